Background: an optimization exercise with open tools, aiming at small area. Do not read the settings as production practice. RTL that was checked went through simulation tests only; none was proved equivalent to the original. Order is by start time. A run may have started before the one above it ended, and the first run may already hold edits. The series may have gaps, and a smaller design here may also do less where the tests do not look. Function not checked in runs 1 to 3, 7 to 15, 23 and 24: the RTL went through the layout flow alone.

File: design/flow/config.mk
export PLATFORM = sky130hd
export DESIGN_NAME = Mesh
export DESIGN_NICKNAME = Mesh
export VERILOG_FILES = /design/flow/design.v
export SDC_FILE = /design/flow/constraint.sdc
export NUM_CORES = 4
export LEC_CHECK = 0
export CAP_MARGIN = 20
export CORE_MARGIN = 2
export CORE_UTILIZATION = 40
export PLACE_DENSITY = 0.6
export SLEW_MARGIN = 20
File: design/flow/constraint.sdc
create_clock -name core_clock -period 5.2 [get_ports {clock}]
set_input_delay 1.0400 -clock core_clock [delete_from_list [all_inputs] [get_ports {clock}]]
set_output_delay 1.0400 -clock core_clock [all_outputs]
set_load 0.01 [all_outputs]
File: design/flow/design.v
module PE_16( 
  input         clock, 
  input  [7:0]  io_in_a, 
  input  [7:0] io_in_b, 
  input  [15:0] io_in_d, 
  output [7:0]  io_out_a,
  output [7:0] io_out_b, 
  output [15:0] io_out_c,
  input         io_in_control_propagate, 
  output        io_out_control_propagate 
);
  wire [7:0] _T_36;    
  wire [7:0] _T_37;    
  wire [15:0] _T_38;   
  wire [15:0] _T_39;   
  wire [15:0] _GEN_20; 
  wire [15:0] _T_40; 
  wire [15:0] _T_41; 
  wire [15:0] _T_78; 
  wire [15:0] _T_79; 
  wire [15:0] _GEN_1; 
  wire [15:0] _GEN_13; 
  wire  _T_99; 
  wire [18:0] _GEN_25; 
  assign _T_36 = io_in_b;  
  assign _T_37 = $signed(_T_36);
  assign _T_38 = $signed(_T_37) * $signed(io_in_a); 
  assign _GEN_20 = _T_38; 
  assign _T_40 = $signed(_GEN_20) + $signed(_T_39); 
  assign _T_41 = $signed(_T_40); 
  assign io_out_a = io_in_a; 											
  assign io_out_b = io_in_b; 											
  assign io_out_control_propagate = io_in_control_propagate;			
double_buffer uutDB(.clock(clock),.io_in_control_propagate(io_in_control_propagate),.io_in_d(io_in_d),.io_in_c(_T_41),.c_fb(_T_39),.c_out(io_out_c)
    );
endmodule
module double_buffer(
input clock,
input io_in_control_propagate, 
input [15:0]io_in_d, 
input [15:0]io_in_c, 
output [15:0] c_fb,  
output [15:0] c_out 
    );
reg [15:0] c1_s; 
reg [15:0] c2_s;
always @(posedge clock) 
begin
 if (io_in_control_propagate)
	  begin
        c1_s <= io_in_d;
      end 
 else 
      begin
        c1_s <= io_in_c;
      end
if (!io_in_control_propagate) 
	  begin
        c2_s <= io_in_d;
      end 
 else 
	  begin
        c2_s <= io_in_c;
	  end
end
assign c_fb =io_in_control_propagate?c2_s:c1_s;
assign c_out=!io_in_control_propagate?c2_s:c1_s;
endmodule
module Tile( 
  input         clock, 
  input  [7:0]  io_in_a_0, 
  input  [7:0] io_in_b_0, 
  input  [15:0] io_in_d_0, 
  input         io_in_control_0_propagate, 
  output [7:0]  io_out_a_0, 
  output [15:0] io_out_c_0, 
  output [7:0] io_out_b_0, 
  output        io_out_control_0_propagate
);
  wire  tile_0_0_clock; 
  wire [7:0] tile_0_0_io_in_a; 
  wire [7:0] tile_0_0_io_in_b;
  wire [15:0] tile_0_0_io_in_d;
  wire [7:0] tile_0_0_io_out_a;
  wire [7:0] tile_0_0_io_out_b; 
  wire [15:0] tile_0_0_io_out_c; 
  wire  tile_0_0_io_in_control_propagate; 
  wire  tile_0_0_io_out_control_propagate;
  PE_16 tile_0_0 ( 
    .clock(tile_0_0_clock),
    .io_in_a(tile_0_0_io_in_a),
    .io_in_b(tile_0_0_io_in_b),
    .io_in_d(tile_0_0_io_in_d),
    .io_out_a(tile_0_0_io_out_a),
    .io_out_b(tile_0_0_io_out_b),
    .io_out_c(tile_0_0_io_out_c),
    .io_in_control_propagate(tile_0_0_io_in_control_propagate),
    .io_out_control_propagate(tile_0_0_io_out_control_propagate)
  );
  assign io_out_a_0 = tile_0_0_io_out_a; 
  assign io_out_c_0 = tile_0_0_io_out_c; 
  assign io_out_b_0 = tile_0_0_io_out_b; 
  assign io_out_control_0_propagate = tile_0_0_io_out_control_propagate;
  assign tile_0_0_clock = clock;
  assign tile_0_0_io_in_a = io_in_a_0; 
  assign tile_0_0_io_in_b = io_in_b_0; 
  assign tile_0_0_io_in_d = io_in_d_0; 
  assign tile_0_0_io_in_control_propagate = io_in_control_0_propagate; 
 endmodule
module Mesh( 
  input         clock, 
  input  [7:0]  io_in_a_0_0, 
  input  [7:0]  io_in_a_1_0, 
  input  [7:0]  io_in_a_2_0, 
  input  [7:0]  io_in_a_3_0, 
  input  [7:0]  io_in_d_0_0, 
  input  [7:0]  io_in_d_1_0, 
  input  [7:0]  io_in_d_2_0, 
  input  [7:0]  io_in_d_3_0, 
  input  [15:0]  io_in_b_0_0, 
  input  [15:0]  io_in_b_1_0, 
  input  [15:0]  io_in_b_2_0, 
  input  [15:0]  io_in_b_3_0, 
  input         io_in_control_0_0_propagate, 
  input         io_in_control_1_0_propagate, 
  input         io_in_control_2_0_propagate, 
  input         io_in_control_3_0_propagate, 
  output reg [15:0] io_out_c_0_0, 
  output reg [15:0] io_out_c_1_0, 
  output reg [15:0] io_out_c_2_0, 
  output reg [15:0] io_out_c_3_0
 );
  wire  mesh_0_0_clock; 		  			
  wire [7:0] mesh_0_0_io_in_a_0;  			
  wire [7:0] mesh_0_0_io_in_b_0; 			
  wire [15:0] mesh_0_0_io_in_d_0; 			
  wire  mesh_0_0_io_in_control_0_propagate; 
  wire [7:0] mesh_0_0_io_out_a_0; 			
  wire [15:0] mesh_0_0_io_out_c_0;			
  wire [7:0] mesh_0_0_io_out_b_0;			
  wire  mesh_0_0_io_out_control_0_propagate;
  wire  mesh_0_1_clock; 
  wire [7:0] mesh_0_1_io_in_a_0; 
  wire [7:0] mesh_0_1_io_in_b_0;
  wire [15:0] mesh_0_1_io_in_d_0;
  wire  mesh_0_1_io_in_control_0_propagate; 
  wire [7:0] mesh_0_1_io_out_a_0; 
  wire [15:0] mesh_0_1_io_out_c_0;
  wire [7:0] mesh_0_1_io_out_b_0;
  wire  mesh_0_1_io_out_control_0_propagate; 
  wire  mesh_0_2_clock; 			
  wire [7:0] mesh_0_2_io_in_a_0; 	
  wire [7:0] mesh_0_2_io_in_b_0; 	
  wire [15:0] mesh_0_2_io_in_d_0; 	
  wire  mesh_0_2_io_in_control_0_propagate; 
  wire [7:0] mesh_0_2_io_out_a_0; 
  wire [15:0] mesh_0_2_io_out_c_0;
  wire [7:0] mesh_0_2_io_out_b_0;
  wire  mesh_0_2_io_out_control_0_propagate; 
  wire  mesh_0_3_clock; 		 
  wire [7:0] mesh_0_3_io_in_a_0; 
  wire [7:0] mesh_0_3_io_in_b_0;
  wire [15:0] mesh_0_3_io_in_d_0;
  wire  mesh_0_3_io_in_control_0_propagate; 
  wire [7:0] mesh_0_3_io_out_a_0; 
  wire [15:0] mesh_0_3_io_out_c_0;
  wire [7:0] mesh_0_3_io_out_b_0;
  wire  mesh_0_3_io_out_control_0_propagate; 
  wire  mesh_1_0_clock;
  wire [7:0] mesh_1_0_io_in_a_0; 
  wire [7:0] mesh_1_0_io_in_b_0;
  wire [15:0] mesh_1_0_io_in_d_0;
  wire  mesh_1_0_io_in_control_0_propagate; 
  wire [7:0] mesh_1_0_io_out_a_0; 
  wire [15:0] mesh_1_0_io_out_c_0;
  wire [7:0] mesh_1_0_io_out_b_0;
  wire  mesh_1_0_io_out_control_0_propagate;
  wire  mesh_1_1_clock; 		 
  wire [7:0] mesh_1_1_io_in_a_0; 
  wire [7:0] mesh_1_1_io_in_b_0;
  wire [15:0] mesh_1_1_io_in_d_0;
  wire  mesh_1_1_io_in_control_0_propagate; 
  wire [7:0] mesh_1_1_io_out_a_0; 			
  wire [15:0] mesh_1_1_io_out_c_0;			
  wire [7:0] mesh_1_1_io_out_b_0;			
  wire  mesh_1_1_io_out_control_0_propagate;
  wire  mesh_1_2_clock; 
  wire [7:0] mesh_1_2_io_in_a_0; 
  wire [7:0] mesh_1_2_io_in_b_0;
  wire [15:0] mesh_1_2_io_in_d_0;
  wire  mesh_1_2_io_in_control_0_propagate; 
  wire [7:0] mesh_1_2_io_out_a_0; 
  wire [15:0] mesh_1_2_io_out_c_0;
  wire [7:0] mesh_1_2_io_out_b_0;
  wire  mesh_1_2_io_out_control_0_propagate;
  wire  mesh_1_3_clock; 		 
  wire [7:0] mesh_1_3_io_in_a_0; 
  wire [7:0] mesh_1_3_io_in_b_0;
  wire [15:0] mesh_1_3_io_in_d_0;
  wire  mesh_1_3_io_in_control_0_propagate; 
  wire [7:0] mesh_1_3_io_out_a_0; 
  wire [15:0] mesh_1_3_io_out_c_0;
  wire [7:0] mesh_1_3_io_out_b_0;
  wire  mesh_1_3_io_out_control_0_propagate;
  wire  mesh_2_0_clock; 
  wire [7:0] mesh_2_0_io_in_a_0; 
  wire [7:0] mesh_2_0_io_in_b_0;
  wire [15:0] mesh_2_0_io_in_d_0;
  wire  mesh_2_0_io_in_control_0_propagate; 
  wire [7:0] mesh_2_0_io_out_a_0; 			
  wire [15:0] mesh_2_0_io_out_c_0;			
  wire [7:0] mesh_2_0_io_out_b_0;			
  wire  mesh_2_0_io_out_control_0_propagate;
  wire  mesh_2_1_clock;						
  wire [7:0] mesh_2_1_io_in_a_0; 			
  wire [7:0] mesh_2_1_io_in_b_0;			
  wire [15:0] mesh_2_1_io_in_d_0;			
  wire  mesh_2_1_io_in_control_0_propagate; 
  wire [7:0] mesh_2_1_io_out_a_0; 			
  wire [15:0] mesh_2_1_io_out_c_0;			
  wire [7:0] mesh_2_1_io_out_b_0;			
  wire  mesh_2_1_io_out_control_0_propagate;
  wire  mesh_2_2_clock; 		 			
  wire [7:0] mesh_2_2_io_in_a_0; 			
  wire [7:0] mesh_2_2_io_in_b_0;			
  wire [15:0] mesh_2_2_io_in_d_0;			
  wire  mesh_2_2_io_in_control_0_propagate; 
  wire [7:0] mesh_2_2_io_out_a_0; 			
  wire [15:0] mesh_2_2_io_out_c_0;			
  wire [7:0] mesh_2_2_io_out_b_0;			
  wire  mesh_2_2_io_out_control_0_propagate;
  wire  mesh_2_3_clock; 		 			
  wire [7:0] mesh_2_3_io_in_a_0; 			
  wire [7:0] mesh_2_3_io_in_b_0;			
  wire [15:0] mesh_2_3_io_in_d_0;			
  wire  mesh_2_3_io_in_control_0_propagate; 
  wire [7:0] mesh_2_3_io_out_a_0; 			
  wire [15:0] mesh_2_3_io_out_c_0;			
  wire [7:0] mesh_2_3_io_out_b_0;			
  wire  mesh_2_3_io_out_control_0_propagate;
  wire  mesh_3_0_clock;			 
  wire [7:0] mesh_3_0_io_in_a_0; 
  wire [7:0] mesh_3_0_io_in_b_0;
  wire [15:0] mesh_3_0_io_in_d_0;
  wire  mesh_3_0_io_in_control_0_propagate; 
  wire [7:0] mesh_3_0_io_out_a_0; 
  wire [15:0] mesh_3_0_io_out_c_0;
  wire [7:0] mesh_3_0_io_out_b_0;
  wire  mesh_3_0_io_out_control_0_propagate;
  wire  mesh_3_1_clock; 		 
  wire [7:0] mesh_3_1_io_in_a_0; 
  wire [7:0] mesh_3_1_io_in_b_0;
  wire [15:0] mesh_3_1_io_in_d_0;
  wire  mesh_3_1_io_in_control_0_propagate; 
  wire [7:0] mesh_3_1_io_out_a_0; 
  wire [15:0] mesh_3_1_io_out_c_0;
  wire [7:0] mesh_3_1_io_out_b_0;
  wire  mesh_3_1_io_out_control_0_propagate;
  wire  mesh_3_2_clock; 
  wire [7:0] mesh_3_2_io_in_a_0; 
  wire [7:0] mesh_3_2_io_in_b_0;
  wire [15:0] mesh_3_2_io_in_d_0;
  wire  mesh_3_2_io_in_control_0_propagate; 
  wire [7:0] mesh_3_2_io_out_a_0; 
  wire [15:0] mesh_3_2_io_out_c_0;
  wire [7:0] mesh_3_2_io_out_b_0;
  wire  mesh_3_2_io_out_control_0_propagate;
  wire  mesh_3_3_clock;
  wire [7:0] mesh_3_3_io_in_a_0; 
  wire [7:0] mesh_3_3_io_in_b_0;
  wire [15:0] mesh_3_3_io_in_d_0;
  wire  mesh_3_3_io_in_control_0_propagate; 
  wire [7:0] mesh_3_3_io_out_a_0; 
  wire [15:0] mesh_3_3_io_out_c_0;
  wire [7:0] mesh_3_3_io_out_b_0;
  wire  mesh_3_3_io_out_control_0_propagate;
  reg [7:0] _T_1_0; 
  reg [7:0] _T_2_0; 
  reg [7:0] _T_3_0; 
  reg [7:0] _T_4_0; 
  reg [7:0] _T_10_0;
  reg [7:0] _T_11_0;
  reg [7:0] _T_12_0; 
  reg [7:0] _T_13_0; 
  reg [7:0] _T_19_0; 
  reg [7:0] _T_20_0; 
  reg [7:0] _T_21_0; 
  reg [7:0] _T_22_0; 
  reg [7:0] _T_28_0;  
  reg [7:0] _T_29_0;  
  reg [7:0] _T_30_0;  
  reg [7:0] _T_31_0;  
  reg [7:0]  _T_74_0;
  reg [7:0]  _T_75_0; 
  reg [7:0]  _T_76_0; 
  reg [7:0]  _T_77_0; 
  reg [7:0]  _T_84_0;
  reg [7:0]  _T_85_0; 
  reg [7:0]  _T_86_0; 
  reg [7:0]  _T_87_0; 
  reg [7:0]  _T_94_0; 
  reg [7:0]  _T_95_0; 
  reg [7:0]  _T_96_0; 
  reg [7:0]  _T_97_0; 
  reg [7:0]  _T_98_0; 
  reg [7:0]  _T_99_0; 
  reg [7:0]  _T_100_0;
  reg [7:0]  _T_101_0; 
  reg [7:0]  _T_104_0; 
  reg [7:0]  _T_105_0; 
  reg [7:0]  _T_106_0; 
  reg [7:0]  _T_107_0; 
  reg [15:0] _T_154_0;
  reg [15:0] _T_155_0; 
  reg [15:0] _T_156_0; 
  reg [15:0] _T_157_0; 
  reg [15:0] _T_164_0; 
  reg [15:0] _T_165_0;
  reg [15:0] _T_166_0;
  reg [15:0] _T_167_0;
  reg [15:0] _T_174_0; 
  reg [15:0] _T_175_0;
  reg [15:0] _T_176_0;
  reg [15:0] _T_177_0;
  reg [15:0] _T_184_0; 
  reg [15:0] _T_185_0;
  reg [15:0] _T_186_0;
  reg [15:0] _T_187_0;
  reg  _T_236; 
  reg  _T_239; 
  reg  _T_242; 
  reg  _T_245; 
  reg  _T_262; 
  reg  _T_265; 
  reg  _T_268; 
  reg  _T_271; 
  reg  _T_288; 
  reg  _T_291; 
  reg  _T_294; 
  reg  _T_297; 
  reg  _T_314; 
  reg  _T_317; 
  reg  _T_320; 
  reg  _T_323; 
  Tile mesh_0_0 ( 
    .clock(mesh_0_0_clock),
    .io_in_a_0(mesh_0_0_io_in_a_0),
    .io_in_b_0(mesh_0_0_io_in_b_0),
    .io_in_d_0(mesh_0_0_io_in_d_0),
    .io_in_control_0_propagate(mesh_0_0_io_in_control_0_propagate),
    .io_out_a_0(mesh_0_0_io_out_a_0),
    .io_out_c_0(mesh_0_0_io_out_c_0),
    .io_out_b_0(mesh_0_0_io_out_b_0),
    .io_out_control_0_propagate(mesh_0_0_io_out_control_0_propagate)
  );
  Tile mesh_0_1 ( 
    .clock(mesh_0_1_clock),
    .io_in_a_0(mesh_0_1_io_in_a_0),
    .io_in_b_0(mesh_0_1_io_in_b_0),
    .io_in_d_0(mesh_0_1_io_in_d_0),
    .io_in_control_0_propagate(mesh_0_1_io_in_control_0_propagate),
    .io_out_a_0(mesh_0_1_io_out_a_0),
    .io_out_c_0(mesh_0_1_io_out_c_0),
    .io_out_b_0(mesh_0_1_io_out_b_0),
    .io_out_control_0_propagate(mesh_0_1_io_out_control_0_propagate)
  );
  Tile mesh_0_2 ( 
    .clock(mesh_0_2_clock),
    .io_in_a_0(mesh_0_2_io_in_a_0),
    .io_in_b_0(mesh_0_2_io_in_b_0),
    .io_in_d_0(mesh_0_2_io_in_d_0),
    .io_in_control_0_propagate(mesh_0_2_io_in_control_0_propagate),
    .io_out_a_0(mesh_0_2_io_out_a_0),
    .io_out_c_0(mesh_0_2_io_out_c_0),
    .io_out_b_0(mesh_0_2_io_out_b_0),
    .io_out_control_0_propagate(mesh_0_2_io_out_control_0_propagate)
  );
  Tile mesh_0_3 (
    .clock(mesh_0_3_clock),
    .io_in_a_0(mesh_0_3_io_in_a_0),
    .io_in_b_0(mesh_0_3_io_in_b_0),
    .io_in_d_0(mesh_0_3_io_in_d_0),
    .io_in_control_0_propagate(mesh_0_3_io_in_control_0_propagate),
    .io_out_a_0(mesh_0_3_io_out_a_0),
    .io_out_c_0(mesh_0_3_io_out_c_0),
    .io_out_b_0(mesh_0_3_io_out_b_0),
    .io_out_control_0_propagate(mesh_0_3_io_out_control_0_propagate)
  );
   Tile mesh_1_0 ( 
    .clock(mesh_1_0_clock),
    .io_in_a_0(mesh_1_0_io_in_a_0),
    .io_in_b_0(mesh_1_0_io_in_b_0),
    .io_in_d_0(mesh_1_0_io_in_d_0),
    .io_in_control_0_propagate(mesh_1_0_io_in_control_0_propagate),
    .io_out_a_0(mesh_1_0_io_out_a_0),
    .io_out_c_0(mesh_1_0_io_out_c_0),
    .io_out_b_0(mesh_1_0_io_out_b_0),
    .io_out_control_0_propagate(mesh_1_0_io_out_control_0_propagate)
  );
  Tile mesh_1_1 ( 
    .clock(mesh_1_1_clock),
    .io_in_a_0(mesh_1_1_io_in_a_0),
    .io_in_b_0(mesh_1_1_io_in_b_0),
    .io_in_d_0(mesh_1_1_io_in_d_0),
    .io_in_control_0_propagate(mesh_1_1_io_in_control_0_propagate),
    .io_out_a_0(mesh_1_1_io_out_a_0),
    .io_out_c_0(mesh_1_1_io_out_c_0),
    .io_out_b_0(mesh_1_1_io_out_b_0),
    .io_out_control_0_propagate(mesh_1_1_io_out_control_0_propagate)
     );
  Tile mesh_1_2 ( 
    .clock(mesh_1_2_clock),
    .io_in_a_0(mesh_1_2_io_in_a_0),
    .io_in_b_0(mesh_1_2_io_in_b_0),
    .io_in_d_0(mesh_1_2_io_in_d_0),
    .io_in_control_0_propagate(mesh_1_2_io_in_control_0_propagate),
    .io_out_a_0(mesh_1_2_io_out_a_0),
    .io_out_c_0(mesh_1_2_io_out_c_0),
    .io_out_b_0(mesh_1_2_io_out_b_0),
    .io_out_control_0_propagate(mesh_1_2_io_out_control_0_propagate)
      );
  Tile mesh_1_3 ( 
    .clock(mesh_1_3_clock),
    .io_in_a_0(mesh_1_3_io_in_a_0),
    .io_in_b_0(mesh_1_3_io_in_b_0),
    .io_in_d_0(mesh_1_3_io_in_d_0),
    .io_in_control_0_propagate(mesh_1_3_io_in_control_0_propagate),
    .io_out_a_0(mesh_1_3_io_out_a_0),
    .io_out_c_0(mesh_1_3_io_out_c_0),
    .io_out_b_0(mesh_1_3_io_out_b_0),
    .io_out_control_0_propagate(mesh_1_3_io_out_control_0_propagate)
      );
   Tile mesh_2_0 ( 
    .clock(mesh_2_0_clock),
    .io_in_a_0(mesh_2_0_io_in_a_0),
    .io_in_b_0(mesh_2_0_io_in_b_0),
    .io_in_d_0(mesh_2_0_io_in_d_0),
    .io_in_control_0_propagate(mesh_2_0_io_in_control_0_propagate),
    .io_out_a_0(mesh_2_0_io_out_a_0),
    .io_out_c_0(mesh_2_0_io_out_c_0),
    .io_out_b_0(mesh_2_0_io_out_b_0),
    .io_out_control_0_propagate(mesh_2_0_io_out_control_0_propagate)
     );
  Tile mesh_2_1 ( 
    .clock(mesh_2_1_clock),
    .io_in_a_0(mesh_2_1_io_in_a_0),
    .io_in_b_0(mesh_2_1_io_in_b_0),
    .io_in_d_0(mesh_2_1_io_in_d_0),
    .io_in_control_0_propagate(mesh_2_1_io_in_control_0_propagate),
    .io_out_a_0(mesh_2_1_io_out_a_0),
    .io_out_c_0(mesh_2_1_io_out_c_0),
    .io_out_b_0(mesh_2_1_io_out_b_0),
    .io_out_control_0_propagate(mesh_2_1_io_out_control_0_propagate)
     );
  Tile mesh_2_2 (
    .clock(mesh_2_2_clock),
    .io_in_a_0(mesh_2_2_io_in_a_0),
    .io_in_b_0(mesh_2_2_io_in_b_0),
    .io_in_d_0(mesh_2_2_io_in_d_0),
    .io_in_control_0_propagate(mesh_2_2_io_in_control_0_propagate),
    .io_out_a_0(mesh_2_2_io_out_a_0),
    .io_out_c_0(mesh_2_2_io_out_c_0),
    .io_out_b_0(mesh_2_2_io_out_b_0),
    .io_out_control_0_propagate(mesh_2_2_io_out_control_0_propagate)
     );
  Tile mesh_2_3 ( 
    .clock(mesh_2_3_clock),
    .io_in_a_0(mesh_2_3_io_in_a_0),
    .io_in_b_0(mesh_2_3_io_in_b_0),
    .io_in_d_0(mesh_2_3_io_in_d_0),
    .io_in_control_0_propagate(mesh_2_3_io_in_control_0_propagate),
    .io_out_a_0(mesh_2_3_io_out_a_0),
    .io_out_c_0(mesh_2_3_io_out_c_0),
    .io_out_b_0(mesh_2_3_io_out_b_0),
    .io_out_control_0_propagate(mesh_2_3_io_out_control_0_propagate)
     );
    Tile mesh_3_0 ( 
    .clock(mesh_3_0_clock),
    .io_in_a_0(mesh_3_0_io_in_a_0),
    .io_in_b_0(mesh_3_0_io_in_b_0),
    .io_in_d_0(mesh_3_0_io_in_d_0),
    .io_in_control_0_propagate(mesh_3_0_io_in_control_0_propagate),
    .io_out_a_0(mesh_3_0_io_out_a_0),
    .io_out_c_0(mesh_3_0_io_out_c_0),
    .io_out_b_0(mesh_3_0_io_out_b_0),
    .io_out_control_0_propagate(mesh_3_0_io_out_control_0_propagate)
  );
  Tile mesh_3_1 ( 
    .clock(mesh_3_1_clock),
    .io_in_a_0(mesh_3_1_io_in_a_0),
    .io_in_b_0(mesh_3_1_io_in_b_0),
    .io_in_d_0(mesh_3_1_io_in_d_0),
    .io_in_control_0_propagate(mesh_3_1_io_in_control_0_propagate),
    .io_out_a_0(mesh_3_1_io_out_a_0),
    .io_out_c_0(mesh_3_1_io_out_c_0),
    .io_out_b_0(mesh_3_1_io_out_b_0),
    .io_out_control_0_propagate(mesh_3_1_io_out_control_0_propagate)
  );
  Tile mesh_3_2 ( 
    .clock(mesh_3_2_clock),
    .io_in_a_0(mesh_3_2_io_in_a_0),
    .io_in_b_0(mesh_3_2_io_in_b_0),
    .io_in_d_0(mesh_3_2_io_in_d_0),
    .io_in_control_0_propagate(mesh_3_2_io_in_control_0_propagate),
    .io_out_a_0(mesh_3_2_io_out_a_0),
    .io_out_c_0(mesh_3_2_io_out_c_0),
    .io_out_b_0(mesh_3_2_io_out_b_0),
    .io_out_control_0_propagate(mesh_3_2_io_out_control_0_propagate)
  );
  Tile mesh_3_3 ( 
    .clock(mesh_3_3_clock),
    .io_in_a_0(mesh_3_3_io_in_a_0),
    .io_in_b_0(mesh_3_3_io_in_b_0),
    .io_in_d_0(mesh_3_3_io_in_d_0),
    .io_in_control_0_propagate(mesh_3_3_io_in_control_0_propagate),
    .io_out_a_0(mesh_3_3_io_out_a_0),
    .io_out_c_0(mesh_3_3_io_out_c_0),
    .io_out_b_0(mesh_3_3_io_out_b_0),
    .io_out_control_0_propagate(mesh_3_3_io_out_control_0_propagate)
   );
always @(posedge clock) begin
  io_out_c_0_0 <= mesh_3_0_io_out_c_0; 
  io_out_c_1_0 <= mesh_3_1_io_out_c_0; 
  io_out_c_2_0 <= mesh_3_2_io_out_c_0; 
  io_out_c_3_0 <= mesh_3_3_io_out_c_0; 
end
  assign mesh_0_0_clock = clock; 	  
  assign mesh_0_0_io_in_a_0 = _T_1_0; 
  assign mesh_0_0_io_in_b_0 = _T_74_0;
  assign mesh_0_0_io_in_d_0 = _T_154_0; 
  assign mesh_0_0_io_in_control_0_propagate = _T_236; 
  assign mesh_0_1_clock = clock; 		
  assign mesh_0_1_io_in_a_0 = _T_2_0; 	
  assign mesh_0_1_io_in_b_0 = _T_84_0; 
  assign mesh_0_1_io_in_d_0 = _T_164_0;
  assign mesh_0_1_io_in_control_0_propagate = _T_262; 
  assign mesh_0_2_clock = clock; 		
  assign mesh_0_2_io_in_a_0 = _T_3_0; 	
  assign mesh_0_2_io_in_b_0 = _T_94_0; 
  assign mesh_0_2_io_in_d_0 = _T_174_0;
  assign mesh_0_2_io_in_control_0_propagate = _T_288; 
  assign mesh_0_3_clock = clock; 		
  assign mesh_0_3_io_in_a_0 = _T_4_0; 	
  assign mesh_0_3_io_in_b_0 = _T_104_0;
  assign mesh_0_3_io_in_d_0 = _T_184_0;
  assign mesh_0_3_io_in_control_0_propagate = _T_314; 
  assign mesh_1_0_clock = clock; 		
  assign mesh_1_0_io_in_a_0 = _T_10_0; 	
  assign mesh_1_0_io_in_b_0 = _T_75_0; 	
  assign mesh_1_0_io_in_d_0 = _T_155_0; 
  assign mesh_1_0_io_in_control_0_propagate = _T_239; 
  assign mesh_1_1_clock = clock; 		
  assign mesh_1_1_io_in_a_0 = _T_11_0; 
  assign mesh_1_1_io_in_b_0 = _T_85_0; 
  assign mesh_1_1_io_in_d_0 = _T_165_0;
  assign mesh_1_1_io_in_control_0_propagate = _T_265; 
  assign mesh_1_2_clock = clock; 		
  assign mesh_1_2_io_in_a_0 = _T_12_0; 
  assign mesh_1_2_io_in_b_0 = _T_95_0; 
  assign mesh_1_2_io_in_d_0 = _T_175_0;
  assign mesh_1_2_io_in_control_0_propagate = _T_291; 
  assign mesh_1_3_clock = clock; 		
  assign mesh_1_3_io_in_a_0 = _T_13_0; 
  assign mesh_1_3_io_in_b_0 = _T_105_0;
  assign mesh_1_3_io_in_d_0 = _T_185_0;
  assign mesh_1_3_io_in_control_0_propagate = _T_317; 
  assign mesh_2_0_clock = clock; 		
  assign mesh_2_0_io_in_a_0 = _T_19_0; 
  assign mesh_2_0_io_in_b_0 = _T_76_0; 
  assign mesh_2_0_io_in_d_0 = _T_156_0;
  assign mesh_2_0_io_in_control_0_propagate = _T_242; 
  assign mesh_2_1_clock = clock; 		
  assign mesh_2_1_io_in_a_0 = _T_20_0; 
  assign mesh_2_1_io_in_b_0 = _T_86_0; 
  assign mesh_2_1_io_in_d_0 = _T_166_0;
  assign mesh_2_1_io_in_control_0_propagate = _T_268; 
  assign mesh_2_2_clock = clock; 		
  assign mesh_2_2_io_in_a_0 = _T_21_0; 
  assign mesh_2_2_io_in_b_0 = _T_96_0; 
  assign mesh_2_2_io_in_d_0 = _T_176_0;
  assign mesh_2_2_io_in_control_0_propagate = _T_294; 
  assign mesh_2_3_clock = clock; 		
  assign mesh_2_3_io_in_a_0 = _T_22_0; 
  assign mesh_2_3_io_in_b_0 = _T_106_0;
  assign mesh_2_3_io_in_d_0 = _T_186_0;
  assign mesh_2_3_io_in_control_0_propagate = _T_320; 
  assign mesh_3_0_clock = clock; 		
  assign mesh_3_0_io_in_a_0 = _T_28_0; 
  assign mesh_3_0_io_in_b_0 = _T_77_0; 
  assign mesh_3_0_io_in_d_0 = _T_157_0;
  assign mesh_3_0_io_in_control_0_propagate = _T_245; 
  assign mesh_3_1_clock = clock; 		
  assign mesh_3_1_io_in_a_0 = _T_29_0; 
  assign mesh_3_1_io_in_b_0 = _T_87_0; 
  assign mesh_3_1_io_in_d_0 = _T_167_0;
  assign mesh_3_1_io_in_control_0_propagate = _T_271; 
  assign mesh_3_2_clock = clock; 		
  assign mesh_3_2_io_in_a_0 = _T_30_0; 
  assign mesh_3_2_io_in_b_0 = _T_97_0; 
  assign mesh_3_2_io_in_d_0 = _T_177_0;
  assign mesh_3_2_io_in_control_0_propagate = _T_297; 
  assign mesh_3_3_clock = clock; 		
  assign mesh_3_3_io_in_a_0 = _T_31_0; 
  assign mesh_3_3_io_in_b_0 = _T_107_0;
  assign mesh_3_3_io_in_d_0 = _T_187_0;
  assign mesh_3_3_io_in_control_0_propagate = _T_323; 
  always @(posedge clock) begin
    _T_1_0 <= io_in_a_0_0;
    _T_2_0 <= mesh_0_0_io_out_a_0;
    _T_3_0 <= mesh_0_1_io_out_a_0;
    _T_4_0 <= mesh_0_2_io_out_a_0;
    _T_10_0 <= io_in_a_1_0;
    _T_11_0 <= mesh_1_0_io_out_a_0;
    _T_12_0 <= mesh_1_1_io_out_a_0;
    _T_13_0 <= mesh_1_2_io_out_a_0;
    _T_19_0 <= io_in_a_2_0;
    _T_20_0 <= mesh_2_0_io_out_a_0;
    _T_21_0 <= mesh_2_1_io_out_a_0;
    _T_22_0 <= mesh_2_2_io_out_a_0;
    _T_28_0 <= io_in_a_3_0;;
    _T_29_0 <= mesh_3_0_io_out_a_0;
    _T_30_0 <= mesh_3_1_io_out_a_0;
    _T_31_0 <= mesh_3_2_io_out_a_0;
    _T_74_0 <= io_in_d_0_0;
    _T_75_0 <= mesh_0_0_io_out_b_0;
    _T_76_0 <= mesh_1_0_io_out_b_0;
    _T_77_0 <= mesh_2_0_io_out_b_0;
    _T_84_0 <= io_in_d_1_0;
    _T_85_0 <= mesh_0_1_io_out_b_0;
    _T_86_0 <= mesh_1_1_io_out_b_0;
    _T_87_0 <= mesh_2_1_io_out_b_0;
    _T_94_0 <=  io_in_d_2_0;
    _T_95_0 <= mesh_0_2_io_out_b_0;
    _T_96_0 <= mesh_1_2_io_out_b_0;
    _T_97_0 <= mesh_2_2_io_out_b_0;
    _T_104_0 <= io_in_d_3_0;
    _T_105_0 <= mesh_0_3_io_out_b_0;
    _T_106_0 <= mesh_1_3_io_out_b_0;
    _T_107_0 <= mesh_2_3_io_out_b_0;
    _T_154_0 <= io_in_b_0_0;
    _T_155_0 <= mesh_0_0_io_out_c_0;
    _T_156_0 <= mesh_1_0_io_out_c_0;
    _T_157_0 <= mesh_2_0_io_out_c_0;
    _T_164_0 <= io_in_b_1_0;
    _T_165_0 <= mesh_0_1_io_out_c_0;
    _T_166_0 <= mesh_1_1_io_out_c_0;
    _T_167_0 <= mesh_2_1_io_out_c_0;
    _T_174_0 <= io_in_b_2_0;
    _T_175_0 <= mesh_0_2_io_out_c_0;
    _T_176_0 <= mesh_1_2_io_out_c_0;
    _T_177_0 <= mesh_2_2_io_out_c_0;
    _T_184_0 <= io_in_b_3_0;
    _T_185_0 <= mesh_0_3_io_out_c_0;
    _T_186_0 <= mesh_1_3_io_out_c_0;
    _T_187_0 <= mesh_2_3_io_out_c_0;
    _T_236 <= io_in_control_0_0_propagate;
    _T_239 <= mesh_0_0_io_out_control_0_propagate;
    _T_242 <= mesh_1_0_io_out_control_0_propagate;
    _T_245 <= mesh_2_0_io_out_control_0_propagate;
	_T_262 <=io_in_control_1_0_propagate;
    _T_265 <= mesh_0_1_io_out_control_0_propagate;
    _T_268 <= mesh_1_1_io_out_control_0_propagate;
    _T_271 <= mesh_2_1_io_out_control_0_propagate;
    _T_288 <=  io_in_control_2_0_propagate;
    _T_291 <= mesh_0_2_io_out_control_0_propagate;
    _T_294 <= mesh_1_2_io_out_control_0_propagate;
    _T_297 <= mesh_2_2_io_out_control_0_propagate;
    _T_314 <= io_in_control_3_0_propagate;
    _T_317 <= mesh_0_3_io_out_control_0_propagate;
    _T_320 <= mesh_1_3_io_out_control_0_propagate;
    _T_323 <= mesh_2_3_io_out_control_0_propagate;
  end
endmodule
File: design/flow/run.sh
#!/bin/bash
# synth_recipe.tcl (not shown) runs the flow's synth.tcl, then flattens the netlist and writes it again
# the make line also repeats each setting of config.mk as NAME=value (left out here)
make -C /OpenROAD-flow-scripts/flow DESIGN_CONFIG=/design/flow/config.mk WORK_HOME=/design/flow/orfs CLKGATE_MAP_FILE= SYNTH_SCRIPT=/design/flow/synth_recipe.tcl finish
==> results.txt, run 1 <==
Largest net degree at the start of global routing = 33
CTS max path bufs = 3
Vias in the first global route = 53929
Synthesized area per cell = 11.0 um2
Final setup viols = 0
Max_cap viols = 0
Max Transition Viols Final = 0
Number of port buffers = 196
Cell count after synthesis = 7270
Place WS = 0.0885 ns
GPL Wtd Cong = 0.857
DRT iter0 DRCs = 2059
CTS tree = yes
Initial antenna violation count = 9
Ys async rst share = 0%
Vias per inst = 4.77
F_max = 0.201 GHz
Least-Margin Pin Slew = 0.593 ns
Antenna Nets Post-Route = 0
DRC = 0
Top Layer Used = met5
Predominant post-synthesis flop cell = dfxtp_1
Slew margin rel. = 60.4%
Gr usage total = 17.6%
Final nets = 9488
GR Overflow Total = 0
Post-Syn Area = 79900 um2
Critical path endpoint category = register
Clock tree root buffer cell = clkbuf_16
Post-synth EDFFs = 0
Startpoint Class = register
First-pass GRT wire length = 288000 um
Clock latency at the later pin of the worst-skew pair = 0.79 ns
CTS Buf Count = 134
Worst Path Arrival = 5.63 ns
Metal-1 WL = 81000 um
Final WL = 173000 um
Tcrit/Tclk final = 95.5%
# clock sinks = 1104
Post-synth top cells = inv_1, fa_1, dfxtp_1
Die X-Extent = 451 um
Outcome = finished clean
Fraction of layout cells with a size suffix above 1 = 14.4%
Num ports = 197
Flops & latches, synth = 1104
Critical Path RT = 5.86 ns
DR WL/cell = 16.6 um
Met3 Routed Length = 5900 um
Largest area contributor in the netlist = fa_1
Synth cell types = 38
Setup tns final = 0 ns
Synth top area share = 28.5%
Max FO, Critical Path = 9
CTS H-tree lvls = 4
DP HPWL = 144000 um
HP Class = register to register
Router iterations before antenna repair = 5
Fin. Hold Viols = 0
Area grow syn2layout = 13.4%
Routed length on met2 = 81600 um
Starting Density = 40.1%
Setup slack after layout = 0.236 ns
Core Footprint = 199000 um2
Skew final = 0.0301 ns
Kind of critical path = register to register
Num rows = 164
Die H = 451 um
Tmin final = 4.96 ns
Die Footprint = 203000 um2
Clk pin slew, worst setup/hold paths = 0.06 ns
Top cells by area, synth = fa_1, dfxtp_1, ha_1, mux2_2, inv_1
Dominant cell by count in the synthesized netlist = inv_1
Synth Warn # = 2
Routed via count = 49603
Register area share after synthesis = 27.7%
Hold buffer count at CTS = 0
final cells by class:
| cell class | instances | area, um2 |
|---|---|---|
| Clock buffer | 173 | 3710 |
| Antenna cell | 3 | 7.51 |
| Clock inverter | 67 | 862 |
| Inverter | 1168 | 4400 |
| Fill cell | 18491 | 108000 |
| Tap cell | 2656 | 3320 |
| Timing Repair Buffer | 367 | 3300 |
| Sequential cell | 1104 | 22200 |
| Multi-Input combinational cell | 4852 | 52900 |
cells in the final DEF (no fill, tap or decap), types with 17 or more instances in the layout:
master / synthesis / final
a211oi_1: 32 / 32
a21o_1: 47 / 47
a21oi_1: 183 / 182
and2_1: 512 / 512
buf_4: 0 / 167
clkbuf_1: 106 / 20
clkbuf_16: 0 / 136
clkbuf_8: 0 / 17
clkdlybuf4s50_1: 0 / 196
dfxtp_1: 1104 / 1073
dfxtp_2: 0 / 27
fa_1: 1136 / 1136
ha_1: 592 / 592
inv_1: 1151 / 1147
mux2_2: 621 / 621
mux2i_1: 224 / 221
nand2_1: 592 / 592
nand2b_1: 32 / 32
nor2_1: 197 / 197
o21ai_0: 108 / 108
o21bai_1: 48 / 42
o31ai_1: 32 / 32
xnor2_1: 205 / 205
xor2_1: 99 / 99
metrics by stage:
| stage | instances | util [%] | instance area, um2 | hold WS [ns] |
|---|---|---|---|---|
| floorplan | 7270 | - | 79900 | 0.326 |
| global placement | 10130 | 43.1 | 85800 | 0.408 |
| detailed placement | 10130 | 43.1 | 85800 | 0.406 |
| CTS | 10370 | 45.4 | 90400 | 0.407 |
| global route | 10388 | 45.5 | 90600 | 0.418 |
| finish | 10390 | 45.5 | 90600 | 0.408 |
cells by family after synthesis:
logic type,Yosys count,synth area share (%)
adders and majority gates,1728,37.7
and+or+nand+nor,1413,8.76
buffers and inverters,1314,6.20
DFF,1104,27.7
muxes,845,11.6
AOI/OAI and AO/OA,562,4.73
xor gates and xnor gates,304,3.33
path summary, 6_finish.rpt:
| check | start | depth (start not counted) | slack [ns] | endpoint |
|---|---|---|---|---|
| min reg2reg | _T_1_0[7] | 0 | 0.41 | _T_2_0[7] |
| max | _T_96_0[4] | 17 | 0.24 | mesh_2_2.tile_0_0.uutDB.c2_s[14] |
| min | _T_1_0[7] | 0 | 0.41 | _T_2_0[7] |
| max reg2reg | _T_96_0[4] | 17 | 0.24 | mesh_2_2.tile_0_0.uutDB.c2_s[14] |
worst max-delay path, stage by stage (launching register included):
cell and delay, ns:
dfxtp_1 0.63, nand2_1 0.16, fa_1 0.53, inv_1 0.05, fa_1 0.46, ha_1 0.30
inv_1 0.05, fa_1 0.49, inv_1 0.05, ha_1 0.27, ha_1 0.23, fa_1 0.47
a21o_1 0.19, a21oi_2 0.23, o21ba_4 0.17, o211ai_2 0.11, and4b_1 0.21, a211o_1 0.25
routing by layer:
layer / GRT usage [%] / vias to the layer above
li1: - / 23762
met1: 24.2 / 24903
met2: 29.0 / 701
met3: 2.48 / 233
met4: 5.01 / 4
met5: 0 / -
what timing repair did:
action	4_1_cts	5_1_grt
setup buffers	0	17
resized for setup	0	34
hold endpoints to repair	0	0
endpoints found under the setup margin	0	58
Power of run 1 is left out: the tool's default activity adds up to more than one toggle a clock period on the data nets, which glitch-free logic cannot reach.
==> inputs of run 2 (changes only) <==
==> design/flow/design.v (replaced) <==
module PE_MAC(
  input [7:0] a,
  input [7:0] b,
  input [15:0] acc,
  output [15:0] sum
);
  wire w1, w2, w3, w4, w5, w6, w7, w8, w9, w10, w11, w12, w13, w14, w15, w16, w17, w18, w19, w20, w21, w22, w23, w24, w25, w26, w27, w28, w29, w30, w31, w32, w33, w34, w35, w36, w37, w38, w39, w40, w41, w42, w43, w44, w45, w46, w47, w48, w49, w50, w51, w52, w53, w54, w55, w56, w57, w58, w59, w60, w61, w62, w63, w64, w65, w66, w67, w68, w69, w70, w71, w72, w73, w74, w75, w76, w77, w78, w79, w80, w81, w82, w83, w84, w85, w86, w87, w88, w89, w90, w91, w92, w93, w94, w95, w96, w97, w98, w99, w100, w101, w102, w103, w104, w105, w106, w107, w108, w109, w110, w111, w112, w113, w114, w115, w116, w117, w118, w119, w120, w121, w122, w123, w124, w125, w126, w127, w128, w129, w130, w131, w132, w133, w134, w135, w136, w137, w138, w139, w140, w141, w142, w143, w144, w145, w146, w147, w148, w149, w150, w151, w152, w153, w154, w155, w156, w157, w158, w159, w160, w161, w162, w163, w164, w165, w166, w167, w168, w169, w170, w171, w172, w173, w174, w175, w176, w177, w178, w179, w180, w181, w182, w183, w184, w185, w186, w187, w188, w189, w190, w191, w192, w193, w194, w195, w196, w197, w198, w199, w200, w201, w202, w203, w204, w205, w206, w207, w208, w209, w210, w211, w212, w213, w214, w215, w216, w217, w218, w219, w220, w221, w222, w223, w224, w225, w226, w227, w228, w229, w230, w231, w232, w233, w234, w235, w236, w237, w238, w239, w240, w241, w242, w243, w244, w245, w246, w247, w248, w249, w250, w251, w252, w253, w254, w255, w256, w257, w258, w259, w260, w261, w262, w263;
  assign w1 = a[0] & b[0];
  assign w2 = a[0] & b[1];
  assign w3 = a[0] & b[2];
  assign w4 = a[0] & b[3];
  assign w5 = a[0] & b[4];
  assign w6 = a[0] & b[5];
  assign w7 = a[0] & b[6];
  assign w8 = ~(a[0] & b[7]);
  assign w9 = a[1] & b[0];
  assign w10 = a[1] & b[1];
  assign w11 = a[1] & b[2];
  assign w12 = a[1] & b[3];
  assign w13 = a[1] & b[4];
  assign w14 = a[1] & b[5];
  assign w15 = a[1] & b[6];
  assign w16 = ~(a[1] & b[7]);
  assign w17 = a[2] & b[0];
  assign w18 = a[2] & b[1];
  assign w19 = a[2] & b[2];
  assign w20 = a[2] & b[3];
  assign w21 = a[2] & b[4];
  assign w22 = a[2] & b[5];
  assign w23 = a[2] & b[6];
  assign w24 = ~(a[2] & b[7]);
  assign w25 = a[3] & b[0];
  assign w26 = a[3] & b[1];
  assign w27 = a[3] & b[2];
  assign w28 = a[3] & b[3];
  assign w29 = a[3] & b[4];
  assign w30 = a[3] & b[5];
  assign w31 = a[3] & b[6];
  assign w32 = ~(a[3] & b[7]);
  assign w33 = a[4] & b[0];
  assign w34 = a[4] & b[1];
  assign w35 = a[4] & b[2];
  assign w36 = a[4] & b[3];
  assign w37 = a[4] & b[4];
  assign w38 = a[4] & b[5];
  assign w39 = a[4] & b[6];
  assign w40 = ~(a[4] & b[7]);
  assign w41 = a[5] & b[0];
  assign w42 = a[5] & b[1];
  assign w43 = a[5] & b[2];
  assign w44 = a[5] & b[3];
  assign w45 = a[5] & b[4];
  assign w46 = a[5] & b[5];
  assign w47 = a[5] & b[6];
  assign w48 = ~(a[5] & b[7]);
  assign w49 = a[6] & b[0];
  assign w50 = a[6] & b[1];
  assign w51 = a[6] & b[2];
  assign w52 = a[6] & b[3];
  assign w53 = a[6] & b[4];
  assign w54 = a[6] & b[5];
  assign w55 = a[6] & b[6];
  assign w56 = ~(a[6] & b[7]);
  assign w57 = ~(a[7] & b[0]);
  assign w58 = ~(a[7] & b[1]);
  assign w59 = ~(a[7] & b[2]);
  assign w60 = ~(a[7] & b[3]);
  assign w61 = ~(a[7] & b[4]);
  assign w62 = ~(a[7] & b[5]);
  assign w63 = ~(a[7] & b[6]);
  assign w64 = a[7] & b[7];
  assign w65 = ~w58;
  assign w66 = acc[1] ^ w2;
  assign w67 = acc[1] & w2;
  assign w68 = acc[2] ^ w3 ^ w10;
  assign w69 = (acc[2] & w3) | (acc[2] & w10) | (w3 & w10);
  assign w70 = w17 ^ w67;
  assign w71 = w17 & w67;
  assign w72 = acc[3] ^ w4 ^ w11;
  assign w73 = (acc[3] & w4) | (acc[3] & w11) | (w4 & w11);
  assign w74 = w18 ^ w25 ^ w69;
  assign w75 = (w18 & w25) | (w18 & w69) | (w25 & w69);
  assign w76 = w72 ^ w71;
  assign w77 = w72 & w71;
  assign w78 = acc[4] ^ w5 ^ w12;
  assign w79 = (acc[4] & w5) | (acc[4] & w12) | (w5 & w12);
  assign w80 = w19 ^ w26 ^ w33;
  assign w81 = (w19 & w26) | (w19 & w33) | (w26 & w33);
  assign w82 = w73 ^ w78 ^ w80;
  assign w83 = (w73 & w78) | (w73 & w80) | (w78 & w80);
  assign w84 = w77 ^ w75;
  assign w85 = w77 & w75;
  assign w86 = acc[5] ^ w6 ^ w13;
  assign w87 = (acc[5] & w6) | (acc[5] & w13) | (w6 & w13);
  assign w88 = w20 ^ w27 ^ w34;
  assign w89 = (w20 & w27) | (w20 & w34) | (w27 & w34);
  assign w90 = w41 ^ w79 ^ w81;
  assign w91 = (w41 & w79) | (w41 & w81) | (w79 & w81);
  assign w92 = w86 ^ w88 ^ w83;
  assign w93 = (w86 & w88) | (w86 & w83) | (w88 & w83);
  assign w94 = w90 ^ w85;
  assign w95 = w90 & w85;
  assign w96 = acc[6] ^ w7 ^ w14;
  assign w97 = (acc[6] & w7) | (acc[6] & w14) | (w7 & w14);
  assign w98 = w21 ^ w28 ^ w35;
  assign w99 = (w21 & w28) | (w21 & w35) | (w28 & w35);
  assign w100 = w42 ^ w49 ^ w87;
  assign w101 = (w42 & w49) | (w42 & w87) | (w49 & w87);
  assign w102 = w89 ^ w96 ^ w98;
  assign w103 = (w89 & w96) | (w89 & w98) | (w96 & w98);
  assign w104 = w91 ^ w100 ^ w102;
  assign w105 = (w91 & w100) | (w91 & w102) | (w100 & w102);
  assign w106 = w93 ^ w95;
  assign w107 = w93 & w95;
  assign w108 = acc[7] ^ w8 ^ w15;
  assign w109 = (acc[7] & w8) | (acc[7] & w15) | (w8 & w15);
  assign w110 = w22 ^ w29 ^ w36;
  assign w111 = (w22 & w29) | (w22 & w36) | (w29 & w36);
  assign w112 = w43 ^ w50 ^ w57;
  assign w113 = (w43 & w50) | (w43 & w57) | (w50 & w57);
  assign w114 = w97 ^ w99 ^ w108;
  assign w115 = (w97 & w99) | (w97 & w108) | (w99 & w108);
  assign w116 = w110 ^ w112 ^ w101;
  assign w117 = (w110 & w112) | (w110 & w101) | (w112 & w101);
  assign w118 = w103 ^ w114 ^ w116;
  assign w119 = (w103 & w114) | (w103 & w116) | (w114 & w116);
  assign w120 = w105 ^ w107;
  assign w121 = w105 & w107;
  assign w122 = acc[8] ^ w16 ^ w23;
  assign w123 = (acc[8] & w16) | (acc[8] & w23) | (w16 & w23);
  assign w124 = w30 ^ w37 ^ w44;
  assign w125 = (w30 & w37) | (w30 & w44) | (w37 & w44);
  assign w126 = w51 ^ w65 ^ w109;
  assign w127 = (w51 & w65) | (w51 & w109) | (w65 & w109);
  assign w128 = w111 ^ w113 ^ w122;
  assign w129 = (w111 & w113) | (w111 & w122) | (w113 & w122);
  assign w130 = w124 ^ w115 ^ w126;
  assign w131 = (w124 & w115) | (w124 & w126) | (w115 & w126);
  assign w132 = w128 ^ w117 ^ w130;
  assign w133 = (w128 & w117) | (w128 & w130) | (w117 & w130);
  assign w134 = w119 ^ w132;
  assign w135 = w119 & w132;
  assign w136 = acc[9] ^ w24 ^ w31;
  assign w137 = (acc[9] & w24) | (acc[9] & w31) | (w24 & w31);
  assign w138 = w38 ^ w45 ^ w52;
  assign w139 = (w38 & w45) | (w38 & w52) | (w45 & w52);
  assign w140 = w59 ^ w58 ^ w123;
  assign w141 = (w59 & w58) | (w59 & w123) | (w58 & w123);
  assign w142 = w125 ^ w136 ^ w138;
  assign w143 = (w125 & w136) | (w125 & w138) | (w136 & w138);
  assign w144 = w127 ^ w129 ^ w140;
  assign w145 = (w127 & w129) | (w127 & w140) | (w129 & w140);
  assign w146 = w142 ^ w131 ^ w144;
  assign w147 = (w142 & w131) | (w142 & w144) | (w131 & w144);
  assign w148 = w133 ^ w146;
  assign w149 = w133 & w146;
  assign w150 = acc[10] ^ w32 ^ w39;
  assign w151 = (acc[10] & w32) | (acc[10] & w39) | (w32 & w39);
  assign w152 = w46 ^ w53 ^ w60;
  assign w153 = (w46 & w53) | (w46 & w60) | (w53 & w60);
  assign w154 = w137 ^ w139 ^ w150;
  assign w155 = (w137 & w139) | (w137 & w150) | (w139 & w150);
  assign w156 = w152 ^ w141 ^ w143;
  assign w157 = (w152 & w141) | (w152 & w143) | (w141 & w143);
  assign w158 = w154 ^ w145 ^ w156;
  assign w159 = (w154 & w145) | (w154 & w156) | (w145 & w156);
  assign w160 = w147 ^ w158;
  assign w161 = w147 & w158;
  assign w162 = acc[11] ^ w40 ^ w47;
  assign w163 = (acc[11] & w40) | (acc[11] & w47) | (w40 & w47);
  assign w164 = w54 ^ w61 ^ w151;
  assign w165 = (w54 & w61) | (w54 & w151) | (w61 & w151);
  assign w166 = w153 ^ w162 ^ w155;
  assign w167 = (w153 & w162) | (w153 & w155) | (w162 & w155);
  assign w168 = w164 ^ w157 ^ w166;
  assign w169 = (w164 & w157) | (w164 & w166) | (w157 & w166);
  assign w170 = w159 ^ w168;
  assign w171 = w159 & w168;
  assign w172 = acc[12] ^ w48 ^ w55;
  assign w173 = (acc[12] & w48) | (acc[12] & w55) | (w48 & w55);
  assign w174 = w62 ^ w163 ^ w172;
  assign w175 = (w62 & w163) | (w62 & w172) | (w163 & w172);
  assign w176 = w165 ^ w174 ^ w167;
  assign w177 = (w165 & w174) | (w165 & w167) | (w174 & w167);
  assign w178 = w176 ^ w169;
  assign w179 = w176 & w169;
  assign w180 = acc[13] ^ w56 ^ w63;
  assign w181 = (acc[13] & w56) | (acc[13] & w63) | (w56 & w63);
  assign w182 = w173 ^ w180 ^ w175;
  assign w183 = (w173 & w180) | (w173 & w175) | (w180 & w175);
  assign w184 = w182 ^ w177;
  assign w185 = w182 & w177;
  assign w186 = acc[14] ^ w64 ^ w181;
  assign w187 = (acc[14] & w64) | (acc[14] & w181) | (w64 & w181);
  assign w188 = w186 ^ w183;
  assign w189 = w186 & w183;
  assign w190 = acc[15] ^ w187;
  assign w191 = acc[0] ^ w1;
  assign w192 = acc[0] & w1;
  assign w193 = w9 ^ w66 ^ w192;
  assign w194 = (w9 & w66) | (w9 & w192) | (w66 & w192);
  assign w195 = w68 ^ w70 ^ w194;
  assign w196 = (w68 & w70) | (w68 & w194) | (w70 & w194);
  assign w197 = w76 ^ w74 ^ w196;
  assign w198 = (w76 & w74) | (w76 & w196) | (w74 & w196);
  assign w199 = w82 ^ w84 ^ w198;
  assign w200 = (w82 & w84) | (w82 & w198) | (w84 & w198);
  assign w201 = w92 ^ w94 ^ w200;
  assign w202 = (w92 & w94) | (w92 & w200) | (w94 & w200);
  assign w203 = w104 & w106;
  assign w204 = w104 ^ w106;
  assign w205 = w118 & w120;
  assign w206 = w118 ^ w120;
  assign w207 = w121 & w134;
  assign w208 = w121 ^ w134;
  assign w209 = w135 & w148;
  assign w210 = w135 ^ w148;
  assign w211 = w149 & w160;
  assign w212 = w149 ^ w160;
  assign w213 = w161 & w170;
  assign w214 = w161 ^ w170;
  assign w215 = w171 & w178;
  assign w216 = w171 ^ w178;
  assign w217 = w184 & w179;
  assign w218 = w184 ^ w179;
  assign w219 = w188 & w185;
  assign w220 = w188 ^ w185;
  assign w221 = w190 & w189;
  assign w222 = w190 ^ w189;
  assign w223 = w203 | (w204 & w202);
  assign w224 = w205 | (w206 & w223);
  assign w225 = w206 & w204;
  assign w226 = w209 | (w210 & w207);
  assign w227 = w210 & w208;
  assign w228 = w213 | (w214 & w211);
  assign w229 = w214 & w212;
  assign w230 = w217 | (w218 & w215);
  assign w231 = w218 & w216;
  assign w232 = w221 | (w222 & w219);
  assign w233 = w222 & w220;
  assign w234 = w207 | (w208 & w224);
  assign w235 = w208 & w225;
  assign w236 = w226 | (w227 & w224);
  assign w237 = w227 & w225;
  assign w238 = w215 | (w216 & w228);
  assign w239 = w216 & w229;
  assign w240 = w230 | (w231 & w228);
  assign w241 = w231 & w229;
  assign w242 = w211 | (w212 & w236);
  assign w243 = w212 & w237;
  assign w244 = w228 | (w229 & w236);
  assign w245 = w229 & w237;
  assign w246 = w238 | (w239 & w236);
  assign w247 = w239 & w237;
  assign w248 = w240 | (w241 & w236);
  assign w249 = w241 & w237;
  assign w250 = w219 | (w220 & w248);
  assign w251 = w220 & w249;
  assign w252 = w232 | (w233 & w248);
  assign w253 = w233 & w249;
  assign w254 = w204 ^ w202;
  assign w255 = w206 ^ w223;
  assign w256 = w208 ^ w224;
  assign w257 = w210 ^ w234;
  assign w258 = w212 ^ w236;
  assign w259 = w214 ^ w242;
  assign w260 = w216 ^ w244;
  assign w261 = w218 ^ w246;
  assign w262 = w220 ^ w248;
  assign w263 = w222 ^ w250;
  assign sum[0] = w191;
  assign sum[1] = w193;
  assign sum[2] = w195;
  assign sum[3] = w197;
  assign sum[4] = w199;
  assign sum[5] = w201;
  assign sum[6] = w254;
  assign sum[7] = w255;
  assign sum[8] = w256;
  assign sum[9] = w257;
  assign sum[10] = w258;
  assign sum[11] = w259;
  assign sum[12] = w260;
  assign sum[13] = w261;
  assign sum[14] = w262;
  assign sum[15] = ~w263;
endmodule
module PE_16(
  input         clock,
  input  [7:0]  a,
  input  [7:0]  b,
  input  [15:0] d,
  input         p,
  input         p_next,
  output [15:0] c_out
);
  reg  [15:0] acc;
  reg  [15:0] sh;
  wire [15:0] sum;
  wire        keep = (p == p_next);
  PE_MAC mac (.a(a), .b(b), .acc(acc), .sum(sum));
  always @(posedge clock) begin
    acc <= keep ? sum : d;
    sh  <= keep ? d : sum;
  end
  assign c_out = sh;
endmodule
module Mesh(
  input         clock,
  input  [7:0]  io_in_a_0_0,
  input  [7:0]  io_in_a_1_0,
  input  [7:0]  io_in_a_2_0,
  input  [7:0]  io_in_a_3_0,
  input  [7:0]  io_in_d_0_0,
  input  [7:0]  io_in_d_1_0,
  input  [7:0]  io_in_d_2_0,
  input  [7:0]  io_in_d_3_0,
  input  [15:0] io_in_b_0_0,
  input  [15:0] io_in_b_1_0,
  input  [15:0] io_in_b_2_0,
  input  [15:0] io_in_b_3_0,
  input         io_in_control_0_0_propagate,
  input         io_in_control_1_0_propagate,
  input         io_in_control_2_0_propagate,
  input         io_in_control_3_0_propagate,
  output [15:0] io_out_c_0_0,
  output [15:0] io_out_c_1_0,
  output [15:0] io_out_c_2_0,
  output [15:0] io_out_c_3_0
);
  wire [7:0]  in_a [0:3];
  wire [7:0]  in_b [0:3];
  wire [15:0] in_d [0:3];
  wire        in_p [0:3];
  assign in_a[0] = io_in_a_0_0; assign in_a[1] = io_in_a_1_0;
  assign in_a[2] = io_in_a_2_0; assign in_a[3] = io_in_a_3_0;
  assign in_b[0] = io_in_d_0_0; assign in_b[1] = io_in_d_1_0;
  assign in_b[2] = io_in_d_2_0; assign in_b[3] = io_in_d_3_0;
  assign in_d[0] = io_in_b_0_0; assign in_d[1] = io_in_b_1_0;
  assign in_d[2] = io_in_b_2_0; assign in_d[3] = io_in_b_3_0;
  assign in_p[0] = io_in_control_0_0_propagate;
  assign in_p[1] = io_in_control_1_0_propagate;
  assign in_p[2] = io_in_control_2_0_propagate;
  assign in_p[3] = io_in_control_3_0_propagate;
  genvar i, j;
  generate
    for (i = 0; i < 4; i = i + 1) begin : row
      for (j = 0; j < 4; j = j + 1) begin : col
        reg  [7:0]  a_r;
        reg  [7:0]  b_r;
        reg  [15:0] d_r;
        reg         p_r;
        wire [15:0] c_out;
        wire        p_next;
        if (j == 0) begin : ain
          always @(posedge clock) a_r <= in_a[i];
        end else begin : ain
          always @(posedge clock) a_r <= row[i].col[j-1].a_r;
        end
        if (i == 0) begin : top
          always @(posedge clock) begin
            b_r <= in_b[j];
            d_r <= in_d[j];
            p_r <= in_p[j];
          end
          assign p_next = in_p[j];
        end else begin : top
          always @(posedge clock) begin
            b_r <= row[i-1].col[j].b_r;
            d_r <= row[i-1].col[j].c_out;
            p_r <= row[i-1].col[j].p_r;
          end
          assign p_next = row[i-1].col[j].p_r;
        end
        PE_16 pe (
          .clock(clock),
          .a(a_r),
          .b(b_r),
          .d(d_r),
          .p(p_r),
          .p_next(p_next),
          .c_out(c_out)
        );
      end
    end
  endgenerate
  reg [15:0] out_0, out_1, out_2, out_3;
  always @(posedge clock) begin
    out_0 <= row[3].col[0].c_out;
    out_1 <= row[3].col[1].c_out;
    out_2 <= row[3].col[2].c_out;
    out_3 <= row[3].col[3].c_out;
  end
  assign io_out_c_0_0 = out_0;
  assign io_out_c_1_0 = out_1;
  assign io_out_c_2_0 = out_2;
  assign io_out_c_3_0 = out_3;
endmodule
==> run 2 against run 1 <==
  * Critical path depth is the same
  * Worst hold slack lost 0.11 ns
  * Final cell count shrank 14%
  * Final area shrank 18%
  * Via count shrank 17%
  * Sequential share of layout area grew 5.3 points
  * Non-clock buffer count grew 112
  * Wire length shrank 18%
  * Core utilization grew 2.0 points
  * Still clean
==> results.txt, run 2 <==
Router iterations before antenna repair = 5
Die H = 401 um
Synth Warn # = 2
Met2 Usage GRT = 28.7%
Clock tree root buffer cell = clkbuf_16
Post-synthesis mux area share = 0%
Gr usage total = 18.2%
WP buf/inv = 0
XOR/XNOR share of the synthesized area = 1.66%
Final nets = 8222
Synth cell types = 30
Fillers = 14409
Fin. Hold Viols = 0
Final WL = 142000 um
Setup tns final = 0 ns
Kind of critical path = register to register
DP HPWL = 114000 um
CTS Buf Count = 120
Antenna Nets Post-Route = 0
Crit-path most repeated cell = fa_2
Max_cap viols = 0
Post-Synth Adder-Cell Area = 36.1%
Worst-path cell chain = and2_1 -> ha_1 -> fa_2 -> fa_2 -> fa_2 -> fa_2 -> fa_2 -> fa_2 -> fa_2 -> a211oi_2 -> o21ai_2 -> and4_1 -> nor2_2 -> fa_2 -> xnor2_2 -> xnor2_1 -> a21oi_1
Final setup viols = 0
Least-Margin Pin Slew = 1.00 ns
Post-synth top cells = nand2_1, inv_1, dfxtp_1
Setup slack after layout = 0.164 ns
Num rows = 145
GR Util met1 = 25.6%
Biggest regs = row.col.d_r x256, row.col.pe.acc x256, row.col.pe.sh x256
CTS H-tree lvls = 3
Skew final = 0.0550 ns
Vias in the first global route = 43656
First-pass GRT wire length = 234000 um
Clock latency at the later pin of the worst-skew pair = 0.74 ns
Commonest non-fill, non-tap cell in the layout = nand2_1
Synthesized area per cell = 9.97 um2
Initial antenna violation count = 3
Critical Path RT = 5.80 ns
DRT iter0 DRCs = 2118
Number of port buffers = 196
Largest net degree at the start of global routing = 43
HP Class = register to register
Slew margin rel. = 33.2%
M3 GR Usage = 2.75%
Tcrit/Tclk final = 96.8%
Max Transition Viols Final = 0
Area grow syn2layout = 17.7%
CTS max path bufs = 3
Clk pin slew, worst setup/hold paths = 0.06 ns
Dominant cell by count in the synthesized netlist = nand2_1
F_max = 0.199 GHz
Max FO, Critical Path = 3
Hold buffer count at CTS = 0
Core Footprint = 157000 um2
Largest family of logic cells by synthesized area = adder cells
Largest area contributor in the netlist = dfxtp_1
Tmin final = 5.04 ns
CP max-delay cell = fa_2
Fraction of layout cells with a size suffix above 1 = 10.6%
Die X-Extent = 401 um
GR Overflow Total = 0
Startpoint Class = register
Outcome = finished clean
Global route hottest layer = met2
# clock sinks = 1104
Register area share after synthesis = 35.0%
Place WS = -0.388 ns
Top cells by area, synth = dfxtp_1, fa_1, nand2_1, inv_1, ha_1
Critical path endpoint category = register
Compound-gate portion of the synthesized area = 4.15%
CTS tree = yes
Routed via count = 41179
Worst stage delay on the critical path = 0.42 ns
DRC = 0
Num ports = 197
Post-synth EDFFs = 0
Flops & latches, synth = 1104
Synth top area share = 35.0%
Simple-Gate Fraction of Synth Area = 15.4%
Vias per inst = 4.59
Ys async rst share = 0%
Post-Syn Area = 63200 um2
GPL Wtd Cong = 0.865
Starting Density = 40.3%
Most frequent cells in the layout = nand2_1, inv_1, dfxtp_1
Die Footprint = 161000 um2
Cell count after synthesis = 6336
Worst Path Arrival = 5.64 ns
DR WL/cell = 15.8 um
Delay-heaviest family, CP = adder cells
Predominant post-synthesis flop cell = dfxtp_1
==> run 2: cell types whose count changed in the layout (fill, tap and decap cells not counted), sizes merged, moves of 112 or more <==
| cell | previous run | this run |
|---|---|---|
| buf | 171 | 283 |
| fa | 1136 | 928 |
| ha | 592 | 336 |
| mux2 | 621 | 0 |
| mux2i | 224 | 0 |
| nand2 | 592 | 1456 |
| nor2 | 197 | 80 |
| xnor2 | 205 | 64 |
==> run 2: final timing paths <==
path | startpoint | endpoint | slack (ns) | cells after the start
hold reg to reg | row[1].col[2].pe.sh[4] | row[2].col[2].d_r[4] | 0.30 | 0
setup / recovery | row[1].col[0].a_r[0] | row[1].col[0].pe.sh[15] | 0.16 | 17
setup reg to reg | row[1].col[0].a_r[0] | row[1].col[0].pe.sh[15] | 0.16 | 17
hold / removal | row[1].col[2].pe.sh[4] | row[2].col[2].d_r[4] | 0.30 | 0
==> run 2: what timing repair did <==
item                                   CTS  global route
gates resized for setup                 64           111
pin swaps                                6            79
setup endpoints to repair               68            68
setup buffers                            3            10
endpoints found under the hold margin    0             0
==> run 2: cell families after synthesis <==
kind of cell	Yosys count
buf+inv	1264
compound gates	432
flops	1104
xor+xnor	112
simple gates	2160
fa+ha+maj	1264
==> run 2: final cells by class <==
class / count / area, um2 / area share [%]
Clock buffer: 144 / 3240 / 4.35
Clock inverter: 71 / 842 / 1.13
Timing Repair Buffer: 479 / 4090 / 5.50
Tap cell: 2058 / 2570 / 3.46
Multi-Input combinational cell: 3968 / 37200 / 50.0
Sequential cell: 1104 / 22100 / 29.8
Inverter: 1152 / 4320 / 5.82
Antenna cell: 3 / 7.51 / 0.0101
==> run 2: metal layers <==
layer	vias up	wire, um
li1	19928	-
met1	20229	67000
met2	786	64300
met3	232	6350
met4	4	4250
met5	-	33
==> run 2: metrics by stage <==
step,instances,util [%],cell area (um2),hold slack (ns)
floorplan,6336,-,63300,0.310
global placement,8748,44.4,69500,0.311
detailed placement,8748,44.4,69600,0.312
CTS,8966,47.1,73800,0.299
global route,8977,47.5,74300,0.303
finish,8979,47.5,74300,0.303
Power of run 2 is left out for the same reason.
==> inputs of run 3 (changes only) <==
--- a/design/flow/design.v
+++ b/design/flow/design.v
@@ -1,3 +1,11 @@
+module FA(input x, input y, input z, output s, output c);
+  assign s = x ^ y ^ z;
+  assign c = (x & y) | (x & z) | (y & z);
+endmodule
+module HA(input x, input y, output s, output c);
+  assign s = x ^ y;
+  assign c = x & y;
+endmodule
 module PE_MAC(
   input [7:0] a,
   input [7:0] b,
@@ -70,143 +78,75 @@
   assign w63 = ~(a[7] & b[6]);
   assign w64 = a[7] & b[7];
   assign w65 = ~w58;
-  assign w66 = acc[1] ^ w2;
-  assign w67 = acc[1] & w2;
-  assign w68 = acc[2] ^ w3 ^ w10;
-  assign w69 = (acc[2] & w3) | (acc[2] & w10) | (w3 & w10);
-  assign w70 = w17 ^ w67;
-  assign w71 = w17 & w67;
-  assign w72 = acc[3] ^ w4 ^ w11;
-  assign w73 = (acc[3] & w4) | (acc[3] & w11) | (w4 & w11);
-  assign w74 = w18 ^ w25 ^ w69;
-  assign w75 = (w18 & w25) | (w18 & w69) | (w25 & w69);
-  assign w76 = w72 ^ w71;
-  assign w77 = w72 & w71;
-  assign w78 = acc[4] ^ w5 ^ w12;
-  assign w79 = (acc[4] & w5) | (acc[4] & w12) | (w5 & w12);
-  assign w80 = w19 ^ w26 ^ w33;
-  assign w81 = (w19 & w26) | (w19 & w33) | (w26 & w33);
-  assign w82 = w73 ^ w78 ^ w80;
-  assign w83 = (w73 & w78) | (w73 & w80) | (w78 & w80);
-  assign w84 = w77 ^ w75;
-  assign w85 = w77 & w75;
-  assign w86 = acc[5] ^ w6 ^ w13;
-  assign w87 = (acc[5] & w6) | (acc[5] & w13) | (w6 & w13);
-  assign w88 = w20 ^ w27 ^ w34;
-  assign w89 = (w20 & w27) | (w20 & w34) | (w27 & w34);
-  assign w90 = w41 ^ w79 ^ w81;
-  assign w91 = (w41 & w79) | (w41 & w81) | (w79 & w81);
-  assign w92 = w86 ^ w88 ^ w83;
-  assign w93 = (w86 & w88) | (w86 & w83) | (w88 & w83);
-  assign w94 = w90 ^ w85;
-  assign w95 = w90 & w85;
-  assign w96 = acc[6] ^ w7 ^ w14;
-  assign w97 = (acc[6] & w7) | (acc[6] & w14) | (w7 & w14);
-  assign w98 = w21 ^ w28 ^ w35;
-  assign w99 = (w21 & w28) | (w21 & w35) | (w28 & w35);
-  assign w100 = w42 ^ w49 ^ w87;
-  assign w101 = (w42 & w49) | (w42 & w87) | (w49 & w87);
-  assign w102 = w89 ^ w96 ^ w98;
-  assign w103 = (w89 & w96) | (w89 & w98) | (w96 & w98);
-  assign w104 = w91 ^ w100 ^ w102;
-  assign w105 = (w91 & w100) | (w91 & w102) | (w100 & w102);
-  assign w106 = w93 ^ w95;
-  assign w107 = w93 & w95;
-  assign w108 = acc[7] ^ w8 ^ w15;
-  assign w109 = (acc[7] & w8) | (acc[7] & w15) | (w8 & w15);
-  assign w110 = w22 ^ w29 ^ w36;
-  assign w111 = (w22 & w29) | (w22 & w36) | (w29 & w36);
-  assign w112 = w43 ^ w50 ^ w57;
-  assign w113 = (w43 & w50) | (w43 & w57) | (w50 & w57);
-  assign w114 = w97 ^ w99 ^ w108;
-  assign w115 = (w97 & w99) | (w97 & w108) | (w99 & w108);
-  assign w116 = w110 ^ w112 ^ w101;
-  assign w117 = (w110 & w112) | (w110 & w101) | (w112 & w101);
-  assign w118 = w103 ^ w114 ^ w116;
-  assign w119 = (w103 & w114) | (w103 & w116) | (w114 & w116);
-  assign w120 = w105 ^ w107;
-  assign w121 = w105 & w107;
-  assign w122 = acc[8] ^ w16 ^ w23;
-  assign w123 = (acc[8] & w16) | (acc[8] & w23) | (w16 & w23);
-  assign w124 = w30 ^ w37 ^ w44;
-  assign w125 = (w30 & w37) | (w30 & w44) | (w37 & w44);
-  assign w126 = w51 ^ w65 ^ w109;
-  assign w127 = (w51 & w65) | (w51 & w109) | (w65 & w109);
-  assign w128 = w111 ^ w113 ^ w122;
-  assign w129 = (w111 & w113) | (w111 & w122) | (w113 & w122);
-  assign w130 = w124 ^ w115 ^ w126;
-  assign w131 = (w124 & w115) | (w124 & w126) | (w115 & w126);
-  assign w132 = w128 ^ w117 ^ w130;
-  assign w133 = (w128 & w117) | (w128 & w130) | (w117 & w130);
-  assign w134 = w119 ^ w132;
-  assign w135 = w119 & w132;
-  assign w136 = acc[9] ^ w24 ^ w31;
-  assign w137 = (acc[9] & w24) | (acc[9] & w31) | (w24 & w31);
-  assign w138 = w38 ^ w45 ^ w52;
-  assign w139 = (w38 & w45) | (w38 & w52) | (w45 & w52);
-  assign w140 = w59 ^ w58 ^ w123;
-  assign w141 = (w59 & w58) | (w59 & w123) | (w58 & w123);
-  assign w142 = w125 ^ w136 ^ w138;
-  assign w143 = (w125 & w136) | (w125 & w138) | (w136 & w138);
-  assign w144 = w127 ^ w129 ^ w140;
-  assign w145 = (w127 & w129) | (w127 & w140) | (w129 & w140);
-  assign w146 = w142 ^ w131 ^ w144;
-  assign w147 = (w142 & w131) | (w142 & w144) | (w131 & w144);
-  assign w148 = w133 ^ w146;
-  assign w149 = w133 & w146;
-  assign w150 = acc[10] ^ w32 ^ w39;
-  assign w151 = (acc[10] & w32) | (acc[10] & w39) | (w32 & w39);
-  assign w152 = w46 ^ w53 ^ w60;
-  assign w153 = (w46 & w53) | (w46 & w60) | (w53 & w60);
-  assign w154 = w137 ^ w139 ^ w150;
-  assign w155 = (w137 & w139) | (w137 & w150) | (w139 & w150);
-  assign w156 = w152 ^ w141 ^ w143;
-  assign w157 = (w152 & w141) | (w152 & w143) | (w141 & w143);
-  assign w158 = w154 ^ w145 ^ w156;
-  assign w159 = (w154 & w145) | (w154 & w156) | (w145 & w156);
-  assign w160 = w147 ^ w158;
-  assign w161 = w147 & w158;
-  assign w162 = acc[11] ^ w40 ^ w47;
-  assign w163 = (acc[11] & w40) | (acc[11] & w47) | (w40 & w47);
-  assign w164 = w54 ^ w61 ^ w151;
-  assign w165 = (w54 & w61) | (w54 & w151) | (w61 & w151);
-  assign w166 = w153 ^ w162 ^ w155;
-  assign w167 = (w153 & w162) | (w153 & w155) | (w162 & w155);
-  assign w168 = w164 ^ w157 ^ w166;
-  assign w169 = (w164 & w157) | (w164 & w166) | (w157 & w166);
-  assign w170 = w159 ^ w168;
-  assign w171 = w159 & w168;
-  assign w172 = acc[12] ^ w48 ^ w55;
-  assign w173 = (acc[12] & w48) | (acc[12] & w55) | (w48 & w55);
-  assign w174 = w62 ^ w163 ^ w172;
-  assign w175 = (w62 & w163) | (w62 & w172) | (w163 & w172);
-  assign w176 = w165 ^ w174 ^ w167;
-  assign w177 = (w165 & w174) | (w165 & w167) | (w174 & w167);
-  assign w178 = w176 ^ w169;
-  assign w179 = w176 & w169;
-  assign w180 = acc[13] ^ w56 ^ w63;
-  assign w181 = (acc[13] & w56) | (acc[13] & w63) | (w56 & w63);
-  assign w182 = w173 ^ w180 ^ w175;
-  assign w183 = (w173 & w180) | (w173 & w175) | (w180 & w175);
-  assign w184 = w182 ^ w177;
-  assign w185 = w182 & w177;
-  assign w186 = acc[14] ^ w64 ^ w181;
-  assign w187 = (acc[14] & w64) | (acc[14] & w181) | (w64 & w181);
-  assign w188 = w186 ^ w183;
-  assign w189 = w186 & w183;
+  HA uw66 (.x(acc[1]), .y(w2), .s(w66), .c(w67));
+  FA uw68 (.x(acc[2]), .y(w3), .z(w10), .s(w68), .c(w69));
+  HA uw70 (.x(w17), .y(w67), .s(w70), .c(w71));
+  FA uw72 (.x(acc[3]), .y(w4), .z(w11), .s(w72), .c(w73));
+  FA uw74 (.x(w18), .y(w25), .z(w69), .s(w74), .c(w75));
+  HA uw76 (.x(w72), .y(w71), .s(w76), .c(w77));
+  FA uw78 (.x(acc[4]), .y(w5), .z(w12), .s(w78), .c(w79));
+  FA uw80 (.x(w19), .y(w26), .z(w33), .s(w80), .c(w81));
+  FA uw82 (.x(w73), .y(w78), .z(w80), .s(w82), .c(w83));
+  HA uw84 (.x(w77), .y(w75), .s(w84), .c(w85));
+  FA uw86 (.x(acc[5]), .y(w6), .z(w13), .s(w86), .c(w87));
+  FA uw88 (.x(w20), .y(w27), .z(w34), .s(w88), .c(w89));
+  FA uw90 (.x(w41), .y(w79), .z(w81), .s(w90), .c(w91));
+  FA uw92 (.x(w86), .y(w88), .z(w83), .s(w92), .c(w93));
+  HA uw94 (.x(w90), .y(w85), .s(w94), .c(w95));
+  FA uw96 (.x(acc[6]), .y(w7), .z(w14), .s(w96), .c(w97));
+  FA uw98 (.x(w21), .y(w28), .z(w35), .s(w98), .c(w99));
+  FA uw100 (.x(w42), .y(w49), .z(w87), .s(w100), .c(w101));
+  FA uw102 (.x(w89), .y(w96), .z(w98), .s(w102), .c(w103));
+  FA uw104 (.x(w91), .y(w100), .z(w102), .s(w104), .c(w105));
+  HA uw106 (.x(w93), .y(w95), .s(w106), .c(w107));
+  FA uw108 (.x(acc[7]), .y(w8), .z(w15), .s(w108), .c(w109));
+  FA uw110 (.x(w22), .y(w29), .z(w36), .s(w110), .c(w111));
+  FA uw112 (.x(w43), .y(w50), .z(w57), .s(w112), .c(w113));
+  FA uw114 (.x(w97), .y(w99), .z(w108), .s(w114), .c(w115));
+  FA uw116 (.x(w110), .y(w112), .z(w101), .s(w116), .c(w117));
+  FA uw118 (.x(w103), .y(w114), .z(w116), .s(w118), .c(w119));
+  HA uw120 (.x(w105), .y(w107), .s(w120), .c(w121));
+  FA uw122 (.x(acc[8]), .y(w16), .z(w23), .s(w122), .c(w123));
+  FA uw124 (.x(w30), .y(w37), .z(w44), .s(w124), .c(w125));
+  FA uw126 (.x(w51), .y(w65), .z(w109), .s(w126), .c(w127));
+  FA uw128 (.x(w111), .y(w113), .z(w122), .s(w128), .c(w129));
+  FA uw130 (.x(w124), .y(w115), .z(w126), .s(w130), .c(w131));
+  FA uw132 (.x(w128), .y(w117), .z(w130), .s(w132), .c(w133));
+  HA uw134 (.x(w119), .y(w132), .s(w134), .c(w135));
+  FA uw136 (.x(acc[9]), .y(w24), .z(w31), .s(w136), .c(w137));
+  FA uw138 (.x(w38), .y(w45), .z(w52), .s(w138), .c(w139));
+  FA uw140 (.x(w59), .y(w58), .z(w123), .s(w140), .c(w141));
+  FA uw142 (.x(w125), .y(w136), .z(w138), .s(w142), .c(w143));
+  FA uw144 (.x(w127), .y(w129), .z(w140), .s(w144), .c(w145));
+  FA uw146 (.x(w142), .y(w131), .z(w144), .s(w146), .c(w147));
+  HA uw148 (.x(w133), .y(w146), .s(w148), .c(w149));
+  FA uw150 (.x(acc[10]), .y(w32), .z(w39), .s(w150), .c(w151));
+  FA uw152 (.x(w46), .y(w53), .z(w60), .s(w152), .c(w153));
+  FA uw154 (.x(w137), .y(w139), .z(w150), .s(w154), .c(w155));
+  FA uw156 (.x(w152), .y(w141), .z(w143), .s(w156), .c(w157));
+  FA uw158 (.x(w154), .y(w145), .z(w156), .s(w158), .c(w159));
+  HA uw160 (.x(w147), .y(w158), .s(w160), .c(w161));
+  FA uw162 (.x(acc[11]), .y(w40), .z(w47), .s(w162), .c(w163));
+  FA uw164 (.x(w54), .y(w61), .z(w151), .s(w164), .c(w165));
+  FA uw166 (.x(w153), .y(w162), .z(w155), .s(w166), .c(w167));
+  FA uw168 (.x(w164), .y(w157), .z(w166), .s(w168), .c(w169));
+  HA uw170 (.x(w159), .y(w168), .s(w170), .c(w171));
+  FA uw172 (.x(acc[12]), .y(w48), .z(w55), .s(w172), .c(w173));
+  FA uw174 (.x(w62), .y(w163), .z(w172), .s(w174), .c(w175));
+  FA uw176 (.x(w165), .y(w174), .z(w167), .s(w176), .c(w177));
+  HA uw178 (.x(w176), .y(w169), .s(w178), .c(w179));
+  FA uw180 (.x(acc[13]), .y(w56), .z(w63), .s(w180), .c(w181));
+  FA uw182 (.x(w173), .y(w180), .z(w175), .s(w182), .c(w183));
+  HA uw184 (.x(w182), .y(w177), .s(w184), .c(w185));
+  FA uw186 (.x(acc[14]), .y(w64), .z(w181), .s(w186), .c(w187));
+  HA uw188 (.x(w186), .y(w183), .s(w188), .c(w189));
   assign w190 = acc[15] ^ w187;
-  assign w191 = acc[0] ^ w1;
-  assign w192 = acc[0] & w1;
-  assign w193 = w9 ^ w66 ^ w192;
-  assign w194 = (w9 & w66) | (w9 & w192) | (w66 & w192);
-  assign w195 = w68 ^ w70 ^ w194;
-  assign w196 = (w68 & w70) | (w68 & w194) | (w70 & w194);
-  assign w197 = w76 ^ w74 ^ w196;
-  assign w198 = (w76 & w74) | (w76 & w196) | (w74 & w196);
-  assign w199 = w82 ^ w84 ^ w198;
-  assign w200 = (w82 & w84) | (w82 & w198) | (w84 & w198);
-  assign w201 = w92 ^ w94 ^ w200;
-  assign w202 = (w92 & w94) | (w92 & w200) | (w94 & w200);
+  HA uw191 (.x(acc[0]), .y(w1), .s(w191), .c(w192));
+  FA uw193 (.x(w9), .y(w66), .z(w192), .s(w193), .c(w194));
+  FA uw195 (.x(w68), .y(w70), .z(w194), .s(w195), .c(w196));
+  FA uw197 (.x(w76), .y(w74), .z(w196), .s(w197), .c(w198));
+  FA uw199 (.x(w82), .y(w84), .z(w198), .s(w199), .c(w200));
+  FA uw201 (.x(w92), .y(w94), .z(w200), .s(w201), .c(w202));
   assign w203 = w104 & w106;
   assign w204 = w104 ^ w106;
   assign w205 = w118 & w120;
--- a/design/flow/config.mk
+++ b/design/flow/config.mk
@@ -10,3 +10,4 @@
 export CORE_UTILIZATION = 40
 export PLACE_DENSITY = 0.6
 export SLEW_MARGIN = 20
+export SYNTH_HIERARCHICAL = 1
==> run 3 against run 2 <==
  * Core utilization is 1.6 points lower
  * Via count is 18% lower
  * Sequential share of layout area is 1.2 points higher
  * Register-to-register slack hardly changed
  * Still clean on timing, DRC and antenna
  * Final cell count is 20% lower
  * Critical endpoint is now row[1].col[2].pe.sh[13]
==> results.txt, run 3 <==
Vias per inst = 4.69
Worst-path cell chain = buf_4 -> and2_1 -> fa_1 -> fa_1 -> fa_1 -> fa_1 -> ha_1 -> ha_1 -> a211oi_2 -> buf_4 -> buf_4 -> buf_4 -> buf_4 -> buf_4 -> o2111a_1 -> or3_1 -> mux2_2
Ys async rst share = 0%
F_max = 0.199 GHz
Antenna Nets Post-Route = 0
Place WS = -0.267 ns
Clock tree root buffer cell = clkbuf_16
Clock latency at the later pin of the worst-skew pair = 0.78 ns
Largest family of logic cells by synthesized area = adder cells
Die H = 399 um
Critical path endpoint category = register
Tcrit/Tclk final = 96.9%
Hold endpoint = row[2].col[2].d_r[1]
Worst Path Arrival = 5.61 ns
Simple-Gate Fraction of Synth Area = 10.1%
Worst hold path stage count = 0
Reg2reg start = row[1].col[2].a_r[1]
Dominant cell by count in the synthesized netlist = dfxtp_1
Clk pin slew, worst setup/hold paths = 0.06 ns
Synthesized area per cell = 13.2 um2
XOR/XNOR share of the synthesized area = 2.18%
WP buf/inv = 6
Post-synthesis mux area share = 9.23%
Commonest non-fill, non-tap cell in the layout = dfxtp_1
Max FO, Critical Path = 5
Startpoint Class = register
Die X-Extent = 399 um
Min-delay src = row[1].col[2].pe.sh[1]
HP Class = register to register
Critical Path RT = 5.77 ns
Reg2Reg Setup Slack = 0.16 ns
Fin. Hold Viols = 0
Core Footprint = 156000 um2
Reg2Reg Depth = 17
Area grow syn2layout = 14.4%
Routed via count = 33613
GPL Wtd Cong = 0.832
Router iterations before antenna repair = 5
CTS Buf Count = 121
Initial antenna violation count = 9
Worst stage delay on the critical path = 0.57 ns
DRC = 0
Largest net degree at the start of global routing = 20
Compound-gate portion of the synthesized area = 2.02%
Outcome = finished clean
Register area share after synthesis = 35.4%
Tmin final = 5.04 ns
Num ports = 197
Biggest regs = row.col.d_r x256, row.col.pe.acc x256, row.col.pe.sh x256
Post-Synth Adder-Cell Area = 36.5%
Gr usage total = 17.6%
First-pass GRT wire length = 218000 um
Number of port buffers = 196
Starting Density = 40.1%
Reg2reg end = row[1].col[2].pe.sh[13]
GR Overflow Total = 0
Final setup viols = 0
Worst hold slack = 0.246 ns
CTS max path bufs = 3
Post-synth EDFFs = 0
Fraction of layout cells with a size suffix above 1 = 23.3%
Fin util = 45.9%
Delay-heaviest family, CP = adder cells
Vias in the first global route = 38331
# clock sinks = 1104
Skew final = 0.0833 ns
Top cells by area, synth = dfxtp_1, fa_1, mux2_2, and2_1, ha_1
Post-Syn Area = 62500 um2
DR WL/cell = 18.9 um
Synth cell types = 27
Setup tns final = 0 ns
Final WL = 136000 um
Synth top area share = 35.4%
Flops & latches, synth = 1104
Kind of critical path = register to register
Synth Warn # = 8
Cell count after synthesis = 4736
Largest area contributor in the netlist = dfxtp_1
Die Footprint = 159000 um2
Max Transition Viols Final = 0
Setup slack after layout = 0.162 ns
Hold buffer count at CTS = 0
Most frequent cells in the layout = dfxtp_1, fa_1, and2_1
Least-Margin Pin Slew = 1.12 ns
Post-synth top cells = dfxtp_1, fa_1, and2_1
CTS tree = yes
CP max-delay cell = fa_1
CTS H-tree lvls = 3
Slew margin rel. = 25.2%
Predominant post-synthesis flop cell = dfxtp_1
Final nets = 6401
Num rows = 145
DP HPWL = 107000 um
Crit-path most repeated cell = buf_4
DRT iter0 DRCs = 1330
Max_cap viols = 0
==> run 3: changes by cell type in the layout (fill, tap and decap cells not counted), moves of 46 or more <==
| cell | before | now |
|---|---|---|
| nand2_1 | 1456 | 240 |
| inv_1 | 1152 | 175 |
| mux2_2 | 0 | 512 |
| and2_1 | 512 | 800 |
| o21ai_0 | 127 | 1 |
| a21oi_1 | 112 | 32 |
| nor2_1 | 65 | 0 |
| buf_4 | 283 | 237 |
==> run 3: logic make-up (layout without fill, tap and decap cells) <==
family / after synthesis / after routing
AOI/OAI and AO/OA: 160 / 160
adders and majority gates: 1264 / 1264
other: 0 / 3
muxes: 512 / 512
and+or+nand+nor: 1104 / 1104
DFF: 1104 / 1104
xor gates and xnor gates: 128 / 128
buffers and inverters: 464 / 838
==> run 3: layer usage <==
metal  wire length [um]  global-route usage (%)
met5                 31                       0
met4               2900                    4.77
met3               5060                    2.89
met2              66100                    29.3
met1              61800                    23.9
==> run 3: final cells by class <==
type	instances	area (um2)
Clock buffer	150	3290
Tap cell	2058	2570
Multi-Input combinational cell	3168	38100
Sequential cell	1104	22100
Fill cell	14003	84200
Clock inverter	79	982
Inverter	176	661
Antenna cell	3	7.51
Timing Repair Buffer	433	3740
==> run 3: worst max-delay path by stage <==
stage,start,endpoint,depth (start not counted)
floorplan,row[3].col[0].b_r[1],row[3].col[0].pe.sh[15],18
global placement,row[3].col[1].a_r[0],row[3].col[1].pe.sh[15],19
detailed placement,row[3].col[3].a_r[0],row[3].col[3].pe.acc[15],18
CTS,row[0].col[1].a_r[0],row[0].col[1].pe.sh[15],18
global route,row[1].col[0].b_r[1],row[1].col[0].pe.sh[15],18
finish,row[1].col[2].a_r[1],row[1].col[2].pe.sh[13],17
==> run 3: worst reg2reg max path, cell delays in order, from the launching register on <==
cell      delay (ns)
dfxtp_2         0.36
buf_4           0.15
and2_1          0.16
fa_1            0.48
fa_1            0.44
fa_1            0.57
fa_1            0.45
ha_1            0.34
ha_1            0.31
a211oi_2        0.08
buf_4           0.13
buf_4           0.12
buf_4           0.12
buf_4           0.12
buf_4           0.12
o2111a_1        0.21
or3_1           0.41
mux2_2          0.32
==> run 3: what timing repair did <==
item	in CTS	in global routing
gates resized for setup	61	79
buffers inserted	16	14
endpoints found under the setup margin	57	45
pin swaps	48	90
hold endpoints to repair	0	0
==> run 3: metrics by stage <==
step | area, um2 | std cells
6_report | 71500 | 7171
5_1_grt | 71500 | 7170
4_1_cts | 71000 | 7154
3_5_place_dp | 66500 | 6909
3_3_place_gp | 66500 | 6909
2_1_floorplan | 62600 | 4736
==> run 3: Yosys stat by module (local to each module, per instance) <==
module	cells	flops+latches
HA	1	0
FA	1	0
Mesh	592	592
PE_MAC	123	0
PE_16	68	32
Power of run 3 is left out for the same reason.
--- run 4: outline of the changes from run 3 ---
design/flow/design.v: 338 -> 1288 lines; modules unchanged: 2
  CPA_R0: new, 34 lines
  PE_R0: new, 255 lines, not shown
  CPA_R1: new, 34 lines
  PE_R1: new, 255 lines, shown in part
  CPA_R2: new, 34 lines, not shown
  PE_R2: new, 255 lines, not shown
  CPA_R3: new, 34 lines, not shown
  PE_R3: new, 255 lines, not shown
  AN2: new, 3 lines
  ND2: new, 3 lines
  NR2: new, 3 lines
  OR2: new, 3 lines
  XOR2: new, 3 lines
  XNR2: new, 3 lines
  INV: new, 3 lines
  MUXI: new, 3 lines
  MUXN: new, 3 lines
  MUXM: new, 3 lines
  Mesh: edited, 91 -> 94 lines, not shown
  removed: PE_MAC, PE_16
==> module CPA_R0 as of run 4 <==
module CPA_R0(input ci, input [8:0] g, input [8:0] p, output [9:0] c);
  wire cin = ~ci;
  wire t1 = g[0] | (p[0] & cin);
  wire t2 = g[2] | (p[2] & g[1]);
  wire t3 = p[2] & p[1];
  wire t4 = g[4] | (p[4] & g[3]);
  wire t5 = p[4] & p[3];
  wire t6 = g[6] | (p[6] & g[5]);
  wire t7 = p[6] & p[5];
  wire t8 = g[8] | (p[8] & g[7]);
  wire t9 = p[8] & p[7];
  wire t10 = g[1] | (p[1] & t1);
  wire t11 = t2 | (t3 & t1);
  wire t12 = g[5] | (p[5] & t4);
  wire t13 = p[5] & t5;
  wire t14 = t6 | (t7 & t4);
  wire t15 = t7 & t5;
  wire t16 = g[3] | (p[3] & t11);
  wire t17 = t4 | (t5 & t11);
  wire t18 = t12 | (t13 & t11);
  wire t19 = t14 | (t15 & t11);
  wire t20 = g[7] | (p[7] & t19);
  wire t21 = t8 | (t9 & t19);
  assign c[0] = cin;
  assign c[1] = t1;
  assign c[2] = t10;
  assign c[3] = t11;
  assign c[4] = t16;
  assign c[5] = t17;
  assign c[6] = t18;
  assign c[7] = t19;
  assign c[8] = t20;
  assign c[9] = t21;
endmodule
==> module CPA_R1 as of run 4 <==
module CPA_R1(input ci, input [8:0] g, input [8:0] p, output [9:0] c);
  wire cin = ~ci;
  wire t1 = g[0] | (p[0] & cin);
  wire t2 = g[2] | (p[2] & g[1]);
  wire t3 = p[2] & p[1];
  wire t4 = g[4] | (p[4] & g[3]);
  wire t5 = p[4] & p[3];
  wire t6 = g[6] | (p[6] & g[5]);
  wire t7 = p[6] & p[5];
  wire t8 = g[8] | (p[8] & g[7]);
  wire t9 = p[8] & p[7];
  wire t10 = g[1] | (p[1] & t1);
  wire t11 = t2 | (t3 & t1);
  wire t12 = g[5] | (p[5] & t4);
  wire t13 = p[5] & t5;
  wire t14 = t6 | (t7 & t4);
  wire t15 = t7 & t5;
  wire t16 = g[3] | (p[3] & t11);
  wire t17 = t4 | (t5 & t11);
  wire t18 = t12 | (t13 & t11);
  wire t19 = t14 | (t15 & t11);
  wire t20 = g[7] | (p[7] & t19);
  wire t21 = t8 | (t9 & t19);
  assign c[0] = cin;
  assign c[1] = t1;
  assign c[2] = t10;
  assign c[3] = t11;
  assign c[4] = t16;
  assign c[5] = t17;
  assign c[6] = t18;
  assign c[7] = t19;
  assign c[8] = t20;
  assign c[9] = t21;
endmodule
==> module PE_R1 as of run 4, first 31 of 255 lines <==
module PE_R1(
  input         clock,
  input  [7:0]  a,
  input  [7:0]  b,
  input  [15:0] d,         
  input         keep,
  input         keep_n,
  output [15:0] c_out      
);
  reg  [15:0] acc;
  reg  [15:0] sh;
  wire [15:0] acc_d, sh_d;
  wire n1, n2, n3, n4, n5, n6, n7, n8, n9, n10, n11, n12, n13, n14, n15, n16;
  wire n17, n18, n19, n20, n21, n22, n23, n24, n25, n26, n27, n28, n29, n30, n31, n32;
  wire n33, n34, n35, n36, n37, n38, n39, n40, n41, n42, n43, n44, n45, n46, n47, n48;
  wire n49, n50, n51, n52, n53, n54, n55, n56, n57, n58, n59, n60, n61, n62, n63, n64;
  wire n65, n66, n67, n68, n69, n70, n71, n72, n73, n74, n75, n76, n77, n78, n79, n80;
  wire n81, n82, n83, n84, n85, n86, n87, n88, n89, n90, n91, n92, n93, n94, n95, n96;
  wire n97, n98, n99, n100, n101, n102, n103, n104, n105, n106, n107, n108, n109, n110, n111, n112;
  wire n113, n114, n115, n116, n117, n118, n119, n120, n121, n122, n123, n124, n125, n126, n127, n128;
  wire n129, n130, n131, n132, n133, n134, n135, n136, n137, n138, n139, n140, n141, n142, n143, n144;
  wire n145, n146, n147, n148, n149, n150, n151, n152, n153, n154, n155, n156, n157, n158, n159, n160;
  wire n161, n162, n163, n164, n165, n166, n167, n168, n169, n170, n171, n172, n173, n174, n175, n176;
  wire n177, n178, n179, n180, n181, n182, n183, n184, n185, n186, n187, n188, n189, n190, n191, n192;
  wire n193, n194, n195, n196, n197, n198, n199, n200, n201, n202, n203, n204, n205, n206, n207, n208;
  wire n209, n210, n211, n212, n213, n214, n215, n216, n217, n218, n219, n220, n221, n222, n223, n224;
  wire n225, n226, n227, n228, n229, n230;
  ND2 u1 (.a(a[0]), .b(b[0]), .y(n1));
  ND2 u2 (.a(a[0]), .b(b[1]), .y(n2));
  ND2 u3 (.a(a[0]), .b(b[2]), .y(n3));
  ND2 u4 (.a(a[0]), .b(b[3]), .y(n4));
==> module AN2 as of run 4 <==
module AN2(input a, input b, output y);
  assign y = a & b;
endmodule
==> module ND2 as of run 4 <==
module ND2(input a, input b, output y);
  assign y = ~(a & b);
endmodule
==> module NR2 as of run 4 <==
module NR2(input a, input b, output y);
  assign y = ~(a | b);
endmodule
==> module OR2 as of run 4 <==
module OR2(input a, input b, output y);
  assign y = a | b;
endmodule
==> module XOR2 as of run 4 <==
module XOR2(input a, input b, output y);
  assign y = a ^ b;
endmodule
==> module XNR2 as of run 4 <==
module XNR2(input a, input b, output y);
  assign y = ~(a ^ b);
endmodule
==> module INV as of run 4 <==
module INV(input a, output y);
  assign y = ~a;
endmodule
==> module MUXI as of run 4 <==
module MUXI(input s, input sn, input x1, input x0, output y);
  assign y = ~((sn | x1) & (s | x0));
endmodule
==> module MUXN as of run 4 <==
module MUXN(input s, input sn, input x1, input x0, output y);
  assign y = (s & x1) | (sn & x0);
endmodule
==> module MUXM as of run 4 <==
module MUXM(input s, input x1, input x0, output y);
  assign y = ~((~s & ~x0) | (s & x1));
endmodule
--- a/design/flow/config.mk
+++ b/design/flow/config.mk
@@ -8,6 +8,9 @@
 export CAP_MARGIN = 20
 export CORE_MARGIN = 2
 export CORE_UTILIZATION = 40
+export CTS_BUF_LIST = sky130_fd_sc_hd__clkbuf_8 sky130_fd_sc_hd__clkbuf_16
+export CTS_CLUSTER_DIAMETER = 50
+export CTS_CLUSTER_SIZE = 20
 export PLACE_DENSITY = 0.6
 export SLEW_MARGIN = 20
 export SYNTH_HIERARCHICAL = 1
==> run 4 against run 3 <==
  * Register-to-register slack better by 0.49 ns
  * Count of clock-buffer cells in the layout down 33
  * Global-route usage fell by 0.086 points
  * Clock skew is 0.054 ns lower
  * Highest routed layer is now met4
  * Critical endpoint is now row[1].col[3].genblk3.pe.u.sh[15]
  * Synthesized cell count increased by 10%
  * Core utilization fell by 0.30 points
==> results.txt, run 4 <==
Outcome = finished clean
Min-delay src = row[2].col[0].genblk3.genblk1.pe.u.sh[4]
Starting Density = 40.3%
Synthesized area per cell = 11.3 um2
Least-Margin Pin Slew = 1.07 ns
Tcrit/Tclk final = 87.4%
Skew final = 0.0290 ns
Max_cap viols = 0
Reg2Reg Setup Slack = 0.65 ns
DP HPWL = 99500 um
Num rows = 140
Routed via count = 36177
Core Footprint = 146000 um2
Most frequent cells in the layout = dfxtp_1, nand2_1, fa_1
Number of port buffers = 196
Die H = 388 um
Final nets = 6378
Top cells by area, synth = dfxtp_1, fa_1, nand2_1, xnor2_1, xor2_1
Worst-path cell chain = nand2_1 -> fa_1 -> fa_1 -> fa_1 -> fa_1 -> or2_1 -> xor2_1 -> a21oi_1 -> o21ai_1 -> nor3_1 -> a21oi_1 -> xor2_1 -> o22ai_1
CTS tree = yes
XOR/XNOR share of the synthesized area = 8.81%
Reg2Reg Depth = 13
Synth cell types = 25
Simple-Gate Fraction of Synth Area = 13.1%
Final WL = 129000 um
Max FO, Critical Path = 9
Final setup viols = 0
Crit-path most repeated cell = fa_1
Largest family of logic cells by synthesized area = adder cells
Vias in the first global route = 39026
Fin. Hold Viols = 0
Commonest non-fill, non-tap cell in the layout = dfxtp_1
Synth top area share = 37.5%
Compound-gate portion of the synthesized area = 7.58%
Flops & latches, synth = 1104
Router iterations before antenna repair = 6
Fin util = 45.6%
Met2 Usage GRT = 27.5%
Register area share after synthesis = 37.5%
Max reg flops = 256
Dominant cell by count in the synthesized netlist = dfxtp_1
Reg2reg end = row[1].col[3].genblk3.pe.u.sh[15]
Setup tns final = 0 ns
Vias per inst = 4.88
Cell count after synthesis = 5216
Fillers = 13402
Slew margin rel. = 28.6%
GR Util met1 = 25.1%
Post-Synth Adder-Cell Area = 28.8%
M3 GR Usage = 2.40%
Global route hottest layer = met2
Post-Syn Area = 58900 um2
Hold endpoint = row[3].col[0].d_r[4]
Delay-heaviest family, CP = adder cells
CTS max path bufs = 3
Critical path endpoint category = register
Worst hold path stage count = 0
# clock sinks = 1104
DR WL/cell = 17.4 um
Gr usage total = 17.6%
GR Overflow Total = 0
Top reg by flops = row.col.d_r
Predominant post-synthesis flop cell = dfxtp_1
First-pass GRT wire length = 213000 um
Fraction of layout cells with a size suffix above 1 = 5.55%
Worst stage delay on the critical path = 0.63 ns
Critical Path RT = 5.78 ns
Ys async rst share = 0%
Tmin final = 4.55 ns
Die X-Extent = 388 um
WP buf/inv = 0
Clk pin slew, worst setup/hold paths = 0.08 ns
Post-synthesis mux area share = 1.36%
Num ports = 197
Post-synth EDFFs = 0
Initial antenna violation count = 1
Clock tree root buffer cell = clkbuf_16
Multi-input gate area = 35300 um2
CTS Buf Count = 112
HP Class = register to register
DRT iter0 DRCs = 2068
Largest net degree at the start of global routing = 34
Antenna Nets Post-Route = 0
Post-synth top cells = dfxtp_1, fa_1, nand2_1
Hold buffer count at CTS = 0
RSZ-0062 raised after global routing = no
Clock latency at the later pin of the worst-skew pair = 0.74 ns
F_max = 0.220 GHz
Worst Path Arrival = 5.12 ns
Kind of critical path = register to register
Area grow syn2layout = 13.1%
Die Footprint = 150000 um2
CP max-delay cell = dfxtp_1
Critical path depth = 13
Max Transition Viols Final = 0
Post-CTS Resized = 0
Largest area contributor in the netlist = dfxtp_1
FF/Latch Area = 22100 um2
DRC = 0
Post-CTS Setup Bufs = 0
Startpoint Class = register
Synth Warn # = 11
Reg2reg start = row[1].col[3].b_r[6]
CTS H-tree lvls = 3
GPL Wtd Cong = 0.834
[run 4: cell types whose count changed after synthesis, moves of 128 or more]
cell / delta
ha_1: -336
o22ai_1: +304
xor2_1: +232
nor2_1: +208
a22o_1: +128
nand2_1: +608
xnor2_1: +264
or2_1: +272
and2_1: -576
mux2_2: -512
[run 4: cells by family (layout without fill, tap and decap cells)]
logic type               after synthesis  count (layout)
AND/OR/NAND/NOR                     1664            1664
flip-flops                          1104            1104
adder cells (fa/ha/maj)              848             848
AO/OA/AOI/OAI                        656             656
XOR/XNOR                             592             592
buffers and inverters                272             553
multiplexers                          80              80
other                                  0               1
[run 4: stage by stage]
| stage | cells | area (um2) | hold slack (ns) | setup slack [ns] |
|---|---|---|---|---|
| 3_3_place_gp | 7200 | 62400 | 0.310 | 0.724 |
| 2_1_floorplan | 5216 | 58900 | 0.310 | 1.19 |
| 4_1_cts | 7414 | 66600 | 0.311 | 0.649 |
| 5_1_grt | 7415 | 66600 | 0.313 | 0.352 |
| 3_5_place_dp | 7200 | 62400 | 0.312 | 0.665 |
| 6_report | 7415 | 66600 | 0.307 | 0.653 |
[run 4: layout make-up]
type / instances / share of cell area, %
Multi-Input combinational cell: 3840 / 53.0
Clock inverter: 97 / 1.98
Sequential cell: 1104 / 33.2
Antenna cell: 1 / 0.00376
Clock buffer: 117 / 4.31
Timing Repair Buffer: 227 / 3.30
Inverter: 112 / 0.631
Tap cell: 1917 / 3.60
[run 4: how the worst max path moves through the flow]
stage,slack (ns),startpoint,endpoint
after floorplan,1.19,row[1].col[0].a_r[2],row[1].col[0].genblk3.pe.u.sh[15]
after global placement,0.72,row[3].col[3].a_r[6],row[3].col[3].genblk3.genblk1.pe.u.sh[15]
after detailed placement,0.66,row[3].col[3].a_r[6],row[3].col[3].genblk3.genblk1.pe.u.sh[15]
after CTS,0.65,row[3].col[3].a_r[6],row[3].col[3].genblk3.genblk1.pe.u.sh[15]
after global routing,0.35,row[3].col[3].a_r[3],row[3].col[3].genblk3.genblk1.pe.u.sh[15]
final,0.65,row[1].col[3].b_r[6],row[1].col[3].genblk3.pe.u.sh[15]
[run 4: per-layer routing]
layer  wire length (um)  part of all wire [%]
met5                  0                     0
met4               3450                   2.7
met3               5600                   4.3
met2              58400                    45
met1              61400                    48
[run 4: modules after synthesis, one instance, submodules excluded, a selection]
module	flops+latches	cell area (um2)	cells	times used
Mesh	592	11900	592	1
PE_R0	32	641	32	4
PE_R3	32	641	32	4
PE_R2	32	641	32	4
CPA_R2	0	245	40	4
CPA_R0	0	245	40	4
CPA_R3	0	245	40	4
FA	0	20.0	1	848
XOR2	0	8.76	1	248
MUXN	0	8.76	1	128
AN2	0	6.26	1	224
MUXI	0	6.26	1	304
OR2	0	6.26	1	240
ND2	0	3.75	1	816
INV	0	3.75	1	16
NR2	0	3.75	1	144
Power of run 4 is left out for the same reason.
==> inputs of run 5 (changes only) <==
==> design/flow/config.mk (replaced) <==
export PLATFORM = sky130hd
export DESIGN_NAME = Mesh
export DESIGN_NICKNAME = Mesh
export VERILOG_FILES = /design/flow/design.v
export SDC_FILE = /design/flow/constraint.sdc
export NUM_CORES = 4
export LEC_CHECK = 0
export CAP_MARGIN = 20
export CORE_MARGIN = 2
export CORE_UTILIZATION = 40
export CTS_BUF_LIST = sky130_fd_sc_hd__clkbuf_8
export CTS_CLUSTER_DIAMETER = 40
export CTS_CLUSTER_SIZE = 16
export PLACE_DENSITY = 0.6
export SLEW_MARGIN = 20
export SYNTH_HIERARCHICAL = 1
==> run 5 against run 4 <==
  * Global-route usage up 0.21 points
  * Highest routed layer unchanged
  * Final cell count up 1.2%
  * Critical path type unchanged
  * Synthesized cell count unchanged
  * Critical endpoint is now row[2].col[2].genblk3.genblk1.pe.u.sh[14]
  * Final area down 0.39%
  * Setup slack better by 0.0065 ns
==> results.txt, run 5 <==
Worst Path Arrival = 5.27 ns
Register area share after synthesis = 37.5%
Synth Warn # = 11
Post-CTS Resized = 0
Clock tree root buffer cell = clkbuf_8
Startpoint Class = register
Setup tns final = 0 ns
Initial antenna violation count = 5
Max Transition Viols Final = 0
Cell count after synthesis = 5216
Final WL = 130000 um
Commonest non-fill, non-tap cell in the layout = dfxtp_1
Fin. Hold Viols = 0
Skew final = 0.0553 ns
Fin area = 66300 um2
Starting Density = 40.3%
Clock latency at the later pin of the worst-skew pair = 0.93 ns
Synth cell types = 25
Vias in the first global route = 39557
GR Overflow Total = 0
Die X-Extent = 388 um
Synth top area share = 37.5%
Place WS = 0.665 ns
HP Class = register to register
Router iterations before antenna repair = 5
Vias per inst = 4.88
Max_cap viols = 0
Tcrit/Tclk final = 87.3%
Metal-1 WL = 61400 um
Kind of critical path = register to register
Final setup viols = 0
Flops & latches, synth = 1104
Final nets = 6427
Post-CTS Setup Bufs = 0
Gr usage total = 17.8%
Tmin final = 4.54 ns
Fraction of layout cells with a size suffix above 1 = 6.99%
Max FO, Critical Path = 9
Outcome = finished clean
Cell Area, Placed = 62400 um2
Post-Syn Area = 58900 um2
DP HPWL = 99500 um
F_max = 0.220 GHz
Num ports = 197
Post-synth top cells = dfxtp_1, fa_1, nand2_1
Post-synth EDFFs = 0
Routed via count = 36580
Top Layer Used = met4
Routed length on met2 = 58200 um
Area grow syn2layout = 12.6%
RSZ-0062 raised after global routing = no
GPL Wtd Cong = 0.834
Die Footprint = 150000 um2
CTS H-tree lvls = 4
CTS Buf Count = 160
CTS tree = yes
Slew margin rel. = 27.7%
Die H = 388 um
Predominant post-synthesis flop cell = dfxtp_1
Fillers = 13462
DR WL/cell = 17.3 um
Critical Path RT = 5.93 ns
Top cells by area, synth = dfxtp_1, fa_1, nand2_1, xnor2_1, xor2_1
Synthesized area per cell = 11.3 um2
Critical path endpoint category = register
Least-Margin Pin Slew = 1.08 ns
Hold buffer count at CTS = 0
Max reg flops = 256
Setup slack after layout = 0.659 ns
Dominant cell by count in the synthesized netlist = dfxtp_1
CTS max path bufs = 3
Core Footprint = 146000 um2
Num rows = 140
First-pass GRT wire length = 214000 um
Top reg by flops = row.col.d_r
Number of port buffers = 196
DRC = 0
Clk pin slew, worst setup/hold paths = 0.08 ns
Met3 Routed Length = 6380 um
Largest area contributor in the netlist = dfxtp_1
# clock sinks = 1104
Ys async rst share = 0%
Antenna Nets Post-Route = 0
Most frequent cells in the layout = dfxtp_1, nand2_1, fa_1
Largest net degree at the start of global routing = 34
DRT iter0 DRCs = 2036
## run 5: changes by cell type in the layout (fill, tap and decap cells not counted), moves of 2 or more
cell / change
inv_16: -8
bufinv_16: +3
inv_8: +17
clkinvlp_4: +11
inv_1: -2
clkinv_8: +10
clkinv_16: -2
clkbuf_8: +161
clkbuf_16: -112
inv_6: +7
clkinv_4: +3
diode_2: +5
inv_12: -5
## run 5: worst paths after layout
check	slack, ns	cells after the start	startpoint	to
hold / removal	0.30	0	row[3].col[2].genblk3.genblk1.pe.u.sh[4]	out_2[4]
setup / recovery	0.66	13	row[2].col[2].a_r[2]	row[2].col[2].genblk3.genblk1.pe.u.sh[14]
hold reg to reg	0.30	0	row[3].col[2].genblk3.genblk1.pe.u.sh[4]	out_2[4]
setup reg to reg	0.66	13	row[2].col[2].a_r[2]	row[2].col[2].genblk3.genblk1.pe.u.sh[14]
## run 5: per-layer routing
metal | global-route usage [%] | up-vias
met2 | 27.2 | 867
met4 | 6.30 | 0
met5 | 0 | -
li1 | - | 17387
met3 | 3.55 | 241
met1 | 25.0 | 18085
## run 5: cell type report
cell class	instances	area, um2	share of cell area (%)
antenna	6	15.0	0.0226
clock buffer	166	2280	3.44
clock inverter	130	1620	2.44
inverter	112	420	0.634
multi-input combinational	3840	35300	53.2
sequential	1104	22100	33.3
tap	1917	2400	3.62
timing repair buffer	228	2210	3.33
## run 5: modules after synthesis, one instance, submodules excluded, excerpt
module	times used	area, um2	flops+latches
PE_R1	4	641	32
MUXM	80	13.8	0
Mesh	1	11900	592
XNR2	344	8.76	0
AN2	224	6.26	0
FA	848	20.0	0
PE_R2	4	641	32
XOR2	248	8.76	0
NR2	144	3.75	0
## run 5: logic make-up (layout without fill, tap and decap cells)
group                      count (synthesis)  count (layout)  synth area share [%]
AOI/OAI and AO/OA                        656             656                  7.58
xor gates and xnor gates                 592             592                  8.81
adders and majority gates                848             848                  28.8
buffers and inverters                    272             636                  2.75
DFF                                     1104            1104                  37.5
muxes                                     80              80                  1.36
other                                      0               6                     0
and+or+nand+nor                         1664            1664                  13.1
## run 5: metrics by stage
step	hold slack, ns	util [%]	cells
finish	0.296	45.5	7503
global route	0.292	45.5	7503
CTS	0.294	45.4	7496
detailed placement	0.312	42.8	7200
global placement	0.310	42.8	7200
floorplan	0.310	-	5216
## run 5: critical path, stage by stage (launching register included)
cell      delay [ns]
dfxtp_1         0.65
nand2_1         0.16
fa_1            0.52
fa_1            0.46
fa_1            0.58
fa_1            0.44
or2_1           0.27
xor2_1          0.33
a21oi_1         0.12
o21ai_1         0.21
nor2_1          0.06
a21boi_1        0.18
xor2_1          0.23
o22ai_1         0.13
Power of run 5 is left out for the same reason.
==> inputs of run 6 (changes only) <==
==> design/flow/flow/run.sh (new file) <==
#!/bin/bash
# Layout with the standard flow (standard synthesis unchanged), with two
# changes: the port buffers are the smallest buffer cell, and clock tree
# synthesis inserts no dummy load cells.
set -euo pipefail
CTS="-sink_clustering_enable -repair_clock_nets -sink_clustering_size 16 -sink_clustering_max_diameter 40 -buf_list sky130_fd_sc_hd__clkbuf_8 -dont_use_dummy_load"
bash standard.sh \
  "BUFFER_PORTS_ARGS=-buffer_cell sky130_fd_sc_hd__buf_1" \
  "CTS_ARGS=$CTS" \
  finish > flow.log 2>&1
==> design/flow/standard.sh (new file) <==
#!/bin/bash
# synth_recipe.tcl (not shown) runs the flow's synth.tcl, then flattens the netlist and writes it again
# the make line also repeats each setting of config.mk as NAME=value (left out here)
make -C /OpenROAD-flow-scripts/flow DESIGN_CONFIG=/design/flow/config.mk WORK_HOME=/design/flow/orfs CLKGATE_MAP_FILE= SYNTH_SCRIPT=/design/flow/synth_recipe.tcl "${@:-finish}"
removed: design/flow/run.sh
==> run 6 against run 5 <==
  * Still clean
  * Critical path type unchanged
  * Critical endpoint is now row[3].col[1].genblk3.genblk1.pe.u.sh[15]
  * Non-clock buffer count shrank 4
  * First-iteration DRC count shrank 0.34%
  * Synthesized cell count did not move
  * Sequential share of layout area increased by 1.6 points
  * Worst hold slack worse by 0.063 ns
==> results.txt, run 6 <==
Outcome = finished clean
CTS Buf Count = 157
Num ports = 197
Kind of critical path = register to register
Top reg by flops = row.col.d_r
DP HPWL = 99600 um
Number of port buffers = 196
Worst hold slack = 0.234 ns
Final nets = 6420
Final setup viols = 0
Post-Syn Area = 58900 um2
Worst Path Arrival = 5.32 ns
Die H = 388 um
GR Overflow Total = 0
Synth cell types = 25
Cell count after synthesis = 5216
Reg2Reg Setup Slack = 0.63 ns
Reg2reg start = row[3].col[1].a_r[2]
DRT iter0 DRCs = 2029
Cell Area, Placed = 61100 um2
Core Footprint = 146000 um2
Reg2Reg Depth = 13
Max_cap viols = 0
Commonest non-fill, non-tap cell in the layout = dfxtp_1
Flops & latches, synth = 1104
Final WL = 129000 um
Synth top area share = 37.5%
Largest net degree at the start of global routing = 34
Fraction of layout cells with a size suffix above 1 = 4.58%
Initial antenna violation count = 4
Top cells by area, synth = dfxtp_1, fa_1, nand2_1, xnor2_1, xor2_1
Starting Density = 40.3%
F_max = 0.219 GHz
Post-CTS Setup Bufs = 0
Router iterations before antenna repair = 5
Hold endpoint = row[0].col[1].d_r[13]
CTS tree = yes
First-pass GRT wire length = 212000 um
Reg2reg end = row[3].col[1].genblk3.genblk1.pe.u.sh[15]
Die Footprint = 150000 um2
Vias in the first global route = 38633
Antenna Nets Post-Route = 0
Fin area = 63300 um2
Vias per inst = 4.91
DR WL/cell = 17.6 um
Critical Path RT = 5.94 ns
Clock latency at the later pin of the worst-skew pair = 0.89 ns
Setup tns final = 0 ns
Gr usage total = 17.6%
Num rows = 140
Max reg flops = 256
# clock sinks = 1104
CTS H-tree lvls = 4
Max FO, Critical Path = 9
DRC = 0
Least-Margin Pin Slew = 1.03 ns
Ys async rst share = 0%
Skew final = 0.110 ns
Synth Warn # = 11
Most frequent cells in the layout = dfxtp_1, nand2_1, fa_1
Fin. Hold Viols = 0
Post-synth top cells = dfxtp_1, fa_1, nand2_1
Synthesized area per cell = 11.3 um2
Tmin final = 4.57 ns
Largest area contributor in the netlist = dfxtp_1
Die X-Extent = 388 um
RSZ-0062 raised after global routing = no
Routed via count = 36155
Startpoint Class = register
CTS max path bufs = 3
Post-synth EDFFs = 0
Max Transition Viols Final = 0
Register area share after synthesis = 37.5%
GPL Wtd Cong = 0.837
Clock tree root buffer cell = clkbuf_8
Area grow syn2layout = 7.53%
Critical path endpoint category = register
Dominant cell by count in the synthesized netlist = dfxtp_1
Post-CTS Resized = 0
Predominant post-synthesis flop cell = dfxtp_1
Clk pin slew, worst setup/hold paths = 0.10 ns
Min-delay src = io_in_b_1_0[13]
Slew margin rel. = 31.0%
Hold buffer count at CTS = 0
Worst hold path stage count = 1
Tcrit/Tclk final = 87.9%
HP Class = primary input to register
run 6: cell counts after synthesis:
No cell type changed its count.
run 6: how the worst max path moves through the flow:
stage                                    start                                        end  slack, ns
after floorplan           row[1].col[0].a_r[2]          row[1].col[0].genblk3.pe.u.sh[15]       1.19
final                     row[3].col[1].a_r[2]  row[3].col[1].genblk3.genblk1.pe.u.sh[15]       0.63
after detailed placement  row[1].col[3].b_r[6]          row[1].col[3].genblk3.pe.u.sh[15]       0.65
after global routing      row[0].col[0].a_r[5]                 row[0].col[0].pe.u.acc[14]       0.28
after CTS                 row[1].col[3].b_r[6]          row[1].col[3].genblk3.pe.u.sh[15]       0.65
after global placement    row[1].col[3].b_r[6]          row[1].col[3].genblk3.pe.u.sh[15]       0.72
run 6: layer usage:
layer | global-route usage (%) | wire length [um]
met2 | 26.9 | 57600
met1 | 25.3 | 62300
met3 | 2.95 | 5510
met4 | 6.14 | 3920
met5 | 0 | 0
run 6: area by class of cell:
| type | instances | area, um2 |
|---|---|---|
| multi-input cells | 3840 | 35300 |
| fillers | 13707 | 82600 |
| repair buffers | 224 | 946 |
| inverters | 112 | 420 |
| clock buffers | 157 | 2160 |
| well taps | 1917 | 2400 |
| diodes | 4 | 10.0 |
| flip-flops and latches | 1104 | 22100 |
run 6: critical path: stages, from the launching register on:
cell,delay (ns)
dfxtp_1,0.62
nand2_1,0.15
fa_1,0.53
fa_1,0.44
fa_1,0.59
fa_1,0.46
or2_1,0.28
xor2_1,0.36
a21oi_1,0.13
o21ai_1,0.25
nor3_1,0.07
a21oi_1,0.23
xor2_1,0.22
o22ai_1,0.12
run 6: Yosys stat by module (local to each module, per instance), a selection:
module | cell area, um2 | cells inside | times used | flops+latches
XOR2 | 8.76 | 1 | 248 | 0
CPA_R1 | 245 | 40 | 4 | 0
PE_R0 | 641 | 32 | 4 | 32
CPA_R0 | 245 | 40 | 4 | 0
MUXN | 8.76 | 1 | 128 | 0
CPA_R2 | 245 | 40 | 4 | 0
run 6: stage by stage:
step / utilization (%) / std cells / worst slack [ns]
floorplan: - / 5216 / 1.19
global placement: 41.9 / 7197 / 0.719
detailed placement: 41.9 / 7197 / 0.654
CTS: 43.4 / 7354 / 0.647
global route: 43.4 / 7358 / 0.277
finish: 43.4 / 7358 / 0.627
run 6: kinds of logic after synthesis:
group	Yosys count	synth area share, %
adders and majority gates	848	28.8
xor gates and xnor gates	592	8.81
DFF	1104	37.5
and+or+nand+nor	1664	13.1
buffers and inverters	272	2.75
muxes	80	1.36
AOI/OAI and AO/OA	656	7.58
Power of run 6 is left out for the same reason.
## Run 7: large edit since run 6, in outline
design/flow/design.v: 1288 -> 1228 lines; modules unchanged: 13
  CPA_R0: edited, 34 -> 28 lines
  PE_R0: edited, 255 -> 246 lines, not shown
  CPA_R1: edited, 34 -> 28 lines
  PE_R1: edited, 255 -> 246 lines, shown in part
  CPA_R2: edited, 34 -> 28 lines
  PE_R2: edited, 255 -> 246 lines, not shown
  CPA_R3: edited, 34 -> 28 lines
  PE_R3: edited, 255 -> 246 lines, not shown
==> module CPA_R0 as of run 7 <==
module CPA_R0(input ci, input [7:0] g, input [7:0] p, output [8:0] c);
  wire cin = ~ci;
  wire t1 = g[0] | (p[0] & cin);
  wire t2 = g[2] | (p[2] & g[1]);
  wire t3 = p[2] & p[1];
  wire t4 = g[4] | (p[4] & g[3]);
  wire t5 = p[4] & p[3];
  wire t6 = g[6] | (p[6] & g[5]);
  wire t7 = p[6] & p[5];
  wire t8 = t2 | (t3 & t1);
  wire t9 = t6 | (t7 & t4);
  wire t10 = t7 & t5;
  wire t11 = t9 | (t10 & t8);
  wire t12 = t4 | (t5 & t8);
  wire t13 = g[1] | (p[1] & t1);
  wire t14 = g[3] | (p[3] & t8);
  wire t15 = g[5] | (p[5] & t12);
  wire t16 = g[7] | (p[7] & t11);
  assign c[0] = cin;
  assign c[1] = t1;
  assign c[2] = t13;
  assign c[3] = t8;
  assign c[4] = t14;
  assign c[5] = t12;
  assign c[6] = t15;
  assign c[7] = t11;
  assign c[8] = t16;
endmodule
==> module CPA_R1 as of run 7 <==
module CPA_R1(input ci, input [7:0] g, input [7:0] p, output [8:0] c);
  wire cin = ~ci;
  wire t1 = g[0] | (p[0] & cin);
  wire t2 = g[2] | (p[2] & g[1]);
  wire t3 = p[2] & p[1];
  wire t4 = g[4] | (p[4] & g[3]);
  wire t5 = p[4] & p[3];
  wire t6 = g[6] | (p[6] & g[5]);
  wire t7 = p[6] & p[5];
  wire t8 = t2 | (t3 & t1);
  wire t9 = t6 | (t7 & t4);
  wire t10 = t7 & t5;
  wire t11 = t9 | (t10 & t8);
  wire t12 = t4 | (t5 & t8);
  wire t13 = g[1] | (p[1] & t1);
  wire t14 = g[3] | (p[3] & t8);
  wire t15 = g[5] | (p[5] & t12);
  wire t16 = g[7] | (p[7] & t11);
  assign c[0] = cin;
  assign c[1] = t1;
  assign c[2] = t13;
  assign c[3] = t8;
  assign c[4] = t14;
  assign c[5] = t12;
  assign c[6] = t15;
  assign c[7] = t11;
  assign c[8] = t16;
endmodule
==> module PE_R1 as of run 7, first 32 of 246 lines <==
module PE_R1(
  input         clock,
  input  [7:0]  a,
  input  [7:0]  b,
  input  [15:0] d,         
  input         keep,
  input         keep_n,
  output [15:0] c_out      
);
  reg  [15:0] acc;
  reg  [15:0] sh;
  wire [15:0] acc_d, sh_d;
  wire n1, n2, n3, n4, n5, n6, n7, n8, n9, n10, n11, n12, n13, n14, n15, n16;
  wire n17, n18, n19, n20, n21, n22, n23, n24, n25, n26, n27, n28, n29, n30, n31, n32;
  wire n33, n34, n35, n36, n37, n38, n39, n40, n41, n42, n43, n44, n45, n46, n47, n48;
  wire n49, n50, n51, n52, n53, n54, n55, n56, n57, n58, n59, n60, n61, n62, n63, n64;
  wire n65, n66, n67, n68, n69, n70, n71, n72, n73, n74, n75, n76, n77, n78, n79, n80;
  wire n81, n82, n83, n84, n85, n86, n87, n88, n89, n90, n91, n92, n93, n94, n95, n96;
  wire n97, n98, n99, n100, n101, n102, n103, n104, n105, n106, n107, n108, n109, n110, n111, n112;
  wire n113, n114, n115, n116, n117, n118, n119, n120, n121, n122, n123, n124, n125, n126, n127, n128;
  wire n129, n130, n131, n132, n133, n134, n135, n136, n137, n138, n139, n140, n141, n142, n143, n144;
  wire n145, n146, n147, n148, n149, n150, n151, n152, n153, n154, n155, n156, n157, n158, n159, n160;
  wire n161, n162, n163, n164, n165, n166, n167, n168, n169, n170, n171, n172, n173, n174, n175, n176;
  wire n177, n178, n179, n180, n181, n182, n183, n184, n185, n186, n187, n188, n189, n190, n191, n192;
  wire n193, n194, n195, n196, n197, n198, n199, n200, n201, n202, n203, n204, n205, n206, n207, n208;
  wire n209, n210, n211, n212, n213, n214, n215, n216, n217, n218, n219;
  ND2 u1 (.a(a[0]), .b(b[0]), .y(n1));
  ND2 u2 (.a(a[0]), .b(b[1]), .y(n2));
  ND2 u3 (.a(a[0]), .b(b[2]), .y(n3));
  ND2 u4 (.a(a[0]), .b(b[3]), .y(n4));
  ND2 u5 (.a(a[0]), .b(b[4]), .y(n5));
  ND2 u6 (.a(a[0]), .b(b[5]), .y(n6));
==> module CPA_R2 as of run 7 <==
module CPA_R2(input ci, input [7:0] g, input [7:0] p, output [8:0] c);
  wire cin = ~ci;
  wire t1 = g[0] | (p[0] & cin);
  wire t2 = g[2] | (p[2] & g[1]);
  wire t3 = p[2] & p[1];
  wire t4 = g[4] | (p[4] & g[3]);
  wire t5 = p[4] & p[3];
  wire t6 = g[6] | (p[6] & g[5]);
  wire t7 = p[6] & p[5];
  wire t8 = t2 | (t3 & t1);
  wire t9 = t6 | (t7 & t4);
  wire t10 = t7 & t5;
  wire t11 = t9 | (t10 & t8);
  wire t12 = t4 | (t5 & t8);
  wire t13 = g[1] | (p[1] & t1);
  wire t14 = g[3] | (p[3] & t8);
  wire t15 = g[5] | (p[5] & t12);
  wire t16 = g[7] | (p[7] & t11);
  assign c[0] = cin;
  assign c[1] = t1;
  assign c[2] = t13;
  assign c[3] = t8;
  assign c[4] = t14;
  assign c[5] = t12;
  assign c[6] = t15;
  assign c[7] = t11;
  assign c[8] = t16;
endmodule
==> module CPA_R3 as of run 7 <==
module CPA_R3(input ci, input [7:0] g, input [7:0] p, output [8:0] c);
  wire cin = ~ci;
  wire t1 = g[0] | (p[0] & cin);
  wire t2 = g[2] | (p[2] & g[1]);
  wire t3 = p[2] & p[1];
  wire t4 = g[4] | (p[4] & g[3]);
  wire t5 = p[4] & p[3];
  wire t6 = g[6] | (p[6] & g[5]);
  wire t7 = p[6] & p[5];
  wire t8 = t2 | (t3 & t1);
  wire t9 = t6 | (t7 & t4);
  wire t10 = t7 & t5;
  wire t11 = t9 | (t10 & t8);
  wire t12 = t4 | (t5 & t8);
  wire t13 = g[1] | (p[1] & t1);
  wire t14 = g[3] | (p[3] & t8);
  wire t15 = g[5] | (p[5] & t12);
  wire t16 = g[7] | (p[7] & t11);
  assign c[0] = cin;
  assign c[1] = t1;
  assign c[2] = t13;
  assign c[3] = t8;
  assign c[4] = t14;
  assign c[5] = t12;
  assign c[6] = t15;
  assign c[7] = t11;
  assign c[8] = t16;
endmodule
==> run 7 against run 6 <==
  * Still clean
  * Wire length decreased by 1.8%
  * Final area up 0.53%
  * Global-route usage up 0.35 points
  * Sequential share of layout area shrank 0.17 points
  * Critical path depth up 1
  * Maximum frequency decreased by 7.6%
  * Setup slack worse by 0.37 ns
  * Final cell count down 0.63%
  * Core utilization grew 0.97 points
  * Count of clock-buffer cells in the layout grew 3
  * Critical endpoint is now row[1].col[2].genblk3.pe.u.sh[12]
  * Largest cell class unchanged
==> results.txt, run 7 <==
Outcome = finished clean
CP max-delay cell = fa_1
Synth cell types = 27
Ys async rst share = 0%
Final setup viols = 0
Max Transition Viols Final = 0
Vias per inst = 4.86
Die Footprint = 147000 um2
Vias in the first global route = 38894
DRC = 0
Post-synthesis mux area share = 0.277%
Largest family of logic cells by synthesized area = adder cells
Largest net degree at the start of global routing = 34
GR Overflow Total = 0
Max reg flops = 256
Router iterations before antenna repair = 5
Delay-heaviest family, CP = adder cells
Crit-path most repeated cell = fa_1
Clock tree root buffer cell = clkbuf_8
DRT iter0 DRCs = 1976
Core Footprint = 143000 um2
Largest area contributor in the netlist = dfxtp_1
Compound-gate portion of the synthesized area = 8.42%
First-pass GRT wire length = 211000 um
Fin util = 44.4%
DR WL/cell = 17.4 um
Synth Warn # = 11
Post-CTS Resized = 0
Top reg by flops = row.col.d_r
Tcrit/Tclk final = 95.1%
Die H = 384 um
Final nets = 6486
Simple-Gate Fraction of Synth Area = 11.4%
Worst-path cell chain = nand2_1 -> fa_1 -> fa_1 -> fa_1 -> fa_1 -> fa_1 -> or2_1 -> fa_1 -> inv_2 -> a21o_1 -> a41oi_2 -> a21boi_0 -> xnor2_1 -> o22ai_1
Post-Syn Area = 57700 um2
XOR/XNOR share of the synthesized area = 6.07%
WP buf/inv = 1
Area grow syn2layout = 10.2%
CTS max path bufs = 3
Predominant post-synthesis flop cell = dfxtp_1
Clock latency at the later pin of the worst-skew pair = 0.87 ns
Routed via count = 35557
Top cells by area, synth = dfxtp_1, fa_1, nand2_1, o22ai_1, xnor2_1
Max FO, Critical Path = 6
Least-Margin Pin Slew = 1.08 ns
Clk pin slew, worst setup/hold paths = 0.09 ns
Tmin final = 4.95 ns
Final WL = 127000 um
Dominant cell by count in the synthesized netlist = dfxtp_1
Hold buffer count at CTS = 0
Post-synth EDFFs = 0
CTS tree = yes
Post-Synth Adder-Cell Area = 32.7%
Reg2Reg Setup Slack = 0.25 ns
Flops & latches, synth = 1104
Commonest non-fill, non-tap cell in the layout = dfxtp_1
CTS H-tree lvls = 4
Register area share after synthesis = 38.3%
Post-synth top cells = dfxtp_1, fa_1, nand2_1
DP HPWL = 99300 um
Antenna Nets Post-Route = 0
CTS Buf Count = 160
Worst Path Arrival = 5.63 ns
Num ports = 197
Starting Density = 40.2%
Cell count after synthesis = 4896
Startpoint Class = register
Max_cap viols = 0
Critical path endpoint category = register
Fraction of layout cells with a size suffix above 1 = 6.34%
Synthesized area per cell = 11.8 um2
Skew final = 0.0943 ns
Synth top area share = 38.3%
Number of port buffers = 196
HP Class = primary input to register
Kind of critical path = register to register
Worst stage delay on the critical path = 0.52 ns
Fillers = 13358
Num rows = 139
# clock sinks = 1104
Gr usage total = 18.0%
Slew margin rel. = 27.8%
Most frequent cells in the layout = dfxtp_1, fa_1, nand2_1
Fin. Hold Viols = 0
Post-CTS Setup Bufs = 0
Die X-Extent = 384 um
GPL Wtd Cong = 0.844
Critical Path RT = 5.88 ns
Initial antenna violation count = 3
F_max = 0.202 GHz
[run 7: changes by cell type after synthesis, moves of 32 or more]
cell | before | now
a21oi_1 | 96 | 48
fa_1 | 848 | 944
mux2i_1 | 80 | 16
nand3_1 | 0 | 32
nor2_1 | 208 | 112
o21ai_2 | 32 | 0
o22ai_1 | 304 | 384
or2_1 | 272 | 160
xnor2_1 | 344 | 216
xor2_1 | 248 | 184
[run 7: logic make-up (layout without fill, tap and decap cells)]
family | Yosys count | in the layout
AO/OA/AOI/OAI | 688 | 688
XOR/XNOR | 400 | 400
adder cells (fa/ha/maj) | 944 | 944
buffers and inverters | 272 | 591
flip-flops | 1104 | 1104
multiplexers | 16 | 16
other | 16 | 210
AND/OR/NAND/NOR | 1456 | 1456
[run 7: layout make-up]
class | instances | area [um2] | share of cell area, %
clock buffers | 160 | 2200 | 3.46
flip-flops and latches | 1104 | 22100 | 34.7
inverters | 128 | 480 | 0.755
multi-input cells | 3712 | 34900 | 54.9
diodes | 2 | 5.00 | 0.00786
repair buffers | 303 | 1540 | 2.42
well taps | 1903 | 2380 | 3.74
[run 7: path summary, 6_finish.rpt]
check        cells past startpoint                                end                              from
max reg2reg                     14  row[1].col[2].genblk3.pe.u.sh[12]              row[1].col[2].b_r[2]
min reg2reg                      0               row[2].col[1].d_r[1]  row[1].col[1].genblk3.pe.u.sh[1]
min                              1               row[3].col[0].a_r[0]                    io_in_a_3_0[0]
max                             14  row[1].col[2].genblk3.pe.u.sh[12]              row[1].col[2].b_r[2]
[run 7: stage by stage]
stage / hold WS, ns / instance area, um2 / TNS [ns] / cells / setup WS, ns
finish: 0.240 / 63600 / 0 / 7312 / 0.253
global route: 0.147 / 63600 / -0.00618 / 7311 / -0.00618
CTS: 0.112 / 63600 / 0 / 7310 / 0.117
detailed placement: 0.312 / 61400 / 0 / 7150 / 0.162
global placement: 0.310 / 61400 / 0 / 7150 / 0.176
floorplan: 0.310 / 58500 / 0 / 5088 / 0.669
[run 7: routing by layer]
metal  up-vias  part of all wire [%]  global-route usage, %
met5         -                 0.010                      0
met4         2                   2.7                   5.82
met3       211                   5.3                   3.56
met2       898                    46                   28.1
met1     17792                    46                   25.1
li1      16654                     -                      -
[run 7: per-module statistics from Yosys, one instance, submodules excluded, a selection]
| module | flops+latches | times used | cells inside | cell area (um2) |
|---|---|---|---|---|
| AN2 | 0 | 224 | 1 | 6.26 |
| CPA_R0 | 0 | 4 | 35 | 234 |
| CPA_R1 | 0 | 4 | 35 | 215 |
| CPA_R2 | 0 | 4 | 35 | 215 |
| CPA_R3 | 0 | 4 | 35 | 215 |
| FA | 0 | 944 | 1 | 20.0 |
| MUXM | 0 | 16 | 2 | 13.8 |
| MUXN | 0 | 128 | 1 | 8.76 |
| Mesh | 592 | 1 | 592 | 11900 |
| ND2 | 0 | 816 | 1 | 3.75 |
| NR2 | 0 | 48 | 1 | 3.75 |
| OR2 | 0 | 160 | 1 | 6.26 |
| PE_R1 | 32 | 4 | 33 | 644 |
| PE_R2 | 32 | 4 | 33 | 644 |
| PE_R3 | 32 | 4 | 33 | 644 |
| XNR2 | 0 | 216 | 1 | 8.76 |
[run 7: worst reg2reg max path, delay by kind of cell (launching register included)]
family	cells	cell delay, ns
adder cells (fa/ha/maj)	6	2.77
XOR/XNOR	1	0.18
buffers and inverters	1	0.08
flip-flops	1	0.51
AO/OA/AOI/OAI	4	0.86
AND/OR/NAND/NOR	2	0.38
Power of run 7 is left out for the same reason.
## Run 8: large edit since run 7, in outline
design/flow/design.v: 1228 -> 1194 lines; modules unchanged: 13
  PE_R0: edited, 246 -> 264 lines, shown in part
  PE_R1: edited, 246 -> 264 lines, not shown
  PE_R2: edited, 246 -> 264 lines, not shown
  PE_R3: edited, 246 -> 264 lines, not shown
  AOI21: new, 3 lines
  OAI21: new, 3 lines
  removed: CPA_R0, CPA_R1, CPA_R2, CPA_R3
==> module PE_R0, changes in run 8, first 30 of 230 lines <==
@@ -23,7 +23,8 @@
   wire n161, n162, n163, n164, n165, n166, n167, n168, n169, n170, n171, n172, n173, n174, n175, n176;
   wire n177, n178, n179, n180, n181, n182, n183, n184, n185, n186, n187, n188, n189, n190, n191, n192;
   wire n193, n194, n195, n196, n197, n198, n199, n200, n201, n202, n203, n204, n205, n206, n207, n208;
-  wire n209, n210, n211, n212, n213, n214, n215, n216, n217, n218, n219;
+  wire n209, n210, n211, n212, n213, n214, n215, n216, n217, n218, n219, n220, n221, n222, n223, n224;
+  wire n225;
   ND2 u1 (.a(a[0]), .b(b[0]), .y(n1));
   ND2 u2 (.a(a[0]), .b(b[1]), .y(n2));
   ND2 u3 (.a(a[0]), .b(b[2]), .y(n3));
@@ -109,133 +110,150 @@
   FA u83 (.x(n42), .y(n49), .z(n87), .s(n100), .c(n101));
   FA u84 (.x(n89), .y(n96), .z(n98), .s(n102), .c(n103));
   FA u85 (.x(n91), .y(n100), .z(n102), .s(n104), .c(n105));
-  XNR2 u86 (.a(n93), .b(n104), .y(n106));
-  OR2 u87 (.a(n93), .b(n104), .y(n107));
-  FA u88 (.x(acc[7]), .y(n8), .z(n15), .s(n108), .c(n109));
-  FA u89 (.x(n22), .y(n29), .z(n36), .s(n110), .c(n111));
-  FA u90 (.x(n43), .y(n50), .z(n57), .s(n112), .c(n113));
-  FA u91 (.x(n97), .y(n99), .z(n108), .s(n114), .c(n115));
-  FA u92 (.x(n110), .y(n112), .z(n101), .s(n116), .c(n117));
-  FA u93 (.x(n103), .y(n114), .z(n116), .s(n118), .c(n119));
-  FA u94 (.x(n105), .y(n107), .z(n118), .s(n120), .c(n121));
+  FA u86 (.x(n93), .y(n104), .z(n95), .s(n106), .c(n107));
+  FA u87 (.x(acc[7]), .y(n8), .z(n15), .s(n108), .c(n109));
+  FA u88 (.x(n22), .y(n29), .z(n36), .s(n110), .c(n111));
+  FA u89 (.x(n43), .y(n50), .z(n57), .s(n112), .c(n113));
+  FA u90 (.x(n97), .y(n99), .z(n108), .s(n114), .c(n115));
+  FA u91 (.x(n110), .y(n112), .z(n101), .s(n116), .c(n117));
+  FA u92 (.x(n103), .y(n114), .z(n116), .s(n118), .c(n119));
==> module AOI21 as of run 8 <==
module AOI21(input a1, input a2, input b1, output y);
  assign y = ~((a1 & a2) | b1);
endmodule
==> module OAI21 as of run 8 <==
module OAI21(input a1, input a2, input b1, output y);
  assign y = ~((a1 | a2) & b1);
endmodule
==> run 8 against run 7 <==
  * Wire length fell by 1.4%
  * First-iteration DRC count is 4.5% higher
  * Setup slack got worse by 0.049 ns
  * Synthesized cell count down 6.5%
  * Still clean on timing, DRC and antenna
==> results.txt, run 8 <==
Ys async rst share = 0%
Routed via count = 34288
GR Overflow Total = 0
Kind of critical path = register to register
FF/Latch Area = 22100 um2
Synth top area share = 40.0%
Startpoint Class = register
Final setup viols = 0
Dominant cell by count in the synthesized netlist = dfxtp_1
Setup tns final = 0 ns
Post-synth top cells = dfxtp_1, fa_1, nand2_1
Vias per inst = 4.95
Fraction of layout cells with a size suffix above 1 = 8.55%
# clock sinks = 1104
GPL Wtd Cong = 0.857
Die X-Extent = 376 um
RSZ-0062 raised after global routing = no
Skew final = 0.107 ns
Commonest non-fill, non-tap cell in the layout = dfxtp_1
Critical path endpoint category = register
Die H = 376 um
Worst stage delay on the critical path = 0.51 ns
Flops & latches, synth = 1104
Predominant post-synthesis flop cell = dfxtp_1
Post-CTS Setup Bufs = 0
Largest area contributor in the netlist = dfxtp_1
Max FO, Critical Path = 6
CP max-delay cell = fa_1
Fin. Hold Viols = 0
DRC = 0
Antenna Nets Post-Route = 0
Die Footprint = 141000 um2
Cell Area, Placed = 59900 um2
F_max = 0.200 GHz
Max Transition Viols Final = 0
Final WL = 125000 um
Delay-heaviest family, CP = adder cells
Fin util = 45.2%
Max reg flops = 256
Cells after DPL = 6763
First-pass GRT wire length = 203000 um
Starting Density = 40.3%
Tcrit/Tclk final = 96.1%
Tmin final = 5.00 ns
Post-CTS Resized = 0
DP HPWL = 97600 um
Router iterations before antenna repair = 5
CTS Buf Count = 155
Gr usage total = 18.3%
Critical Path RT = 5.94 ns
CTS H-tree lvls = 4
Fillers = 12545
Num rows = 136
Synthesized area per cell = 12.1 um2
Num ports = 197
Outcome = finished clean
Clk pin slew, worst setup/hold paths = 0.09 ns
Register area share after synthesis = 40.0%
DR WL/cell = 18.1 um
WP buf/inv = 2
Post-synth EDFFs = 0
Vias in the first global route = 37256
CTS max path bufs = 3
Post-Syn Area = 55300 um2
DRT iter0 DRCs = 2065
Fin area = 62000 um2
Crit-path most repeated cell = fa_1
Worst-path cell chain = nand2_1 -> fa_1 -> fa_1 -> fa_1 -> fa_1 -> fa_1 -> fa_1 -> or2_1 -> inv_1 -> a21oi_2 -> o21ai_1 -> inv_1 -> o21ai_1 -> a21oi_2 -> xor2_1 -> a22o_1
Synth Warn # = 11
Final nets = 6187
HP Class = primary input to register
Number of port buffers = 196
Initial antenna violation count = 3
Area grow syn2layout = 12.2%
Hold buffer count at CTS = 0
Synth cell types = 13
Least-Margin Pin Slew = 1.06 ns
Worst Path Arrival = 5.73 ns
Clock latency at the later pin of the worst-skew pair = 0.90 ns
Cell count after synthesis = 4576
CTS tree = yes
Largest net degree at the start of global routing = 34
Top reg by flops = row.col.d_r
Top cells by area, synth = dfxtp_1, fa_1, nand2_1, o22ai_1, xor2_1
Slew margin rel. = 29.0%
Core Footprint = 137000 um2
Multi-input gate area = 32900 um2
Max_cap viols = 0
Post-Layout Cell Count = 6921
Most frequent cells in the layout = dfxtp_1, fa_1, nand2_1
Clock tree root buffer cell = clkbuf_8
==> run 8: changes by cell type in the layout (fill, tap and decap cells not counted), moves of 28 or more <==
| cell | change |
|---|---|
| a21o_1 | -44 |
| a21oi_1 | -48 |
| a21oi_2 | +48 |
| buf_4 | +90 |
| conb_1 | -208 |
| nand2_1 | +32 |
| nand3_1 | -32 |
| nor3_1 | -32 |
| o21ai_0 | -32 |
| o21ai_1 | +28 |
| xor2_1 | +41 |
==> run 8: area by class of cell <==
| cell class | count | share of cell area [%] |
|---|---|---|
| Antenna cell | 3 | 0.0121 |
| Clock buffer | 155 | 3.44 |
| Inverter | 112 | 0.678 |
| Multi-Input combinational cell | 3360 | 53.0 |
| Sequential cell | 1104 | 35.7 |
| Tap cell | 1794 | 3.62 |
| Timing Repair Buffer | 393 | 3.57 |
==> run 8: kinds of logic (layout without fill, tap and decap cells) <==
kind of cell | Yosys count | in the layout | synth area share (%)
adder cells (fa/ha/maj) | 928 | 928 | 33.6
XOR/XNOR | 432 | 432 | 6.85
flip-flops | 1104 | 1104 | 40.0
AO/OA/AOI/OAI | 592 | 592 | 7.42
other | 0 | 3 | 0
AND/OR/NAND/NOR | 1408 | 1408 | 11.4
buffers and inverters | 112 | 660 | 0.761
==> run 8: Yosys stat by module, one instance, submodules excluded, a selection <==
module / flip-flops and latches / times used
AN2: 0 / 224
FA: 0 / 928
MUXI: 0 / 384
OAI21: 0 / 32
OR2: 0 / 176
PE_R1: 32 / 4
PE_R2: 32 / 4
XNR2: 0 / 208
==> run 8: through the flow <==
stage	hold WS, ns	setup WS (ns)
2_1_floorplan	0.310	0.499
3_3_place_gp	0.311	0.143
3_5_place_dp	0.312	0.0493
4_1_cts	0.112	0.0484
5_1_grt	0.156	0.00348
6_report	0.238	0.204
==> run 8: final timing paths <==
kind / to / slack [ns] / depth (start not counted) / from
worst max-delay path: row[1].col[0].genblk3.pe.u.acc[15] / 0.20 / 16 / row[1].col[0].a_r[1]
worst min-delay path: row[0].col[2].d_r[8] / 0.24 / 1 / io_in_b_2_0[8]
worst max register to register: row[1].col[0].genblk3.pe.u.acc[15] / 0.20 / 16 / row[1].col[0].a_r[1]
worst min register to register: row[3].col[2].d_r[2] / 0.26 / 0 / row[2].col[2].genblk3.genblk1.pe.u.sh[2]
==> run 8: per-layer routing <==
metal	track usage [%]	wire length (um)	vias to the layer above
li1	-	-	15930
met1	25.6	58100	17258
met2	28.2	57000	892
met3	3.80	6870	208
met4	6.08	3300	0
met5	0	0	-
Power of run 8 is left out for the same reason.
==> run 9: too many edits to list; what changed since run 8 <==
design/flow/design.v: 1194 -> 1174 lines; modules unchanged: 15
  PE_R0: edited, 264 -> 259 lines, shown in part
  PE_R1: edited, 264 -> 259 lines, not shown
  PE_R2: edited, 264 -> 259 lines, not shown
  PE_R3: edited, 264 -> 259 lines, not shown
==> module PE_R0, changes in run 9, first 29 of 205 lines <==
@@ -23,8 +23,7 @@
   wire n161, n162, n163, n164, n165, n166, n167, n168, n169, n170, n171, n172, n173, n174, n175, n176;
   wire n177, n178, n179, n180, n181, n182, n183, n184, n185, n186, n187, n188, n189, n190, n191, n192;
   wire n193, n194, n195, n196, n197, n198, n199, n200, n201, n202, n203, n204, n205, n206, n207, n208;
-  wire n209, n210, n211, n212, n213, n214, n215, n216, n217, n218, n219, n220, n221, n222, n223, n224;
-  wire n225;
+  wire n209, n210, n211, n212, n213, n214, n215, n216, n217, n218, n219, n220, n221, n222, n223;
   ND2 u1 (.a(a[0]), .b(b[0]), .y(n1));
   ND2 u2 (.a(a[0]), .b(b[1]), .y(n2));
   ND2 u3 (.a(a[0]), .b(b[2]), .y(n3));
@@ -117,81 +116,77 @@
   FA u90 (.x(n97), .y(n99), .z(n108), .s(n114), .c(n115));
   FA u91 (.x(n110), .y(n112), .z(n101), .s(n116), .c(n117));
   FA u92 (.x(n103), .y(n114), .z(n116), .s(n118), .c(n119));
-  XNR2 u93 (.a(n105), .b(n118), .y(n120));
-  OR2 u94 (.a(n105), .b(n118), .y(n121));
-  FA u95 (.x(acc[8]), .y(n23), .z(n30), .s(n122), .c(n123));
-  FA u96 (.x(n37), .y(n44), .z(n51), .s(n124), .c(n125));
-  FA u97 (.x(n58), .y(n65), .z(n109), .s(n126), .c(n127));
-  FA u98 (.x(n111), .y(n113), .z(n122), .s(n128), .c(n129));
-  FA u99 (.x(n124), .y(n115), .z(n126), .s(n130), .c(n131));
-  FA u100 (.x(n128), .y(n117), .z(n130), .s(n132), .c(n133));
-  FA u101 (.x(n119), .y(n132), .z(n121), .s(n134), .c(n135));
+  FA u93 (.x(n105), .y(n118), .z(n107), .s(n120), .c(n121));
+  FA u94 (.x(acc[8]), .y(n23), .z(n30), .s(n122), .c(n123));
+  FA u95 (.x(n37), .y(n44), .z(n51), .s(n124), .c(n125));
+  FA u96 (.x(n58), .y(n65), .z(n109), .s(n126), .c(n127));
+  FA u97 (.x(n111), .y(n113), .z(n122), .s(n128), .c(n129));
+  FA u98 (.x(n124), .y(n115), .z(n126), .s(n130), .c(n131));
==> run 9 against run 8 <==
  * Die area down 0.50%
  * Non-clock buffer count up 59
  * Critical path depth up 1
  * Synthesized cell count down 1.4%
  * Via count down 0.26%
  * Still clean on timing, DRC and antenna
==> results.txt, run 9 <==
Place WS = -0.00829 ns
Startpoint Class = register
CP max-delay cell = fa_1
Cell count after synthesis = 4512
WP buf/inv = 1
Initial antenna violation count = 1
Fin util = 45.6%
CTS max path bufs = 3
RSZ-0062 raised after global routing = yes
Worst hold path stage count = 1
DRT iter0 DRCs = 2133
GPL Wtd Cong = 0.873
Synth Warn # = 11
Clk pin slew, worst setup/hold paths = 0.09 ns
Die Footprint = 140000 um2
Fraction of layout cells with a size suffix above 1 = 11.5%
Post-synth top cells = dfxtp_1, fa_1, nand2_1
Worst hold slack = 0.240 ns
DR WL/cell = 18.1 um
Routed via count = 34200
Reg2Reg Depth = 17
Slew margin rel. = 30.8%
Flops & latches, synth = 1104
CTS H-tree lvls = 4
Outcome = finished clean
Synthesized area per cell = 12.2 um2
Final nets = 6210
Vias in the first global route = 37127
CTS Buf Count = 151
Largest area contributor in the netlist = dfxtp_1
Final WL = 125000 um
Vias per inst = 4.95
Register area share after synthesis = 40.2%
DP HPWL = 98400 um
GR Overflow Total = 0
Fin. Hold Viols = 0
Top cells by area, synth = dfxtp_1, fa_1, nand2_1, o22ai_1, xor2_1
# clock sinks = 1104
Reg2Reg Setup Slack = 0.17 ns
Critical path depth = 17
Setup slack after layout = 0.173 ns
Skew final = 0.0693 ns
DRC = 0
Synth top area share = 40.2%
Worst Path Arrival = 5.76 ns
Clock tree root buffer cell = clkbuf_8
Ys async rst share = 0%
Critical path endpoint category = register
Delay-heaviest family, CP = adder cells
Number of port buffers = 196
Area grow syn2layout = 13.7%
Num rows = 136
Post-Syn Area = 55000 um2
Critical Path End = row[2].col[0].genblk3.genblk1.pe.u.sh[15]
Antenna Nets Post-Route = 0
Dominant cell by count in the synthesized netlist = dfxtp_1
Predominant post-synthesis flop cell = dfxtp_1
Critical Path RT = 5.93 ns
Reg2reg start = row[2].col[0].b_r[6]
Post-synth EDFFs = 0
First-pass GRT wire length = 202000 um
Max FO, Critical Path = 4
Least-Margin Pin Slew = 1.04 ns
Max_cap viols = 0
Worst setup path startpoint = row[2].col[0].b_r[6]
Starting Density = 40.1%
Kind of critical path = register to register
Die X-Extent = 375 um
F_max = 0.199 GHz
Die H = 375 um
HP Class = primary input to register
Commonest non-fill, non-tap cell in the layout = dfxtp_1
Worst-path cell chain = nand2_1 -> fa_1 -> fa_1 -> fa_1 -> fa_1 -> or2_1 -> fa_1 -> fa_1 -> xor2_2 -> nand2_1 -> o21ai_1 -> a21oi_2 -> inv_1 -> nand2_1 -> nor2_1 -> xor2_1 -> o22ai_1
Reg2reg end = row[2].col[0].genblk3.genblk1.pe.u.sh[15]
Crit-path most repeated cell = fa_1
Synth cell types = 13
Final setup viols = 0
Max Transition Viols Final = 0
Largest net degree at the start of global routing = 34
Most frequent cells in the layout = dfxtp_1, fa_1, nand2_1
Tmin final = 5.03 ns
Clock latency at the later pin of the worst-skew pair = 0.88 ns
Core Footprint = 137000 um2
Worst stage delay on the critical path = 0.59 ns
Num ports = 197
Top reg by flops = row.col.d_r
Setup tns final = 0 ns
Max reg flops = 256
Router iterations before antenna repair = 5
Tcrit/Tclk final = 96.7%
Gr usage total = 18.3%
CTS tree = yes
run 9: area by class of cell:
cell class              instances  area (um2)
diodes                          3        7.51
flip-flops and latches       1104       22300
fillers                     12471       74500
multi-input cells            3296       32800
repair buffers                452        2660
well taps                    1794        2240
clock buffers                 151        2080
inverters                     112         420
run 9: repair_timing:
item,in CTS,in global routing
hold endpoints to repair,0,0
pin swaps,0,12
setup endpoints to repair,8,125
resized for setup,5,160
buffers inserted,0,9
hold buffers,0,0
gates cloned,0,0
run 9: kinds of logic (layout without fill, tap and decap cells):
logic type | count (synthesis) | count (layout) | synth area share, %
compound gates | 576 | 576 | 7.21
xor+xnor | 368 | 368 | 5.86
fa+ha+maj | 960 | 960 | 34.9
buf+inv | 112 | 715 | 0.764
flops | 1104 | 1104 | 40.2
other cells | 0 | 3 | 0
simple gates | 1392 | 1392 | 11.0
run 9: how the worst min path moves through the flow:
stage	startpoint	to	slack (ns)
6_report	io_in_b_3_0[0]	row[0].col[3].d_r[0]	0.24
3_5_place_dp	row[3].col[0].genblk3.genblk1.pe.u.sh[10]	out_0[10]	0.31
2_1_floorplan	row[3].col[0].genblk3.genblk1.pe.u.sh[0]	out_0[0]	0.31
4_1_cts	io_in_b_3_0[1]	row[0].col[3].d_r[1]	0.13
5_1_grt	io_in_a_2_0[4]	row[2].col[0].a_r[4]	0.17
3_3_place_gp	row[2].col[2].genblk3.genblk1.pe.u.sh[8]	row[3].col[2].d_r[8]	0.31
run 9: stage by stage:
| stage | instances | area (um2) |
|---|---|---|
| after floorplan | 4512 | 55000 |
| after global routing | 6912 | 62500 |
| after CTS | 6899 | 62000 |
| after global placement | 6748 | 59900 |
| after detailed placement | 6748 | 59900 |
| final | 6912 | 62500 |
run 9: routing by layer:
metal  vias up  GRT usage (%)  part of all wire, %
li1      15839              -                    -
met1     17198           25.9                   46
met2       943           27.8                   45
met3       220           4.14                  5.8
met4         0           5.90                  2.7
met5         -              0                    0
run 9: worst register-to-register path: cells and delay by family (launching register included):
kind            cells  cell delay, ns
buf+inv             1            0.06
compound gates      3            0.37
xor+xnor            2            0.43
simple gates        5            0.70
flops               1            0.44
fa+ha+maj           6            2.89
run 9: modules after synthesis, one instance, submodules excluded, a selection:
module / times used / cells / flops+latches / area [um2]
AN2: 224 / 1 / 0 / 6.26
FA: 960 / 1 / 0 / 20.0
INV: 112 / 1 / 0 / 3.75
MUXN: 128 / 1 / 0 / 8.76
ND2: 928 / 1 / 0 / 3.75
NR2: 128 / 1 / 0 / 3.75
OAI21: 32 / 1 / 0 / 5.00
OR2: 112 / 1 / 0 / 6.26
PE_R0: 4 / 32 / 32 / 641
PE_R2: 4 / 32 / 32 / 641
PE_R3: 4 / 32 / 32 / 641
XNR2: 176 / 1 / 0 / 8.76
XOR2: 192 / 1 / 0 / 8.76
Power of run 9 is left out for the same reason.
==> inputs of run 10 (changes only) <==
==> design/flow/design.v: back to that of run 8 <==
--- a/design/flow/config.mk
+++ b/design/flow/config.mk
@@ -8,9 +8,7 @@
 export CAP_MARGIN = 20
 export CORE_MARGIN = 2
 export CORE_UTILIZATION = 40
-export CTS_BUF_LIST = sky130_fd_sc_hd__clkbuf_8
-export CTS_CLUSTER_DIAMETER = 40
-export CTS_CLUSTER_SIZE = 16
+export GPL_TIMING_DRIVEN = 0
 export PLACE_DENSITY = 0.6
 export SLEW_MARGIN = 20
 export SYNTH_HIERARCHICAL = 1
==> run 10 against run 9 <==
  * Sequential cell count stayed put
  * Maximum frequency is 0.46% lower
  * Non-clock buffer count is 231 lower
  * Die area is 0.50% higher
  * Count of clock-buffer cells in the layout is 5 higher
  * Setup slack worse by 0.023 ns
  * Synthesized area is 0.51% higher
  * Final area is 2.2% lower
  * Register-to-register slack worse by 0.02 ns
  * Clock skew is 0.030 ns higher
  * Via count is 1.7% lower
  * Global-route usage is 0.53 points lower
  * Critical path type unchanged
  * Critical endpoint is now row[1].col[1].genblk3.pe.u.sh[15]
==> results.txt, run 10 <==
Area grow syn2layout = 10.6%
Reg2Reg Setup Slack = 0.15 ns
Final setup viols = 0
Starting Density = 40.3%
Number of port buffers = 196
Max FO, Critical Path = 9
Top Layer Used = met4
Routed via count = 33615
Post-synth top cells = dfxtp_1, fa_1, nand2_1
Fillers = 12664
Largest net degree at the start of global routing = 33
Fin. Hold Viols = 0
CTS tree = yes
Place WS = -0.193 ns
Setup slack after layout = 0.150 ns
Post-CTS Setup Bufs = 0
Flops & latches, synth = 1104
Max Transition Viols Final = 0
CTS H-tree lvls = 4
Vias per inst = 4.98
Critical path endpoint category = register
Critical Path End = row[1].col[1].genblk3.pe.u.sh[15]
Register area share after synthesis = 40.0%
Clock tree root buffer cell = clkbuf_8
Startpoint Class = register
Skew final = 0.0996 ns
Post-synth EDFFs = 0
F_max = 0.198 GHz
Synthesized area per cell = 12.1 um2
Num ports = 197
Top reg by flops = row.col.d_r
Worst setup path startpoint = row[1].col[1].b_r[2]
Die X-Extent = 376 um
Worst Path Arrival = 5.80 ns
DRT iter0 DRCs = 1937
Most frequent cells in the layout = dfxtp_1, fa_1, nand2_1
Slew margin rel. = 27.8%
Reg2reg end = row[1].col[1].genblk3.pe.u.sh[15]
Die H = 376 um
Predominant post-synthesis flop cell = dfxtp_1
GR Overflow Total = 0
DRC = 0
Kind of critical path = register to register
Reg2Reg Depth = 16
CTS Buf Count = 156
Routed length on met2 = 56100 um
DR WL/cell = 17.9 um
Final WL = 121000 um
Initial antenna violation count = 3
Post-Syn Area = 55300 um2
Top cells by area, synth = dfxtp_1, fa_1, nand2_1, o22ai_1, xor2_1
Least-Margin Pin Slew = 1.08 ns
CTS max path bufs = 3
Fraction of layout cells with a size suffix above 1 = 7.41%
GPL Wtd Cong = 0.831
Max_cap viols = 0
Final nets = 6016
# clock sinks = 1104
Ys async rst share = 0%
Outcome = finished clean
Die Footprint = 141000 um2
Dominant cell by count in the synthesized netlist = dfxtp_1
Hold buffer count at CTS = 0
Critical Path RT = 5.95 ns
Synth cell types = 13
Vias in the first global route = 36899
Clk pin slew, worst setup/hold paths = 0.09 ns
Worst hold slack = 0.232 ns
Tmin final = 5.05 ns
Commonest non-fill, non-tap cell in the layout = dfxtp_1
First-pass GRT wire length = 199000 um
Gr usage total = 17.8%
Synth top area share = 40.0%
Tcrit/Tclk final = 97.1%
Clock latency at the later pin of the worst-skew pair = 0.90 ns
Antenna Nets Post-Route = 0
Cell count after synthesis = 4576
Metal-1 WL = 55600 um
HP Class = primary input to register
DP HPWL = 92300 um
Max reg flops = 256
Reg2reg start = row[1].col[1].b_r[2]
Num rows = 136
Router iterations before antenna repair = 5
Largest area contributor in the netlist = dfxtp_1
Core Footprint = 137000 um2
Met3 Routed Length = 6450 um
Synth Warn # = 11
[run 10: cell count changes after synthesis, sizes merged]
cell   previous run  this run
xor2            192       224
or2             112       176
nand2           928       896
fa              960       928
nor2            128       112
a21oi            32        48
xnor2           176       208
[run 10: metal layers]
| layer | vias to the layer above | track usage [%] |
|---|---|---|
| met2 | 852 | 27.8 |
| met4 | 0 | 5.71 |
| met5 | - | 0 |
| met3 | 193 | 3.52 |
| li1 | 15574 | - |
| met1 | 16996 | 24.8 |
[run 10: worst min path at each step]
stage                                              startpoint  slack [ns]                   end  cells past startpoint
CTS                                            io_in_a_0_0[6]        0.11  row[0].col[0].a_r[6]                      1
global route                                   io_in_a_0_0[6]        0.14  row[0].col[0].a_r[6]                      1
detailed placement  row[3].col[3].genblk3.genblk1.pe.u.sh[11]        0.31             out_3[11]                      0
global placement     row[2].col[2].genblk3.genblk1.pe.u.sh[6]        0.31  row[3].col[2].d_r[6]                      0
floorplan            row[3].col[0].genblk3.genblk1.pe.u.sh[0]        0.31              out_0[0]                      0
finish                                         io_in_a_0_0[1]        0.23  row[0].col[0].a_r[1]                      1
[run 10: area by class of cell]
type | instances | area [um2] | share of cell area, %
Antenna cell | 1 | 2.50 | 0.00409
Clock buffer | 156 | 2150 | 3.51
Inverter | 112 | 420 | 0.688
Multi-Input combinational cell | 3360 | 33000 | 54.1
Sequential cell | 1104 | 22300 | 36.4
Tap cell | 1794 | 2240 | 3.67
Timing Repair Buffer | 221 | 1020 | 1.68
[run 10: modules after synthesis (local to each module, per instance), excerpt]
module  flops+latches  copies in the design
NR2                 0                   112
XNR2                0                   208
FA                  0                   928
XOR2                0                   224
INV                 0                   112
Mesh              592                     1
OAI21               0                    32
[run 10: cells by family after synthesis]
group           count (synthesis)  share of synthesized area, %
flops                        1104                          40.0
compound gates                592                          7.42
buf+inv                       112                         0.761
simple gates                 1408                          11.4
xor+xnor                      432                          6.85
fa+ha+maj                     928                          33.6
[run 10: repair_timing]
action	4_1_cts	5_1_grt
endpoints found under the setup margin	37	83
pin swaps	0	1
resized for setup	42	101
[run 10: critical path, cell delays in order (launching register included)]
cell and delay, ns:
dfxtp_2 0.46, nand2_1 0.12, fa_1 0.51, fa_1 0.44, fa_1 0.46, fa_1 0.43
fa_1 0.44, fa_1 0.50, or2_1 0.26, inv_1 0.08, a21oi_2 0.08, o21ai_2 0.26
inv_1 0.09, o21ai_2 0.21, a21oi_2 0.08, xor2_1 0.18, o22ai_1 0.32
[run 10: through the flow]
| step | std cells | TNS, ns | area, um2 | util, % |
|---|---|---|---|---|
| after floorplan | 4576 | 0 | 55300 | - |
| after global placement | 6566 | -2.81 | 58300 | 42.4 |
| after detailed placement | 6591 | -1.04 | 58700 | 42.7 |
| after CTS | 6747 | 0 | 60900 | 44.3 |
| after global routing | 6748 | -0.0316 | 61100 | 44.5 |
| final | 6748 | 0 | 61100 | 44.5 |
Power of run 10 is left out for the same reason.
--- run 11: outline of the changes from run 10 ---
design/flow/design.v: 1194 -> 1226 lines; modules unchanged: 15
  PE_R0: edited, 264 -> 272 lines, shown in part
  PE_R1: edited, 264 -> 272 lines, not shown
  PE_R2: edited, 264 -> 272 lines, not shown
  PE_R3: edited, 264 -> 272 lines, not shown
==> module PE_R0, changes in run 11, first 32 of 259 lines <==
@@ -24,7 +24,7 @@
   wire n177, n178, n179, n180, n181, n182, n183, n184, n185, n186, n187, n188, n189, n190, n191, n192;
   wire n193, n194, n195, n196, n197, n198, n199, n200, n201, n202, n203, n204, n205, n206, n207, n208;
   wire n209, n210, n211, n212, n213, n214, n215, n216, n217, n218, n219, n220, n221, n222, n223, n224;
-  wire n225;
+  wire n225, n226, n227, n228, n229, n230, n231;
   ND2 u1 (.a(a[0]), .b(b[0]), .y(n1));
   ND2 u2 (.a(a[0]), .b(b[1]), .y(n2));
   ND2 u3 (.a(a[0]), .b(b[2]), .y(n3));
@@ -110,150 +110,158 @@
   FA u83 (.x(n42), .y(n49), .z(n87), .s(n100), .c(n101));
   FA u84 (.x(n89), .y(n96), .z(n98), .s(n102), .c(n103));
   FA u85 (.x(n91), .y(n100), .z(n102), .s(n104), .c(n105));
-  FA u86 (.x(n93), .y(n104), .z(n95), .s(n106), .c(n107));
-  FA u87 (.x(acc[7]), .y(n8), .z(n15), .s(n108), .c(n109));
-  FA u88 (.x(n22), .y(n29), .z(n36), .s(n110), .c(n111));
-  FA u89 (.x(n43), .y(n50), .z(n57), .s(n112), .c(n113));
-  FA u90 (.x(n97), .y(n99), .z(n108), .s(n114), .c(n115));
-  FA u91 (.x(n110), .y(n112), .z(n101), .s(n116), .c(n117));
-  FA u92 (.x(n103), .y(n114), .z(n116), .s(n118), .c(n119));
-  XNR2 u93 (.a(n105), .b(n118), .y(n120));
-  OR2 u94 (.a(n105), .b(n118), .y(n121));
+  XNR2 u86 (.a(n93), .b(n104), .y(n106));
+  OR2 u87 (.a(n93), .b(n104), .y(n107));
+  FA u88 (.x(acc[7]), .y(n8), .z(n15), .s(n108), .c(n109));
+  FA u89 (.x(n22), .y(n29), .z(n36), .s(n110), .c(n111));
+  FA u90 (.x(n43), .y(n50), .z(n57), .s(n112), .c(n113));
+  FA u91 (.x(n97), .y(n99), .z(n108), .s(n114), .c(n115));
+  FA u92 (.x(n110), .y(n112), .z(n101), .s(n116), .c(n117));
+  FA u93 (.x(n103), .y(n114), .z(n116), .s(n118), .c(n119));
+  FA u94 (.x(n105), .y(n107), .z(n118), .s(n120), .c(n121));
   FA u95 (.x(acc[8]), .y(n23), .z(n30), .s(n122), .c(n123));
--- a/design/flow/config.mk
+++ b/design/flow/config.mk
@@ -8,7 +8,9 @@
 export CAP_MARGIN = 20
 export CORE_MARGIN = 2
 export CORE_UTILIZATION = 40
-export GPL_TIMING_DRIVEN = 0
+export CTS_BUF_LIST = sky130_fd_sc_hd__clkbuf_8
+export CTS_CLUSTER_DIAMETER = 40
+export CTS_CLUSTER_SIZE = 16
 export PLACE_DENSITY = 0.6
 export SLEW_MARGIN = 20
 export SYNTH_HIERARCHICAL = 1
==> run 11 against run 10 <==
  * Still clean on timing, DRC and antenna
  * Synthesized cell count is 2.8% higher
  * Sequential cell count stayed put
  * Final cell count is 4.0% higher
  * Register-to-register slack better by 0.18 ns
  * Setup slack better by 0.18 ns
  * Sequential share of layout area is 0.66 points lower
  * Critical path type unchanged
  * Largest cell class unchanged
==> results.txt, run 11 <==
CTS max path bufs = 3
Max Transition Viols Final = 0
Fraction of layout cells with a size suffix above 1 = 6.87%
Largest family of logic cells by synthesized area = adder cells
CTS Buf Count = 157
First-pass GRT wire length = 204000 um
Synthesized area per cell = 11.9 um2
Post-synth EDFFs = 0
Critical Path RT = 5.92 ns
Slew margin rel. = 29.7%
Top cells by area, synth = dfxtp_1, fa_1, nand2_1, o22ai_1, xnor2_1
Max reg flops = 256
CTS H-tree lvls = 4
Worst Path Arrival = 5.59 ns
DR WL/cell = 17.8 um
Flops & latches, synth = 1104
Final WL = 125000 um
Dominant cell by count in the synthesized netlist = dfxtp_1
Skew final = 0.0807 ns
Synth cell types = 13
Largest net degree at the start of global routing = 34
Clock latency at the later pin of the worst-skew pair = 0.90 ns
Setup tns final = 0 ns
Max_cap viols = 0
Post-CTS Setup Bufs = 0
Outcome = finished clean
Clk pin slew, worst setup/hold paths = 0.09 ns
# clock sinks = 1104
Post-synthesis mux area share = 0%
Delay-heaviest family, CP = adder cells
Post-Syn Area = 55900 um2
Worst-path cell chain = nand2_1 -> fa_1 -> fa_1 -> fa_1 -> fa_1 -> fa_1 -> or2_1 -> inv_1 -> a21oi_2 -> o21ai_1 -> inv_1 -> o21ai_1 -> a21oi_2 -> xor2_1 -> a22o_1
Initial antenna violation count = 2
Post-Synth Adder-Cell Area = 32.1%
Routed via count = 34530
DRC = 0
Kind of critical path = register to register
DRT iter0 DRCs = 2023
Router iterations before antenna repair = 8
Worst stage delay on the critical path = 0.61 ns
Vias in the first global route = 37399
Predominant post-synthesis flop cell = dfxtp_1
Critical path endpoint category = register
Vias per inst = 4.92
XOR/XNOR share of the synthesized area = 7.78%
Final setup viols = 0
Fin. Hold Viols = 0
Starting Density = 40.2%
HP Class = primary input to register
GR Overflow Total = 0
Tmin final = 4.87 ns
DP HPWL = 97000 um
Commonest non-fill, non-tap cell in the layout = dfxtp_1
F_max = 0.205 GHz
Ys async rst share = 0%
Die Footprint = 143000 um2
Number of port buffers = 196
Cell count after synthesis = 4704
Largest area contributor in the netlist = dfxtp_1
RSZ-0062 raised after global routing = no
Die H = 378 um
CTS tree = yes
Die X-Extent = 378 um
Synth top area share = 39.6%
CP max-delay cell = dfxtp_1
Simple-Gate Fraction of Synth Area = 11.6%
Max FO, Critical Path = 9
Num ports = 197
Most frequent cells in the layout = dfxtp_1, fa_1, nand2_1
Compound-gate portion of the synthesized area = 8.24%
Clock tree root buffer cell = clkbuf_8
Gr usage total = 18.2%
WP buf/inv = 2
Top reg by flops = row.col.d_r
Tcrit/Tclk final = 93.7%
Antenna Nets Post-Route = 0
GPL Wtd Cong = 0.864
Startpoint Class = register
Num rows = 137
Least-Margin Pin Slew = 1.05 ns
Register area share after synthesis = 39.6%
Crit-path most repeated cell = fa_1
Final nets = 6170
Area grow syn2layout = 10.7%
Post-synth top cells = dfxtp_1, fa_1, nand2_1
Core Footprint = 139000 um2
Synth Warn # = 11
## run 11: cell types whose count changed after synthesis, moves of 32 or more
cell     before  now
nor2_1      112  160
fa_1        928  896
xnor2_1     208  256
a21oi_2      48   96
## run 11: per-module statistics from Yosys, one instance, submodules excluded, excerpt
| module | cells | times used |
|---|---|---|
| PE_R1 | 32 | 4 |
| OR2 | 1 | 192 |
| PE_R0 | 32 | 4 |
| FA | 1 | 896 |
| XOR2 | 1 | 240 |
| AN2 | 1 | 224 |
| PE_R2 | 32 | 4 |
| NR2 | 1 | 160 |
| INV | 1 | 96 |
| MUXN | 1 | 128 |
| AOI21 | 1 | 96 |
| ND2 | 1 | 880 |
| OAI21 | 1 | 48 |
| Mesh | 592 | 1 |
| MUXI | 1 | 384 |
## run 11: cells by family (layout without fill, tap and decap cells)
group / count (synthesis) / count (layout)
flops: 1104 / 1104
other cells: 0 / 1
compound gates: 656 / 656
buf+inv: 96 / 531
xor+xnor: 496 / 496
fa+ha+maj: 896 / 896
simple gates: 1456 / 1456
## run 11: final cells by class
cell class / instances / area (um2)
Antenna cell: 1 / 2.50
Clock buffer: 157 / 2160
Fill cell: 12930 / 77200
Inverter: 96 / 360
Multi-Input combinational cell: 3504 / 33500
Sequential cell: 1104 / 22100
Tap cell: 1876 / 2350
Timing Repair Buffer: 278 / 1360
## run 11: worst register-to-register path: stages, from the launching register on
cell,delay [ns]
dfxtp_1,0.61
nand2_1,0.16
fa_1,0.52
fa_1,0.44
fa_1,0.45
fa_1,0.43
fa_1,0.50
or2_1,0.26
inv_1,0.07
a21oi_2,0.07
o21ai_1,0.39
inv_1,0.09
o21ai_1,0.25
a21oi_2,0.09
xor2_1,0.19
a22o_1,0.24
## run 11: final timing paths
kind	start	endpoint	slack [ns]	cells past startpoint
worst min-delay path	io_in_a_1_0[0]	row[1].col[0].a_r[0]	0.25	1
worst max-delay path	row[3].col[0].a_r[0]	row[3].col[0].genblk3.genblk1.pe.u.acc[12]	0.33	15
worst min register to register	row[2].col[1].genblk3.genblk1.pe.u.sh[6]	row[3].col[1].d_r[6]	0.28	0
worst max register to register	row[3].col[0].a_r[0]	row[3].col[0].genblk3.genblk1.pe.u.acc[12]	0.33	15
## run 11: repair_timing
item / 4_1_cts / 5_1_grt
gates resized for setup: 0 / 2
endpoints found under the setup margin: 0 / 2
hold buffers: 0 / 0
## run 11: metal layers
metal,wire length (um),global-route usage (%)
met5,13,0
met1,58400,25.7
met4,3440,6.13
met2,56800,28.0
met3,6560,3.51
## run 11: per-stage QoR
stage	utilization [%]	instances	hold WS (ns)	cell area (um2)	setup WS, ns
after floorplan	-	4704	0.310	55900	0.874
after global placement	42.9	6857	0.311	59700	0.218
after detailed placement	42.9	6857	0.312	59700	0.238
after CTS	44.5	7014	0.106	61800	0.209
after global routing	44.5	7016	0.165	61800	0.0497
final	44.5	7016	0.251	61800	0.329
Power of run 11 is left out for the same reason.
==> inputs of run 12 (changes only) <==
==> design/flow/design.v: back to that of run 8 <==
==> design/flow/flow/run.sh (replaced) <==
#!/bin/bash
# Layout with the standard flow (standard synthesis unchanged), with two
# changes: the port buffers are the smallest buffer cell, and clock tree
# synthesis inserts no dummy load cells.
set -euo pipefail
CTS="-sink_clustering_enable -repair_clock_nets -sink_clustering_size 30 -sink_clustering_max_diameter 60 -buf_list sky130_fd_sc_hd__clkbuf_16 -dont_use_dummy_load"
bash standard.sh \
  "BUFFER_PORTS_ARGS=-buffer_cell sky130_fd_sc_hd__buf_1" \
  "CTS_ARGS=$CTS" \
  finish > flow.log 2>&1
--- a/design/flow/config.mk
+++ b/design/flow/config.mk
@@ -8,9 +8,7 @@
 export CAP_MARGIN = 20
 export CORE_MARGIN = 2
 export CORE_UTILIZATION = 40
-export CTS_BUF_LIST = sky130_fd_sc_hd__clkbuf_8
-export CTS_CLUSTER_DIAMETER = 40
-export CTS_CLUSTER_SIZE = 16
+export GPL_TIMING_DRIVEN = 0
 export PLACE_DENSITY = 0.6
 export SLEW_MARGIN = 20
 export SYNTH_HIERARCHICAL = 1
==> run 12 against run 11 <==
  * Sequential share of layout area rose by 0.48 points
  * Still clean on timing, DRC and antenna
  * Wire length fell by 3.8%
  * Via count fell by 3.1%
  * Synthesized cell count fell by 2.7%
  * Sequential cell count did not move
  * Clock skew fell by 0.012 ns
  * Count of clock-buffer cells in the layout fell by 60
  * Highest routed layer is now met4
  * Final cell count fell by 4.7%
  * Core utilization rose by 0.21 points
  * Critical path depth rose by 1
  * Synthesized area fell by 1.0%
==> results.txt, run 12 <==
Num ports = 197
Fraction of layout cells with a size suffix above 1 = 6.13%
DR WL/cell = 18.0 um
Dominant cell by count in the synthesized netlist = dfxtp_1
Top reg by flops = row.col.d_r
Max_cap viols = 0
Worst stage delay on the critical path = 0.51 ns
Hold endpoint = row[1].col[2].d_r[11]
Die Footprint = 141000 um2
Clock latency at the later pin of the worst-skew pair = 0.71 ns
CTS tree = yes
Outcome = finished clean
Routed via count = 33455
Largest net degree at the start of global routing = 33
Max FO, Critical Path = 9
Area grow syn2layout = 11.0%
Synthesized area per cell = 12.1 um2
Post-synth EDFFs = 0
DRT iter0 DRCs = 1902
Worst-path cell chain = nand2_1 -> fa_1 -> fa_1 -> fa_1 -> fa_1 -> fa_1 -> fa_1 -> or2_1 -> inv_1 -> a21oi_2 -> o21ai_2 -> inv_1 -> o21ai_2 -> a21oi_2 -> xor2_1 -> o22ai_1
Place WS = -0.193 ns
Worst Path Arrival = 5.58 ns
Worst setup path startpoint = row[1].col[2].b_r[2]
Slew margin rel. = 27.6%
CTS Buf Count = 97
Commonest non-fill, non-tap cell in the layout = dfxtp_1
CTS H-tree lvls = 3
Antenna Nets Post-Route = 0
GR Overflow Total = 0
Reg2Reg Setup Slack = 0.20 ns
Cell Area, Placed = 58700 um2
Vias in the first global route = 36520
Tmin final = 5.00 ns
CP max-delay cell = fa_1
Crit-path most repeated cell = fa_1
Clock tree root buffer cell = clkbuf_16
Metal-1 WL = 55400 um
Most frequent cells in the layout = dfxtp_1, fa_1, nand2_1
Critical Path RT = 5.78 ns
Reg2Reg Depth = 16
Initial antenna violation count = 2
DRC = 0
Gr usage total = 17.6%
Fin. Hold Viols = 0
Synth cell types = 13
Synth top area share = 40.0%
Reg2reg start = row[1].col[2].b_r[2]
Met3 Routed Length = 6140 um
Startpoint Class = register
WP buf/inv = 2
# clock sinks = 1104
Setup slack after layout = 0.197 ns
Router iterations before antenna repair = 5
Die X-Extent = 376 um
Critical path endpoint category = register
Post-CTS Setup Bufs = 0
Max reg flops = 256
Worst hold slack = 0.295 ns
Least-Margin Pin Slew = 1.09 ns
Clk pin slew, worst setup/hold paths = 0.07 ns
Reg2reg end = row[1].col[2].genblk3.pe.u.sh[15]
Die H = 376 um
Kind of critical path = register to register
Synth Warn # = 11
Predominant post-synthesis flop cell = dfxtp_1
Antenna diode count = 0
First-pass GRT wire length = 199000 um
Post-Syn Area = 55300 um2
CTS max path bufs = 3
Starting Density = 40.3%
Critical path depth = 16
Number of port buffers = 196
Core Footprint = 137000 um2
Post-synth top cells = dfxtp_1, fa_1, nand2_1
Fin area = 61400 um2
Ys async rst share = 0%
Flops & latches, synth = 1104
Top cells by area, synth = dfxtp_1, fa_1, nand2_1, o22ai_1, xor2_1
Final WL = 120000 um
Cell count after synthesis = 4576
Routed length on met2 = 55900 um
GPL Wtd Cong = 0.831
Vias per inst = 5.00
HP Class = register to register
Max Transition Viols Final = 0
F_max = 0.200 GHz
Tcrit/Tclk final = 96.2%
Final setup viols = 0
Top Layer Used = met4
Final nets = 5958
Register area share after synthesis = 40.0%
DP HPWL = 92300 um
Skew final = 0.0684 ns
Largest area contributor in the netlist = dfxtp_1
Num rows = 136
Setup tns final = 0 ns
Worst hold path stage count = 0
Delay-heaviest family, CP = adder cells
Min-delay src = row[0].col[2].pe.u.sh[11]
[run 12: stage by stage]
stage | util [%] | std cells
2_1_floorplan | - | 4576
3_3_place_gp | 42.4 | 6566
3_5_place_dp | 42.7 | 6591
4_1_cts | 44.5 | 6688
5_1_grt | 44.7 | 6689
6_report | 44.7 | 6689
[run 12: repair_timing]
item | 4_1_cts | 5_1_grt
hold buffers | 0 | 0
pin swaps | 0 | 1
endpoints found under the setup margin | 30 | 94
resized for setup | 28 | 96
[run 12: area by class of cell]
cell class,count,area (um2)
inverters,112,420
repair buffers,222,1050
well taps,1794,2240
flip-flops and latches,1104,22200
fillers,12632,75900
multi-input cells,3360,33000
clock buffers,97,2430
[run 12: worst max path at each step]
stage / to / slack (ns)
4_1_cts: row[0].col[0].pe.u.acc[15] / 0.003
3_3_place_gp: row[1].col[1].genblk3.pe.u.sh[15] / -0.20
2_1_floorplan: row[1].col[0].genblk3.pe.u.acc[15] / 0.50
5_1_grt: row[1].col[2].genblk3.pe.u.sh[15] / -0.02
6_report: row[1].col[2].genblk3.pe.u.sh[15] / 0.20
3_5_place_dp: row[1].col[3].genblk3.pe.u.sh[15] / -0.19
[run 12: cell families after synthesis]
| kind of cell | count (synthesis) | share of synthesized area (%) |
|---|---|---|
| simple gates | 1408 | 11.4 |
| fa+ha+maj | 928 | 33.6 |
| compound gates | 592 | 7.42 |
| xor+xnor | 432 | 6.85 |
| flops | 1104 | 40.0 |
| buf+inv | 112 | 0.761 |
[run 12: Yosys stat by module (local to each module, per instance), excerpt]
module  flops+latches  area (um2)  cells inside
Mesh              592       11900           592
AOI21               0        8.76             1
PE_R3              32         641            32
PE_R1              32         641            32
PE_R0              32         641            32
MUXN                0        8.76             1
FA                  0        20.0             1
OAI21               0        5.00             1
ND2                 0        3.75             1
PE_R2              32         641            32
NR2                 0        3.75             1
OR2                 0        6.26             1
MUXI                0        6.26             1
AN2                 0        6.26             1
XOR2                0        8.76             1
[run 12: metal layers]
metal / up-vias / GRT usage (%)
li1: 15495 / -
met2: 788 / 28.0
met4: 0 / 5.35
met5: - / 0
met1: 16997 / 24.8
met3: 175 / 2.80
[run 12: worst reg2reg max path: cells and delay by family, from the launching register on]
kind / cells / cell delay, ns
compound gates: 5 / 0.91
flops: 1 / 0.46
simple gates: 2 / 0.38
xor+xnor: 1 / 0.18
buf+inv: 2 / 0.18
fa+ha+maj: 6 / 2.77
Power of run 12 is left out for the same reason.
==> inputs of run 13 (changes only) <==
==> design/flow/flow/run.sh (replaced) <==
#!/bin/bash
# Layout with the standard flow (standard synthesis unchanged), with two
# changes: the port buffers are the smallest buffer cell, and clock tree
# synthesis inserts no dummy load cells.
set -euo pipefail
CTS="-sink_clustering_enable -repair_clock_nets -sink_clustering_size 24 -sink_clustering_max_diameter 50 -buf_list {sky130_fd_sc_hd__clkbuf_8 sky130_fd_sc_hd__clkbuf_16} -dont_use_dummy_load"
bash standard.sh \
  "BUFFER_PORTS_ARGS=-buffer_cell sky130_fd_sc_hd__buf_1" \
  "CTS_ARGS=$CTS" \
  finish > flow.log 2>&1
==> run 13 against run 12 <==
  * Synthesized area stayed put
  * Final area is 0.50% higher
  * Synthesized cell count stayed put
  * Global-route usage hardly changed
  * Die area stayed put
  * Core utilization is 0.22 points higher
  * Final cell count is 0.16% higher
  * Non-clock buffer count is 1 lower
  * Clock skew is 0.0017 ns higher
  * Maximum frequency is 0.24% higher
  * Sequential cell count stayed put
==> results.txt, run 13 <==
Top reg by flops = row.col.d_r
DR WL/cell = 18.0 um
Number of port buffers = 196
CTS tree = yes
Largest area contributor in the netlist = dfxtp_1
Flops & latches, synth = 1104
Die H = 376 um
Commonest non-fill, non-tap cell in the layout = dfxtp_1
Max_cap viols = 0
# clock sinks = 1104
Clock tree root buffer cell = clkbuf_16
Worst Path Arrival = 5.50 ns
Router iterations before antenna repair = 5
Cell count after synthesis = 4576
Max FO, Critical Path = 9
Worst hold slack = 0.288 ns
Routed length on met2 = 56400 um
Clock latency at the later pin of the worst-skew pair = 0.74 ns
DP HPWL = 92300 um
Startpoint Class = register
Post-synth top cells = dfxtp_1, fa_1, nand2_1
Starting Density = 40.3%
Met3 Routed Length = 6160 um
Hold buffer count at CTS = 0
WP buf/inv = 0
Area grow syn2layout = 11.6%
Num ports = 197
Fillers = 12574
Predominant post-synthesis flop cell = dfxtp_1
Reg2reg start = row[0].col[3].b_r[4]
Largest net degree at the start of global routing = 33
DRC = 0
Slew margin rel. = 28.5%
Initial antenna violation count = 1
Crit-path most repeated cell = fa_1
Antenna diode count = 0
Gr usage total = 17.6%
Vias in the first global route = 36525
Synth cell types = 13
Worst setup path startpoint = row[0].col[3].b_r[4]
Routed via count = 33556
Metal-1 WL = 55900 um
Skew final = 0.0700 ns
Post-Syn Area = 55300 um2
Worst-path cell chain = nand2_1 -> fa_1 -> fa_1 -> fa_1 -> fa_1 -> or2_1 -> fa_1 -> fa_1 -> nor2_1 -> nand2_1 -> o21ai_1 -> a21oi_2 -> xnor2_1 -> o22ai_1
Final nets = 5969
Least-Margin Pin Slew = 1.07 ns
Max reg flops = 256
Critical Path RT = 5.71 ns
Die Footprint = 141000 um2
Fraction of layout cells with a size suffix above 1 = 6.44%
CTS Buf Count = 109
Top cells by area, synth = dfxtp_1, fa_1, nand2_1, o22ai_1, xor2_1
Dominant cell by count in the synthesized netlist = dfxtp_1
Setup slack after layout = 0.209 ns
Min-delay src = row[1].col[3].genblk3.pe.u.sh[15]
Tcrit/Tclk final = 96.0%
GPL Wtd Cong = 0.831
Core Footprint = 137000 um2
Final WL = 121000 um
Fin. Hold Viols = 0
Synth top area share = 40.0%
Max Transition Viols Final = 0
Synthesized area per cell = 12.1 um2
DRT iter0 DRCs = 1990
CP max-delay cell = dfxtp_1
Top Layer Used = met4
Antenna Nets Post-Route = 0
Post-synth EDFFs = 0
Register area share after synthesis = 40.0%
Delay-heaviest family, CP = adder cells
Place WS = -0.193 ns
CTS H-tree lvls = 3
CTS max path bufs = 3
Final setup viols = 0
Synth Warn # = 11
GR Overflow Total = 0
Outcome = finished clean
Tmin final = 4.99 ns
Fin util = 44.9%
Setup tns final = 0 ns
Kind of critical path = register to register
Worst stage delay on the critical path = 0.62 ns
Clk pin slew, worst setup/hold paths = 0.07 ns
HP Class = register to register
F_max = 0.200 GHz
Post-CTS Setup Bufs = 0
First-pass GRT wire length = 199000 um
Die X-Extent = 376 um
Num rows = 136
Most frequent cells in the layout = dfxtp_1, fa_1, nand2_1
Critical path endpoint category = register
Vias per inst = 5.01
Ys async rst share = 0%
run 13: cell counts after synthesis:
Identical to the previous run, type by type.
run 13: routing by layer:
| layer | track usage, % | up-vias |
|---|---|---|
| li1 | - | 15522 |
| met1 | 25.0 | 17047 |
| met2 | 28.0 | 834 |
| met3 | 2.79 | 153 |
| met4 | 4.94 | 0 |
| met5 | 0 | - |
run 13: worst paths after layout:
kind / depth (start not counted) / slack (ns) / to
hold / removal: 0 / 0.29 / row[2].col[3].d_r[15]
hold reg to reg: 0 / 0.29 / row[2].col[3].d_r[15]
setup reg to reg: 14 / 0.21 / row[0].col[3].pe.u.acc[15]
setup / recovery: 14 / 0.21 / row[0].col[3].pe.u.acc[15]
run 13: worst register-to-register path, stage by stage, from the launching register on:
cell and delay [ns]:
dfxtp_1 0.62, nand2_1 0.17, fa_1 0.47, fa_1 0.48, fa_1 0.55, fa_1 0.44, or2_1 0.26, fa_1 0.41
fa_1 0.51, nor2_1 0.15, nand2_1 0.07, o21ai_1 0.24, a21oi_2 0.09, xnor2_1 0.20, o22ai_1 0.13
run 13: area by class of cell:
type,instances,area (um2),share of cell area [%]
clock buffer,109,2730,4.42
tap,1794,2240,3.64
inverter,112,420,0.682
multi-input combinational,3360,33000,53.6
timing repair buffer,221,1020,1.66
sequential,1104,22200,36.0
run 13: what timing repair did:
item	4_1_cts	5_1_grt
gates resized for setup	29	102
pin swaps	0	1
endpoints found under the setup margin	31	90
run 13: through the flow:
step | area [um2] | cells
2_1_floorplan | 55300 | 4576
3_3_place_gp | 58300 | 6566
3_5_place_dp | 58700 | 6591
4_1_cts | 61400 | 6700
5_1_grt | 61700 | 6700
6_report | 61700 | 6700
run 13: per-module statistics from Yosys, one instance, submodules excluded, a selection:
module / times used / flops+latches / area [um2]
MUXN: 128 / 0 / 8.76
XNR2: 208 / 0 / 8.76
XOR2: 224 / 0 / 8.76
NR2: 112 / 0 / 3.75
ND2: 896 / 0 / 3.75
PE_R0: 4 / 32 / 641
OR2: 176 / 0 / 6.26
AOI21: 48 / 0 / 8.76
PE_R3: 4 / 32 / 641
FA: 928 / 0 / 20.0
run 13: logic make-up (layout without fill, tap and decap cells):
kind of cell             count (synthesis)  after routing  share of synthesized area, %
AO/OA/AOI/OAI                          592            592                          7.42
XOR/XNOR                               432            432                          6.85
adder cells (fa/ha/maj)                928            928                          33.6
buffers and inverters                  112            442                         0.761
flip-flops                            1104           1104                          40.0
AND/OR/NAND/NOR                       1408           1408                          11.4
Power of run 13 is left out for the same reason.
==> inputs of run 14 (changes only) <==
==> design/flow/flow/run.sh (replaced) <==
#!/bin/bash
# Layout with the standard flow (standard synthesis unchanged), with two
# changes: the port buffers are the smallest buffer cell, and clock tree
# synthesis inserts no dummy load cells.
set -euo pipefail
CTS="-sink_clustering_enable -repair_clock_nets -sink_clustering_size 10 -sink_clustering_max_diameter 40 -buf_list {sky130_fd_sc_hd__clkbuf_4 sky130_fd_sc_hd__clkbuf_8} -dont_use_dummy_load"
bash standard.sh \
  "BUFFER_PORTS_ARGS=-buffer_cell sky130_fd_sc_hd__buf_1" \
  "CTS_ARGS=$CTS" \
  finish > flow.log 2>&1
==> run 14 against run 13 <==
  * Synthesized area unchanged
  * Final cell count up 1.0%
  * Non-clock buffer count unchanged
  * First-iteration DRC count down 6.1%
  * Maximum frequency down 0.85%
  * Worst hold slack worse by 0.061 ns
  * Via count up 0.52%
  * Synthesized cell count unchanged
  * Die area unchanged
  * Critical path depth up 2
  * Final area down 0.49%
  * Sequential cell count unchanged
==> results.txt, run 14 <==
Most frequent cells in the layout = dfxtp_1, fa_1, nand2_1
Num rows = 136
DR WL/cell = 18.0 um
Final WL = 122000 um
Max reg flops = 256
CTS Buf Count = 175
DRC = 0
Fin util = 44.7%
Max FO, Critical Path = 9
Routed via count = 33730
Kind of critical path = register to register
Metal-1 WL = 56000 um
Antenna Nets Post-Route = 0
Reg2reg end = row[1].col[1].genblk3.pe.u.sh[15]
Worst stage delay on the critical path = 0.50 ns
CTS max path bufs = 3
Vias in the first global route = 37131
Slew margin rel. = 28.7%
Worst setup path startpoint = row[1].col[1].a_r[0]
Tcrit/Tclk final = 96.8%
Predominant post-synthesis flop cell = dfxtp_1
Max_cap viols = 0
Outcome = finished clean
Critical path endpoint category = register
Worst Path Arrival = 5.75 ns
Skew final = 0.101 ns
Routed length on met2 = 56400 um
Synthesized area per cell = 12.1 um2
Min-delay src = io_in_b_2_0[8]
Die X-Extent = 376 um
Die H = 376 um
Synth cell types = 13
DRT iter0 DRCs = 1869
Clk pin slew, worst setup/hold paths = 0.07 ns
Crit-path most repeated cell = fa_1
Clock latency at the later pin of the worst-skew pair = 0.90 ns
Starting Density = 40.3%
Post-CTS Setup Bufs = 0
Ys async rst share = 0%
# clock sinks = 1104
Commonest non-fill, non-tap cell in the layout = dfxtp_1
Vias per inst = 4.98
Reg2Reg Depth = 16
Clock tree root buffer cell = clkbuf_8
Post-synth EDFFs = 0
Reg2Reg Setup Slack = 0.17 ns
CP max-delay cell = fa_1
Synth Warn # = 11
Top Layer Used = met4
Number of port buffers = 196
Router iterations before antenna repair = 6
Post-Syn Area = 55300 um2
CTS tree = yes
Hold endpoint = row[0].col[2].d_r[8]
Dominant cell by count in the synthesized netlist = dfxtp_1
F_max = 0.199 GHz
First-pass GRT wire length = 200000 um
Critical Path RT = 5.92 ns
Gr usage total = 17.8%
Top reg by flops = row.col.d_r
Flops & latches, synth = 1104
Largest net degree at the start of global routing = 33
Worst hold path stage count = 1
Core Footprint = 137000 um2
Initial antenna violation count = 3
Fraction of layout cells with a size suffix above 1 = 7.80%
Tmin final = 5.03 ns
GPL Wtd Cong = 0.831
GR Overflow Total = 0
Fillers = 12643
Fin. Hold Viols = 0
Largest area contributor in the netlist = dfxtp_1
Final nets = 6035
HP Class = primary input to register
Final setup viols = 0
Post-synth top cells = dfxtp_1, fa_1, nand2_1
Startpoint Class = register
Worst-path cell chain = nand2_1 -> fa_1 -> fa_1 -> fa_1 -> fa_1 -> fa_1 -> fa_1 -> or2_1 -> inv_1 -> a21oi_2 -> o21ai_2 -> inv_1 -> o21ai_2 -> a21oi_2 -> xor2_1 -> o22ai_1
Area grow syn2layout = 11.0%
Top cells by area, synth = dfxtp_1, fa_1, nand2_1, o22ai_1, xor2_1
Met3 Routed Length = 6390 um
Cell count after synthesis = 4576
Die Footprint = 141000 um2
Reg2reg start = row[1].col[1].a_r[0]
Max Transition Viols Final = 0
Register area share after synthesis = 40.0%
Least-Margin Pin Slew = 1.07 ns
DP HPWL = 92300 um
CTS H-tree lvls = 4
Num ports = 197
Synth top area share = 40.0%
## run 14: critical path: cells and delay by family (launching register included)
| kind | cells | cell delay [ns] |
|---|---|---|
| AO/OA/AOI/OAI | 5 | 0.93 |
| XOR/XNOR | 1 | 0.18 |
| adder cells (fa/ha/maj) | 6 | 2.78 |
| buffers and inverters | 2 | 0.17 |
| flip-flops | 1 | 0.45 |
| AND/OR/NAND/NOR | 2 | 0.38 |
## run 14: logic make-up after synthesis
kind of cell	synth area share (%)
compound gates	7.42
flops	40.0
xor+xnor	6.85
simple gates	11.4
fa+ha+maj	33.6
buf+inv	0.761
## run 14: layer usage
layer	vias up	GRT usage [%]
met5	-	0
met4	0	5.73
met3	193	3.64
met2	830	27.9
met1	17079	24.8
li1	15628	-
## run 14: layout make-up
cell class | count | area, um2 | share of cell area (%)
multi-input cells | 3360 | 33000 | 53.8
flip-flops and latches | 1104 | 22200 | 36.2
clock buffers | 175 | 2410 | 3.92
well taps | 1794 | 2240 | 3.66
repair buffers | 221 | 1020 | 1.67
inverters | 112 | 420 | 0.685
diodes | 1 | 2.50 | 0.00408
## run 14: timing repair
| action | in CTS | in global routing |
|---|---|---|
| setup endpoints to repair | 32 | 90 |
| cloned | 0 | 0 |
| hold endpoints to repair | 0 | 0 |
| hold buffers | 0 | 0 |
| pin swaps | 0 | 2 |
| resized for setup | 28 | 111 |
## run 14: how the worst max path moves through the flow
stage                                               to  slack [ns]  cells past startpoint
global route         row[1].col[2].genblk3.pe.u.sh[15]       -0.01                     16
CTS                          row[0].col[1].pe.u.sh[15]       0.004                     16
floorplan           row[1].col[0].genblk3.pe.u.acc[15]        0.50                     16
global placement     row[1].col[1].genblk3.pe.u.sh[15]       -0.20                     16
finish               row[1].col[1].genblk3.pe.u.sh[15]        0.17                     16
detailed placement   row[1].col[3].genblk3.pe.u.sh[15]       -0.19                     16
## run 14: metrics by stage
step	hold slack (ns)	worst slack [ns]	setup TNS (ns)	std cells	instance area, um2
floorplan	0.310	0.499	0	4576	55300
global placement	0.311	-0.197	-2.81	6566	58300
detailed placement	0.312	-0.193	-1.04	6591	58700
CTS	0.107	0.00427	0	6766	61100
global route	0.147	-0.0105	-0.0268	6767	61400
finish	0.228	0.166	0	6767	61400
## run 14: per-module statistics from Yosys, one instance, submodules excluded, excerpt
module	flops+latches	times used	cells
INV	0	112	1
NR2	0	112	1
XOR2	0	224	1
PE_R0	32	4	32
ND2	0	896	1
PE_R3	32	4	32
OR2	0	176	1
PE_R2	32	4	32
PE_R1	32	4	32
Mesh	592	1	592
MUXI	0	384	1
AN2	0	224	1
MUXN	0	128	1
FA	0	928	1
AOI21	0	48	1
XNR2	0	208	1
Power of run 14 is left out for the same reason.
==> inputs of run 15 (changes only) <==
==> design/flow/flow/run.sh (replaced) <==
#!/bin/bash
# Layout with the standard flow (standard synthesis unchanged), with two
# changes: the port buffers are the smallest buffer cell, and clock tree
# synthesis inserts no dummy load cells.
set -euo pipefail
CTS="-sink_clustering_enable -repair_clock_nets -sink_clustering_size 16 -sink_clustering_max_diameter 70 -buf_list sky130_fd_sc_hd__clkbuf_8 -dont_use_dummy_load"
bash standard.sh \
  "BUFFER_PORTS_ARGS=-buffer_cell sky130_fd_sc_hd__buf_1" \
  "CTS_ARGS=$CTS" \
  finish > flow.log 2>&1
==> run 15 against run 14 <==
  * Wire length shrank 0.95%
  * Non-clock buffer count did not move
  * Register-to-register slack about the same
  * Via count fell by 0.97%
  * Largest cell class unchanged
==> results.txt, run 15 <==
Hold buffer count at CTS = 0
Register area share after synthesis = 40.0%
Fillers = 12710
Global route hottest layer = met2
DRC = 0
Num ports = 197
Top reg by flops = row.col.d_r
Antenna Nets Post-Route = 0
Final setup viols = 0
Largest area contributor in the netlist = dfxtp_1
Skew final = 0.0677 ns
Reg2Reg Setup Slack = 0.18 ns
First-pass GRT wire length = 199000 um
Vias in the first global route = 36443
CTS H-tree lvls = 3
Largest family of logic cells by synthesized area = adder cells
Synthesized area per cell = 12.1 um2
Critical path endpoint category = register
Post-synthesis mux area share = 0%
Gr usage total = 17.6%
Startpoint Class = register
DRT iter0 DRCs = 1839
Vias per inst = 4.99
Dominant cell by count in the synthesized netlist = dfxtp_1
Die Footprint = 141000 um2
CTS Buf Count = 95
Outcome = finished clean
Largest net degree at the start of global routing = 33
HP Class = register to register
Area grow syn2layout = 9.03%
Post-synth top cells = dfxtp_1, fa_1, nand2_1
Top cells by area, synth = dfxtp_1, fa_1, nand2_1, o22ai_1, xor2_1
Clk pin slew, worst setup/hold paths = 0.10 ns
Clock latency at the later pin of the worst-skew pair = 0.79 ns
GR Overflow Total = 0
XOR/XNOR share of the synthesized area = 6.85%
F_max = 0.199 GHz
Max Transition Viols Final = 0
GPL Wtd Cong = 0.831
Predominant post-synthesis flop cell = dfxtp_1
Max FO, Critical Path = 10
Synth cell types = 13
Most frequent cells in the layout = dfxtp_1, fa_1, nand2_1
Post-CTS Setup Bufs = 0
Die X-Extent = 376 um
Place WS = -0.193 ns
CTS max path bufs = 3
CTS tree = yes
M3 GR Usage = 2.60%
FF/Latch Area = 22200 um2
Slew margin rel. = 27.7%
GR Util met1 = 25.0%
Setup slack after layout = 0.176 ns
Critical Path RT = 5.88 ns
Initial antenna violation count = 3
Flops & latches, synth = 1104
Fin. Hold Viols = 0
Kind of critical path = register to register
Simple-Gate Fraction of Synth Area = 11.4%
Routed via count = 33404
Core Footprint = 137000 um2
# clock sinks = 1104
Max_cap viols = 0
Router iterations before antenna repair = 5
Post-Syn Area = 55300 um2
Max reg flops = 256
Final nets = 5955
Final WL = 120000 um
Num rows = 136
Tmin final = 5.02 ns
Synth Warn # = 11
Least-Margin Pin Slew = 1.08 ns
Multi-input gate area = 33000 um2
Cell count after synthesis = 4576
Synth top area share = 40.0%
Post-synth EDFFs = 0
Die H = 376 um
Fin util = 43.9%
Commonest non-fill, non-tap cell in the layout = dfxtp_1
Fraction of layout cells with a size suffix above 1 = 6.09%
Compound-gate portion of the synthesized area = 7.42%
DP HPWL = 92300 um
Clock tree root buffer cell = clkbuf_8
Number of port buffers = 196
Met2 Usage GRT = 28.1%
Starting Density = 40.3%
Tcrit/Tclk final = 96.6%
Worst Path Arrival = 5.71 ns
DR WL/cell = 18.0 um
Post-Synth Adder-Cell Area = 33.6%
Ys async rst share = 0%
run 15: cell counts after synthesis:
Identical to the previous run, type by type.
run 15: critical path, cell delays in order, from the launching register on:
cell,delay [ns]
dfxtp_2,0.47
nand2_1,0.12
fa_1,0.49
fa_1,0.44
fa_1,0.46
fa_1,0.43
fa_1,0.45
fa_1,0.50
or2_1,0.26
inv_1,0.08
a21oi_2,0.08
o21ai_2,0.26
inv_1,0.09
o21ai_2,0.21
a21oi_2,0.08
xor2_1,0.18
o22ai_1,0.30
run 15: repair_timing:
item,in CTS,in global routing
resized for setup,28,103
endpoints found under the setup margin,32,92
pin swaps,0,1
run 15: layer usage:
layer	vias up	part of all wire, %
met5	-	0
met4	0	2.1
met3	157	5.0
met2	789	47
met1	16980	46
li1	15478	-
run 15: cell type report:
| cell class | instances | area share, % |
|---|---|---|
| inverter | 112 | 0.698 |
| multi-input combinational | 3360 | 54.8 |
| clock buffer | 95 | 2.17 |
| tap | 1794 | 3.72 |
| antenna | 2 | 0.00830 |
| sequential | 1104 | 36.9 |
| timing repair buffer | 221 | 1.70 |
run 15: path summary, 6_finish.rpt:
path / startpoint / to / cells past startpoint
worst max-delay path: row[1].col[1].a_r[1] / row[1].col[1].genblk3.pe.u.sh[15] / 16
worst min-delay path: row[0].col[1].pe.u.sh[3] / row[1].col[1].d_r[3] / 0
worst max register to register: row[1].col[1].a_r[1] / row[1].col[1].genblk3.pe.u.sh[15] / 16
worst min register to register: row[0].col[1].pe.u.sh[3] / row[1].col[1].d_r[3] / 0
run 15: per-stage QoR:
stage / cells / hold slack [ns] / instance area, um2 / setup TNS, ns
floorplan: 4576 / 0.310 / 55300 / 0
global placement: 6566 / 0.311 / 58300 / -2.81
detailed placement: 6591 / 0.312 / 58700 / -1.04
CTS: 6686 / 0.209 / 60000 / 0
global route: 6688 / 0.245 / 60300 / -0.0254
finish: 6688 / 0.297 / 60300 / 0
run 15: logic make-up (layout without fill, tap and decap cells):
logic type,after synthesis,count (layout)
AND/OR/NAND/NOR,1408,1408
flip-flops,1104,1104
other,0,2
buffers and inverters,112,428
XOR/XNOR,432,432
adder cells (fa/ha/maj),928,928
AO/OA/AOI/OAI,592,592
run 15: modules after synthesis (local to each module, per instance), excerpt:
module  times used  cell area [um2]  flip-flops and latches
AOI21           48             8.76                       0
ND2            896             3.75                       0
PE_R1            4              641                      32
XNR2           208             8.76                       0
PE_R2            4              641                      32
OR2            176             6.26                       0
NR2            112             3.75                       0
PE_R0            4              641                      32
MUXN           128             8.76                       0
Mesh             1            11900                     592
OAI21           32             5.00                       0
PE_R3            4              641                      32
FA             928             20.0                       0
XOR2           224             8.76                       0
AN2            224             6.26                       0
MUXI           384             6.26                       0
Power of run 15 is left out for the same reason.
==> inputs of run 16 (changes only) <==
--- a/design/flow/design.v
+++ b/design/flow/design.v
@@ -1142,9 +1142,8 @@
         reg  [7:0]  a_r;
         reg  [7:0]  b_r;
         reg  [15:0] d_r;
-        reg         p_r;
+        reg         p_r;       
         wire [15:0] c_out;
-        wire        p_next;
         wire        keep, keep_n;
         if (j == 0) begin : ain
           always @(posedge clock) a_r <= in_a[i];
@@ -1157,16 +1156,15 @@
             d_r <= in_d[j];
             p_r <= in_p[j];
           end
-          assign p_next = in_p[j];
+          XNR2 ukeep (.a(p_r), .b(in_p[j]), .y(keep));
         end else begin : top
           always @(posedge clock) begin
             b_r <= row[i-1].col[j].b_r;
             d_r <= row[i-1].col[j].c_out;
-            p_r <= row[i-1].col[j].p_r;
+            p_r <= row[i-1].col[j].keep;
           end
-          assign p_next = row[i-1].col[j].p_r;
+          assign keep = p_r;
         end
-        XNR2 ukeep (.a(p_r), .b(p_next), .y(keep));
         INV  ukeepn (.a(keep), .y(keep_n));
         if (i == 0) begin : pe
           PE_R0 u (.clock(clock), .a(a_r), .b(b_r), .d(d_r), .keep(keep), .keep_n(keep_n), .c_out(c_out));
==> design/flow/flow/run.sh (replaced) <==
#!/bin/bash
# Layout with the standard flow (standard synthesis unchanged), with two
# changes: the port buffers are the smallest buffer cell, and clock tree
# synthesis inserts no dummy load cells.
set -euo pipefail
CTS="-sink_clustering_enable -repair_clock_nets -sink_clustering_size 18 -sink_clustering_max_diameter 100 -buf_list sky130_fd_sc_hd__clkbuf_8 -dont_use_dummy_load"
bash standard.sh \
  "BUFFER_PORTS_ARGS=-buffer_cell sky130_fd_sc_hd__buf_1" \
  "CTS_ARGS=$CTS" \
  finish > flow.log 2>&1
==> run 16 against run 15 <==
  * Clock skew grew 0.017 ns
  * Synthesized area decreased by 0.19%
  * Die area is 0.19% lower
  * Final area down 1.2%
  * Non-clock buffer count decreased by 18
  * Final cell count fell by 0.79%
  * Highest routed layer unchanged
==> results.txt, run 16 <==
Critical path endpoint category = register
Post-Layout Cell Count = 6635
Skew final = 0.0844 ns
Initial antenna violation count = 3
Dominant cell by count in the synthesized netlist = dfxtp_1
Clk pin slew, worst setup/hold paths = 0.11 ns
Final WL = 119000 um
Top reg by flops = row.col.d_r
Synth Warn # = 11
Gr usage total = 17.4%
Least-Margin Pin Slew = 1.09 ns
Post-synth EDFFs = 0
GPL Wtd Cong = 0.828
Flops & latches, synth = 1104
Die H = 375 um
Final nets = 5902
Num rows = 136
Post-synth top cells = dfxtp_1, fa_1, nand2_1
Startpoint Class = register
Tmin final = 5.01 ns
Starting Density = 40.2%
Vias per inst = 4.96
CTS max path bufs = 3
Worst Path Arrival = 5.60 ns
Slew margin rel. = 27.3%
CTS Buf Count = 72
Die Footprint = 141000 um2
GR Overflow Total = 0
Ys async rst share = 0%
Top cells by area, synth = dfxtp_1, fa_1, nand2_1, o22ai_1, xor2_1
Top Layer Used = met4
Post-CTS Setup Bufs = 0
Core Footprint = 137000 um2
Fraction of layout cells with a size suffix above 1 = 5.62%
Worst hold slack = 0.282 ns
Router iterations before antenna repair = 5
CP max-delay cell = fa_1
Clock latency at the later pin of the worst-skew pair = 0.79 ns
Kind of critical path = register to register
Most frequent cells in the layout = dfxtp_1, fa_1, nand2_1
Clock tree root buffer cell = clkbuf_8
Max reg flops = 256
Synth cell types = 13
Register area share after synthesis = 40.1%
Worst-path cell chain = nand2_1 -> fa_1 -> fa_1 -> fa_1 -> fa_1 -> fa_1 -> fa_1 -> or2_1 -> inv_1 -> a21oi_2 -> o21ai_2 -> inv_1 -> o21ai_1 -> a21oi_2 -> xor2_1 -> o22ai_1
CTS H-tree lvls = 3
Predominant post-synthesis flop cell = dfxtp_1
Number of port buffers = 196
Metal-1 WL = 55600 um
Critical Path RT = 5.79 ns
First-pass GRT wire length = 196000 um
Commonest non-fill, non-tap cell in the layout = dfxtp_1
F_max = 0.200 GHz
Area grow syn2layout = 7.94%
Largest net degree at the start of global routing = 35
Num ports = 197
Cell count after synthesis = 4564
Max Transition Viols Final = 0
Max_cap viols = 0
DP HPWL = 90500 um
Cells after DPL = 6561
# clock sinks = 1104
Antenna Nets Post-Route = 0
Fin. Hold Viols = 0
Routed via count = 32934
HP Class = register to register
Final setup viols = 0
Crit-path most repeated cell = fa_1
Worst stage delay on the critical path = 0.49 ns
DRC = 0
Routed length on met2 = 55400 um
Tcrit/Tclk final = 96.3%
Met3 Routed Length = 5710 um
CTS tree = yes
Vias in the first global route = 35756
DR WL/cell = 17.9 um
Die X-Extent = 375 um
Synth top area share = 40.1%
DRT iter0 DRCs = 1958
Post-Syn Area = 55200 um2
Synthesized area per cell = 12.1 um2
Outcome = finished clean
Largest area contributor in the netlist = dfxtp_1
Max FO, Critical Path = 9
run 16: cell count changes after synthesis, sizes merged:
cell,change
xnor2,-12
run 16: cells by family (layout without fill, tap and decap cells):
logic type / after synthesis / after routing / share of synthesized area [%]
and+or+nand+nor: 1408 / 1408 / 11.4
DFF: 1104 / 1104 / 40.1
adders and majority gates: 928 / 928 / 33.7
AOI/OAI and AO/OA: 592 / 592 / 7.44
xor gates and xnor gates: 420 / 420 / 6.67
buffers and inverters: 112 / 387 / 0.762
other: 0 / 2 / 0
run 16: layout make-up:
class,count,area (um2)
fill,12776,77600
multi-input combinational,3348,32800
sequential,1104,22300
tap,1794,2240
clock buffer,72,991
timing repair buffer,203,815
inverter,112,420
antenna,2,5.00
run 16: per-module statistics from Yosys (local to each module, per instance), excerpt:
module | cells | cell area [um2]
AOI21 | 1 | 8.76
NR2 | 1 | 3.75
FA | 1 | 20.0
OAI21 | 1 | 5.00
XOR2 | 1 | 8.76
PE_R3 | 32 | 641
Mesh | 592 | 11900
PE_R0 | 32 | 641
ND2 | 1 | 3.75
PE_R2 | 32 | 641
MUXN | 1 | 8.76
MUXI | 1 | 6.26
PE_R1 | 32 | 641
XNR2 | 1 | 8.76
OR2 | 1 | 6.26
AN2 | 1 | 6.26
run 16: timing repair:
item                       CTS  global route
gates resized for setup     32           111
hold buffers                 0             0
setup endpoints to repair   27            86
pin swaps                    0             1
run 16: through the flow:
stage	TNS [ns]	utilization (%)	area (um2)	setup slack, ns
floorplan	0	-	55200	0.502
global placement	-1.17	42.4	58100	-0.184
detailed placement	-0.787	42.5	58300	-0.211
CTS	0	43.2	59300	0.00479
global route	-0.00539	43.4	59500	-0.00310
finish	0	43.4	59500	0.190
run 16: path summary, 6_finish.rpt:
check,startpoint,end,slack [ns],cells after the start
worst max register to register,row[1].col[1].b_r[1],row[1].col[1].genblk3.pe.u.sh[15],0.19,16
worst min register to register,row[3].col[1].genblk3.genblk1.pe.u.sh[15],out_1[15],0.28,0
worst min-delay path,row[3].col[1].genblk3.genblk1.pe.u.sh[15],out_1[15],0.28,0
worst max-delay path,row[1].col[1].b_r[1],row[1].col[1].genblk3.pe.u.sh[15],0.19,16
run 16: worst max-delay path: cells and delay by family (launching register included):
family                     cells  cell delay (ns)
adders and majority gates      6             2.77
AOI/OAI and AO/OA              5             0.84
DFF                            1             0.47
and+or+nand+nor                2             0.37
xor gates and xnor gates       1             0.20
buffers and inverters          2             0.16
run 16: routing by layer:
metal / up-vias / track usage, %
li1: 15337 / -
met1: 16729 / 25.0
met2: 742 / 27.6
met3: 126 / 2.52
met4: 0 / 4.77
met5: - / 0
Power of run 16 is left out for the same reason.
==> inputs of run 17 (changes only) <==
==> design/flow/flow/run.sh (replaced) <==
#!/bin/bash
# Layout with the standard flow (standard synthesis unchanged), with two
# changes: the port buffers are the smallest buffer cell, and clock tree
# synthesis inserts no dummy load cells.
set -euo pipefail
CTS="-sink_clustering_enable -repair_clock_nets -sink_clustering_size 16 -sink_clustering_max_diameter 70 -buf_list sky130_fd_sc_hd__clkbuf_8 -dont_use_dummy_load"
bash standard.sh \
  "BUFFER_PORTS_ARGS=-buffer_cell sky130_fd_sc_hd__buf_1" \
  "CTS_ARGS=$CTS" \
  finish > flow.log 2>&1
==> run 17 against run 16 <==
  * Final area rose by 0.48%
  * Synthesized cell count did not move
  * Highest routed layer unchanged
  * Synthesized area did not move
==> results.txt, run 17 <==
Reg2reg end = row[0].col[1].pe.u.sh[15]
Top reg by flops = row.col.d_r
Max_cap viols = 0
Starting Density = 40.2%
Tmin final = 5.01 ns
Worst setup path startpoint = row[0].col[1].a_r[0]
Startpoint Class = register
Cell count after synthesis = 4564
Reg2reg start = row[0].col[1].a_r[0]
Critical Path RT = 5.82 ns
# clock sinks = 1104
Number of port buffers = 196
Num rows = 136
Antenna Nets Post-Route = 0
DRT iter0 DRCs = 1901
Most frequent cells in the layout = dfxtp_1, fa_1, nand2_1
GPL Wtd Cong = 0.828
Flops & latches, synth = 1104
Skew final = 0.0855 ns
Commonest non-fill, non-tap cell in the layout = dfxtp_1
Ys async rst share = 0%
Dominant cell by count in the synthesized netlist = dfxtp_1
Largest net degree at the start of global routing = 35
Final setup viols = 0
DRC = 0
Largest area contributor in the netlist = dfxtp_1
Post-CTS Setup Bufs = 0
Critical Path End = row[0].col[1].pe.u.sh[15]
Max Transition Viols Final = 0
Predominant post-synthesis flop cell = dfxtp_1
Worst Path Arrival = 5.63 ns
Die X-Extent = 375 um
Post-synth EDFFs = 0
Worst hold slack = 0.271 ns
Final nets = 5925
Gr usage total = 17.4%
Die Footprint = 141000 um2
Reg2Reg Setup Slack = 0.19 ns
Least-Margin Pin Slew = 1.07 ns
Synth cell types = 13
Fraction of layout cells with a size suffix above 1 = 5.78%
Top cells by area, synth = dfxtp_1, fa_1, nand2_1, o22ai_1, xor2_1
Post-Syn Area = 55200 um2
CTS max path bufs = 3
Num ports = 197
Fin area = 59800 um2
Synth top area share = 40.1%
HP Class = register to register
Post-synth top cells = dfxtp_1, fa_1, nand2_1
Core Footprint = 137000 um2
Die H = 375 um
Register area share after synthesis = 40.1%
Clk pin slew, worst setup/hold paths = 0.10 ns
Vias in the first global route = 35925
Slew margin rel. = 28.3%
GR Overflow Total = 0
CTS H-tree lvls = 3
Clock tree root buffer cell = clkbuf_8
Fin util = 43.6%
Clock latency at the later pin of the worst-skew pair = 0.82 ns
Critical path endpoint category = register
F_max = 0.200 GHz
Outcome = finished clean
CTS Buf Count = 95
DR WL/cell = 17.9 um
Setup tns final = 0 ns
Kind of critical path = register to register
Cell Area, Placed = 58300 um2
Synthesized area per cell = 12.1 um2
Initial antenna violation count = 2
Max FO, Critical Path = 9
Max reg flops = 256
Area grow syn2layout = 8.46%
Router iterations before antenna repair = 5
Vias per inst = 4.94
Tcrit/Tclk final = 96.3%
First-pass GRT wire length = 196000 um
Synth Warn # = 11
Hold buffer count at CTS = 0
Reg2Reg Depth = 16
CTS tree = yes
Final WL = 119000 um
Routed via count = 32909
Fin. Hold Viols = 0
DP HPWL = 90500 um
-- run 17: cell counts after synthesis --
Identical to the previous run, type by type.
-- run 17: timing repair --
item                                    4_1_cts  5_1_grt
endpoints found under the setup margin       24       80
pin swaps                                     0        1
gates resized for setup                      28       94
-- run 17: per-module statistics from Yosys, one instance, submodules excluded, a selection --
module,cells inside,copies in the design
XOR2,1,224
ND2,1,896
AOI21,1,48
AN2,1,224
FA,1,928
MUXI,1,384
MUXN,1,128
PE_R3,32,4
OR2,1,176
PE_R1,32,4
XNR2,1,196
Mesh,592,1
NR2,1,112
PE_R2,32,4
INV,1,112
PE_R0,32,4
-- run 17: cell families after synthesis --
| logic type | share of synthesized area (%) |
|---|---|
| buffers and inverters | 0.762 |
| adders and majority gates | 33.7 |
| DFF | 40.1 |
| and+or+nand+nor | 11.4 |
| xor gates and xnor gates | 6.67 |
| AOI/OAI and AO/OA | 7.44 |
-- run 17: routing by layer --
layer	wire, um	GRT usage (%)	part of all wire, %
met5	0	0	0
met4	2410	4.87	2.0
met3	5530	2.64	4.7
met2	55100	27.5	46
met1	55800	25.0	47
-- run 17: worst min-delay path by stage --
stage / startpoint / endpoint / slack [ns] / cells after the start
after floorplan: row[3].col[0].genblk3.genblk1.pe.u.sh[0] / out_0[0] / 0.31 / 0
after global placement: row[3].col[3].genblk3.genblk1.pe.u.sh[10] / out_3[10] / 0.31 / 0
after detailed placement: row[3].col[3].genblk3.genblk1.pe.u.sh[13] / out_3[13] / 0.31 / 0
after CTS: io_in_b_0_0[13] / row[0].col[0].d_r[13] / 0.19 / 1
after global routing: io_in_b_0_0[3] / row[0].col[0].d_r[3] / 0.24 / 1
final: row[3].col[3].genblk3.genblk1.pe.u.sh[10] / out_3[10] / 0.27 / 0
-- run 17: worst max-delay path: stages (launching register included) --
cell and delay, ns:
dfxtp_2 0.45, nand2_1 0.11, fa_1 0.51, fa_1 0.46, fa_1 0.46, fa_1 0.43, fa_1 0.44, fa_1 0.49
or2_1 0.27, inv_1 0.09, a21oi_2 0.08, o21ai_2 0.26, inv_1 0.07, o21ai_1 0.25, a21oi_2 0.09, xnor2_1 0.20
o22ai_1 0.14
-- run 17: per-stage QoR --
stage	setup slack [ns]	std cells
after floorplan	0.502	4564
after detailed placement	-0.211	6561
after global routing	-0.00268	6658
after CTS	0.00292	6656
final	0.194	6658
after global placement	-0.184	6554
-- run 17: area by class of cell --
cell class / count / area, um2
diodes: 2 / 5.00
clock buffers: 95 / 1310
fillers: 12767 / 77300
inverters: 112 / 420
multi-input cells: 3348 / 32800
flip-flops and latches: 1104 / 22200
well taps: 1794 / 2240
repair buffers: 203 / 815
Power of run 17 is left out for the same reason.
==> inputs of run 18 (changes only) <==
==> design/flow/flow/run.sh (replaced) <==
#!/bin/bash
# Layout with the standard flow (standard synthesis unchanged), with two
# changes: the port buffers are the smallest buffer cell, and clock tree
# synthesis inserts no dummy load cells.
set -euo pipefail
CTS="-sink_clustering_enable -repair_clock_nets -sink_clustering_size 16 -sink_clustering_max_diameter 120 -buf_list sky130_fd_sc_hd__clkbuf_8 -dont_use_dummy_load"
bash standard.sh \
  "BUFFER_PORTS_ARGS=-buffer_cell sky130_fd_sc_hd__buf_1" \
  "CTS_ARGS=$CTS" \
  finish > flow.log 2>&1
==> run 18 against run 17 <==
  * Still clean
  * Die area is the same
  * Worst hold slack better by 0.029 ns
  * Via count is essentially flat
  * Non-clock buffer count stayed put
  * Setup slack gained 0.028 ns
  * Final cell count shrank 0.24%
  * Critical path depth is the same
  * Register-to-register slack improved by 0.03 ns
  * Final area is 0.31% lower
  * Global-route usage about the same
  * Core utilization is 0.13 points lower
  * Largest cell class unchanged
==> results.txt, run 18 <==
Synthesized area per cell = 12.1 um2
Worst setup path startpoint = row[0].col[1].b_r[2]
Flops & latches, synth = 1104
Fillers = 12757
Simple-Gate Fraction of Synth Area = 11.4%
Num rows = 136
Dominant cell by count in the synthesized netlist = dfxtp_1
Worst Path Arrival = 5.61 ns
Skew final = 0.0420 ns
Compound-gate portion of the synthesized area = 7.44%
Die X-Extent = 375 um
CTS Buf Count = 79
Gr usage total = 17.5%
Area grow syn2layout = 8.13%
Largest area contributor in the netlist = dfxtp_1
Reg2Reg Setup Slack = 0.22 ns
Reg2reg start = row[0].col[1].b_r[2]
Hold buffer count at CTS = 0
Starting Density = 40.2%
Cells after DPL = 6561
Die Footprint = 141000 um2
Die H = 375 um
DR WL/cell = 18.0 um
Post-Layout Cell Count = 6642
Synth cell types = 13
Post-CTS Setup Bufs = 0
Clk pin slew, worst setup/hold paths = 0.11 ns
Largest net degree at the start of global routing = 35
CTS tree = yes
Final setup viols = 0
Multi-input gate area = 32800 um2
Critical Path RT = 5.83 ns
Routed via count = 32932
HP Class = register to register
Max reg flops = 256
Synth top area share = 40.1%
Max Transition Viols Final = 0
Top cells by area, synth = dfxtp_1, fa_1, nand2_1, o22ai_1, xor2_1
Predominant post-synthesis flop cell = dfxtp_1
Post-Synth Adder-Cell Area = 33.7%
Reg2Reg Depth = 16
Least-Margin Pin Slew = 1.12 ns
Core Footprint = 137000 um2
Top reg by flops = row.col.d_r
Router iterations before antenna repair = 5
Post-Syn Area = 55200 um2
Largest family of logic cells by synthesized area = adder cells
Synth Warn # = 11
Vias in the first global route = 35792
Slew margin rel. = 25.0%
First-pass GRT wire length = 197000 um
Antenna Nets Post-Route = 0
Post-synth top cells = dfxtp_1, fa_1, nand2_1
Post-synth EDFFs = 0
Critical path endpoint category = register
Most frequent cells in the layout = dfxtp_1, fa_1, nand2_1
Critical Path End = row[0].col[1].pe.u.sh[15]
Post-synthesis mux area share = 0%
Final WL = 119000 um
Fraction of layout cells with a size suffix above 1 = 5.74%
Max FO, Critical Path = 9
Clock tree root buffer cell = clkbuf_8
GR Overflow Total = 0
Initial antenna violation count = 2
Cell count after synthesis = 4564
F_max = 0.201 GHz
FF/Latch Area = 22300 um2
DP HPWL = 90500 um
Num ports = 197
Register area share after synthesis = 40.1%
Fin. Hold Viols = 0
CTS max path bufs = 3
DRT iter0 DRCs = 1771
XOR/XNOR share of the synthesized area = 6.67%
Clock latency at the later pin of the worst-skew pair = 0.80 ns
Kind of critical path = register to register
Max_cap viols = 0
Commonest non-fill, non-tap cell in the layout = dfxtp_1
DRC = 0
# clock sinks = 1104
Vias per inst = 4.96
Startpoint Class = register
Tmin final = 4.98 ns
GPL Wtd Cong = 0.828
CTS H-tree lvls = 3
Ys async rst share = 0%
RSZ-0062 raised after global routing = no
Number of port buffers = 196
Final nets = 5909
Reg2reg end = row[0].col[1].pe.u.sh[15]
Tcrit/Tclk final = 95.7%
Outcome = finished clean
==> run 18: cell counts after synthesis <==
Identical to the previous run, type by type.
==> run 18: per-module statistics from Yosys, one instance, submodules excluded, a selection <==
| module | area [um2] | times used | flops+latches | cells |
|---|---|---|---|---|
| AOI21 | 8.76 | 48 | 0 | 1 |
| FA | 20.0 | 928 | 0 | 1 |
| ND2 | 3.75 | 896 | 0 | 1 |
| OR2 | 6.26 | 176 | 0 | 1 |
| PE_R0 | 641 | 4 | 32 | 32 |
| PE_R2 | 641 | 4 | 32 | 32 |
| XNR2 | 8.76 | 196 | 0 | 1 |
| XOR2 | 8.76 | 224 | 0 | 1 |
==> run 18: routing by layer <==
layer  GRT usage, %  wire [um]
met3           2.52       5550
met4           4.71       2390
met1           25.1      55700
met5              0          0
met2           27.7      55600
==> run 18: kinds of logic (layout without fill, tap and decap cells) <==
| group | count (synthesis) | after routing |
|---|---|---|
| AO/OA/AOI/OAI | 592 | 592 |
| XOR/XNOR | 420 | 420 |
| adder cells (fa/ha/maj) | 928 | 928 |
| buffers and inverters | 112 | 394 |
| flip-flops | 1104 | 1104 |
| other | 0 | 2 |
| AND/OR/NAND/NOR | 1408 | 1408 |
==> run 18: per-stage QoR <==
| stage | TNS (ns) | hold WS (ns) | instance area [um2] | worst slack [ns] | util, % |
|---|---|---|---|---|---|
| 3_3_place_gp | -1.17 | 0.310 | 58100 | -0.184 | 42.4 |
| 5_1_grt | 0 | 0.256 | 59700 | 0.00275 | 43.5 |
| 6_report | 0 | 0.300 | 59700 | 0.223 | 43.5 |
| 2_1_floorplan | 0 | 0.310 | 55200 | 0.502 | - |
| 3_5_place_dp | -0.787 | 0.312 | 58300 | -0.211 | 42.5 |
| 4_1_cts | 0 | 0.219 | 59400 | 0.0112 | 43.3 |
==> run 18: layout make-up <==
class                   instances  area share, %
well taps                    1794           3.76
diodes                          2        0.00839
clock buffers                  79           1.82
flip-flops and latches       1104           37.3
inverters                     112          0.705
repair buffers                203           1.37
multi-input cells            3348           55.0
==> run 18: what timing repair did <==
item,in CTS,in global routing
setup endpoints to repair,29,79
resized for setup,36,107
pin swaps,0,1
==> run 18: how the worst min path moves through the flow <==
stage,from,to,slack (ns),depth (start not counted)
finish,row[1].col[0].genblk3.pe.u.sh[2],row[2].col[0].d_r[2],0.30,0
global route,io_in_a_1_0[3],row[1].col[0].a_r[3],0.26,1
CTS,io_in_a_1_0[3],row[1].col[0].a_r[3],0.22,1
global placement,row[3].col[3].genblk3.genblk1.pe.u.sh[10],out_3[10],0.31,0
detailed placement,row[3].col[3].genblk3.genblk1.pe.u.sh[13],out_3[13],0.31,0
floorplan,row[3].col[0].genblk3.genblk1.pe.u.sh[0],out_0[0],0.31,0
==> run 18: critical path, stage by stage (launching register included) <==
cell and delay, ns:
dfxtp_2 0.47, nand2_1 0.12, fa_1 0.52, fa_1 0.46
fa_1 0.46, fa_1 0.43, fa_1 0.44, fa_1 0.50
or2_1 0.27, inv_1 0.09, a21oi_2 0.07, o21ai_2 0.25
inv_1 0.07, o21ai_1 0.25, a21oi_2 0.09, xnor2_1 0.20
o22ai_1 0.15
Power of run 18 is left out for the same reason.
==> inputs of run 19 (changes only) <==
==> design/flow/flow/run.sh (replaced) <==
#!/bin/bash
# Layout with the standard flow (standard synthesis unchanged), with two
# changes: the port buffers are the smallest buffer cell, and clock tree
# synthesis inserts no dummy load cells.
set -euo pipefail
CTS="-sink_clustering_enable -repair_clock_nets -sink_clustering_size 16 -sink_clustering_max_diameter 70 -buf_list sky130_fd_sc_hd__clkbuf_8 -dont_use_dummy_load"
bash standard.sh \
  "BUFFER_PORTS_ARGS=-buffer_cell sky130_fd_sc_hd__buf_1" \
  "CTS_ARGS=$CTS" \
  finish > flow.log 2>&1
--- a/design/flow/config.mk
+++ b/design/flow/config.mk
@@ -7,8 +7,8 @@
 export LEC_CHECK = 0
 export CAP_MARGIN = 20
 export CORE_MARGIN = 2
-export CORE_UTILIZATION = 40
+export CORE_UTILIZATION = 55
 export GPL_TIMING_DRIVEN = 0
-export PLACE_DENSITY = 0.6
+export PLACE_DENSITY = 0.7
 export SLEW_MARGIN = 20
 export SYNTH_HIERARCHICAL = 1
==> run 19 against run 18 <==
  * Maximum frequency shrank 0.85%
  * Die area shrank 27%
  * Final cell count shrank 7.4%
  * Synthesized cell count is the same
  * Sequential cell count is the same
  * Via count grew 1.0%
  * Register-to-register slack lost 0.04 ns
  * Count of clock-buffer cells in the layout grew 8
  * Setup slack lost 0.043 ns
  * Worst hold slack lost 0.012 ns
  * Critical endpoint is now row[1].col[0].genblk3.pe.u.acc[15]
  * Largest cell class unchanged
  * Highest routed layer is now met5
==> results.txt, run 19 <==
Num ports = 197
Final WL = 113000 um
Gr usage total = 23.0%
Register area share after synthesis = 40.1%
Fillers = 8058
Synth top area share = 40.1%
Fin area = 59100 um2
Post-synth EDFFs = 0
Clock tree root buffer cell = clkbuf_8
# clock sinks = 1104
Worst setup path startpoint = row[1].col[0].b_r[2]
Min-delay src = row[1].col[1].genblk3.pe.u.sh[0]
Cell Area, Placed = 57600 um2
Cell count after synthesis = 4564
Post-synth top cells = dfxtp_1, fa_1, nand2_1
Post-Syn Area = 55200 um2
Skew final = 0.0645 ns
CTS H-tree lvls = 3
Least-Margin Pin Slew = 1.05 ns
Vias in the first global route = 35739
Outcome = finished clean
Hold buffer count at CTS = 0
Number of port buffers = 196
CTS tree = yes
Critical Path RT = 5.84 ns
Reg2Reg Setup Slack = 0.18 ns
First-pass GRT wire length = 189000 um
Post-CTS Setup Bufs = 0
Post-Layout Cell Count = 6153
Router iterations before antenna repair = 6
Fraction of layout cells with a size suffix above 1 = 5.46%
Synthesized area per cell = 12.1 um2
DRC = 0
Startpoint Class = register
Final nets = 5916
Antenna Nets Post-Route = 0
Worst-path cell chain = nand2_1 -> fa_1 -> fa_1 -> fa_1 -> fa_1 -> fa_1 -> fa_1 -> or2_1 -> inv_1 -> a21oi_2 -> o21ai_2 -> inv_1 -> o21ai_1 -> a21oi_2 -> xor2_1 -> a22o_1
Tcrit/Tclk final = 96.5%
Max Transition Viols Final = 0
Top reg by flops = row.col.d_r
Vias per inst = 5.41
Die Footprint = 103000 um2
Delay-heaviest family, CP = adder cells
DR WL/cell = 18.3 um
HP Class = register to register
Largest area contributor in the netlist = dfxtp_1
Ys async rst share = 0%
Synth cell types = 13
Routed via count = 33274
Die H = 321 um
CP max-delay cell = fa_1
DRT iter0 DRCs = 2007
Dominant cell by count in the synthesized netlist = dfxtp_1
Commonest non-fill, non-tap cell in the layout = dfxtp_1
CTS max path bufs = 3
Reg2reg start = row[1].col[0].b_r[2]
Kind of critical path = register to register
Flops & latches, synth = 1104
F_max = 0.199 GHz
Worst Path Arrival = 5.66 ns
Top cells by area, synth = dfxtp_1, fa_1, nand2_1, o22ai_1, xor2_1
Final setup viols = 0
Core Footprint = 99700 um2
GPL Wtd Cong = 0.849
Slew margin rel. = 29.8%
Hold endpoint = row[2].col[1].d_r[0]
Die X-Extent = 321 um
Clock latency at the later pin of the worst-skew pair = 0.75 ns
Critical path endpoint category = register
GR Overflow Total = 0
Cells after DPL = 6064
Synth Warn # = 11
Reg2reg end = row[1].col[0].genblk3.pe.u.acc[15]
Initial antenna violation count = 3
Clk pin slew, worst setup/hold paths = 0.10 ns
WP buf/inv = 2
Max reg flops = 256
Predominant post-synthesis flop cell = dfxtp_1
Crit-path most repeated cell = fa_1
Fin. Hold Viols = 0
Tmin final = 5.02 ns
Starting Density = 55.3%
Num rows = 116
Worst hold slack = 0.288 ns
DP HPWL = 86200 um
Most frequent cells in the layout = dfxtp_1, fa_1, nand2_1
Worst hold path stage count = 0
Max_cap viols = 0
Largest net degree at the start of global routing = 35
CTS Buf Count = 87
Worst stage delay on the critical path = 0.51 ns
Max FO, Critical Path = 9
Reg2Reg Depth = 16
Area grow syn2layout = 7.15%
run 19: area by class of cell:
type                       count  area [um2]  share of cell area (%)
antenna                        2        5.00                 0.00847
clock buffer                  87        1200                    2.03
inverter                     112         420                   0.711
multi-input combinational   3348       32800                    55.5
sequential                  1104       22200                    37.6
tap                         1298        1620                    2.75
timing repair buffer         202         803                    1.36
run 19: cells by family after synthesis:
kind of cell | share of synthesized area (%)
compound gates | 7.44
xor+xnor | 6.67
fa+ha+maj | 33.7
buf+inv | 0.762
flops | 40.1
simple gates | 11.4
run 19: worst max-delay path by stage:
stage                                            endpoint  slack [ns]  cells after the start
2_1_floorplan          row[1].col[0].genblk3.pe.u.acc[15]        0.50                     16
3_5_place_dp            row[1].col[3].genblk3.pe.u.sh[15]       -0.23                     16
6_report               row[1].col[0].genblk3.pe.u.acc[15]        0.18                     16
3_3_place_gp                    row[0].col[2].pe.u.sh[15]       -0.10                     16
4_1_cts        row[2].col[3].genblk3.genblk1.pe.u.acc[15]       0.002                     16
5_1_grt                 row[1].col[3].genblk3.pe.u.sh[15]      -0.002                     14
run 19: repair_timing:
| action | 4_1_cts | 5_1_grt |
|---|---|---|
| endpoints found under the hold margin | 0 | 0 |
| setup endpoints to repair | 26 | 78 |
| gates cloned | 0 | 0 |
| pin swaps | 0 | 2 |
| gates resized for setup | 35 | 84 |
run 19: layer usage:
layer  vias up  routed length [um]  track usage (%)
li1      15378                   -                -
met1     16874               52500             33.9
met3       160                6110             3.56
met2       858               51800             35.6
met5         -                  27                0
met4         4                2290             5.92
run 19: through the flow:
step                utilization (%)  worst slack [ns]   TNS, ns
global route                   59.3          -0.00205  -0.00205
finish                         59.3             0.180         0
floorplan                         -             0.502         0
CTS                            59.1           0.00167         0
detailed placement             57.8            -0.230     -1.06
global placement               57.7            -0.102    -0.664
run 19: modules after synthesis, one instance, submodules excluded, excerpt:
module	flip-flops and latches	copies in the design	cells	area [um2]
MUXI	0	384	1	6.26
XOR2	0	224	1	8.76
FA	0	928	1	20.0
INV	0	112	1	3.75
XNR2	0	196	1	8.76
PE_R0	32	4	32	641
Power of run 19 is left out for the same reason.
==> inputs of run 20 (changes only) <==
--- a/design/flow/design.v
+++ b/design/flow/design.v
@@ -23,8 +23,7 @@
   wire n161, n162, n163, n164, n165, n166, n167, n168, n169, n170, n171, n172, n173, n174, n175, n176;
   wire n177, n178, n179, n180, n181, n182, n183, n184, n185, n186, n187, n188, n189, n190, n191, n192;
   wire n193, n194, n195, n196, n197, n198, n199, n200, n201, n202, n203, n204, n205, n206, n207, n208;
-  wire n209, n210, n211, n212, n213, n214, n215, n216, n217, n218, n219, n220, n221, n222, n223, n224;
-  wire n225;
+  wire n209, n210, n211, n212, n213, n214, n215, n216, n217, n218, n219, n220, n221, n222;
   ND2 u1 (.a(a[0]), .b(b[0]), .y(n1));
   ND2 u2 (.a(a[0]), .b(b[1]), .y(n2));
   ND2 u3 (.a(a[0]), .b(b[2]), .y(n3));
@@ -158,46 +157,43 @@
   OR2 u131 (.a(n186), .b(n183), .y(n189));
   XOR2 u132 (.a(acc[15]), .b(n187), .y(n191));
   XOR2 u133 (.a(n191), .b(n189), .y(n190));
-  OR2 u134 (.a(acc[0]), .b(n1), .y(n192));
-  OR2 u135 (.a(n66), .b(n192), .y(n193));
-  OR2 u136 (.a(n70), .b(n193), .y(n194));
-  OR2 u137 (.a(n76), .b(n194), .y(n195));
-  OR2 u138 (.a(n84), .b(n195), .y(n196));
-  OR2 u139 (.a(n94), .b(n196), .y(n197));
-  OR2 u140 (.a(n106), .b(n197), .y(n198));
+  NR2 u134 (.a(acc[0]), .b(n1), .y(n192));
+  NAND2B u135 (.an(n66), .b(n192), .y(n193));
+  NR2 u136 (.a(n70), .b(n193), .y(n194));
+  NAND2B u137 (.an(n76), .b(n194), .y(n195));
+  NR2 u138 (.a(n84), .b(n195), .y(n196));
+  NAND2B u139 (.an(n94), .b(n196), .y(n197));
+  NR2 u140 (.a(n106), .b(n197), .y(n198));
   XOR2 u141 (.a(n120), .b(n107), .y(n199));
   NR2 u142 (.a(n120), .b(n107), .y(n200));
   XOR2 u143 (.a(n148), .b(n135), .y(n201));
-  NR2 u144 (.a(n148), .b(n135), .y(n202));
-  XOR2 u145 (.a(n170), .b(n161), .y(n203));
+  OR2 u144 (.a(n148), .b(n135), .y(n202));
+  XNR2 u145 (.a(n170), .b(n161), .y(n203));
   NR2 u146 (.a(n170), .b(n161), .y(n204));
   XOR2 u147 (.a(n188), .b(n185), .y(n205));
   NR2 u148 (.a(n188), .b(n185), .y(n206));
-  INV u149 (.a(n198), .y(n207));
-  AOI21 u150 (.a1(n199), .a2(n207), .b1(n200), .y(n208));
-  NR2 u151 (.a(n134), .b(n208), .y(n209));
-  INV u152 (.a(n134), .y(n210));
-  ND2 u153 (.a(n201), .b(n210), .y(n211));
-  INV u154 (.a(n202), .y(n212));
-  OAI21 u155 (.a1(n211), .a2(n208), .b1(n212), .y(n213));
-  INV u156 (.a(n160), .y(n214));
-  ND2 u157 (.a(n214), .b(n213), .y(n215));
-  ND2 u158 (.a(n203), .b(n214), .y(n216));
-  INV u159 (.a(n216), .y(n217));
-  AOI21 u160 (.a1(n217), .a2(n213), .b1(n204), .y(n218));
-  NR2 u161 (.a(n178), .b(n218), .y(n219));
-  NR2 u162 (.a(n184), .b(n178), .y(n220));
-  ND2 u163 (.a(n220), .b(n204), .y(n221));
-  ND2 u164 (.a(n220), .b(n217), .y(n222));
-  INV u165 (.a(n213), .y(n223));
-  OAI21 u166 (.a1(n222), .a2(n223), .b1(n221), .y(n224));
-  AOI21 u167 (.a1(n205), .a2(n224), .b1(n206), .y(n225));
+  AOI21 u149 (.a1(n199), .a2(n198), .b1(n200), .y(n207));
+  NR2 u150 (.a(n134), .b(n207), .y(n208));
+  INV u151 (.a(n134), .y(n209));
+  ND2 u152 (.a(n201), .b(n209), .y(n210));
+  OAI21 u153 (.a1(n210), .a2(n207), .b1(n202), .y(n211));
+  INV u154 (.a(n160), .y(n212));
+  ND2 u155 (.a(n212), .b(n211), .y(n213));
+  NR2 u156 (.a(n203), .b(n160), .y(n214));
+  AOI21 u157 (.a1(n214), .a2(n211), .b1(n204), .y(n215));
+  NR2 u158 (.a(n178), .b(n215), .y(n216));
+  NR2 u159 (.a(n184), .b(n178), .y(n217));
+  ND2 u160 (.a(n217), .b(n204), .y(n218));
+  ND2 u161 (.a(n217), .b(n214), .y(n219));
+  INV u162 (.a(n211), .y(n220));
+  OAI21 u163 (.a1(n219), .a2(n220), .b1(n218), .y(n221));
+  AOI21 u164 (.a1(n205), .a2(n221), .b1(n206), .y(n222));
   wire sx0_T;
   XOR2 ux0_T (.a(acc[0]), .b(n1), .y(sx0_T));
   MUXI ma0 (.s(keep), .sn(keep_n), .x1(sx0_T), .x0(d[0]), .y(acc_d[0]));
   MUXI ms0 (.s(keep), .sn(keep_n), .x1(d[0]), .x0(sx0_T), .y(sh_d[0]));
   wire sx1_T;
-  XOR2 ux1_T (.a(n66), .b(n192), .y(sx1_T));
+  XNR2 ux1_T (.a(n66), .b(n192), .y(sx1_T));
   MUXI ma1 (.s(keep), .sn(keep_n), .x1(sx1_T), .x0(d[1]), .y(acc_d[1]));
   MUXI ms1 (.s(keep), .sn(keep_n), .x1(d[1]), .x0(sx1_T), .y(sh_d[1]));
   wire sx2_T;
@@ -205,7 +201,7 @@
   MUXI ma2 (.s(keep), .sn(keep_n), .x1(sx2_T), .x0(d[2]), .y(acc_d[2]));
   MUXI ms2 (.s(keep), .sn(keep_n), .x1(d[2]), .x0(sx2_T), .y(sh_d[2]));
   wire sx3_T;
-  XOR2 ux3_T (.a(n76), .b(n194), .y(sx3_T));
+  XNR2 ux3_T (.a(n76), .b(n194), .y(sx3_T));
   MUXI ma3 (.s(keep), .sn(keep_n), .x1(sx3_T), .x0(d[3]), .y(acc_d[3]));
   MUXI ms3 (.s(keep), .sn(keep_n), .x1(d[3]), .x0(sx3_T), .y(sh_d[3]));
   wire sx4_T;
@@ -213,7 +209,7 @@
   MUXI ma4 (.s(keep), .sn(keep_n), .x1(sx4_T), .x0(d[4]), .y(acc_d[4]));
   MUXI ms4 (.s(keep), .sn(keep_n), .x1(d[4]), .x0(sx4_T), .y(sh_d[4]));
   wire sx5_T;
-  XOR2 ux5_T (.a(n94), .b(n196), .y(sx5_T));
+  XNR2 ux5_T (.a(n94), .b(n196), .y(sx5_T));
   MUXI ma5 (.s(keep), .sn(keep_n), .x1(sx5_T), .x0(d[5]), .y(acc_d[5]));
   MUXI ms5 (.s(keep), .sn(keep_n), .x1(d[5]), .x0(sx5_T), .y(sh_d[5]));
   wire sx6_T;
@@ -221,39 +217,39 @@
   MUXI ma6 (.s(keep), .sn(keep_n), .x1(sx6_T), .x0(d[6]), .y(acc_d[6]));
   MUXI ms6 (.s(keep), .sn(keep_n), .x1(d[6]), .x0(sx6_T), .y(sh_d[6]));
   wire sx7_T;
-  XNR2 ux7_T (.a(n199), .b(n198), .y(sx7_T));
+  XOR2 ux7_T (.a(n199), .b(n198), .y(sx7_T));
   MUXI ma7 (.s(keep), .sn(keep_n), .x1(sx7_T), .x0(d[7]), .y(acc_d[7]));
   MUXI ms7 (.s(keep), .sn(keep_n), .x1(d[7]), .x0(sx7_T), .y(sh_d[7]));
   wire sx8_T;
-  XOR2 ux8_T (.a(n134), .b(n208), .y(sx8_T));
+  XOR2 ux8_T (.a(n134), .b(n207), .y(sx8_T));
   MUXI ma8 (.s(keep), .sn(keep_n), .x1(sx8_T), .x0(d[8]), .y(acc_d[8]));
   MUXI ms8 (.s(keep), .sn(keep_n), .x1(d[8]), .x0(sx8_T), .y(sh_d[8]));
   wire sx9_T;
-  XOR2 ux9_T (.a(n201), .b(n209), .y(sx9_T));
+  XOR2 ux9_T (.a(n201), .b(n208), .y(sx9_T));
   MUXI ma9 (.s(keep), .sn(keep_n), .x1(sx9_T), .x0(d[9]), .y(acc_d[9]));
   MUXI ms9 (.s(keep), .sn(keep_n), .x1(d[9]), .x0(sx9_T), .y(sh_d[9]));
   wire sx10_T;
-  XNR2 ux10_T (.a(n160), .b(n213), .y(sx10_T));
+  XNR2 ux10_T (.a(n160), .b(n211), .y(sx10_T));
   MUXI ma10 (.s(keep), .sn(keep_n), .x1(sx10_T), .x0(d[10]), .y(acc_d[10]));
   MUXI ms10 (.s(keep), .sn(keep_n), .x1(d[10]), .x0(sx10_T), .y(sh_d[10]));
   wire sx11_T;
-  XNR2 ux11_T (.a(n203), .b(n215), .y(sx11_T));
+  XOR2 ux11_T (.a(n203), .b(n213), .y(sx11_T));
   MUXI ma11 (.s(keep), .sn(keep_n), .x1(sx11_T), .x0(d[11]), .y(acc_d[11]));
   MUXI ms11 (.s(keep), .sn(keep_n), .x1(d[11]), .x0(sx11_T), .y(sh_d[11]));
   wire sx12_T;
-  XOR2 ux12_T (.a(n178), .b(n218), .y(sx12_T));
+  XOR2 ux12_T (.a(n178), .b(n215), .y(sx12_T));
   MUXI ma12 (.s(keep), .sn(keep_n), .x1(sx12_T), .x0(d[12]), .y(acc_d[12]));
   MUXI ms12 (.s(keep), .sn(keep_n), .x1(d[12]), .x0(sx12_T), .y(sh_d[12]));
   wire sx13_T;
-  XNR2 ux13_T (.a(n184), .b(n219), .y(sx13_T));
+  XNR2 ux13_T (.a(n184), .b(n216), .y(sx13_T));
   MUXI ma13 (.s(keep), .sn(keep_n), .x1(sx13_T), .x0(d[13]), .y(acc_d[13]));
   MUXI ms13 (.s(keep), .sn(keep_n), .x1(d[13]), .x0(sx13_T), .y(sh_d[13]));
   wire sx14_T;
-  XOR2 ux14_T (.a(n205), .b(n224), .y(sx14_T));
+  XOR2 ux14_T (.a(n205), .b(n221), .y(sx14_T));
   MUXI ma14 (.s(keep), .sn(keep_n), .x1(sx14_T), .x0(d[14]), .y(acc_d[14]));
   MUXI ms14 (.s(keep), .sn(keep_n), .x1(d[14]), .x0(sx14_T), .y(sh_d[14]));
   wire sx15_T;
-  XNR2 ux15_T (.a(n190), .b(n225), .y(sx15_T));
+  XNR2 ux15_T (.a(n190), .b(n222), .y(sx15_T));
   MUXI ma15 (.s(keep), .sn(keep_n), .x1(sx15_T), .x0(d[15]), .y(acc_d[15]));
   MUXI ms15 (.s(keep), .sn(keep_n), .x1(d[15]), .x0(sx15_T), .y(sh_d[15]));
   always @(posedge clock) begin
@@ -287,8 +283,7 @@
   wire n161, n162, n163, n164, n165, n166, n167, n168, n169, n170, n171, n172, n173, n174, n175, n176;
   wire n177, n178, n179, n180, n181, n182, n183, n184, n185, n186, n187, n188, n189, n190, n191, n192;
   wire n193, n194, n195, n196, n197, n198, n199, n200, n201, n202, n203, n204, n205, n206, n207, n208;
-  wire n209, n210, n211, n212, n213, n214, n215, n216, n217, n218, n219, n220, n221, n222, n223, n224;
-  wire n225;
+  wire n209, n210, n211, n212, n213, n214, n215, n216, n217, n218, n219, n220, n221, n222;
   ND2 u1 (.a(a[0]), .b(b[0]), .y(n1));
   ND2 u2 (.a(a[0]), .b(b[1]), .y(n2));
   ND2 u3 (.a(a[0]), .b(b[2]), .y(n3));
@@ -422,46 +417,43 @@
   OR2 u131 (.a(n186), .b(n183), .y(n189));
   XOR2 u132 (.a(acc[15]), .b(n187), .y(n191));
   XOR2 u133 (.a(n191), .b(n189), .y(n190));
-  OR2 u134 (.a(acc[0]), .b(n1), .y(n192));
-  OR2 u135 (.a(n66), .b(n192), .y(n193));
-  OR2 u136 (.a(n70), .b(n193), .y(n194));
-  OR2 u137 (.a(n76), .b(n194), .y(n195));
-  OR2 u138 (.a(n84), .b(n195), .y(n196));
-  OR2 u139 (.a(n94), .b(n196), .y(n197));
-  OR2 u140 (.a(n106), .b(n197), .y(n198));
+  NR2 u134 (.a(acc[0]), .b(n1), .y(n192));
+  NAND2B u135 (.an(n66), .b(n192), .y(n193));
+  NR2 u136 (.a(n70), .b(n193), .y(n194));
+  NAND2B u137 (.an(n76), .b(n194), .y(n195));
+  NR2 u138 (.a(n84), .b(n195), .y(n196));
+  NAND2B u139 (.an(n94), .b(n196), .y(n197));
+  NR2 u140 (.a(n106), .b(n197), .y(n198));
   XOR2 u141 (.a(n120), .b(n107), .y(n199));
   NR2 u142 (.a(n120), .b(n107), .y(n200));
   XOR2 u143 (.a(n148), .b(n135), .y(n201));
-  NR2 u144 (.a(n148), .b(n135), .y(n202));
-  XOR2 u145 (.a(n170), .b(n161), .y(n203));
+  OR2 u144 (.a(n148), .b(n135), .y(n202));
+  XNR2 u145 (.a(n170), .b(n161), .y(n203));
   NR2 u146 (.a(n170), .b(n161), .y(n204));
   XOR2 u147 (.a(n188), .b(n185), .y(n205));
   NR2 u148 (.a(n188), .b(n185), .y(n206));
-  INV u149 (.a(n198), .y(n207));
-  AOI21 u150 (.a1(n199), .a2(n207), .b1(n200), .y(n208));
-  NR2 u151 (.a(n134), .b(n208), .y(n209));
-  INV u152 (.a(n134), .y(n210));
-  ND2 u153 (.a(n201), .b(n210), .y(n211));
-  INV u154 (.a(n202), .y(n212));
-  OAI21 u155 (.a1(n211), .a2(n208), .b1(n212), .y(n213));
-  INV u156 (.a(n160), .y(n214));
-  ND2 u157 (.a(n214), .b(n213), .y(n215));
-  ND2 u158 (.a(n203), .b(n214), .y(n216));
-  INV u159 (.a(n216), .y(n217));
-  AOI21 u160 (.a1(n217), .a2(n213), .b1(n204), .y(n218));
-  NR2 u161 (.a(n178), .b(n218), .y(n219));
-  NR2 u162 (.a(n184), .b(n178), .y(n220));
-  ND2 u163 (.a(n220), .b(n204), .y(n221));
-  ND2 u164 (.a(n220), .b(n217), .y(n222));
-  INV u165 (.a(n213), .y(n223));
-  OAI21 u166 (.a1(n222), .a2(n223), .b1(n221), .y(n224));
-  AOI21 u167 (.a1(n205), .a2(n224), .b1(n206), .y(n225));
+  AOI21 u149 (.a1(n199), .a2(n198), .b1(n200), .y(n207));
+  NR2 u150 (.a(n134), .b(n207), .y(n208));
+  INV u151 (.a(n134), .y(n209));
+  ND2 u152 (.a(n201), .b(n209), .y(n210));
+  OAI21 u153 (.a1(n210), .a2(n207), .b1(n202), .y(n211));
+  INV u154 (.a(n160), .y(n212));
+  ND2 u155 (.a(n212), .b(n211), .y(n213));
+  NR2 u156 (.a(n203), .b(n160), .y(n214));
+  AOI21 u157 (.a1(n214), .a2(n211), .b1(n204), .y(n215));
+  NR2 u158 (.a(n178), .b(n215), .y(n216));
+  NR2 u159 (.a(n184), .b(n178), .y(n217));
+  ND2 u160 (.a(n217), .b(n204), .y(n218));
+  ND2 u161 (.a(n217), .b(n214), .y(n219));
+  INV u162 (.a(n211), .y(n220));
+  OAI21 u163 (.a1(n219), .a2(n220), .b1(n218), .y(n221));
+  AOI21 u164 (.a1(n205), .a2(n221), .b1(n206), .y(n222));
   wire sx0_N;
   XNR2 ux0_N (.a(acc[0]), .b(n1), .y(sx0_N));
   MUXN ma0 (.s(keep), .sn(keep_n), .x1(sx0_N), .x0(d[0]), .y(acc_d[0]));
   MUXI ms0 (.s(keep), .sn(keep_n), .x1(d[0]), .x0(sx0_N), .y(sh_d[0]));
   wire sx1_N;
-  XNR2 ux1_N (.a(n66), .b(n192), .y(sx1_N));
+  XOR2 ux1_N (.a(n66), .b(n192), .y(sx1_N));
   MUXN ma1 (.s(keep), .sn(keep_n), .x1(sx1_N), .x0(d[1]), .y(acc_d[1]));
   MUXI ms1 (.s(keep), .sn(keep_n), .x1(d[1]), .x0(sx1_N), .y(sh_d[1]));
   wire sx2_N;
@@ -469,7 +461,7 @@
   MUXN ma2 (.s(keep), .sn(keep_n), .x1(sx2_N), .x0(d[2]), .y(acc_d[2]));
   MUXI ms2 (.s(keep), .sn(keep_n), .x1(d[2]), .x0(sx2_N), .y(sh_d[2]));
   wire sx3_N;
-  XNR2 ux3_N (.a(n76), .b(n194), .y(sx3_N));
+  XOR2 ux3_N (.a(n76), .b(n194), .y(sx3_N));
   MUXN ma3 (.s(keep), .sn(keep_n), .x1(sx3_N), .x0(d[3]), .y(acc_d[3]));
   MUXI ms3 (.s(keep), .sn(keep_n), .x1(d[3]), .x0(sx3_N), .y(sh_d[3]));
   wire sx4_N;
@@ -477,7 +469,7 @@
   MUXN ma4 (.s(keep), .sn(keep_n), .x1(sx4_N), .x0(d[4]), .y(acc_d[4]));
   MUXI ms4 (.s(keep), .sn(keep_n), .x1(d[4]), .x0(sx4_N), .y(sh_d[4]));
   wire sx5_N;
-  XNR2 ux5_N (.a(n94), .b(n196), .y(sx5_N));
+  XOR2 ux5_N (.a(n94), .b(n196), .y(sx5_N));
   MUXN ma5 (.s(keep), .sn(keep_n), .x1(sx5_N), .x0(d[5]), .y(acc_d[5]));
   MUXI ms5 (.s(keep), .sn(keep_n), .x1(d[5]), .x0(sx5_N), .y(sh_d[5]));
   wire sx6_N;
@@ -485,39 +477,39 @@
   MUXN ma6 (.s(keep), .sn(keep_n), .x1(sx6_N), .x0(d[6]), .y(acc_d[6]));
   MUXI ms6 (.s(keep), .sn(keep_n), .x1(d[6]), .x0(sx6_N), .y(sh_d[6]));
   wire sx7_N;
-  XOR2 ux7_N (.a(n199), .b(n198), .y(sx7_N));
+  XNR2 ux7_N (.a(n199), .b(n198), .y(sx7_N));
   MUXN ma7 (.s(keep), .sn(keep_n), .x1(sx7_N), .x0(d[7]), .y(acc_d[7]));
   MUXI ms7 (.s(keep), .sn(keep_n), .x1(d[7]), .x0(sx7_N), .y(sh_d[7]));
   wire sx8_N;
-  XNR2 ux8_N (.a(n134), .b(n208), .y(sx8_N));
+  XNR2 ux8_N (.a(n134), .b(n207), .y(sx8_N));
   MUXN ma8 (.s(keep), .sn(keep_n), .x1(sx8_N), .x0(d[8]), .y(acc_d[8]));
   MUXI ms8 (.s(keep), .sn(keep_n), .x1(d[8]), .x0(sx8_N), .y(sh_d[8]));
   wire sx9_N;
-  XNR2 ux9_N (.a(n201), .b(n209), .y(sx9_N));
+  XNR2 ux9_N (.a(n201), .b(n208), .y(sx9_N));
   MUXN ma9 (.s(keep), .sn(keep_n), .x1(sx9_N), .x0(d[9]), .y(acc_d[9]));
   MUXI ms9 (.s(keep), .sn(keep_n), .x1(d[9]), .x0(sx9_N), .y(sh_d[9]));
   wire sx10_N;
-  XOR2 ux10_N (.a(n160), .b(n213), .y(sx10_N));
+  XOR2 ux10_N (.a(n160), .b(n211), .y(sx10_N));
   MUXN ma10 (.s(keep), .sn(keep_n), .x1(sx10_N), .x0(d[10]), .y(acc_d[10]));
   MUXI ms10 (.s(keep), .sn(keep_n), .x1(d[10]), .x0(sx10_N), .y(sh_d[10]));
   wire sx11_N;
-  XOR2 ux11_N (.a(n203), .b(n215), .y(sx11_N));
+  XNR2 ux11_N (.a(n203), .b(n213), .y(sx11_N));
   MUXN ma11 (.s(keep), .sn(keep_n), .x1(sx11_N), .x0(d[11]), .y(acc_d[11]));
   MUXI ms11 (.s(keep), .sn(keep_n), .x1(d[11]), .x0(sx11_N), .y(sh_d[11]));
   wire sx12_N;
-  XNR2 ux12_N (.a(n178), .b(n218), .y(sx12_N));
+  XNR2 ux12_N (.a(n178), .b(n215), .y(sx12_N));
   MUXN ma12 (.s(keep), .sn(keep_n), .x1(sx12_N), .x0(d[12]), .y(acc_d[12]));
   MUXI ms12 (.s(keep), .sn(keep_n), .x1(d[12]), .x0(sx12_N), .y(sh_d[12]));
   wire sx13_N;
-  XOR2 ux13_N (.a(n184), .b(n219), .y(sx13_N));
+  XOR2 ux13_N (.a(n184), .b(n216), .y(sx13_N));
   MUXN ma13 (.s(keep), .sn(keep_n), .x1(sx13_N), .x0(d[13]), .y(acc_d[13]));
   MUXI ms13 (.s(keep), .sn(keep_n), .x1(d[13]), .x0(sx13_N), .y(sh_d[13]));
   wire sx14_N;
-  XNR2 ux14_N (.a(n205), .b(n224), .y(sx14_N));
+  XNR2 ux14_N (.a(n205), .b(n221), .y(sx14_N));
   MUXN ma14 (.s(keep), .sn(keep_n), .x1(sx14_N), .x0(d[14]), .y(acc_d[14]));
   MUXI ms14 (.s(keep), .sn(keep_n), .x1(d[14]), .x0(sx14_N), .y(sh_d[14]));
   wire sx15_N;
-  XOR2 ux15_N (.a(n190), .b(n225), .y(sx15_N));
+  XOR2 ux15_N (.a(n190), .b(n222), .y(sx15_N));
   MUXN ma15 (.s(keep), .sn(keep_n), .x1(sx15_N), .x0(d[15]), .y(acc_d[15]));
   MUXI ms15 (.s(keep), .sn(keep_n), .x1(d[15]), .x0(sx15_N), .y(sh_d[15]));
   always @(posedge clock) begin
@@ -551,8 +543,7 @@
   wire n161, n162, n163, n164, n165, n166, n167, n168, n169, n170, n171, n172, n173, n174, n175, n176;
   wire n177, n178, n179, n180, n181, n182, n183, n184, n185, n186, n187, n188, n189, n190, n191, n192;
   wire n193, n194, n195, n196, n197, n198, n199, n200, n201, n202, n203, n204, n205, n206, n207, n208;
-  wire n209, n210, n211, n212, n213, n214, n215, n216, n217, n218, n219, n220, n221, n222, n223, n224;
-  wire n225;
+  wire n209, n210, n211, n212, n213, n214, n215, n216, n217, n218, n219, n220, n221, n222;
   ND2 u1 (.a(a[0]), .b(b[0]), .y(n1));
   ND2 u2 (.a(a[0]), .b(b[1]), .y(n2));
   ND2 u3 (.a(a[0]), .b(b[2]), .y(n3));
@@ -686,46 +677,43 @@
   OR2 u131 (.a(n186), .b(n183), .y(n189));
   XOR2 u132 (.a(acc[15]), .b(n187), .y(n191));
   XOR2 u133 (.a(n191), .b(n189), .y(n190));
-  OR2 u134 (.a(acc[0]), .b(n1), .y(n192));
-  OR2 u135 (.a(n66), .b(n192), .y(n193));
-  OR2 u136 (.a(n70), .b(n193), .y(n194));
-  OR2 u137 (.a(n76), .b(n194), .y(n195));
-  OR2 u138 (.a(n84), .b(n195), .y(n196));
-  OR2 u139 (.a(n94), .b(n196), .y(n197));
-  OR2 u140 (.a(n106), .b(n197), .y(n198));
+  NR2 u134 (.a(acc[0]), .b(n1), .y(n192));
+  NAND2B u135 (.an(n66), .b(n192), .y(n193));
+  NR2 u136 (.a(n70), .b(n193), .y(n194));
+  NAND2B u137 (.an(n76), .b(n194), .y(n195));
+  NR2 u138 (.a(n84), .b(n195), .y(n196));
+  NAND2B u139 (.an(n94), .b(n196), .y(n197));
+  NR2 u140 (.a(n106), .b(n197), .y(n198));
   XOR2 u141 (.a(n120), .b(n107), .y(n199));
   NR2 u142 (.a(n120), .b(n107), .y(n200));
   XOR2 u143 (.a(n148), .b(n135), .y(n201));
-  NR2 u144 (.a(n148), .b(n135), .y(n202));
-  XOR2 u145 (.a(n170), .b(n161), .y(n203));
+  OR2 u144 (.a(n148), .b(n135), .y(n202));
+  XNR2 u145 (.a(n170), .b(n161), .y(n203));
   NR2 u146 (.a(n170), .b(n161), .y(n204));
   XOR2 u147 (.a(n188), .b(n185), .y(n205));
   NR2 u148 (.a(n188), .b(n185), .y(n206));
-  INV u149 (.a(n198), .y(n207));
-  AOI21 u150 (.a1(n199), .a2(n207), .b1(n200), .y(n208));
-  NR2 u151 (.a(n134), .b(n208), .y(n209));
-  INV u152 (.a(n134), .y(n210));
-  ND2 u153 (.a(n201), .b(n210), .y(n211));
-  INV u154 (.a(n202), .y(n212));
-  OAI21 u155 (.a1(n211), .a2(n208), .b1(n212), .y(n213));
-  INV u156 (.a(n160), .y(n214));
-  ND2 u157 (.a(n214), .b(n213), .y(n215));
-  ND2 u158 (.a(n203), .b(n214), .y(n216));
-  INV u159 (.a(n216), .y(n217));
-  AOI21 u160 (.a1(n217), .a2(n213), .b1(n204), .y(n218));
-  NR2 u161 (.a(n178), .b(n218), .y(n219));
-  NR2 u162 (.a(n184), .b(n178), .y(n220));
-  ND2 u163 (.a(n220), .b(n204), .y(n221));
-  ND2 u164 (.a(n220), .b(n217), .y(n222));
-  INV u165 (.a(n213), .y(n223));
-  OAI21 u166 (.a1(n222), .a2(n223), .b1(n221), .y(n224));
-  AOI21 u167 (.a1(n205), .a2(n224), .b1(n206), .y(n225));
+  AOI21 u149 (.a1(n199), .a2(n198), .b1(n200), .y(n207));
+  NR2 u150 (.a(n134), .b(n207), .y(n208));
+  INV u151 (.a(n134), .y(n209));
+  ND2 u152 (.a(n201), .b(n209), .y(n210));
+  OAI21 u153 (.a1(n210), .a2(n207), .b1(n202), .y(n211));
+  INV u154 (.a(n160), .y(n212));
+  ND2 u155 (.a(n212), .b(n211), .y(n213));
+  NR2 u156 (.a(n203), .b(n160), .y(n214));
+  AOI21 u157 (.a1(n214), .a2(n211), .b1(n204), .y(n215));
+  NR2 u158 (.a(n178), .b(n215), .y(n216));
+  NR2 u159 (.a(n184), .b(n178), .y(n217));
+  ND2 u160 (.a(n217), .b(n204), .y(n218));
+  ND2 u161 (.a(n217), .b(n214), .y(n219));
+  INV u162 (.a(n211), .y(n220));
+  OAI21 u163 (.a1(n219), .a2(n220), .b1(n218), .y(n221));
+  AOI21 u164 (.a1(n205), .a2(n221), .b1(n206), .y(n222));
   wire sx0_T;
   XOR2 ux0_T (.a(acc[0]), .b(n1), .y(sx0_T));
   MUXI ma0 (.s(keep), .sn(keep_n), .x1(sx0_T), .x0(d[0]), .y(acc_d[0]));
   MUXI ms0 (.s(keep), .sn(keep_n), .x1(d[0]), .x0(sx0_T), .y(sh_d[0]));
   wire sx1_T;
-  XOR2 ux1_T (.a(n66), .b(n192), .y(sx1_T));
+  XNR2 ux1_T (.a(n66), .b(n192), .y(sx1_T));
   MUXI ma1 (.s(keep), .sn(keep_n), .x1(sx1_T), .x0(d[1]), .y(acc_d[1]));
   MUXI ms1 (.s(keep), .sn(keep_n), .x1(d[1]), .x0(sx1_T), .y(sh_d[1]));
   wire sx2_T;
@@ -733,7 +721,7 @@
   MUXI ma2 (.s(keep), .sn(keep_n), .x1(sx2_T), .x0(d[2]), .y(acc_d[2]));
   MUXI ms2 (.s(keep), .sn(keep_n), .x1(d[2]), .x0(sx2_T), .y(sh_d[2]));
   wire sx3_T;
-  XOR2 ux3_T (.a(n76), .b(n194), .y(sx3_T));
+  XNR2 ux3_T (.a(n76), .b(n194), .y(sx3_T));
   MUXI ma3 (.s(keep), .sn(keep_n), .x1(sx3_T), .x0(d[3]), .y(acc_d[3]));
   MUXI ms3 (.s(keep), .sn(keep_n), .x1(d[3]), .x0(sx3_T), .y(sh_d[3]));
   wire sx4_T;
@@ -741,7 +729,7 @@
   MUXI ma4 (.s(keep), .sn(keep_n), .x1(sx4_T), .x0(d[4]), .y(acc_d[4]));
   MUXI ms4 (.s(keep), .sn(keep_n), .x1(d[4]), .x0(sx4_T), .y(sh_d[4]));
   wire sx5_T;
-  XOR2 ux5_T (.a(n94), .b(n196), .y(sx5_T));
+  XNR2 ux5_T (.a(n94), .b(n196), .y(sx5_T));
   MUXI ma5 (.s(keep), .sn(keep_n), .x1(sx5_T), .x0(d[5]), .y(acc_d[5]));
   MUXI ms5 (.s(keep), .sn(keep_n), .x1(d[5]), .x0(sx5_T), .y(sh_d[5]));
   wire sx6_T;
@@ -749,39 +737,39 @@
   MUXI ma6 (.s(keep), .sn(keep_n), .x1(sx6_T), .x0(d[6]), .y(acc_d[6]));
   MUXI ms6 (.s(keep), .sn(keep_n), .x1(d[6]), .x0(sx6_T), .y(sh_d[6]));
   wire sx7_T;
-  XNR2 ux7_T (.a(n199), .b(n198), .y(sx7_T));
+  XOR2 ux7_T (.a(n199), .b(n198), .y(sx7_T));
   MUXI ma7 (.s(keep), .sn(keep_n), .x1(sx7_T), .x0(d[7]), .y(acc_d[7]));
   MUXI ms7 (.s(keep), .sn(keep_n), .x1(d[7]), .x0(sx7_T), .y(sh_d[7]));
   wire sx8_T;
-  XOR2 ux8_T (.a(n134), .b(n208), .y(sx8_T));
+  XOR2 ux8_T (.a(n134), .b(n207), .y(sx8_T));
   MUXI ma8 (.s(keep), .sn(keep_n), .x1(sx8_T), .x0(d[8]), .y(acc_d[8]));
   MUXI ms8 (.s(keep), .sn(keep_n), .x1(d[8]), .x0(sx8_T), .y(sh_d[8]));
   wire sx9_T;
-  XOR2 ux9_T (.a(n201), .b(n209), .y(sx9_T));
+  XOR2 ux9_T (.a(n201), .b(n208), .y(sx9_T));
   MUXI ma9 (.s(keep), .sn(keep_n), .x1(sx9_T), .x0(d[9]), .y(acc_d[9]));
   MUXI ms9 (.s(keep), .sn(keep_n), .x1(d[9]), .x0(sx9_T), .y(sh_d[9]));
   wire sx10_T;
-  XNR2 ux10_T (.a(n160), .b(n213), .y(sx10_T));
+  XNR2 ux10_T (.a(n160), .b(n211), .y(sx10_T));
   MUXI ma10 (.s(keep), .sn(keep_n), .x1(sx10_T), .x0(d[10]), .y(acc_d[10]));
   MUXI ms10 (.s(keep), .sn(keep_n), .x1(d[10]), .x0(sx10_T), .y(sh_d[10]));
   wire sx11_T;
-  XNR2 ux11_T (.a(n203), .b(n215), .y(sx11_T));
+  XOR2 ux11_T (.a(n203), .b(n213), .y(sx11_T));
   MUXI ma11 (.s(keep), .sn(keep_n), .x1(sx11_T), .x0(d[11]), .y(acc_d[11]));
   MUXI ms11 (.s(keep), .sn(keep_n), .x1(d[11]), .x0(sx11_T), .y(sh_d[11]));
   wire sx12_T;
-  XOR2 ux12_T (.a(n178), .b(n218), .y(sx12_T));
+  XOR2 ux12_T (.a(n178), .b(n215), .y(sx12_T));
   MUXI ma12 (.s(keep), .sn(keep_n), .x1(sx12_T), .x0(d[12]), .y(acc_d[12]));
   MUXI ms12 (.s(keep), .sn(keep_n), .x1(d[12]), .x0(sx12_T), .y(sh_d[12]));
   wire sx13_T;
-  XNR2 ux13_T (.a(n184), .b(n219), .y(sx13_T));
+  XNR2 ux13_T (.a(n184), .b(n216), .y(sx13_T));
   MUXI ma13 (.s(keep), .sn(keep_n), .x1(sx13_T), .x0(d[13]), .y(acc_d[13]));
   MUXI ms13 (.s(keep), .sn(keep_n), .x1(d[13]), .x0(sx13_T), .y(sh_d[13]));
   wire sx14_T;
-  XOR2 ux14_T (.a(n205), .b(n224), .y(sx14_T));
+  XOR2 ux14_T (.a(n205), .b(n221), .y(sx14_T));
   MUXI ma14 (.s(keep), .sn(keep_n), .x1(sx14_T), .x0(d[14]), .y(acc_d[14]));
   MUXI ms14 (.s(keep), .sn(keep_n), .x1(d[14]), .x0(sx14_T), .y(sh_d[14]));
   wire sx15_T;
-  XNR2 ux15_T (.a(n190), .b(n225), .y(sx15_T));
+  XNR2 ux15_T (.a(n190), .b(n222), .y(sx15_T));
   MUXI ma15 (.s(keep), .sn(keep_n), .x1(sx15_T), .x0(d[15]), .y(acc_d[15]));
   MUXI ms15 (.s(keep), .sn(keep_n), .x1(d[15]), .x0(sx15_T), .y(sh_d[15]));
   always @(posedge clock) begin
@@ -815,8 +803,7 @@
   wire n161, n162, n163, n164, n165, n166, n167, n168, n169, n170, n171, n172, n173, n174, n175, n176;
   wire n177, n178, n179, n180, n181, n182, n183, n184, n185, n186, n187, n188, n189, n190, n191, n192;
   wire n193, n194, n195, n196, n197, n198, n199, n200, n201, n202, n203, n204, n205, n206, n207, n208;
-  wire n209, n210, n211, n212, n213, n214, n215, n216, n217, n218, n219, n220, n221, n222, n223, n224;
-  wire n225;
+  wire n209, n210, n211, n212, n213, n214, n215, n216, n217, n218, n219, n220, n221, n222;
   ND2 u1 (.a(a[0]), .b(b[0]), .y(n1));
   ND2 u2 (.a(a[0]), .b(b[1]), .y(n2));
   ND2 u3 (.a(a[0]), .b(b[2]), .y(n3));
@@ -950,46 +937,43 @@
   OR2 u131 (.a(n186), .b(n183), .y(n189));
   XOR2 u132 (.a(acc[15]), .b(n187), .y(n191));
   XOR2 u133 (.a(n191), .b(n189), .y(n190));
-  OR2 u134 (.a(acc[0]), .b(n1), .y(n192));
-  OR2 u135 (.a(n66), .b(n192), .y(n193));
-  OR2 u136 (.a(n70), .b(n193), .y(n194));
-  OR2 u137 (.a(n76), .b(n194), .y(n195));
-  OR2 u138 (.a(n84), .b(n195), .y(n196));
-  OR2 u139 (.a(n94), .b(n196), .y(n197));
-  OR2 u140 (.a(n106), .b(n197), .y(n198));
+  NR2 u134 (.a(acc[0]), .b(n1), .y(n192));
+  NAND2B u135 (.an(n66), .b(n192), .y(n193));
+  NR2 u136 (.a(n70), .b(n193), .y(n194));
+  NAND2B u137 (.an(n76), .b(n194), .y(n195));
+  NR2 u138 (.a(n84), .b(n195), .y(n196));
+  NAND2B u139 (.an(n94), .b(n196), .y(n197));
+  NR2 u140 (.a(n106), .b(n197), .y(n198));
   XOR2 u141 (.a(n120), .b(n107), .y(n199));
   NR2 u142 (.a(n120), .b(n107), .y(n200));
   XOR2 u143 (.a(n148), .b(n135), .y(n201));
-  NR2 u144 (.a(n148), .b(n135), .y(n202));
-  XOR2 u145 (.a(n170), .b(n161), .y(n203));
+  OR2 u144 (.a(n148), .b(n135), .y(n202));
+  XNR2 u145 (.a(n170), .b(n161), .y(n203));
   NR2 u146 (.a(n170), .b(n161), .y(n204));
   XOR2 u147 (.a(n188), .b(n185), .y(n205));
   NR2 u148 (.a(n188), .b(n185), .y(n206));
-  INV u149 (.a(n198), .y(n207));
-  AOI21 u150 (.a1(n199), .a2(n207), .b1(n200), .y(n208));
-  NR2 u151 (.a(n134), .b(n208), .y(n209));
-  INV u152 (.a(n134), .y(n210));
-  ND2 u153 (.a(n201), .b(n210), .y(n211));
-  INV u154 (.a(n202), .y(n212));
-  OAI21 u155 (.a1(n211), .a2(n208), .b1(n212), .y(n213));
-  INV u156 (.a(n160), .y(n214));
-  ND2 u157 (.a(n214), .b(n213), .y(n215));
-  ND2 u158 (.a(n203), .b(n214), .y(n216));
-  INV u159 (.a(n216), .y(n217));
-  AOI21 u160 (.a1(n217), .a2(n213), .b1(n204), .y(n218));
-  NR2 u161 (.a(n178), .b(n218), .y(n219));
-  NR2 u162 (.a(n184), .b(n178), .y(n220));
-  ND2 u163 (.a(n220), .b(n204), .y(n221));
-  ND2 u164 (.a(n220), .b(n217), .y(n222));
-  INV u165 (.a(n213), .y(n223));
-  OAI21 u166 (.a1(n222), .a2(n223), .b1(n221), .y(n224));
-  AOI21 u167 (.a1(n205), .a2(n224), .b1(n206), .y(n225));
+  AOI21 u149 (.a1(n199), .a2(n198), .b1(n200), .y(n207));
+  NR2 u150 (.a(n134), .b(n207), .y(n208));
+  INV u151 (.a(n134), .y(n209));
+  ND2 u152 (.a(n201), .b(n209), .y(n210));
+  OAI21 u153 (.a1(n210), .a2(n207), .b1(n202), .y(n211));
+  INV u154 (.a(n160), .y(n212));
+  ND2 u155 (.a(n212), .b(n211), .y(n213));
+  NR2 u156 (.a(n203), .b(n160), .y(n214));
+  AOI21 u157 (.a1(n214), .a2(n211), .b1(n204), .y(n215));
+  NR2 u158 (.a(n178), .b(n215), .y(n216));
+  NR2 u159 (.a(n184), .b(n178), .y(n217));
+  ND2 u160 (.a(n217), .b(n204), .y(n218));
+  ND2 u161 (.a(n217), .b(n214), .y(n219));
+  INV u162 (.a(n211), .y(n220));
+  OAI21 u163 (.a1(n219), .a2(n220), .b1(n218), .y(n221));
+  AOI21 u164 (.a1(n205), .a2(n221), .b1(n206), .y(n222));
   wire sx0_N;
   XNR2 ux0_N (.a(acc[0]), .b(n1), .y(sx0_N));
   MUXN ma0 (.s(keep), .sn(keep_n), .x1(sx0_N), .x0(d[0]), .y(acc_d[0]));
   MUXI ms0 (.s(keep), .sn(keep_n), .x1(d[0]), .x0(sx0_N), .y(sh_d[0]));
   wire sx1_N;
-  XNR2 ux1_N (.a(n66), .b(n192), .y(sx1_N));
+  XOR2 ux1_N (.a(n66), .b(n192), .y(sx1_N));
   MUXN ma1 (.s(keep), .sn(keep_n), .x1(sx1_N), .x0(d[1]), .y(acc_d[1]));
   MUXI ms1 (.s(keep), .sn(keep_n), .x1(d[1]), .x0(sx1_N), .y(sh_d[1]));
   wire sx2_N;
@@ -997,7 +981,7 @@
   MUXN ma2 (.s(keep), .sn(keep_n), .x1(sx2_N), .x0(d[2]), .y(acc_d[2]));
   MUXI ms2 (.s(keep), .sn(keep_n), .x1(d[2]), .x0(sx2_N), .y(sh_d[2]));
   wire sx3_N;
-  XNR2 ux3_N (.a(n76), .b(n194), .y(sx3_N));
+  XOR2 ux3_N (.a(n76), .b(n194), .y(sx3_N));
   MUXN ma3 (.s(keep), .sn(keep_n), .x1(sx3_N), .x0(d[3]), .y(acc_d[3]));
   MUXI ms3 (.s(keep), .sn(keep_n), .x1(d[3]), .x0(sx3_N), .y(sh_d[3]));
   wire sx4_N;
@@ -1005,7 +989,7 @@
   MUXN ma4 (.s(keep), .sn(keep_n), .x1(sx4_N), .x0(d[4]), .y(acc_d[4]));
   MUXI ms4 (.s(keep), .sn(keep_n), .x1(d[4]), .x0(sx4_N), .y(sh_d[4]));
   wire sx5_N;
-  XNR2 ux5_N (.a(n94), .b(n196), .y(sx5_N));
+  XOR2 ux5_N (.a(n94), .b(n196), .y(sx5_N));
   MUXN ma5 (.s(keep), .sn(keep_n), .x1(sx5_N), .x0(d[5]), .y(acc_d[5]));
   MUXI ms5 (.s(keep), .sn(keep_n), .x1(d[5]), .x0(sx5_N), .y(sh_d[5]));
   wire sx6_N;
@@ -1013,39 +997,39 @@
   MUXN ma6 (.s(keep), .sn(keep_n), .x1(sx6_N), .x0(d[6]), .y(acc_d[6]));
   MUXI ms6 (.s(keep), .sn(keep_n), .x1(d[6]), .x0(sx6_N), .y(sh_d[6]));
   wire sx7_N;
-  XOR2 ux7_N (.a(n199), .b(n198), .y(sx7_N));
+  XNR2 ux7_N (.a(n199), .b(n198), .y(sx7_N));
   MUXN ma7 (.s(keep), .sn(keep_n), .x1(sx7_N), .x0(d[7]), .y(acc_d[7]));
   MUXI ms7 (.s(keep), .sn(keep_n), .x1(d[7]), .x0(sx7_N), .y(sh_d[7]));
   wire sx8_N;
-  XNR2 ux8_N (.a(n134), .b(n208), .y(sx8_N));
+  XNR2 ux8_N (.a(n134), .b(n207), .y(sx8_N));
   MUXN ma8 (.s(keep), .sn(keep_n), .x1(sx8_N), .x0(d[8]), .y(acc_d[8]));
   MUXI ms8 (.s(keep), .sn(keep_n), .x1(d[8]), .x0(sx8_N), .y(sh_d[8]));
   wire sx9_N;
-  XNR2 ux9_N (.a(n201), .b(n209), .y(sx9_N));
+  XNR2 ux9_N (.a(n201), .b(n208), .y(sx9_N));
   MUXN ma9 (.s(keep), .sn(keep_n), .x1(sx9_N), .x0(d[9]), .y(acc_d[9]));
   MUXI ms9 (.s(keep), .sn(keep_n), .x1(d[9]), .x0(sx9_N), .y(sh_d[9]));
   wire sx10_N;
-  XOR2 ux10_N (.a(n160), .b(n213), .y(sx10_N));
+  XOR2 ux10_N (.a(n160), .b(n211), .y(sx10_N));
   MUXN ma10 (.s(keep), .sn(keep_n), .x1(sx10_N), .x0(d[10]), .y(acc_d[10]));
   MUXI ms10 (.s(keep), .sn(keep_n), .x1(d[10]), .x0(sx10_N), .y(sh_d[10]));
   wire sx11_N;
-  XOR2 ux11_N (.a(n203), .b(n215), .y(sx11_N));
+  XNR2 ux11_N (.a(n203), .b(n213), .y(sx11_N));
   MUXN ma11 (.s(keep), .sn(keep_n), .x1(sx11_N), .x0(d[11]), .y(acc_d[11]));
   MUXI ms11 (.s(keep), .sn(keep_n), .x1(d[11]), .x0(sx11_N), .y(sh_d[11]));
   wire sx12_N;
-  XNR2 ux12_N (.a(n178), .b(n218), .y(sx12_N));
+  XNR2 ux12_N (.a(n178), .b(n215), .y(sx12_N));
   MUXN ma12 (.s(keep), .sn(keep_n), .x1(sx12_N), .x0(d[12]), .y(acc_d[12]));
   MUXI ms12 (.s(keep), .sn(keep_n), .x1(d[12]), .x0(sx12_N), .y(sh_d[12]));
   wire sx13_N;
-  XOR2 ux13_N (.a(n184), .b(n219), .y(sx13_N));
+  XOR2 ux13_N (.a(n184), .b(n216), .y(sx13_N));
   MUXN ma13 (.s(keep), .sn(keep_n), .x1(sx13_N), .x0(d[13]), .y(acc_d[13]));
   MUXI ms13 (.s(keep), .sn(keep_n), .x1(d[13]), .x0(sx13_N), .y(sh_d[13]));
   wire sx14_N;
-  XNR2 ux14_N (.a(n205), .b(n224), .y(sx14_N));
+  XNR2 ux14_N (.a(n205), .b(n221), .y(sx14_N));
   MUXN ma14 (.s(keep), .sn(keep_n), .x1(sx14_N), .x0(d[14]), .y(acc_d[14]));
   MUXI ms14 (.s(keep), .sn(keep_n), .x1(d[14]), .x0(sx14_N), .y(sh_d[14]));
   wire sx15_N;
-  XOR2 ux15_N (.a(n190), .b(n225), .y(sx15_N));
+  XOR2 ux15_N (.a(n190), .b(n222), .y(sx15_N));
   MUXN ma15 (.s(keep), .sn(keep_n), .x1(sx15_N), .x0(d[15]), .y(acc_d[15]));
   MUXI ms15 (.s(keep), .sn(keep_n), .x1(d[15]), .x0(sx15_N), .y(sh_d[15]));
   always @(posedge clock) begin
@@ -1083,6 +1067,9 @@
 module INV(input a, output y);
   assign y = ~a;
 endmodule
+module NAND2B(input an, input b, output y);
+  assign y = ~(~an & b);
+endmodule
 module AOI21(input a1, input a2, input b1, output y);
   assign y = ~((a1 & a2) | b1);
 endmodule
==> design/flow/flow/run.sh (replaced) <==
#!/bin/bash
# Layout with the standard flow (standard synthesis unchanged), with two
# changes: the port buffers are the smallest buffer cell, and clock tree
# synthesis inserts no dummy load cells.
set -euo pipefail
CTS="-sink_clustering_enable -repair_clock_nets -sink_clustering_size 16 -sink_clustering_max_diameter 120 -buf_list sky130_fd_sc_hd__clkbuf_8 -dont_use_dummy_load"
bash standard.sh \
  "BUFFER_PORTS_ARGS=-buffer_cell sky130_fd_sc_hd__buf_1" \
  "CTS_ARGS=$CTS" \
  finish > flow.log 2>&1
==> run 20 against run 19 <==
  * Worst hold slack improved by 0.013 ns
  * Highest routed layer is now met4
  * Final area fell by 0.76%
  * Largest cell class unchanged
  * Wire length rose by 0.19%
  * Setup slack improved by 0.027 ns
==> results.txt, run 20 <==
Outcome = finished clean
Final nets = 5859
Top reg by flops = row.col.d_r
Setup tns final = 0 ns
DRT iter0 DRCs = 2118
Most frequent cells in the layout = dfxtp_1, fa_1, nand2_1
Post-synth top cells = dfxtp_1, fa_1, nand2_1
Vias in the first global route = 35226
Synth Warn # = 11
DR WL/cell = 18.6 um
Kind of critical path = register to register
Num rows = 115
First-pass GRT wire length = 187000 um
Post-synth EDFFs = 0
Initial antenna violation count = 1
Routed length on met2 = 52400 um
Die Footprint = 102000 um2
Top cells by area, synth = dfxtp_1, fa_1, nand2_1, o22ai_1, xnor2_1
Clk pin slew, worst setup/hold paths = 0.13 ns
Routed via count = 33245
Least-Margin Pin Slew = 1.06 ns
Gr usage total = 22.9%
Final setup viols = 0
Core Footprint = 98600 um2
Tcrit/Tclk final = 96.0%
CTS tree = yes
Ys async rst share = 0%
Register area share after synthesis = 40.3%
Cell count after synthesis = 4516
Synth top area share = 40.3%
Startpoint Class = register
CTS H-tree lvls = 3
Final WL = 113000 um
DP HPWL = 85800 um
Met3 Routed Length = 5980 um
GPL Wtd Cong = 0.850
Critical path endpoint category = register
Post-Layout Cell Count = 6084
Die X-Extent = 320 um
Max_cap viols = 0
Router iterations before antenna repair = 7
CTS Buf Count = 78
HP Class = register to register
Vias per inst = 5.46
Skew final = 0.0771 ns
Largest net degree at the start of global routing = 35
Clock latency at the later pin of the worst-skew pair = 0.76 ns
Synth cell types = 14
Num ports = 197
Metal-1 WL = 52400 um
Clock tree root buffer cell = clkbuf_8
Max reg flops = 256
Number of port buffers = 196
Dominant cell by count in the synthesized netlist = dfxtp_1
Fin. Hold Viols = 0
Flops & latches, synth = 1104
Area grow syn2layout = 6.92%
Synthesized area per cell = 12.1 um2
CTS max path bufs = 3
Die H = 320 um
Fraction of layout cells with a size suffix above 1 = 5.73%
Commonest non-fill, non-tap cell in the layout = dfxtp_1
Tmin final = 4.99 ns
Top Layer Used = met4
DRC = 0
Predominant post-synthesis flop cell = dfxtp_1
F_max = 0.200 GHz
Post-CTS Setup Bufs = 0
Slew margin rel. = 29.1%
Worst Path Arrival = 5.62 ns
Cells after DPL = 6004
GR Overflow Total = 0
Starting Density = 55.7%
Largest area contributor in the netlist = dfxtp_1
Max FO, Critical Path = 9
Critical Path RT = 5.82 ns
Post-Syn Area = 54900 um2
Max Transition Viols Final = 0
Antenna Nets Post-Route = 0
# clock sinks = 1104
==> run 20: cell count changes in the layout (fill, tap and decap cells not counted), sizes merged <==
cell	change
inv	-48
xor2	-16
nand2	-16
xnor2	+16
nand2b	+48
diode	-1
nor2	+64
clkbuf	-9
or2	-96
==> run 20: logic make-up after synthesis <==
kind of cell,Yosys count,share of synthesized area [%]
flip-flops,1104,40.3
adder cells (fa/ha/maj),928,33.9
XOR/XNOR,420,6.70
buffers and inverters,64,0.438
AND/OR/NAND/NOR,1408,11.2
AO/OA/AOI/OAI,592,7.48
==> run 20: area by class of cell <==
| class | instances | area [um2] |
|---|---|---|
| Fill cell | 7939 | 39900 |
| Sequential cell | 1104 | 22200 |
| Clock buffer | 78 | 1070 |
| Inverter | 64 | 240 |
| Tap cell | 1287 | 1610 |
| Timing Repair Buffer | 202 | 811 |
| Antenna cell | 1 | 2.50 |
| Multi-Input combinational cell | 3348 | 32700 |
==> run 20: path summary, 6_finish.rpt <==
| check | cells after the start | endpoint | from | slack (ns) |
|---|---|---|---|---|
| setup / recovery | 14 | row[3].col[2].genblk3.genblk1.pe.u.sh[15] | row[3].col[2].a_r[2] | 0.21 |
| hold / removal | 0 | row[3].col[1].d_r[7] | row[2].col[1].genblk3.genblk1.pe.u.sh[7] | 0.30 |
| setup reg to reg | 14 | row[3].col[2].genblk3.genblk1.pe.u.sh[15] | row[3].col[2].a_r[2] | 0.21 |
| hold reg to reg | 0 | row[3].col[1].d_r[7] | row[2].col[1].genblk3.genblk1.pe.u.sh[7] | 0.30 |
==> run 20: critical path, cell delays in order (launching register included) <==
cell and delay, ns:
dfxtp_1 0.58, and2_1 0.22, fa_1 0.42, fa_1 0.46, fa_1 0.43, fa_1 0.52
or2_1 0.27, fa_1 0.42, fa_1 0.50, nor2_1 0.16, nand2_1 0.09, o21ai_2 0.22
a21oi_2 0.09, xor2_1 0.18, o22ai_1 0.31
==> run 20: routing by layer <==
metal | vias to the layer above | GRT usage, %
li1 | 15256 | -
met1 | 16902 | 33.9
met2 | 941 | 35.6
met3 | 146 | 3.13
met4 | 0 | 5.86
met5 | - | 0
==> run 20: through the flow <==
| stage | area (um2) | util [%] | hold WS (ns) | worst slack [ns] |
|---|---|---|---|---|
| after global routing | 58700 | 59.5 | 0.302 | -0.00558 |
| after floorplan | 54900 | - | 0.310 | 0.568 |
| final | 58700 | 59.5 | 0.301 | 0.207 |
| after global placement | 57200 | 58.0 | 0.310 | -0.0544 |
| after CTS | 58400 | 59.3 | 0.279 | 0.00809 |
| after detailed placement | 57300 | 58.1 | 0.312 | -0.0506 |
==> run 20: repair_timing <==
| action | CTS | global route |
|---|---|---|
| hold endpoints to repair | 0 | 0 |
| setup endpoints to repair | 15 | 78 |
| hold buffers | 0 | 0 |
| gates resized for setup | 20 | 111 |
==> run 20: modules after synthesis (local to each module, per instance), excerpt <==
module  cell area [um2]  times used  cells inside
Mesh              11900           1           592
PE_R0               641           4            32
PE_R3               641           4            32
PE_R2               641           4            32
PE_R1               641           4            32
FA                 20.0         928             1
MUXN               8.76         128             1
XOR2               8.76         208             1
AOI21              8.76          48             1
AN2                6.26         224             1
OR2                6.26          80             1
OAI21              5.00          32             1
ND2                3.75         880             1
INV                3.75          64             1
NR2                3.75         176             1
Power of run 20 is left out for the same reason.
==> inputs of run 21 (changes only) <==
==> design/flow/flow/run.sh (replaced) <==
#!/bin/bash
# Layout with the standard flow (standard synthesis unchanged), with two
# changes: the port buffers are the smallest buffer cell, and clock tree
# synthesis inserts no dummy load cells.
set -euo pipefail
CTS="-sink_clustering_enable -repair_clock_nets -sink_clustering_size 16 -sink_clustering_max_diameter 70 -buf_list sky130_fd_sc_hd__clkbuf_8 -dont_use_dummy_load"
bash standard.sh \
  "BUFFER_PORTS_ARGS=-buffer_cell sky130_fd_sc_hd__buf_1" \
  "CTS_ARGS=$CTS" \
  finish > flow.log 2>&1
==> run 21 against run 20 <==
  * Final cell count rose by 0.15%
  * Core utilization increased by 0.12 points
  * First-iteration DRC count grew 7.5%
  * Non-clock buffer count unchanged
  * Sequential share of layout area is 0.086 points lower
  * Clock skew about the same
  * Still clean on timing, DRC and antenna
  * Register-to-register slack is essentially flat
  * Critical path depth unchanged
  * Sequential cell count stayed put
  * Global-route usage barely moved
==> results.txt, run 21 <==
Starting Density = 55.7%
Die H = 320 um
Number of port buffers = 196
Synthesized area per cell = 12.1 um2
Hold buffer count at CTS = 0
Crit-path most repeated cell = fa_1
CP max-delay cell = dfxtp_1
Fin. Hold Viols = 0
F_max = 0.200 GHz
Skew final = 0.0769 ns
Max Transition Viols Final = 0
CTS Buf Count = 87
Max reg flops = 256
Setup tns final = 0 ns
DRT iter0 DRCs = 2277
Critical path depth = 14
Post-synth EDFFs = 0
Antenna Nets Post-Route = 0
Clk pin slew, worst setup/hold paths = 0.10 ns
Worst hold path stage count = 0
Kind of critical path = register to register
Top cells by area, synth = dfxtp_1, fa_1, nand2_1, o22ai_1, xnor2_1
Top reg by flops = row.col.d_r
Final WL = 113000 um
Die X-Extent = 320 um
GPL Wtd Cong = 0.850
Max_cap viols = 0
Initial antenna violation count = 3
Vias per inst = 5.45
DP HPWL = 85800 um
Area grow syn2layout = 7.13%
M3 GR Usage = 3.43%
Post-synth top cells = dfxtp_1, fa_1, nand2_1
First-pass GRT wire length = 187000 um
Post-Syn Area = 54900 um2
Reg2reg end = row[1].col[2].genblk3.pe.u.sh[15]
Worst-path cell chain = nand2_1 -> fa_1 -> fa_1 -> fa_1 -> fa_1 -> or2_1 -> fa_1 -> fa_1 -> nor2_1 -> nand2_1 -> o21ai_1 -> a21oi_2 -> xor2_1 -> o22ai_1
Tcrit/Tclk final = 95.9%
Vias in the first global route = 35280
Setup slack after layout = 0.211 ns
Reg2Reg Depth = 14
Clock tree root buffer cell = clkbuf_8
Least-Margin Pin Slew = 1.06 ns
Dominant cell by count in the synthesized netlist = dfxtp_1
Num ports = 197
Cell count after synthesis = 4516
Gr usage total = 22.8%
Fraction of layout cells with a size suffix above 1 = 5.74%
Post-CTS Setup Bufs = 0
Slew margin rel. = 29.5%
Hold endpoint = row[2].col[0].d_r[9]
Synth Warn # = 11
Predominant post-synthesis flop cell = dfxtp_1
Max FO, Critical Path = 9
Most frequent cells in the layout = dfxtp_1, fa_1, nand2_1
Synth cell types = 14
Reg2Reg Setup Slack = 0.21 ns
Routed via count = 33199
Reg2reg start = row[1].col[2].a_r[6]
GR Util met1 = 33.8%
Critical path endpoint category = register
Startpoint Class = register
Synth top area share = 40.3%
Tmin final = 4.99 ns
Commonest non-fill, non-tap cell in the layout = dfxtp_1
Global route hottest layer = met2
Ys async rst share = 0%
Die Footprint = 102000 um2
Critical Path RT = 5.86 ns
WP buf/inv = 0
CTS tree = yes
Router iterations before antenna repair = 5
Num rows = 115
CTS H-tree lvls = 3
GR Overflow Total = 0
Clock latency at the later pin of the worst-skew pair = 0.77 ns
DR WL/cell = 18.5 um
Core Footprint = 98600 um2
CTS max path bufs = 3
HP Class = register to register
Worst stage delay on the critical path = 0.56 ns
Largest net degree at the start of global routing = 35
Worst Path Arrival = 5.65 ns
Outcome = finished clean
Delay-heaviest family, CP = adder cells
Final setup viols = 0
DRC = 0
Met2 Usage GRT = 35.5%
Largest area contributor in the netlist = dfxtp_1
Flops & latches, synth = 1104
Register area share after synthesis = 40.3%
Place WS = -0.0506 ns
Final nets = 5868
# clock sinks = 1104
Min-delay src = row[1].col[0].genblk3.pe.u.sh[9]
-- run 21: changes by cell type in the layout (fill, tap and decap cells not counted), sizes merged --
| cell | delta |
|---|---|
| clkbuf | +9 |
-- run 21: timing repair --
item,4_1_cts,5_1_grt
hold endpoints to repair,0,0
resized for setup,14,109
setup endpoints to repair,8,82
-- run 21: area by class of cell --
class,count,area (um2)
timing repair buffer,202,811
inverter,64,240
fill,7936,39800
sequential,1104,22200
clock buffer,87,1200
antenna,1,2.50
multi-input combinational,3348,32700
tap,1287,1610
-- run 21: per-layer routing --
layer / share of wire [%] / wire length (um)
met1: 46 / 51800
met3: 5.7 / 6450
met2: 47 / 52400
met4: 1.7 / 1960
met5: 0.025 / 28
-- run 21: worst register-to-register path: cells and delay by family (launching register included) --
| kind | cells | cell delay (ns) |
|---|---|---|
| AOI/OAI and AO/OA | 3 | 0.65 |
| xor gates and xnor gates | 1 | 0.18 |
| adders and majority gates | 6 | 2.85 |
| DFF | 1 | 0.56 |
| and+or+nand+nor | 4 | 0.64 |
-- run 21: kinds of logic after synthesis --
logic type,after synthesis,synth area share (%)
AO/OA/AOI/OAI,592,7.48
XOR/XNOR,420,6.70
adder cells (fa/ha/maj),928,33.9
buffers and inverters,64,0.438
flip-flops,1104,40.3
AND/OR/NAND/NOR,1408,11.2
-- run 21: worst max path at each step --
stage,startpoint,to,slack [ns]
5_1_grt,row[3].col[2].a_r[5],row[3].col[2].genblk3.genblk1.pe.u.sh[15],-0.005
6_report,row[1].col[2].a_r[6],row[1].col[2].genblk3.pe.u.sh[15],0.21
2_1_floorplan,row[1].col[0].a_r[0],row[1].col[0].genblk3.pe.u.acc[15],0.57
3_3_place_gp,row[3].col[2].a_r[0],row[3].col[2].genblk3.genblk1.pe.u.sh[15],-0.05
4_1_cts,row[1].col[0].a_r[1],row[1].col[0].genblk3.pe.u.acc[15],0.01
3_5_place_dp,row[1].col[3].b_r[2],row[1].col[3].genblk3.pe.u.sh[15],-0.05
-- run 21: modules after synthesis, one instance, submodules excluded, excerpt --
module / copies in the design / area (um2) / flops+latches
AN2: 224 / 6.26 / 0
XNR2: 212 / 8.76 / 0
MUXN: 128 / 8.76 / 0
Mesh: 1 / 11900 / 592
NAND2B: 48 / 6.26 / 0
FA: 928 / 20.0 / 0
INV: 64 / 3.75 / 0
-- run 21: per-stage QoR --
step                hold WS (ns)  instance area, um2  instances  utilization, %
floorplan                  0.310               54900       4516               -
global placement           0.310               57200       5999            58.0
detailed placement         0.312               57300       6004            58.1
CTS                        0.264               58500       6091            59.4
global route               0.291               58800       6093            59.6
finish                     0.284               58800       6093            59.6
Power of run 21 is left out for the same reason.
==> inputs of run 22 (changes only) <==
--- a/design/flow/config.mk
+++ b/design/flow/config.mk
@@ -7,8 +7,8 @@
 export LEC_CHECK = 0
 export CAP_MARGIN = 20
 export CORE_MARGIN = 2
-export CORE_UTILIZATION = 55
+export CORE_UTILIZATION = 65
 export GPL_TIMING_DRIVEN = 0
-export PLACE_DENSITY = 0.7
+export PLACE_DENSITY = 0.8
 export SLEW_MARGIN = 20
 export SYNTH_HIERARCHICAL = 1
==> run 22 against run 21 <==
  * Still clean
  * Sequential share of layout area grew 0.23 points
  * Setup slack got worse by 0.032 ns
  * Global-route usage is 4.1 points higher
  * First-iteration DRC count grew 9.3%
  * Count of clock-buffer cells in the layout fell by 6
==> results.txt, run 22 <==
Die Footprint = 86800 um2
Critical Path RT = 5.81 ns
F_max = 0.199 GHz
Core Footprint = 83600 um2
DP HPWL = 84800 um
CTS Buf Count = 81
Die X-Extent = 295 um
Outcome = finished clean
Post-Syn Area = 54900 um2
Worst-path cell chain = nand2_1 -> fa_1 -> fa_1 -> fa_1 -> fa_1 -> fa_1 -> fa_1 -> xor2_1 -> a21oi_2 -> o21ai_2 -> inv_1 -> o21ai_1 -> a21oi_2 -> xor2_1 -> o22ai_1
Hold buffer count at CTS = 0
Clock tree root buffer cell = clkbuf_8
Slew margin rel. = 29.1%
Synth top area share = 40.3%
Flops & latches, synth = 1104
DR WL/cell = 19.1 um
Max reg flops = 256
Largest net degree at the start of global routing = 35
Starting Density = 65.7%
Most frequent cells in the layout = dfxtp_1, fa_1, nand2_1
# clock sinks = 1104
Post-synth EDFFs = 0
Met3 Routed Length = 6890 um
Crit-path most repeated cell = fa_1
Clock latency at the later pin of the worst-skew pair = 0.74 ns
Routed via count = 33660
Top reg by flops = row.col.d_r
Final setup viols = 0
Register area share after synthesis = 40.3%
Worst stage delay on the critical path = 0.53 ns
HP Class = register to register
Least-Margin Pin Slew = 1.06 ns
Worst Path Arrival = 5.63 ns
Fillers = 5948
Gr usage total = 27.0%
Max Transition Viols Final = 0
Max_cap viols = 0
Vias in the first global route = 35898
Clk pin slew, worst setup/hold paths = 0.10 ns
Post-Layout Cell Count = 5880
Fin. Hold Viols = 0
Die H = 295 um
Startpoint Class = register
DRC = 0
CTS tree = yes
Dominant cell by count in the synthesized netlist = dfxtp_1
DRT iter0 DRCs = 2489
Vias per inst = 5.72
Number of port buffers = 196
GPL Wtd Cong = 0.865
WP buf/inv = 1
Synth Warn # = 11
CTS max path bufs = 3
CP max-delay cell = dfxtp_1
Metal-1 WL = 49400 um
Final WL = 112000 um
Cell count after synthesis = 4516
Routed length on met2 = 52900 um
CTS H-tree lvls = 3
Largest area contributor in the netlist = dfxtp_1
Router iterations before antenna repair = 8
Post-synth top cells = dfxtp_1, fa_1, nand2_1
Predominant post-synthesis flop cell = dfxtp_1
Synthesized area per cell = 12.1 um2
Initial antenna violation count = 2
Final nets = 5861
Max FO, Critical Path = 9
Cells after DPL = 5796
Fraction of layout cells with a size suffix above 1 = 5.65%
Tcrit/Tclk final = 96.6%
Num ports = 197
Tmin final = 5.02 ns
Num rows = 106
Ys async rst share = 0%
Kind of critical path = register to register
Synth cell types = 14
Delay-heaviest family, CP = adder cells
Area grow syn2layout = 6.49%
Antenna Nets Post-Route = 0
Critical path endpoint category = register
Top cells by area, synth = dfxtp_1, fa_1, nand2_1, o22ai_1, xnor2_1
Commonest non-fill, non-tap cell in the layout = dfxtp_1
Top Layer Used = met4
Skew final = 0.0820 ns
First-pass GRT wire length = 186000 um
GR Overflow Total = 0
run 22: final timing paths:
path                                                           startpoint  cells after the start  slack, ns                                 to
worst max-delay path                                 row[1].col[2].b_r[0]                     15       0.18  row[1].col[2].genblk3.pe.u.sh[15]
worst min-delay path            row[3].col[0].genblk3.genblk1.pe.u.sh[10]                      0       0.30                          out_0[10]
worst max register to register                       row[1].col[2].b_r[0]                     15       0.18  row[1].col[2].genblk3.pe.u.sh[15]
worst min register to register  row[3].col[0].genblk3.genblk1.pe.u.sh[10]                      0       0.30                          out_0[10]
run 22: kinds of logic (layout without fill, tap and decap cells):
group | Yosys count | after routing | share of synthesized area, %
AO/OA/AOI/OAI | 592 | 592 | 7.48
XOR/XNOR | 420 | 420 | 6.70
adder cells (fa/ha/maj) | 928 | 928 | 33.9
buffers and inverters | 64 | 346 | 0.438
flip-flops | 1104 | 1104 | 40.3
other | 0 | 2 | 0
AND/OR/NAND/NOR | 1408 | 1408 | 11.2
run 22: what timing repair did:
item | 4_1_cts | 5_1_grt
setup endpoints to repair | 14 | 74
buffers inserted | 0 | 0
gates resized for setup | 15 | 111
run 22: final cells by class:
| cell class | count | area [um2] | share of cell area (%) |
|---|---|---|---|
| antenna | 2 | 5.00 | 0.00857 |
| inverter | 64 | 240 | 0.411 |
| tap | 1080 | 1350 | 2.31 |
| clock buffer | 81 | 1110 | 1.91 |
| multi-input combinational | 3348 | 32700 | 55.9 |
| timing repair buffer | 201 | 800 | 1.37 |
| sequential | 1104 | 22200 | 38.1 |
run 22: modules after synthesis, one instance, submodules excluded, excerpt:
module,cell area (um2),flip-flops and latches,cells
Mesh,11900,592,592
PE_R3,641,32,32
PE_R0,641,32,32
XNR2,8.76,0,1
XOR2,8.76,0,1
OAI21,5.00,0,1
INV,3.75,0,1
NR2,3.75,0,1
run 22: metrics by stage:
stage / setup WS (ns) / area [um2] / util, % / TNS [ns] / hold WS, ns
6_report: 0.179 / 58400 / 69.9 / 0 / 0.303
5_1_grt: -0.0188 / 58400 / 69.9 / -0.0188 / 0.296
2_1_floorplan: 0.568 / 54900 / - / 0 / 0.310
3_5_place_dp: -0.0734 / 57000 / 68.3 / -0.308 / 0.312
4_1_cts: 0.00282 / 58200 / 69.6 / 0 / 0.312
3_3_place_gp: 0.0114 / 57000 / 68.2 / 0 / 0.311
run 22: per-layer routing:
metal  up-vias  track usage (%)
met5         -                0
met4         0             7.59
met3       200             4.09
met2      1160             42.7
met1     17053             39.2
li1      15247                -
Power of run 22 is left out for the same reason.
==> run 23: too many edits to list; what changed since run 22 <==
design/flow/design.v: 1179 -> 1169 lines; modules unchanged: 16
  PE_R0: edited, 260 -> 256 lines, shown in part
  PE_R1: edited, 260 -> 256 lines, not shown
  PE_R2: edited, 260 -> 256 lines, not shown
  PE_R3: edited, 260 -> 256 lines, not shown
  AO21: new, 3 lines
  OA21: new, 3 lines
==> module PE_R0, changes in run 23, first 29 of 198 lines <==
@@ -23,7 +23,7 @@
   wire n161, n162, n163, n164, n165, n166, n167, n168, n169, n170, n171, n172, n173, n174, n175, n176;
   wire n177, n178, n179, n180, n181, n182, n183, n184, n185, n186, n187, n188, n189, n190, n191, n192;
   wire n193, n194, n195, n196, n197, n198, n199, n200, n201, n202, n203, n204, n205, n206, n207, n208;
-  wire n209, n210, n211, n212, n213, n214, n215, n216, n217, n218, n219, n220, n221, n222;
+  wire n209, n210, n211, n212, n213, n214, n215, n216, n217, n218, n219, n220;
   ND2 u1 (.a(a[0]), .b(b[0]), .y(n1));
   ND2 u2 (.a(a[0]), .b(b[1]), .y(n2));
   ND2 u3 (.a(a[0]), .b(b[2]), .y(n3));
@@ -116,78 +116,74 @@
   FA u90 (.x(n97), .y(n99), .z(n108), .s(n114), .c(n115));
   FA u91 (.x(n110), .y(n112), .z(n101), .s(n116), .c(n117));
   FA u92 (.x(n103), .y(n114), .z(n116), .s(n118), .c(n119));
-  XNR2 u93 (.a(n105), .b(n118), .y(n120));
-  OR2 u94 (.a(n105), .b(n118), .y(n121));
-  FA u95 (.x(acc[8]), .y(n23), .z(n30), .s(n122), .c(n123));
-  FA u96 (.x(n37), .y(n44), .z(n51), .s(n124), .c(n125));
-  FA u97 (.x(n58), .y(n65), .z(n109), .s(n126), .c(n127));
-  FA u98 (.x(n111), .y(n113), .z(n122), .s(n128), .c(n129));
-  FA u99 (.x(n124), .y(n115), .z(n126), .s(n130), .c(n131));
-  FA u100 (.x(n128), .y(n117), .z(n130), .s(n132), .c(n133));
-  FA u101 (.x(n119), .y(n132), .z(n121), .s(n134), .c(n135));
+  FA u93 (.x(n105), .y(n118), .z(n107), .s(n120), .c(n121));
+  FA u94 (.x(acc[8]), .y(n23), .z(n30), .s(n122), .c(n123));
+  FA u95 (.x(n37), .y(n44), .z(n51), .s(n124), .c(n125));
+  FA u96 (.x(n58), .y(n65), .z(n109), .s(n126), .c(n127));
+  FA u97 (.x(n111), .y(n113), .z(n122), .s(n128), .c(n129));
+  FA u98 (.x(n124), .y(n115), .z(n126), .s(n130), .c(n131));
+  FA u99 (.x(n128), .y(n117), .z(n130), .s(n132), .c(n133));
==> module AO21 as of run 23 <==
module AO21(input a1, input a2, input b1, output y);
  assign y = (a1 & a2) | b1;
endmodule
==> module OA21 as of run 23 <==
module OA21(input a1, input a2, input b1, output y);
  assign y = (a1 | a2) & b1;
endmodule
--- a/design/flow/config.mk
+++ b/design/flow/config.mk
@@ -7,8 +7,8 @@
 export LEC_CHECK = 0
 export CAP_MARGIN = 20
 export CORE_MARGIN = 2
-export CORE_UTILIZATION = 65
+export CORE_UTILIZATION = 55
 export GPL_TIMING_DRIVEN = 0
-export PLACE_DENSITY = 0.8
+export PLACE_DENSITY = 0.7
 export SLEW_MARGIN = 20
 export SYNTH_HIERARCHICAL = 1
==> run 23 against run 22 <==
  * Still clean
  * Final area increased by 1.1%
  * Maximum frequency decreased by 0.97%
  * Final cell count increased by 2.7%
  * First-iteration DRC count decreased by 15%
  * Sequential share of layout area increased by 0.075 points
  * Global-route usage decreased by 4.0 points
  * Highest routed layer unchanged
==> results.txt, run 23 <==
Worst stage delay on the critical path = 0.50 ns
Max Transition Viols Final = 0
Num ports = 197
Worst Path Arrival = 5.64 ns
Final setup viols = 0
GPL Wtd Cong = 0.855
Ys async rst share = 0%
Antenna Nets Post-Route = 0
WP buf/inv = 0
Metal-1 WL = 52000 um
Skew final = 0.0673 ns
Hold buffer count at CTS = 0
DR WL/cell = 18.7 um
Predominant post-synthesis flop cell = dfxtp_1
Max FO, Critical Path = 9
Cell count after synthesis = 4452
Post-Syn Area = 54600 um2
Tmin final = 5.07 ns
Least-Margin Pin Slew = 1.06 ns
Worst-path cell chain = nand2_1 -> fa_1 -> fa_1 -> fa_1 -> fa_1 -> fa_1 -> fa_1 -> fa_1 -> xnor2_2 -> nor2_1 -> a21o_1 -> a21o_1 -> nand2_1 -> xor2_1 -> o22ai_1
CTS max path bufs = 3
F_max = 0.197 GHz
Max_cap viols = 0
DRC = 0
Top cells by area, synth = dfxtp_1, fa_1, nand2_1, o22ai_1, xnor2_1
Setup slack after layout = 0.130 ns
Clock tree root buffer cell = clkbuf_8
First-pass GRT wire length = 187000 um
Multi-input gate area = 32500 um2
Met3 Routed Length = 5900 um
Die H = 319 um
Final nets = 5847
Crit-path most repeated cell = fa_1
Outcome = finished clean
Cells after DPL = 5941
FF/Latch Area = 22500 um2
Num rows = 115
Fin. Hold Viols = 0
CTS tree = yes
CTS H-tree lvls = 3
Clk pin slew, worst setup/hold paths = 0.10 ns
GR Overflow Total = 0
Starting Density = 55.5%
Flops & latches, synth = 1104
Synth top area share = 40.5%
CP max-delay cell = fa_1
Post-synth EDFFs = 0
Die Footprint = 102000 um2
Most frequent cells in the layout = fa_1, nand2_1, dfxtp_1
Area grow syn2layout = 8.15%
Routed length on met2 = 52500 um
Final WL = 113000 um
Critical Path RT = 5.77 ns
Gr usage total = 23.0%
Synth cell types = 14
DRT iter0 DRCs = 2122
Top Layer Used = met4
Top reg by flops = row.col.d_r
Place WS = -0.0850 ns
Vias per inst = 5.47
Largest area contributor in the netlist = dfxtp_1
# clock sinks = 1104
Post-Layout Cell Count = 6040
Synthesized area per cell = 12.3 um2
Slew margin rel. = 29.0%
Dominant cell by count in the synthesized netlist = dfxtp_1
Die X-Extent = 319 um
Router iterations before antenna repair = 5
Tcrit/Tclk final = 97.5%
Synth Warn # = 11
Register area share after synthesis = 40.5%
Fillers = 7963
HP Class = register to register
Critical path endpoint category = register
Startpoint Class = register
Routed via count = 33035
Commonest non-fill, non-tap cell in the layout = fa_1
Clock latency at the later pin of the worst-skew pair = 0.74 ns
Largest net degree at the start of global routing = 35
CTS Buf Count = 88
Delay-heaviest family, CP = adder cells
DP HPWL = 85700 um
Initial antenna violation count = 1
Core Footprint = 98400 um2
Number of port buffers = 196
Vias in the first global route = 35290
Kind of critical path = register to register
Post-synth top cells = dfxtp_1, fa_1, nand2_1
Max reg flops = 256
Fraction of layout cells with a size suffix above 1 = 7.70%
## run 23: cell types whose count changed after synthesis
| cell | before | now |
|---|---|---|
| a21oi_2 | 48 | 0 |
| xnor2_1 | 212 | 196 |
| xor2_1 | 208 | 160 |
| nand2_1 | 880 | 912 |
| o21ai_1 | 32 | 16 |
| or2_1 | 80 | 48 |
| fa_1 | 928 | 960 |
| inv_1 | 64 | 80 |
| a21o_1 | 0 | 32 |
| nor2_1 | 176 | 160 |
## run 23: final timing paths
kind | start | to | slack [ns] | depth (start not counted)
setup / recovery | row[2].col[1].b_r[1] | row[2].col[1].genblk3.genblk1.pe.u.sh[14] | 0.13 | 15
hold / removal | row[0].col[0].pe.u.sh[11] | row[1].col[0].d_r[11] | 0.28 | 0
setup reg to reg | row[2].col[1].b_r[1] | row[2].col[1].genblk3.genblk1.pe.u.sh[14] | 0.13 | 15
hold reg to reg | row[0].col[0].pe.u.sh[11] | row[1].col[0].d_r[11] | 0.28 | 0
## run 23: worst register-to-register path, stage by stage (launching register included)
cell,delay [ns]
dfxtp_2,0.44
nand2_1,0.11
fa_1,0.50
fa_1,0.45
fa_1,0.46
fa_1,0.45
fa_1,0.44
fa_1,0.43
fa_1,0.47
xnor2_2,0.21
nor2_1,0.06
a21o_1,0.23
a21o_1,0.21
nand2_1,0.08
xor2_1,0.20
o22ai_1,0.16
## run 23: layout make-up
cell class	instances	area share [%]
Clock buffer	88	2.05
Antenna cell	1	0.00424
Inverter	80	0.508
Sequential cell	1104	38.1
Timing Repair Buffer	212	1.51
Multi-Input combinational cell	3268	55.1
Tap cell	1287	2.73
## run 23: per-module statistics from Yosys, one instance, submodules excluded, a selection
| module | copies in the design | area [um2] | cells | flip-flops and latches |
|---|---|---|---|---|
| OAI21 | 16 | 5.00 | 1 | 0 |
| PE_R0 | 4 | 641 | 32 | 32 |
| PE_R3 | 4 | 641 | 32 | 32 |
| NR2 | 160 | 3.75 | 1 | 0 |
| INV | 80 | 3.75 | 1 | 0 |
| FA | 960 | 20.0 | 1 | 0 |
| AO21 | 32 | 7.51 | 1 | 0 |
## run 23: layer usage
| metal | vias to the layer above | track usage [%] |
|---|---|---|
| li1 | 15040 | - |
| met1 | 16944 | 34.0 |
| met2 | 890 | 35.5 |
| met3 | 161 | 3.35 |
| met4 | 0 | 6.38 |
| met5 | - | 0 |
## run 23: logic make-up after synthesis
logic type	count (synthesis)	synth area share (%)
buffers and inverters	80	0.550
AND/OR/NAND/NOR	1392	11.0
XOR/XNOR	356	5.71
adder cells (fa/ha/maj)	960	35.2
AO/OA/AOI/OAI	560	7.04
flip-flops	1104	40.5
## run 23: what timing repair did
action / in CTS / in global routing
setup buffers: 0 / 9
resized for setup: 38 / 268
pin swaps: 0 / 6
setup endpoints to repair: 39 / 150
## run 23: through the flow
stage / utilization [%] / hold WS (ns) / cell area, um2 / setup TNS [ns]
CTS: 59.3 / 0.275 / 58300 / 0
finish: 60.0 / 0.283 / 59100 / 0
global placement: 57.9 / 0.311 / 57000 / -1.11
floorplan: - / 0.310 / 54600 / 0
global route: 60.0 / 0.283 / 59100 / -0.101
detailed placement: 58.0 / 0.312 / 57100 / -1.05
Power of run 23 is left out for the same reason.
==> inputs of run 24 (changes only) <==
--- a/design/flow/config.mk
+++ b/design/flow/config.mk
@@ -7,8 +7,8 @@
 export LEC_CHECK = 0
 export CAP_MARGIN = 20
 export CORE_MARGIN = 2
-export CORE_UTILIZATION = 55
+export CORE_UTILIZATION = 65
 export GPL_TIMING_DRIVEN = 0
-export PLACE_DENSITY = 0.7
+export PLACE_DENSITY = 0.8
 export SLEW_MARGIN = 20
 export SYNTH_HIERARCHICAL = 1
==> run 24 against run 23 <==
  * Worst hold slack lost 0.0050 ns
  * Critical path depth is the same
  * Die area decreased by 15%
  * Final cell count shrank 3.6%
  * Final area down 0.53%
  * Synthesized cell count did not move
  * Global-route usage rose by 3.8 points
  * First-iteration DRC count grew 21%
  * Synthesized area unchanged
  * Sequential share of layout area rose by 0.22 points
  * Core utilization up 10 points
  * Clock skew fell by 0.0086 ns
  * Critical endpoint is now row[1].col[0].genblk3.pe.u.sh[15]
  * Largest cell class unchanged
  * Highest routed layer unchanged
==> results.txt, run 24 <==
Outcome = finished clean
DP HPWL = 84000 um
Setup slack after layout = 0.130 ns
DRT iter0 DRCs = 2567
Num rows = 106
Dominant cell by count in the synthesized netlist = dfxtp_1
Fin area = 58700 um2
Core Footprint = 83400 um2
Clock latency at the later pin of the worst-skew pair = 0.71 ns
Register area share after synthesis = 40.5%
Tcrit/Tclk final = 97.5%
Worst hold slack = 0.278 ns
Clk pin slew, worst setup/hold paths = 0.10 ns
Starting Density = 65.5%
Worst Path Arrival = 5.61 ns
Number of port buffers = 196
Die H = 294 um
Startpoint Class = register
Fin. Hold Viols = 0
Largest net degree at the start of global routing = 35
Top cells by area, synth = dfxtp_1, fa_1, nand2_1, o22ai_1, xnor2_1
Crit-path most repeated cell = fa_1
CTS Buf Count = 82
Largest area contributor in the netlist = dfxtp_1
Flops & latches, synth = 1104
Most frequent cells in the layout = fa_1, nand2_1, dfxtp_1
Place WS = -0.121 ns
Ys async rst share = 0%
Skew final = 0.0586 ns
Critical path endpoint category = register
Predominant post-synthesis flop cell = dfxtp_1
Top reg by flops = row.col.d_r
Tmin final = 5.07 ns
Synthesized area per cell = 12.3 um2
Area grow syn2layout = 7.58%
Fraction of layout cells with a size suffix above 1 = 7.76%
Post-Syn Area = 54600 um2
Cell count after synthesis = 4452
Kind of critical path = register to register
Routed via count = 33620
Post-synth top cells = dfxtp_1, fa_1, nand2_1
Critical Path RT = 5.74 ns
Synth cell types = 14
Delay-heaviest family, CP = adder cells
CP max-delay cell = fa_1
Max Transition Viols Final = 0
F_max = 0.197 GHz
HP Class = register to register
Cells after DPL = 5732
Final WL = 112000 um
GR Overflow Total = 0
Initial antenna violation count = 1
Die Footprint = 86300 um2
DR WL/cell = 19.3 um
Commonest non-fill, non-tap cell in the layout = fa_1
Vias per inst = 5.77
Worst stage delay on the critical path = 0.52 ns
Vias in the first global route = 35557
First-pass GRT wire length = 184000 um
FF/Latch Area = 22500 um2
Post-synth EDFFs = 0
Post-Layout Cell Count = 5824
Final nets = 5838
RSZ-0062 raised after global routing = yes
Max_cap viols = 0
Die X-Extent = 294 um
Router iterations before antenna repair = 6
Synth top area share = 40.5%
Multi-input gate area = 32600 um2
Least-Margin Pin Slew = 1.09 ns
Gr usage total = 26.7%
CTS max path bufs = 3
Max FO, Critical Path = 9
Clock tree root buffer cell = clkbuf_8
GPL Wtd Cong = 0.870
Synth Warn # = 11
WP buf/inv = 0
Fillers = 5695
CTS H-tree lvls = 3
Slew margin rel. = 27.6%
Max reg flops = 256
CTS tree = yes
Cell Area, Placed = 56800 um2
# clock sinks = 1104
Worst-path cell chain = nand2_1 -> fa_1 -> fa_1 -> fa_1 -> fa_1 -> fa_1 -> fa_1 -> fa_1 -> xnor2_2 -> nor2_1 -> a21o_1 -> a21o_1 -> nand2_1 -> xor2_1 -> o22ai_1
DRC = 0
Num ports = 197
Final setup viols = 0
Antenna Nets Post-Route = 0
[run 24: cell types whose count changed in the layout (fill, tap and decap cells not counted), moves of 2 or more]
cell | previous run | this run
o22ai_1 | 381 | 378
o22ai_2 | 3 | 6
o21ai_1 | 16 | 14
buf_6 | 5 | 3
dfxtp_4 | 60 | 64
xor2_2 | 3 | 6
dfxtp_2 | 156 | 154
o21ai_2 | 0 | 2
dfxtp_1 | 888 | 886
clkbuf_8 | 88 | 82
xor2_1 | 157 | 154
[run 24: final cells by class]
class,instances,area share [%]
repair buffers,209,1.45
well taps,1080,2.30
diodes,1,0.00426
flip-flops and latches,1104,38.4
clock buffers,82,1.92
inverters,80,0.511
multi-input cells,3268,55.5
[run 24: worst paths after layout]
check	cells past startpoint	to	slack, ns	start
worst max-delay path	15	row[1].col[0].genblk3.pe.u.sh[15]	0.13	row[1].col[0].b_r[2]
worst min-delay path	0	row[2].col[1].d_r[0]	0.28	row[1].col[1].genblk3.pe.u.sh[0]
worst max register to register	15	row[1].col[0].genblk3.pe.u.sh[15]	0.13	row[1].col[0].b_r[2]
worst min register to register	0	row[2].col[1].d_r[0]	0.28	row[1].col[1].genblk3.pe.u.sh[0]
[run 24: through the flow]
step,utilization (%),setup TNS (ns)
2_1_floorplan,-,0
3_3_place_gp,68.0,-0.107
3_5_place_dp,68.1,-1.45
4_1_cts,69.5,0
5_1_grt,70.4,-0.487
6_report,70.4,0
[run 24: kinds of logic (layout without fill, tap and decap cells)]
family                     count (synthesis)  in the layout  share of synthesized area (%)
adders and majority gates                960            960                           35.2
xor gates and xnor gates                 356            356                           5.71
DFF                                     1104           1104                           40.5
other                                      0              1                              0
and+or+nand+nor                         1392           1392                           11.0
buffers and inverters                     80            371                          0.550
AOI/OAI and AO/OA                        560            560                           7.04
[run 24: what timing repair did]
item,CTS,global route
setup buffers,0,9
pin swaps,0,7
cloned,0,0
hold buffers,0,0
setup endpoints to repair,40,162
resized for setup,38,283
[run 24: per-layer routing]
| metal | GRT usage (%) | part of all wire (%) | routed length, um |
|---|---|---|---|
| met1 | 39.2 | 43 | 48700 |
| met2 | 42.4 | 48 | 53900 |
| met4 | 6.02 | 1.8 | 2010 |
| met5 | 0 | 0 | 0 |
| met3 | 4.50 | 7.0 | 7870 |
[run 24: per-module statistics from Yosys, one instance, submodules excluded, a selection]
module | copies in the design | flip-flops and latches
MUXI | 384 | 0
NR2 | 160 | 0
ND2 | 912 | 0
AO21 | 32 | 0
PE_R0 | 4 | 32
NAND2B | 48 | 0
Power of run 24 is left out for the same reason.
==> inputs of run 25 (changes only) <==
==> design/flow/design.v: back to that of run 20 <==
==> design/flow/flow/run.sh (replaced) <==
#!/bin/bash
# Layout with the standard flow (standard synthesis unchanged), with two
# changes: the port buffers are the smallest buffer cell, and clock tree
# synthesis inserts no dummy load cells.
set -euo pipefail
CTS="-sink_clustering_enable -repair_clock_nets -sink_clustering_size 16 -sink_clustering_max_diameter 90 -buf_list sky130_fd_sc_hd__clkbuf_8 -dont_use_dummy_load"
bash standard.sh \
  "BUFFER_PORTS_ARGS=-buffer_cell sky130_fd_sc_hd__buf_1" \
  "CTS_ARGS=$CTS" \
  finish > flow.log 2>&1
==> run 25 against run 24 <==
  * Still clean
  * Clock skew grew 0.0013 ns
  * Non-clock buffer count is 8 lower
  * Global-route usage is 0.085 points higher
  * Register-to-register slack improved by 0.02 ns
  * Count of clock-buffer cells in the layout down 3
  * Sequential cell count unchanged
  * Critical endpoint is now row[1].col[2].genblk3.pe.u.sh[15]
==> results.txt, run 25 <==
Outcome = finished clean
Tcrit/Tclk final = 97.2%
Most frequent cells in the layout = dfxtp_1, fa_1, nand2_1
Router iterations before antenna repair = 6
Top reg by flops = row.col.d_r
Max Transition Viols Final = 0
Largest area contributor in the netlist = dfxtp_1
DP HPWL = 84800 um
Num rows = 106
Top cells by area, synth = dfxtp_1, fa_1, nand2_1, o22ai_1, xnor2_1
First-pass GRT wire length = 185000 um
Num ports = 197
Max reg flops = 256
HP Class = register to register
DR WL/cell = 19.1 um
Setup slack after layout = 0.147 ns
Worst Path Arrival = 5.64 ns
Post-synth EDFFs = 0
Worst hold path stage count = 0
Startpoint Class = register
Post-CTS Setup Bufs = 0
Tmin final = 5.05 ns
Number of port buffers = 196
Largest net degree at the start of global routing = 35
Slew margin rel. = 28.7%
Synth top area share = 40.3%
Fillers = 5980
DRT iter0 DRCs = 2443
Least-Margin Pin Slew = 1.07 ns
Final nets = 5859
Fin. Hold Viols = 0
Core Footprint = 83600 um2
Register area share after synthesis = 40.3%
Final WL = 112000 um
Area grow syn2layout = 6.48%
Kind of critical path = register to register
Max FO, Critical Path = 10
Synth cell types = 14
Commonest non-fill, non-tap cell in the layout = dfxtp_1
Post-Syn Area = 54900 um2
Hold buffer count at CTS = 0
Clock tree root buffer cell = clkbuf_8
Place WS = -0.0734 ns
Vias per inst = 5.77
Initial antenna violation count = 1
Cell count after synthesis = 4516
DRC = 0
Synthesized area per cell = 12.1 um2
Clk pin slew, worst setup/hold paths = 0.10 ns
Fraction of layout cells with a size suffix above 1 = 5.78%
Antenna Nets Post-Route = 0
Clock latency at the later pin of the worst-skew pair = 0.73 ns
Critical Path RT = 5.79 ns
Die X-Extent = 295 um
CTS Buf Count = 79
GR Overflow Total = 0
# clock sinks = 1104
CTS H-tree lvls = 3
Die Footprint = 86800 um2
Worst hold slack = 0.317 ns
Routed via count = 33904
Gr usage total = 26.8%
Dominant cell by count in the synthesized netlist = dfxtp_1
CTS max path bufs = 3
CTS tree = yes
Ys async rst share = 0%
Die H = 295 um
Skew final = 0.0599 ns
Synth Warn # = 11
Vias in the first global route = 35975
Reg2Reg Depth = 15
Predominant post-synthesis flop cell = dfxtp_1
Flops & latches, synth = 1104
Post-synth top cells = dfxtp_1, fa_1, nand2_1
Starting Density = 65.7%
GPL Wtd Cong = 0.865
Max_cap viols = 0
Final setup viols = 0
Critical path endpoint category = register
F_max = 0.198 GHz
-- run 25: cell types whose count changed after synthesis, sizes merged, moves of 32 or more --
| cell | change |
|---|---|
| a21oi | +48 |
| fa | -32 |
| nand2 | -32 |
| a21o | -32 |
| or2 | +32 |
| xor2 | +48 |
-- run 25: Yosys stat by module (local to each module, per instance), a selection --
module	cell area (um2)	copies in the design
AN2	6.26	224
OR2	6.26	80
XOR2	8.76	208
MUXN	8.76	128
NR2	3.75	176
ND2	3.75	880
PE_R3	641	4
AOI21	8.76	48
PE_R1	641	4
XNR2	8.76	212
PE_R0	641	4
PE_R2	641	4
Mesh	11900	1
MUXI	6.26	384
FA	20.0	928
-- run 25: kinds of logic after synthesis --
logic type | Yosys count | share of synthesized area (%)
buf+inv | 64 | 0.438
flops | 1104 | 40.3
compound gates | 592 | 7.48
fa+ha+maj | 928 | 33.9
simple gates | 1408 | 11.2
xor+xnor | 420 | 6.70
-- run 25: through the flow --
step / cell area, um2 / util [%] / instances / TNS [ns]
final: 58400 / 69.9 / 5878 / 0
after global routing: 58400 / 69.9 / 5877 / -0.0314
after floorplan: 54900 / - / 4516 / 0
after global placement: 57000 / 68.2 / 5792 / 0
after CTS: 58200 / 69.6 / 5875 / 0
after detailed placement: 57000 / 68.3 / 5796 / -0.308
-- run 25: layout make-up --
type / instances / area, um2 / area share (%)
antenna: 2 / 5.00 / 0.00857
multi-input combinational: 3348 / 32700 / 56.0
inverter: 64 / 240 / 0.411
clock buffer: 79 / 1090 / 1.86
tap: 1080 / 1350 / 2.31
timing repair buffer: 201 / 800 / 1.37
sequential: 1104 / 22300 / 38.1
-- run 25: final timing paths --
path                                                               start                                 to  slack [ns]
worst min register to register  row[2].col[2].genblk3.genblk1.pe.u.sh[2]               row[3].col[2].d_r[2]        0.32
worst max-delay path                                row[1].col[2].a_r[1]  row[1].col[2].genblk3.pe.u.sh[15]        0.15
worst max register to register                      row[1].col[2].a_r[1]  row[1].col[2].genblk3.pe.u.sh[15]        0.15
worst min-delay path            row[2].col[2].genblk3.genblk1.pe.u.sh[2]               row[3].col[2].d_r[2]        0.32
-- run 25: worst max-delay path, cell delays in order (launching register included) --
cell,delay (ns)
dfxtp_2,0.48
nand2_1,0.12
fa_1,0.48
fa_1,0.44
fa_1,0.46
fa_1,0.43
fa_1,0.44
fa_1,0.44
xor2_1,0.30
a21oi_2,0.14
o21ai_2,0.31
inv_1,0.07
o21ai_1,0.27
a21oi_2,0.10
xor2_1,0.18
o22ai_1,0.27
-- run 25: layer usage --
metal,vias to the layer above,GRT usage (%),share of wire [%]
li1,15249,-,-
met1,17243,39.0,44
met2,1211,42.8,48
met3,201,3.76,6.1
met4,0,7.45,2.2
met5,-,0,0
-- run 25: timing repair --
item,in CTS,in global routing
gates resized for setup,18,118
pin swaps,0,0
endpoints found under the setup margin,13,79
Power of run 25 is left out for the same reason.
==> inputs of run 26 (changes only) <==
==> design/flow/flow/run.sh (replaced) <==
#!/bin/bash
# Layout with the standard flow (standard synthesis unchanged), with two
# changes: the port buffers are the smallest buffer cell, and clock tree
# synthesis inserts no dummy load cells.
set -euo pipefail
CTS="-sink_clustering_enable -repair_clock_nets -sink_clustering_size 16 -sink_clustering_max_diameter 70 -buf_list sky130_fd_sc_hd__clkbuf_8 -dont_use_dummy_load"
bash standard.sh \
  "BUFFER_PORTS_ARGS=-buffer_cell sky130_fd_sc_hd__buf_1" \
  "CTS_ARGS=$CTS" \
  finish > flow.log 2>&1
--- a/design/flow/config.mk
+++ b/design/flow/config.mk
@@ -7,8 +7,8 @@
 export LEC_CHECK = 0
 export CAP_MARGIN = 20
 export CORE_MARGIN = 2
-export CORE_UTILIZATION = 65
+export CORE_UTILIZATION = 70
 export GPL_TIMING_DRIVEN = 0
-export PLACE_DENSITY = 0.8
+export PLACE_DENSITY = 0.85
 export SLEW_MARGIN = 20
 export SYNTH_HIERARCHICAL = 1
==> run 26 against run 25 <==
  * Maximum frequency up 0.65%
  * Global-route usage up 2.3 points
  * Via count up 1.4%
  * Worst hold slack worse by 0.015 ns
  * Critical path type unchanged
==> results.txt, run 26 <==
CTS H-tree lvls = 3
Most frequent cells in the layout = dfxtp_1, fa_1, nand2_1
Min-delay src = row[2].col[2].genblk3.genblk1.pe.u.sh[3]
Post-CTS Setup Bufs = 0
Post-synth EDFFs = 0
FF/Latch Area = 22200 um2
Critical Path End = row[2].col[0].genblk3.genblk1.pe.u.acc[15]
Clock latency at the later pin of the worst-skew pair = 0.71 ns
Num ports = 197
Fin area = 58400 um2
Reg2Reg Setup Slack = 0.18 ns
Vias in the first global route = 37143
Tmin final = 5.02 ns
Fillers = 4864
Die X-Extent = 284 um
Number of port buffers = 196
Worst Path Arrival = 5.57 ns
Synthesized area per cell = 12.1 um2
Slew margin rel. = 27.7%
Dominant cell by count in the synthesized netlist = dfxtp_1
Tcrit/Tclk final = 96.5%
Reg2Reg Depth = 15
# clock sinks = 1104
DRT iter0 DRCs = 2732
Outcome = finished clean
Router iterations before antenna repair = 6
Num rows = 102
Cell count after synthesis = 4516
Max_cap viols = 0
Fin. Hold Viols = 0
Top cells by area, synth = dfxtp_1, fa_1, nand2_1, o22ai_1, xnor2_1
Skew final = 0.0457 ns
Multi-input gate area = 32700 um2
GR Overflow Total = 0
Cell Area, Placed = 57000 um2
Gr usage total = 29.2%
Initial antenna violation count = 2
Area grow syn2layout = 6.44%
DR WL/cell = 19.7 um
Fin util = 75.4%
F_max = 0.199 GHz
Largest net degree at the start of global routing = 35
Vias per inst = 5.89
Startpoint Class = register
Final setup viols = 0
Antenna Nets Post-Route = 0
Worst setup path startpoint = row[2].col[0].a_r[1]
Clk pin slew, worst setup/hold paths = 0.10 ns
First-pass GRT wire length = 189000 um
Flops & latches, synth = 1104
Clock tree root buffer cell = clkbuf_8
CTS max path bufs = 3
Commonest non-fill, non-tap cell in the layout = dfxtp_1
Synth Warn # = 11
Routed via count = 34385
Reg2reg start = row[2].col[0].a_r[1]
Reg2reg end = row[2].col[0].genblk3.genblk1.pe.u.acc[15]
DRC = 0
Fraction of layout cells with a size suffix above 1 = 5.63%
Kind of critical path = register to register
Starting Density = 70.8%
CTS tree = yes
Post-synth top cells = dfxtp_1, fa_1, nand2_1
Critical Path RT = 5.75 ns
Die H = 284 um
Critical path endpoint category = register
Final nets = 5861
Register area share after synthesis = 40.3%
HP Class = register to register
Synth cell types = 14
Largest area contributor in the netlist = dfxtp_1
Final WL = 115000 um
Ys async rst share = 0%
CTS Buf Count = 80
Core Footprint = 77500 um2
Hold buffer count at CTS = 0
Predominant post-synthesis flop cell = dfxtp_1
GPL Wtd Cong = 0.878
Worst hold slack = 0.302 ns
Synth top area share = 40.3%
Least-Margin Pin Slew = 1.08 ns
Max reg flops = 256
Post-Syn Area = 54900 um2
Max Transition Viols Final = 0
DP HPWL = 86100 um
Top reg by flops = row.col.d_r
Max FO, Critical Path = 10
Die Footprint = 80600 um2
[run 26: cell count changes in the layout (fill, tap and decap cells not counted), sizes merged]
| cell | before | now |
|---|---|---|
| clkbuf | 79 | 80 |
| buf | 201 | 202 |
| diode | 2 | 1 |
[run 26: stage by stage]
stage               instances  setup WS (ns)  TNS, ns
finish                   5839          0.180        0
floorplan                4516          0.568        0
global route             5839        -0.0331  -0.0976
CTS                      5838        0.00106        0
global placement         5752         0.0462        0
detailed placement       5758        -0.0733   -0.244
[run 26: critical path: stages (launching register included)]
cell and delay (ns):
dfxtp_2 0.50, nand2_1 0.13, fa_1 0.49, fa_1 0.44, fa_1 0.46, fa_1 0.43, fa_1 0.44, fa_1 0.50
nor2_1 0.24, a21oi_2 0.14, o21ai_2 0.31, inv_1 0.08, o21ai_1 0.26, a21oi_2 0.09, xnor2_1 0.21, o22ai_1 0.14
[run 26: Yosys stat by module (local to each module, per instance), excerpt]
module | flip-flops and latches | cell area [um2]
FA | 0 | 20.0
PE_R2 | 32 | 641
MUXI | 0 | 6.26
PE_R1 | 32 | 641
NR2 | 0 | 3.75
XNR2 | 0 | 8.76
PE_R3 | 32 | 641
OAI21 | 0 | 5.00
Mesh | 592 | 11900
AOI21 | 0 | 8.76
OR2 | 0 | 6.26
ND2 | 0 | 3.75
[run 26: layer usage]
layer | wire [um] | global-route usage [%] | vias to the layer above
li1 | - | - | 15238
met1 | 48300 | 41.2 | 17489
met2 | 56000 | 47.3 | 1453
met3 | 8020 | 4.81 | 203
met4 | 2540 | 8.49 | 2
met5 | 13 | 0 | -
[run 26: worst min path at each step]
stage	cells after the start	slack (ns)	end
5_1_grt	0	0.32	row[3].col[2].d_r[1]
2_1_floorplan	0	0.31	out_0[0]
6_report	0	0.30	row[3].col[2].d_r[3]
3_3_place_gp	0	0.31	row[3].col[2].d_r[7]
3_5_place_dp	0	0.31	out_1[0]
4_1_cts	0	0.30	row[3].col[2].d_r[1]
[run 26: cells by family after synthesis]
kind of cell    Yosys count  synth area share, %
compound gates          592                 7.48
xor+xnor                420                 6.70
fa+ha+maj               928                 33.9
buf+inv                  64                0.438
flops                  1104                 40.3
simple gates           1408                 11.2
[run 26: repair_timing]
action	4_1_cts	5_1_grt
endpoints found under the setup margin	13	82
resized for setup	13	111
hold endpoints to repair	0	0
[run 26: cell type report]
type,count,share of cell area (%)
diodes,1,0.00429
clock buffers,80,1.89
well taps,1040,2.23
multi-input cells,3348,56.0
inverters,64,0.411
repair buffers,202,1.39
flip-flops and latches,1104,38.1
Power of run 26 is left out for the same reason.
==> inputs of run 27 (changes only) <==
--- a/design/flow/design.v
+++ b/design/flow/design.v
@@ -153,103 +153,102 @@
   FA u127 (.x(n173), .y(n180), .z(n175), .s(n182), .c(n183));
   FA u128 (.x(n182), .y(n177), .z(n179), .s(n184), .c(n185));
   FA u129 (.x(acc[14]), .y(n64), .z(n181), .s(n186), .c(n187));
-  XNR2 u130 (.a(n186), .b(n183), .y(n188));
-  OR2 u131 (.a(n186), .b(n183), .y(n189));
-  XOR2 u132 (.a(acc[15]), .b(n187), .y(n191));
-  XOR2 u133 (.a(n191), .b(n189), .y(n190));
-  NR2 u134 (.a(acc[0]), .b(n1), .y(n192));
-  NAND2B u135 (.an(n66), .b(n192), .y(n193));
-  NR2 u136 (.a(n70), .b(n193), .y(n194));
-  NAND2B u137 (.an(n76), .b(n194), .y(n195));
-  NR2 u138 (.a(n84), .b(n195), .y(n196));
-  NAND2B u139 (.an(n94), .b(n196), .y(n197));
-  NR2 u140 (.a(n106), .b(n197), .y(n198));
-  XOR2 u141 (.a(n120), .b(n107), .y(n199));
-  NR2 u142 (.a(n120), .b(n107), .y(n200));
-  XOR2 u143 (.a(n148), .b(n135), .y(n201));
-  OR2 u144 (.a(n148), .b(n135), .y(n202));
-  XNR2 u145 (.a(n170), .b(n161), .y(n203));
-  NR2 u146 (.a(n170), .b(n161), .y(n204));
-  XOR2 u147 (.a(n188), .b(n185), .y(n205));
-  NR2 u148 (.a(n188), .b(n185), .y(n206));
-  AOI21 u149 (.a1(n199), .a2(n198), .b1(n200), .y(n207));
-  NR2 u150 (.a(n134), .b(n207), .y(n208));
-  INV u151 (.a(n134), .y(n209));
-  ND2 u152 (.a(n201), .b(n209), .y(n210));
-  OAI21 u153 (.a1(n210), .a2(n207), .b1(n202), .y(n211));
-  INV u154 (.a(n160), .y(n212));
-  ND2 u155 (.a(n212), .b(n211), .y(n213));
-  NR2 u156 (.a(n203), .b(n160), .y(n214));
-  AOI21 u157 (.a1(n214), .a2(n211), .b1(n204), .y(n215));
-  NR2 u158 (.a(n178), .b(n215), .y(n216));
-  NR2 u159 (.a(n184), .b(n178), .y(n217));
-  ND2 u160 (.a(n217), .b(n204), .y(n218));
-  ND2 u161 (.a(n217), .b(n214), .y(n219));
-  INV u162 (.a(n211), .y(n220));
-  OAI21 u163 (.a1(n219), .a2(n220), .b1(n218), .y(n221));
-  AOI21 u164 (.a1(n205), .a2(n221), .b1(n206), .y(n222));
+  FA u130 (.x(n186), .y(n183), .z(n185), .s(n188), .c(n189));
+  XNR2 u131 (.a(acc[15]), .b(n187), .y(n190));
+  NR2 u132 (.a(acc[0]), .b(n1), .y(n191));
+  NAND2B u133 (.an(n66), .b(n191), .y(n192));
+  NR2 u134 (.a(n70), .b(n192), .y(n193));
+  NAND2B u135 (.an(n76), .b(n193), .y(n194));
+  NR2 u136 (.a(n84), .b(n194), .y(n195));
+  NAND2B u137 (.an(n94), .b(n195), .y(n196));
+  NR2 u138 (.a(n106), .b(n196), .y(n197));
+  XOR2 u139 (.a(n120), .b(n107), .y(n198));
+  NR2 u140 (.a(n120), .b(n107), .y(n199));
+  XNR2 u141 (.a(n148), .b(n135), .y(n200));
+  NR2 u142 (.a(n148), .b(n135), .y(n201));
+  XNR2 u143 (.a(n170), .b(n161), .y(n202));
+  NR2 u144 (.a(n170), .b(n161), .y(n203));
+  XOR2 u145 (.a(n190), .b(n189), .y(n204));
+  AO21 u146 (.a1(n198), .a2(n197), .b1(n199), .y(n205));
+  INV u147 (.a(n134), .y(n206));
+  ND2 u148 (.a(n206), .b(n205), .y(n207));
+  NR2 u149 (.a(n200), .b(n134), .y(n208));
+  AO21 u150 (.a1(n208), .a2(n205), .b1(n201), .y(n209));
+  INV u151 (.a(n160), .y(n210));
+  ND2 u152 (.a(n210), .b(n209), .y(n211));
+  NR2 u153 (.a(n202), .b(n160), .y(n212));
+  AO21 u154 (.a1(n212), .a2(n209), .b1(n203), .y(n213));
+  INV u155 (.a(n178), .y(n214));
+  ND2 u156 (.a(n214), .b(n213), .y(n215));
+  NR2 u157 (.a(n184), .b(n178), .y(n216));
+  ND2 u158 (.a(n216), .b(n203), .y(n217));
+  ND2 u159 (.a(n216), .b(n212), .y(n218));
+  INV u160 (.a(n209), .y(n219));
+  OAI21 u161 (.a1(n218), .a2(n219), .b1(n217), .y(n220));
+  INV u162 (.a(n188), .y(n221));
+  ND2 u163 (.a(n221), .b(n220), .y(n222));
   wire sx0_T;
   XOR2 ux0_T (.a(acc[0]), .b(n1), .y(sx0_T));
   MUXI ma0 (.s(keep), .sn(keep_n), .x1(sx0_T), .x0(d[0]), .y(acc_d[0]));
   MUXI ms0 (.s(keep), .sn(keep_n), .x1(d[0]), .x0(sx0_T), .y(sh_d[0]));
   wire sx1_T;
-  XNR2 ux1_T (.a(n66), .b(n192), .y(sx1_T));
+  XNR2 ux1_T (.a(n66), .b(n191), .y(sx1_T));
   MUXI ma1 (.s(keep), .sn(keep_n), .x1(sx1_T), .x0(d[1]), .y(acc_d[1]));
   MUXI ms1 (.s(keep), .sn(keep_n), .x1(d[1]), .x0(sx1_T), .y(sh_d[1]));
   wire sx2_T;
-  XOR2 ux2_T (.a(n70), .b(n193), .y(sx2_T));
+  XOR2 ux2_T (.a(n70), .b(n192), .y(sx2_T));
   MUXI ma2 (.s(keep), .sn(keep_n), .x1(sx2_T), .x0(d[2]), .y(acc_d[2]));
   MUXI ms2 (.s(keep), .sn(keep_n), .x1(d[2]), .x0(sx2_T), .y(sh_d[2]));
   wire sx3_T;
-  XNR2 ux3_T (.a(n76), .b(n194), .y(sx3_T));
+  XNR2 ux3_T (.a(n76), .b(n193), .y(sx3_T));
   MUXI ma3 (.s(keep), .sn(keep_n), .x1(sx3_T), .x0(d[3]), .y(acc_d[3]));
   MUXI ms3 (.s(keep), .sn(keep_n), .x1(d[3]), .x0(sx3_T), .y(sh_d[3]));
   wire sx4_T;
-  XOR2 ux4_T (.a(n84), .b(n195), .y(sx4_T));
+  XOR2 ux4_T (.a(n84), .b(n194), .y(sx4_T));
   MUXI ma4 (.s(keep), .sn(keep_n), .x1(sx4_T), .x0(d[4]), .y(acc_d[4]));
   MUXI ms4 (.s(keep), .sn(keep_n), .x1(d[4]), .x0(sx4_T), .y(sh_d[4]));
   wire sx5_T;
-  XNR2 ux5_T (.a(n94), .b(n196), .y(sx5_T));
+  XNR2 ux5_T (.a(n94), .b(n195), .y(sx5_T));
   MUXI ma5 (.s(keep), .sn(keep_n), .x1(sx5_T), .x0(d[5]), .y(acc_d[5]));
   MUXI ms5 (.s(keep), .sn(keep_n), .x1(d[5]), .x0(sx5_T), .y(sh_d[5]));
   wire sx6_T;
-  XOR2 ux6_T (.a(n106), .b(n197), .y(sx6_T));
+  XOR2 ux6_T (.a(n106), .b(n196), .y(sx6_T));
   MUXI ma6 (.s(keep), .sn(keep_n), .x1(sx6_T), .x0(d[6]), .y(acc_d[6]));
   MUXI ms6 (.s(keep), .sn(keep_n), .x1(d[6]), .x0(sx6_T), .y(sh_d[6]));
   wire sx7_T;
-  XOR2 ux7_T (.a(n199), .b(n198), .y(sx7_T));
+  XOR2 ux7_T (.a(n198), .b(n197), .y(sx7_T));
   MUXI ma7 (.s(keep), .sn(keep_n), .x1(sx7_T), .x0(d[7]), .y(acc_d[7]));
   MUXI ms7 (.s(keep), .sn(keep_n), .x1(d[7]), .x0(sx7_T), .y(sh_d[7]));
   wire sx8_T;
-  XOR2 ux8_T (.a(n134), .b(n207), .y(sx8_T));
+  XNR2 ux8_T (.a(n134), .b(n205), .y(sx8_T));
   MUXI ma8 (.s(keep), .sn(keep_n), .x1(sx8_T), .x0(d[8]), .y(acc_d[8]));
   MUXI ms8 (.s(keep), .sn(keep_n), .x1(d[8]), .x0(sx8_T), .y(sh_d[8]));
   wire sx9_T;
-  XOR2 ux9_T (.a(n201), .b(n208), .y(sx9_T));
+  XOR2 ux9_T (.a(n200), .b(n207), .y(sx9_T));
   MUXI ma9 (.s(keep), .sn(keep_n), .x1(sx9_T), .x0(d[9]), .y(acc_d[9]));
   MUXI ms9 (.s(keep), .sn(keep_n), .x1(d[9]), .x0(sx9_T), .y(sh_d[9]));
   wire sx10_T;
-  XNR2 ux10_T (.a(n160), .b(n211), .y(sx10_T));
+  XNR2 ux10_T (.a(n160), .b(n209), .y(sx10_T));
   MUXI ma10 (.s(keep), .sn(keep_n), .x1(sx10_T), .x0(d[10]), .y(acc_d[10]));
   MUXI ms10 (.s(keep), .sn(keep_n), .x1(d[10]), .x0(sx10_T), .y(sh_d[10]));
   wire sx11_T;
-  XOR2 ux11_T (.a(n203), .b(n213), .y(sx11_T));
+  XOR2 ux11_T (.a(n202), .b(n211), .y(sx11_T));
   MUXI ma11 (.s(keep), .sn(keep_n), .x1(sx11_T), .x0(d[11]), .y(acc_d[11]));
   MUXI ms11 (.s(keep), .sn(keep_n), .x1(d[11]), .x0(sx11_T), .y(sh_d[11]));
   wire sx12_T;
-  XOR2 ux12_T (.a(n178), .b(n215), .y(sx12_T));
+  XNR2 ux12_T (.a(n178), .b(n213), .y(sx12_T));
   MUXI ma12 (.s(keep), .sn(keep_n), .x1(sx12_T), .x0(d[12]), .y(acc_d[12]));
   MUXI ms12 (.s(keep), .sn(keep_n), .x1(d[12]), .x0(sx12_T), .y(sh_d[12]));
   wire sx13_T;
-  XNR2 ux13_T (.a(n184), .b(n216), .y(sx13_T));
+  XOR2 ux13_T (.a(n184), .b(n215), .y(sx13_T));
   MUXI ma13 (.s(keep), .sn(keep_n), .x1(sx13_T), .x0(d[13]), .y(acc_d[13]));
   MUXI ms13 (.s(keep), .sn(keep_n), .x1(d[13]), .x0(sx13_T), .y(sh_d[13]));
   wire sx14_T;
-  XOR2 ux14_T (.a(n205), .b(n221), .y(sx14_T));
+  XNR2 ux14_T (.a(n188), .b(n220), .y(sx14_T));
   MUXI ma14 (.s(keep), .sn(keep_n), .x1(sx14_T), .x0(d[14]), .y(acc_d[14]));
   MUXI ms14 (.s(keep), .sn(keep_n), .x1(d[14]), .x0(sx14_T), .y(sh_d[14]));
   wire sx15_T;
-  XNR2 ux15_T (.a(n190), .b(n222), .y(sx15_T));
+  XOR2 ux15_T (.a(n204), .b(n222), .y(sx15_T));
   MUXI ma15 (.s(keep), .sn(keep_n), .x1(sx15_T), .x0(d[15]), .y(acc_d[15]));
   MUXI ms15 (.s(keep), .sn(keep_n), .x1(d[15]), .x0(sx15_T), .y(sh_d[15]));
   always @(posedge clock) begin
@@ -413,103 +412,102 @@
   FA u127 (.x(n173), .y(n180), .z(n175), .s(n182), .c(n183));
   FA u128 (.x(n182), .y(n177), .z(n179), .s(n184), .c(n185));
   FA u129 (.x(acc[14]), .y(n64), .z(n181), .s(n186), .c(n187));
-  XNR2 u130 (.a(n186), .b(n183), .y(n188));
-  OR2 u131 (.a(n186), .b(n183), .y(n189));
-  XOR2 u132 (.a(acc[15]), .b(n187), .y(n191));
-  XOR2 u133 (.a(n191), .b(n189), .y(n190));
-  NR2 u134 (.a(acc[0]), .b(n1), .y(n192));
-  NAND2B u135 (.an(n66), .b(n192), .y(n193));
-  NR2 u136 (.a(n70), .b(n193), .y(n194));
-  NAND2B u137 (.an(n76), .b(n194), .y(n195));
-  NR2 u138 (.a(n84), .b(n195), .y(n196));
-  NAND2B u139 (.an(n94), .b(n196), .y(n197));
-  NR2 u140 (.a(n106), .b(n197), .y(n198));
-  XOR2 u141 (.a(n120), .b(n107), .y(n199));
-  NR2 u142 (.a(n120), .b(n107), .y(n200));
-  XOR2 u143 (.a(n148), .b(n135), .y(n201));
-  OR2 u144 (.a(n148), .b(n135), .y(n202));
-  XNR2 u145 (.a(n170), .b(n161), .y(n203));
-  NR2 u146 (.a(n170), .b(n161), .y(n204));
-  XOR2 u147 (.a(n188), .b(n185), .y(n205));
-  NR2 u148 (.a(n188), .b(n185), .y(n206));
-  AOI21 u149 (.a1(n199), .a2(n198), .b1(n200), .y(n207));
-  NR2 u150 (.a(n134), .b(n207), .y(n208));
-  INV u151 (.a(n134), .y(n209));
-  ND2 u152 (.a(n201), .b(n209), .y(n210));
-  OAI21 u153 (.a1(n210), .a2(n207), .b1(n202), .y(n211));
-  INV u154 (.a(n160), .y(n212));
-  ND2 u155 (.a(n212), .b(n211), .y(n213));
-  NR2 u156 (.a(n203), .b(n160), .y(n214));
-  AOI21 u157 (.a1(n214), .a2(n211), .b1(n204), .y(n215));
-  NR2 u158 (.a(n178), .b(n215), .y(n216));
-  NR2 u159 (.a(n184), .b(n178), .y(n217));
-  ND2 u160 (.a(n217), .b(n204), .y(n218));
-  ND2 u161 (.a(n217), .b(n214), .y(n219));
-  INV u162 (.a(n211), .y(n220));
-  OAI21 u163 (.a1(n219), .a2(n220), .b1(n218), .y(n221));
-  AOI21 u164 (.a1(n205), .a2(n221), .b1(n206), .y(n222));
+  FA u130 (.x(n186), .y(n183), .z(n185), .s(n188), .c(n189));
+  XNR2 u131 (.a(acc[15]), .b(n187), .y(n190));
+  NR2 u132 (.a(acc[0]), .b(n1), .y(n191));
+  NAND2B u133 (.an(n66), .b(n191), .y(n192));
+  NR2 u134 (.a(n70), .b(n192), .y(n193));
+  NAND2B u135 (.an(n76), .b(n193), .y(n194));
+  NR2 u136 (.a(n84), .b(n194), .y(n195));
+  NAND2B u137 (.an(n94), .b(n195), .y(n196));
+  NR2 u138 (.a(n106), .b(n196), .y(n197));
+  XOR2 u139 (.a(n120), .b(n107), .y(n198));
+  NR2 u140 (.a(n120), .b(n107), .y(n199));
+  XNR2 u141 (.a(n148), .b(n135), .y(n200));
+  NR2 u142 (.a(n148), .b(n135), .y(n201));
+  XNR2 u143 (.a(n170), .b(n161), .y(n202));
+  NR2 u144 (.a(n170), .b(n161), .y(n203));
+  XOR2 u145 (.a(n190), .b(n189), .y(n204));
+  AO21 u146 (.a1(n198), .a2(n197), .b1(n199), .y(n205));
+  INV u147 (.a(n134), .y(n206));
+  ND2 u148 (.a(n206), .b(n205), .y(n207));
+  NR2 u149 (.a(n200), .b(n134), .y(n208));
+  AO21 u150 (.a1(n208), .a2(n205), .b1(n201), .y(n209));
+  INV u151 (.a(n160), .y(n210));
+  ND2 u152 (.a(n210), .b(n209), .y(n211));
+  NR2 u153 (.a(n202), .b(n160), .y(n212));
+  AO21 u154 (.a1(n212), .a2(n209), .b1(n203), .y(n213));
+  INV u155 (.a(n178), .y(n214));
+  ND2 u156 (.a(n214), .b(n213), .y(n215));
+  NR2 u157 (.a(n184), .b(n178), .y(n216));
+  ND2 u158 (.a(n216), .b(n203), .y(n217));
+  ND2 u159 (.a(n216), .b(n212), .y(n218));
+  INV u160 (.a(n209), .y(n219));
+  OAI21 u161 (.a1(n218), .a2(n219), .b1(n217), .y(n220));
+  INV u162 (.a(n188), .y(n221));
+  ND2 u163 (.a(n221), .b(n220), .y(n222));
   wire sx0_N;
   XNR2 ux0_N (.a(acc[0]), .b(n1), .y(sx0_N));
   MUXN ma0 (.s(keep), .sn(keep_n), .x1(sx0_N), .x0(d[0]), .y(acc_d[0]));
   MUXI ms0 (.s(keep), .sn(keep_n), .x1(d[0]), .x0(sx0_N), .y(sh_d[0]));
   wire sx1_N;
-  XOR2 ux1_N (.a(n66), .b(n192), .y(sx1_N));
+  XOR2 ux1_N (.a(n66), .b(n191), .y(sx1_N));
   MUXN ma1 (.s(keep), .sn(keep_n), .x1(sx1_N), .x0(d[1]), .y(acc_d[1]));
   MUXI ms1 (.s(keep), .sn(keep_n), .x1(d[1]), .x0(sx1_N), .y(sh_d[1]));
   wire sx2_N;
-  XNR2 ux2_N (.a(n70), .b(n193), .y(sx2_N));
+  XNR2 ux2_N (.a(n70), .b(n192), .y(sx2_N));
   MUXN ma2 (.s(keep), .sn(keep_n), .x1(sx2_N), .x0(d[2]), .y(acc_d[2]));
   MUXI ms2 (.s(keep), .sn(keep_n), .x1(d[2]), .x0(sx2_N), .y(sh_d[2]));
   wire sx3_N;
-  XOR2 ux3_N (.a(n76), .b(n194), .y(sx3_N));
+  XOR2 ux3_N (.a(n76), .b(n193), .y(sx3_N));
   MUXN ma3 (.s(keep), .sn(keep_n), .x1(sx3_N), .x0(d[3]), .y(acc_d[3]));
   MUXI ms3 (.s(keep), .sn(keep_n), .x1(d[3]), .x0(sx3_N), .y(sh_d[3]));
   wire sx4_N;
-  XNR2 ux4_N (.a(n84), .b(n195), .y(sx4_N));
+  XNR2 ux4_N (.a(n84), .b(n194), .y(sx4_N));
   MUXN ma4 (.s(keep), .sn(keep_n), .x1(sx4_N), .x0(d[4]), .y(acc_d[4]));
   MUXI ms4 (.s(keep), .sn(keep_n), .x1(d[4]), .x0(sx4_N), .y(sh_d[4]));
   wire sx5_N;
-  XOR2 ux5_N (.a(n94), .b(n196), .y(sx5_N));
+  XOR2 ux5_N (.a(n94), .b(n195), .y(sx5_N));
   MUXN ma5 (.s(keep), .sn(keep_n), .x1(sx5_N), .x0(d[5]), .y(acc_d[5]));
   MUXI ms5 (.s(keep), .sn(keep_n), .x1(d[5]), .x0(sx5_N), .y(sh_d[5]));
   wire sx6_N;
-  XNR2 ux6_N (.a(n106), .b(n197), .y(sx6_N));
+  XNR2 ux6_N (.a(n106), .b(n196), .y(sx6_N));
   MUXN ma6 (.s(keep), .sn(keep_n), .x1(sx6_N), .x0(d[6]), .y(acc_d[6]));
   MUXI ms6 (.s(keep), .sn(keep_n), .x1(d[6]), .x0(sx6_N), .y(sh_d[6]));
   wire sx7_N;
-  XNR2 ux7_N (.a(n199), .b(n198), .y(sx7_N));
+  XNR2 ux7_N (.a(n198), .b(n197), .y(sx7_N));
   MUXN ma7 (.s(keep), .sn(keep_n), .x1(sx7_N), .x0(d[7]), .y(acc_d[7]));
   MUXI ms7 (.s(keep), .sn(keep_n), .x1(d[7]), .x0(sx7_N), .y(sh_d[7]));
   wire sx8_N;
-  XNR2 ux8_N (.a(n134), .b(n207), .y(sx8_N));
+  XOR2 ux8_N (.a(n134), .b(n205), .y(sx8_N));
   MUXN ma8 (.s(keep), .sn(keep_n), .x1(sx8_N), .x0(d[8]), .y(acc_d[8]));
   MUXI ms8 (.s(keep), .sn(keep_n), .x1(d[8]), .x0(sx8_N), .y(sh_d[8]));
   wire sx9_N;
-  XNR2 ux9_N (.a(n201), .b(n208), .y(sx9_N));
+  XNR2 ux9_N (.a(n200), .b(n207), .y(sx9_N));
   MUXN ma9 (.s(keep), .sn(keep_n), .x1(sx9_N), .x0(d[9]), .y(acc_d[9]));
   MUXI ms9 (.s(keep), .sn(keep_n), .x1(d[9]), .x0(sx9_N), .y(sh_d[9]));
   wire sx10_N;
-  XOR2 ux10_N (.a(n160), .b(n211), .y(sx10_N));
+  XOR2 ux10_N (.a(n160), .b(n209), .y(sx10_N));
   MUXN ma10 (.s(keep), .sn(keep_n), .x1(sx10_N), .x0(d[10]), .y(acc_d[10]));
   MUXI ms10 (.s(keep), .sn(keep_n), .x1(d[10]), .x0(sx10_N), .y(sh_d[10]));
   wire sx11_N;
-  XNR2 ux11_N (.a(n203), .b(n213), .y(sx11_N));
+  XNR2 ux11_N (.a(n202), .b(n211), .y(sx11_N));
   MUXN ma11 (.s(keep), .sn(keep_n), .x1(sx11_N), .x0(d[11]), .y(acc_d[11]));
   MUXI ms11 (.s(keep), .sn(keep_n), .x1(d[11]), .x0(sx11_N), .y(sh_d[11]));
   wire sx12_N;
-  XNR2 ux12_N (.a(n178), .b(n215), .y(sx12_N));
+  XOR2 ux12_N (.a(n178), .b(n213), .y(sx12_N));
   MUXN ma12 (.s(keep), .sn(keep_n), .x1(sx12_N), .x0(d[12]), .y(acc_d[12]));
   MUXI ms12 (.s(keep), .sn(keep_n), .x1(d[12]), .x0(sx12_N), .y(sh_d[12]));
   wire sx13_N;
-  XOR2 ux13_N (.a(n184), .b(n216), .y(sx13_N));
+  XNR2 ux13_N (.a(n184), .b(n215), .y(sx13_N));
   MUXN ma13 (.s(keep), .sn(keep_n), .x1(sx13_N), .x0(d[13]), .y(acc_d[13]));
   MUXI ms13 (.s(keep), .sn(keep_n), .x1(d[13]), .x0(sx13_N), .y(sh_d[13]));
   wire sx14_N;
-  XNR2 ux14_N (.a(n205), .b(n221), .y(sx14_N));
+  XOR2 ux14_N (.a(n188), .b(n220), .y(sx14_N));
   MUXN ma14 (.s(keep), .sn(keep_n), .x1(sx14_N), .x0(d[14]), .y(acc_d[14]));
   MUXI ms14 (.s(keep), .sn(keep_n), .x1(d[14]), .x0(sx14_N), .y(sh_d[14]));
   wire sx15_N;
-  XOR2 ux15_N (.a(n190), .b(n222), .y(sx15_N));
+  XNR2 ux15_N (.a(n204), .b(n222), .y(sx15_N));
   MUXN ma15 (.s(keep), .sn(keep_n), .x1(sx15_N), .x0(d[15]), .y(acc_d[15]));
   MUXI ms15 (.s(keep), .sn(keep_n), .x1(d[15]), .x0(sx15_N), .y(sh_d[15]));
   always @(posedge clock) begin
@@ -673,103 +671,102 @@
   FA u127 (.x(n173), .y(n180), .z(n175), .s(n182), .c(n183));
   FA u128 (.x(n182), .y(n177), .z(n179), .s(n184), .c(n185));
   FA u129 (.x(acc[14]), .y(n64), .z(n181), .s(n186), .c(n187));
-  XNR2 u130 (.a(n186), .b(n183), .y(n188));
-  OR2 u131 (.a(n186), .b(n183), .y(n189));
-  XOR2 u132 (.a(acc[15]), .b(n187), .y(n191));
-  XOR2 u133 (.a(n191), .b(n189), .y(n190));
-  NR2 u134 (.a(acc[0]), .b(n1), .y(n192));
-  NAND2B u135 (.an(n66), .b(n192), .y(n193));
-  NR2 u136 (.a(n70), .b(n193), .y(n194));
-  NAND2B u137 (.an(n76), .b(n194), .y(n195));
-  NR2 u138 (.a(n84), .b(n195), .y(n196));
-  NAND2B u139 (.an(n94), .b(n196), .y(n197));
-  NR2 u140 (.a(n106), .b(n197), .y(n198));
-  XOR2 u141 (.a(n120), .b(n107), .y(n199));
-  NR2 u142 (.a(n120), .b(n107), .y(n200));
-  XOR2 u143 (.a(n148), .b(n135), .y(n201));
-  OR2 u144 (.a(n148), .b(n135), .y(n202));
-  XNR2 u145 (.a(n170), .b(n161), .y(n203));
-  NR2 u146 (.a(n170), .b(n161), .y(n204));
-  XOR2 u147 (.a(n188), .b(n185), .y(n205));
-  NR2 u148 (.a(n188), .b(n185), .y(n206));
-  AOI21 u149 (.a1(n199), .a2(n198), .b1(n200), .y(n207));
-  NR2 u150 (.a(n134), .b(n207), .y(n208));
-  INV u151 (.a(n134), .y(n209));
-  ND2 u152 (.a(n201), .b(n209), .y(n210));
-  OAI21 u153 (.a1(n210), .a2(n207), .b1(n202), .y(n211));
-  INV u154 (.a(n160), .y(n212));
-  ND2 u155 (.a(n212), .b(n211), .y(n213));
-  NR2 u156 (.a(n203), .b(n160), .y(n214));
-  AOI21 u157 (.a1(n214), .a2(n211), .b1(n204), .y(n215));
-  NR2 u158 (.a(n178), .b(n215), .y(n216));
-  NR2 u159 (.a(n184), .b(n178), .y(n217));
-  ND2 u160 (.a(n217), .b(n204), .y(n218));
-  ND2 u161 (.a(n217), .b(n214), .y(n219));
-  INV u162 (.a(n211), .y(n220));
-  OAI21 u163 (.a1(n219), .a2(n220), .b1(n218), .y(n221));
-  AOI21 u164 (.a1(n205), .a2(n221), .b1(n206), .y(n222));
+  FA u130 (.x(n186), .y(n183), .z(n185), .s(n188), .c(n189));
+  XNR2 u131 (.a(acc[15]), .b(n187), .y(n190));
+  NR2 u132 (.a(acc[0]), .b(n1), .y(n191));
+  NAND2B u133 (.an(n66), .b(n191), .y(n192));
+  NR2 u134 (.a(n70), .b(n192), .y(n193));
+  NAND2B u135 (.an(n76), .b(n193), .y(n194));
+  NR2 u136 (.a(n84), .b(n194), .y(n195));
+  NAND2B u137 (.an(n94), .b(n195), .y(n196));
+  NR2 u138 (.a(n106), .b(n196), .y(n197));
+  XOR2 u139 (.a(n120), .b(n107), .y(n198));
+  NR2 u140 (.a(n120), .b(n107), .y(n199));
+  XNR2 u141 (.a(n148), .b(n135), .y(n200));
+  NR2 u142 (.a(n148), .b(n135), .y(n201));
+  XNR2 u143 (.a(n170), .b(n161), .y(n202));
+  NR2 u144 (.a(n170), .b(n161), .y(n203));
+  XOR2 u145 (.a(n190), .b(n189), .y(n204));
+  AO21 u146 (.a1(n198), .a2(n197), .b1(n199), .y(n205));
+  INV u147 (.a(n134), .y(n206));
+  ND2 u148 (.a(n206), .b(n205), .y(n207));
+  NR2 u149 (.a(n200), .b(n134), .y(n208));
+  AO21 u150 (.a1(n208), .a2(n205), .b1(n201), .y(n209));
+  INV u151 (.a(n160), .y(n210));
+  ND2 u152 (.a(n210), .b(n209), .y(n211));
+  NR2 u153 (.a(n202), .b(n160), .y(n212));
+  AO21 u154 (.a1(n212), .a2(n209), .b1(n203), .y(n213));
+  INV u155 (.a(n178), .y(n214));
+  ND2 u156 (.a(n214), .b(n213), .y(n215));
+  NR2 u157 (.a(n184), .b(n178), .y(n216));
+  ND2 u158 (.a(n216), .b(n203), .y(n217));
+  ND2 u159 (.a(n216), .b(n212), .y(n218));
+  INV u160 (.a(n209), .y(n219));
+  OAI21 u161 (.a1(n218), .a2(n219), .b1(n217), .y(n220));
+  INV u162 (.a(n188), .y(n221));
+  ND2 u163 (.a(n221), .b(n220), .y(n222));
   wire sx0_T;
   XOR2 ux0_T (.a(acc[0]), .b(n1), .y(sx0_T));
   MUXI ma0 (.s(keep), .sn(keep_n), .x1(sx0_T), .x0(d[0]), .y(acc_d[0]));
   MUXI ms0 (.s(keep), .sn(keep_n), .x1(d[0]), .x0(sx0_T), .y(sh_d[0]));
   wire sx1_T;
-  XNR2 ux1_T (.a(n66), .b(n192), .y(sx1_T));
+  XNR2 ux1_T (.a(n66), .b(n191), .y(sx1_T));
   MUXI ma1 (.s(keep), .sn(keep_n), .x1(sx1_T), .x0(d[1]), .y(acc_d[1]));
   MUXI ms1 (.s(keep), .sn(keep_n), .x1(d[1]), .x0(sx1_T), .y(sh_d[1]));
   wire sx2_T;
-  XOR2 ux2_T (.a(n70), .b(n193), .y(sx2_T));
+  XOR2 ux2_T (.a(n70), .b(n192), .y(sx2_T));
   MUXI ma2 (.s(keep), .sn(keep_n), .x1(sx2_T), .x0(d[2]), .y(acc_d[2]));
   MUXI ms2 (.s(keep), .sn(keep_n), .x1(d[2]), .x0(sx2_T), .y(sh_d[2]));
   wire sx3_T;
-  XNR2 ux3_T (.a(n76), .b(n194), .y(sx3_T));
+  XNR2 ux3_T (.a(n76), .b(n193), .y(sx3_T));
   MUXI ma3 (.s(keep), .sn(keep_n), .x1(sx3_T), .x0(d[3]), .y(acc_d[3]));
   MUXI ms3 (.s(keep), .sn(keep_n), .x1(d[3]), .x0(sx3_T), .y(sh_d[3]));
   wire sx4_T;
-  XOR2 ux4_T (.a(n84), .b(n195), .y(sx4_T));
+  XOR2 ux4_T (.a(n84), .b(n194), .y(sx4_T));
   MUXI ma4 (.s(keep), .sn(keep_n), .x1(sx4_T), .x0(d[4]), .y(acc_d[4]));
   MUXI ms4 (.s(keep), .sn(keep_n), .x1(d[4]), .x0(sx4_T), .y(sh_d[4]));
   wire sx5_T;
-  XNR2 ux5_T (.a(n94), .b(n196), .y(sx5_T));
+  XNR2 ux5_T (.a(n94), .b(n195), .y(sx5_T));
   MUXI ma5 (.s(keep), .sn(keep_n), .x1(sx5_T), .x0(d[5]), .y(acc_d[5]));
   MUXI ms5 (.s(keep), .sn(keep_n), .x1(d[5]), .x0(sx5_T), .y(sh_d[5]));
   wire sx6_T;
-  XOR2 ux6_T (.a(n106), .b(n197), .y(sx6_T));
+  XOR2 ux6_T (.a(n106), .b(n196), .y(sx6_T));
   MUXI ma6 (.s(keep), .sn(keep_n), .x1(sx6_T), .x0(d[6]), .y(acc_d[6]));
   MUXI ms6 (.s(keep), .sn(keep_n), .x1(d[6]), .x0(sx6_T), .y(sh_d[6]));
   wire sx7_T;
-  XOR2 ux7_T (.a(n199), .b(n198), .y(sx7_T));
+  XOR2 ux7_T (.a(n198), .b(n197), .y(sx7_T));
   MUXI ma7 (.s(keep), .sn(keep_n), .x1(sx7_T), .x0(d[7]), .y(acc_d[7]));
   MUXI ms7 (.s(keep), .sn(keep_n), .x1(d[7]), .x0(sx7_T), .y(sh_d[7]));
   wire sx8_T;
-  XOR2 ux8_T (.a(n134), .b(n207), .y(sx8_T));
+  XNR2 ux8_T (.a(n134), .b(n205), .y(sx8_T));
   MUXI ma8 (.s(keep), .sn(keep_n), .x1(sx8_T), .x0(d[8]), .y(acc_d[8]));
   MUXI ms8 (.s(keep), .sn(keep_n), .x1(d[8]), .x0(sx8_T), .y(sh_d[8]));
   wire sx9_T;
-  XOR2 ux9_T (.a(n201), .b(n208), .y(sx9_T));
+  XOR2 ux9_T (.a(n200), .b(n207), .y(sx9_T));
   MUXI ma9 (.s(keep), .sn(keep_n), .x1(sx9_T), .x0(d[9]), .y(acc_d[9]));
   MUXI ms9 (.s(keep), .sn(keep_n), .x1(d[9]), .x0(sx9_T), .y(sh_d[9]));
   wire sx10_T;
-  XNR2 ux10_T (.a(n160), .b(n211), .y(sx10_T));
+  XNR2 ux10_T (.a(n160), .b(n209), .y(sx10_T));
   MUXI ma10 (.s(keep), .sn(keep_n), .x1(sx10_T), .x0(d[10]), .y(acc_d[10]));
   MUXI ms10 (.s(keep), .sn(keep_n), .x1(d[10]), .x0(sx10_T), .y(sh_d[10]));
   wire sx11_T;
-  XOR2 ux11_T (.a(n203), .b(n213), .y(sx11_T));
+  XOR2 ux11_T (.a(n202), .b(n211), .y(sx11_T));
   MUXI ma11 (.s(keep), .sn(keep_n), .x1(sx11_T), .x0(d[11]), .y(acc_d[11]));
   MUXI ms11 (.s(keep), .sn(keep_n), .x1(d[11]), .x0(sx11_T), .y(sh_d[11]));
   wire sx12_T;
-  XOR2 ux12_T (.a(n178), .b(n215), .y(sx12_T));
+  XNR2 ux12_T (.a(n178), .b(n213), .y(sx12_T));
   MUXI ma12 (.s(keep), .sn(keep_n), .x1(sx12_T), .x0(d[12]), .y(acc_d[12]));
   MUXI ms12 (.s(keep), .sn(keep_n), .x1(d[12]), .x0(sx12_T), .y(sh_d[12]));
   wire sx13_T;
-  XNR2 ux13_T (.a(n184), .b(n216), .y(sx13_T));
+  XOR2 ux13_T (.a(n184), .b(n215), .y(sx13_T));
   MUXI ma13 (.s(keep), .sn(keep_n), .x1(sx13_T), .x0(d[13]), .y(acc_d[13]));
   MUXI ms13 (.s(keep), .sn(keep_n), .x1(d[13]), .x0(sx13_T), .y(sh_d[13]));
   wire sx14_T;
-  XOR2 ux14_T (.a(n205), .b(n221), .y(sx14_T));
+  XNR2 ux14_T (.a(n188), .b(n220), .y(sx14_T));
   MUXI ma14 (.s(keep), .sn(keep_n), .x1(sx14_T), .x0(d[14]), .y(acc_d[14]));
   MUXI ms14 (.s(keep), .sn(keep_n), .x1(d[14]), .x0(sx14_T), .y(sh_d[14]));
   wire sx15_T;
-  XNR2 ux15_T (.a(n190), .b(n222), .y(sx15_T));
+  XOR2 ux15_T (.a(n204), .b(n222), .y(sx15_T));
   MUXI ma15 (.s(keep), .sn(keep_n), .x1(sx15_T), .x0(d[15]), .y(acc_d[15]));
   MUXI ms15 (.s(keep), .sn(keep_n), .x1(d[15]), .x0(sx15_T), .y(sh_d[15]));
   always @(posedge clock) begin
@@ -933,103 +930,102 @@
   FA u127 (.x(n173), .y(n180), .z(n175), .s(n182), .c(n183));
   FA u128 (.x(n182), .y(n177), .z(n179), .s(n184), .c(n185));
   FA u129 (.x(acc[14]), .y(n64), .z(n181), .s(n186), .c(n187));
-  XNR2 u130 (.a(n186), .b(n183), .y(n188));
-  OR2 u131 (.a(n186), .b(n183), .y(n189));
-  XOR2 u132 (.a(acc[15]), .b(n187), .y(n191));
-  XOR2 u133 (.a(n191), .b(n189), .y(n190));
-  NR2 u134 (.a(acc[0]), .b(n1), .y(n192));
-  NAND2B u135 (.an(n66), .b(n192), .y(n193));
-  NR2 u136 (.a(n70), .b(n193), .y(n194));
-  NAND2B u137 (.an(n76), .b(n194), .y(n195));
-  NR2 u138 (.a(n84), .b(n195), .y(n196));
-  NAND2B u139 (.an(n94), .b(n196), .y(n197));
-  NR2 u140 (.a(n106), .b(n197), .y(n198));
-  XOR2 u141 (.a(n120), .b(n107), .y(n199));
-  NR2 u142 (.a(n120), .b(n107), .y(n200));
-  XOR2 u143 (.a(n148), .b(n135), .y(n201));
-  OR2 u144 (.a(n148), .b(n135), .y(n202));
-  XNR2 u145 (.a(n170), .b(n161), .y(n203));
-  NR2 u146 (.a(n170), .b(n161), .y(n204));
-  XOR2 u147 (.a(n188), .b(n185), .y(n205));
-  NR2 u148 (.a(n188), .b(n185), .y(n206));
-  AOI21 u149 (.a1(n199), .a2(n198), .b1(n200), .y(n207));
-  NR2 u150 (.a(n134), .b(n207), .y(n208));
-  INV u151 (.a(n134), .y(n209));
-  ND2 u152 (.a(n201), .b(n209), .y(n210));
-  OAI21 u153 (.a1(n210), .a2(n207), .b1(n202), .y(n211));
-  INV u154 (.a(n160), .y(n212));
-  ND2 u155 (.a(n212), .b(n211), .y(n213));
-  NR2 u156 (.a(n203), .b(n160), .y(n214));
-  AOI21 u157 (.a1(n214), .a2(n211), .b1(n204), .y(n215));
-  NR2 u158 (.a(n178), .b(n215), .y(n216));
-  NR2 u159 (.a(n184), .b(n178), .y(n217));
-  ND2 u160 (.a(n217), .b(n204), .y(n218));
-  ND2 u161 (.a(n217), .b(n214), .y(n219));
-  INV u162 (.a(n211), .y(n220));
-  OAI21 u163 (.a1(n219), .a2(n220), .b1(n218), .y(n221));
-  AOI21 u164 (.a1(n205), .a2(n221), .b1(n206), .y(n222));
+  FA u130 (.x(n186), .y(n183), .z(n185), .s(n188), .c(n189));
+  XNR2 u131 (.a(acc[15]), .b(n187), .y(n190));
+  NR2 u132 (.a(acc[0]), .b(n1), .y(n191));
+  NAND2B u133 (.an(n66), .b(n191), .y(n192));
+  NR2 u134 (.a(n70), .b(n192), .y(n193));
+  NAND2B u135 (.an(n76), .b(n193), .y(n194));
+  NR2 u136 (.a(n84), .b(n194), .y(n195));
+  NAND2B u137 (.an(n94), .b(n195), .y(n196));
+  NR2 u138 (.a(n106), .b(n196), .y(n197));
+  XOR2 u139 (.a(n120), .b(n107), .y(n198));
+  NR2 u140 (.a(n120), .b(n107), .y(n199));
+  XNR2 u141 (.a(n148), .b(n135), .y(n200));
+  NR2 u142 (.a(n148), .b(n135), .y(n201));
+  XNR2 u143 (.a(n170), .b(n161), .y(n202));
+  NR2 u144 (.a(n170), .b(n161), .y(n203));
+  XOR2 u145 (.a(n190), .b(n189), .y(n204));
+  AO21 u146 (.a1(n198), .a2(n197), .b1(n199), .y(n205));
+  INV u147 (.a(n134), .y(n206));
+  ND2 u148 (.a(n206), .b(n205), .y(n207));
+  NR2 u149 (.a(n200), .b(n134), .y(n208));
+  AO21 u150 (.a1(n208), .a2(n205), .b1(n201), .y(n209));
+  INV u151 (.a(n160), .y(n210));
+  ND2 u152 (.a(n210), .b(n209), .y(n211));
+  NR2 u153 (.a(n202), .b(n160), .y(n212));
+  AO21 u154 (.a1(n212), .a2(n209), .b1(n203), .y(n213));
+  INV u155 (.a(n178), .y(n214));
+  ND2 u156 (.a(n214), .b(n213), .y(n215));
+  NR2 u157 (.a(n184), .b(n178), .y(n216));
+  ND2 u158 (.a(n216), .b(n203), .y(n217));
+  ND2 u159 (.a(n216), .b(n212), .y(n218));
+  INV u160 (.a(n209), .y(n219));
+  OAI21 u161 (.a1(n218), .a2(n219), .b1(n217), .y(n220));
+  INV u162 (.a(n188), .y(n221));
+  ND2 u163 (.a(n221), .b(n220), .y(n222));
   wire sx0_N;
   XNR2 ux0_N (.a(acc[0]), .b(n1), .y(sx0_N));
   MUXN ma0 (.s(keep), .sn(keep_n), .x1(sx0_N), .x0(d[0]), .y(acc_d[0]));
   MUXI ms0 (.s(keep), .sn(keep_n), .x1(d[0]), .x0(sx0_N), .y(sh_d[0]));
   wire sx1_N;
-  XOR2 ux1_N (.a(n66), .b(n192), .y(sx1_N));
+  XOR2 ux1_N (.a(n66), .b(n191), .y(sx1_N));
   MUXN ma1 (.s(keep), .sn(keep_n), .x1(sx1_N), .x0(d[1]), .y(acc_d[1]));
   MUXI ms1 (.s(keep), .sn(keep_n), .x1(d[1]), .x0(sx1_N), .y(sh_d[1]));
   wire sx2_N;
-  XNR2 ux2_N (.a(n70), .b(n193), .y(sx2_N));
+  XNR2 ux2_N (.a(n70), .b(n192), .y(sx2_N));
   MUXN ma2 (.s(keep), .sn(keep_n), .x1(sx2_N), .x0(d[2]), .y(acc_d[2]));
   MUXI ms2 (.s(keep), .sn(keep_n), .x1(d[2]), .x0(sx2_N), .y(sh_d[2]));
   wire sx3_N;
-  XOR2 ux3_N (.a(n76), .b(n194), .y(sx3_N));
+  XOR2 ux3_N (.a(n76), .b(n193), .y(sx3_N));
   MUXN ma3 (.s(keep), .sn(keep_n), .x1(sx3_N), .x0(d[3]), .y(acc_d[3]));
   MUXI ms3 (.s(keep), .sn(keep_n), .x1(d[3]), .x0(sx3_N), .y(sh_d[3]));
   wire sx4_N;
-  XNR2 ux4_N (.a(n84), .b(n195), .y(sx4_N));
+  XNR2 ux4_N (.a(n84), .b(n194), .y(sx4_N));
   MUXN ma4 (.s(keep), .sn(keep_n), .x1(sx4_N), .x0(d[4]), .y(acc_d[4]));
   MUXI ms4 (.s(keep), .sn(keep_n), .x1(d[4]), .x0(sx4_N), .y(sh_d[4]));
   wire sx5_N;
-  XOR2 ux5_N (.a(n94), .b(n196), .y(sx5_N));
+  XOR2 ux5_N (.a(n94), .b(n195), .y(sx5_N));
   MUXN ma5 (.s(keep), .sn(keep_n), .x1(sx5_N), .x0(d[5]), .y(acc_d[5]));
   MUXI ms5 (.s(keep), .sn(keep_n), .x1(d[5]), .x0(sx5_N), .y(sh_d[5]));
   wire sx6_N;
-  XNR2 ux6_N (.a(n106), .b(n197), .y(sx6_N));
+  XNR2 ux6_N (.a(n106), .b(n196), .y(sx6_N));
   MUXN ma6 (.s(keep), .sn(keep_n), .x1(sx6_N), .x0(d[6]), .y(acc_d[6]));
   MUXI ms6 (.s(keep), .sn(keep_n), .x1(d[6]), .x0(sx6_N), .y(sh_d[6]));
   wire sx7_N;
-  XNR2 ux7_N (.a(n199), .b(n198), .y(sx7_N));
+  XNR2 ux7_N (.a(n198), .b(n197), .y(sx7_N));
   MUXN ma7 (.s(keep), .sn(keep_n), .x1(sx7_N), .x0(d[7]), .y(acc_d[7]));
   MUXI ms7 (.s(keep), .sn(keep_n), .x1(d[7]), .x0(sx7_N), .y(sh_d[7]));
   wire sx8_N;
-  XNR2 ux8_N (.a(n134), .b(n207), .y(sx8_N));
+  XOR2 ux8_N (.a(n134), .b(n205), .y(sx8_N));
   MUXN ma8 (.s(keep), .sn(keep_n), .x1(sx8_N), .x0(d[8]), .y(acc_d[8]));
   MUXI ms8 (.s(keep), .sn(keep_n), .x1(d[8]), .x0(sx8_N), .y(sh_d[8]));
   wire sx9_N;
-  XNR2 ux9_N (.a(n201), .b(n208), .y(sx9_N));
+  XNR2 ux9_N (.a(n200), .b(n207), .y(sx9_N));
   MUXN ma9 (.s(keep), .sn(keep_n), .x1(sx9_N), .x0(d[9]), .y(acc_d[9]));
   MUXI ms9 (.s(keep), .sn(keep_n), .x1(d[9]), .x0(sx9_N), .y(sh_d[9]));
   wire sx10_N;
-  XOR2 ux10_N (.a(n160), .b(n211), .y(sx10_N));
+  XOR2 ux10_N (.a(n160), .b(n209), .y(sx10_N));
   MUXN ma10 (.s(keep), .sn(keep_n), .x1(sx10_N), .x0(d[10]), .y(acc_d[10]));
   MUXI ms10 (.s(keep), .sn(keep_n), .x1(d[10]), .x0(sx10_N), .y(sh_d[10]));
   wire sx11_N;
-  XNR2 ux11_N (.a(n203), .b(n213), .y(sx11_N));
+  XNR2 ux11_N (.a(n202), .b(n211), .y(sx11_N));
   MUXN ma11 (.s(keep), .sn(keep_n), .x1(sx11_N), .x0(d[11]), .y(acc_d[11]));
   MUXI ms11 (.s(keep), .sn(keep_n), .x1(d[11]), .x0(sx11_N), .y(sh_d[11]));
   wire sx12_N;
-  XNR2 ux12_N (.a(n178), .b(n215), .y(sx12_N));
+  XOR2 ux12_N (.a(n178), .b(n213), .y(sx12_N));
   MUXN ma12 (.s(keep), .sn(keep_n), .x1(sx12_N), .x0(d[12]), .y(acc_d[12]));
   MUXI ms12 (.s(keep), .sn(keep_n), .x1(d[12]), .x0(sx12_N), .y(sh_d[12]));
   wire sx13_N;
-  XOR2 ux13_N (.a(n184), .b(n216), .y(sx13_N));
+  XNR2 ux13_N (.a(n184), .b(n215), .y(sx13_N));
   MUXN ma13 (.s(keep), .sn(keep_n), .x1(sx13_N), .x0(d[13]), .y(acc_d[13]));
   MUXI ms13 (.s(keep), .sn(keep_n), .x1(d[13]), .x0(sx13_N), .y(sh_d[13]));
   wire sx14_N;
-  XNR2 ux14_N (.a(n205), .b(n221), .y(sx14_N));
+  XOR2 ux14_N (.a(n188), .b(n220), .y(sx14_N));
   MUXN ma14 (.s(keep), .sn(keep_n), .x1(sx14_N), .x0(d[14]), .y(acc_d[14]));
   MUXI ms14 (.s(keep), .sn(keep_n), .x1(d[14]), .x0(sx14_N), .y(sh_d[14]));
   wire sx15_N;
-  XOR2 ux15_N (.a(n190), .b(n222), .y(sx15_N));
+  XNR2 ux15_N (.a(n204), .b(n222), .y(sx15_N));
   MUXN ma15 (.s(keep), .sn(keep_n), .x1(sx15_N), .x0(d[15]), .y(acc_d[15]));
   MUXI ms15 (.s(keep), .sn(keep_n), .x1(d[15]), .x0(sx15_N), .y(sh_d[15]));
   always @(posedge clock) begin
@@ -1073,6 +1069,12 @@
 module AOI21(input a1, input a2, input b1, output y);
   assign y = ~((a1 & a2) | b1);
 endmodule
+module AO21(input a1, input a2, input b1, output y);
+  assign y = (a1 & a2) | b1;
+endmodule
+module OA21(input a1, input a2, input b1, output y);
+  assign y = (a1 | a2) & b1;
+endmodule
 module OAI21(input a1, input a2, input b1, output y);
   assign y = ~((a1 | a2) & b1);
 endmodule
--- a/design/flow/config.mk
+++ b/design/flow/config.mk
@@ -7,8 +7,8 @@
 export LEC_CHECK = 0
 export CAP_MARGIN = 20
 export CORE_MARGIN = 2
-export CORE_UTILIZATION = 70
+export CORE_UTILIZATION = 55
 export GPL_TIMING_DRIVEN = 0
-export PLACE_DENSITY = 0.85
+export PLACE_DENSITY = 0.7
 export SLEW_MARGIN = 20
 export SYNTH_HIERARCHICAL = 1
==> run 27 against run 26 <==
  * Wire length fell by 2.9%
  * Still clean
  * Non-clock buffer count is the same
  * Via count is 4.2% lower
  * Synthesized cell count fell by 0.35%
  * Critical endpoint is now row[1].col[0].genblk3.pe.u.sh[15]
==> results.txt, run 27 <==
Core Footprint = 98600 um2
Initial antenna violation count = 1
Ys async rst share = 0%
Multi-input gate area = 32300 um2
Worst stage delay on the critical path = 0.63 ns
Synth Warn # = 11
Starting Density = 55.5%
Flops & latches, synth = 1104
Dominant cell by count in the synthesized netlist = dfxtp_1
Num ports = 197
Critical Path RT = 5.77 ns
GR Overflow Total = 0
First-pass GRT wire length = 187000 um
Worst-path cell chain = nand2_1 -> fa_1 -> fa_1 -> fa_1 -> fa_1 -> or2_1 -> fa_1 -> fa_1 -> nor2_1 -> nand2_1 -> o21ai_1 -> nand2_1 -> xnor2_1 -> o22ai_1
Clock latency at the later pin of the worst-skew pair = 0.76 ns
Cell count after synthesis = 4500
Setup tns final = 0 ns
Final nets = 5869
Register area share after synthesis = 40.4%
Die H = 320 um
Post-CTS Resized = 0
CTS Buf Count = 88
Synth top area share = 40.4%
DRC = 0
Tmin final = 4.99 ns
Reg2Reg Setup Slack = 0.21 ns
Die Footprint = 102000 um2
Critical path endpoint category = register
Max FO, Critical Path = 9
Fin. Hold Viols = 0
Max_cap viols = 0
Die X-Extent = 320 um
Tcrit/Tclk final = 95.9%
DP HPWL = 85300 um
Fraction of layout cells with a size suffix above 1 = 4.20%
Skew final = 0.0734 ns
Slew margin rel. = 29.1%
Most frequent cells in the layout = dfxtp_1, fa_1, nand2_1
FF/Latch Area = 22200 um2
Min-delay src = row[1].col[0].genblk3.pe.u.sh[7]
Clock tree root buffer cell = clkbuf_8
Top reg by flops = row.col.d_r
CTS tree = yes
Kind of critical path = register to register
Crit-path most repeated cell = fa_1
Gr usage total = 22.8%
F_max = 0.200 GHz
GPL Wtd Cong = 0.858
Least-Margin Pin Slew = 1.06 ns
# clock sinks = 1104
Top cells by area, synth = dfxtp_1, fa_1, nand2_1, o22ai_1, xnor2_1
Router iterations before antenna repair = 5
Worst Path Arrival = 5.56 ns
Antenna Nets Post-Route = 0
Final setup viols = 0
Reg2reg end = row[1].col[0].genblk3.pe.u.sh[15]
Worst hold path stage count = 0
Reg2Reg Depth = 14
Max reg flops = 256
Routed via count = 32955
DRT iter0 DRCs = 2016
CTS max path bufs = 3
Max Transition Viols Final = 0
Startpoint Class = register
Post-synth top cells = dfxtp_1, fa_1, nand2_1
Vias in the first global route = 35136
Post-synth EDFFs = 0
Largest area contributor in the netlist = dfxtp_1
DR WL/cell = 18.4 um
Commonest non-fill, non-tap cell in the layout = dfxtp_1
Num rows = 115
Fillers = 8041
Post-CTS Setup Bufs = 0
Synthesized area per cell = 12.2 um2
Outcome = finished clean
HP Class = register to register
Post-Syn Area = 54700 um2
RSZ-0062 raised after global routing = no
Largest net degree at the start of global routing = 35
Vias per inst = 5.42
Hold endpoint = row[2].col[0].d_r[7]
Number of port buffers = 196
Hold buffer count at CTS = 0
Area grow syn2layout = 6.96%
Final WL = 112000 um
CTS H-tree lvls = 3
Clk pin slew, worst setup/hold paths = 0.10 ns
Reg2reg start = row[1].col[0].a_r[6]
CP max-delay cell = dfxtp_1
Predominant post-synthesis flop cell = dfxtp_1
Synth cell types = 14
-- run 27: cell count changes in the layout (fill, tap and decap cells not counted), sizes merged, moves of 32 or more --
| cell | change |
|---|---|
| a21o | +48 |
| a21oi | -48 |
| inv | +32 |
| nand2 | +32 |
| or2 | -32 |
| xor2 | -48 |
-- run 27: worst max-delay path by stage --
stage	from	to	slack [ns]	depth (start not counted)
3_3_place_gp	row[3].col[2].a_r[1]	row[3].col[2].genblk3.genblk1.pe.u.sh[15]	0.11	15
3_5_place_dp	row[3].col[2].a_r[1]	row[3].col[2].genblk3.genblk1.pe.u.sh[15]	0.06	15
5_1_grt	row[3].col[3].b_r[0]	row[3].col[3].genblk3.genblk1.pe.u.sh[15]	0.0003	15
2_1_floorplan	row[0].col[0].a_r[3]	row[0].col[0].pe.u.acc[15]	0.59	13
6_report	row[1].col[0].a_r[6]	row[1].col[0].genblk3.pe.u.sh[15]	0.21	14
4_1_cts	row[3].col[2].a_r[1]	row[3].col[2].genblk3.genblk1.pe.u.sh[15]	0.05	15
-- run 27: logic make-up after synthesis --
| group | count (synthesis) | synth area share (%) |
|---|---|---|
| and+or+nand+nor | 1392 | 11.0 |
| DFF | 1104 | 40.4 |
| adders and majority gates | 944 | 34.5 |
| AOI/OAI and AO/OA | 576 | 7.24 |
| xor gates and xnor gates | 388 | 6.21 |
| buffers and inverters | 96 | 0.658 |
-- run 27: per-module statistics from Yosys (local to each module, per instance), excerpt --
module	cells inside	flip-flops and latches
NR2	1	0
OR2	1	0
PE_R1	32	32
FA	1	0
MUXN	1	0
AN2	1	0
NAND2B	1	0
XOR2	1	0
PE_R3	32	32
MUXI	1	0
INV	1	0
PE_R0	32	32
-- run 27: per-layer routing --
layer	vias to the layer above	wire length (um)	global-route usage, %
met1	16638	51400	33.6
li1	15173	-	-
met4	0	2350	6.27
met5	-	0	0
met3	158	6710	3.86
met2	986	51100	35.2
-- run 27: critical path: cells and delay by family, from the launching register on --
kind                     cells  cell delay, ns
AO/OA/AOI/OAI                2            0.38
XOR/XNOR                     1            0.21
adder cells (fa/ha/maj)      6            2.86
flip-flops                   1            0.63
AND/OR/NAND/NOR              5            0.74
-- run 27: final cells by class --
type | instances | share of cell area [%]
flip-flops and latches | 1104 | 38.0
inverters | 96 | 0.615
clock buffers | 88 | 2.07
multi-input cells | 3300 | 55.2
repair buffers | 202 | 1.38
well taps | 1287 | 2.75
diodes | 3 | 0.0128
-- run 27: metrics by stage --
| stage | setup WS, ns | cells | util (%) | hold slack (ns) | instance area, um2 |
|---|---|---|---|---|---|
| global route | 0.000284 | 6080 | 59.4 | 0.277 | 58600 |
| detailed placement | 0.0613 | 5988 | 58.0 | 0.312 | 57200 |
| global placement | 0.109 | 5983 | 57.9 | 0.310 | 57100 |
| CTS | 0.0499 | 6076 | 59.3 | 0.273 | 58400 |
| finish | 0.211 | 6080 | 59.4 | 0.281 | 58600 |
| floorplan | 0.594 | 4500 | - | 0.310 | 54700 |
Power of run 27 is left out for the same reason.
==> inputs of run 28 (changes only) <==
--- a/design/flow/config.mk
+++ b/design/flow/config.mk
@@ -7,8 +7,8 @@
 export LEC_CHECK = 0
 export CAP_MARGIN = 20
 export CORE_MARGIN = 2
-export CORE_UTILIZATION = 55
+export CORE_UTILIZATION = 65
 export GPL_TIMING_DRIVEN = 0
-export PLACE_DENSITY = 0.7
+export PLACE_DENSITY = 0.8
 export SLEW_MARGIN = 20
 export SYNTH_HIERARCHICAL = 1
==> run 28 against run 27 <==
  * Maximum frequency rose by 0.21%
  * Count of clock-buffer cells in the layout down 7
  * Wire length is 0.62% lower
  * Non-clock buffer count is 1 higher
  * First-iteration DRC count rose by 19%
  * Register-to-register slack hardly changed
  * Still clean on timing, DRC and antenna
  * Largest cell class unchanged
  * Highest routed layer is now met5
  * Synthesized area unchanged
  * Critical endpoint is now row[0].col[1].pe.u.sh[15]
  * Critical path depth decreased by 1
  * Core utilization is 10 points higher
  * Sequential cell count did not move
==> results.txt, run 28 <==
F_max = 0.201 GHz
Outcome = finished clean
Final nets = 5863
Tmin final = 4.98 ns
Worst Path Arrival = 5.52 ns
Max_cap viols = 0
Skew final = 0.0659 ns
Setup tns final = 0 ns
Max FO, Critical Path = 9
Register area share after synthesis = 40.4%
GR Overflow Total = 0
Synthesized area per cell = 12.2 um2
Gr usage total = 26.8%
First-pass GRT wire length = 184000 um
GPL Wtd Cong = 0.863
Area grow syn2layout = 6.36%
Initial antenna violation count = 4
Slew margin rel. = 30.5%
Starting Density = 65.5%
Post-synth EDFFs = 0
Top cells by area, synth = dfxtp_1, fa_1, nand2_1, o22ai_1, xnor2_1
Router iterations before antenna repair = 6
Fin. Hold Viols = 0
Num ports = 197
Max reg flops = 256
Post-Synth Adder-Cell Area = 34.5%
Compound-gate portion of the synthesized area = 7.24%
Ys async rst share = 0%
Dominant cell by count in the synthesized netlist = dfxtp_1
Worst hold slack = 0.289 ns
# clock sinks = 1104
Critical Path RT = 5.74 ns
Synth Warn # = 11
Largest family of logic cells by synthesized area = adder cells
Die X-Extent = 294 um
Simple-Gate Fraction of Synth Area = 11.0%
Commonest non-fill, non-tap cell in the layout = dfxtp_1
XOR/XNOR share of the synthesized area = 6.21%
Post-synthesis mux area share = 0%
HP Class = register to register
Tcrit/Tclk final = 95.7%
Clk pin slew, worst setup/hold paths = 0.10 ns
Synth cell types = 14
CTS H-tree lvls = 3
Flops & latches, synth = 1104
Critical path endpoint category = register
Largest net degree at the start of global routing = 35
Clock tree root buffer cell = clkbuf_8
Reg2Reg Setup Slack = 0.22 ns
Final setup viols = 0
Hold buffer count at CTS = 0
Die Footprint = 86600 um2
Final WL = 111000 um
DRT iter0 DRCs = 2405
Antenna Nets Post-Route = 0
CTS max path bufs = 3
Fraction of layout cells with a size suffix above 1 = 4.20%
Vias in the first global route = 35914
Top reg by flops = row.col.d_r
Cell Area, Placed = 56900 um2
Num rows = 106
Core Footprint = 83600 um2
DR WL/cell = 18.9 um
Cell count after synthesis = 4500
Post-Syn Area = 54700 um2
Routed via count = 33693
Startpoint Class = register
Die H = 294 um
CTS Buf Count = 81
Max Transition Viols Final = 0
Fin area = 58200 um2
Largest area contributor in the netlist = dfxtp_1
DRC = 0
Kind of critical path = register to register
Number of port buffers = 196
Least-Margin Pin Slew = 1.04 ns
Vias per inst = 5.74
DP HPWL = 84400 um
Post-synth top cells = dfxtp_1, fa_1, nand2_1
Synth top area share = 40.4%
Predominant post-synthesis flop cell = dfxtp_1
CTS tree = yes
Most frequent cells in the layout = dfxtp_1, fa_1, nand2_1
Clock latency at the later pin of the worst-skew pair = 0.70 ns
==> run 28: cell counts after synthesis <==
Identical to the previous run, type by type.
==> run 28: layout make-up <==
class	instances	area [um2]
Multi-Input combinational cell	3300	32300
Fill cell	5974	25300
Sequential cell	1104	22200
Tap cell	1080	1350
Clock buffer	81	1110
Timing Repair Buffer	203	822
Inverter	96	360
Antenna cell	1	2.50
==> run 28: cells by family after synthesis <==
family | after synthesis
simple gates | 1392
flops | 1104
fa+ha+maj | 944
compound gates | 576
xor+xnor | 388
buf+inv | 96
==> run 28: through the flow <==
stage	worst slack [ns]	util [%]	instances
after global placement	0.143	68.0	5776
after detailed placement	0.0655	68.1	5782
after global routing	-0.000310	69.7	5865
after floorplan	0.594	-	4500
final	0.222	69.7	5865
after CTS	0.0441	69.5	5863
==> run 28: critical path: stages (launching register included) <==
cell and delay [ns]:
dfxtp_1 0.56, and2_1 0.22, fa_1 0.45, fa_1 0.48
fa_1 0.44, fa_1 0.53, or2_1 0.27, fa_1 0.42
fa_1 0.44, fa_1 0.55, inv_1 0.05, nand2_1 0.08
xor2_1 0.18, o22ai_1 0.13
==> run 28: modules after synthesis (local to each module, per instance), excerpt <==
module,copies in the design,cell area [um2],flip-flops and latches
Mesh,1,11900,592
MUXI,384,6.26,0
PE_R1,4,641,32
OR2,48,6.26,0
AO21,48,7.51,0
MUXN,128,8.76,0
ND2,912,3.75,0
NR2,160,3.75,0
PE_R2,4,641,32
OAI21,16,5.00,0
FA,944,20.0,0
==> run 28: timing repair <==
item | 4_1_cts | 5_1_grt
resized for setup | 0 | 102
endpoints found under the setup margin | 0 | 45
setup buffers | 0 | 0
==> run 28: per-layer routing <==
| layer | vias to the layer above | part of all wire [%] | wire, um | track usage, % |
|---|---|---|---|---|
| met3 | 235 | 6.9 | 7670 | 4.54 |
| li1 | 15173 | - | - | - |
| met4 | 2 | 2.8 | 3050 | 9.03 |
| met5 | - | 0.0072 | 8 | 0 |
| met2 | 1258 | 47 | 52200 | 41.7 |
| met1 | 17025 | 43 | 47900 | 38.7 |
==> run 28: path summary, 6_finish.rpt <==
path | from | end | depth (start not counted)
setup / recovery | row[0].col[1].a_r[2] | row[0].col[1].pe.u.sh[15] | 13
hold / removal | row[0].col[3].pe.u.sh[14] | row[1].col[3].d_r[14] | 0
setup reg to reg | row[0].col[1].a_r[2] | row[0].col[1].pe.u.sh[15] | 13
hold reg to reg | row[0].col[3].pe.u.sh[14] | row[1].col[3].d_r[14] | 0
Power of run 28 is left out for the same reason.
==> inputs of run 29 (changes only) <==
==> design/flow/flow/run.sh (replaced) <==
#!/bin/bash
# Layout with the standard flow (standard synthesis unchanged), with two
# changes: the port buffers are the smallest buffer cell, and clock tree
# synthesis inserts no dummy load cells.
set -euo pipefail
CTS="-sink_clustering_enable -repair_clock_nets -sink_clustering_size 14 -sink_clustering_max_diameter 100 -buf_list sky130_fd_sc_hd__clkbuf_8 -dont_use_dummy_load"
bash standard.sh \
  "BUFFER_PORTS_ARGS=-buffer_cell sky130_fd_sc_hd__buf_1" \
  "CTS_ARGS=$CTS" \
  finish > flow.log 2>&1
==> run 29 against run 28 <==
  * Still clean on timing, DRC and antenna
  * Setup slack worse by 0.039 ns
  * Maximum frequency down 0.78%
  * Die area unchanged
  * Worst hold slack better by 0.019 ns
  * Clock skew down 0.025 ns
  * Final area up 0.15%
  * Global-route usage up 0.074 points
==> results.txt, run 29 <==
Die Footprint = 86600 um2
Worst stage delay on the critical path = 0.57 ns
Router iterations before antenna repair = 6
Worst setup path startpoint = row[3].col[2].a_r[2]
CTS Buf Count = 88
Cells after DPL = 5782
Number of port buffers = 196
Largest area contributor in the netlist = dfxtp_1
DP HPWL = 84400 um
Reg2Reg Depth = 13
Synth cell types = 14
Post-CTS Resized = 0
GR Overflow Total = 0
Tmin final = 5.02 ns
Gr usage total = 26.9%
Area grow syn2layout = 6.52%
Ys async rst share = 0%
Post-synth top cells = dfxtp_1, fa_1, nand2_1
Synth Warn # = 11
Top reg by flops = row.col.d_r
Clk pin slew, worst setup/hold paths = 0.10 ns
DR WL/cell = 19.0 um
Post-CTS Setup Bufs = 0
Startpoint Class = register
Post-Layout Cell Count = 5872
Routed via count = 33854
Least-Margin Pin Slew = 1.03 ns
CTS tree = yes
Largest net degree at the start of global routing = 35
Clock tree root buffer cell = clkbuf_8
CTS max path bufs = 3
Post-Syn Area = 54700 um2
Vias per inst = 5.77
HP Class = register to register
Core Footprint = 83600 um2
Synth top area share = 40.4%
Kind of critical path = register to register
Max FO, Critical Path = 9
DRT iter0 DRCs = 2510
Flops & latches, synth = 1104
Critical path endpoint category = register
Initial antenna violation count = 2
Commonest non-fill, non-tap cell in the layout = dfxtp_1
Dominant cell by count in the synthesized netlist = dfxtp_1
DRC = 0
Fin. Hold Viols = 0
Synthesized area per cell = 12.2 um2
Critical Path RT = 5.73 ns
Multi-input gate area = 32300 um2
Fraction of layout cells with a size suffix above 1 = 4.30%
Fillers = 5963
F_max = 0.199 GHz
Max_cap viols = 0
# clock sinks = 1104
Num rows = 106
Final WL = 111000 um
Max reg flops = 256
Clock latency at the later pin of the worst-skew pair = 0.72 ns
Predominant post-synthesis flop cell = dfxtp_1
First-pass GRT wire length = 185000 um
Final nets = 5870
Skew final = 0.0413 ns
FF/Latch Area = 22200 um2
Outcome = finished clean
Num ports = 197
Tcrit/Tclk final = 96.5%
CTS H-tree lvls = 3
Register area share after synthesis = 40.4%
Starting Density = 65.5%
GPL Wtd Cong = 0.863
Critical Path End = row[3].col[2].genblk3.genblk1.pe.u.sh[15]
Hold buffer count at CTS = 0
Most frequent cells in the layout = dfxtp_1, fa_1, nand2_1
Antenna Nets Post-Route = 0
Reg2reg end = row[3].col[2].genblk3.genblk1.pe.u.sh[15]
Die H = 294 um
CP max-delay cell = dfxtp_1
Slew margin rel. = 31.1%
Max Transition Viols Final = 0
Reg2reg start = row[3].col[2].a_r[2]
Die X-Extent = 294 um
Cell count after synthesis = 4500
Vias in the first global route = 35969
Top cells by area, synth = dfxtp_1, fa_1, nand2_1, o22ai_1, xnor2_1
Worst-path cell chain = and2_1 -> fa_1 -> fa_1 -> fa_1 -> fa_1 -> or2_1 -> fa_1 -> fa_1 -> fa_1 -> inv_1 -> nand2_1 -> xnor2_1 -> o22ai_1
Worst Path Arrival = 5.55 ns
Post-synth EDFFs = 0
Crit-path most repeated cell = fa_1
Final setup viols = 0
Reg2Reg Setup Slack = 0.18 ns
==> run 29: how the worst min path moves through the flow <==
stage | startpoint | end | slack [ns] | depth (start not counted)
finish | row[0].col[1].pe.u.sh[15] | row[1].col[1].d_r[15] | 0.31 | 0
detailed placement | row[3].col[2].genblk3.genblk1.pe.u.sh[15] | out_2[15] | 0.31 | 0
global placement | row[0].col[3].pe.u.sh[14] | row[1].col[3].d_r[14] | 0.31 | 0
floorplan | row[3].col[0].genblk3.genblk1.pe.u.sh[0] | out_0[0] | 0.31 | 0
CTS | row[0].col[1].pe.u.sh[15] | row[1].col[1].d_r[15] | 0.31 | 0
global route | row[0].col[3].pe.u.sh[14] | row[1].col[3].d_r[14] | 0.31 | 0
==> run 29: cell families (layout without fill, tap and decap cells) <==
kind of cell / count (synthesis) / count (layout) / share of synthesized area [%]
AND/OR/NAND/NOR: 1392 / 1392 / 11.0
flip-flops: 1104 / 1104 / 40.4
adder cells (fa/ha/maj): 944 / 944 / 34.5
AO/OA/AOI/OAI: 576 / 576 / 7.24
XOR/XNOR: 388 / 388 / 6.21
buffers and inverters: 96 / 387 / 0.658
other: 0 / 1 / 0
==> run 29: through the flow <==
| step | instance area, um2 | setup TNS, ns | util (%) | setup slack, ns | hold slack (ns) |
|---|---|---|---|---|---|
| 6_report | 58300 | 0 | 69.8 | 0.183 | 0.308 |
| 5_1_grt | 58300 | -0.000121 | 69.8 | -0.000121 | 0.312 |
| 4_1_cts | 58100 | 0 | 69.6 | 0.0451 | 0.308 |
| 3_5_place_dp | 56900 | 0 | 68.1 | 0.0655 | 0.312 |
| 3_3_place_gp | 56800 | 0 | 68.0 | 0.143 | 0.310 |
| 2_1_floorplan | 54700 | 0 | - | 0.594 | 0.310 |
==> run 29: modules after synthesis (local to each module, per instance), excerpt <==
module	area (um2)	copies in the design	flip-flops and latches
MUXI	6.26	384	0
PE_R1	641	4	32
ND2	3.75	912	0
INV	3.75	96	0
PE_R2	641	4	32
PE_R0	641	4	32
Mesh	11900	1	592
AN2	6.26	224	0
==> run 29: layer usage <==
layer	up-vias	GRT usage, %	wire (um)
li1	15186	-	-
met1	17080	38.9	48100
met2	1352	42.0	52500
met3	236	4.44	7780
met4	0	8.64	3050
met5	-	0	0
==> run 29: critical path: cells and delay by family, from the launching register on <==
family | cells | cell delay [ns]
XOR/XNOR | 1 | 0.23
adder cells (fa/ha/maj) | 7 | 3.24
flip-flops | 1 | 0.57
AND/OR/NAND/NOR | 3 | 0.56
AO/OA/AOI/OAI | 1 | 0.19
buffers and inverters | 1 | 0.07
==> run 29: layout make-up <==
class	instances	share of cell area [%]
Antenna cell	1	0.00429
Clock buffer	88	2.08
Inverter	96	0.618
Multi-Input combinational cell	3300	55.5
Sequential cell	1104	38.1
Tap cell	1080	2.32
Timing Repair Buffer	203	1.40
Power of run 29 is left out for the same reason.
==> inputs of run 30 (changes only) <==
==> design/flow/flow/run.sh (replaced) <==
#!/bin/bash
# Layout with the standard flow (standard synthesis unchanged), with two
# changes: the port buffers are the smallest buffer cell, and clock tree
# synthesis inserts no dummy load cells.
set -euo pipefail
CTS="-sink_clustering_enable -repair_clock_nets -sink_clustering_size 20 -sink_clustering_max_diameter 60 -buf_list sky130_fd_sc_hd__clkbuf_8 -dont_use_dummy_load"
bash standard.sh \
  "BUFFER_PORTS_ARGS=-buffer_cell sky130_fd_sc_hd__buf_1" \
  "CTS_ARGS=$CTS" \
  finish > flow.log 2>&1
==> run 30 against run 29 <==
  * Clock skew rose by 0.047 ns
  * Final cell count fell by 0.14%
  * Sequential share of layout area grew 0.062 points
  * Register-to-register slack got worse by 0.02 ns
  * Count of clock-buffer cells in the layout fell by 8
  * Sequential cell count unchanged
  * Die area unchanged
  * Non-clock buffer count did not move
  * Via count decreased by 0.78%
  * Highest routed layer unchanged
  * Critical endpoint unchanged
  * Final area decreased by 0.20%
==> results.txt, run 30 <==
Outcome = finished clean
Worst Path Arrival = 5.59 ns
Initial antenna violation count = 2
Fin. Hold Viols = 0
Ys async rst share = 0%
Startpoint Class = register
Max Transition Viols Final = 0
Core Footprint = 83600 um2
Top cells by area, synth = dfxtp_1, fa_1, nand2_1, o22ai_1, xnor2_1
Tmin final = 5.04 ns
Skew final = 0.0885 ns
Post-synth top cells = dfxtp_1, fa_1, nand2_1
Post-Syn Area = 54700 um2
Num ports = 197
M3 GR Usage = 4.89%
Post-synth EDFFs = 0
Setup tns final = 0 ns
Final nets = 5862
Starting Density = 65.5%
Hold buffer count at CTS = 0
Synthesized area per cell = 12.2 um2
Die Footprint = 86600 um2
DR WL/cell = 18.9 um
Clock tree root buffer cell = clkbuf_8
Most frequent cells in the layout = dfxtp_1, fa_1, nand2_1
Global route hottest layer = met2
CTS tree = yes
Fraction of layout cells with a size suffix above 1 = 3.81%
# clock sinks = 1104
CTS Buf Count = 80
Clk pin slew, worst setup/hold paths = 0.11 ns
Flops & latches, synth = 1104
Met2 Usage GRT = 41.8%
GPL Wtd Cong = 0.863
Max reg flops = 256
Number of port buffers = 196
Fillers = 5964
Final setup viols = 0
GR Util met1 = 38.6%
DRT iter0 DRCs = 2488
CTS max path bufs = 3
Register area share after synthesis = 40.4%
Critical Path RT = 5.75 ns
Max FO, Critical Path = 9
Slew margin rel. = 30.0%
Final WL = 111000 um
Clock latency at the later pin of the worst-skew pair = 0.75 ns
Cell count after synthesis = 4500
Vias in the first global route = 35786
DP HPWL = 84400 um
Largest area contributor in the netlist = dfxtp_1
Largest net degree at the start of global routing = 35
Antenna Nets Post-Route = 0
DRC = 0
Least-Margin Pin Slew = 1.05 ns
Commonest non-fill, non-tap cell in the layout = dfxtp_1
F_max = 0.198 GHz
Router iterations before antenna repair = 5
HP Class = register to register
Area grow syn2layout = 6.31%
Die H = 294 um
Critical path endpoint category = register
Num rows = 106
Top reg by flops = row.col.d_r
Routed via count = 33589
Synth top area share = 40.4%
Gr usage total = 26.7%
Dominant cell by count in the synthesized netlist = dfxtp_1
Predominant post-synthesis flop cell = dfxtp_1
Synth Warn # = 11
Tcrit/Tclk final = 96.9%
Kind of critical path = register to register
Max_cap viols = 0
Die X-Extent = 294 um
Vias per inst = 5.73
CTS H-tree lvls = 3
Synth cell types = 14
GR Overflow Total = 0
First-pass GRT wire length = 184000 um
-- run 30: per-layer routing --
metal,part of all wire (%),wire length (um)
met3,6.7,7450
met4,2.7,3000
met1,43,48100
met2,47,52200
met5,0,0
-- run 30: path summary, 6_finish.rpt --
check,from,end,slack (ns),cells after the start
setup / recovery,row[3].col[2].a_r[4],row[3].col[2].genblk3.genblk1.pe.u.sh[15],0.16,14
setup reg to reg,row[3].col[2].a_r[4],row[3].col[2].genblk3.genblk1.pe.u.sh[15],0.16,14
hold reg to reg,row[0].col[1].pe.u.sh[2],row[1].col[1].d_r[2],0.27,0
hold / removal,row[0].col[1].pe.u.sh[2],row[1].col[1].d_r[2],0.27,0
-- run 30: worst max-delay path, stage by stage (launching register included) --
cell and delay [ns]:
dfxtp_1 0.57, nand2_1 0.15, fa_1 0.51, fa_1 0.43, fa_1 0.55, fa_1 0.45, or2_1 0.27, fa_1 0.43
fa_1 0.51, nor2_1 0.14, nand2_1 0.07, o21ai_1 0.25, nand2_1 0.11, xnor2_1 0.23, o22ai_1 0.19
-- run 30: per-stage QoR --
stage          std cells  hold WS [ns]  area, um2  setup slack (ns)  util, %
5_1_grt             5864         0.261      58200         -0.000664     69.7
6_report            5864         0.274      58200             0.162     69.7
3_3_place_gp        5776         0.310      56800             0.143     68.0
2_1_floorplan       4500         0.310      54700             0.594        -
3_5_place_dp        5782         0.312      56900            0.0655     68.1
4_1_cts             5862         0.271      58000            0.0458     69.5
-- run 30: modules after synthesis, one instance, submodules excluded, excerpt --
module	cell area, um2	copies in the design	cells inside
PE_R3	641	4	32
OR2	6.26	48	1
NAND2B	6.26	48	1
ND2	3.75	912	1
MUXI	6.26	384	1
XNR2	8.76	228	1
-- run 30: cell families (layout without fill, tap and decap cells) --
group                      Yosys count  count (layout)  synth area share, %
DFF                               1104            1104                 40.4
AOI/OAI and AO/OA                  576             576                 7.24
adders and majority gates          944             944                 34.5
and+or+nand+nor                   1392            1392                 11.0
buffers and inverters               96             379                0.658
xor gates and xnor gates           388             388                 6.21
other                                0               1                    0
-- run 30: layout make-up --
cell class / count / area [um2] / area share [%]
Inverter: 96 / 360 / 0.619
Timing Repair Buffer: 203 / 822 / 1.41
Multi-Input combinational cell: 3300 / 32300 / 55.6
Tap cell: 1080 / 1350 / 2.32
Clock buffer: 80 / 1100 / 1.89
Antenna cell: 1 / 2.50 / 0.00430
Sequential cell: 1104 / 22200 / 38.2
-- run 30: what timing repair did --
action / 4_1_cts / 5_1_grt
resized for setup: 0 / 87
endpoints found under the setup margin: 0 / 45
buffers inserted: 0 / 0
Power of run 30 is left out for the same reason.
==> inputs of run 31 (changes only) <==
--- a/design/flow/design.v
+++ b/design/flow/design.v
@@ -23,7 +23,7 @@
   wire n161, n162, n163, n164, n165, n166, n167, n168, n169, n170, n171, n172, n173, n174, n175, n176;
   wire n177, n178, n179, n180, n181, n182, n183, n184, n185, n186, n187, n188, n189, n190, n191, n192;
   wire n193, n194, n195, n196, n197, n198, n199, n200, n201, n202, n203, n204, n205, n206, n207, n208;
-  wire n209, n210, n211, n212, n213, n214, n215, n216, n217, n218, n219, n220, n221, n222;
+  wire n209, n210, n211, n212, n213, n214, n215, n216, n217, n218;
   ND2 u1 (.a(a[0]), .b(b[0]), .y(n1));
   ND2 u2 (.a(a[0]), .b(b[1]), .y(n2));
   ND2 u3 (.a(a[0]), .b(b[2]), .y(n3));
@@ -169,24 +169,20 @@
   XNR2 u143 (.a(n170), .b(n161), .y(n202));
   NR2 u144 (.a(n170), .b(n161), .y(n203));
   XOR2 u145 (.a(n190), .b(n189), .y(n204));
-  AO21 u146 (.a1(n198), .a2(n197), .b1(n199), .y(n205));
-  INV u147 (.a(n134), .y(n206));
-  ND2 u148 (.a(n206), .b(n205), .y(n207));
-  NR2 u149 (.a(n200), .b(n134), .y(n208));
-  AO21 u150 (.a1(n208), .a2(n205), .b1(n201), .y(n209));
-  INV u151 (.a(n160), .y(n210));
-  ND2 u152 (.a(n210), .b(n209), .y(n211));
-  NR2 u153 (.a(n202), .b(n160), .y(n212));
-  AO21 u154 (.a1(n212), .a2(n209), .b1(n203), .y(n213));
-  INV u155 (.a(n178), .y(n214));
-  ND2 u156 (.a(n214), .b(n213), .y(n215));
-  NR2 u157 (.a(n184), .b(n178), .y(n216));
-  ND2 u158 (.a(n216), .b(n203), .y(n217));
-  ND2 u159 (.a(n216), .b(n212), .y(n218));
-  INV u160 (.a(n209), .y(n219));
-  OAI21 u161 (.a1(n218), .a2(n219), .b1(n217), .y(n220));
-  INV u162 (.a(n188), .y(n221));
-  ND2 u163 (.a(n221), .b(n220), .y(n222));
+  AO21 u146 (.b1(n199), .a1(n198), .a2(n197), .y(n205));
+  NAND2B u147 (.an(n134), .b(n205), .y(n206));
+  NR2 u148 (.a(n200), .b(n134), .y(n207));
+  AO21 u149 (.b1(n201), .a1(n207), .a2(n205), .y(n208));
+  NAND2B u150 (.an(n160), .b(n208), .y(n209));
+  NR2 u151 (.a(n202), .b(n160), .y(n210));
+  AO21 u152 (.b1(n203), .a1(n210), .a2(n208), .y(n211));
+  NAND2B u153 (.an(n178), .b(n211), .y(n212));
+  NR2 u154 (.a(n184), .b(n178), .y(n213));
+  ND2 u155 (.a(n213), .b(n203), .y(n214));
+  ND2 u156 (.a(n213), .b(n210), .y(n215));
+  INV u157 (.a(n208), .y(n216));
+  OAI21 u158 (.b1(n214), .a1(n215), .a2(n216), .y(n217));
+  NAND2B u159 (.an(n188), .b(n217), .y(n218));
   wire sx0_T;
   XOR2 ux0_T (.a(acc[0]), .b(n1), .y(sx0_T));
   MUXI ma0 (.s(keep), .sn(keep_n), .x1(sx0_T), .x0(d[0]), .y(acc_d[0]));
@@ -224,31 +220,31 @@
   MUXI ma8 (.s(keep), .sn(keep_n), .x1(sx8_T), .x0(d[8]), .y(acc_d[8]));
   MUXI ms8 (.s(keep), .sn(keep_n), .x1(d[8]), .x0(sx8_T), .y(sh_d[8]));
   wire sx9_T;
-  XOR2 ux9_T (.a(n200), .b(n207), .y(sx9_T));
+  XOR2 ux9_T (.a(n200), .b(n206), .y(sx9_T));
   MUXI ma9 (.s(keep), .sn(keep_n), .x1(sx9_T), .x0(d[9]), .y(acc_d[9]));
   MUXI ms9 (.s(keep), .sn(keep_n), .x1(d[9]), .x0(sx9_T), .y(sh_d[9]));
   wire sx10_T;
-  XNR2 ux10_T (.a(n160), .b(n209), .y(sx10_T));
+  XNR2 ux10_T (.a(n160), .b(n208), .y(sx10_T));
   MUXI ma10 (.s(keep), .sn(keep_n), .x1(sx10_T), .x0(d[10]), .y(acc_d[10]));
   MUXI ms10 (.s(keep), .sn(keep_n), .x1(d[10]), .x0(sx10_T), .y(sh_d[10]));
   wire sx11_T;
-  XOR2 ux11_T (.a(n202), .b(n211), .y(sx11_T));
+  XOR2 ux11_T (.a(n202), .b(n209), .y(sx11_T));
   MUXI ma11 (.s(keep), .sn(keep_n), .x1(sx11_T), .x0(d[11]), .y(acc_d[11]));
   MUXI ms11 (.s(keep), .sn(keep_n), .x1(d[11]), .x0(sx11_T), .y(sh_d[11]));
   wire sx12_T;
-  XNR2 ux12_T (.a(n178), .b(n213), .y(sx12_T));
+  XNR2 ux12_T (.a(n178), .b(n211), .y(sx12_T));
   MUXI ma12 (.s(keep), .sn(keep_n), .x1(sx12_T), .x0(d[12]), .y(acc_d[12]));
   MUXI ms12 (.s(keep), .sn(keep_n), .x1(d[12]), .x0(sx12_T), .y(sh_d[12]));
   wire sx13_T;
-  XOR2 ux13_T (.a(n184), .b(n215), .y(sx13_T));
+  XOR2 ux13_T (.a(n184), .b(n212), .y(sx13_T));
   MUXI ma13 (.s(keep), .sn(keep_n), .x1(sx13_T), .x0(d[13]), .y(acc_d[13]));
   MUXI ms13 (.s(keep), .sn(keep_n), .x1(d[13]), .x0(sx13_T), .y(sh_d[13]));
   wire sx14_T;
-  XNR2 ux14_T (.a(n188), .b(n220), .y(sx14_T));
+  XNR2 ux14_T (.a(n188), .b(n217), .y(sx14_T));
   MUXI ma14 (.s(keep), .sn(keep_n), .x1(sx14_T), .x0(d[14]), .y(acc_d[14]));
   MUXI ms14 (.s(keep), .sn(keep_n), .x1(d[14]), .x0(sx14_T), .y(sh_d[14]));
   wire sx15_T;
-  XOR2 ux15_T (.a(n204), .b(n222), .y(sx15_T));
+  XOR2 ux15_T (.a(n204), .b(n218), .y(sx15_T));
   MUXI ma15 (.s(keep), .sn(keep_n), .x1(sx15_T), .x0(d[15]), .y(acc_d[15]));
   MUXI ms15 (.s(keep), .sn(keep_n), .x1(d[15]), .x0(sx15_T), .y(sh_d[15]));
   always @(posedge clock) begin
@@ -282,7 +278,7 @@
   wire n161, n162, n163, n164, n165, n166, n167, n168, n169, n170, n171, n172, n173, n174, n175, n176;
   wire n177, n178, n179, n180, n181, n182, n183, n184, n185, n186, n187, n188, n189, n190, n191, n192;
   wire n193, n194, n195, n196, n197, n198, n199, n200, n201, n202, n203, n204, n205, n206, n207, n208;
-  wire n209, n210, n211, n212, n213, n214, n215, n216, n217, n218, n219, n220, n221, n222;
+  wire n209, n210, n211, n212, n213, n214, n215, n216, n217, n218;
   ND2 u1 (.a(a[0]), .b(b[0]), .y(n1));
   ND2 u2 (.a(a[0]), .b(b[1]), .y(n2));
   ND2 u3 (.a(a[0]), .b(b[2]), .y(n3));
@@ -428,24 +424,20 @@
   XNR2 u143 (.a(n170), .b(n161), .y(n202));
   NR2 u144 (.a(n170), .b(n161), .y(n203));
   XOR2 u145 (.a(n190), .b(n189), .y(n204));
-  AO21 u146 (.a1(n198), .a2(n197), .b1(n199), .y(n205));
-  INV u147 (.a(n134), .y(n206));
-  ND2 u148 (.a(n206), .b(n205), .y(n207));
-  NR2 u149 (.a(n200), .b(n134), .y(n208));
-  AO21 u150 (.a1(n208), .a2(n205), .b1(n201), .y(n209));
-  INV u151 (.a(n160), .y(n210));
-  ND2 u152 (.a(n210), .b(n209), .y(n211));
-  NR2 u153 (.a(n202), .b(n160), .y(n212));
-  AO21 u154 (.a1(n212), .a2(n209), .b1(n203), .y(n213));
-  INV u155 (.a(n178), .y(n214));
-  ND2 u156 (.a(n214), .b(n213), .y(n215));
-  NR2 u157 (.a(n184), .b(n178), .y(n216));
-  ND2 u158 (.a(n216), .b(n203), .y(n217));
-  ND2 u159 (.a(n216), .b(n212), .y(n218));
-  INV u160 (.a(n209), .y(n219));
-  OAI21 u161 (.a1(n218), .a2(n219), .b1(n217), .y(n220));
-  INV u162 (.a(n188), .y(n221));
-  ND2 u163 (.a(n221), .b(n220), .y(n222));
+  AO21 u146 (.b1(n199), .a1(n198), .a2(n197), .y(n205));
+  NAND2B u147 (.an(n134), .b(n205), .y(n206));
+  NR2 u148 (.a(n200), .b(n134), .y(n207));
+  AO21 u149 (.b1(n201), .a1(n207), .a2(n205), .y(n208));
+  NAND2B u150 (.an(n160), .b(n208), .y(n209));
+  NR2 u151 (.a(n202), .b(n160), .y(n210));
+  AO21 u152 (.b1(n203), .a1(n210), .a2(n208), .y(n211));
+  NAND2B u153 (.an(n178), .b(n211), .y(n212));
+  NR2 u154 (.a(n184), .b(n178), .y(n213));
+  ND2 u155 (.a(n213), .b(n203), .y(n214));
+  ND2 u156 (.a(n213), .b(n210), .y(n215));
+  INV u157 (.a(n208), .y(n216));
+  OAI21 u158 (.b1(n214), .a1(n215), .a2(n216), .y(n217));
+  NAND2B u159 (.an(n188), .b(n217), .y(n218));
   wire sx0_N;
   XNR2 ux0_N (.a(acc[0]), .b(n1), .y(sx0_N));
   MUXN ma0 (.s(keep), .sn(keep_n), .x1(sx0_N), .x0(d[0]), .y(acc_d[0]));
@@ -483,31 +475,31 @@
   MUXN ma8 (.s(keep), .sn(keep_n), .x1(sx8_N), .x0(d[8]), .y(acc_d[8]));
   MUXI ms8 (.s(keep), .sn(keep_n), .x1(d[8]), .x0(sx8_N), .y(sh_d[8]));
   wire sx9_N;
-  XNR2 ux9_N (.a(n200), .b(n207), .y(sx9_N));
+  XNR2 ux9_N (.a(n200), .b(n206), .y(sx9_N));
   MUXN ma9 (.s(keep), .sn(keep_n), .x1(sx9_N), .x0(d[9]), .y(acc_d[9]));
   MUXI ms9 (.s(keep), .sn(keep_n), .x1(d[9]), .x0(sx9_N), .y(sh_d[9]));
   wire sx10_N;
-  XOR2 ux10_N (.a(n160), .b(n209), .y(sx10_N));
+  XOR2 ux10_N (.a(n160), .b(n208), .y(sx10_N));
   MUXN ma10 (.s(keep), .sn(keep_n), .x1(sx10_N), .x0(d[10]), .y(acc_d[10]));
   MUXI ms10 (.s(keep), .sn(keep_n), .x1(d[10]), .x0(sx10_N), .y(sh_d[10]));
   wire sx11_N;
-  XNR2 ux11_N (.a(n202), .b(n211), .y(sx11_N));
+  XNR2 ux11_N (.a(n202), .b(n209), .y(sx11_N));
   MUXN ma11 (.s(keep), .sn(keep_n), .x1(sx11_N), .x0(d[11]), .y(acc_d[11]));
   MUXI ms11 (.s(keep), .sn(keep_n), .x1(d[11]), .x0(sx11_N), .y(sh_d[11]));
   wire sx12_N;
-  XOR2 ux12_N (.a(n178), .b(n213), .y(sx12_N));
+  XOR2 ux12_N (.a(n178), .b(n211), .y(sx12_N));
   MUXN ma12 (.s(keep), .sn(keep_n), .x1(sx12_N), .x0(d[12]), .y(acc_d[12]));
   MUXI ms12 (.s(keep), .sn(keep_n), .x1(d[12]), .x0(sx12_N), .y(sh_d[12]));
   wire sx13_N;
-  XNR2 ux13_N (.a(n184), .b(n215), .y(sx13_N));
+  XNR2 ux13_N (.a(n184), .b(n212), .y(sx13_N));
   MUXN ma13 (.s(keep), .sn(keep_n), .x1(sx13_N), .x0(d[13]), .y(acc_d[13]));
   MUXI ms13 (.s(keep), .sn(keep_n), .x1(d[13]), .x0(sx13_N), .y(sh_d[13]));
   wire sx14_N;
-  XOR2 ux14_N (.a(n188), .b(n220), .y(sx14_N));
+  XOR2 ux14_N (.a(n188), .b(n217), .y(sx14_N));
   MUXN ma14 (.s(keep), .sn(keep_n), .x1(sx14_N), .x0(d[14]), .y(acc_d[14]));
   MUXI ms14 (.s(keep), .sn(keep_n), .x1(d[14]), .x0(sx14_N), .y(sh_d[14]));
   wire sx15_N;
-  XNR2 ux15_N (.a(n204), .b(n222), .y(sx15_N));
+  XNR2 ux15_N (.a(n204), .b(n218), .y(sx15_N));
   MUXN ma15 (.s(keep), .sn(keep_n), .x1(sx15_N), .x0(d[15]), .y(acc_d[15]));
   MUXI ms15 (.s(keep), .sn(keep_n), .x1(d[15]), .x0(sx15_N), .y(sh_d[15]));
   always @(posedge clock) begin
@@ -541,7 +533,7 @@
   wire n161, n162, n163, n164, n165, n166, n167, n168, n169, n170, n171, n172, n173, n174, n175, n176;
   wire n177, n178, n179, n180, n181, n182, n183, n184, n185, n186, n187, n188, n189, n190, n191, n192;
   wire n193, n194, n195, n196, n197, n198, n199, n200, n201, n202, n203, n204, n205, n206, n207, n208;
-  wire n209, n210, n211, n212, n213, n214, n215, n216, n217, n218, n219, n220, n221, n222;
+  wire n209, n210, n211, n212, n213, n214, n215, n216, n217, n218;
   ND2 u1 (.a(a[0]), .b(b[0]), .y(n1));
   ND2 u2 (.a(a[0]), .b(b[1]), .y(n2));
   ND2 u3 (.a(a[0]), .b(b[2]), .y(n3));
@@ -687,24 +679,20 @@
   XNR2 u143 (.a(n170), .b(n161), .y(n202));
   NR2 u144 (.a(n170), .b(n161), .y(n203));
   XOR2 u145 (.a(n190), .b(n189), .y(n204));
-  AO21 u146 (.a1(n198), .a2(n197), .b1(n199), .y(n205));
-  INV u147 (.a(n134), .y(n206));
-  ND2 u148 (.a(n206), .b(n205), .y(n207));
-  NR2 u149 (.a(n200), .b(n134), .y(n208));
-  AO21 u150 (.a1(n208), .a2(n205), .b1(n201), .y(n209));
-  INV u151 (.a(n160), .y(n210));
-  ND2 u152 (.a(n210), .b(n209), .y(n211));
-  NR2 u153 (.a(n202), .b(n160), .y(n212));
-  AO21 u154 (.a1(n212), .a2(n209), .b1(n203), .y(n213));
-  INV u155 (.a(n178), .y(n214));
-  ND2 u156 (.a(n214), .b(n213), .y(n215));
-  NR2 u157 (.a(n184), .b(n178), .y(n216));
-  ND2 u158 (.a(n216), .b(n203), .y(n217));
-  ND2 u159 (.a(n216), .b(n212), .y(n218));
-  INV u160 (.a(n209), .y(n219));
-  OAI21 u161 (.a1(n218), .a2(n219), .b1(n217), .y(n220));
-  INV u162 (.a(n188), .y(n221));
-  ND2 u163 (.a(n221), .b(n220), .y(n222));
+  AO21 u146 (.b1(n199), .a1(n198), .a2(n197), .y(n205));
+  NAND2B u147 (.an(n134), .b(n205), .y(n206));
+  NR2 u148 (.a(n200), .b(n134), .y(n207));
+  AO21 u149 (.b1(n201), .a1(n207), .a2(n205), .y(n208));
+  NAND2B u150 (.an(n160), .b(n208), .y(n209));
+  NR2 u151 (.a(n202), .b(n160), .y(n210));
+  AO21 u152 (.b1(n203), .a1(n210), .a2(n208), .y(n211));
+  NAND2B u153 (.an(n178), .b(n211), .y(n212));
+  NR2 u154 (.a(n184), .b(n178), .y(n213));
+  ND2 u155 (.a(n213), .b(n203), .y(n214));
+  ND2 u156 (.a(n213), .b(n210), .y(n215));
+  INV u157 (.a(n208), .y(n216));
+  OAI21 u158 (.b1(n214), .a1(n215), .a2(n216), .y(n217));
+  NAND2B u159 (.an(n188), .b(n217), .y(n218));
   wire sx0_T;
   XOR2 ux0_T (.a(acc[0]), .b(n1), .y(sx0_T));
   MUXI ma0 (.s(keep), .sn(keep_n), .x1(sx0_T), .x0(d[0]), .y(acc_d[0]));
@@ -742,31 +730,31 @@
   MUXI ma8 (.s(keep), .sn(keep_n), .x1(sx8_T), .x0(d[8]), .y(acc_d[8]));
   MUXI ms8 (.s(keep), .sn(keep_n), .x1(d[8]), .x0(sx8_T), .y(sh_d[8]));
   wire sx9_T;
-  XOR2 ux9_T (.a(n200), .b(n207), .y(sx9_T));
+  XOR2 ux9_T (.a(n200), .b(n206), .y(sx9_T));
   MUXI ma9 (.s(keep), .sn(keep_n), .x1(sx9_T), .x0(d[9]), .y(acc_d[9]));
   MUXI ms9 (.s(keep), .sn(keep_n), .x1(d[9]), .x0(sx9_T), .y(sh_d[9]));
   wire sx10_T;
-  XNR2 ux10_T (.a(n160), .b(n209), .y(sx10_T));
+  XNR2 ux10_T (.a(n160), .b(n208), .y(sx10_T));
   MUXI ma10 (.s(keep), .sn(keep_n), .x1(sx10_T), .x0(d[10]), .y(acc_d[10]));
   MUXI ms10 (.s(keep), .sn(keep_n), .x1(d[10]), .x0(sx10_T), .y(sh_d[10]));
   wire sx11_T;
-  XOR2 ux11_T (.a(n202), .b(n211), .y(sx11_T));
+  XOR2 ux11_T (.a(n202), .b(n209), .y(sx11_T));
   MUXI ma11 (.s(keep), .sn(keep_n), .x1(sx11_T), .x0(d[11]), .y(acc_d[11]));
   MUXI ms11 (.s(keep), .sn(keep_n), .x1(d[11]), .x0(sx11_T), .y(sh_d[11]));
   wire sx12_T;
-  XNR2 ux12_T (.a(n178), .b(n213), .y(sx12_T));
+  XNR2 ux12_T (.a(n178), .b(n211), .y(sx12_T));
   MUXI ma12 (.s(keep), .sn(keep_n), .x1(sx12_T), .x0(d[12]), .y(acc_d[12]));
   MUXI ms12 (.s(keep), .sn(keep_n), .x1(d[12]), .x0(sx12_T), .y(sh_d[12]));
   wire sx13_T;
-  XOR2 ux13_T (.a(n184), .b(n215), .y(sx13_T));
+  XOR2 ux13_T (.a(n184), .b(n212), .y(sx13_T));
   MUXI ma13 (.s(keep), .sn(keep_n), .x1(sx13_T), .x0(d[13]), .y(acc_d[13]));
   MUXI ms13 (.s(keep), .sn(keep_n), .x1(d[13]), .x0(sx13_T), .y(sh_d[13]));
   wire sx14_T;
-  XNR2 ux14_T (.a(n188), .b(n220), .y(sx14_T));
+  XNR2 ux14_T (.a(n188), .b(n217), .y(sx14_T));
   MUXI ma14 (.s(keep), .sn(keep_n), .x1(sx14_T), .x0(d[14]), .y(acc_d[14]));
   MUXI ms14 (.s(keep), .sn(keep_n), .x1(d[14]), .x0(sx14_T), .y(sh_d[14]));
   wire sx15_T;
-  XOR2 ux15_T (.a(n204), .b(n222), .y(sx15_T));
+  XOR2 ux15_T (.a(n204), .b(n218), .y(sx15_T));
   MUXI ma15 (.s(keep), .sn(keep_n), .x1(sx15_T), .x0(d[15]), .y(acc_d[15]));
   MUXI ms15 (.s(keep), .sn(keep_n), .x1(d[15]), .x0(sx15_T), .y(sh_d[15]));
   always @(posedge clock) begin
@@ -800,7 +788,7 @@
   wire n161, n162, n163, n164, n165, n166, n167, n168, n169, n170, n171, n172, n173, n174, n175, n176;
   wire n177, n178, n179, n180, n181, n182, n183, n184, n185, n186, n187, n188, n189, n190, n191, n192;
   wire n193, n194, n195, n196, n197, n198, n199, n200, n201, n202, n203, n204, n205, n206, n207, n208;
-  wire n209, n210, n211, n212, n213, n214, n215, n216, n217, n218, n219, n220, n221, n222;
+  wire n209, n210, n211, n212, n213, n214, n215, n216, n217, n218;
   ND2 u1 (.a(a[0]), .b(b[0]), .y(n1));
   ND2 u2 (.a(a[0]), .b(b[1]), .y(n2));
   ND2 u3 (.a(a[0]), .b(b[2]), .y(n3));
@@ -946,24 +934,20 @@
   XNR2 u143 (.a(n170), .b(n161), .y(n202));
   NR2 u144 (.a(n170), .b(n161), .y(n203));
   XOR2 u145 (.a(n190), .b(n189), .y(n204));
-  AO21 u146 (.a1(n198), .a2(n197), .b1(n199), .y(n205));
-  INV u147 (.a(n134), .y(n206));
-  ND2 u148 (.a(n206), .b(n205), .y(n207));
-  NR2 u149 (.a(n200), .b(n134), .y(n208));
-  AO21 u150 (.a1(n208), .a2(n205), .b1(n201), .y(n209));
-  INV u151 (.a(n160), .y(n210));
-  ND2 u152 (.a(n210), .b(n209), .y(n211));
-  NR2 u153 (.a(n202), .b(n160), .y(n212));
-  AO21 u154 (.a1(n212), .a2(n209), .b1(n203), .y(n213));
-  INV u155 (.a(n178), .y(n214));
-  ND2 u156 (.a(n214), .b(n213), .y(n215));
-  NR2 u157 (.a(n184), .b(n178), .y(n216));
-  ND2 u158 (.a(n216), .b(n203), .y(n217));
-  ND2 u159 (.a(n216), .b(n212), .y(n218));
-  INV u160 (.a(n209), .y(n219));
-  OAI21 u161 (.a1(n218), .a2(n219), .b1(n217), .y(n220));
-  INV u162 (.a(n188), .y(n221));
-  ND2 u163 (.a(n221), .b(n220), .y(n222));
+  AO21 u146 (.b1(n199), .a1(n198), .a2(n197), .y(n205));
+  NAND2B u147 (.an(n134), .b(n205), .y(n206));
+  NR2 u148 (.a(n200), .b(n134), .y(n207));
+  AO21 u149 (.b1(n201), .a1(n207), .a2(n205), .y(n208));
+  NAND2B u150 (.an(n160), .b(n208), .y(n209));
+  NR2 u151 (.a(n202), .b(n160), .y(n210));
+  AO21 u152 (.b1(n203), .a1(n210), .a2(n208), .y(n211));
+  NAND2B u153 (.an(n178), .b(n211), .y(n212));
+  NR2 u154 (.a(n184), .b(n178), .y(n213));
+  ND2 u155 (.a(n213), .b(n203), .y(n214));
+  ND2 u156 (.a(n213), .b(n210), .y(n215));
+  INV u157 (.a(n208), .y(n216));
+  OAI21 u158 (.b1(n214), .a1(n215), .a2(n216), .y(n217));
+  NAND2B u159 (.an(n188), .b(n217), .y(n218));
   wire sx0_N;
   XNR2 ux0_N (.a(acc[0]), .b(n1), .y(sx0_N));
   MUXN ma0 (.s(keep), .sn(keep_n), .x1(sx0_N), .x0(d[0]), .y(acc_d[0]));
@@ -1001,31 +985,31 @@
   MUXN ma8 (.s(keep), .sn(keep_n), .x1(sx8_N), .x0(d[8]), .y(acc_d[8]));
   MUXI ms8 (.s(keep), .sn(keep_n), .x1(d[8]), .x0(sx8_N), .y(sh_d[8]));
   wire sx9_N;
-  XNR2 ux9_N (.a(n200), .b(n207), .y(sx9_N));
+  XNR2 ux9_N (.a(n200), .b(n206), .y(sx9_N));
   MUXN ma9 (.s(keep), .sn(keep_n), .x1(sx9_N), .x0(d[9]), .y(acc_d[9]));
   MUXI ms9 (.s(keep), .sn(keep_n), .x1(d[9]), .x0(sx9_N), .y(sh_d[9]));
   wire sx10_N;
-  XOR2 ux10_N (.a(n160), .b(n209), .y(sx10_N));
+  XOR2 ux10_N (.a(n160), .b(n208), .y(sx10_N));
   MUXN ma10 (.s(keep), .sn(keep_n), .x1(sx10_N), .x0(d[10]), .y(acc_d[10]));
   MUXI ms10 (.s(keep), .sn(keep_n), .x1(d[10]), .x0(sx10_N), .y(sh_d[10]));
   wire sx11_N;
-  XNR2 ux11_N (.a(n202), .b(n211), .y(sx11_N));
+  XNR2 ux11_N (.a(n202), .b(n209), .y(sx11_N));
   MUXN ma11 (.s(keep), .sn(keep_n), .x1(sx11_N), .x0(d[11]), .y(acc_d[11]));
   MUXI ms11 (.s(keep), .sn(keep_n), .x1(d[11]), .x0(sx11_N), .y(sh_d[11]));
   wire sx12_N;
-  XOR2 ux12_N (.a(n178), .b(n213), .y(sx12_N));
+  XOR2 ux12_N (.a(n178), .b(n211), .y(sx12_N));
   MUXN ma12 (.s(keep), .sn(keep_n), .x1(sx12_N), .x0(d[12]), .y(acc_d[12]));
   MUXI ms12 (.s(keep), .sn(keep_n), .x1(d[12]), .x0(sx12_N), .y(sh_d[12]));
   wire sx13_N;
-  XNR2 ux13_N (.a(n184), .b(n215), .y(sx13_N));
+  XNR2 ux13_N (.a(n184), .b(n212), .y(sx13_N));
   MUXN ma13 (.s(keep), .sn(keep_n), .x1(sx13_N), .x0(d[13]), .y(acc_d[13]));
   MUXI ms13 (.s(keep), .sn(keep_n), .x1(d[13]), .x0(sx13_N), .y(sh_d[13]));
   wire sx14_N;
-  XOR2 ux14_N (.a(n188), .b(n220), .y(sx14_N));
+  XOR2 ux14_N (.a(n188), .b(n217), .y(sx14_N));
   MUXN ma14 (.s(keep), .sn(keep_n), .x1(sx14_N), .x0(d[14]), .y(acc_d[14]));
   MUXI ms14 (.s(keep), .sn(keep_n), .x1(d[14]), .x0(sx14_N), .y(sh_d[14]));
   wire sx15_N;
-  XNR2 ux15_N (.a(n204), .b(n222), .y(sx15_N));
+  XNR2 ux15_N (.a(n204), .b(n218), .y(sx15_N));
   MUXN ma15 (.s(keep), .sn(keep_n), .x1(sx15_N), .x0(d[15]), .y(acc_d[15]));
   MUXI ms15 (.s(keep), .sn(keep_n), .x1(d[15]), .x0(sx15_N), .y(sh_d[15]));
   always @(posedge clock) begin
@@ -1069,6 +1053,15 @@
 module AOI21(input a1, input a2, input b1, output y);
   assign y = ~((a1 & a2) | b1);
 endmodule
+module NOR2B(input a, input bn, output y);
+  assign y = ~(a | ~bn);
+endmodule
+module A21BOI(input a1, input a2, input b1n, output y);
+  assign y = ~((a1 & a2) | ~b1n);
+endmodule
+module O21BAI(input a1, input a2, input b1n, output y);
+  assign y = ~((a1 | a2) & ~b1n);
+endmodule
 module AO21(input a1, input a2, input b1, output y);
   assign y = (a1 & a2) | b1;
 endmodule
==> design/flow/flow/run.sh (replaced) <==
#!/bin/bash
# Layout with the standard flow (standard synthesis unchanged), with two
# changes: the port buffers are the smallest buffer cell, and clock tree
# synthesis inserts no dummy load cells.
set -euo pipefail
CTS="-sink_clustering_enable -repair_clock_nets -sink_clustering_size 16 -sink_clustering_max_diameter 70 -buf_list sky130_fd_sc_hd__clkbuf_8 -dont_use_dummy_load"
bash standard.sh \
  "BUFFER_PORTS_ARGS=-buffer_cell sky130_fd_sc_hd__buf_1" \
  "CTS_ARGS=$CTS" \
  finish > flow.log 2>&1
==> run 31 against run 30 <==
  * Maximum frequency increased by 0.79%
  * Sequential cell count unchanged
  * Final area decreased by 0.14%
  * Still clean on timing, DRC and antenna
==> results.txt, run 31 <==
Most frequent cells in the layout = dfxtp_1, fa_1, nand2_1
Reg2reg start = row[1].col[2].a_r[1]
Antenna Nets Post-Route = 0
Cell count after synthesis = 4436
Fillers = 5768
CTS tree = yes
Die X-Extent = 294 um
Slew margin rel. = 28.3%
Max FO, Critical Path = 10
First-pass GRT wire length = 183000 um
Critical path endpoint category = register
Starting Density = 65.5%
Reg2reg end = row[1].col[2].genblk3.pe.u.sh[15]
Num ports = 197
Worst stage delay on the critical path = 0.49 ns
CTS max path bufs = 3
Vias in the first global route = 35378
Fraction of layout cells with a size suffix above 1 = 4.37%
Top Layer Used = met5
Initial antenna violation count = 3
Largest net degree at the start of global routing = 35
Top reg by flops = row.col.d_r
CP max-delay cell = dfxtp_2
Skew final = 0.0852 ns
DRC = 0
Routed length on met2 = 52200 um
Core Footprint = 83400 um2
Met3 Routed Length = 6600 um
Outcome = finished clean
Synthesized area per cell = 12.3 um2
Area grow syn2layout = 6.32%
Num rows = 106
Post-Syn Area = 54700 um2
Reg2Reg Setup Slack = 0.20 ns
GPL Wtd Cong = 0.864
HP Class = register to register
Number of port buffers = 196
Synth top area share = 40.4%
Worst-path cell chain = nand2_1 -> fa_1 -> fa_1 -> fa_1 -> fa_1 -> fa_1 -> fa_1 -> xor2_1 -> a21o_1 -> a21o_1 -> inv_1 -> o21ai_1 -> nand2b_1 -> xnor2_1 -> o22ai_1
Synth cell types = 14
Critical Path End = row[1].col[2].genblk3.pe.u.sh[15]
WP buf/inv = 1
Worst setup path startpoint = row[1].col[2].a_r[1]
Crit-path most repeated cell = fa_1
Max reg flops = 256
Largest area contributor in the netlist = dfxtp_1
Clock latency at the later pin of the worst-skew pair = 0.72 ns
Setup tns final = 0 ns
GR Overflow Total = 0
Post-synth top cells = dfxtp_1, fa_1, nand2_1
Max_cap viols = 0
Delay-heaviest family, CP = adder cells
Die H = 294 um
Critical path depth = 15
Worst Path Arrival = 5.54 ns
CTS H-tree lvls = 3
Post-synth EDFFs = 0
Router iterations before antenna repair = 6
Synth Warn # = 11
# clock sinks = 1104
Flops & latches, synth = 1104
Commonest non-fill, non-tap cell in the layout = dfxtp_1
Clock tree root buffer cell = clkbuf_8
Fin. Hold Viols = 0
Reg2Reg Depth = 15
Max Transition Viols Final = 0
Tmin final = 5.00 ns
Kind of critical path = register to register
Metal-1 WL = 48400 um
Gr usage total = 26.6%
F_max = 0.200 GHz
Top cells by area, synth = dfxtp_1, fa_1, nand2_1, o22ai_1, xnor2_1
Die Footprint = 86400 um2
Register area share after synthesis = 40.4%
Final WL = 110000 um
DR WL/cell = 19.0 um
Least-Margin Pin Slew = 1.07 ns
Setup slack after layout = 0.202 ns
Routed via count = 33184
Tcrit/Tclk final = 96.1%
Critical Path RT = 5.74 ns
CTS Buf Count = 82
Clk pin slew, worst setup/hold paths = 0.10 ns
DP HPWL = 84200 um
Final setup viols = 0
Ys async rst share = 0%
Final nets = 5798
DRT iter0 DRCs = 2409
Vias per inst = 5.72
Predominant post-synthesis flop cell = dfxtp_1
Startpoint Class = register
Place WS = 0.0630 ns
Post-CTS Setup Bufs = 0
Dominant cell by count in the synthesized netlist = dfxtp_1
[run 31: Yosys stat by module (local to each module, per instance), excerpt]
| module | flip-flops and latches | copies in the design |
|---|---|---|
| AO21 | 0 | 48 |
| XOR2 | 0 | 160 |
| Mesh | 592 | 1 |
| NR2 | 0 | 160 |
| NAND2B | 0 | 112 |
| INV | 0 | 32 |
| MUXI | 0 | 384 |
[run 31: timing repair]
item                       CTS  global route
hold buffers                 0             0
resized for setup            0           105
setup endpoints to repair    0            34
[run 31: metal layers]
| metal | vias up | track usage, % |
|---|---|---|
| met3 | 202 | 3.82 |
| met1 | 16799 | 38.9 |
| li1 | 15034 | - |
| met2 | 1147 | 41.8 |
| met5 | - | 0 |
| met4 | 2 | 7.94 |
[run 31: layout make-up]
cell class	instances	area, um2	area share (%)
inverters	32	120	0.207
flip-flops and latches	1104	22200	38.3
clock buffers	82	1130	1.94
repair buffers	201	792	1.36
diodes	2	5.00	0.00861
well taps	1080	1350	2.32
multi-input cells	3300	32500	55.9
[run 31: logic make-up (layout without fill, tap and decap cells)]
kind of cell	after synthesis	count (layout)	synth area share (%)
and+or+nand+nor	1392	1392	11.3
DFF	1104	1104	40.4
adders and majority gates	944	944	34.6
AOI/OAI and AO/OA	576	576	7.25
xor gates and xnor gates	388	388	6.22
buffers and inverters	32	315	0.220
other	0	2	0
[run 31: how the worst min path moves through the flow]
stage	startpoint	endpoint	slack, ns	cells after the start
after CTS	row[2].col[3].genblk3.genblk1.pe.u.sh[14]	row[3].col[3].d_r[14]	0.31	0
after floorplan	row[3].col[0].genblk3.genblk1.pe.u.sh[0]	out_0[0]	0.31	0
after detailed placement	row[3].col[2].genblk3.genblk1.pe.u.sh[12]	out_2[12]	0.31	0
after global placement	row[3].col[3].genblk3.genblk1.pe.u.sh[15]	out_3[15]	0.31	0
after global routing	row[2].col[3].genblk3.genblk1.pe.u.sh[14]	row[3].col[3].d_r[14]	0.32	0
final	row[2].col[3].genblk3.genblk1.pe.u.sh[14]	row[3].col[3].d_r[14]	0.32	0
[run 31: metrics by stage]
stage | cells | instance area [um2] | hold slack, ns | utilization [%]
final | 5801 | 58100 | 0.315 | 69.7
after global routing | 5800 | 58100 | 0.319 | 69.7
after CTS | 5799 | 58000 | 0.310 | 69.5
after detailed placement | 5717 | 56800 | 0.312 | 68.1
after global placement | 5712 | 56800 | 0.310 | 68.0
after floorplan | 4436 | 54700 | 0.310 | -
Power of run 31 is left out for the same reason.

what the ideal ports hide:
Ports are ideal in the flow. The routed layouts listed here were re-timed in OpenROAD. Step 1 sets driving cells, clkbuf_16 on the clock port and buf_2 on the other inputs (assumed; they add their load-dependent delay and slew). Step 2 times the ports against the registers' clock, not the clock port: input delays grow and output delays shrink by t, the midpoint of the rising clock arrivals with the driver on. Three values: ideal ports, drivers, drivers and shift; two values: the first two.
| run | t (ns) | setup WS [ns] | worst setup path at the end | worst register clock-pin slew, ns | worst data-port slew with drivers (ns) |
|---|---|---|---|---|---|
| run 1 | 0.859 | 0.236 / 0.236 / 0.236 | register to register | 0.06 / 0.06 | 0.06 |
| run 2 | 0.795 | 0.164 / 0.164 / 0.164 | register to register | 0.07 / 0.07 | 0.09 |
| run 3 | 0.814 | 0.162 / 0.162 / 0.162 | register to register | 0.07 / 0.07 | 0.09 |
| run 4 | 0.804 | 0.653 / 0.653 / 0.653 | register to register | 0.08 / 0.08 | 0.08 |
| run 5 | 0.977 | 0.659 / 0.659 / 0.659 | register to register | 0.10 / 0.10 | 0.09 |
| run 6 | 0.916 | 0.627 / 0.627 / 0.627 | register to register | 0.10 / 0.10 | 0.10 |
| run 7 | 0.903 | 0.253 / 0.253 / 0.253 | register to register | 0.10 / 0.10 | 0.11 |
| run 8 | 0.923 | 0.204 / 0.204 / 0.204 | register to register | 0.09 / 0.09 | 0.07 |
| run 9 | 0.918 | 0.173 / 0.173 / 0.173 | register to register | 0.09 / 0.09 | 0.08 |
| run 10 | 0.920 | 0.150 / 0.150 / 0.150 | register to register | 0.09 / 0.09 | 0.16 |
| run 11 | 0.923 | 0.329 / 0.329 / 0.329 | register to register | 0.09 / 0.09 | 0.10 |
| run 12 | 0.758 | 0.197 / 0.197 / 0.197 | register to register | 0.09 / 0.09 | 0.16 |
| run 13 | 0.772 | 0.209 / 0.209 / 0.209 | register to register | 0.09 / 0.09 | 0.16 |
| run 14 | 0.923 | 0.166 / 0.166 / 0.166 | register to register | 0.07 / 0.07 | 0.16 |
| run 15 | 0.838 | 0.176 / 0.176 / 0.176 | register to register | 0.10 / 0.10 | 0.16 |
| run 16 | 0.822 | 0.190 / 0.190 / 0.190 | register to register | 0.12 / 0.12 | 0.07 |
| run 17 | 0.843 | 0.194 / 0.194 / 0.194 | register to register | 0.11 / 0.11 | 0.07 |
| run 18 | 0.842 | 0.223 / 0.223 / 0.223 | register to register | 0.11 / 0.11 | 0.07 |
| run 19 | 0.785 | 0.180 / 0.180 / 0.180 | register to register | 0.10 / 0.10 | 0.05 |
| run 20 | 0.786 | 0.207 / 0.207 / 0.207 | register to register | 0.13 / 0.13 | 0.05 |
| run 21 | 0.798 | 0.211 / 0.211 / 0.211 | register to register | 0.10 / 0.10 | 0.05 |
| run 22 | 0.757 | 0.179 / 0.179 / 0.179 | register to register | 0.10 / 0.10 | 0.10 |
| run 23 | 0.775 | 0.130 / 0.130 / 0.130 | register to register | 0.10 / 0.10 | 0.04 |
| run 24 | 0.746 | 0.130 / 0.130 / 0.130 | register to register | 0.11 / 0.11 | 0.04 |
| run 25 | 0.762 | 0.147 / 0.147 / 0.147 | register to register | 0.11 / 0.11 | 0.09 |
| run 26 | 0.750 | 0.180 / 0.180 / 0.180 | register to register | 0.11 / 0.11 | 0.04 |
| run 27 | 0.781 | 0.211 / 0.211 / 0.211 | register to register | 0.11 / 0.11 | 0.05 |
| run 28 | 0.748 | 0.222 / 0.222 / 0.222 | register to register | 0.11 / 0.11 | 0.04 |
| run 29 | 0.757 | 0.183 / 0.183 / 0.183 | register to register | 0.10 / 0.10 | 0.04 |
| run 30 | 0.762 | 0.162 / 0.162 / 0.162 | register to register | 0.11 / 0.11 | 0.04 |
| run 31 | 0.742 | 0.202 / 0.202 / 0.202 | register to register | 0.11 / 0.11 | 0.04 |
After both steps setup and hold are still met in every run listed.
